This is an optimization exercise on Yosys and OpenROAD, whose aim is small area, a short achievable clock period and few clock cycles per item, not a production implementation. At most, simulation tests tie the RTL to the original design; equivalence was not proved. Order is by start time. A run may have started before the one above it ended, and the first run may already hold edits. Not every run is shown, and edits may drop behaviour that the tests do not exercise. No functional check of the RTL was part of runs 2 to 12 and 15 to 21. Power and IR drop assume default switching activity.

[design.v]
module friet_permutation_round (a, b, c, rc, new_a, new_b, new_c);
input [127:0] a;
input [127:0] b;
input [127:0] c;
input [4:0] rc;
output [127:0] new_a;
output [127:0] new_b;
output [127:0] new_c;
wire [127:0] temp_a;
wire [127:0] temp_b;
wire [127:0] temp_c;
wire [127:0] temp_t;
wire [127:0] temp_first_mix;
wire [127:0] temp_new_a;
wire [127:0] temp_new_b;
wire [127:0] temp_new_c;
assign temp_a = a;
assign temp_b = b;
assign temp_c[0]  = c[0]  ^ (rc[0] & (~rc[4]));
assign temp_c[4]  = c[4]  ^ (rc[1] & (~rc[4]));
assign temp_c[8]  = c[8]  ^ (rc[2] & (~rc[4]));
assign temp_c[12] = c[12] ^ (rc[3] & (~rc[4]));
assign temp_c[16] = c[16] ^ (rc[0] & rc[4]);
assign temp_c[20] = c[20] ^ (rc[1] & rc[4]);
assign temp_c[24] = c[24] ^ (rc[2] & rc[4]);
assign temp_c[28] = c[28] ^ (rc[3] & rc[4]);
assign temp_c[3:1]    = c[3:1];
assign temp_c[7:5]    = c[7:5];
assign temp_c[11:9]   = c[11:9];
assign temp_c[15:13]  = c[15:13];
assign temp_c[19:17]  = c[19:17];
assign temp_c[23:21]  = c[23:21];
assign temp_c[27:25]  = c[27:25];
assign temp_c[127:29] = c[127:29];
assign temp_t = temp_a ^ temp_b ^ temp_c;
assign temp_first_mix[0]     = temp_a[127]   ^ temp_c[0];
assign temp_first_mix[127:1] = temp_a[126:0] ^ temp_c[127:1];
assign temp_new_c[79:0]   = temp_first_mix[127:48] ^ temp_a[79:0];
assign temp_new_c[127:80] = temp_first_mix[47:0]   ^ temp_a[127:80];
assign temp_new_b = temp_new_c ^ temp_first_mix ^ temp_t;
assign temp_new_a[35:0]   = (temp_new_c[96:61]  & temp_new_b[127:92]) ^ temp_t[35:0];
assign temp_new_a[66:36]  = (temp_new_c[127:97] & temp_new_b[30:0])   ^ temp_t[66:36];
assign temp_new_a[127:67] = (temp_new_c[60:0]   & temp_new_b[91:31])  ^ temp_t[127:67];
assign new_a = temp_new_a;
assign new_b = temp_new_b;
assign new_c = temp_new_c;
endmodule
module friet_permutation_rc(rc, new_rc);
input [4:0] rc;
output [4:0] new_rc;
assign new_rc[0] = rc[0] ^ rc[3];
assign new_rc[1] = rc[0];
assign new_rc[2] = rc[1];
assign new_rc[3] = rc[2];
assign new_rc[4] = ~rc[4];
endmodule
module friet_ae_32_bits_state_machine(clk, arstn, din, din_valid, dout_ready, din_ready, is_din_less_than_four, is_ctr_data_size_zero, is_ctr_data_size_four, is_ctr_data_size_four_five_six_seven, is_ctr_data_size_less_than_four, is_ctr_data_size_start_zero, ctr_data_size_enable, ctr_data_size_load, is_ctr_data_duplex_one, is_ctr_data_duplex_zero, ctr_data_duplex_start, ctr_data_duplex_enable, ctr_data_duplex_force_valid, permutation_force_din_valid, permutation_din_type, permutation_din_padded_force_size_zero, permutation_state_reset, permutation_state_mode_duplex, permutation_state_mode_new_round, permutation_state_din_direct_din, is_last_rc, permutation_rc_enable, permutation_rc_start, accumulated_tag_difference_reset, tag_accumulated_tag_out, receiving_data, tag_generation_mode, tag_verification_mode);
input clk;
input arstn;
input[31:0] din;
input din_valid;
input dout_ready;
output din_ready;
input is_din_less_than_four;
input is_ctr_data_size_zero;
input is_ctr_data_size_four;
input is_ctr_data_size_four_five_six_seven;
input is_ctr_data_size_less_than_four;
input is_ctr_data_size_start_zero;
output ctr_data_size_enable;
output ctr_data_size_load;
input is_ctr_data_duplex_zero;
input is_ctr_data_duplex_one;
output ctr_data_duplex_start;
output ctr_data_duplex_enable;
output ctr_data_duplex_force_valid;
output permutation_force_din_valid;
output [1:0] permutation_din_type;
output permutation_din_padded_force_size_zero;
output permutation_state_reset;
output permutation_state_mode_duplex;
output permutation_state_mode_new_round;
output permutation_state_din_direct_din;
input is_last_rc;
output permutation_rc_enable;
output permutation_rc_start;
output accumulated_tag_difference_reset;
output tag_accumulated_tag_out;
output receiving_data;
output tag_generation_mode;
output tag_verification_mode;
reg r_din_ready;
reg r_ctr_data_size_enable;
reg r_ctr_data_size_load;
reg r_ctr_data_duplex_start;
reg r_ctr_data_duplex_enable;
reg r_ctr_data_duplex_force_valid;
reg r_permutation_force_din_valid;
reg [1:0] r_permutation_din_type;
reg r_permutation_din_padded_force_size_zero;
reg r_permutation_state_reset;
reg r_permutation_state_mode_duplex;
reg r_permutation_state_mode_new_round;
reg r_permutation_state_din_direct_din;
reg r_permutation_rc_enable;
reg r_permutation_rc_start;
reg r_accumulated_tag_difference_reset;
reg r_tag_accumulated_tag_out;
reg r_receiving_data;
reg r_tag_generation_mode;
reg r_tag_verification_mode;
localparam s_reset = 7'b0000000, s_wait_command = 7'b0000001,
s_duplex_empty_0 = 7'b0010000, s_duplex_empty_2 = 7'b0010010, s_duplex_empty_3 = 7'b0010011, s_duplex_empty_4 = 7'b0010100, s_duplex_empty_5 = 7'b0010101, s_duplex_empty_6 = 7'b0010110, s_duplex_empty_7 = 7'b0010111, s_duplex_empty_8 = 7'b0011000,
s_duplex_empty_9 = 7'b0011001, s_duplex_empty_10 = 7'b0011010, s_duplex_empty_6b = 7'b0011011, s_duplex_empty_9b = 7'b0011100,
s_duplex_enc_0 = 7'b0100000, s_duplex_enc_2 = 7'b0100010, s_duplex_enc_3 = 7'b0100011, s_duplex_enc_4 = 7'b0100100, s_duplex_enc_5 = 7'b0100101, s_duplex_enc_6 = 7'b0100110, s_duplex_enc_7 = 7'b0100111, s_duplex_enc_8 = 7'b0101000,
s_duplex_enc_9 = 7'b0101001, s_duplex_enc_10 = 7'b0101010, s_duplex_enc_6b = 7'b0101011, s_duplex_enc_9b = 7'b0101100,
s_duplex_dec_0 = 7'b0110000, s_duplex_dec_2 = 7'b0110010, s_duplex_dec_3 = 7'b0110011, s_duplex_dec_4 = 7'b0110100, s_duplex_dec_5 = 7'b0110101, s_duplex_dec_6 = 7'b0110110, s_duplex_dec_7 = 7'b0110111, s_duplex_dec_8 = 7'b0111000,
s_duplex_dec_9 = 7'b0111001, s_duplex_dec_10 = 7'b0111010, s_duplex_dec_6b = 7'b0111011, s_duplex_dec_9b = 7'b0111100,
s_duplex_gtag_0 = 7'b1000000, s_duplex_gtag_2 = 7'b1000010, s_duplex_gtag_3 = 7'b1000011, s_duplex_gtag_4 = 7'b1000100, s_duplex_gtag_5 = 7'b1000101, s_duplex_gtag_6 = 7'b1000110, s_duplex_gtag_7 = 7'b1000111, s_duplex_gtag_8 = 7'b1001000,
s_duplex_vtag_0 = 7'b1010000, s_duplex_vtag_2 = 7'b1010010, s_duplex_vtag_3 = 7'b1010011, s_duplex_vtag_4 = 7'b1010100, s_duplex_vtag_5 = 7'b1010101, s_duplex_vtag_6 = 7'b1010110, s_duplex_vtag_7 = 7'b1010111, s_duplex_vtag_8 = 7'b1011000;
reg[6:0] actual_state, next_state;
always @(posedge clk or negedge arstn) begin
    if (arstn == 1'b0) begin
        actual_state <= s_reset;
    end
    else begin
        actual_state <= next_state;
    end
end
always @(*) begin
    case(actual_state)
        s_reset : begin
            r_din_ready = 1'b0;
            r_ctr_data_size_enable = 1'b0;
            r_ctr_data_size_load = 1'b0;
            r_ctr_data_duplex_start = 1'b0;
            r_ctr_data_duplex_enable = 1'b0;
            r_ctr_data_duplex_force_valid = 1'b0;
            r_permutation_force_din_valid = 1'b0;
            r_permutation_din_type = 2'b00;
            r_permutation_din_padded_force_size_zero = 1'b0;
            r_permutation_state_reset = 1'b1;
            r_permutation_state_mode_duplex = 1'b0;
            r_permutation_state_mode_new_round = 1'b0;
            r_permutation_state_din_direct_din = 1'b0;
            r_permutation_rc_enable = 1'b0;
            r_permutation_rc_start = 1'b0;
            r_accumulated_tag_difference_reset = 1'b0;
            r_tag_accumulated_tag_out = 1'b0;
            r_receiving_data = 1'b0;
            r_tag_generation_mode = 1'b0;
            r_tag_verification_mode = 1'b0;
        end
        s_wait_command: begin
            r_din_ready = 1'b1;
            r_ctr_data_size_enable = 1'b0;
            r_ctr_data_size_load = 1'b0;
            r_ctr_data_duplex_start = 1'b0;
            r_ctr_data_duplex_enable = 1'b0;
            r_ctr_data_duplex_force_valid = 1'b0;
            r_permutation_force_din_valid = 1'b0;
            r_permutation_din_type = 2'b00;
            r_permutation_din_padded_force_size_zero = 1'b0;
            r_permutation_state_reset = 1'b0;
            r_permutation_state_mode_duplex = 1'b0;
            r_permutation_state_mode_new_round = 1'b0;
            r_permutation_state_din_direct_din = 1'b0;
            r_permutation_rc_enable = 1'b0;
            r_permutation_rc_start = 1'b0;
            r_accumulated_tag_difference_reset = 1'b0;
            r_tag_accumulated_tag_out = 1'b0;
            r_receiving_data = 1'b0;
            r_tag_generation_mode = 1'b0;
            r_tag_verification_mode = 1'b0;
        end
        s_duplex_empty_0: begin
            r_din_ready = 1'b1;
            r_ctr_data_size_enable = 1'b1;
            r_ctr_data_size_load = 1'b1;
            r_ctr_data_duplex_start = 1'b1;
            r_ctr_data_duplex_enable = 1'b1;
            r_ctr_data_duplex_force_valid = 1'b0;
            r_permutation_force_din_valid = 1'b0;
            r_permutation_din_type = 2'b00;
            r_permutation_din_padded_force_size_zero = 1'b0;
            r_permutation_state_reset = 1'b0;
            r_permutation_state_mode_duplex = 1'b0;
            r_permutation_state_mode_new_round = 1'b0;
            r_permutation_state_din_direct_din = 1'b0;
            r_permutation_rc_enable = 1'b0;
            r_permutation_rc_start = 1'b0;
            r_accumulated_tag_difference_reset = 1'b0;
            r_tag_accumulated_tag_out = 1'b0;
            r_receiving_data = 1'b0;
            r_tag_generation_mode = 1'b0;
            r_tag_verification_mode = 1'b0;
        end
        s_duplex_empty_2: begin
            r_din_ready = 1'b1;
            r_ctr_data_size_enable = 1'b1;
            r_ctr_data_size_load = 1'b0;
            r_ctr_data_duplex_start = 1'b1;
            r_ctr_data_duplex_enable = 1'b1;
            r_ctr_data_duplex_force_valid = 1'b0;
            r_permutation_force_din_valid = 1'b0;
            r_permutation_din_type = 2'b11;
            r_permutation_din_padded_force_size_zero = 1'b0;
            r_permutation_state_reset = 1'b0;
            r_permutation_state_mode_duplex = 1'b1;
            r_permutation_state_mode_new_round = 1'b0;
            r_permutation_state_din_direct_din = 1'b0;
            r_permutation_rc_enable = 1'b0;
            r_permutation_rc_start = 1'b0;
            r_accumulated_tag_difference_reset = 1'b0;
            r_tag_accumulated_tag_out = 1'b0;
            r_receiving_data = 1'b0;
            r_tag_generation_mode = 1'b0;
            r_tag_verification_mode = 1'b0;
        end
        s_duplex_empty_3: begin
            r_din_ready = 1'b1;
            r_ctr_data_size_enable = 1'b1;
            r_ctr_data_size_load = 1'b0;
            r_ctr_data_duplex_start = 1'b0;
            r_ctr_data_duplex_enable = 1'b1;
            r_ctr_data_duplex_force_valid = 1'b0;
            r_permutation_force_din_valid = 1'b0;
            r_permutation_din_type = 2'b11;
            r_permutation_din_padded_force_size_zero = 1'b0;
            r_permutation_state_reset = 1'b0;
            r_permutation_state_mode_duplex = 1'b1;
            r_permutation_state_mode_new_round = 1'b0;
            r_permutation_state_din_direct_din = 1'b0;
            r_permutation_rc_enable = 1'b0;
            r_permutation_rc_start = 1'b0;
            r_accumulated_tag_difference_reset = 1'b0;
            r_tag_accumulated_tag_out = 1'b0;
            r_receiving_data = 1'b0;
            r_tag_generation_mode = 1'b0;
            r_tag_verification_mode = 1'b0;
        end
        s_duplex_empty_4: begin
            r_din_ready = 1'b0;
            r_ctr_data_size_enable = 1'b0;
            r_ctr_data_size_load = 1'b0;
            r_ctr_data_duplex_start = 1'b0;
            r_ctr_data_duplex_enable = 1'b0;
            r_ctr_data_duplex_force_valid = 1'b0;
            r_permutation_force_din_valid = 1'b1;
            r_permutation_din_type = 2'b01;
            r_permutation_din_padded_force_size_zero = 1'b1;
            r_permutation_state_reset = 1'b0;
            r_permutation_state_mode_duplex = 1'b1;
            r_permutation_state_mode_new_round = 1'b0;
            r_permutation_state_din_direct_din = 1'b0;
            r_permutation_rc_enable = 1'b1;
            r_permutation_rc_start = 1'b1;
            r_accumulated_tag_difference_reset = 1'b0;
            r_tag_accumulated_tag_out = 1'b0;
            r_receiving_data = 1'b0;
            r_tag_generation_mode = 1'b0;
            r_tag_verification_mode = 1'b0;
        end
        s_duplex_empty_5: begin
            r_din_ready = 1'b0;
            r_ctr_data_size_enable = 1'b0;
            r_ctr_data_size_load = 1'b0;
            r_ctr_data_duplex_start = 1'b0;
            r_ctr_data_duplex_enable = 1'b0;
            r_ctr_data_duplex_force_valid = 1'b0;
            r_permutation_force_din_valid = 1'b0;
            r_permutation_din_type = 2'b00;
            r_permutation_din_padded_force_size_zero = 1'b0;
            r_permutation_state_reset = 1'b0;
            r_permutation_state_mode_duplex = 1'b0;
            r_permutation_state_mode_new_round = 1'b1;
            r_permutation_state_din_direct_din = 1'b0;
            r_permutation_rc_enable = 1'b1;
            r_permutation_rc_start = 1'b0;
            r_accumulated_tag_difference_reset = 1'b0;
            r_tag_accumulated_tag_out = 1'b0;
            r_receiving_data = 1'b0;
            r_tag_generation_mode = 1'b0;
            r_tag_verification_mode = 1'b0;
        end
        s_duplex_empty_6: begin
            r_din_ready = 1'b0;
            r_ctr_data_size_enable = 1'b0;
            r_ctr_data_size_load = 1'b0;
            r_ctr_data_duplex_start = 1'b0;
            r_ctr_data_duplex_enable = 1'b0;
            r_ctr_data_duplex_force_valid = 1'b0;
            r_permutation_force_din_valid = 1'b1;
            r_permutation_din_type = 2'b10;
            r_permutation_din_padded_force_size_zero = 1'b0;
            r_permutation_state_reset = 1'b0;
            r_permutation_state_mode_duplex = 1'b1;
            r_permutation_state_mode_new_round = 1'b0;
            r_permutation_state_din_direct_din = 1'b0;
            r_permutation_rc_enable = 1'b1;
            r_permutation_rc_start = 1'b1;
            r_accumulated_tag_difference_reset = 1'b0;
            r_tag_accumulated_tag_out = 1'b0;
            r_receiving_data = 1'b0;
            r_tag_generation_mode = 1'b0;
            r_tag_verification_mode = 1'b0;
        end
        s_duplex_empty_6b: begin
            r_din_ready = 1'b1;
            r_ctr_data_size_enable = 1'b0;
            r_ctr_data_size_load = 1'b0;
            r_ctr_data_duplex_start = 1'b0;
            r_ctr_data_duplex_enable = 1'b0;
            r_ctr_data_duplex_force_valid = 1'b0;
            r_permutation_force_din_valid = 1'b0;
            r_permutation_din_type = 2'b10;
            r_permutation_din_padded_force_size_zero = 1'b0;
            r_permutation_state_reset = 1'b0;
            r_permutation_state_mode_duplex = 1'b1;
            r_permutation_state_mode_new_round = 1'b0;
            r_permutation_state_din_direct_din = 1'b0;
            r_permutation_rc_enable = 1'b1;
            r_permutation_rc_start = 1'b1;
            r_accumulated_tag_difference_reset = 1'b0;
            r_tag_accumulated_tag_out = 1'b0;
            r_receiving_data = 1'b0;
            r_tag_generation_mode = 1'b0;
            r_tag_verification_mode = 1'b0;
        end
        s_duplex_empty_7: begin
            r_din_ready = 1'b0;
            r_ctr_data_size_enable = 1'b0;
            r_ctr_data_size_load = 1'b0;
            r_ctr_data_duplex_start = 1'b0;
            r_ctr_data_duplex_enable = 1'b1;
            r_ctr_data_duplex_force_valid = 1'b1;
            r_permutation_force_din_valid = 1'b1;
            r_permutation_din_type = 2'b00;
            r_permutation_din_padded_force_size_zero = 1'b0;
            r_permutation_state_reset = 1'b0;
            r_permutation_state_mode_duplex = 1'b1;
            r_permutation_state_mode_new_round = 1'b0;
            r_permutation_state_din_direct_din = 1'b0;
            r_permutation_rc_enable = 1'b1;
            r_permutation_rc_start = 1'b1;
            r_accumulated_tag_difference_reset = 1'b0;
            r_tag_accumulated_tag_out = 1'b0;
            r_receiving_data = 1'b0;
            r_tag_generation_mode = 1'b0;
            r_tag_verification_mode = 1'b0;
        end
        s_duplex_empty_8: begin
            r_din_ready = 1'b0;
            r_ctr_data_size_enable = 1'b0;
            r_ctr_data_size_load = 1'b0;
            r_ctr_data_duplex_start = 1'b0;
            r_ctr_data_duplex_enable = 1'b0;
            r_ctr_data_duplex_force_valid = 1'b0;
            r_permutation_force_din_valid = 1'b0;
            r_permutation_din_type = 2'b00;
            r_permutation_din_padded_force_size_zero = 1'b0;
            r_permutation_state_reset = 1'b0;
            r_permutation_state_mode_duplex = 1'b0;
            r_permutation_state_mode_new_round = 1'b1;
            r_permutation_state_din_direct_din = 1'b0;
            r_permutation_rc_enable = 1'b1;
            r_permutation_rc_start = 1'b0;
            r_accumulated_tag_difference_reset = 1'b0;
            r_tag_accumulated_tag_out = 1'b0;
            r_receiving_data = 1'b0;
            r_tag_generation_mode = 1'b0;
            r_tag_verification_mode = 1'b0;
        end
        s_duplex_empty_9: begin
            r_din_ready = 1'b0;
            r_ctr_data_size_enable = 1'b0;
            r_ctr_data_size_load = 1'b0;
            r_ctr_data_duplex_start = 1'b1;
            r_ctr_data_duplex_enable = 1'b1;
            r_ctr_data_duplex_force_valid = 1'b0;
            r_permutation_force_din_valid = 1'b1;
            r_permutation_din_type = 2'b10;
            r_permutation_din_padded_force_size_zero = 1'b1;
            r_permutation_state_reset = 1'b0;
            r_permutation_state_mode_duplex = 1'b1;
            r_permutation_state_mode_new_round = 1'b0;
            r_permutation_state_din_direct_din = 1'b0;
            r_permutation_rc_enable = 1'b1;
            r_permutation_rc_start = 1'b1;
            r_accumulated_tag_difference_reset = 1'b0;
            r_tag_accumulated_tag_out = 1'b0;
            r_receiving_data = 1'b0;
            r_tag_generation_mode = 1'b0;
            r_tag_verification_mode = 1'b0;
        end
        s_duplex_empty_9b: begin
            r_din_ready = 1'b1;
            r_ctr_data_size_enable = 1'b0;
            r_ctr_data_size_load = 1'b0;
            r_ctr_data_duplex_start = 1'b1;
            r_ctr_data_duplex_enable = 1'b1;
            r_ctr_data_duplex_force_valid = 1'b0;
            r_permutation_force_din_valid = 1'b0;
            r_permutation_din_type = 2'b10;
            r_permutation_din_padded_force_size_zero = 1'b0;
            r_permutation_state_reset = 1'b0;
            r_permutation_state_mode_duplex = 1'b1;
            r_permutation_state_mode_new_round = 1'b0;
            r_permutation_state_din_direct_din = 1'b0;
            r_permutation_rc_enable = 1'b1;
            r_permutation_rc_start = 1'b1;
            r_accumulated_tag_difference_reset = 1'b0;
            r_tag_accumulated_tag_out = 1'b0;
            r_receiving_data = 1'b0;
            r_tag_generation_mode = 1'b0;
            r_tag_verification_mode = 1'b0;
        end
        s_duplex_empty_10: begin
            r_din_ready = 1'b0;
            r_ctr_data_size_enable = 1'b0;
            r_ctr_data_size_load = 1'b0;
            r_ctr_data_duplex_start = 1'b0;
            r_ctr_data_duplex_enable = 1'b0;
            r_ctr_data_duplex_force_valid = 1'b0;
            r_permutation_force_din_valid = 1'b1;
            r_permutation_din_type = 2'b00;
            r_permutation_din_padded_force_size_zero = 1'b0;
            r_permutation_state_reset = 1'b0;
            r_permutation_state_mode_duplex = 1'b1;
            r_permutation_state_mode_new_round = 1'b0;
            r_permutation_state_din_direct_din = 1'b0;
            r_permutation_rc_enable = 1'b1;
            r_permutation_rc_start = 1'b1;
            r_accumulated_tag_difference_reset = 1'b0;
            r_tag_accumulated_tag_out = 1'b0;
            r_receiving_data = 1'b0;
            r_tag_generation_mode = 1'b0;
            r_tag_verification_mode = 1'b0;
        end
        s_duplex_enc_0: begin
            r_din_ready = 1'b1;
            r_ctr_data_size_enable = 1'b1;
            r_ctr_data_size_load = 1'b1;
            r_ctr_data_duplex_start = 1'b1;
            r_ctr_data_duplex_enable = 1'b1;
            r_ctr_data_duplex_force_valid = 1'b0;
            r_permutation_force_din_valid = 1'b0;
            r_permutation_din_type = 2'b00;
            r_permutation_din_padded_force_size_zero = 1'b0;
            r_permutation_state_reset = 1'b0;
            r_permutation_state_mode_duplex = 1'b0;
            r_permutation_state_mode_new_round = 1'b0;
            r_permutation_state_din_direct_din = 1'b0;
            r_permutation_rc_enable = 1'b0;
            r_permutation_rc_start = 1'b0;
            r_accumulated_tag_difference_reset = 1'b0;
            r_tag_accumulated_tag_out = 1'b0;
            r_receiving_data = 1'b0;
            r_tag_generation_mode = 1'b0;
            r_tag_verification_mode = 1'b0;
        end
        s_duplex_enc_2: begin
            r_din_ready = 1'b1;
            r_ctr_data_size_enable = 1'b1;
            r_ctr_data_size_load = 1'b0;
            r_ctr_data_duplex_start = 1'b1;
            r_ctr_data_duplex_enable = 1'b1;
            r_ctr_data_duplex_force_valid = 1'b0;
            r_permutation_force_din_valid = 1'b0;
            r_permutation_din_type = 2'b11;
            r_permutation_din_padded_force_size_zero = 1'b0;
            r_permutation_state_reset = 1'b0;
            r_permutation_state_mode_duplex = 1'b1;
            r_permutation_state_mode_new_round = 1'b0;
            r_permutation_state_din_direct_din = 1'b0;
            r_permutation_rc_enable = 1'b0;
            r_permutation_rc_start = 1'b0;
            r_accumulated_tag_difference_reset = 1'b0;
            r_tag_accumulated_tag_out = 1'b0;
            r_receiving_data = 1'b1;
            r_tag_generation_mode = 1'b0;
            r_tag_verification_mode = 1'b0;
        end
        s_duplex_enc_3: begin
            r_din_ready = 1'b1;
            r_ctr_data_size_enable = 1'b1;
            r_ctr_data_size_load = 1'b0;
            r_ctr_data_duplex_start = 1'b0;
            r_ctr_data_duplex_enable = 1'b1;
            r_ctr_data_duplex_force_valid = 1'b0;
            r_permutation_force_din_valid = 1'b0;
            r_permutation_din_type = 2'b11;
            r_permutation_din_padded_force_size_zero = 1'b0;
            r_permutation_state_reset = 1'b0;
            r_permutation_state_mode_duplex = 1'b1;
            r_permutation_state_mode_new_round = 1'b0;
            r_permutation_state_din_direct_din = 1'b0;
            r_permutation_rc_enable = 1'b0;
            r_permutation_rc_start = 1'b0;
            r_accumulated_tag_difference_reset = 1'b0;
            r_tag_accumulated_tag_out = 1'b0;
            r_receiving_data = 1'b1;
            r_tag_generation_mode = 1'b0;
            r_tag_verification_mode = 1'b0;
        end
        s_duplex_enc_4: begin
            r_din_ready = 1'b0;
            r_ctr_data_size_enable = 1'b0;
            r_ctr_data_size_load = 1'b0;
            r_ctr_data_duplex_start = 1'b0;
            r_ctr_data_duplex_enable = 1'b0;
            r_ctr_data_duplex_force_valid = 1'b0;
            r_permutation_force_din_valid = 1'b1;
            r_permutation_din_type = 2'b10;
            r_permutation_din_padded_force_size_zero = 1'b1;
            r_permutation_state_reset = 1'b0;
            r_permutation_state_mode_duplex = 1'b1;
            r_permutation_state_mode_new_round = 1'b0;
            r_permutation_state_din_direct_din = 1'b0;
            r_permutation_rc_enable = 1'b1;
            r_permutation_rc_start = 1'b1;
            r_accumulated_tag_difference_reset = 1'b0;
            r_tag_accumulated_tag_out = 1'b0;
            r_receiving_data = 1'b0;
            r_tag_generation_mode = 1'b0;
            r_tag_verification_mode = 1'b0;
        end
        s_duplex_enc_5: begin
            r_din_ready = 1'b0;
            r_ctr_data_size_enable = 1'b0;
            r_ctr_data_size_load = 1'b0;
            r_ctr_data_duplex_start = 1'b0;
            r_ctr_data_duplex_enable = 1'b0;
            r_ctr_data_duplex_force_valid = 1'b0;
            r_permutation_force_din_valid = 1'b0;
            r_permutation_din_type = 2'b00;
            r_permutation_din_padded_force_size_zero = 1'b0;
            r_permutation_state_reset = 1'b0;
            r_permutation_state_mode_duplex = 1'b0;
            r_permutation_state_mode_new_round = 1'b1;
            r_permutation_state_din_direct_din = 1'b0;
            r_permutation_rc_enable = 1'b1;
            r_permutation_rc_start = 1'b0;
            r_accumulated_tag_difference_reset = 1'b0;
            r_tag_accumulated_tag_out = 1'b0;
            r_receiving_data = 1'b0;
            r_tag_generation_mode = 1'b0;
            r_tag_verification_mode = 1'b0;
        end
        s_duplex_enc_6: begin
            r_din_ready = 1'b0;
            r_ctr_data_size_enable = 1'b0;
            r_ctr_data_size_load = 1'b0;
            r_ctr_data_duplex_start = 1'b0;
            r_ctr_data_duplex_enable = 1'b0;
            r_ctr_data_duplex_force_valid = 1'b0;
            r_permutation_force_din_valid = 1'b1;
            r_permutation_din_type = 2'b01;
            r_permutation_din_padded_force_size_zero = 1'b0;
            r_permutation_state_reset = 1'b0;
            r_permutation_state_mode_duplex = 1'b1;
            r_permutation_state_mode_new_round = 1'b0;
            r_permutation_state_din_direct_din = 1'b0;
            r_permutation_rc_enable = 1'b1;
            r_permutation_rc_start = 1'b1;
            r_accumulated_tag_difference_reset = 1'b0;
            r_tag_accumulated_tag_out = 1'b0;
            r_receiving_data = 1'b0;
            r_tag_generation_mode = 1'b0;
            r_tag_verification_mode = 1'b0;
        end
        s_duplex_enc_6b: begin
            r_din_ready = 1'b1;
            r_ctr_data_size_enable = 1'b0;
            r_ctr_data_size_load = 1'b0;
            r_ctr_data_duplex_start = 1'b0;
            r_ctr_data_duplex_enable = 1'b0;
            r_ctr_data_duplex_force_valid = 1'b0;
            r_permutation_force_din_valid = 1'b0;
            r_permutation_din_type = 2'b01;
            r_permutation_din_padded_force_size_zero = 1'b0;
            r_permutation_state_reset = 1'b0;
            r_permutation_state_mode_duplex = 1'b1;
            r_permutation_state_mode_new_round = 1'b0;
            r_permutation_state_din_direct_din = 1'b0;
            r_permutation_rc_enable = 1'b1;
            r_permutation_rc_start = 1'b1;
            r_accumulated_tag_difference_reset = 1'b0;
            r_tag_accumulated_tag_out = 1'b0;
            r_receiving_data = 1'b1;
            r_tag_generation_mode = 1'b0;
            r_tag_verification_mode = 1'b0;
        end
        s_duplex_enc_7: begin
            r_din_ready = 1'b0;
            r_ctr_data_size_enable = 1'b0;
            r_ctr_data_size_load = 1'b0;
            r_ctr_data_duplex_start = 1'b0;
            r_ctr_data_duplex_enable = 1'b1;
            r_ctr_data_duplex_force_valid = 1'b1;
            r_permutation_force_din_valid = 1'b1;
            r_permutation_din_type = 2'b00;
            r_permutation_din_padded_force_size_zero = 1'b0;
            r_permutation_state_reset = 1'b0;
            r_permutation_state_mode_duplex = 1'b1;
            r_permutation_state_mode_new_round = 1'b0;
            r_permutation_state_din_direct_din = 1'b0;
            r_permutation_rc_enable = 1'b1;
            r_permutation_rc_start = 1'b1;
            r_accumulated_tag_difference_reset = 1'b0;
            r_tag_accumulated_tag_out = 1'b0;
            r_receiving_data = 1'b0;
            r_tag_generation_mode = 1'b0;
            r_tag_verification_mode = 1'b0;
        end
        s_duplex_enc_8: begin
            r_din_ready = 1'b0;
            r_ctr_data_size_enable = 1'b0;
            r_ctr_data_size_load = 1'b0;
            r_ctr_data_duplex_start = 1'b0;
            r_ctr_data_duplex_enable = 1'b0;
            r_ctr_data_duplex_force_valid = 1'b0;
            r_permutation_force_din_valid = 1'b0;
            r_permutation_din_type = 2'b00;
            r_permutation_din_padded_force_size_zero = 1'b0;
            r_permutation_state_reset = 1'b0;
            r_permutation_state_mode_duplex = 1'b0;
            r_permutation_state_mode_new_round = 1'b1;
            r_permutation_state_din_direct_din = 1'b0;
            r_permutation_rc_enable = 1'b1;
            r_permutation_rc_start = 1'b0;
            r_accumulated_tag_difference_reset = 1'b0;
            r_tag_accumulated_tag_out = 1'b0;
            r_receiving_data = 1'b0;
            r_tag_generation_mode = 1'b0;
            r_tag_verification_mode = 1'b0;
        end
        s_duplex_enc_9: begin
            r_din_ready = 1'b0;
            r_ctr_data_size_enable = 1'b0;
            r_ctr_data_size_load = 1'b0;
            r_ctr_data_duplex_start = 1'b1;
            r_ctr_data_duplex_enable = 1'b1;
            r_ctr_data_duplex_force_valid = 1'b0;
            r_permutation_force_din_valid = 1'b1;
            r_permutation_din_type = 2'b01;
            r_permutation_din_padded_force_size_zero = 1'b1;
            r_permutation_state_reset = 1'b0;
            r_permutation_state_mode_duplex = 1'b1;
            r_permutation_state_mode_new_round = 1'b0;
            r_permutation_state_din_direct_din = 1'b0;
            r_permutation_rc_enable = 1'b1;
            r_permutation_rc_start = 1'b1;
            r_accumulated_tag_difference_reset = 1'b0;
            r_tag_accumulated_tag_out = 1'b0;
            r_receiving_data = 1'b0;
            r_tag_generation_mode = 1'b0;
            r_tag_verification_mode = 1'b0;
        end
        s_duplex_enc_9b: begin
            r_din_ready = 1'b1;
            r_ctr_data_size_enable = 1'b0;
            r_ctr_data_size_load = 1'b0;
            r_ctr_data_duplex_start = 1'b1;
            r_ctr_data_duplex_enable = 1'b1;
            r_ctr_data_duplex_force_valid = 1'b0;
            r_permutation_force_din_valid = 1'b0;
            r_permutation_din_type = 2'b01;
            r_permutation_din_padded_force_size_zero = 1'b0;
            r_permutation_state_reset = 1'b0;
            r_permutation_state_mode_duplex = 1'b1;
            r_permutation_state_mode_new_round = 1'b0;
            r_permutation_state_din_direct_din = 1'b0;
            r_permutation_rc_enable = 1'b1;
            r_permutation_rc_start = 1'b1;
            r_accumulated_tag_difference_reset = 1'b0;
            r_tag_accumulated_tag_out = 1'b0;
            r_receiving_data = 1'b1;
            r_tag_generation_mode = 1'b0;
            r_tag_verification_mode = 1'b0;
        end
        s_duplex_enc_10: begin
            r_din_ready = 1'b0;
            r_ctr_data_size_enable = 1'b0;
            r_ctr_data_size_load = 1'b0;
            r_ctr_data_duplex_start = 1'b0;
            r_ctr_data_duplex_enable = 1'b0;
            r_ctr_data_duplex_force_valid = 1'b0;
            r_permutation_force_din_valid = 1'b1;
            r_permutation_din_type = 2'b00;
            r_permutation_din_padded_force_size_zero = 1'b0;
            r_permutation_state_reset = 1'b0;
            r_permutation_state_mode_duplex = 1'b1;
            r_permutation_state_mode_new_round = 1'b0;
            r_permutation_state_din_direct_din = 1'b0;
            r_permutation_rc_enable = 1'b1;
            r_permutation_rc_start = 1'b1;
            r_accumulated_tag_difference_reset = 1'b0;
            r_tag_accumulated_tag_out = 1'b0;
            r_receiving_data = 1'b0;
            r_tag_generation_mode = 1'b0;
            r_tag_verification_mode = 1'b0;
        end
        s_duplex_dec_0: begin
            r_din_ready = 1'b1;
            r_ctr_data_size_enable = 1'b1;
            r_ctr_data_size_load = 1'b1;
            r_ctr_data_duplex_start = 1'b1;
            r_ctr_data_duplex_enable = 1'b1;
            r_ctr_data_duplex_force_valid = 1'b0;
            r_permutation_force_din_valid = 1'b0;
            r_permutation_din_type = 2'b00;
            r_permutation_din_padded_force_size_zero = 1'b0;
            r_permutation_state_reset = 1'b0;
            r_permutation_state_mode_duplex = 1'b0;
            r_permutation_state_mode_new_round = 1'b0;
            r_permutation_state_din_direct_din = 1'b0;
            r_permutation_rc_enable = 1'b0;
            r_permutation_rc_start = 1'b0;
            r_accumulated_tag_difference_reset = 1'b0;
            r_tag_accumulated_tag_out = 1'b0;
            r_receiving_data = 1'b0;
            r_tag_generation_mode = 1'b0;
            r_tag_verification_mode = 1'b0;
        end
        s_duplex_dec_2: begin
            r_din_ready = 1'b1;
            r_ctr_data_size_enable = 1'b1;
            r_ctr_data_size_load = 1'b0;
            r_ctr_data_duplex_start = 1'b1;
            r_ctr_data_duplex_enable = 1'b1;
            r_ctr_data_duplex_force_valid = 1'b0;
            r_permutation_force_din_valid = 1'b0;
            r_permutation_din_type = 2'b11;
            r_permutation_din_padded_force_size_zero = 1'b0;
            r_permutation_state_reset = 1'b0;
            r_permutation_state_mode_duplex = 1'b1;
            r_permutation_state_mode_new_round = 1'b0;
            r_permutation_state_din_direct_din = 1'b1;
            r_permutation_rc_enable = 1'b0;
            r_permutation_rc_start = 1'b0;
            r_accumulated_tag_difference_reset = 1'b0;
            r_tag_accumulated_tag_out = 1'b0;
            r_receiving_data = 1'b1;
            r_tag_generation_mode = 1'b0;
            r_tag_verification_mode = 1'b0;
        end
        s_duplex_dec_3: begin
            r_din_ready = 1'b1;
            r_ctr_data_size_enable = 1'b1;
            r_ctr_data_size_load = 1'b0;
            r_ctr_data_duplex_start = 1'b0;
            r_ctr_data_duplex_enable = 1'b1;
            r_ctr_data_duplex_force_valid = 1'b0;
            r_permutation_force_din_valid = 1'b0;
            r_permutation_din_type = 2'b11;
            r_permutation_din_padded_force_size_zero = 1'b0;
            r_permutation_state_reset = 1'b0;
            r_permutation_state_mode_duplex = 1'b1;
            r_permutation_state_mode_new_round = 1'b0;
            r_permutation_state_din_direct_din = 1'b1;
            r_permutation_rc_enable = 1'b0;
            r_permutation_rc_start = 1'b0;
            r_accumulated_tag_difference_reset = 1'b0;
            r_tag_accumulated_tag_out = 1'b0;
            r_receiving_data = 1'b1;
            r_tag_generation_mode = 1'b0;
            r_tag_verification_mode = 1'b0;
        end
        s_duplex_dec_4: begin
            r_din_ready = 1'b0;
            r_ctr_data_size_enable = 1'b0;
            r_ctr_data_size_load = 1'b0;
            r_ctr_data_duplex_start = 1'b0;
            r_ctr_data_duplex_enable = 1'b0;
            r_ctr_data_duplex_force_valid = 1'b0;
            r_permutation_force_din_valid = 1'b1;
            r_permutation_din_type = 2'b10;
            r_permutation_din_padded_force_size_zero = 1'b1;
            r_permutation_state_reset = 1'b0;
            r_permutation_state_mode_duplex = 1'b1;
            r_permutation_state_mode_new_round = 1'b0;
            r_permutation_state_din_direct_din = 1'b0;
            r_permutation_rc_enable = 1'b1;
            r_permutation_rc_start = 1'b1;
            r_accumulated_tag_difference_reset = 1'b0;
            r_tag_accumulated_tag_out = 1'b0;
            r_receiving_data = 1'b0;
            r_tag_generation_mode = 1'b0;
            r_tag_verification_mode = 1'b0;
        end
        s_duplex_dec_5: begin
            r_din_ready = 1'b0;
            r_ctr_data_size_enable = 1'b0;
            r_ctr_data_size_load = 1'b0;
            r_ctr_data_duplex_start = 1'b0;
            r_ctr_data_duplex_enable = 1'b0;
            r_ctr_data_duplex_force_valid = 1'b0;
            r_permutation_force_din_valid = 1'b0;
            r_permutation_din_type = 2'b00;
            r_permutation_din_padded_force_size_zero = 1'b0;
            r_permutation_state_reset = 1'b0;
            r_permutation_state_mode_duplex = 1'b0;
            r_permutation_state_mode_new_round = 1'b1;
            r_permutation_state_din_direct_din = 1'b0;
            r_permutation_rc_enable = 1'b1;
            r_permutation_rc_start = 1'b0;
            r_accumulated_tag_difference_reset = 1'b0;
            r_tag_accumulated_tag_out = 1'b0;
            r_receiving_data = 1'b0;
            r_tag_generation_mode = 1'b0;
            r_tag_verification_mode = 1'b0;
        end
        s_duplex_dec_6: begin
            r_din_ready = 1'b0;
            r_ctr_data_size_enable = 1'b0;
            r_ctr_data_size_load = 1'b0;
            r_ctr_data_duplex_start = 1'b0;
            r_ctr_data_duplex_enable = 1'b0;
            r_ctr_data_duplex_force_valid = 1'b0;
            r_permutation_force_din_valid = 1'b1;
            r_permutation_din_type = 2'b01;
            r_permutation_din_padded_force_size_zero = 1'b0;
            r_permutation_state_reset = 1'b0;
            r_permutation_state_mode_duplex = 1'b1;
            r_permutation_state_mode_new_round = 1'b0;
            r_permutation_state_din_direct_din = 1'b0;
            r_permutation_rc_enable = 1'b1;
            r_permutation_rc_start = 1'b1;
            r_accumulated_tag_difference_reset = 1'b0;
            r_tag_accumulated_tag_out = 1'b0;
            r_receiving_data = 1'b0;
            r_tag_generation_mode = 1'b0;
            r_tag_verification_mode = 1'b0;
        end
        s_duplex_dec_6b: begin
            r_din_ready = 1'b1;
            r_ctr_data_size_enable = 1'b0;
            r_ctr_data_size_load = 1'b0;
            r_ctr_data_duplex_start = 1'b0;
            r_ctr_data_duplex_enable = 1'b0;
            r_ctr_data_duplex_force_valid = 1'b0;
            r_permutation_force_din_valid = 1'b0;
            r_permutation_din_type = 2'b01;
            r_permutation_din_padded_force_size_zero = 1'b0;
            r_permutation_state_reset = 1'b0;
            r_permutation_state_mode_duplex = 1'b1;
            r_permutation_state_mode_new_round = 1'b0;
            r_permutation_state_din_direct_din = 1'b1;
            r_permutation_rc_enable = 1'b1;
            r_permutation_rc_start = 1'b1;
            r_accumulated_tag_difference_reset = 1'b0;
            r_tag_accumulated_tag_out = 1'b0;
            r_receiving_data = 1'b1;
            r_tag_generation_mode = 1'b0;
            r_tag_verification_mode = 1'b0;
        end
        s_duplex_dec_7: begin
            r_din_ready = 1'b0;
            r_ctr_data_size_enable = 1'b0;
            r_ctr_data_size_load = 1'b0;
            r_ctr_data_duplex_start = 1'b0;
            r_ctr_data_duplex_enable = 1'b1;
            r_ctr_data_duplex_force_valid = 1'b1;
            r_permutation_force_din_valid = 1'b1;
            r_permutation_din_type = 2'b00;
            r_permutation_din_padded_force_size_zero = 1'b0;
            r_permutation_state_reset = 1'b0;
            r_permutation_state_mode_duplex = 1'b1;
            r_permutation_state_mode_new_round = 1'b0;
            r_permutation_state_din_direct_din = 1'b0;
            r_permutation_rc_enable = 1'b1;
            r_permutation_rc_start = 1'b1;
            r_accumulated_tag_difference_reset = 1'b0;
            r_tag_accumulated_tag_out = 1'b0;
            r_receiving_data = 1'b0;
            r_tag_generation_mode = 1'b0;
            r_tag_verification_mode = 1'b0;
        end
        s_duplex_dec_8: begin
            r_din_ready = 1'b0;
            r_ctr_data_size_enable = 1'b0;
            r_ctr_data_size_load = 1'b0;
            r_ctr_data_duplex_start = 1'b0;
            r_ctr_data_duplex_enable = 1'b0;
            r_ctr_data_duplex_force_valid = 1'b0;
            r_permutation_force_din_valid = 1'b0;
            r_permutation_din_type = 2'b00;
            r_permutation_din_padded_force_size_zero = 1'b0;
            r_permutation_state_reset = 1'b0;
            r_permutation_state_mode_duplex = 1'b0;
            r_permutation_state_mode_new_round = 1'b1;
            r_permutation_state_din_direct_din = 1'b0;
            r_permutation_rc_enable = 1'b1;
            r_permutation_rc_start = 1'b0;
            r_accumulated_tag_difference_reset = 1'b0;
            r_tag_accumulated_tag_out = 1'b0;
            r_receiving_data = 1'b0;
            r_tag_generation_mode = 1'b0;
            r_tag_verification_mode = 1'b0;
        end
        s_duplex_dec_9: begin
            r_din_ready = 1'b0;
            r_ctr_data_size_enable = 1'b0;
            r_ctr_data_size_load = 1'b0;
            r_ctr_data_duplex_start = 1'b1;
            r_ctr_data_duplex_enable = 1'b1;
            r_ctr_data_duplex_force_valid = 1'b0;
            r_permutation_force_din_valid = 1'b1;
            r_permutation_din_type = 2'b01;
            r_permutation_din_padded_force_size_zero = 1'b1;
            r_permutation_state_reset = 1'b0;
            r_permutation_state_mode_duplex = 1'b1;
            r_permutation_state_mode_new_round = 1'b0;
            r_permutation_state_din_direct_din = 1'b0;
            r_permutation_rc_enable = 1'b1;
            r_permutation_rc_start = 1'b1;
            r_accumulated_tag_difference_reset = 1'b0;
            r_tag_accumulated_tag_out = 1'b0;
            r_receiving_data = 1'b0;
            r_tag_generation_mode = 1'b0;
            r_tag_verification_mode = 1'b0;
        end
        s_duplex_dec_9b: begin
            r_din_ready = 1'b1;
            r_ctr_data_size_enable = 1'b0;
            r_ctr_data_size_load = 1'b0;
            r_ctr_data_duplex_start = 1'b1;
            r_ctr_data_duplex_enable = 1'b1;
            r_ctr_data_duplex_force_valid = 1'b0;
            r_permutation_force_din_valid = 1'b0;
            r_permutation_din_type = 2'b01;
            r_permutation_din_padded_force_size_zero = 1'b0;
            r_permutation_state_reset = 1'b0;
            r_permutation_state_mode_duplex = 1'b1;
            r_permutation_state_mode_new_round = 1'b0;
            r_permutation_state_din_direct_din = 1'b1;
            r_permutation_rc_enable = 1'b1;
            r_permutation_rc_start = 1'b1;
            r_accumulated_tag_difference_reset = 1'b0;
            r_tag_accumulated_tag_out = 1'b0;
            r_receiving_data = 1'b1;
            r_tag_generation_mode = 1'b0;
            r_tag_verification_mode = 1'b0;
        end
        s_duplex_dec_10: begin
            r_din_ready = 1'b0;
            r_ctr_data_size_enable = 1'b0;
            r_ctr_data_size_load = 1'b0;
            r_ctr_data_duplex_start = 1'b0;
            r_ctr_data_duplex_enable = 1'b0;
            r_ctr_data_duplex_force_valid = 1'b0;
            r_permutation_force_din_valid = 1'b1;
            r_permutation_din_type = 2'b00;
            r_permutation_din_padded_force_size_zero = 1'b0;
            r_permutation_state_reset = 1'b0;
            r_permutation_state_mode_duplex = 1'b1;
            r_permutation_state_mode_new_round = 1'b0;
            r_permutation_state_din_direct_din = 1'b0;
            r_permutation_rc_enable = 1'b1;
            r_permutation_rc_start = 1'b1;
            r_accumulated_tag_difference_reset = 1'b0;
            r_tag_accumulated_tag_out = 1'b0;
            r_receiving_data = 1'b0;
            r_tag_generation_mode = 1'b0;
            r_tag_verification_mode = 1'b0;
        end
        s_duplex_gtag_0: begin
            r_din_ready = 1'b1;
            r_ctr_data_size_enable = 1'b1;
            r_ctr_data_size_load = 1'b1;
            r_ctr_data_duplex_start = 1'b1;
            r_ctr_data_duplex_enable = 1'b1;
            r_ctr_data_duplex_force_valid = 1'b0;
            r_permutation_force_din_valid = 1'b0;
            r_permutation_din_type = 2'b00;
            r_permutation_din_padded_force_size_zero = 1'b0;
            r_permutation_state_reset = 1'b0;
            r_permutation_state_mode_duplex = 1'b0;
            r_permutation_state_mode_new_round = 1'b0;
            r_permutation_state_din_direct_din = 1'b0;
            r_permutation_rc_enable = 1'b0;
            r_permutation_rc_start = 1'b0;
            r_accumulated_tag_difference_reset = 1'b0;
            r_tag_accumulated_tag_out = 1'b0;
            r_receiving_data = 1'b0;
            r_tag_generation_mode = 1'b0;
            r_tag_verification_mode = 1'b0;
        end
        s_duplex_gtag_2: begin
            r_din_ready = 1'b0;
            r_ctr_data_size_enable = 1'b1;
            r_ctr_data_size_load = 1'b0;
            r_ctr_data_duplex_start = 1'b1;
            r_ctr_data_duplex_enable = 1'b1;
            r_ctr_data_duplex_force_valid = 1'b0;
            r_permutation_force_din_valid = 1'b0;
            r_permutation_din_type = 2'b00;
            r_permutation_din_padded_force_size_zero = 1'b0;
            r_permutation_state_reset = 1'b0;
            r_permutation_state_mode_duplex = 1'b1;
            r_permutation_state_mode_new_round = 1'b0;
            r_permutation_state_din_direct_din = 1'b0;
            r_permutation_rc_enable = 1'b0;
            r_permutation_rc_start = 1'b0;
            r_accumulated_tag_difference_reset = 1'b0;
            r_tag_accumulated_tag_out = 1'b0;
            r_receiving_data = 1'b1;
            r_tag_generation_mode = 1'b1;
            r_tag_verification_mode = 1'b0;
        end
        s_duplex_gtag_3: begin
            r_din_ready = 1'b0;
            r_ctr_data_size_enable = 1'b1;
            r_ctr_data_size_load = 1'b0;
            r_ctr_data_duplex_start = 1'b0;
            r_ctr_data_duplex_enable = 1'b1;
            r_ctr_data_duplex_force_valid = 1'b0;
            r_permutation_force_din_valid = 1'b0;
            r_permutation_din_type = 2'b00;
            r_permutation_din_padded_force_size_zero = 1'b0;
            r_permutation_state_reset = 1'b0;
            r_permutation_state_mode_duplex = 1'b1;
            r_permutation_state_mode_new_round = 1'b0;
            r_permutation_state_din_direct_din = 1'b0;
            r_permutation_rc_enable = 1'b0;
            r_permutation_rc_start = 1'b0;
            r_accumulated_tag_difference_reset = 1'b0;
            r_tag_accumulated_tag_out = 1'b0;
            r_receiving_data = 1'b1;
            r_tag_generation_mode = 1'b1;
            r_tag_verification_mode = 1'b0;
        end
        s_duplex_gtag_4: begin
            r_din_ready = 1'b0;
            r_ctr_data_size_enable = 1'b0;
            r_ctr_data_size_load = 1'b0;
            r_ctr_data_duplex_start = 1'b0;
            r_ctr_data_duplex_enable = 1'b1;
            r_ctr_data_duplex_force_valid = 1'b1;
            r_permutation_force_din_valid = 1'b1;
            r_permutation_din_type = 2'b00;
            r_permutation_din_padded_force_size_zero = 1'b0;
            r_permutation_state_reset = 1'b0;
            r_permutation_state_mode_duplex = 1'b1;
            r_permutation_state_mode_new_round = 1'b0;
            r_permutation_state_din_direct_din = 1'b0;
            r_permutation_rc_enable = 1'b0;
            r_permutation_rc_start = 1'b0;
            r_accumulated_tag_difference_reset = 1'b0;
            r_tag_accumulated_tag_out = 1'b0;
            r_receiving_data = 1'b0;
            r_tag_generation_mode = 1'b0;
            r_tag_verification_mode = 1'b0;
        end
        s_duplex_gtag_5: begin
            r_din_ready = 1'b0;
            r_ctr_data_size_enable = 1'b0;
            r_ctr_data_size_load = 1'b0;
            r_ctr_data_duplex_start = 1'b1;
            r_ctr_data_duplex_enable = 1'b1;
            r_ctr_data_duplex_force_valid = 1'b0;
            r_permutation_force_din_valid = 1'b1;
            r_permutation_din_type = 2'b01;
            r_permutation_din_padded_force_size_zero = 1'b1;
            r_permutation_state_reset = 1'b0;
            r_permutation_state_mode_duplex = 1'b1;
            r_permutation_state_mode_new_round = 1'b0;
            r_permutation_state_din_direct_din = 1'b0;
            r_permutation_rc_enable = 1'b1;
            r_permutation_rc_start = 1'b1;
            r_accumulated_tag_difference_reset = 1'b0;
            r_tag_accumulated_tag_out = 1'b0;
            r_receiving_data = 1'b0;
            r_tag_generation_mode = 1'b0;
            r_tag_verification_mode = 1'b0;
        end
        s_duplex_gtag_6: begin
            r_din_ready = 1'b0;
            r_ctr_data_size_enable = 1'b0;
            r_ctr_data_size_load = 1'b0;
            r_ctr_data_duplex_start = 1'b0;
            r_ctr_data_duplex_enable = 1'b1;
            r_ctr_data_duplex_force_valid = 1'b1;
            r_permutation_force_din_valid = 1'b1;
            r_permutation_din_type = 2'b00;
            r_permutation_din_padded_force_size_zero = 1'b0;
            r_permutation_state_reset = 1'b0;
            r_permutation_state_mode_duplex = 1'b1;
            r_permutation_state_mode_new_round = 1'b0;
            r_permutation_state_din_direct_din = 1'b0;
            r_permutation_rc_enable = 1'b0;
            r_permutation_rc_start = 1'b0;
            r_accumulated_tag_difference_reset = 1'b0;
            r_tag_accumulated_tag_out = 1'b0;
            r_receiving_data = 1'b0;
            r_tag_generation_mode = 1'b0;
            r_tag_verification_mode = 1'b0;
        end
        s_duplex_gtag_7: begin
            r_din_ready = 1'b0;
            r_ctr_data_size_enable = 1'b0;
            r_ctr_data_size_load = 1'b0;
            r_ctr_data_duplex_start = 1'b0;
            r_ctr_data_duplex_enable = 1'b0;
            r_ctr_data_duplex_force_valid = 1'b0;
            r_permutation_force_din_valid = 1'b0;
            r_permutation_din_type = 2'b00;
            r_permutation_din_padded_force_size_zero = 1'b0;
            r_permutation_state_reset = 1'b0;
            r_permutation_state_mode_duplex = 1'b0;
            r_permutation_state_mode_new_round = 1'b1;
            r_permutation_state_din_direct_din = 1'b0;
            r_permutation_rc_enable = 1'b1;
            r_permutation_rc_start = 1'b0;
            r_accumulated_tag_difference_reset = 1'b0;
            r_tag_accumulated_tag_out = 1'b0;
            r_receiving_data = 1'b0;
            r_tag_generation_mode = 1'b0;
            r_tag_verification_mode = 1'b0;
        end
        s_duplex_gtag_8: begin
            r_din_ready = 1'b0;
            r_ctr_data_size_enable = 1'b0;
            r_ctr_data_size_load = 1'b0;
            r_ctr_data_duplex_start = 1'b1;
            r_ctr_data_duplex_enable = 1'b1;
            r_ctr_data_duplex_force_valid = 1'b0;
            r_permutation_force_din_valid = 1'b0;
            r_permutation_din_type = 2'b00;
            r_permutation_din_padded_force_size_zero = 1'b0;
            r_permutation_state_reset = 1'b0;
            r_permutation_state_mode_duplex = 1'b1;
            r_permutation_state_mode_new_round = 1'b0;
            r_permutation_state_din_direct_din = 1'b0;
            r_permutation_rc_enable = 1'b0;
            r_permutation_rc_start = 1'b0;
            r_accumulated_tag_difference_reset = 1'b0;
            r_tag_accumulated_tag_out = 1'b0;
            r_receiving_data = 1'b1;
            r_tag_generation_mode = 1'b1;
            r_tag_verification_mode = 1'b0;
        end
        s_duplex_vtag_0: begin
            r_din_ready = 1'b1;
            r_ctr_data_size_enable = 1'b1;
            r_ctr_data_size_load = 1'b1;
            r_ctr_data_duplex_start = 1'b1;
            r_ctr_data_duplex_enable = 1'b1;
            r_ctr_data_duplex_force_valid = 1'b0;
            r_permutation_force_din_valid = 1'b0;
            r_permutation_din_type = 2'b00;
            r_permutation_din_padded_force_size_zero = 1'b0;
            r_permutation_state_reset = 1'b0;
            r_permutation_state_mode_duplex = 1'b0;
            r_permutation_state_mode_new_round = 1'b0;
            r_permutation_state_din_direct_din = 1'b0;
            r_permutation_rc_enable = 1'b0;
            r_permutation_rc_start = 1'b0;
            r_accumulated_tag_difference_reset = 1'b1;
            r_tag_accumulated_tag_out = 1'b0;
            r_receiving_data = 1'b0;
            r_tag_generation_mode = 1'b0;
            r_tag_verification_mode = 1'b0;
        end
        s_duplex_vtag_2: begin
            r_din_ready = 1'b1;
            r_ctr_data_size_enable = 1'b1;
            r_ctr_data_size_load = 1'b0;
            r_ctr_data_duplex_start = 1'b1;
            r_ctr_data_duplex_enable = 1'b1;
            r_ctr_data_duplex_force_valid = 1'b0;
            r_permutation_force_din_valid = 1'b0;
            r_permutation_din_type = 2'b00;
            r_permutation_din_padded_force_size_zero = 1'b0;
            r_permutation_state_reset = 1'b0;
            r_permutation_state_mode_duplex = 1'b1;
            r_permutation_state_mode_new_round = 1'b0;
            r_permutation_state_din_direct_din = 1'b0;
            r_permutation_rc_enable = 1'b0;
            r_permutation_rc_start = 1'b0;
            r_accumulated_tag_difference_reset = 1'b0;
            r_tag_accumulated_tag_out = 1'b0;
            r_receiving_data = 1'b1;
            r_tag_generation_mode = 1'b0;
            r_tag_verification_mode = 1'b1;
        end
        s_duplex_vtag_3: begin
            r_din_ready = 1'b1;
            r_ctr_data_size_enable = 1'b1;
            r_ctr_data_size_load = 1'b0;
            r_ctr_data_duplex_start = 1'b0;
            r_ctr_data_duplex_enable = 1'b1;
            r_ctr_data_duplex_force_valid = 1'b0;
            r_permutation_force_din_valid = 1'b0;
            r_permutation_din_type = 2'b00;
            r_permutation_din_padded_force_size_zero = 1'b0;
            r_permutation_state_reset = 1'b0;
            r_permutation_state_mode_duplex = 1'b1;
            r_permutation_state_mode_new_round = 1'b0;
            r_permutation_state_din_direct_din = 1'b0;
            r_permutation_rc_enable = 1'b0;
            r_permutation_rc_start = 1'b0;
            r_accumulated_tag_difference_reset = 1'b0;
            r_tag_accumulated_tag_out = 1'b0;
            r_receiving_data = 1'b1;
            r_tag_generation_mode = 1'b0;
            r_tag_verification_mode = 1'b1;
        end
        s_duplex_vtag_4: begin
            r_din_ready = 1'b0;
            r_ctr_data_size_enable = 1'b0;
            r_ctr_data_size_load = 1'b0;
            r_ctr_data_duplex_start = 1'b0;
            r_ctr_data_duplex_enable = 1'b1;
            r_ctr_data_duplex_force_valid = 1'b1;
            r_permutation_force_din_valid = 1'b1;
            r_permutation_din_type = 2'b00;
            r_permutation_din_padded_force_size_zero = 1'b0;
            r_permutation_state_reset = 1'b0;
            r_permutation_state_mode_duplex = 1'b1;
            r_permutation_state_mode_new_round = 1'b0;
            r_permutation_state_din_direct_din = 1'b0;
            r_permutation_rc_enable = 1'b0;
            r_permutation_rc_start = 1'b0;
            r_accumulated_tag_difference_reset = 1'b0;
            r_tag_accumulated_tag_out = 1'b0;
            r_receiving_data = 1'b0;
            r_tag_generation_mode = 1'b0;
            r_tag_verification_mode = 1'b0;
        end
        s_duplex_vtag_5: begin
            r_din_ready = 1'b0;
            r_ctr_data_size_enable = 1'b0;
            r_ctr_data_size_load = 1'b0;
            r_ctr_data_duplex_start = 1'b1;
            r_ctr_data_duplex_enable = 1'b1;
            r_ctr_data_duplex_force_valid = 1'b0;
            r_permutation_force_din_valid = 1'b1;
            r_permutation_din_type = 2'b01;
            r_permutation_din_padded_force_size_zero = 1'b1;
            r_permutation_state_reset = 1'b0;
            r_permutation_state_mode_duplex = 1'b1;
            r_permutation_state_mode_new_round = 1'b0;
            r_permutation_state_din_direct_din = 1'b0;
            r_permutation_rc_enable = 1'b1;
            r_permutation_rc_start = 1'b1;
            r_accumulated_tag_difference_reset = 1'b0;
            r_tag_accumulated_tag_out = 1'b0;
            r_receiving_data = 1'b0;
            r_tag_generation_mode = 1'b0;
            r_tag_verification_mode = 1'b0;
        end
        s_duplex_vtag_6: begin
            r_din_ready = 1'b0;
            r_ctr_data_size_enable = 1'b0;
            r_ctr_data_size_load = 1'b0;
            r_ctr_data_duplex_start = 1'b0;
            r_ctr_data_duplex_enable = 1'b1;
            r_ctr_data_duplex_force_valid = 1'b1;
            r_permutation_force_din_valid = 1'b1;
            r_permutation_din_type = 2'b00;
            r_permutation_din_padded_force_size_zero = 1'b0;
            r_permutation_state_reset = 1'b0;
            r_permutation_state_mode_duplex = 1'b1;
            r_permutation_state_mode_new_round = 1'b0;
            r_permutation_state_din_direct_din = 1'b0;
            r_permutation_rc_enable = 1'b0;
            r_permutation_rc_start = 1'b0;
            r_accumulated_tag_difference_reset = 1'b0;
            r_tag_accumulated_tag_out = 1'b0;
            r_receiving_data = 1'b0;
            r_tag_generation_mode = 1'b0;
            r_tag_verification_mode = 1'b0;
        end
        s_duplex_vtag_7: begin
            r_din_ready = 1'b0;
            r_ctr_data_size_enable = 1'b0;
            r_ctr_data_size_load = 1'b0;
            r_ctr_data_duplex_start = 1'b0;
            r_ctr_data_duplex_enable = 1'b0;
            r_ctr_data_duplex_force_valid = 1'b0;
            r_permutation_force_din_valid = 1'b0;
            r_permutation_din_type = 2'b00;
            r_permutation_din_padded_force_size_zero = 1'b0;
            r_permutation_state_reset = 1'b0;
            r_permutation_state_mode_duplex = 1'b0;
            r_permutation_state_mode_new_round = 1'b1;
            r_permutation_state_din_direct_din = 1'b0;
            r_permutation_rc_enable = 1'b1;
            r_permutation_rc_start = 1'b0;
            r_accumulated_tag_difference_reset = 1'b0;
            r_tag_accumulated_tag_out = 1'b0;
            r_receiving_data = 1'b0;
            r_tag_generation_mode = 1'b0;
            r_tag_verification_mode = 1'b0;
        end
        s_duplex_vtag_8: begin
            r_din_ready = 1'b0;
            r_ctr_data_size_enable = 1'b0;
            r_ctr_data_size_load = 1'b0;
            r_ctr_data_duplex_start = 1'b0;
            r_ctr_data_duplex_enable = 1'b0;
            r_ctr_data_duplex_force_valid = 1'b0;
            r_permutation_force_din_valid = 1'b0;
            r_permutation_din_type = 2'b00;
            r_permutation_din_padded_force_size_zero = 1'b0;
            r_permutation_state_reset = 1'b0;
            r_permutation_state_mode_duplex = 1'b0;
            r_permutation_state_mode_new_round = 1'b0;
            r_permutation_state_din_direct_din = 1'b0;
            r_permutation_rc_enable = 1'b0;
            r_permutation_rc_start = 1'b0;
            r_accumulated_tag_difference_reset = 1'b0;
            r_tag_accumulated_tag_out = 1'b1;
            r_receiving_data = 1'b0;
            r_tag_generation_mode = 1'b1;
            r_tag_verification_mode = 1'b1;
        end
        default : begin
            r_din_ready = 1'b0;
            r_ctr_data_size_enable = 1'b0;
            r_ctr_data_size_load = 1'b0;
            r_ctr_data_duplex_start = 1'b0;
            r_ctr_data_duplex_enable = 1'b0;
            r_ctr_data_duplex_force_valid = 1'b0;
            r_permutation_force_din_valid = 1'b0;
            r_permutation_din_type = 2'b00;
            r_permutation_din_padded_force_size_zero = 1'b0;
            r_permutation_state_reset = 1'b0;
            r_permutation_state_mode_duplex = 1'b0;
            r_permutation_state_mode_new_round = 1'b0;
            r_permutation_state_din_direct_din = 1'b0;
            r_permutation_rc_enable = 1'b0;
            r_permutation_rc_start = 1'b0;
            r_accumulated_tag_difference_reset = 1'b0;
            r_tag_accumulated_tag_out = 1'b0;
            r_receiving_data = 1'b0;
            r_tag_generation_mode = 1'b0;
            r_tag_verification_mode = 1'b0;
        end
    endcase
end
always @(*) begin
    case(actual_state)
        s_reset : begin
            next_state = s_wait_command;
        end
        s_wait_command: begin
            if(din_valid == 1'b1) begin
                case(din[7:0])
                    8'h00: begin
                        next_state = s_reset;
                    end
                    8'h01: begin
                        next_state = s_duplex_empty_0;
                    end
                    8'h02: begin
                        next_state = s_duplex_enc_0;
                    end
                    8'h03: begin
                        next_state = s_duplex_dec_0;
                    end
                    8'h04: begin
                        next_state = s_duplex_gtag_0;
                    end
                    8'h05: begin
                        next_state = s_duplex_vtag_0;
                    end
                    default: begin
                        next_state = s_wait_command;
                    end
                endcase
            end else begin
                next_state = s_wait_command;
            end
        end
        s_duplex_empty_0: begin
            if(din_valid == 1'b1) begin
                if(is_ctr_data_size_start_zero == 1'b1) begin
                    next_state = s_duplex_empty_9;
                end else if(is_din_less_than_four == 1'b1) begin
                    next_state = s_duplex_empty_9b;
                end else begin
                    next_state = s_duplex_empty_2;
                end
            end else begin
                next_state = s_duplex_empty_0;
            end
        end
        s_duplex_empty_2: begin
            if(din_valid == 1'b1) begin
                if(is_ctr_data_size_four == 1'b1) begin
                    next_state = s_duplex_empty_6;
                end else if(is_ctr_data_size_four_five_six_seven == 1'b1) begin
                    next_state = s_duplex_empty_6b;
                end else begin
                    next_state = s_duplex_empty_3;
                end
            end else begin
                next_state = s_duplex_empty_2;
            end
        end
        s_duplex_empty_3: begin
            if(din_valid == 1'b1) begin
                if(is_ctr_data_size_four == 1'b1) begin
                    next_state = s_duplex_empty_6;
                end else if(is_ctr_data_duplex_one == 1'b1) begin
                    next_state = s_duplex_empty_4;
                end else if(is_ctr_data_size_four_five_six_seven == 1'b1) begin
                    next_state = s_duplex_empty_6b;
                end else begin
                    next_state = s_duplex_empty_3;
                end
            end else begin
                next_state = s_duplex_empty_3;
            end
        end
        s_duplex_empty_4: begin
            next_state = s_duplex_empty_5;
        end
        s_duplex_empty_5: begin
            if(is_last_rc == 1'b1) begin
                if(is_ctr_data_size_less_than_four == 1'b1) begin
                    next_state = s_duplex_empty_9b;
                end else begin
                    next_state = s_duplex_empty_2;
                end
            end else begin
                next_state = s_duplex_empty_5;
            end
        end
        s_duplex_empty_6: begin
            if(is_ctr_data_duplex_zero == 1'b1) begin
                next_state = s_duplex_empty_8;
            end else begin
                next_state = s_duplex_empty_7;
            end
        end
        s_duplex_empty_6b: begin
            if(din_valid == 1'b1) begin
                if(is_ctr_data_duplex_zero == 1'b1) begin
                    next_state = s_duplex_empty_8;
                end else begin
                    next_state = s_duplex_empty_7;
                end
            end else begin
                next_state = s_duplex_empty_6b;
            end
        end
        s_duplex_empty_7: begin
            if(is_ctr_data_duplex_one == 1'b1) begin
                next_state = s_duplex_empty_8;
            end else begin
                next_state = s_duplex_empty_7;
            end
        end
        s_duplex_empty_8: begin
            if(is_last_rc == 1'b1) begin
                next_state = s_wait_command;
            end else begin
                next_state = s_duplex_empty_8;
            end
        end
        s_duplex_empty_9: begin
            next_state = s_duplex_empty_10;
        end
        s_duplex_empty_9b: begin
            if(din_valid == 1'b1) begin
                next_state = s_duplex_empty_10;
            end else begin
                next_state = s_duplex_empty_9b;
            end
        end
        s_duplex_empty_10: begin
            next_state = s_duplex_empty_7;
        end
        s_duplex_enc_0: begin
            if(din_valid == 1'b1) begin
                if(is_ctr_data_size_start_zero == 1'b1) begin
                    next_state = s_duplex_enc_9;
                end else if(is_din_less_than_four == 1'b1) begin
                    next_state = s_duplex_enc_9b;
                end else begin
                    next_state = s_duplex_enc_2;
                end
            end else begin
                next_state = s_duplex_enc_0;
            end
        end
        s_duplex_enc_2: begin
            if(din_valid == 1'b1) begin
                if(is_ctr_data_size_four == 1'b1) begin
                    next_state = s_duplex_enc_6;
                end else if(is_ctr_data_size_four_five_six_seven == 1'b1) begin
                    next_state = s_duplex_enc_6b;
                end else begin
                    next_state = s_duplex_enc_3;
                end
            end else begin
                next_state = s_duplex_enc_2;
            end
        end
        s_duplex_enc_3: begin
            if(din_valid == 1'b1) begin
                if(is_ctr_data_size_four == 1'b1) begin
                    next_state = s_duplex_enc_6;
                end else if(is_ctr_data_duplex_one == 1'b1) begin
                    next_state = s_duplex_enc_4;
                end else if(is_ctr_data_size_four_five_six_seven == 1'b1) begin
                    next_state = s_duplex_enc_6b;
                end else begin
                    next_state = s_duplex_enc_3;
                end
            end else begin
                next_state = s_duplex_enc_3;
            end
        end
        s_duplex_enc_4: begin
            next_state = s_duplex_enc_5;
        end
        s_duplex_enc_5: begin
            if(is_last_rc == 1'b1) begin
                if(is_ctr_data_size_less_than_four == 1'b1) begin
                    next_state = s_duplex_enc_9b;
                end else begin
                    next_state = s_duplex_enc_2;
                end
            end else begin
                next_state = s_duplex_enc_5;
            end
        end
        s_duplex_enc_6: begin
            if(is_ctr_data_duplex_zero == 1'b1) begin
                next_state = s_duplex_enc_8;
            end else begin
                next_state = s_duplex_enc_7;
            end
        end
        s_duplex_enc_6b: begin
            if(din_valid == 1'b1) begin
                if(is_ctr_data_duplex_zero == 1'b1) begin
                    next_state = s_duplex_enc_8;
                end else begin
                    next_state = s_duplex_enc_7;
                end
            end else begin
                next_state = s_duplex_enc_6b;
            end
        end
        s_duplex_enc_7: begin
            if(is_ctr_data_duplex_one == 1'b1) begin
                next_state = s_duplex_enc_8;
            end else begin
                next_state = s_duplex_enc_7;
            end
        end
        s_duplex_enc_8: begin
            if(is_last_rc == 1'b1) begin
                next_state = s_wait_command;
            end else begin
                next_state = s_duplex_enc_8;
            end
        end
        s_duplex_enc_9: begin
            next_state = s_duplex_enc_10;
        end
        s_duplex_enc_9b: begin
            if(din_valid == 1'b1) begin
                next_state = s_duplex_enc_10;
            end else begin
                next_state = s_duplex_enc_9b;
            end
        end
        s_duplex_enc_10: begin
            next_state = s_duplex_enc_7;
        end
        s_duplex_dec_0: begin
            if(din_valid == 1'b1) begin
                if(is_ctr_data_size_start_zero == 1'b1) begin
                    next_state = s_duplex_dec_9;
                end else if(is_din_less_than_four == 1'b1) begin
                    next_state = s_duplex_dec_9b;
                end else begin
                    next_state = s_duplex_dec_2;
                end
            end else begin
                next_state = s_duplex_dec_0;
            end
        end
        s_duplex_dec_2: begin
            if(din_valid == 1'b1) begin
                if(is_ctr_data_size_four == 1'b1) begin
                    next_state = s_duplex_dec_6;
                end else if(is_ctr_data_size_four_five_six_seven == 1'b1) begin
                    next_state = s_duplex_dec_6b;
                end else begin
                    next_state = s_duplex_dec_3;
                end
            end else begin
                next_state = s_duplex_dec_2;
            end
        end
        s_duplex_dec_3: begin
            if(din_valid == 1'b1) begin
                if(is_ctr_data_size_four == 1'b1) begin
                    next_state = s_duplex_dec_6;
                end else if(is_ctr_data_duplex_one == 1'b1) begin
                    next_state = s_duplex_dec_4;
                end else if(is_ctr_data_size_four_five_six_seven == 1'b1) begin
                    next_state = s_duplex_dec_6b;
                end else begin
                    next_state = s_duplex_dec_3;
                end
            end else begin
                next_state = s_duplex_dec_3;
            end
        end
        s_duplex_dec_4: begin
            next_state = s_duplex_dec_5;
        end
        s_duplex_dec_5: begin
            if(is_last_rc == 1'b1) begin
                if(is_ctr_data_size_less_than_four == 1'b1) begin
                    next_state = s_duplex_dec_9b;
                end else begin
                    next_state = s_duplex_dec_2;
                end
            end else begin
                next_state = s_duplex_dec_5;
            end
        end
        s_duplex_dec_6: begin
            if(is_ctr_data_duplex_zero == 1'b1) begin
                next_state = s_duplex_dec_8;
            end else begin
                next_state = s_duplex_dec_7;
            end
        end
        s_duplex_dec_6b: begin
            if(din_valid == 1'b1) begin
                if(is_ctr_data_duplex_zero == 1'b1) begin
                    next_state = s_duplex_dec_8;
                end else begin
                    next_state = s_duplex_dec_7;
                end
            end else begin
                next_state = s_duplex_dec_6b;
            end
        end
        s_duplex_dec_7: begin
            if(is_ctr_data_duplex_one == 1'b1) begin
                next_state = s_duplex_dec_8;
            end else begin
                next_state = s_duplex_dec_7;
            end
        end
        s_duplex_dec_8: begin
            if(is_last_rc == 1'b1) begin
                next_state = s_wait_command;
            end else begin
                next_state = s_duplex_dec_8;
            end
        end
        s_duplex_dec_9: begin
            next_state = s_duplex_dec_10;
        end
        s_duplex_dec_9b: begin
            if(din_valid == 1'b1) begin
                next_state = s_duplex_dec_10;
            end else begin
                next_state = s_duplex_dec_9b;
            end
        end
        s_duplex_dec_10: begin
            next_state = s_duplex_dec_7;
        end
        s_duplex_gtag_0: begin
            if(din_valid == 1'b1) begin
                if(is_ctr_data_size_start_zero == 1'b1) begin
                    next_state = s_wait_command;
                end else begin
                    next_state = s_duplex_gtag_2;
                end
            end else begin
                next_state = s_duplex_gtag_0;
            end
        end
        s_duplex_gtag_2: begin
            if(dout_ready == 1'b1) begin
                if((is_ctr_data_size_four == 1'b1) || (is_ctr_data_size_less_than_four == 1'b1)) begin
                    next_state = s_duplex_gtag_4;
                end else begin
                    next_state = s_duplex_gtag_3;
                end
            end else begin
                next_state = s_duplex_gtag_2;
            end
        end
        s_duplex_gtag_3: begin
            if(dout_ready == 1'b1) begin
                if((is_ctr_data_size_four == 1'b1) || (is_ctr_data_size_less_than_four == 1'b1)) begin
                    next_state = s_duplex_gtag_4;
                end else if(is_ctr_data_duplex_one == 1'b1) begin
                    next_state = s_duplex_gtag_4;
                end else begin
                    next_state = s_duplex_gtag_3;
                end
            end else begin
                next_state = s_duplex_gtag_3;
            end
        end
        s_duplex_gtag_4: begin
            if(is_ctr_data_duplex_zero == 1'b1) begin
                next_state = s_duplex_gtag_5;
            end else begin
                next_state = s_duplex_gtag_4;
            end
        end
        s_duplex_gtag_5: begin
            next_state = s_duplex_gtag_6;
        end
        s_duplex_gtag_6: begin
            if(is_ctr_data_duplex_zero == 1'b1) begin
                next_state = s_duplex_gtag_7;
            end else begin
                next_state = s_duplex_gtag_6;
            end
        end
        s_duplex_gtag_7: begin
            if(is_last_rc == 1'b1) begin
                if(is_ctr_data_size_zero == 1'b1) begin
                    next_state = s_wait_command;
                end else begin
                    next_state = s_duplex_gtag_2;
                end
            end else begin
                next_state = s_duplex_gtag_7;
            end
        end
        s_duplex_gtag_8: begin
            if(dout_ready == 1'b1) begin
                next_state = s_duplex_gtag_4;
            end else begin
                next_state = s_duplex_gtag_8;
            end
        end
        s_duplex_vtag_0: begin
            if(din_valid == 1'b1) begin
                if(is_ctr_data_size_start_zero == 1'b1) begin
                    next_state = s_wait_command;
                end else begin
                    next_state = s_duplex_vtag_2;
                end
            end else begin
                next_state = s_duplex_vtag_0;
            end
        end
        s_duplex_vtag_2: begin
            if(din_valid == 1'b1) begin
                if((is_ctr_data_size_four == 1'b1) || (is_ctr_data_size_less_than_four == 1'b1)) begin
                    next_state = s_duplex_vtag_8;
                end else begin
                    next_state = s_duplex_vtag_3;
                end
            end else begin
                next_state = s_duplex_vtag_2;
            end
        end
        s_duplex_vtag_3: begin
            if(din_valid == 1'b1) begin
                if((is_ctr_data_size_four == 1'b1) || (is_ctr_data_size_less_than_four == 1'b1)) begin
                    next_state = s_duplex_vtag_8;
                end else if(is_ctr_data_duplex_one == 1'b1) begin
                    next_state = s_duplex_vtag_4;
                end else begin
                    next_state = s_duplex_vtag_3;
                end
            end else begin
                next_state = s_duplex_vtag_3;
            end
        end
        s_duplex_vtag_4: begin
            if(is_ctr_data_duplex_zero == 1'b1) begin
                next_state = s_duplex_vtag_5;
            end else begin
                next_state = s_duplex_vtag_4;
            end
        end
        s_duplex_vtag_5: begin
            next_state = s_duplex_vtag_6;
        end
        s_duplex_vtag_6: begin
            if(is_ctr_data_duplex_zero == 1'b1) begin
                next_state = s_duplex_vtag_7;
            end else begin
                next_state = s_duplex_vtag_6;
            end
        end
        s_duplex_vtag_7: begin
            if(is_last_rc == 1'b1) begin
                if(is_ctr_data_size_zero == 1'b1) begin
                    next_state = s_wait_command;
                end else begin
                    next_state = s_duplex_vtag_2;
                end
            end else begin
                next_state = s_duplex_vtag_7;
            end
        end
        s_duplex_vtag_8: begin
            if(dout_ready == 1'b1) begin
                next_state = s_duplex_vtag_4;
            end else begin
                next_state = s_duplex_vtag_8;
            end
        end
        default : begin
            next_state = s_reset;
        end
    endcase
end
assign din_ready = r_din_ready;
assign ctr_data_size_enable = r_ctr_data_size_enable;
assign ctr_data_size_load = r_ctr_data_size_load;
assign ctr_data_duplex_start = r_ctr_data_duplex_start;
assign ctr_data_duplex_enable = r_ctr_data_duplex_enable;
assign ctr_data_duplex_force_valid = r_ctr_data_duplex_force_valid;
assign permutation_force_din_valid = r_permutation_force_din_valid;
assign permutation_din_type = r_permutation_din_type;
assign permutation_din_padded_force_size_zero = r_permutation_din_padded_force_size_zero;
assign permutation_state_reset = r_permutation_state_reset;
assign permutation_state_mode_duplex = r_permutation_state_mode_duplex;
assign permutation_state_mode_new_round = r_permutation_state_mode_new_round;
assign permutation_state_din_direct_din = r_permutation_state_din_direct_din;
assign permutation_rc_enable = r_permutation_rc_enable;
assign permutation_rc_start = r_permutation_rc_start;
assign accumulated_tag_difference_reset = r_accumulated_tag_difference_reset;
assign tag_accumulated_tag_out = r_tag_accumulated_tag_out;
assign receiving_data = r_receiving_data;
assign tag_generation_mode = r_tag_generation_mode;
assign tag_verification_mode = r_tag_verification_mode;
endmodule
module friet_ae_32_bits(clk, arstn, din, din_valid, din_ready, dout, dout_valid, dout_ready);
parameter COMBINATIONAL_ROUNDS = 1;
input clk;
input arstn;
input [31:0] din;
input din_valid;
output din_ready;
output [31:0] dout;
output dout_valid;
input dout_ready;
reg is_din_zero;
reg is_din_less_than_four;
wire is_ctr_data_size_start_zero;
reg [31:0] ctr_data_size;
wire ctr_data_size_enable;
wire ctr_data_size_load;
wire [31:0] new_ctr_data_size;
reg is_ctr_data_size_zero;
reg is_ctr_data_size_four_five_six_seven;
reg is_ctr_data_size_less_than_four;
reg is_ctr_data_size_four;
reg [1:0] ctr_data_duplex;
wire ctr_data_duplex_start;
wire ctr_data_duplex_enable;
wire ctr_data_duplex_force_valid;
wire ctr_data_duplex_ctr_valid;
wire [1:0] new_ctr_data_duplex;
reg is_ctr_data_duplex_zero;
reg is_ctr_data_duplex_one;
reg [31:0] permutation_din;
wire permutation_din_valid;
wire permutation_force_din_valid;
wire [1:0] permutation_din_type;
wire [31:0] permutation_din_xor_state;
wire [31:0] permutation_din_xor_state_masked;
reg [31:0] din_padded;
wire permutation_din_padded_force_size_zero;
reg[31:0] permutation_state_direct_din_padded;
wire [1:0] dout_mask_type;
reg [31:0] dout_mask;
wire permutation_state_reset;
wire permutation_state_mode_duplex;
wire permutation_state_mode_new_round;
reg [383:0] permutation_state;
wire [383:0] permutation_state_one_round;
wire [127:0] friet_permutation_state_a [(COMBINATIONAL_ROUNDS - 1) : 0];
wire [127:0] friet_permutation_state_b [(COMBINATIONAL_ROUNDS - 1) : 0];
wire [127:0] friet_permutation_state_c [(COMBINATIONAL_ROUNDS - 1) : 0];
wire [127:0] friet_permutation_state_new_a [(COMBINATIONAL_ROUNDS - 1) : 0];
wire [127:0] friet_permutation_state_new_b [(COMBINATIONAL_ROUNDS - 1) : 0];
wire [127:0] friet_permutation_state_new_c [(COMBINATIONAL_ROUNDS - 1) : 0];
wire [4:0] friet_permutation_rc [(COMBINATIONAL_ROUNDS - 1) : 0];
wire [4:0] friet_permutation_new_rc [(COMBINATIONAL_ROUNDS - 1) : 0];
localparam [4:0] master_round_constant = 5'b01111;
localparam [4:0] last_round_constant_23 = 5'b11001;
localparam [4:0] last_round_constant_22 = 5'b01100;
localparam [4:0] last_round_constant_21 = 5'b10110;
localparam [4:0] last_round_constant_20 = 5'b01011;
localparam [4:0] last_round_constant_18 = 5'b01010;
localparam [4:0] last_round_constant_16 = 5'b01110;
localparam [4:0] last_round_constant_12 = 5'b00001;
localparam [4:0] last_round_constant_0 = 5'b01111;
wire permutation_rc_enable;
wire permutation_rc_start;
reg [4:0] permutation_rc;
reg is_last_rc;
wire accumulated_tag_difference_reset;
reg [31:0] accumulated_tag_difference;
wire tag_accumulated_tag_out;
wire [31:0] tag_difference;
wire permutation_state_din_direct_din;
wire receiving_data;
wire tag_generation_mode;
wire tag_verification_mode;
reg [31:0] reg_dout;
reg reg_dout_valid;
reg reg_dout_enable;
always @(*) begin
    if(ctr_data_size[31:2] == 30'd0) begin
        is_ctr_data_size_less_than_four = 1'b1;
    end else begin
        is_ctr_data_size_less_than_four = 1'b0;
    end
end
always @(*) begin
    if(ctr_data_size[31:2] == 30'd1) begin
        is_ctr_data_size_four_five_six_seven = 1'b1;
    end else begin
        is_ctr_data_size_four_five_six_seven = 1'b0;
    end
end
always @(*) begin
    if(ctr_data_size == 32'd0) begin
        is_ctr_data_size_zero = 1'b1;
    end else begin
        is_ctr_data_size_zero = 1'b0;
    end
end
always @(*) begin
    if((is_ctr_data_size_four_five_six_seven == 1'b1) && (ctr_data_size[1:0] == 2'b00)) begin
        is_ctr_data_size_four = 1'b1;
    end else begin
        is_ctr_data_size_four = 1'b0;
    end
end
always @(*) begin
    if(din == 32'd0) begin
        is_din_zero =  1'b1;
    end else begin
        is_din_zero =  1'b0;
    end
end
always @(*) begin
    if(din[31:2] == 30'd0) begin
        is_din_less_than_four =  1'b1;
    end else begin
        is_din_less_than_four =  1'b0;
    end
end
assign is_ctr_data_size_start_zero = is_din_zero;
assign new_ctr_data_size = ctr_data_size - 32'd04;
always @(posedge clk) begin
    if(ctr_data_size_enable == 1'b1) begin
        if(ctr_data_size_load == 1'b1) begin
            if((din_valid == 1'b1)) begin
                ctr_data_size <= din;
            end
        end else if((din_valid == 1'b1) || (tag_generation_mode == 1'b1 && dout_ready == 1'b1)) begin
            if(is_ctr_data_size_less_than_four == 1'b1) begin
                ctr_data_size <= 32'h00000000;
            end else begin
                ctr_data_size <= new_ctr_data_size;
            end
        end
    end
end
always @(*) begin
    if(ctr_data_duplex == 2'd1) begin
        is_ctr_data_duplex_one =  1'b1;
    end else begin
        is_ctr_data_duplex_one =  1'b0;
    end
end
always @(*) begin
    if(ctr_data_duplex == 2'd0) begin
        is_ctr_data_duplex_zero =  1'b1;
    end else begin
        is_ctr_data_duplex_zero =  1'b0;
    end
end
assign new_ctr_data_duplex = ctr_data_duplex - 2'b01;
assign ctr_data_duplex_ctr_valid = din_valid | ctr_data_duplex_force_valid | (tag_generation_mode & dout_ready);
always @(posedge clk) begin
    if(ctr_data_duplex_enable == 1'b1) begin
        if((ctr_data_duplex_start == 1'b1)) begin
            ctr_data_duplex <= 2'd3;
        end else if((ctr_data_duplex_ctr_valid == 1'b1)) begin
            ctr_data_duplex <= new_ctr_data_duplex;
        end
    end
end
assign permutation_din_valid = din_valid | permutation_force_din_valid | (tag_generation_mode & dout_ready);
always @(*) begin
    if(permutation_din_padded_force_size_zero == 1'b1) begin
        din_padded = {24'h000000, 6'b000000, 1'b1, permutation_din_type[1]};
    end else begin
        case(ctr_data_size[1:0])
            2'b00 : begin
                din_padded = {24'h000000, 6'b000000, 1'b1, permutation_din_type[1]};
            end
            2'b01 : begin
                din_padded = {16'h0000, 6'b000000, 1'b1, permutation_din_type[1], din[7:0]};
            end
            2'b10 : begin
                din_padded = {8'h00, 6'b000000, 1'b1, permutation_din_type[1], din[15:0]};
            end
            default : begin
                din_padded = {6'b000000, 1'b1, permutation_din_type[1], din[23:0]};
            end
        endcase
    end
end
always @(*) begin
    case(permutation_din_type)
        2'b00 : begin
            permutation_din = 32'h00;
        end
        2'b01, 2'b10: begin
            permutation_din = din_padded;
        end
        default : begin
            permutation_din = din;
        end
    endcase
end
assign permutation_din_xor_state = permutation_din ^ permutation_state[31:0];
assign friet_permutation_state_a[0] = permutation_state[127:0];
assign friet_permutation_state_b[0] = permutation_state[255:128];
assign friet_permutation_state_c[0] = permutation_state[383:256];
assign friet_permutation_rc[0] = permutation_rc;
generate
    genvar gen_j;
    for (gen_j = 0; gen_j < COMBINATIONAL_ROUNDS; gen_j = gen_j + 1) begin: all_combinational_rounds
        friet_permutation_round  permutation_gen_j(
            .a(friet_permutation_state_a[gen_j]),
            .b(friet_permutation_state_b[gen_j]),
            .c(friet_permutation_state_c[gen_j]),
            .rc(friet_permutation_rc[gen_j]),
            .new_a(friet_permutation_state_new_a[gen_j]),
            .new_b(friet_permutation_state_new_b[gen_j]),
            .new_c(friet_permutation_state_new_c[gen_j])
            );
        friet_permutation_rc rc_gen_j(
            .rc(friet_permutation_rc[gen_j]),
            .new_rc(friet_permutation_new_rc[gen_j])
        );
        if(gen_j > 0) begin: all_combinational_rounds_next_iteration
            assign friet_permutation_state_a[gen_j]  = friet_permutation_state_new_a[gen_j-1];
            assign friet_permutation_state_b[gen_j]  = friet_permutation_state_new_b[gen_j-1];
            assign friet_permutation_state_c[gen_j]  = friet_permutation_state_new_c[gen_j-1];
            assign friet_permutation_rc[gen_j] = friet_permutation_new_rc[gen_j-1];
        end
    end
endgenerate
always @(posedge clk) begin
    if(permutation_rc_enable == 1'b1) begin
        if(permutation_rc_start == 1'b1) begin
            permutation_rc <= master_round_constant;
        end else begin
            permutation_rc <= friet_permutation_new_rc[COMBINATIONAL_ROUNDS-1];
        end
    end
end
generate
    if(COMBINATIONAL_ROUNDS == 1) begin: last_round_for_1_round
        always @(*) begin
            if(permutation_rc == last_round_constant_23) begin
                is_last_rc = 1'b1;
            end else begin
                is_last_rc = 1'b0;
            end
        end
    end else if(COMBINATIONAL_ROUNDS == 2) begin: last_round_for_2_rounds
        always @(*) begin
            if(permutation_rc == last_round_constant_22) begin
                is_last_rc = 1'b1;
            end else begin
                is_last_rc = 1'b0;
            end
        end
    end else if(COMBINATIONAL_ROUNDS == 3) begin: last_round_for_3_rounds
        always @(*) begin
            if(permutation_rc == last_round_constant_21) begin
                is_last_rc = 1'b1;
            end else begin
                is_last_rc = 1'b0;
            end
        end
    end else if(COMBINATIONAL_ROUNDS == 4) begin: last_round_for_4_rounds
        always @(*) begin
            if(permutation_rc == last_round_constant_20) begin
                is_last_rc = 1'b1;
            end else begin
                is_last_rc = 1'b0;
            end
        end
    end else if(COMBINATIONAL_ROUNDS == 6) begin: last_round_for_6_rounds
        always @(*) begin
            if(permutation_rc == last_round_constant_18) begin
                is_last_rc = 1'b1;
            end else begin
                is_last_rc = 1'b0;
            end
        end
    end else if(COMBINATIONAL_ROUNDS == 8) begin: last_round_for_8_rounds
        always @(*) begin
            if(permutation_rc == last_round_constant_16) begin
                is_last_rc = 1'b1;
            end else begin
                is_last_rc = 1'b0;
            end
        end
    end else if(COMBINATIONAL_ROUNDS == 12) begin: last_round_for_12_rounds
        always @(*) begin
            if(permutation_rc == last_round_constant_12) begin
                is_last_rc = 1'b1;
            end else begin
                is_last_rc = 1'b0;
            end
        end
    end else if(COMBINATIONAL_ROUNDS == 24) begin: last_round_for_24_rounds
        always @(*) begin
            if(permutation_rc == last_round_constant_0) begin
                is_last_rc = 1'b1;
            end else begin
                is_last_rc = 1'b0;
            end
        end
    end
endgenerate
assign permutation_state_one_round = {friet_permutation_state_new_c[COMBINATIONAL_ROUNDS-1], friet_permutation_state_new_b[COMBINATIONAL_ROUNDS-1], friet_permutation_state_new_a[COMBINATIONAL_ROUNDS-1]};
always @(*) begin
    case(dout_mask_type)
        2'b01 : begin
            permutation_state_direct_din_padded <= {permutation_state[31:10], permutation_state[9] ^  1'b1, permutation_state[8] ^ permutation_din_type[1], din[7:0]};
        end
        2'b10 : begin
            permutation_state_direct_din_padded <= {permutation_state[31:18], permutation_state[17] ^  1'b1, permutation_state[16] ^ permutation_din_type[1], din[15:0]};
        end
        2'b11 : begin
            permutation_state_direct_din_padded <= {permutation_state[31:26], permutation_state[25] ^  1'b1, permutation_state[24] ^ permutation_din_type[1], din[23:0]};
        end
        default : begin
            permutation_state_direct_din_padded <= din;
        end
    endcase
end
always @(posedge clk) begin
    if(permutation_state_reset == 1'b1) begin
        permutation_state <= 384'b0;
    end else begin
        if(permutation_state_mode_duplex == 1'b1) begin
            if(permutation_din_valid == 1'b1) begin
                if(permutation_state_din_direct_din == 1'b1) begin
                    permutation_state[159:0] <= {permutation_state_direct_din_padded, permutation_state[159:32]};
                end else begin
                    permutation_state[159:0] <= {permutation_din_xor_state, permutation_state[159:32]};
                end
            end
        end else if(permutation_state_mode_new_round == 1'b1) begin
            permutation_state <= permutation_state_one_round;
        end
    end
end
always @(*) begin
    if((receiving_data == 1'b1 && din_valid == 1'b1) || (tag_generation_mode == 1'b1 && dout_ready == 1'b1)) begin
        reg_dout_enable = 1'b1;
    end else begin
        reg_dout_enable = 1'b0;
    end
end
assign dout_mask_type = ctr_data_size[1:0] & {2{is_ctr_data_size_less_than_four}};
always @(*) begin
    case(dout_mask_type)
        2'b01 : begin
            dout_mask = {24'h00, 8'hff};
        end
        2'b10 : begin
            dout_mask = {16'h00, 16'hffff};
        end
        2'b11 : begin
            dout_mask = {8'h00, 24'hffffff};
        end
        default : begin
            dout_mask = 32'hffffffff;
        end
    endcase
end
assign tag_difference = din ^ (permutation_state[31:0] & dout_mask);
always @(posedge clk) begin
    if(accumulated_tag_difference_reset == 1'b1) begin
        accumulated_tag_difference <= 32'b00;
    end else if(receiving_data == 1'b1 && din_valid == 1'b1 && tag_verification_mode == 1'b1) begin
        accumulated_tag_difference <= accumulated_tag_difference | tag_difference;
    end
end
assign permutation_din_xor_state_masked = permutation_din_xor_state & dout_mask;
always @(posedge clk or negedge arstn) begin
    if(arstn == 1'b0) begin
        reg_dout <= 32'h00;
    end else if(reg_dout_enable == 1'b1) begin
        if(tag_verification_mode == 1'b1) begin
            if(tag_accumulated_tag_out == 1'b1) begin
                reg_dout <= accumulated_tag_difference;
            end else begin
                reg_dout <= tag_difference;
            end
        end else begin
            reg_dout <= permutation_din_xor_state_masked;
        end
    end
end
always @(posedge clk or negedge arstn) begin
    if(arstn == 1'b0) begin
        reg_dout_valid <= 1'b0;
    end else if(reg_dout_enable == 1'b1) begin
        reg_dout_valid <= 1'b1;
    end else begin
        reg_dout_valid <= 1'b0;
    end
end
assign dout = reg_dout;
assign dout_valid = reg_dout_valid;
friet_ae_32_bits_state_machine state_machine(
    .clk(clk),
    .arstn(arstn),
    .din(din),
    .din_valid(din_valid),
    .dout_ready(dout_ready),
    .din_ready(din_ready),
    .is_din_less_than_four(is_din_less_than_four),
    .is_ctr_data_size_zero(is_ctr_data_size_zero),
    .is_ctr_data_size_four(is_ctr_data_size_four),
    .is_ctr_data_size_four_five_six_seven(is_ctr_data_size_four_five_six_seven),
    .is_ctr_data_size_less_than_four(is_ctr_data_size_less_than_four),
    .is_ctr_data_size_start_zero(is_ctr_data_size_start_zero),
    .ctr_data_size_enable(ctr_data_size_enable),
    .ctr_data_size_load(ctr_data_size_load),
    .is_ctr_data_duplex_zero(is_ctr_data_duplex_zero),
    .is_ctr_data_duplex_one(is_ctr_data_duplex_one),
    .ctr_data_duplex_start(ctr_data_duplex_start),
    .ctr_data_duplex_enable(ctr_data_duplex_enable),
    .ctr_data_duplex_force_valid(ctr_data_duplex_force_valid),
    .permutation_force_din_valid(permutation_force_din_valid),
    .permutation_din_type(permutation_din_type),
    .permutation_din_padded_force_size_zero(permutation_din_padded_force_size_zero),
    .permutation_state_reset(permutation_state_reset),
    .permutation_state_mode_duplex(permutation_state_mode_duplex),
    .permutation_state_mode_new_round(permutation_state_mode_new_round),
    .permutation_state_din_direct_din(permutation_state_din_direct_din),
    .is_last_rc(is_last_rc),
    .permutation_rc_enable(permutation_rc_enable),
    .permutation_rc_start(permutation_rc_start),
    .accumulated_tag_difference_reset(accumulated_tag_difference_reset),
    .tag_accumulated_tag_out(tag_accumulated_tag_out),
    .receiving_data(receiving_data),
    .tag_generation_mode(tag_generation_mode),
    .tag_verification_mode(tag_verification_mode)
);
endmodule
[run.sh]
#!/bin/bash
# synth_recipe.tcl (not shown) runs the flow's synth.tcl, then flattens the netlist and writes it again
# the make line also repeats each setting of config.mk as NAME=value (left out here)
make -C /OpenROAD-flow-scripts/flow DESIGN_CONFIG=/design/flow/config.mk WORK_HOME=/design/flow/orfs CLKGATE_MAP_FILE= SYNTH_SCRIPT=/design/flow/synth_recipe.tcl finish
[config.mk]
export PLATFORM = sky130hd
export DESIGN_NAME = friet_ae_32_bits
export DESIGN_NICKNAME = friet_ae_32_bits
export VERILOG_FILES = /design/flow/design.v
export SDC_FILE = /design/flow/constraint.sdc
export NUM_CORES = 4
export LEC_CHECK = 0
export CAP_MARGIN = 20
export CORE_MARGIN = 2
export CORE_UTILIZATION = 40
export SLEW_MARGIN = 20
[constraint.sdc]
create_clock -name core_clock -period 5.0 [get_ports {clk}]
set_input_delay 1.0000 -clock core_clock [delete_from_list [all_inputs] [get_ports {clk}]]
set_output_delay 1.0000 -clock core_clock [all_outputs]
set_load 0.01 [all_outputs]
==> results of run 1 <==
per-stage QoR:
step / util (%) / std cells / setup slack (ns) / power [mW]
2_1_floorplan: - / 3962 / 1.17 / 4.53
3_3_place_gp: 41.8 / 4811 / 1.00 / 4.84
5_1_grt: 44.1 / 4912 / 0.470 / 9.16
3_5_place_dp: 41.8 / 4811 / 0.998 / 4.83
4_1_cts: 44.1 / 4912 / 0.628 / 8.95
6_report: 44.1 / 4912 / 0.599 / 8.92
sequential cells by signal (all words and copies together) (netlist names):
register / count
permutation_rc: 5
accumulated_tag_difference: 32
reg_dout: 32
state_machine.actual_state: 7
permutation_state: 384
ctr_data_duplex: 2
reg_dout_valid: 1
ctr_data_size: 32
metal layers:
metal,up-vias,routed length [µm]
met1,13000,47300
li1,12800,-
met5,-,0
met2,1055,48700
met4,0,3660
met3,161,7820
path summary, 6_finish.rpt:
kind	to	startpoint	slack, ns	depth (start not counted)
setup / recovery	din_ready	state_machine.actual_state[3]	0.60	6
hold / removal	state_machine.actual_state[3]	arstn	0.45	2
setup reg to reg	reg_dout[16]	state_machine.actual_state[0]	0.95	14
hold reg to reg	accumulated_tag_difference[14]	accumulated_tag_difference[14]	0.47	2
max in group asynchronous	reg_dout[29]	arstn	4.07	2
min in group core_clock	accumulated_tag_difference[14]	accumulated_tag_difference[14]	0.47	2
critical path, delay by kind of cell, from the launching register on:
family	cells	cell delay [ns]
and+or+nand+nor	3	1.16
buffers and inverters	2	0.88
DFF	1	0.55
AOI/OAI and AO/OA	1	0.16
cells in the final DEF (no fill, tap or decap), types with 68 or more instances in the layout:
cell               n
nand3_1          120
o21ai_0          177
xor2_1           412
nand2_1          239
nor2_1           665
xnor2_1          665
clkdlybuf4s50_1   68
dfxtp_1          416
a21oi_1          286
mux2i_1           97
area by class of cell:
type | count | area [µm²]
Clock buffer | 92 | 1740
Fill cell | 8007 | 44800
Sequential cell | 495 | 10500
Multi-Input combinational cell | 3098 | 20400
Tap cell | 1060 | 1330
Clock inverter | 9 | 76.3
Timing Repair Buffer | 137 | 1280
Inverter | 21 | 78.8
report_power, final:
group	internal, mW	total (mW)	leakage, nW	switching [mW]
Sequential	4.00	4.01	4.25	0.0123
Clock	2.37	4.15	0.896	1.79
Combinational	0.149	0.752	8.43	0.603
cell families after synthesis:
group / after synthesis / share of synthesized area (%)
adder cells (fa/ha/maj): 17 / 0.660
multiplexers: 106 / 3.32
AND/OR/NAND/NOR: 1183 / 15.7
XOR/XNOR: 1085 / 29.8
AO/OA/AOI/OAI: 707 / 13.4
flip-flops: 495 / 32.6
buffers and inverters: 369 / 4.46
==> results.py, run 1 <==
metrics = {
    "worst_setup_path": {
        "slowest_stage": "nor4_1",
        "crit_required_ns": 4.00,
        "start_kind": "flop",
        "critPathMaxStageDelay_ns": 0.59,
        "arrival_ns": 3.40,
        "crit_fanout": 21,
        "worstSetupPathType": "flop to output pin",
        "end_kind": "output pin",
        "worstPathCellList": "buf_4 -> or2_2 -> nor4_1 -> nand2_1 -> o221ai_1 -> clkdlybuf4s50_1",
    },
    "place": {
        "postPlaceCellArea_um2": 33500,
        "port_buffers": 69,
        "dpl.hpwl_mm": 79.4,
        "gp_congestion": 0.918,
    },
    "logic_synthesis": {
        "yosysWarnings": 2,
        "syn_nets": 4015,
        "ys.flop_type": "dfxtp_1",
        "synth_common_cells": "nor2_1 (669), xnor2_1 (665), dfxtp_1 (416), xor2_1 (412), clkbuf_1 (294)",
        "synthTopCellsByArea": "dfxtp_1 (26%), xnor2_1 (18%), xor2_1 (11%), nor2_1 (7.8%), a21oi_1 (4.4%)",
        "syn_area_per_cell_um2": 8.13,
        "synthesis.area_um2": 32200,
        "synth_area_leader_cell": "dfxtp_1",
        "synth_top_area_share_pct": 25.8,
        "async_reset_ff_share_pct": 8.08,
        "synth_most_common_cell": "nor2_1",
        "ys_seq_elements": 495,
        "postSynthCellCount": 3962,
        "synth_edf_count": 39,
        "yosysSeqAreaShare_pct": 32.6,
        "yosysUniqueCellTypes": 85,
    },
    "power": {
        "irDropWorstVdd_mv": 0.270,
        "p_leak_nw": 13.6,
        "p_per_area_nw_per_um2": 252,
    },
    "final_layout": {
        "drive_gt1_share_pct": 5.09,
        "area_growth_pct": 9.74,
        "n_antenna_cell": 0,
        "final_nets": 3862,
        "final_cell_area_um2": 35400,
    },
    "sta": {
        "hold_slack_ns": 0.452,
        "slew_violations": 0,
        "worst_pin_slew_ns": 1.05,
        "fmax_mhz": 227,
        "rsz0062_at_grt": "no",
        "finalCriticalPeriod_ns": 4.40,
        "fin_crit_sh_pct": 88.0,
        "fin_worst_skew_ns": 0.0214,
        "maxSlewHeadroom_pct": 30.0,
        "setup_violations": 0,
        "setup-tns-final_ns": 0,
        "hold_viol": 0,
    },
    "clock_network": {
        "clock_path_buffers": 3,
        "clock-root-buffer": "clkbuf_16",
        "cts_hold_buffers": 0,
        "htreeDepth": 2,
        "cts.clk_slew.worst_paths_ns": 0.06,
        "numCtsBuffers": 56,
        "cts_tree": "yes",
        "insertion_delay_ns": 0.64,
        "cts_resized": 0,
        "post_cts_buffers": 0,
        "clock-sinks": 495,
    },
    "drt": {
        "drtPass1Iterations": 7,
        "drc_errors": 0,
        "wl_per_cell_um": 21.9,
        "wirelength_mm": 107,
        "drt_iter0_drc": 2608,
        "detailroute.via_count": 27000,
        "antenna_left": 0,
        "viasPerCell": 5.50,
    },
    "job": {
        "drv_cap": 0,
    },
    "die": {
        "io_pins": 70,
        "start_util_pct": 40.2,
        "die_w_um": 288,
        "die_y_um": 288,
        "die_area_um2": 82900,
        "fp.coreArea_um2": 80200,
        "rows": 104,
    },
    "grt": {
        "global_route.usage.met1_pct": 35.3,
        "grt_pass1_vias": 24600,
        "grt.met3_usage_pct": 2.96,
        "grt_usage_pct": 25.3,
        "top_usage_layer": "met2",
        "grt_pass1_wl_mm": 160,
        "globalRouteOverflowTotal": 0,
        "antenna_found_initial": 0,
        "grt_max_degree": 150,
        "use_met2_pct": 40.5,
    },
    "min_path": {
        "hold_path_class": "primary input to async pin",
    },
    "run_status": {
        "status": "timing/DRC/antenna clean",
    },
}
Testbench counts, summed over its fixed seeds: cycles 222,460, bytes 106,199.
==> inputs of run 2 (changes only) <==
==> design.v (replaced) <==
module friet_permutation_round (a, b, c, rc, new_a, new_b, new_c);
input [127:0] a;
input [127:0] b;
input [127:0] c;
input [4:0] rc;
output [127:0] new_a;
output [127:0] new_b;
output [127:0] new_c;
wire [127:0] cc;
wire [127:0] fm;
wire [127:0] t;
assign cc[0]  = c[0]  ^ (rc[0] & (~rc[4]));
assign cc[4]  = c[4]  ^ (rc[1] & (~rc[4]));
assign cc[8]  = c[8]  ^ (rc[2] & (~rc[4]));
assign cc[12] = c[12] ^ (rc[3] & (~rc[4]));
assign cc[16] = c[16] ^ (rc[0] & rc[4]);
assign cc[20] = c[20] ^ (rc[1] & rc[4]);
assign cc[24] = c[24] ^ (rc[2] & rc[4]);
assign cc[28] = c[28] ^ (rc[3] & rc[4]);
assign cc[3:1]    = c[3:1];
assign cc[7:5]    = c[7:5];
assign cc[11:9]   = c[11:9];
assign cc[15:13]  = c[15:13];
assign cc[19:17]  = c[19:17];
assign cc[23:21]  = c[23:21];
assign cc[27:25]  = c[27:25];
assign cc[127:29] = c[127:29];
assign fm = {a[46:0], a[127:47]} ^ {cc[47:0], cc[127:48]};
assign t = a ^ b ^ cc;
assign new_c = fm ^ a;
assign new_b = fm ^ {a[126:0], a[127]} ^ b;
assign new_a = ({new_c[60:0], new_c[127:61]} & {new_b[91:0], new_b[127:92]}) ^ t;
endmodule
module friet_permutation_rc(rc, new_rc);
input [4:0] rc;
output [4:0] new_rc;
assign new_rc[0] = rc[0] ^ rc[3];
assign new_rc[1] = rc[0];
assign new_rc[2] = rc[1];
assign new_rc[3] = rc[2];
assign new_rc[4] = ~rc[4];
endmodule
module friet_ae_32_bits(clk, arstn, din, din_valid, din_ready, dout, dout_valid, dout_ready);
parameter ROUNDS = 1;
input clk;
input arstn;
input [31:0] din;
input din_valid;
output din_ready;
output [31:0] dout;
output dout_valid;
input dout_ready;
localparam [2:0] PH_CMD = 3'd0, PH_SIZE = 3'd1, PH_DATA = 3'd2, PH_PAD0 = 3'd3, PH_ORW = 3'd4;
localparam [2:0] OP_ABS = 3'd1, OP_ENC = 3'd2, OP_DEC = 3'd3, OP_GTAG = 3'd4, OP_VTAG = 3'd5;
localparam [4:0] RC_START = 5'b01111;
localparam [4:0] RC_LAST = (ROUNDS == 1)  ? 5'b11001 :
                           (ROUNDS == 2)  ? 5'b01100 :
                           (ROUNDS == 3)  ? 5'b10110 :
                           (ROUNDS == 4)  ? 5'b01011 :
                           (ROUNDS == 6)  ? 5'b01010 :
                           (ROUNDS == 8)  ? 5'b01110 :
                           (ROUNDS == 12) ? 5'b00001 : 5'b01111;
reg [2:0] phase;
reg [2:0] op;
reg busy;
reg clr;
reg [31:0] ctr;
reg [1:0] widx;
reg [4:0] rc;
reg [383:0] state;
reg [31:0] acc;
reg [31:0] reg_dout;
reg reg_dout_valid;
wire op_abs  = (op == OP_ABS);
wire op_dec  = (op == OP_DEC);
wire op_gtag = (op == OP_GTAG);
wire op_vtag = (op == OP_VTAG);
wire in_data = (phase == PH_DATA);
assign din_ready = (phase == PH_CMD) | (phase == PH_SIZE) | (in_data & ~busy & ~op_gtag);
wire take = din_valid & din_ready;
wire step = in_data & ~busy & (op_gtag ? dout_ready : din_valid);
wire partial = (ctr[31:2] == 30'd0);
wire ctr_four = (ctr[31:2] == 30'd1) & (ctr[1:0] == 2'b00);
wire last = partial | ctr_four;
wire block_end = last | (widx == 2'd3);
reg [31:0] mask;
always @(*) begin
    case ({partial, ctr[1:0]})
        3'b101 : mask = 32'h000000ff;
        3'b110 : mask = 32'h0000ffff;
        3'b111 : mask = 32'h00ffffff;
        default : mask = 32'hffffffff;
    endcase
end
wire fpad0 = op_abs;
reg [31:0] inpad;
always @(*) begin
    case ({partial, ctr[1:0]})
        3'b101 : inpad = {22'd0, 1'b1, fpad0, 8'd0};
        3'b110 : inpad = {14'd0, 1'b1, fpad0, 16'd0};
        3'b111 : inpad = {6'd0, 1'b1, fpad0, 24'd0};
        default : inpad = 32'd0;
    endcase
end
reg [31:0] wsel;
always @(*) begin
    case (widx)
        2'd0 : wsel = state[31:0];
        2'd1 : wsel = state[63:32];
        2'd2 : wsel = state[95:64];
        default : wsel = state[127:96];
    endcase
end
wire [31:0] din_x_w = din ^ wsel;
wire [31:0] din_x_w_masked = din_x_w & mask;
wire [31:0] inj = (op_dec ? din_x_w_masked : (din & mask)) ^ inpad;
wire inj_en = step & ~op_gtag & ~op_vtag;
wire npad_en = step & ~op_gtag & ~op_vtag & (ctr_four | (~last & (widx == 2'd3)));
wire [1:0] npad = {1'b1, ctr_four ? fpad0 : ~fpad0};
wire spad_en = step & (op_gtag | op_vtag) & block_end;
wire zpad_en = (phase == PH_PAD0) & ~busy;
reg [159:0] rate_x;
integer k;
always @(*) begin
    rate_x = 160'd0;
    for (k = 0; k < 4; k = k + 1) begin
        if (inj_en && widx == k) begin
            rate_x[32*k +: 32] = inj;
        end
    end
    for (k = 0; k < 4; k = k + 1) begin
        if (npad_en && widx == k) begin
            rate_x[32*(k+1) +: 2] = npad;
        end
    end
    if (spad_en) begin
        rate_x[1] = 1'b1;
    end
    if (zpad_en) begin
        rate_x[1:0] = {1'b1, fpad0};
    end
end
wire start_perm = (step & block_end) | zpad_en;
wire [127:0] ra [0:ROUNDS];
wire [127:0] rb [0:ROUNDS];
wire [127:0] rcc [0:ROUNDS];
wire [4:0] rrc [0:ROUNDS];
assign ra[0] = state[127:0];
assign rb[0] = state[255:128];
assign rcc[0] = state[383:256];
assign rrc[0] = rc;
genvar g;
generate
    for (g = 0; g < ROUNDS; g = g + 1) begin : rounds
        friet_permutation_round round_g(
            .a(ra[g]), .b(rb[g]), .c(rcc[g]), .rc(rrc[g]),
            .new_a(ra[g+1]), .new_b(rb[g+1]), .new_c(rcc[g+1]));
        friet_permutation_rc rc_g(.rc(rrc[g]), .new_rc(rrc[g+1]));
    end
endgenerate
always @(posedge clk) begin
    if (clr == 1'b1) begin
        state <= 384'd0;
    end else if (busy == 1'b1) begin
        state <= {rcc[ROUNDS], rb[ROUNDS], ra[ROUNDS]};
    end else begin
        state[159:0] <= state[159:0] ^ rate_x;
    end
end
always @(posedge clk) begin
    if (start_perm == 1'b1) begin
        rc <= RC_START;
    end else if (busy == 1'b1) begin
        rc <= rrc[ROUNDS];
    end
end
always @(posedge clk or negedge arstn) begin
    if (arstn == 1'b0) begin
        busy <= 1'b0;
    end else if (phase == PH_CMD && take == 1'b1 && din[7:0] == 8'h00) begin
        busy <= 1'b0;
    end else if (start_perm == 1'b1) begin
        busy <= 1'b1;
    end else if (busy == 1'b1 && rc == RC_LAST) begin
        busy <= 1'b0;
    end
end
always @(posedge clk or negedge arstn) begin
    if (arstn == 1'b0) begin
        clr <= 1'b1;
    end else begin
        clr <= (phase == PH_CMD) & take & (din[7:0] == 8'h00);
    end
end
always @(posedge clk or negedge arstn) begin
    if (arstn == 1'b0) begin
        phase <= PH_CMD;
    end else begin
        case (phase)
            PH_CMD : begin
                if (take == 1'b1 && din[7:0] >= 8'h01 && din[7:0] <= 8'h05) begin
                    phase <= PH_SIZE;
                end
            end
            PH_SIZE : begin
                if (take == 1'b1) begin
                    if (din != 32'd0) begin
                        phase <= PH_DATA;
                    end else if (op_gtag == 1'b1 || op_vtag == 1'b1) begin
                        phase <= PH_CMD;
                    end else begin
                        phase <= PH_PAD0;
                    end
                end
            end
            PH_DATA : begin
                if (step == 1'b1 && last == 1'b1) begin
                    phase <= op_vtag ? PH_ORW : PH_CMD;
                end
            end
            PH_PAD0 : begin
                if (busy == 1'b0) begin
                    phase <= PH_CMD;
                end
            end
            default : begin
                if (dout_ready == 1'b1) begin
                    phase <= PH_CMD;
                end
            end
        endcase
    end
end
always @(posedge clk) begin
    if (phase == PH_CMD && take == 1'b1) begin
        op <= din[2:0];
    end
end
always @(posedge clk) begin
    if (phase == PH_SIZE && take == 1'b1) begin
        ctr <= din;
    end else if (step == 1'b1) begin
        if (partial == 1'b1) begin
            ctr <= 32'd0;
        end else begin
            ctr <= ctr - 32'd4;
        end
    end
end
always @(posedge clk) begin
    if (phase == PH_SIZE) begin
        widx <= 2'd0;
    end else if (step == 1'b1) begin
        if (block_end == 1'b1) begin
            widx <= 2'd0;
        end else begin
            widx <= widx + 2'd1;
        end
    end
end
wire [31:0] tag_difference = din ^ (wsel & mask);
always @(posedge clk) begin
    if (phase == PH_SIZE) begin
        acc <= 32'd0;
    end else if (step == 1'b1 && op_vtag == 1'b1) begin
        acc <= acc | tag_difference;
    end
end
wire out_en = step & ~op_abs;
wire orw_en = (phase == PH_ORW) & dout_ready;
always @(posedge clk or negedge arstn) begin
    if (arstn == 1'b0) begin
        reg_dout <= 32'd0;
    end else if (orw_en == 1'b1) begin
        reg_dout <= acc;
    end else if (out_en == 1'b1) begin
        if (op_vtag == 1'b1) begin
            reg_dout <= tag_difference;
        end else if (op_gtag == 1'b1) begin
            reg_dout <= wsel & mask;
        end else begin
            reg_dout <= din_x_w_masked;
        end
    end
end
always @(posedge clk or negedge arstn) begin
    if (arstn == 1'b0) begin
        reg_dout_valid <= 1'b0;
    end else begin
        reg_dout_valid <= out_en | orw_en;
    end
end
assign dout = reg_dout;
assign dout_valid = reg_dout_valid;
endmodule
==> results.py, run 2 <==
metrics = {
    "run_status": {
        "status": "timing/DRC/antenna clean",
    },
    "die": {
        "start_util_pct": 40.5,
        "io_pins": 70,
        "rows": 103,
        "die_area_um2": 82400,
        "die_y_um": 287,
        "die_w_um": 287,
        "fp.coreArea_um2": 79100,
    },
    "grt": {
        "grt_pass1_vias": 23100,
        "antenna_found_initial": 0,
        "grt_usage_pct": 25.2,
        "globalRouteOverflowTotal": 0,
        "grt_max_degree": 156,
        "grt_pass1_wl_mm": 155,
    },
    "clock_network": {
        "post_cts_buffers": 0,
        "cts_tree": "yes",
        "clock-sinks": 496,
        "numCtsBuffers": 56,
        "htreeDepth": 2,
        "cts_hold_buffers": 0,
        "cts_resized": 0,
        "clock_path_buffers": 3,
        "clock-root-buffer": "clkbuf_16",
        "insertion_delay_ns": 0.63,
        "cts.clk_slew.worst_paths_ns": 0.06,
    },
    "place": {
        "gp_congestion": 0.899,
        "postPlaceCellArea_um2": 33300,
        "port_buffers": 69,
        "dpl.hpwl_mm": 77.5,
    },
    "logic_synthesis": {
        "synth_edf_count": 35,
        "synthesis.area_um2": 32100,
        "ys.flop_type": "dfxtp_1",
        "postSynthCellCount": 3583,
        "synth_common_cells": "xnor2_1 (648), nor2_1 (480), dfxtp_1 (423), xor2_1 (380), nand2_1 (337)",
        "syn_nets": 3626,
        "async_reset_ff_share_pct": 7.66,
        "yosysUniqueCellTypes": 72,
        "synthTopCellsByArea": "dfxtp_1 (26%), xnor2_1 (18%), xor2_1 (10%), xnor3_1 (7.0%), nor2_1 (5.6%)",
        "synth_top_area_share_pct": 26.4,
        "synth_most_common_cell": "xnor2_1",
        "ys_seq_elements": 496,
        "synth_area_leader_cell": "dfxtp_1",
        "yosysWarnings": 1,
        "yosysSeqAreaShare_pct": 32.7,
        "syn_area_per_cell_um2": 8.95,
    },
    "job": {
        "drv_cap": 0,
    },
    "final_layout": {
        "drive_gt1_share_pct": 5.30,
        "area_growth_pct": 9.61,
        "largest-register": "state",
        "largest_reg_flops": 384,
        "final_cell_area_um2": 35100,
        "final_util_pct": 44.4,
        "mostFrequentLayoutCells": "xnor2_1 (648), nor2_1 (480), dfxtp_1 (423)",
        "final_common_cell": "xnor2_1",
        "final_nets": 3488,
    },
    "sta": {
        "fmax_mhz": 280,
        "setup_violations": 0,
        "fin_crit_sh_pct": 71.5,
        "maxSlewHeadroom_pct": 26.1,
        "slew_violations": 0,
        "fin_worst_skew_ns": 0.0129,
        "setup-tns-final_ns": 0,
        "hold_slack_ns": 0.471,
        "finalCriticalPeriod_ns": 3.58,
        "rsz0062_at_grt": "no",
        "worst_pin_slew_ns": 1.11,
        "hold_viol": 0,
    },
    "drt": {
        "detailroute.via_count": 24500,
        "drt_iter0_drc": 2438,
        "viasPerCell": 5.38,
        "wirelength_mm": 106,
        "wl_per_cell_um": 23.3,
        "antenna_left": 0,
        "drc_errors": 0,
        "drtPass1Iterations": 7,
    },
    "worst_setup_path": {
        "start_kind": "flop",
        "crit_fanout": 11,
        "cpLargestDelayFamily": "simple AND/OR/NAND/NOR gates",
        "crit_required_ns": 5.50,
        "arrival_ns": 4.08,
        "cpMostUsedCell": "nor4_4",
        "end_kind": "flop",
        "worstPathCellList": "nor4_4 -> nand4_2 -> nor4_4 -> a21oi_1 -> a311oi_1 -> nor2_1",
        "path_buf_inv": 0,
        "slowest_stage": "nor4_4",
        "worstSetupPathType": "flop to flop",
        "critPathMaxStageDelay_ns": 0.92,
    },
    "min_path": {
        "hold_path_class": "flop to flop",
    },
}
[run 2: cell types whose count changed after synthesis, sizes merged, moves of 96 or more]
cell	before	now
nor2	669	482
a21oi	286	120
a22oi	9	135
o21ai	181	57
nand3	120	10
nand2	241	337
[run 2: stage by stage]
stage | cells | worst slack (ns)
6_report | 4544 | 1.42
5_1_grt | 4543 | 1.31
4_1_cts | 4543 | 1.43
3_5_place_dp | 4437 | 0.888
3_3_place_gp | 4437 | 0.976
2_1_floorplan | 3583 | 2.27
[run 2: layer usage]
metal  track usage [%]  part of all wire [%]
met1              35.8                    45
met2              38.3                    44
met3              3.87                   7.6
met4              9.57                   3.8
met5                 0                     0
[run 2: final timing paths]
| check | to | depth (start not counted) | startpoint | slack [ns] |
|---|---|---|---|---|
| max | reg_dout[28] | 6 | ctr[12] | 1.42 |
| max reg2reg | reg_dout[28] | 6 | ctr[12] | 1.42 |
| min reg2reg | acc[2] | 2 | acc[2] | 0.47 |
| min in group asynchronous | reg_dout[30] | 1 | arstn | 0.51 |
| min | acc[2] | 2 | acc[2] | 0.47 |
| max in group asynchronous | busy | 1 | arstn | 3.80 |
[run 2: worst register-to-register path: cells and delay by family, from the launching register on]
family	cells	cell delay (ns)
AND/OR/NAND/NOR	4	1.97
AO/OA/AOI/OAI	2	0.98
flip-flops	1	0.51
[run 2: cell type report]
type	instances	area [µm²]
clock inverters	20	133
fillers	7798	44000
inverters	18	67.6
well taps	1050	1310
repair buffers	114	1070
diodes	1	2.50
flip-flops and latches	496	10500
clock buffers	86	1730
multi-input cells	2759	20300
[run 2: logic make-up (layout without fill, tap and decap cells)]
kind of cell               after synthesis  in the layout  synth area share [%]
muxes                                  134            134                  4.23
other                                    0              1                     0
xor gates and xnor gates              1129           1129                  35.2
buffers and inverters                  328            238                  3.94
DFF                                    496            496                  32.7
AOI/OAI and AO/OA                      464            464                  9.71
and+or+nand+nor                       1025           1025                  14.0
adders and majority gates                7              7                 0.273
Power of run 2 is left out: the tool's default activity adds up to more than one toggle a clock period on the data nets, which glitch-free logic cannot reach.
==> inputs of run 3 (changes only) <==
--- a/config.mk
+++ b/config.mk
@@ -5,7 +5,9 @@
 export SDC_FILE = /design/flow/constraint.sdc
 export NUM_CORES = 4
 export LEC_CHECK = 0
+export ABC_CLOCK_PERIOD_IN_PS = 2000
 export CAP_MARGIN = 20
 export CORE_MARGIN = 2
 export CORE_UTILIZATION = 40
+export SETUP_SLACK_MARGIN = 3.0
 export SLEW_MARGIN = 20
==> results.py, run 3 <==
metrics = {
    "run_status": {
        "status": "timing/DRC/antenna clean",
    },
    "final_layout": {
        "area_growth_pct": 24.6,
        "final_common_cell": "xnor2_1",
        "largest-register": "state",
        "final_nets": 3709,
        "largest_reg_flops": 384,
        "n_antenna_cell": 0,
        "mostFrequentLayoutCells": "xnor2_1 (638), nor2_1 (437), dfxtp_1 (417)",
        "final_cells": 4763,
        "drive_gt1_share_pct": 21.2,
    },
    "worst_setup_path": {
        "reg2reg_slack_ns": 2.30,
        "r2r_start": "ctr[5]",
        "crit_required_ns": 4.00,
        "end_kind": "output pin",
        "startpoint": "op[2]",
        "crit_fanout": 2,
        "r2r-end": "state[116]",
        "start_kind": "flop",
        "r2r_cells": 10,
        "arrival_ns": 1.85,
        "slowest_stage": "edfxtp_1",
        "crit_cells": 5,
        "cpLargestDelayFamily": "simple AND/OR/NAND/NOR gates",
        "critPathMaxStageDelay_ns": 0.44,
        "worstSetupPathType": "flop to output pin",
        "worstPathCellList": "nand2b_4 -> nor2_4 -> or3_4 -> a21oi_4 -> buf_6",
        "path_buf_inv": 1,
    },
    "clock_network": {
        "cts.clk_slew.worst_paths_ns": 0.06,
        "cts_hold_buffers": 0,
        "clock_path_buffers": 3,
        "numCtsBuffers": 57,
        "htreeDepth": 2,
        "clock-sinks": 496,
        "cts_tree": "yes",
        "clock-root-buffer": "clkbuf_16",
        "insertion_delay_ns": 0.64,
    },
    "grt": {
        "grt_max_degree": 171,
        "grt_usage_pct": 27.3,
        "grt_pass1_wl_mm": 167,
        "globalRouteOverflowTotal": 0,
        "antenna_found_initial": 0,
        "grt_pass1_vias": 24800,
    },
    "sta": {
        "rsz0062_at_grt": "yes",
        "setup-tns-final_ns": 0,
        "finalCriticalPeriod_ns": 2.85,
        "slew_violations": 0,
        "fin_worst_skew_ns": 0.0258,
        "hold_viol": 0,
        "setup_violations": 0,
        "fin_crit_sh_pct": 57.0,
        "worst_pin_slew_ns": 0.939,
        "fmax_mhz": 351,
        "worst_slack_ns": 2.15,
        "maxSlewHeadroom_pct": 37.3,
    },
    "die": {
        "die_y_um": 287,
        "die_w_um": 287,
        "rows": 103,
        "io_pins": 70,
        "fp.coreArea_um2": 79100,
        "start_util_pct": 40.5,
        "die_area_um2": 82400,
    },
    "logic_synthesis": {
        "yosysWarnings": 1,
        "synth_top_area_share_pct": 26.4,
        "postSynthCellCount": 3583,
        "yosysUniqueCellTypes": 72,
        "synth_most_common_cell": "xnor2_1",
        "syn_nets": 3626,
        "ys.flop_type": "dfxtp_1",
        "syn_area_per_cell_um2": 8.95,
        "yosysSeqAreaShare_pct": 32.7,
        "async_reset_ff_share_pct": 7.66,
        "synth_area_leader_cell": "dfxtp_1",
        "synth_edf_count": 35,
        "ys_seq_elements": 496,
        "synthesis.area_um2": 32100,
        "synth_common_cells": "xnor2_1 (648), nor2_1 (480), dfxtp_1 (423), xor2_1 (380), nand2_1 (337)",
        "synthTopCellsByArea": "dfxtp_1 (26%), xnor2_1 (18%), xor2_1 (10%), xnor3_1 (7.0%), nor2_1 (5.6%)",
    },
    "drt": {
        "wl_per_cell_um": 24.6,
        "wirelength_mm": 117,
        "drc_errors": 0,
        "antenna_left": 0,
        "viasPerCell": 5.58,
        "detailroute.via_count": 26600,
        "drt_iter0_drc": 2966,
        "drtPass1Iterations": 8,
    },
    "min_path": {
        "hold_path_class": "primary input to async pin",
    },
    "job": {
        "drv_cap": 0,
    },
    "place": {
        "port_buffers": 69,
        "gp_congestion": 0.909,
        "dp.cells": 4431,
        "place_ws_ns": 1.27,
        "dpl.hpwl_mm": 77.7,
    },
}
run 3: worst register-to-register path, delay by kind of cell (launching register included):
kind	cells	cell delay (ns)
AO/OA/AOI/OAI	2	0.44
buffers and inverters	3	0.58
flip-flops	1	0.51
multiplexers	1	0.30
AND/OR/NAND/NOR	4	0.77
run 3: worst max-delay path by stage:
stage | endpoint | slack [ns]
after floorplan | phase[0] | 2.49
after global placement | state[4] | 1.25
after detailed placement | state[4] | 1.27
after CTS | din_ready | 2.05
after global routing | din_ready | 2.11
final | din_ready | 2.15
run 3: area by class of cell:
class	instances	area, µm²
Fill cell	7193	39200
Multi-Input combinational cell	2764	22700
Sequential cell	496	10500
Timing Repair Buffer	329	3390
Clock buffer	84	1690
Tap cell	1050	1310
Clock inverter	22	283
Inverter	18	83.8
run 3: cells by family after synthesis:
logic type / synth area share, %
flops: 32.7
simple gates: 14.0
fa+ha+maj: 0.273
xor+xnor: 35.2
compound gates: 9.71
mux: 4.23
buf+inv: 3.94
run 3: per-stage QoR:
step                      hold slack [ns]  cell area (µm²)  utilization, %
after floorplan                     0.437            32800               -
after CTS                           0.424            38700            48.9
final                               0.434            39900            50.5
after detailed placement            0.454            33800            42.7
after global placement              0.449            33800            42.7
after global routing                0.467            39900            50.5
run 3: repair_timing:
item / 4_1_cts / 5_1_grt
cloned: 9 / 2
endpoints found under the setup margin: 516 / 430
buffers inserted: 152 / 63
pin swaps: 173 / 129
gates resized for setup: 537 / 140
run 3: layer usage:
layer  wire length [µm]  share of wire, %  vias to the layer above  GRT usage, %
li1                   -                 -                    12000             -
met1              49700                42                    13100          38.3
met2              50700                43                     1241          41.3
met3              10600               9.1                      283          4.77
met4               6170               5.3                        0          11.2
met5                  0                 0                        -             0
Power of run 3 is left out for the same reason.
==> inputs of run 4 (changes only) <==
==> design.v (replaced) <==
module friet_permutation_round (a, b, c, rc, new_a, new_b, new_c);
input [127:0] a;
input [127:0] b;
input [127:0] c;
input [4:0] rc;
output [127:0] new_a;
output [127:0] new_b;
output [127:0] new_c;
wire [127:0] cc;
wire [127:0] fm;
wire [127:0] t;
assign cc[0]  = c[0]  ^ (rc[0] & (~rc[4]));
assign cc[4]  = c[4]  ^ (rc[1] & (~rc[4]));
assign cc[8]  = c[8]  ^ (rc[2] & (~rc[4]));
assign cc[12] = c[12] ^ (rc[3] & (~rc[4]));
assign cc[16] = c[16] ^ (rc[0] & rc[4]);
assign cc[20] = c[20] ^ (rc[1] & rc[4]);
assign cc[24] = c[24] ^ (rc[2] & rc[4]);
assign cc[28] = c[28] ^ (rc[3] & rc[4]);
assign cc[3:1]    = c[3:1];
assign cc[7:5]    = c[7:5];
assign cc[11:9]   = c[11:9];
assign cc[15:13]  = c[15:13];
assign cc[19:17]  = c[19:17];
assign cc[23:21]  = c[23:21];
assign cc[27:25]  = c[27:25];
assign cc[127:29] = c[127:29];
assign fm = {a[46:0], a[127:47]} ^ {cc[47:0], cc[127:48]};
assign t = a ^ b ^ cc;
assign new_c = fm ^ a;
assign new_b = fm ^ {a[126:0], a[127]} ^ b;
assign new_a = ({new_c[60:0], new_c[127:61]} & {new_b[91:0], new_b[127:92]}) ^ t;
endmodule
module friet_permutation_rc(rc, new_rc);
input [4:0] rc;
output [4:0] new_rc;
assign new_rc[0] = rc[0] ^ rc[3];
assign new_rc[1] = rc[0];
assign new_rc[2] = rc[1];
assign new_rc[3] = rc[2];
assign new_rc[4] = ~rc[4];
endmodule
module friet_ae_32_bits(clk, arstn, din, din_valid, din_ready, dout, dout_valid, dout_ready);
parameter ROUNDS = 1;
input clk;
input arstn;
input [31:0] din;
input din_valid;
output din_ready;
output [31:0] dout;
output dout_valid;
input dout_ready;
localparam [1:0] PH_CMD = 2'd0, PH_SIZE = 2'd1, PH_DATA = 2'd2, PH_ORW = 2'd3;
localparam [2:0] OP_ABS = 3'd1, OP_ENC = 3'd2, OP_DEC = 3'd3, OP_GTAG = 3'd4, OP_VTAG = 3'd5;
localparam [4:0] RC_START = 5'b01111;
localparam [4:0] RC_LAST = (ROUNDS == 1)  ? 5'b11001 :
                           (ROUNDS == 2)  ? 5'b01100 :
                           (ROUNDS == 3)  ? 5'b10110 : 5'b01011;
localparam [4:0] RC_PEN  = (ROUNDS == 1)  ? 5'b01100 :
                           (ROUNDS == 2)  ? 5'b01011 :
                           (ROUNDS == 3)  ? 5'b01010 : 5'b01110;
reg [31:0] din_q;
reg vld_q;
reg din_ready_q;
reg [2:0] room;
wire take = din_valid & din_ready_q;
always @(posedge clk) begin
    din_q <= din;
end
wire inc1;
wire data_grant;
wire [2:0] data_amt;
wire [2:0] room_inc = room + {2'b00, inc1};
always @(posedge clk or negedge arstn) begin
    if (arstn == 1'b0) begin
        vld_q <= 1'b0;
        room <= 3'd1;
        din_ready_q <= 1'b1;
    end else begin
        vld_q <= take;
        if (data_grant == 1'b1) begin
            room <= data_amt;
        end else if (take == 1'b1) begin
            room <= room_inc - 3'd1;
        end else begin
            room <= room_inc;
        end
        din_ready_q <= data_grant | inc1 | (take ? (room[2:1] != 2'b00) : din_ready_q);
    end
end
assign din_ready = din_ready_q;
reg [1:0] phase;
reg [2:0] op;
reg busy;
reg clr;
reg pad0_pend;
reg granted;
reg dec16_pend;
reg gtag_done;
reg op_abs_pad0;    
reg orw_done;
reg zero_done;
reg [31:0] ctr;
reg gt16;           
reg [1:0] widx;
reg [4:0] rc;
reg [383:0] state;
reg [31:0] acc;
reg [31:0] reg_dout;
reg reg_dout_valid;
wire op_abs  = (op == OP_ABS);
wire op_enc  = (op == OP_ENC);
wire op_dec  = (op == OP_DEC);
wire op_gtag = (op == OP_GTAG);
wire op_vtag = (op == OP_VTAG);
wire ph_cmd  = (phase == PH_CMD);
wire ph_size = (phase == PH_SIZE);
wire ph_data = (phase == PH_DATA);
wire ph_orw  = (phase == PH_ORW);
wire [3:0] ctr_low_m1 = ctr[3:0] - 4'd1;
wire [1:0] nm1 = gt16 ? 2'd3 : ctr_low_m1[3:2];
wire final_blk = ~gt16;
wire last_w = (widx == nm1);
wire op_last_w = final_blk & last_w;
wire partial = op_last_w & (ctr[1:0] != 2'b00);
wire full_end = op_last_w & (ctr[1:0] == 2'b00);
reg [31:0] mask;
always @(*) begin
    case ({partial, ctr[1:0]})
        3'b101 : mask = 32'h000000ff;
        3'b110 : mask = 32'h0000ffff;
        3'b111 : mask = 32'h00ffffff;
        default : mask = 32'hffffffff;
    endcase
end
wire fpad0 = op_abs;
reg [31:0] inpad;
always @(*) begin
    case ({partial, ctr[1:0]})
        3'b101 : inpad = {22'd0, 1'b1, fpad0, 8'd0};
        3'b110 : inpad = {14'd0, 1'b1, fpad0, 16'd0};
        3'b111 : inpad = {6'd0, 1'b1, fpad0, 24'd0};
        default : inpad = 32'd0;
    endcase
end
reg [31:0] wsel;
always @(*) begin
    case (widx)
        2'd0 : wsel = state[31:0];
        2'd1 : wsel = state[63:32];
        2'd2 : wsel = state[95:64];
        default : wsel = state[127:96];
    endcase
end
wire s_idle = ~busy & ~clr & ~pad0_pend;
wire dstep = vld_q & ph_data;
wire dstep_x = dstep & ~op_vtag;
wire emit_ok = ph_data & op_gtag & s_idle;
wire emit = emit_ok & dout_ready;
wire [31:0] din_x_w = din_q ^ wsel;
wire [31:0] din_x_w_masked = din_x_w & mask;
wire [31:0] wsel_masked = wsel & mask;
wire [31:0] tag_difference = din_q ^ wsel_masked;
wire [31:0] inj = (op_dec ? din_x_w_masked : (din_q & mask)) ^ inpad;
wire npad_en = dstep_x & (full_end | (~final_blk & (widx == 2'd3)));
wire [1:0] npad = {1'b1, final_blk ? fpad0 : ~fpad0};
wire spad_en = (emit & last_w) | (dstep & op_vtag & last_w);
wire zpad_en = pad0_pend & ~busy & ~clr;
reg [159:0] rate_x;
integer k;
always @(*) begin
    rate_x = 160'd0;
    for (k = 0; k < 4; k = k + 1) begin
        if (dstep_x && widx == k) begin
            rate_x[32*k +: 32] = inj;
        end
    end
    for (k = 0; k < 4; k = k + 1) begin
        if (npad_en && widx == k) begin
            rate_x[32*(k+1) +: 2] = npad;
        end
    end
    if (spad_en) begin
        rate_x[1] = 1'b1;
    end
    if (zpad_en) begin
        rate_x[1:0] = {1'b1, op_abs_pad0};
    end
end
wire start_perm = (dstep & last_w) | (emit & last_w) | zpad_en;
wire [127:0] ra [0:ROUNDS];
wire [127:0] rb [0:ROUNDS];
wire [127:0] rcc [0:ROUNDS];
wire [4:0] rrc [0:ROUNDS];
assign ra[0] = state[127:0];
assign rb[0] = state[255:128];
assign rcc[0] = state[383:256];
assign rrc[0] = rc;
genvar g;
generate
    for (g = 0; g < ROUNDS; g = g + 1) begin : rounds
        friet_permutation_round round_g(
            .a(ra[g]), .b(rb[g]), .c(rcc[g]), .rc(rrc[g]),
            .new_a(ra[g+1]), .new_b(rb[g+1]), .new_c(rcc[g+1]));
        friet_permutation_rc rc_g(.rc(rrc[g]), .new_rc(rrc[g+1]));
    end
endgenerate
always @(posedge clk) begin
    if (clr == 1'b1) begin
        state <= 384'd0;
    end else if (busy == 1'b1) begin
        state <= {rcc[ROUNDS], rb[ROUNDS], ra[ROUNDS]};
    end else begin
        state[159:0] <= state[159:0] ^ rate_x;
    end
end
always @(posedge clk) begin
    if (busy == 1'b0) begin
        rc <= RC_START;
    end else begin
        rc <= rrc[ROUNDS];
    end
end
wire cmd_step = vld_q & ph_cmd;
wire [7:0] cmd = din_q[7:0];
wire cmd_clear = cmd_step & (cmd == 8'h00);
wire cmd_op = cmd_step & (cmd >= 8'h01) & (cmd <= 8'h05);
wire size_step = vld_q & ph_size;
wire size_zero = (din_q == 32'd0);
wire size_gt16 = (din_q[31:5] != 27'd0) | (din_q[4] & (din_q[3:0] != 4'd0));
wire op_data = op_abs | op_enc | op_dec | op_vtag;
always @(posedge clk or negedge arstn) begin
    if (arstn == 1'b0) begin
        busy <= 1'b0;
    end else if (cmd_clear == 1'b1) begin
        busy <= 1'b0;
    end else if (start_perm == 1'b1) begin
        busy <= 1'b1;
    end else if (busy == 1'b1 && rc == RC_LAST) begin
        busy <= 1'b0;
    end
end
always @(posedge clk or negedge arstn) begin
    if (arstn == 1'b0) begin
        clr <= 1'b1;
    end else begin
        clr <= cmd_clear;
    end
end
always @(posedge clk or negedge arstn) begin
    if (arstn == 1'b0) begin
        pad0_pend <= 1'b0;
    end else if (cmd_clear == 1'b1) begin
        pad0_pend <= 1'b0;
    end else if (size_step == 1'b1 && size_zero == 1'b1 && op_data == 1'b1 && op_vtag == 1'b0) begin
        pad0_pend <= 1'b1;
    end else if (zpad_en == 1'b1) begin
        pad0_pend <= 1'b0;
    end
end
always @(posedge clk) begin
    if (size_step == 1'b1 && size_zero == 1'b1 && op_data == 1'b1 && op_vtag == 1'b0) begin
        op_abs_pad0 <= op_abs;
    end
end
always @(posedge clk or negedge arstn) begin
    if (arstn == 1'b0) begin
        phase <= PH_CMD;
    end else begin
        case (phase)
            PH_CMD : begin
                if (cmd_op == 1'b1) begin
                    phase <= PH_SIZE;
                end
            end
            PH_SIZE : begin
                if (vld_q == 1'b1) begin
                    phase <= size_zero ? PH_CMD : PH_DATA;
                end
            end
            PH_DATA : begin
                if ((dstep | emit) & op_last_w) begin
                    phase <= op_vtag ? PH_ORW : PH_CMD;
                end
            end
            default : begin
                if (dout_ready == 1'b1) begin
                    phase <= PH_CMD;
                end
            end
        endcase
    end
end
always @(posedge clk) begin
    if (cmd_step == 1'b1) begin
        op <= din_q[2:0];
    end
end
always @(posedge clk) begin
    if (size_step == 1'b1) begin
        ctr <= din_q;
        gt16 <= size_gt16;
    end else if (dec16_pend == 1'b1) begin
        ctr[31:4] <= ctr[31:4] - 28'd1;
        gt16 <= (ctr[31:6] != 26'd0) | (ctr[5] & (ctr[4:0] != 5'd0));
    end
end
always @(posedge clk or negedge arstn) begin
    if (arstn == 1'b0) begin
        dec16_pend <= 1'b0;
    end else begin
        dec16_pend <= (dstep | emit) & last_w & ~final_blk;
    end
end
always @(posedge clk) begin
    if (size_step == 1'b1) begin
        widx <= 2'd0;
    end else if (dstep | emit) begin
        widx <= last_w ? 2'd0 : widx + 2'd1;
    end
end
wire s_ready_soon = ~clr & ~pad0_pend & (~busy | rc == RC_PEN | rc == RC_LAST);
assign data_grant = ph_data & op_data & ~granted & s_ready_soon;
always @(posedge clk) begin
    if (size_step == 1'b1) begin
        granted <= 1'b0;
    end else if (dstep == 1'b1 && last_w == 1'b1) begin
        granted <= 1'b0;
    end else if (data_grant == 1'b1) begin
        granted <= 1'b1;
    end
end
always @(posedge clk or negedge arstn) begin
    if (arstn == 1'b0) begin
        gtag_done <= 1'b0;
        orw_done <= 1'b0;
        zero_done <= 1'b0;
    end else begin
        gtag_done <= emit & op_last_w;
        orw_done <= ph_orw & dout_ready;
        zero_done <= size_step & size_zero;
    end
end
wire [2:0] data_n = {1'b0, nm1} + 3'd1;
assign data_amt = data_n + {2'b00, final_blk & ~op_vtag};
assign inc1 = cmd_step | zero_done | gtag_done | orw_done;
always @(posedge clk) begin
    if (size_step == 1'b1) begin
        acc <= 32'd0;
    end else if (dstep == 1'b1 && op_vtag == 1'b1) begin
        acc <= acc | tag_difference;
    end
end
always @(posedge clk) begin
    if (ph_orw == 1'b1) begin
        reg_dout <= acc;
    end else if (op_gtag == 1'b1) begin
        reg_dout <= wsel_masked;
    end else if (op_vtag == 1'b1) begin
        reg_dout <= tag_difference;
    end else begin
        reg_dout <= din_x_w_masked;
    end
end
always @(posedge clk or negedge arstn) begin
    if (arstn == 1'b0) begin
        reg_dout_valid <= 1'b0;
    end else begin
        reg_dout_valid <= (dstep & ~op_abs) | emit | (ph_orw & dout_ready);
    end
end
assign dout = reg_dout;
assign dout_valid = reg_dout_valid;
endmodule
--- a/config.mk
+++ b/config.mk
@@ -5,9 +5,7 @@
 export SDC_FILE = /design/flow/constraint.sdc
 export NUM_CORES = 4
 export LEC_CHECK = 0
-export ABC_CLOCK_PERIOD_IN_PS = 2000
 export CAP_MARGIN = 20
 export CORE_MARGIN = 2
 export CORE_UTILIZATION = 40
-export SETUP_SLACK_MARGIN = 3.0
 export SLEW_MARGIN = 20
==> results.py, run 4 <==
metrics = {
    "final_layout": {
        "multi_input_area_um2": 20500,
        "largest_reg_flops": 384,
        "regArea_um2": 11300,
        "area_growth_pct": 9.75,
        "largest-register": "state",
        "mostFrequentLayoutCells": "xnor2_1 (638), dfxtp_1 (488), nor2_1 (485)",
        "final_common_cell": "xnor2_1",
        "drive_gt1_share_pct": 5.16,
        "final_nets": 3628,
        "filler_cell_count": 8003,
    },
    "sta": {
        "setup_violations": 0,
        "slew_violations": 0,
        "setup-tns-final_ns": 0,
        "finalCriticalPeriod_ns": 3.69,
        "fin_crit_sh_pct": 73.8,
        "fmax_mhz": 271,
        "worst_pin_slew_ns": 1.12,
        "fin_worst_skew_ns": 0.0227,
        "maxSlewHeadroom_pct": 25.1,
        "hold_viol": 0,
        "rsz0062_at_grt": "no",
    },
    "logic_synthesis": {
        "postSynthCellCount": 3716,
        "syn_area_per_cell_um2": 8.91,
        "syn_nets": 3766,
        "synthesis.area_um2": 33100,
        "ys.flop_type": "dfxtp_1",
        "yosysUniqueCellTypes": 81,
        "yosysSeqAreaShare_pct": 34.0,
        "async_reset_ff_share_pct": 2.78,
        "synth_common_cells": "xnor2_1 (638), dfxtp_1 (488), nor2_1 (487), xor2_1 (384), nand2_1 (378)",
        "ys_seq_elements": 540,
        "synthTopCellsByArea": "dfxtp_1 (30%), xnor2_1 (17%), xor2_1 (10%), xnor3_1 (6.9%), nor2_1 (5.5%)",
        "synth_top_area_share_pct": 29.5,
        "synth_edf_count": 37,
        "yosysWarnings": 1,
        "synth_most_common_cell": "xnor2_1",
        "synth_area_leader_cell": "dfxtp_1",
    },
    "clock_network": {
        "clock-sinks": 540,
        "insertion_delay_ns": 0.61,
        "cts_hold_buffers": 0,
        "clock_path_buffers": 3,
        "numCtsBuffers": 67,
        "cts_resized": 0,
        "post_cts_buffers": 0,
        "htreeDepth": 3,
        "cts_tree": "yes",
        "clock-root-buffer": "clkbuf_16",
        "cts.clk_slew.worst_paths_ns": 0.06,
    },
    "place": {
        "gp_congestion": 0.925,
        "dpl.hpwl_mm": 80.8,
        "port_buffers": 69,
    },
    "drt": {
        "wl_per_cell_um": 23.4,
        "viasPerCell": 5.36,
        "drc_errors": 0,
        "wirelength_mm": 110,
        "drt_iter0_drc": 2714,
        "antenna_left": 0,
        "detailroute.via_count": 25200,
        "drtPass1Iterations": 7,
    },
    "worst_setup_path": {
        "cpLargestDelayFamily": "compound AO/OA/AOI/OAI gates",
        "crit_required_ns": 5.49,
        "path_buf_inv": 2,
        "crit_fanout": 19,
        "start_kind": "flop",
        "slowest_stage": "ha_1",
        "worstPathCellList": "inv_1 -> ha_1 -> buf_4 -> a22oi_1 -> a211oi_1 -> xnor2_1 -> nor2_1 -> a2111oi_0 -> a21oi_1 -> mux2_1",
        "worstSetupPathType": "flop to flop",
        "arrival_ns": 4.18,
        "end_kind": "flop",
        "critPathMaxStageDelay_ns": 0.91,
    },
    "die": {
        "die_w_um": 292,
        "io_pins": 70,
        "start_util_pct": 40.4,
        "die_area_um2": 85000,
        "fp.coreArea_um2": 82000,
        "die_y_um": 292,
        "rows": 105,
    },
    "grt": {
        "globalRouteOverflowTotal": 0,
        "antenna_found_initial": 1,
        "grt_max_degree": 176,
        "grt_pass1_vias": 23400,
        "grt_usage_pct": 25.2,
        "grt_pass1_wl_mm": 159,
    },
    "job": {
        "drv_cap": 0,
    },
    "run_status": {
        "status": "timing/DRC/antenna clean",
    },
    "min_path": {
        "hold_path_class": "flop to flop",
    },
}
[run 4: changes by cell type after synthesis, moves of 25 or more]
| cell | change |
|---|---|
| dfrtp_1 | -25 |
| dfxtp_1 | +65 |
| buf_2 | +37 |
| nand2_1 | +41 |
| a31oi_1 | +27 |
| clkbuf_1 | -29 |
| a22oi_1 | -59 |
| o21ai_0 | +37 |
| a21oi_1 | +73 |
[run 4: through the flow]
stage                     area [µm²]  instances  hold slack, ns  util (%)  worst slack (ns)
after floorplan                33100       3716           0.426         -              2.58
after global placement         34200       4579           0.440      41.7              1.53
after detailed placement       34200       4579           0.445      41.7              1.48
after CTS                      36300       4692           0.448      44.3              1.47
after global routing           36300       4692           0.481      44.3              1.20
final                          36300       4695           0.435      44.3              1.31
[run 4: layer usage]
| layer | vias to the layer above | GRT usage [%] | part of all wire, % |
|---|---|---|---|
| met4 | 0 | 11.5 | 5.1 |
| met3 | 205 | 4.37 | 7.6 |
| li1 | 11900 | - | - |
| met5 | - | 0 | 0 |
| met2 | 926 | 38.3 | 43 |
| met1 | 12200 | 34.9 | 44 |
[run 4: cell families after synthesis]
logic type / after synthesis / share of synthesized area, %
XOR/XNOR: 1127 / 34.2
AND/OR/NAND/NOR: 1048 / 13.5
flip-flops: 540 / 34.0
AO/OA/AOI/OAI: 506 / 9.45
multiplexers: 138 / 4.24
buffers and inverters: 343 / 4.14
adder cells (fa/ha/maj): 14 / 0.529
[run 4: area by class of cell]
class	instances	share of cell area, %
Antenna cell	3	0.0207
Clock buffer	99	5.37
Clock inverter	14	0.376
Inverter	29	0.300
Multi-Input combinational cell	2833	56.4
Sequential cell	540	31.0
Tap cell	1070	3.69
Timing Repair Buffer	107	2.82
[run 4: worst paths after layout]
path                              start            to  slack, ns  cells past startpoint
worst max-delay path            widx[0]      state[1]       1.31                     10
worst min-delay path            acc[10]  reg_dout[10]       0.44                      2
worst max register to register  widx[0]      state[1]       1.31                     10
worst min register to register  acc[10]  reg_dout[10]       0.44                      2
max in group asynchronous         arstn          busy       3.68                      1
min in group asynchronous         arstn       room[2]       0.81                      1
[run 4: tightest hold or removal path: cells and delay by family (launching register included)]
kind,cells,cell delay [ns]
AO/OA/AOI/OAI,1,0.05
AND/OR/NAND/NOR,1,0.05
flip-flops,1,0.31
Power of run 4 is not shown: the default activity estimate is doubtful for this run.
==> inputs of run 5 (changes only) <==
--- a/config.mk
+++ b/config.mk
@@ -8,4 +8,5 @@
 export CAP_MARGIN = 20
 export CORE_MARGIN = 2
 export CORE_UTILIZATION = 40
+export SETUP_SLACK_MARGIN = 2.5
 export SLEW_MARGIN = 20
==> results.py, run 5 <==
metrics = {
    "run_status": {
        "status": "timing/DRC/antenna clean",
    },
    "logic_synthesis": {
        "syn_area_per_cell_um2": 8.91,
        "syn_nets": 3766,
        "yosysUniqueCellTypes": 81,
        "synth_common_cells": "xnor2_1 (638), dfxtp_1 (488), nor2_1 (487), xor2_1 (384), nand2_1 (378)",
        "synth_top_family_by_area": "XOR/XNOR gates",
        "yosysWarnings": 1,
        "async_reset_ff_share_pct": 2.78,
        "yosys.area_share.adder_pct": 0.529,
        "synth-simple-area-share_pct": 13.5,
        "ys_seq_elements": 540,
        "synth-compound-area-share_pct": 9.44,
        "synth_edf_count": 37,
        "ys.flop_type": "dfxtp_1",
        "yosys-mux-area-fraction_pct": 4.24,
        "synth_xor_xnor_area_share_pct": 34.2,
        "synthesis.area_um2": 33100,
        "synth_area_leader_cell": "dfxtp_1",
        "postSynthCellCount": 3716,
        "synth_most_common_cell": "xnor2_1",
        "yosysSeqAreaShare_pct": 34.0,
        "synthTopCellsByArea": "dfxtp_1 (30%), xnor2_1 (17%), xor2_1 (10%), xnor3_1 (6.9%), nor2_1 (5.5%)",
        "synth_top_area_share_pct": 29.5,
    },
    "clock_network": {
        "htreeDepth": 3,
        "cts.clk_slew.worst_paths_ns": 0.06,
        "clock-root-buffer": "clkbuf_16",
        "insertion_delay_ns": 0.61,
        "clock_path_buffers": 3,
        "cts_tree": "yes",
        "clock-sinks": 540,
        "numCtsBuffers": 67,
    },
    "grt": {
        "grt_pass1_wl_mm": 164,
        "grt_usage_pct": 26.1,
        "grt_pass1_vias": 24000,
        "globalRouteOverflowTotal": 0,
        "grt_max_degree": 154,
        "antenna_found_initial": 4,
    },
    "die": {
        "start_util_pct": 40.4,
        "die_w_um": 292,
        "rows": 105,
        "io_pins": 70,
        "die_area_um2": 85000,
        "fp.coreArea_um2": 82000,
        "die_y_um": 292,
    },
    "final_layout": {
        "largest-register": "state",
        "final_util_pct": 47.3,
        "area_growth_pct": 17.2,
        "final_nets": 3739,
        "final_common_cell": "xnor2_1",
        "largest_reg_flops": 384,
        "drive_gt1_share_pct": 13.2,
        "mostFrequentLayoutCells": "xnor2_1 (615), dfxtp_1 (484), nor2_1 (477)",
        "filler_cell_count": 7728,
    },
    "sta": {
        "hold_viol": 0,
        "maxSlewHeadroom_pct": 39.0,
        "fmax_mhz": 374,
        "finalCriticalPeriod_ns": 2.68,
        "worst_pin_slew_ns": 0.914,
        "fin_crit_sh_pct": 53.5,
        "rsz0062_at_grt": "yes",
        "fin_worst_skew_ns": 0.0242,
        "setup_violations": 0,
        "setup-tns-final_ns": 0,
        "slew_violations": 0,
    },
    "worst_setup_path": {
        "worstSetupPathType": "flop to flop",
        "arrival_ns": 3.16,
        "r2r_cells": 7,
        "crit_fanout": 6,
        "start_kind": "flop",
        "crit_required_ns": 5.49,
        "end_kind": "flop",
    },
    "min_path": {
        "hold_depth": 2,
        "hold_path_class": "flop to flop",
    },
    "place": {
        "gp_congestion": 0.925,
        "port_buffers": 69,
        "dpl.hpwl_mm": 80.8,
    },
    "job": {
        "drv_cap": 0,
    },
    "drt": {
        "drtPass1Iterations": 9,
        "antenna_left": 0,
        "detailroute.via_count": 26400,
        "drc_errors": 0,
        "drt_iter0_drc": 2812,
        "viasPerCell": 5.50,
        "wirelength_mm": 117,
        "wl_per_cell_um": 24.3,
    },
}
==> run 5: cell counts after synthesis <==
No cell type changed its count.
==> run 5: area by class of cell <==
class	instances	area (µm²)	share of cell area, %
Clock inverter	14	136	0.352
Multi-Input combinational cell	2834	21600	55.8
Timing Repair Buffer	217	2320	5.99
Tap cell	1070	1340	3.45
Antenna cell	3	7.51	0.0194
Inverter	29	120	0.310
Clock buffer	99	1950	5.03
Sequential cell	540	11300	29.1
==> run 5: routing by layer <==
| layer | vias to the layer above | part of all wire (%) | global-route usage (%) |
|---|---|---|---|
| met5 | - | 0.011 | 0 |
| met4 | 2 | 6.0 | 12.6 |
| met3 | 293 | 9.6 | 4.09 |
| met2 | 1258 | 43 | 39.2 |
| met1 | 12800 | 42 | 36.5 |
| li1 | 12100 | - | - |
==> run 5: critical path, stage by stage, from the launching register on <==
cell	delay (ns)
edfxtp_1	0.49
buf_4	0.22
and3b_1	0.64
nand2_1	0.22
xnor2_2	0.21
a221o_1	0.34
o31a_1	0.12
mux2_1	0.31
==> run 5: kinds of logic after synthesis <==
logic type      after synthesis
compound gates              506
xor+xnor                   1127
fa+ha+maj                    14
buf+inv                     343
flops                       540
mux                         138
simple gates               1048
==> run 5: metrics by stage <==
step	hold slack (ns)	cells	instance area [µm²]	setup slack (ns)
after floorplan	0.426	3716	33100	2.58
after global placement	0.440	4579	34200	1.53
after detailed placement	0.445	4579	34200	1.48
after CTS	0.448	4741	37200	2.32
after global routing	0.483	4803	38800	2.33
final	0.439	4806	38800	2.32
==> run 5: final timing paths <==
kind	from	end	slack, ns
worst max-delay path	op[2]	state[0]	2.32
worst min-delay path	acc[10]	reg_dout[10]	0.44
worst max register to register	op[2]	state[0]	2.32
worst min register to register	acc[10]	reg_dout[10]	0.44
max in group asynchronous	arstn	busy	3.65
min in group asynchronous	arstn	room[2]	0.82
==> run 5: timing repair <==
action / CTS / global route
endpoints found under the setup margin: 324 / 187
hold buffers: 0 / 0
pin swaps: 10 / 94
gates resized for setup: 96 / 210
gates cloned: 5 / 4
buffers inserted: 44 / 58
Power of run 5 is not shown: the default activity estimate is doubtful for this run.
==> inputs of run 6 (changes only) <==
==> design.v (replaced) <==
module friet_permutation_round (a, b, c, rc, new_a, new_b, new_c);
input [127:0] a;
input [127:0] b;
input [127:0] c;
input [4:0] rc;
output [127:0] new_a;
output [127:0] new_b;
output [127:0] new_c;
wire [127:0] cc;
wire [127:0] fm;
wire [127:0] t;
assign cc[0]  = c[0]  ^ (rc[0] & (~rc[4]));
assign cc[4]  = c[4]  ^ (rc[1] & (~rc[4]));
assign cc[8]  = c[8]  ^ (rc[2] & (~rc[4]));
assign cc[12] = c[12] ^ (rc[3] & (~rc[4]));
assign cc[16] = c[16] ^ (rc[0] & rc[4]);
assign cc[20] = c[20] ^ (rc[1] & rc[4]);
assign cc[24] = c[24] ^ (rc[2] & rc[4]);
assign cc[28] = c[28] ^ (rc[3] & rc[4]);
assign cc[3:1]    = c[3:1];
assign cc[7:5]    = c[7:5];
assign cc[11:9]   = c[11:9];
assign cc[15:13]  = c[15:13];
assign cc[19:17]  = c[19:17];
assign cc[23:21]  = c[23:21];
assign cc[27:25]  = c[27:25];
assign cc[127:29] = c[127:29];
assign fm = {a[46:0], a[127:47]} ^ {cc[47:0], cc[127:48]};
assign t = a ^ b ^ cc;
assign new_c = fm ^ a;
assign new_b = fm ^ {a[126:0], a[127]} ^ b;
assign new_a = ({new_c[60:0], new_c[127:61]} & {new_b[91:0], new_b[127:92]}) ^ t;
endmodule
module friet_permutation_rc(rc, new_rc);
input [4:0] rc;
output [4:0] new_rc;
assign new_rc[0] = rc[0] ^ rc[3];
assign new_rc[1] = rc[0];
assign new_rc[2] = rc[1];
assign new_rc[3] = rc[2];
assign new_rc[4] = ~rc[4];
endmodule
module friet_ae_32_bits(clk, arstn, din, din_valid, din_ready, dout, dout_valid, dout_ready);
input clk;
input arstn;
input [31:0] din;
input din_valid;
output din_ready;
output [31:0] dout;
output dout_valid;
input dout_ready;
localparam [4:0] RC_START = 5'b01111;
localparam [4:0] RC_PEN   = 5'b01100;
localparam [4:0] RC_LAST  = 5'b11001;
reg [31:0] din_q;
reg vld_q;
reg din_ready_q;
reg [2:0] room;
wire take = din_valid & din_ready_q;
always @(posedge clk) begin
    din_q <= din;
end
wire [1:0] inc;
wire data_grant;
wire [2:0] data_amt;
wire [2:0] room_inc = room + {1'b0, inc};
always @(posedge clk or negedge arstn) begin
    if (arstn == 1'b0) begin
        vld_q <= 1'b0;
        room <= 3'd2;
        din_ready_q <= 1'b1;
    end else begin
        vld_q <= take;
        if (data_grant == 1'b1) begin
            room <= data_amt;
        end else if (take == 1'b1) begin
            room <= room_inc - 3'd1;
        end else begin
            room <= room_inc;
        end
        din_ready_q <= data_grant | (inc != 2'b00) | (take ? (room[2:1] != 2'b00) : din_ready_q);
    end
end
assign din_ready = din_ready_q;
reg p_cmd, p_size, p_data, p_orw;
reg o_abs, o_enc, o_dec, o_gtag, o_vtag;
reg busy;
reg clr;
reg pad0_pend;
reg pad0_abs;       
reg granted;
reg dec16_pend;
reg gblk_done;      
reg gtag_done;
reg orw_done;
reg zero_done;
reg noop_done;
reg [31:0] ctr;
reg gt16;           
reg [1:0] widx;
reg [4:0] rc;
reg [383:0] state;
reg [31:0] acc;
reg [31:0] reg_dout;
reg reg_dout_valid;
wire o_data = o_abs | o_enc | o_dec | o_vtag;
wire o_dup = o_abs | o_enc | o_dec;
wire [3:0] ctr_low_m1 = ctr[3:0] - 4'd1;
wire [1:0] nm1 = gt16 ? 2'd3 : ctr_low_m1[3:2];
wire final_blk = ~gt16;
wire last_w = (widx == nm1);
wire op_last_w = final_blk & last_w;
wire partial = op_last_w & (ctr[1:0] != 2'b00);
wire full_end = op_last_w & (ctr[1:0] == 2'b00);
wire [3:0] bmask;
assign bmask[0] = 1'b1;
assign bmask[1] = ~partial | (ctr[1:0] != 2'b01);
assign bmask[2] = ~partial | (ctr[1:0] == 2'b11);
assign bmask[3] = ~partial;
wire [31:0] mask = {{8{bmask[3]}}, {8{bmask[2]}}, {8{bmask[1]}}, {8{bmask[0]}}};
wire [3:0] pbyte;
assign pbyte[0] = 1'b0;
assign pbyte[1] = partial & (ctr[1:0] == 2'b01);
assign pbyte[2] = partial & (ctr[1:0] == 2'b10);
assign pbyte[3] = partial & (ctr[1:0] == 2'b11);
wire [31:0] inpad = {6'd0, pbyte[3], pbyte[3] & o_abs, 6'd0, pbyte[2], pbyte[2] & o_abs,
                     6'd0, pbyte[1], pbyte[1] & o_abs, 8'd0};
wire s_idle = ~busy & ~clr & ~pad0_pend;
wire dstep = vld_q & p_data;
wire dstep_x = dstep & o_dup;
wire emit_ok = p_data & o_gtag & s_idle & ~gblk_done;
wire emit = emit_ok & dout_ready;
reg [31:0] wsel;
always @(*) begin
    case (widx)
        2'd0 : wsel = state[31:0];
        2'd1 : wsel = state[63:32];
        2'd2 : wsel = state[95:64];
        default : wsel = state[127:96];
    endcase
end
wire [3:0] wsel_1h;
assign wsel_1h[0] = dstep_x & (widx == 2'd0);
assign wsel_1h[1] = dstep_x & (widx == 2'd1);
assign wsel_1h[2] = dstep_x & (widx == 2'd2);
assign wsel_1h[3] = dstep_x & (widx == 2'd3);
wire npad_en = dstep_x & (full_end | (~final_blk & (widx == 2'd3)));
wire npad0 = final_blk ? o_abs : ~o_abs;
wire spad_en = gblk_done | (dstep & o_vtag & last_w);
wire zpad_en = pad0_pend & ~busy & ~clr;
reg [159:0] rate_x;
integer j;
always @(*) begin
    for (j = 0; j < 4; j = j + 1) begin
        rate_x[32*j +: 32] = ({32{wsel_1h[j]}} & mask & (o_dec ? (din_q ^ state[32*j +: 32]) : din_q))
                           ^ ({32{wsel_1h[j]}} & inpad);
    end
    rate_x[159:128] = 32'd0;
    for (j = 0; j < 4; j = j + 1) begin
        rate_x[32*(j+1)]     = rate_x[32*(j+1)]     ^ (npad_en & (widx == j) & npad0);
        rate_x[32*(j+1) + 1] = rate_x[32*(j+1) + 1] ^ (npad_en & (widx == j));
    end
    rate_x[0] = rate_x[0] ^ (zpad_en & pad0_abs);
    rate_x[1] = rate_x[1] ^ zpad_en ^ spad_en;
end
wire start_perm = (dstep & last_w) | gblk_done | zpad_en;
wire [383:0] state_round;
wire [4:0] rc_next;
friet_permutation_round round_0(
    .a(state[127:0]), .b(state[255:128]), .c(state[383:256]), .rc(rc),
    .new_a(state_round[127:0]), .new_b(state_round[255:128]), .new_c(state_round[383:256]));
friet_permutation_rc rc_0(.rc(rc), .new_rc(rc_next));
always @(posedge clk) begin
    if (clr == 1'b1) begin
        state <= 384'd0;
    end else if (busy == 1'b1) begin
        state <= state_round;
    end else begin
        state[159:0] <= state[159:0] ^ rate_x;
    end
end
always @(posedge clk) begin
    if (busy == 1'b0) begin
        rc <= RC_START;
    end else begin
        rc <= rc_next;
    end
end
wire cmd_step = vld_q & p_cmd;
wire [7:0] cmd = din_q[7:0];
wire cmd_clear = cmd_step & (cmd == 8'h00);
wire cmd_op = (cmd >= 8'h01) & (cmd <= 8'h05);
wire size_step = vld_q & p_size;
wire size_zero = (din_q == 32'd0);
wire size_gt16 = (din_q[31:5] != 27'd0) | (din_q[4] & (din_q[3:0] != 4'd0));
always @(posedge clk or negedge arstn) begin
    if (arstn == 1'b0) begin
        busy <= 1'b0;
    end else if (cmd_clear == 1'b1) begin
        busy <= 1'b0;
    end else if (start_perm == 1'b1) begin
        busy <= 1'b1;
    end else if (busy == 1'b1 && rc == RC_LAST) begin
        busy <= 1'b0;
    end
end
always @(posedge clk or negedge arstn) begin
    if (arstn == 1'b0) begin
        clr <= 1'b1;
    end else begin
        clr <= cmd_clear;
    end
end
always @(posedge clk or negedge arstn) begin
    if (arstn == 1'b0) begin
        pad0_pend <= 1'b0;
    end else if (cmd_clear == 1'b1) begin
        pad0_pend <= 1'b0;
    end else if (size_step == 1'b1 && size_zero == 1'b1 && o_dup == 1'b1) begin
        pad0_pend <= 1'b1;
    end else if (zpad_en == 1'b1) begin
        pad0_pend <= 1'b0;
    end
end
always @(posedge clk) begin
    if (size_step == 1'b1 && size_zero == 1'b1 && o_dup == 1'b1) begin
        pad0_abs <= o_abs;
    end
end
wire blk_end = (dstep | emit) & last_w;
wire op_end = (dstep | emit) & op_last_w;
always @(posedge clk or negedge arstn) begin
    if (arstn == 1'b0) begin
        p_cmd <= 1'b1;
        p_size <= 1'b0;
        p_data <= 1'b0;
        p_orw <= 1'b0;
    end else begin
        p_cmd <= (p_cmd & ~(vld_q & cmd_op)) | (size_step & size_zero) | (op_end & ~o_vtag) | (p_orw & dout_ready);
        p_size <= (p_size & ~vld_q) | (cmd_step & cmd_op);
        p_data <= (p_data & ~op_end) | (size_step & ~size_zero);
        p_orw <= (p_orw & ~dout_ready) | (op_end & o_vtag);
    end
end
always @(posedge clk) begin
    if (cmd_step == 1'b1) begin
        o_abs <= (cmd[2:0] == 3'd1);
        o_enc <= (cmd[2:0] == 3'd2);
        o_dec <= (cmd[2:0] == 3'd3);
        o_gtag <= (cmd[2:0] == 3'd4);
        o_vtag <= (cmd[2:0] == 3'd5);
    end
end
always @(posedge clk) begin
    if (size_step == 1'b1) begin
        ctr <= din_q;
        gt16 <= size_gt16;
    end else if (dec16_pend == 1'b1) begin
        ctr[31:4] <= ctr[31:4] - 28'd1;
        gt16 <= (ctr[31:6] != 26'd0) | (ctr[5] & (ctr[4:0] != 5'd0));
    end
end
always @(posedge clk or negedge arstn) begin
    if (arstn == 1'b0) begin
        dec16_pend <= 1'b0;
        gblk_done <= 1'b0;
    end else begin
        dec16_pend <= blk_end & ~final_blk;
        gblk_done <= emit & last_w;
    end
end
always @(posedge clk) begin
    if (size_step == 1'b1) begin
        widx <= 2'd0;
    end else if (dstep | emit) begin
        widx <= last_w ? 2'd0 : widx + 2'd1;
    end
end
wire s_ready_soon = ~clr & ~pad0_pend & (~busy | rc == RC_PEN | rc == RC_LAST);
assign data_grant = p_data & o_data & ~granted & s_ready_soon;
always @(posedge clk) begin
    if (size_step == 1'b1) begin
        granted <= 1'b0;
    end else if (dstep == 1'b1 && last_w == 1'b1) begin
        granted <= 1'b0;
    end else if (data_grant == 1'b1) begin
        granted <= 1'b1;
    end
end
always @(posedge clk or negedge arstn) begin
    if (arstn == 1'b0) begin
        gtag_done <= 1'b0;
        orw_done <= 1'b0;
        zero_done <= 1'b0;
        noop_done <= 1'b0;
    end else begin
        gtag_done <= emit & op_last_w;
        orw_done <= p_orw & dout_ready;
        zero_done <= size_step & size_zero;
        noop_done <= cmd_step & ~cmd_op;
    end
end
assign data_amt = {1'b0, nm1} + 3'd1 + {final_blk & ~o_vtag, 1'b0};
assign inc = {zero_done | gtag_done | orw_done, noop_done};
wire [31:0] w_m = (o_vtag | o_gtag) ? (wsel & mask) : wsel;
wire [31:0] w_x = o_gtag ? w_m : (din_q ^ w_m);
wire [31:0] out_word = (o_enc | o_dec) ? (w_x & mask) : w_x;
always @(posedge clk) begin
    if (size_step == 1'b1) begin
        acc <= 32'd0;
    end else if (dstep == 1'b1 && o_vtag == 1'b1) begin
        acc <= acc | w_x;
    end
end
always @(posedge clk) begin
    if (p_orw == 1'b1) begin
        reg_dout <= acc;
    end else begin
        reg_dout <= out_word;
    end
end
always @(posedge clk or negedge arstn) begin
    if (arstn == 1'b0) begin
        reg_dout_valid <= 1'b0;
    end else begin
        reg_dout_valid <= (dstep & ~o_abs) | emit | (p_orw & dout_ready);
    end
end
assign dout = reg_dout;
assign dout_valid = reg_dout_valid;
endmodule
--- a/config.mk
+++ b/config.mk
@@ -8,5 +8,5 @@
 export CAP_MARGIN = 20
 export CORE_MARGIN = 2
 export CORE_UTILIZATION = 40
-export SETUP_SLACK_MARGIN = 2.5
+export SETUP_SLACK_MARGIN = 3.2
 export SLEW_MARGIN = 20
==> results.py, run 6 <==
metrics = {
    "sta": {
        "worst_pin_slew_ns": 0.801,
        "rsz0062_at_grt": "yes",
        "fin_crit_sh_pct": 51.6,
        "fmax_mhz": 388,
        "setup_violations": 0,
        "slew_violations": 0,
        "setup-tns-final_ns": 0,
        "fin_worst_skew_ns": 0.0215,
        "finalCriticalPeriod_ns": 2.58,
        "hold_viol": 0,
        "maxSlewHeadroom_pct": 46.4,
    },
    "grt": {
        "grt_pass1_vias": 27900,
        "grt_max_degree": 77,
        "antenna_found_initial": 2,
        "grt_pass1_wl_mm": 194,
        "grt_usage_pct": 30.5,
        "globalRouteOverflowTotal": 0,
    },
    "die": {
        "rows": 106,
        "die_y_um": 294,
        "fp.coreArea_um2": 83400,
        "start_util_pct": 40.3,
        "die_area_um2": 86500,
        "die_w_um": 294,
        "io_pins": 70,
    },
    "worst_setup_path": {
        "critPathMaxStageDelay_ns": 0.63,
        "crit_cells": 9,
        "worstPathCellList": "buf_6 -> nor3_4 -> or4_4 -> a21oi_4 -> buf_8 -> a22oi_2 -> buf_4 -> or3_4 -> a31oi_1",
        "cpLargestDelayFamily": "simple AND/OR/NAND/NOR gates",
        "r2r_start": "ctr[0]",
        "crit_fanout": 8,
        "crit_required_ns": 5.59,
        "worstSetupPathType": "flop to flop",
        "path_buf_inv": 3,
        "start_kind": "flop",
        "reg2reg_slack_ns": 2.42,
        "r2r-end": "state[128]",
        "r2r_cells": 9,
        "slowest_stage": "or4_4",
        "arrival_ns": 3.17,
        "end_kind": "flop",
    },
    "drt": {
        "antenna_left": 0,
        "drtPass1Iterations": 14,
        "drt_iter0_drc": 3893,
        "drc_errors": 0,
        "viasPerCell": 5.91,
        "wl_per_cell_um": 27.3,
        "wirelength_mm": 139,
        "detailroute.via_count": 30100,
    },
    "logic_synthesis": {
        "yosysWarnings": 1,
        "syn_area_per_cell_um2": 8.66,
        "ys.flop_type": "dfxtp_1",
        "synthTopCellsByArea": "dfxtp_1 (29%), xnor2_1 (20%), xor2_1 (8.0%), nor2_1 (4.7%), nand2_1 (4.0%)",
        "ys_seq_elements": 546,
        "synth_common_cells": "xnor2_1 (771), dfxtp_1 (488), nor2_1 (417), nand2_1 (360), xor2_1 (309)",
        "syn_nets": 3932,
        "async_reset_ff_share_pct": 3.48,
        "postSynthCellCount": 3887,
        "synth_most_common_cell": "xnor2_1",
        "yosysUniqueCellTypes": 77,
        "yosysSeqAreaShare_pct": 33.9,
        "synthesis.area_um2": 33600,
        "synth_top_area_share_pct": 29.0,
        "synth_area_leader_cell": "dfxtp_1",
        "synth_edf_count": 39,
    },
    "final_layout": {
        "largest-register": "state",
        "final_cells": 5098,
        "area_growth_pct": 27.7,
        "drive_gt1_share_pct": 22.7,
        "mostFrequentLayoutCells": "xnor2_1 (743), dfxtp_1 (406), nor2_1 (395)",
        "filler_cell_count": 7378,
        "final_common_cell": "xnor2_1",
        "largest_reg_flops": 384,
        "regArea_um2": 11600,
        "multi_input_area_um2": 23700,
        "final_nets": 4012,
    },
    "job": {
        "drv_cap": 0,
    },
    "run_status": {
        "status": "timing/DRC/antenna clean",
    },
    "clock_network": {
        "clock-sinks": 546,
        "cts_tree": "yes",
        "numCtsBuffers": 60,
        "clock_path_buffers": 3,
        "cts.clk_slew.worst_paths_ns": 0.07,
        "clock-root-buffer": "clkbuf_16",
        "htreeDepth": 2,
        "insertion_delay_ns": 0.66,
    },
    "place": {
        "port_buffers": 69,
        "dpl.hpwl_mm": 86.5,
        "dp.cells": 4739,
        "gp_congestion": 0.942,
    },
    "min_path": {
        "hold_path_class": "primary input to async pin",
    },
}
run 6: cell types whose count changed after synthesis, sizes merged, moves of 58 or more:
cell and change:
xnor2 +131, o21ai +85, a21oi -81, xnor3 -75
xor2 -75, nor2 -73, clkbuf +58
run 6: worst reg2reg max path, stage by stage (launching register included):
cell and delay [ns]:
edfxtp_1 0.49, buf_6 0.17, nor3_4 0.06, or4_4 0.63, a21oi_4 0.22, buf_8 0.16, a22oi_2 0.11, buf_4 0.18
or3_4 0.31, a31oi_1 0.16
run 6: routing by layer:
metal | up-vias | GRT usage (%) | routed length [µm]
li1 | 13300 | - | -
met1 | 14500 | 38.5 | 52800
met2 | 1867 | 46.9 | 59600
met3 | 528 | 6.81 | 15100
met4 | 0 | 19.4 | 11500
met5 | - | 0 | 0
run 6: worst max path at each step:
stage            endpoint    from
5_1_grt        state[128]  ctr[3]
6_report       state[128]  ctr[0]
4_1_cts         state[88]  ctr[1]
3_5_place_dp   state[213]    busy
3_3_place_gp   state[180]    busy
2_1_floorplan   state[56]  ctr[1]
run 6: cells by family after synthesis:
logic type / after synthesis / share of synthesized area [%]
xor gates and xnor gates: 1111 / 30.2
and+or+nand+nor: 1025 / 13.2
AOI/OAI and AO/OA: 692 / 14.0
DFF: 546 / 33.9
buffers and inverters: 372 / 4.28
muxes: 132 / 3.99
adders and majority gates: 9 / 0.379
run 6: area by class of cell:
type,count,area share (%)
Multi-Input combinational cell,2982,55.2
Sequential cell,546,26.9
Timing Repair Buffer,347,9.53
Clock buffer,84,4.01
Tap cell,1080,3.14
Clock inverter,27,0.902
Inverter,30,0.314
Antenna cell,2,0.0116
run 6: what timing repair did:
action,in CTS,in global routing
hold buffers,0,0
cloned,28,7
pin swaps,154,173
setup endpoints to repair,551,407
hold endpoints to repair,0,0
resized for setup,584,268
buffers inserted,158,53
run 6: per-stage QoR:
| stage | hold slack, ns | setup WS, ns | utilization [%] | area [µm²] |
|---|---|---|---|---|
| floorplan | 0.422 | 2.63 | - | 34700 |
| global placement | 0.445 | 2.15 | 42.4 | 35400 |
| detailed placement | 0.452 | 2.14 | 42.4 | 35400 |
| CTS | 0.471 | 2.53 | 49.4 | 41200 |
| global route | 0.347 | 2.36 | 51.5 | 43000 |
| finish | 0.321 | 2.42 | 51.5 | 43000 |
Power of run 6 is left out: the tool's default activity adds up to more than one toggle a clock period on the data nets, which glitch-free logic cannot reach.
==> inputs of run 7 (changes only) <==
--- a/design.v
+++ b/design.v
@@ -49,9 +49,14 @@
 output [31:0] dout;
 output dout_valid;
 input dout_ready;
+parameter ROUNDS = 2;
 localparam [4:0] RC_START = 5'b01111;
-localparam [4:0] RC_PEN   = 5'b01100;
-localparam [4:0] RC_LAST  = 5'b11001;
+localparam [4:0] RC_LAST = (ROUNDS == 1)  ? 5'b11001 :
+                           (ROUNDS == 2)  ? 5'b01100 :
+                           (ROUNDS == 3)  ? 5'b10110 : 5'b01011;
+localparam [4:0] RC_PEN  = (ROUNDS == 1)  ? 5'b01100 :
+                           (ROUNDS == 2)  ? 5'b01011 :
+                           (ROUNDS == 3)  ? 5'b01010 : 5'b01110;
 reg [31:0] din_q;
 reg vld_q;
 reg din_ready_q;
@@ -107,28 +112,45 @@
 wire o_dup = o_abs | o_enc | o_dec;
 wire [3:0] ctr_low_m1 = ctr[3:0] - 4'd1;
 wire [1:0] nm1 = gt16 ? 2'd3 : ctr_low_m1[3:2];
+reg [3:0] lastpos;
+reg [3:1] pmask;
+reg r_nz;           
+reg [2:0] blk_n;
+reg flags_ok;
+reg size_step_d;
+always @(posedge clk) begin
+    lastpos <= {nm1 == 2'd3, nm1 == 2'd2, nm1 == 2'd1, nm1 == 2'd0};
+    pmask[1] <= (ctr[1:0] != 2'b01);
+    pmask[2] <= (ctr[1:0] == 2'b11);
+    pmask[3] <= 1'b0;
+    r_nz <= ~gt16 & (ctr[1:0] != 2'b00);
+    blk_n <= {1'b0, nm1} + 3'd1;
+    size_step_d <= size_step;
+    flags_ok <= ~size_step & ~size_step_d;
+end
+reg [3:0] widx_1h;
 wire final_blk = ~gt16;
-wire last_w = (widx == nm1);
+wire last_w = |(widx_1h & lastpos);
 wire op_last_w = final_blk & last_w;
-wire partial = op_last_w & (ctr[1:0] != 2'b00);
-wire full_end = op_last_w & (ctr[1:0] == 2'b00);
+wire partial = last_w & r_nz;
+wire full_end = op_last_w & ~r_nz;
 wire [3:0] bmask;
 assign bmask[0] = 1'b1;
-assign bmask[1] = ~partial | (ctr[1:0] != 2'b01);
-assign bmask[2] = ~partial | (ctr[1:0] == 2'b11);
+assign bmask[1] = ~partial | pmask[1];
+assign bmask[2] = ~partial | pmask[2];
 assign bmask[3] = ~partial;
 wire [31:0] mask = {{8{bmask[3]}}, {8{bmask[2]}}, {8{bmask[1]}}, {8{bmask[0]}}};
 wire [3:0] pbyte;
 assign pbyte[0] = 1'b0;
-assign pbyte[1] = partial & (ctr[1:0] == 2'b01);
-assign pbyte[2] = partial & (ctr[1:0] == 2'b10);
-assign pbyte[3] = partial & (ctr[1:0] == 2'b11);
+assign pbyte[1] = partial & ~pmask[1];
+assign pbyte[2] = partial & pmask[1] & ~pmask[2];
+assign pbyte[3] = partial & pmask[2];
 wire [31:0] inpad = {6'd0, pbyte[3], pbyte[3] & o_abs, 6'd0, pbyte[2], pbyte[2] & o_abs,
                      6'd0, pbyte[1], pbyte[1] & o_abs, 8'd0};
 wire s_idle = ~busy & ~clr & ~pad0_pend;
 wire dstep = vld_q & p_data;
 wire dstep_x = dstep & o_dup;
-wire emit_ok = p_data & o_gtag & s_idle & ~gblk_done;
+wire emit_ok = p_data & o_gtag & s_idle & ~gblk_done & flags_ok;
 wire emit = emit_ok & dout_ready;
 reg [31:0] wsel;
 always @(*) begin
@@ -139,12 +161,8 @@
         default : wsel = state[127:96];
     endcase
 end
-wire [3:0] wsel_1h;
-assign wsel_1h[0] = dstep_x & (widx == 2'd0);
-assign wsel_1h[1] = dstep_x & (widx == 2'd1);
-assign wsel_1h[2] = dstep_x & (widx == 2'd2);
-assign wsel_1h[3] = dstep_x & (widx == 2'd3);
-wire npad_en = dstep_x & (full_end | (~final_blk & (widx == 2'd3)));
+wire [3:0] wsel_1h = {4{dstep_x}} & widx_1h;
+wire npad_en = dstep_x & (full_end | (~final_blk & widx_1h[3]));
 wire npad0 = final_blk ? o_abs : ~o_abs;
 wire spad_en = gblk_done | (dstep & o_vtag & last_w);
 wire zpad_en = pad0_pend & ~busy & ~clr;
@@ -157,19 +175,32 @@
     end
     rate_x[159:128] = 32'd0;
     for (j = 0; j < 4; j = j + 1) begin
-        rate_x[32*(j+1)]     = rate_x[32*(j+1)]     ^ (npad_en & (widx == j) & npad0);
-        rate_x[32*(j+1) + 1] = rate_x[32*(j+1) + 1] ^ (npad_en & (widx == j));
+        rate_x[32*(j+1)]     = rate_x[32*(j+1)]     ^ (npad_en & widx_1h[j] & npad0);
+        rate_x[32*(j+1) + 1] = rate_x[32*(j+1) + 1] ^ (npad_en & widx_1h[j]);
     end
     rate_x[0] = rate_x[0] ^ (zpad_en & pad0_abs);
     rate_x[1] = rate_x[1] ^ zpad_en ^ spad_en;
 end
 wire start_perm = (dstep & last_w) | gblk_done | zpad_en;
-wire [383:0] state_round;
-wire [4:0] rc_next;
-friet_permutation_round round_0(
-    .a(state[127:0]), .b(state[255:128]), .c(state[383:256]), .rc(rc),
-    .new_a(state_round[127:0]), .new_b(state_round[255:128]), .new_c(state_round[383:256]));
-friet_permutation_rc rc_0(.rc(rc), .new_rc(rc_next));
+wire [127:0] ra [0:ROUNDS];
+wire [127:0] rb [0:ROUNDS];
+wire [127:0] rcc [0:ROUNDS];
+wire [4:0] rrc [0:ROUNDS];
+assign ra[0] = state[127:0];
+assign rb[0] = state[255:128];
+assign rcc[0] = state[383:256];
+assign rrc[0] = rc;
+genvar g;
+generate
+    for (g = 0; g < ROUNDS; g = g + 1) begin : rounds
+        friet_permutation_round round_g(
+            .a(ra[g]), .b(rb[g]), .c(rcc[g]), .rc(rrc[g]),
+            .new_a(ra[g+1]), .new_b(rb[g+1]), .new_c(rcc[g+1]));
+        friet_permutation_rc rc_g(.rc(rrc[g]), .new_rc(rrc[g+1]));
+    end
+endgenerate
+wire [383:0] state_round = {rcc[ROUNDS], rb[ROUNDS], ra[ROUNDS]};
+wire [4:0] rc_next = rrc[ROUNDS];
 always @(posedge clk) begin
     if (clr == 1'b1) begin
         state <= 384'd0;
@@ -192,7 +223,6 @@
 wire cmd_op = (cmd >= 8'h01) & (cmd <= 8'h05);
 wire size_step = vld_q & p_size;
 wire size_zero = (din_q == 32'd0);
-wire size_gt16 = (din_q[31:5] != 27'd0) | (din_q[4] & (din_q[3:0] != 4'd0));
 always @(posedge clk or negedge arstn) begin
     if (arstn == 1'b0) begin
         busy <= 1'b0;
@@ -251,14 +281,20 @@
         o_vtag <= (cmd[2:0] == 3'd5);
     end
 end
+reg borrow_q;
 always @(posedge clk) begin
     if (size_step == 1'b1) begin
         ctr <= din_q;
-        gt16 <= size_gt16;
-    end else if (dec16_pend == 1'b1) begin
-        ctr[31:4] <= ctr[31:4] - 28'd1;
-        gt16 <= (ctr[31:6] != 26'd0) | (ctr[5] & (ctr[4:0] != 5'd0));
+    end else begin
+        if (dec16_pend == 1'b1) begin
+            ctr[17:4] <= ctr[17:4] - 14'd1;
+        end
+        if (borrow_q == 1'b1) begin
+            ctr[31:18] <= ctr[31:18] - 14'd1;
+        end
     end
+    borrow_q <= dec16_pend & (ctr[17:4] == 14'd0);
+    gt16 <= (ctr[31:5] != 27'd0) | (ctr[4] & (ctr[3:0] != 4'd0));
 end
 always @(posedge clk or negedge arstn) begin
     if (arstn == 1'b0) begin
@@ -272,12 +308,14 @@
 always @(posedge clk) begin
     if (size_step == 1'b1) begin
         widx <= 2'd0;
+        widx_1h <= 4'b0001;
     end else if (dstep | emit) begin
         widx <= last_w ? 2'd0 : widx + 2'd1;
+        widx_1h <= last_w ? 4'b0001 : {widx_1h[2:0], 1'b0};
     end
 end
 wire s_ready_soon = ~clr & ~pad0_pend & (~busy | rc == RC_PEN | rc == RC_LAST);
-assign data_grant = p_data & o_data & ~granted & s_ready_soon;
+assign data_grant = p_data & o_data & ~granted & s_ready_soon & flags_ok;
 always @(posedge clk) begin
     if (size_step == 1'b1) begin
         granted <= 1'b0;
@@ -300,7 +338,7 @@
         noop_done <= cmd_step & ~cmd_op;
     end
 end
-assign data_amt = {1'b0, nm1} + 3'd1 + {final_blk & ~o_vtag, 1'b0};
+assign data_amt = blk_n + {final_blk & ~o_vtag, 1'b0};
 assign inc = {zero_done | gtag_done | orw_done, noop_done};
 wire [31:0] w_m = (o_vtag | o_gtag) ? (wsel & mask) : wsel;
 wire [31:0] w_x = o_gtag ? w_m : (din_q ^ w_m);
--- a/config.mk
+++ b/config.mk
@@ -8,5 +8,5 @@
 export CAP_MARGIN = 20
 export CORE_MARGIN = 2
 export CORE_UTILIZATION = 40
-export SETUP_SLACK_MARGIN = 3.2
+export SETUP_SLACK_MARGIN = 2.0
 export SLEW_MARGIN = 20
==> results.py, run 7 <==
metrics = {
    "sta": {
        "fmax_mhz": 319,
        "fin_crit_sh_pct": 62.8,
        "finalCriticalPeriod_ns": 3.14,
        "setup-tns-final_ns": 0,
        "worst_pin_slew_ns": 1.27,
        "hold_viol": 0,
        "rsz0062_at_grt": "yes",
        "slew_violations": 0,
        "setup_violations": 0,
        "fin_worst_skew_ns": 0.0369,
        "maxSlewHeadroom_pct": 15.1,
    },
    "clock_network": {
        "insertion_delay_ns": 0.69,
        "clock-root-buffer": "clkbuf_16",
        "clock-sinks": 561,
        "cts_hold_buffers": 0,
        "numCtsBuffers": 71,
        "cts.clk_slew.worst_paths_ns": 0.06,
        "cts_tree": "yes",
        "htreeDepth": 3,
        "clock_path_buffers": 3,
    },
    "logic_synthesis": {
        "synth_area_leader_cell": "dfxtp_1",
        "yosysWarnings": 1,
        "synth_top_area_share_pct": 23.2,
        "syn_area_per_cell_um2": 9.25,
        "yosys.area_share.adder_pct": 0.420,
        "yosysUniqueCellTypes": 82,
        "synth-compound-area-share_pct": 12.3,
        "synth_common_cells": "xnor2_1 (961), dfxtp_1 (504), nor2_1 (444), xor2_1 (409), nand2_1 (350)",
        "ys.flop_type": "dfxtp_1",
        "yosys-mux-area-fraction_pct": 2.49,
        "synth_most_common_cell": "xnor2_1",
        "yosysSeqAreaShare_pct": 26.9,
        "synth_xor_xnor_area_share_pct": 42.2,
        "ys_seq_elements": 561,
        "postSynthCellCount": 4697,
        "syn_nets": 4747,
        "synth-simple-area-share_pct": 11.8,
        "synth_top_family_by_area": "XOR/XNOR gates",
        "synth_edf_count": 38,
        "synthTopCellsByArea": "dfxtp_1 (23%), xnor2_1 (19%), xnor3_1 (9.2%), xor2_1 (8.2%), nor2_1 (3.8%)",
        "async_reset_ff_share_pct": 3.39,
        "synthesis.area_um2": 43500,
    },
    "grt": {
        "grt.met3_usage_pct": 13.8,
        "grt_pass1_vias": 34300,
        "top_usage_layer": "met2",
        "grt_pass1_wl_mm": 271,
        "use_met2_pct": 49.0,
        "globalRouteOverflowTotal": 0,
        "global_route.usage.met1_pct": 42.9,
        "antenna_found_initial": 11,
        "grt_usage_pct": 34.7,
        "grt_max_degree": 155,
    },
    "min_path": {
        "hold_path_class": "primary input to async pin",
    },
    "worst_setup_path": {
        "r2r_cells": 9,
        "crit_required_ns": 5.58,
        "crit_fanout": 9,
        "start_kind": "flop",
        "worstSetupPathType": "flop to flop",
        "arrival_ns": 3.72,
        "end_kind": "flop",
    },
    "die": {
        "die_w_um": 334,
        "io_pins": 70,
        "start_util_pct": 40.5,
        "die_area_um2": 111000,
        "rows": 120,
        "die_y_um": 334,
        "fp.coreArea_um2": 107000,
    },
    "final_layout": {
        "area_growth_pct": 15.8,
        "final_common_cell": "xnor2_1",
        "drive_gt1_share_pct": 16.7,
        "mostFrequentLayoutCells": "xnor2_1 (852), dfxtp_1 (392), nor2_1 (353), xor2_1 (353), nand2_1 (340)",
        "largest-register": "state",
        "largest_reg_flops": 384,
        "final_nets": 4666,
    },
    "place": {
        "dpl.hpwl_mm": 151,
        "port_buffers": 69,
        "gp_congestion": 1.08,
    },
    "drt": {
        "drtPass1Iterations": 7,
        "drt_iter0_drc": 6271,
        "drc_errors": 0,
        "wl_per_cell_um": 32.7,
        "wirelength_mm": 199,
        "viasPerCell": 6.10,
        "detailroute.via_count": 37100,
        "antenna_left": 0,
    },
    "run_status": {
        "status": "timing/DRC/antenna clean",
    },
    "job": {
        "drv_cap": 0,
    },
}
run 7: cell count changes in the layout (fill, tap and decap cells not counted), moves of 61 or more:
cell      before  now
xnor3_1       25  166
a21oi_1       86  185
a311oi_1       8   73
xnor2_1      743  852
xnor2_2       27  127
o21ai_0       67  288
xor2_2         1   62
buf_6         89    3
run 7: timing repair:
item | in CTS | in global routing
cloned | 0 | 0
pin swaps | 13 | 24
setup buffers | 17 | 18
setup endpoints to repair | 226 | 125
gates resized for setup | 348 | 218
run 7: routing by layer:
metal	part of all wire [%]	vias to the layer above
li1	-	15600
met4	8.7	10
met5	0.033	-
met1	36	17800
met3	15	734
met2	40	2894
run 7: cell type report:
class	count	area, µm²
fill	9966	57000
multi-input combinational	3761	32400
sequential	561	11900
clock buffer	97	2030
tap	1403	1760
timing repair buffer	187	1720
clock inverter	28	319
inverter	34	134
antenna	8	20.0
run 7: path summary, 6_finish.rpt:
kind	slack (ns)	start	end
worst max-delay path	1.86	o_enc	state[11]
worst min-delay path	0.30	arstn	dec16_pend
worst max register to register	1.86	o_enc	state[11]
worst min register to register	0.38	size_step_d	flags_ok
max in group asynchronous	4.31	arstn	busy
min in group core_clock	0.38	size_step_d	flags_ok
run 7: worst max-delay path, cell delays in order (launching register included):
cell,delay [ns]
edfxtp_1,0.44
o311a_1,0.49
nand2_2,0.42
buf_4,0.31
nor2_2,0.11
nand2_1,0.23
a21oi_1,0.12
a311oi_1,0.45
nor2_1,0.23
a211oi_1,0.24
run 7: metrics by stage:
stage	cell area (µm²)	worst slack (ns)	util [%]	hold WS [ns]	instances
6_report	50300	1.86	46.9	0.298	6079
5_1_grt	50300	1.87	46.8	0.325	6071
4_1_cts	49000	1.96	45.7	0.383	6052
3_5_place_dp	45100	1.28	42.0	0.373	5910
3_3_place_gp	45100	1.28	42.0	0.374	5909
2_1_floorplan	43500	2.44	-	0.368	4697
run 7: cells by family (layout without fill, tap and decap cells):
| family | count (synthesis) | count (layout) |
|---|---|---|
| XOR/XNOR | 1663 | 1663 |
| AND/OR/NAND/NOR | 1136 | 1136 |
| AO/OA/AOI/OAI | 841 | 841 |
| flip-flops | 561 | 561 |
| buffers and inverters | 375 | 346 |
| multiplexers | 107 | 107 |
| adder cells (fa/ha/maj) | 14 | 14 |
| other | 0 | 8 |
Power of run 7 is left out for the same reason.
==> inputs of run 8 (changes only) <==
--- a/design.v
+++ b/design.v
@@ -49,14 +49,9 @@
 output [31:0] dout;
 output dout_valid;
 input dout_ready;
-parameter ROUNDS = 2;
 localparam [4:0] RC_START = 5'b01111;
-localparam [4:0] RC_LAST = (ROUNDS == 1)  ? 5'b11001 :
-                           (ROUNDS == 2)  ? 5'b01100 :
-                           (ROUNDS == 3)  ? 5'b10110 : 5'b01011;
-localparam [4:0] RC_PEN  = (ROUNDS == 1)  ? 5'b01100 :
-                           (ROUNDS == 2)  ? 5'b01011 :
-                           (ROUNDS == 3)  ? 5'b01010 : 5'b01110;
+localparam [4:0] RC_PEN   = 5'b01100;
+localparam [4:0] RC_LAST  = 5'b11001;
 reg [31:0] din_q;
 reg vld_q;
 reg din_ready_q;
@@ -182,25 +177,12 @@
     rate_x[1] = rate_x[1] ^ zpad_en ^ spad_en;
 end
 wire start_perm = (dstep & last_w) | gblk_done | zpad_en;
-wire [127:0] ra [0:ROUNDS];
-wire [127:0] rb [0:ROUNDS];
-wire [127:0] rcc [0:ROUNDS];
-wire [4:0] rrc [0:ROUNDS];
-assign ra[0] = state[127:0];
-assign rb[0] = state[255:128];
-assign rcc[0] = state[383:256];
-assign rrc[0] = rc;
-genvar g;
-generate
-    for (g = 0; g < ROUNDS; g = g + 1) begin : rounds
-        friet_permutation_round round_g(
-            .a(ra[g]), .b(rb[g]), .c(rcc[g]), .rc(rrc[g]),
-            .new_a(ra[g+1]), .new_b(rb[g+1]), .new_c(rcc[g+1]));
-        friet_permutation_rc rc_g(.rc(rrc[g]), .new_rc(rrc[g+1]));
-    end
-endgenerate
-wire [383:0] state_round = {rcc[ROUNDS], rb[ROUNDS], ra[ROUNDS]};
-wire [4:0] rc_next = rrc[ROUNDS];
+wire [383:0] state_round;
+wire [4:0] rc_next;
+friet_permutation_round round_0(
+    .a(state[127:0]), .b(state[255:128]), .c(state[383:256]), .rc(rc),
+    .new_a(state_round[127:0]), .new_b(state_round[255:128]), .new_c(state_round[383:256]));
+friet_permutation_rc rc_0(.rc(rc), .new_rc(rc_next));
 always @(posedge clk) begin
     if (clr == 1'b1) begin
         state <= 384'd0;
--- a/config.mk
+++ b/config.mk
@@ -8,5 +8,5 @@
 export CAP_MARGIN = 20
 export CORE_MARGIN = 2
 export CORE_UTILIZATION = 40
-export SETUP_SLACK_MARGIN = 2.0
+export SETUP_SLACK_MARGIN = 2.5
 export SLEW_MARGIN = 20
==> results.py, run 8 <==
metrics = {
    "run_status": {
        "status": "timing/DRC/antenna clean",
    },
    "final_layout": {
        "area_growth_pct": 10.3,
        "drive_gt1_share_pct": 6.36,
        "final_common_cell": "xnor2_1",
        "final_nets": 3868,
        "filler_cell_count": 8184,
        "largest_reg_flops": 384,
        "mostFrequentLayoutCells": "xnor2_1 (791), dfxtp_1 (503), nor2_1 (409)",
        "n_antenna_cell": 0,
        "largest-register": "state",
    },
    "die": {
        "die_w_um": 294,
        "io_pins": 70,
        "fp.coreArea_um2": 83400,
        "die_area_um2": 86300,
        "start_util_pct": 40.3,
        "rows": 106,
        "die_y_um": 294,
    },
    "logic_synthesis": {
        "synth_xor_xnor_area_share_pct": 29.7,
        "yosysWarnings": 1,
        "yosys.area_share.adder_pct": 0.544,
        "synth_edf_count": 38,
        "synth_common_cells": "xnor2_1 (791), dfxtp_1 (505), nor2_1 (421), nand2_1 (413), clkbuf_1 (303)",
        "yosys-mux-area-fraction_pct": 2.94,
        "yosysUniqueCellTypes": 77,
        "synth_area_leader_cell": "dfxtp_1",
        "ys_seq_elements": 562,
        "synth-simple-area-share_pct": 14.2,
        "synthesis.area_um2": 33600,
        "syn_nets": 4018,
        "postSynthCellCount": 3968,
        "synthTopCellsByArea": "dfxtp_1 (30%), xnor2_1 (21%), xor2_1 (7.5%), nor2_1 (4.7%), nand2_1 (4.6%)",
        "synth_top_family_by_area": "XOR/XNOR gates",
        "syn_area_per_cell_um2": 8.47,
        "ys.flop_type": "dfxtp_1",
        "synth_most_common_cell": "xnor2_1",
        "async_reset_ff_share_pct": 3.38,
        "synth-compound-area-share_pct": 13.5,
        "yosysSeqAreaShare_pct": 34.9,
        "synth_top_area_share_pct": 30.1,
    },
    "drt": {
        "antenna_left": 0,
        "detailroute.via_count": 27300,
        "drt_iter0_drc": 3357,
        "drtPass1Iterations": 9,
        "wl_per_cell_um": 23.7,
        "viasPerCell": 5.51,
        "wirelength_mm": 117,
        "drc_errors": 0,
    },
    "worst_setup_path": {
        "endpoint": "state[79]",
        "startpoint": "widx_1h[1]",
        "r2r_start": "widx_1h[1]",
        "start_kind": "flop",
        "crit_fanout": 10,
        "arrival_ns": 3.00,
        "worstSetupPathType": "flop to flop",
        "r2r_cells": 6,
        "end_kind": "flop",
        "crit_required_ns": 5.50,
        "reg2reg_slack_ns": 2.50,
        "r2r-end": "state[79]",
    },
    "clock_network": {
        "insertion_delay_ns": 0.66,
        "htreeDepth": 2,
        "clock-root-buffer": "clkbuf_16",
        "numCtsBuffers": 60,
        "cts_tree": "yes",
        "cts.clk_slew.worst_paths_ns": 0.07,
        "clock_path_buffers": 3,
        "clock-sinks": 562,
    },
    "grt": {
        "grt_max_degree": 128,
        "globalRouteOverflowTotal": 0,
        "antenna_found_initial": 0,
        "grt_pass1_vias": 25200,
        "grt_usage_pct": 26.4,
        "grt_pass1_wl_mm": 170,
    },
    "sta": {
        "fmax_mhz": 400,
        "fin_crit_sh_pct": 50.0,
        "hold_viol": 0,
        "fin_worst_skew_ns": 0.0295,
        "worst_pin_slew_ns": 1.30,
        "finalCriticalPeriod_ns": 2.50,
        "slew_violations": 0,
        "setup_violations": 0,
        "maxSlewHeadroom_pct": 12.5,
        "setup-tns-final_ns": 0,
        "rsz0062_at_grt": "yes",
    },
    "place": {
        "port_buffers": 69,
        "dpl.hpwl_mm": 84.2,
        "gp_congestion": 0.969,
    },
    "min_path": {
        "hold_path_class": "primary input to async pin",
    },
    "job": {
        "drv_cap": 0,
    },
}
## run 8: changes by cell type in the layout (fill, tap and decap cells not counted), moves of 62 or more
cell     previous run  this run
xnor3_1           166        22
dfxtp_2            82         2
xor2_2             62         0
xnor2_2           127         0
buf_4             103        40
xor2_1            353       289
dfxtp_1           392       503
nand2_1           340       406
## run 8: cell families after synthesis
family	after synthesis
flip-flops	562
buffers and inverters	368
AND/OR/NAND/NOR	1100
adder cells (fa/ha/maj)	14
AO/OA/AOI/OAI	725
XOR/XNOR	1103
multiplexers	96
## run 8: stage by stage
stage                     std cells  hold WS [ns]  instance area [µm²]  setup slack, ns  utilization [%]
final                          4948         0.324                37100             2.50             44.4
after CTS                      4941         0.405                36900             2.46             44.2
after global routing           4948         0.350                37100             2.44             44.4
after global placement         4828         0.374                34700             2.01             41.6
after detailed placement       4828         0.398                34700             1.98             41.6
after floorplan                3968         0.368                33600             2.65                -
## run 8: worst min-delay path by stage
stage,slack (ns),to,cells past startpoint
after floorplan,0.37,flags_ok,1
after global placement,0.37,flags_ok,1
after detailed placement,0.40,flags_ok,1
after CTS,0.41,flags_ok,1
after global routing,0.35,dec16_pend,1
final,0.32,dec16_pend,1
## run 8: routing by layer
layer / wire length (µm) / part of all wire, % / vias to the layer above / GRT usage [%]
met1: 48400 / 41 / 13000 / 34.9
met4: 6500 / 5.5 / 0 / 12.8
met2: 51900 / 44 / 1239 / 41.7
li1: - / - / 12800 / -
met5: 0 / 0 / - / 0
met3: 10600 / 9.0 / 268 / 4.62
## run 8: repair_timing
item | 4_1_cts | 5_1_grt
hold endpoints to repair | 0 | 0
pin swaps | 0 | 2
setup endpoints to repair | 232 | 106
setup buffers | 0 | 7
resized for setup | 71 | 32
cloned | 1 | 0
hold buffers | 0 | 0
## run 8: layout make-up
type	instances	area (µm²)	area share, %
inverters	35	138	0.371
flip-flops and latches	562	11700	31.7
multi-input cells	3039	20700	55.8
clock buffers	94	1870	5.05
clock inverters	18	176	0.476
well taps	1080	1350	3.65
repair buffers	120	1120	3.01
## run 8: worst max-delay path, cell delays in order (launching register included)
cell and delay [ns]:
dfxtp_1 0.42, a22oi_2 0.48, a211o_2 0.46, nand2_1 0.40, o21ai_0 0.30, o311a_1 0.19, o22ai_1 0.07
Power of run 8 is left out for the same reason.
==> inputs of run 9 (changes only) <==
--- a/design.v
+++ b/design.v
@@ -49,9 +49,14 @@
 output [31:0] dout;
 output dout_valid;
 input dout_ready;
+parameter ROUNDS = 2;
 localparam [4:0] RC_START = 5'b01111;
-localparam [4:0] RC_PEN   = 5'b01100;
-localparam [4:0] RC_LAST  = 5'b11001;
+localparam [4:0] RC_LAST = (ROUNDS == 1)  ? 5'b11001 :
+                           (ROUNDS == 2)  ? 5'b01100 :
+                           (ROUNDS == 3)  ? 5'b10110 : 5'b01011;
+localparam [4:0] RC_PEN  = (ROUNDS == 1)  ? 5'b01100 :
+                           (ROUNDS == 2)  ? 5'b01011 :
+                           (ROUNDS == 3)  ? 5'b01010 : 5'b01110;
 reg [31:0] din_q;
 reg vld_q;
 reg din_ready_q;
@@ -113,6 +118,7 @@
 reg [2:0] blk_n;
 reg flags_ok;
 reg size_step_d;
+reg size_step_dd;
 always @(posedge clk) begin
     lastpos <= {nm1 == 2'd3, nm1 == 2'd2, nm1 == 2'd1, nm1 == 2'd0};
     pmask[1] <= (ctr[1:0] != 2'b01);
@@ -121,32 +127,48 @@
     r_nz <= ~gt16 & (ctr[1:0] != 2'b00);
     blk_n <= {1'b0, nm1} + 3'd1;
     size_step_d <= size_step;
-    flags_ok <= ~size_step & ~size_step_d;
+    size_step_dd <= size_step_d;
+    flags_ok <= ~size_step & ~size_step_d & ~size_step_dd;
 end
-reg [3:0] widx_1h;
 wire final_blk = ~gt16;
-wire last_w = |(widx_1h & lastpos);
-wire op_last_w = final_blk & last_w;
-wire partial = last_w & r_nz;
-wire full_end = op_last_w & ~r_nz;
-wire [3:0] bmask;
-assign bmask[0] = 1'b1;
-assign bmask[1] = ~partial | pmask[1];
-assign bmask[2] = ~partial | pmask[2];
-assign bmask[3] = ~partial;
-wire [31:0] mask = {{8{bmask[3]}}, {8{bmask[2]}}, {8{bmask[1]}}, {8{bmask[0]}}};
-wire [3:0] pbyte;
-assign pbyte[0] = 1'b0;
-assign pbyte[1] = partial & ~pmask[1];
-assign pbyte[2] = partial & pmask[1] & ~pmask[2];
-assign pbyte[3] = partial & pmask[2];
-wire [31:0] inpad = {6'd0, pbyte[3], pbyte[3] & o_abs, 6'd0, pbyte[2], pbyte[2] & o_abs,
-                     6'd0, pbyte[1], pbyte[1] & o_abs, 8'd0};
+reg [3:0] widx_1h;
+reg lw_q;
+reg part_q;
+reg [3:1] bm_q;
+reg [15:0] we_q;
+reg [11:0] ip_q;
+reg [3:0] np_q;
+wire adv;
+wire [3:0] widx_1h_n = size_step ? 4'b0001 :
+                       adv ? (lw_q ? 4'b0001 : {widx_1h[2:0], 1'b0}) : widx_1h;
+wire lw_n = |(widx_1h_n & lastpos);
+wire part_n = lw_n & r_nz;
+wire fe_n = final_blk & lw_n & ~r_nz;
+wire [3:1] bm_n = {~part_n, ~part_n | pmask[2], ~part_n | pmask[1]};
+wire [3:1] pb_n = {part_n & pmask[2], part_n & pmask[1] & ~pmask[2], part_n & ~pmask[1]};
+integer jj, kk;
+always @(posedge clk) begin
+    widx_1h <= widx_1h_n;
+    lw_q <= lw_n;
+    part_q <= part_n;
+    bm_q <= bm_n;
+    for (jj = 0; jj < 4; jj = jj + 1) begin
+        we_q[4*jj] <= widx_1h_n[jj] & o_dup;
+        for (kk = 1; kk < 4; kk = kk + 1) begin
+            we_q[4*jj+kk] <= widx_1h_n[jj] & o_dup & bm_n[kk];
+            ip_q[3*jj+kk-1] <= widx_1h_n[jj] & o_dup & pb_n[kk];
+        end
+        np_q[jj] <= widx_1h_n[jj] & o_dup & (fe_n | (gt16 & (jj == 3)));
+    end
+end
+wire last_w = lw_q;
+wire op_last_w = final_blk & lw_q;
+wire [31:0] mask = {{8{bm_q[3]}}, {8{bm_q[2]}}, {8{bm_q[1]}}, 8'hff};
 wire s_idle = ~busy & ~clr & ~pad0_pend;
 wire dstep = vld_q & p_data;
-wire dstep_x = dstep & o_dup;
 wire emit_ok = p_data & o_gtag & s_idle & ~gblk_done & flags_ok;
 wire emit = emit_ok & dout_ready;
+assign adv = dstep | emit;
 reg [31:0] wsel;
 always @(*) begin
     case (widx)
@@ -156,33 +178,50 @@
         default : wsel = state[127:96];
     endcase
 end
-wire [3:0] wsel_1h = {4{dstep_x}} & widx_1h;
-wire npad_en = dstep_x & (full_end | (~final_blk & widx_1h[3]));
 wire npad0 = final_blk ? o_abs : ~o_abs;
 wire spad_en = gblk_done | (dstep & o_vtag & last_w);
 wire zpad_en = pad0_pend & ~busy & ~clr;
 reg [159:0] rate_x;
-integer j;
+integer j, k;
 always @(*) begin
+    rate_x = 160'd0;
     for (j = 0; j < 4; j = j + 1) begin
-        rate_x[32*j +: 32] = ({32{wsel_1h[j]}} & mask & (o_dec ? (din_q ^ state[32*j +: 32]) : din_q))
-                           ^ ({32{wsel_1h[j]}} & inpad);
+        for (k = 0; k < 4; k = k + 1) begin
+            rate_x[32*j+8*k +: 8] = {8{dstep & we_q[4*j+k]}} &
+                (o_dec ? (din_q[8*k +: 8] ^ state[32*j+8*k +: 8]) : din_q[8*k +: 8]);
+        end
+        for (k = 1; k < 4; k = k + 1) begin
+            rate_x[32*j+8*k]     = rate_x[32*j+8*k]     ^ (dstep & ip_q[3*j+k-1] & o_abs);
+            rate_x[32*j+8*k + 1] = rate_x[32*j+8*k + 1] ^ (dstep & ip_q[3*j+k-1]);
+        end
     end
-    rate_x[159:128] = 32'd0;
     for (j = 0; j < 4; j = j + 1) begin
-        rate_x[32*(j+1)]     = rate_x[32*(j+1)]     ^ (npad_en & widx_1h[j] & npad0);
-        rate_x[32*(j+1) + 1] = rate_x[32*(j+1) + 1] ^ (npad_en & widx_1h[j]);
+        rate_x[32*(j+1)]     = rate_x[32*(j+1)]     ^ (dstep & np_q[j] & npad0);
+        rate_x[32*(j+1) + 1] = rate_x[32*(j+1) + 1] ^ (dstep & np_q[j]);
     end
     rate_x[0] = rate_x[0] ^ (zpad_en & pad0_abs);
     rate_x[1] = rate_x[1] ^ zpad_en ^ spad_en;
 end
 wire start_perm = (dstep & last_w) | gblk_done | zpad_en;
-wire [383:0] state_round;
-wire [4:0] rc_next;
-friet_permutation_round round_0(
-    .a(state[127:0]), .b(state[255:128]), .c(state[383:256]), .rc(rc),
-    .new_a(state_round[127:0]), .new_b(state_round[255:128]), .new_c(state_round[383:256]));
-friet_permutation_rc rc_0(.rc(rc), .new_rc(rc_next));
+wire [127:0] ra [0:ROUNDS];
+wire [127:0] rb [0:ROUNDS];
+wire [127:0] rcc [0:ROUNDS];
+wire [4:0] rrc [0:ROUNDS];
+assign ra[0] = state[127:0];
+assign rb[0] = state[255:128];
+assign rcc[0] = state[383:256];
+assign rrc[0] = rc;
+genvar g;
+generate
+    for (g = 0; g < ROUNDS; g = g + 1) begin : rounds
+        friet_permutation_round round_g(
+            .a(ra[g]), .b(rb[g]), .c(rcc[g]), .rc(rrc[g]),
+            .new_a(ra[g+1]), .new_b(rb[g+1]), .new_c(rcc[g+1]));
+        friet_permutation_rc rc_g(.rc(rrc[g]), .new_rc(rrc[g+1]));
+    end
+endgenerate
+wire [383:0] state_round = {rcc[ROUNDS], rb[ROUNDS], ra[ROUNDS]};
+wire [4:0] rc_next = rrc[ROUNDS];
 always @(posedge clk) begin
     if (clr == 1'b1) begin
         state <= 384'd0;
@@ -290,10 +329,8 @@
 always @(posedge clk) begin
     if (size_step == 1'b1) begin
         widx <= 2'd0;
-        widx_1h <= 4'b0001;
-    end else if (dstep | emit) begin
+    end else if (adv == 1'b1) begin
         widx <= last_w ? 2'd0 : widx + 2'd1;
-        widx_1h <= last_w ? 4'b0001 : {widx_1h[2:0], 1'b0};
     end
 end
 wire s_ready_soon = ~clr & ~pad0_pend & (~busy | rc == RC_PEN | rc == RC_LAST);
--- a/config.mk
+++ b/config.mk
@@ -8,5 +8,5 @@
 export CAP_MARGIN = 20
 export CORE_MARGIN = 2
 export CORE_UTILIZATION = 40
-export SETUP_SLACK_MARGIN = 2.5
+export SETUP_SLACK_MARGIN = 2.0
 export SLEW_MARGIN = 20
==> results.py, run 9 <==
metrics = {
    "clock_network": {
        "htreeDepth": 3,
        "cts_tree": "yes",
        "insertion_delay_ns": 0.68,
        "clock-sinks": 598,
        "numCtsBuffers": 76,
        "clock-root-buffer": "clkbuf_16",
        "cts.clk_slew.worst_paths_ns": 0.06,
        "clock_path_buffers": 3,
        "cts_hold_buffers": 0,
    },
    "die": {
        "rows": 123,
        "start_util_pct": 40.2,
        "io_pins": 70,
        "die_w_um": 340,
        "fp.coreArea_um2": 112000,
        "die_area_um2": 116000,
        "die_y_um": 340,
    },
    "final_layout": {
        "area_growth_pct": 19.0,
        "final_common_cell": "xnor2_1",
        "n_antenna_cell": 0,
        "mostFrequentLayoutCells": "xnor2_1 (864), nor2_1 (523), dfxtp_1 (432)",
        "largest_reg_flops": 384,
        "drive_gt1_share_pct": 18.2,
        "final_util_pct": 47.9,
        "largest-register": "state",
        "final_nets": 4931,
    },
    "logic_synthesis": {
        "async_reset_ff_share_pct": 3.18,
        "yosysUniqueCellTypes": 77,
        "synth_top_area_share_pct": 24.0,
        "synth_edf_count": 38,
        "synthesis.area_um2": 45100,
        "ys_seq_elements": 598,
        "ys.flop_type": "dfxtp_1",
        "postSynthCellCount": 4946,
        "synth_common_cells": "xnor2_1 (1034), nor2_1 (621), dfxtp_1 (541), xor2_1 (434), nand2_1 (261)",
        "yosysSeqAreaShare_pct": 27.6,
        "synth_area_leader_cell": "dfxtp_1",
        "synth_most_common_cell": "xnor2_1",
        "syn_nets": 4996,
        "syn_area_per_cell_um2": 9.12,
        "synthTopCellsByArea": "dfxtp_1 (24%), xnor2_1 (20%), xor2_1 (8.4%), xnor3_1 (7.8%), nor2_1 (5.2%)",
        "yosysWarnings": 1,
    },
    "sta": {
        "fin_worst_skew_ns": 0.0330,
        "fin_crit_sh_pct": 62.9,
        "worst_pin_slew_ns": 1.15,
        "slew_violations": 0,
        "maxSlewHeadroom_pct": 23.2,
        "hold_viol": 0,
        "finalCriticalPeriod_ns": 3.14,
        "rsz0062_at_grt": "yes",
        "setup_violations": 0,
        "fmax_mhz": 318,
        "setup-tns-final_ns": 0,
    },
    "run_status": {
        "status": "timing/DRC/antenna clean",
    },
    "drt": {
        "viasPerCell": 5.87,
        "drc_errors": 0,
        "wirelength_mm": 202,
        "drt_iter0_drc": 5645,
        "detailroute.via_count": 37800,
        "drtPass1Iterations": 10,
        "antenna_left": 0,
        "wl_per_cell_um": 31.4,
    },
    "worst_setup_path": {
        "r2r_cells": 8,
        "reg2reg_slack_ns": 1.86,
        "worstSetupPathType": "flop to flop",
        "end_kind": "flop",
        "start_kind": "flop",
        "r2r_start": "state[25]",
        "arrival_ns": 3.67,
        "r2r-end": "state[82]",
        "crit_fanout": 7,
        "crit_required_ns": 5.53,
    },
    "place": {
        "port_buffers": 69,
        "gp_congestion": 1.07,
        "dpl.hpwl_mm": 159,
    },
    "job": {
        "drv_cap": 0,
    },
    "grt": {
        "grt_usage_pct": 33.9,
        "antenna_found_initial": 6,
        "grt_pass1_vias": 34800,
        "grt_max_degree": 162,
        "grt_pass1_wl_mm": 275,
        "globalRouteOverflowTotal": 0,
    },
    "min_path": {
        "hold_path_class": "flop to flop",
        "min-delay-start": "size_step_d",
        "worstHoldEndpoint": "size_step_dd",
        "hold_depth": 0,
    },
}
==> run 9: changes by cell type in the layout (fill, tap and decap cells not counted), moves of 82 or more <==
cell      before  now
nand2_1      406  254
xnor2_2        0  152
nor2_1       409  523
xnor3_1       22  134
a311oi_1      15  123
o21ai_0      241  144
a21oi_1      148  238
buf_4         40  128
mux2i_1       74  162
xor2_2         0   83
nand2b_1      37  119
==> run 9: cells by family (layout without fill, tap and decap cells) <==
logic type	Yosys count	in the layout	share of synthesized area, %
xor gates and xnor gates	1707	1707	40.3
and+or+nand+nor	1277	1277	12.9
AOI/OAI and AO/OA	727	727	10.6
DFF	598	598	27.6
buffers and inverters	447	442	4.24
muxes	176	176	3.94
adders and majority gates	14	14	0.405
==> run 9: how the worst max path moves through the flow <==
stage / startpoint / to / depth (start not counted) / slack, ns
floorplan: dout_ready / we_q[10] / 7 / 2.31
finish: state[25] / state[82] / 8 / 1.86
CTS: state[56] / state[82] / 7 / 1.85
global placement: state[25] / state[82] / 8 / 0.64
global route: state[42] / state[82] / 8 / 1.83
detailed placement: state[25] / state[82] / 8 / 0.74
==> run 9: routing by layer <==
metal	vias up	GRT usage (%)	wire length, µm
li1	16300	-	-
met1	18500	45.9	80600
met2	2415	47.4	81500
met3	545	8.72	23900
met4	2	22.1	16100
met5	-	0	11
==> run 9: repair_timing <==
item                                    in CTS  in global routing
gates resized for setup                    506                252
hold endpoints to repair                     0                  0
buffers inserted                            13                 37
pin swaps                                   19                 47
endpoints found under the setup margin     323                166
==> run 9: worst max-delay path, stage by stage, from the launching register on <==
cell and delay (ns):
dfxtp_4 0.53, xnor2_1 0.12, xnor2_1 0.41, nor2_2 0.17, xnor2_4 0.43, xnor2_1 0.19
xor2_1 0.20, or3_1 0.42, a311oi_4 0.52
==> run 9: area by class of cell <==
class / instances / area (µm²)
Clock buffer: 105 / 2170
Tap cell: 1500 / 1880
Multi-Input combinational cell: 3901 / 34300
Inverter: 91 / 345
Sequential cell: 598 / 12700
Clock inverter: 33 / 358
Fill cell: 10400 / 58500
Timing Repair Buffer: 213 / 1920
==> run 9: through the flow <==
step | setup WS, ns | hold slack, ns | std cells | instance area [µm²]
2_1_floorplan | 2.31 | 0.332 | 4946 | 45100
3_3_place_gp | 0.635 | 0.339 | 6253 | 46900
3_5_place_dp | 0.739 | 0.340 | 6253 | 46900
4_1_cts | 1.85 | 0.358 | 6404 | 51800
5_1_grt | 1.83 | 0.370 | 6441 | 53700
6_report | 1.86 | 0.354 | 6441 | 53700
Power of run 9 is left out for the same reason.
==> inputs of run 10 (changes only) <==
--- a/design.v
+++ b/design.v
@@ -49,7 +49,7 @@
 output [31:0] dout;
 output dout_valid;
 input dout_ready;
-parameter ROUNDS = 2;
+parameter ROUNDS = 1;
 localparam [4:0] RC_START = 5'b01111;
 localparam [4:0] RC_LAST = (ROUNDS == 1)  ? 5'b11001 :
                            (ROUNDS == 2)  ? 5'b01100 :
--- a/config.mk
+++ b/config.mk
@@ -5,8 +5,9 @@
 export SDC_FILE = /design/flow/constraint.sdc
 export NUM_CORES = 4
 export LEC_CHECK = 0
+export ABC_AREA = 1
 export CAP_MARGIN = 20
 export CORE_MARGIN = 2
 export CORE_UTILIZATION = 40
-export SETUP_SLACK_MARGIN = 2.0
+export SETUP_SLACK_MARGIN = 2.5
 export SLEW_MARGIN = 20
==> results.py, run 10 <==
metrics = {
    "logic_synthesis": {
        "synth_most_common_cell": "nand2_1",
        "synth_edf_count": 38,
        "syn_nets": 4419,
        "synth_top_area_share_pct": 32.1,
        "async_reset_ff_share_pct": 3.17,
        "postSynthCellCount": 4369,
        "synthTopCellsByArea": "dfxtp_1 (32%), xnor2_1 (13%), xor2_1 (10%), o21ai_0 (7.7%), nand2_1 (7.0%)",
        "yosysUniqueCellTypes": 53,
        "synth_area_leader_cell": "dfxtp_1",
        "yosysSeqAreaShare_pct": 36.9,
        "ys.flop_type": "dfxtp_1",
        "syn_area_per_cell_um2": 7.73,
        "synthesis.area_um2": 33800,
        "yosysWarnings": 1,
        "synth_common_cells": "nand2_1 (633), dfxtp_1 (542), o21ai_0 (520), xnor2_1 (500), inv_1 (442)",
        "ys_seq_elements": 599,
    },
    "sta": {
        "slew_violations": 0,
        "setup_violations": 0,
        "setup-tns-final_ns": 0,
        "fin_worst_skew_ns": 0.0318,
        "fmax_mhz": 392,
        "rsz0062_at_grt": "yes",
        "hold_viol": 0,
        "worst_pin_slew_ns": 1.10,
        "fin_crit_sh_pct": 51.0,
        "maxSlewHeadroom_pct": 27.0,
        "finalCriticalPeriod_ns": 2.55,
    },
    "place": {
        "dpl.hpwl_mm": 98.2,
        "gp_congestion": 1.01,
        "postPlaceCellArea_um2": 34900,
        "port_buffers": 69,
    },
    "clock_network": {
        "htreeDepth": 3,
        "insertion_delay_ns": 0.64,
        "cts.clk_slew.worst_paths_ns": 0.06,
        "cts_tree": "yes",
        "numCtsBuffers": 67,
        "clock-sinks": 599,
        "clock_path_buffers": 3,
        "clock-root-buffer": "clkbuf_16",
    },
    "worst_setup_path": {
        "start_kind": "flop",
        "crit_required_ns": 5.50,
        "end_kind": "flop",
        "arrival_ns": 3.05,
        "worstSetupPathType": "flop to flop",
        "crit_fanout": 34,
    },
    "drt": {
        "viasPerCell": 5.62,
        "wl_per_cell_um": 24.5,
        "detailroute.via_count": 30300,
        "wirelength_mm": 132,
        "drtPass1Iterations": 8,
        "antenna_left": 0,
        "drc_errors": 0,
        "drt_iter0_drc": 3904,
    },
    "final_layout": {
        "area_growth_pct": 10.4,
        "mostFrequentLayoutCells": "nand2_1 (630), dfxtp_1 (541), o21ai_0 (519)",
        "regArea_um2": 12500,
        "drive_gt1_share_pct": 4.89,
        "final_cell_area_um2": 37300,
        "multi_input_area_um2": 18500,
        "largest-register": "state",
        "filler_cell_count": 8390,
        "final_nets": 4312,
        "final_common_cell": "nand2_1",
        "largest_reg_flops": 384,
    },
    "die": {
        "rows": 106,
        "die_y_um": 295,
        "start_util_pct": 40.4,
        "io_pins": 70,
        "die_w_um": 295,
        "fp.coreArea_um2": 83600,
        "die_area_um2": 86700,
    },
    "grt": {
        "antenna_found_initial": 3,
        "globalRouteOverflowTotal": 0,
        "grt_usage_pct": 30.0,
        "grt_pass1_vias": 27700,
        "grt_max_degree": 126,
        "grt_pass1_wl_mm": 190,
    },
    "run_status": {
        "status": "timing/DRC/antenna clean",
    },
    "job": {
        "drv_cap": 0,
    },
    "min_path": {
        "hold_path_class": "flop to flop",
    },
}
-- run 10: changes by cell type in the layout (fill, tap and decap cells not counted), moves of 162 or more --
cell / before / now
nor2_1: 523 / 200
inv_1: 87 / 440
o21ai_0: 144 / 519
xnor2_1: 864 / 499
nand2_1: 254 / 630
mux2i_1: 162 / 0
-- run 10: cells by family after synthesis --
family,after synthesis,synth area share (%)
AOI/OAI and AO/OA,1028,16.7
xor gates and xnor gates,895,23.2
adders and majority gates,14,0.541
buffers and inverters,731,8.53
DFF,599,36.9
and+or+nand+nor,1102,14.1
-- run 10: cell type report --
| cell class | instances | share of cell area [%] |
|---|---|---|
| well taps | 1080 | 3.63 |
| clock inverters | 25 | 0.712 |
| inverters | 454 | 4.65 |
| multi-input cells | 3040 | 49.7 |
| repair buffers | 100 | 2.61 |
| flip-flops and latches | 599 | 33.5 |
| diodes | 1 | 0.00671 |
| clock buffers | 95 | 5.25 |
-- run 10: per-stage QoR --
stage / worst slack, ns / utilization [%] / hold WS (ns) / std cells
2_1_floorplan: 2.86 / - / 0.331 / 4369
3_3_place_gp: 2.12 / 41.8 / 0.339 / 5271
3_5_place_dp: 2.10 / 41.8 / 0.343 / 5271
4_1_cts: 2.50 / 44.5 / 0.356 / 5392
5_1_grt: 2.46 / 44.6 / 0.368 / 5394
6_report: 2.45 / 44.6 / 0.357 / 5394
-- run 10: timing repair --
action | CTS | global route
setup endpoints to repair | 259 | 76
setup buffers | 1 | 0
cloned | 0 | 1
hold buffers | 0 | 0
pin swaps | 0 | 2
gates resized for setup | 36 | 24
endpoints found under the hold margin | 0 | 0
-- run 10: worst max-delay path, cell delays in order (launching register included) --
cell     delay (ns)
dfrtp_4        0.41
inv_2          0.09
buf_6          0.23
a21oi_1        0.78
o31ai_1        0.19
buf_4          0.23
nand2_1        0.19
inv_1          0.12
nand2_1        0.07
o21ai_0        0.08
-- run 10: path summary, 6_finish.rpt --
| path | startpoint | to | slack (ns) | depth (start not counted) |
|---|---|---|---|---|
| worst max-delay path | busy | room[0] | 2.45 | 9 |
| worst min-delay path | size_step_d | size_step_dd | 0.36 | 0 |
| worst max register to register | busy | room[0] | 2.45 | 9 |
| worst min register to register | size_step_d | size_step_dd | 0.36 | 0 |
| max in group asynchronous | arstn | busy | 3.37 | 1 |
| min in group asynchronous | arstn | dec16_pend | 0.90 | 1 |
-- run 10: metal layers --
| metal | vias up | part of all wire, % | global-route usage, % |
|---|---|---|---|
| met2 | 1667 | 42 | 44.6 |
| met5 | - | 0 | 0 |
| li1 | 13900 | - | - |
| met3 | 356 | 9.9 | 5.16 |
| met4 | 0 | 5.7 | 15.0 |
| met1 | 14500 | 42 | 41.7 |
Power of run 10 is left out for the same reason.
==> inputs of run 11 (changes only) <==
--- a/config.mk
+++ b/config.mk
@@ -9,5 +9,5 @@
 export CAP_MARGIN = 20
 export CORE_MARGIN = 2
 export CORE_UTILIZATION = 40
-export SETUP_SLACK_MARGIN = 2.5
+export SETUP_SLACK_MARGIN = 2.7
 export SLEW_MARGIN = 20
==> results.py, run 11 <==
metrics = {
    "logic_synthesis": {
        "ys_seq_elements": 599,
        "yosysSeqAreaShare_pct": 36.9,
        "syn_nets": 4419,
        "synthTopCellsByArea": "dfxtp_1 (32%), xnor2_1 (13%), xor2_1 (10%), o21ai_0 (7.7%), nand2_1 (7.0%)",
        "ys.flop_type": "dfxtp_1",
        "yosysUniqueCellTypes": 53,
        "async_reset_ff_share_pct": 3.17,
        "synthesis.area_um2": 33800,
        "synth_area_leader_cell": "dfxtp_1",
        "yosysWarnings": 1,
        "synth_common_cells": "nand2_1 (633), dfxtp_1 (542), o21ai_0 (520), xnor2_1 (500), inv_1 (442)",
        "syn_area_per_cell_um2": 7.73,
        "synth_top_area_share_pct": 32.1,
        "synth_edf_count": 38,
        "synth_most_common_cell": "nand2_1",
        "postSynthCellCount": 4369,
    },
    "drt": {
        "drc_errors": 0,
        "detailroute.via_count": 30500,
        "wirelength_mm": 133,
        "drt_iter0_drc": 3862,
        "drtPass1Iterations": 6,
        "antenna_left": 0,
        "viasPerCell": 5.64,
        "wl_per_cell_um": 24.5,
    },
    "worst_setup_path": {
        "start_kind": "flop",
        "crit_fanout": 100,
        "cpLargestDelayFamily": "buffers and inverters",
        "worstPathCellList": "inv_2 -> buf_6 -> nor2_4 -> buf_16 -> nand3b_1 -> o21ai_0",
        "worstSetupPathType": "flop to flop",
        "arrival_ns": 2.91,
        "path_buf_inv": 3,
        "critPathMaxStageDelay_ns": 0.47,
        "crit_required_ns": 5.54,
        "slowest_stage": "buf_16",
        "end_kind": "flop",
    },
    "sta": {
        "setup-tns-final_ns": 0,
        "slew_violations": 0,
        "hold_viol": 0,
        "fin_crit_sh_pct": 47.6,
        "setup_violations": 0,
        "fmax_mhz": 420,
        "worst_pin_slew_ns": 0.991,
        "maxSlewHeadroom_pct": 33.7,
        "finalCriticalPeriod_ns": 2.38,
        "rsz0062_at_grt": "yes",
        "fin_worst_skew_ns": 0.0331,
    },
    "clock_network": {
        "insertion_delay_ns": 0.64,
        "clock-root-buffer": "clkbuf_16",
        "cts_tree": "yes",
        "numCtsBuffers": 67,
        "clock-sinks": 599,
        "clock_path_buffers": 3,
        "cts.clk_slew.worst_paths_ns": 0.06,
        "htreeDepth": 3,
    },
    "die": {
        "io_pins": 70,
        "die_area_um2": 86700,
        "die_y_um": 295,
        "rows": 106,
        "die_w_um": 295,
        "fp.coreArea_um2": 83600,
        "start_util_pct": 40.4,
    },
    "place": {
        "dpl.hpwl_mm": 98.2,
        "gp_congestion": 1.01,
        "port_buffers": 69,
        "dp.cells": 5271,
    },
    "grt": {
        "antenna_found_initial": 2,
        "grt_pass1_wl_mm": 191,
        "grt_usage_pct": 30.0,
        "grt_pass1_vias": 27800,
        "grt_max_degree": 126,
        "globalRouteOverflowTotal": 0,
    },
    "final_layout": {
        "largest_reg_flops": 384,
        "filler_cell_count": 8350,
        "mostFrequentLayoutCells": "nand2_1 (625), dfxtp_1 (540), o21ai_0 (518)",
        "largest-register": "state",
        "drive_gt1_share_pct": 5.99,
        "area_growth_pct": 11.4,
        "final_nets": 4321,
        "final_cells": 5403,
        "final_common_cell": "nand2_1",
    },
    "run_status": {
        "status": "timing/DRC/antenna clean",
    },
    "min_path": {
        "hold_path_class": "flop to flop",
    },
    "job": {
        "drv_cap": 0,
    },
}
[run 11: changes by cell type in the layout (fill, tap and decap cells not counted), moves of 5 or more]
cell             delta
nand2_4             +5
nor2_1              -5
nand2_1             -5
xnor2_1             -6
xnor2_2             +6
clkdlybuf4s50_1     -6
clkdlybuf4s15_2     +5
[run 11: final timing paths]
check / from / end / slack, ns / cells past startpoint
setup / recovery: busy / state[66] / 2.62 / 6
hold reg to reg: size_step_d / size_step_dd / 0.36 / 0
setup reg to reg: busy / state[66] / 2.62 / 6
hold / removal: size_step_d / size_step_dd / 0.36 / 0
max in group asynchronous: arstn / busy / 3.35 / 1
min in group asynchronous: arstn / dec16_pend / 0.91 / 1
[run 11: timing repair]
action / 4_1_cts / 5_1_grt
setup endpoints to repair: 372 / 162
buffers inserted: 4 / 6
resized for setup: 87 / 53
gates cloned: 0 / 1
pin swaps: 3 / 4
hold buffers: 0 / 0
[run 11: area by class of cell]
cell class	instances	area, µm²	area share [%]
Multi-Input combinational cell	3040	18700	49.7
Timing Repair Buffer	109	1090	2.90
Clock inverter	25	265	0.705
Sequential cell	599	12500	33.2
Tap cell	1080	1350	3.59
Inverter	454	1770	4.69
Antenna cell	1	2.50	0.00665
Clock buffer	95	1960	5.20
[run 11: routing by layer]
| metal | part of all wire [%] | global-route usage [%] | wire length (µm) |
|---|---|---|---|
| met2 | 43 | 44.6 | 56500 |
| met1 | 42 | 41.8 | 55900 |
| met4 | 5.5 | 15.0 | 7250 |
| met5 | 0 | 0 | 0 |
| met3 | 9.8 | 4.95 | 13000 |
[run 11: per-stage QoR]
stage	utilization (%)	hold slack [ns]	setup slack, ns	instance area [µm²]
final	45.0	0.357	2.62	37600
after global routing	45.0	0.368	2.62	37600
after CTS	44.6	0.356	2.70	37300
after detailed placement	41.8	0.343	2.10	34900
after global placement	41.8	0.339	2.12	34900
after floorplan	-	0.331	2.86	33800
[run 11: logic make-up (layout without fill, tap and decap cells)]
kind of cell	after synthesis	after routing	share of synthesized area (%)
compound gates	1028	1028	16.7
xor+xnor	895	895	23.2
fa+ha+maj	14	14	0.541
buf+inv	731	683	8.53
flops	599	599	36.9
other cells	0	1	0
simple gates	1102	1103	14.1
Power of run 11 is left out for the same reason.
==> inputs of run 12 (changes only) <==
--- a/config.mk
+++ b/config.mk
@@ -9,5 +9,5 @@
 export CAP_MARGIN = 20
 export CORE_MARGIN = 2
 export CORE_UTILIZATION = 40
-export SETUP_SLACK_MARGIN = 2.7
+export SETUP_SLACK_MARGIN = 2.9
 export SLEW_MARGIN = 20
==> results.py, run 12 <==
metrics = {
    "run_status": {
        "status": "timing/DRC/antenna clean",
    },
    "sta": {
        "rsz0062_at_grt": "yes",
        "setup-tns-final_ns": 0,
        "fmax_mhz": 441,
        "finalCriticalPeriod_ns": 2.27,
        "worst_pin_slew_ns": 0.962,
        "hold_viol": 0,
        "hold_slack_ns": 0.353,
        "setup_violations": 0,
        "maxSlewHeadroom_pct": 35.8,
        "fin_worst_skew_ns": 0.0265,
        "slew_violations": 0,
        "fin_crit_sh_pct": 45.3,
    },
    "worst_setup_path": {
        "worstSetupPathType": "flop to output pin",
        "slowest_stage": "dfstp_2",
        "path_buf_inv": 1,
        "arrival_ns": 1.27,
        "worstPathCellList": "buf_6",
        "cpLargestDelayFamily": "flip-flops",
        "crit_fanout": 2,
        "start_kind": "flop",
        "critPathMaxStageDelay_ns": 0.54,
        "crit_required_ns": 4.00,
        "end_kind": "output pin",
    },
    "clock_network": {
        "clock-sinks": 599,
        "cts.clk_slew.worst_paths_ns": 0.06,
        "clock_path_buffers": 3,
        "insertion_delay_ns": 0.64,
        "clock-root-buffer": "clkbuf_16",
        "cts_hold_buffers": 0,
        "numCtsBuffers": 66,
        "htreeDepth": 3,
        "cts_tree": "yes",
    },
    "place": {
        "port_buffers": 69,
        "dp.cells": 5271,
        "gp_congestion": 0.990,
        "dpl.hpwl_mm": 99.4,
    },
    "logic_synthesis": {
        "yosysSeqAreaShare_pct": 36.9,
        "synth_common_cells": "nand2_1 (633), dfxtp_1 (542), o21ai_0 (520), xnor2_1 (500), inv_1 (442)",
        "synth_area_leader_cell": "dfxtp_1",
        "postSynthCellCount": 4369,
        "synth_edf_count": 38,
        "synth_most_common_cell": "nand2_1",
        "syn_nets": 4419,
        "yosysWarnings": 1,
        "synthTopCellsByArea": "dfxtp_1 (32%), xnor2_1 (13%), xor2_1 (10%), o21ai_0 (7.7%), nand2_1 (7.0%)",
        "ys.flop_type": "dfxtp_1",
        "syn_area_per_cell_um2": 7.73,
        "yosysUniqueCellTypes": 53,
        "synthesis.area_um2": 33800,
        "synth_top_area_share_pct": 32.1,
        "async_reset_ff_share_pct": 3.17,
        "ys_seq_elements": 599,
    },
    "drt": {
        "detailroute.via_count": 31100,
        "wl_met2_mm": 57.6,
        "drc_errors": 0,
        "wl_met3_mm": 15.3,
        "antenna_left": 0,
        "drt_iter0_drc": 4177,
        "wl_per_cell_um": 25.5,
        "top_layer": "met5",
        "drtPass1Iterations": 5,
        "viasPerCell": 5.71,
        "wirelength_mm": 139,
        "wl_met1_mm": 56.6,
    },
    "grt": {
        "grt_max_degree": 76,
        "grt_pass1_wl_mm": 195,
        "grt_pass1_vias": 27800,
        "antenna_found_initial": 4,
        "grt_usage_pct": 31.0,
        "globalRouteOverflowTotal": 0,
    },
    "die": {
        "start_util_pct": 40.4,
        "die_y_um": 295,
        "fp.coreArea_um2": 83600,
        "die_area_um2": 86700,
        "io_pins": 70,
        "rows": 106,
        "die_w_um": 295,
    },
    "final_layout": {
        "filler_cell_count": 8231,
        "drive_gt1_share_pct": 9.87,
        "final_common_cell": "nand2_1",
        "final_nets": 4366,
        "mostFrequentLayoutCells": "nand2_1 (619), o21ai_0 (509), dfxtp_1 (502)",
        "largest_reg_flops": 384,
        "final_cells": 5449,
        "area_growth_pct": 14.2,
        "largest-register": "state",
    },
    "min_path": {
        "hold_path_class": "flop to flop",
    },
    "job": {
        "drv_cap": 0,
    },
}
==> run 12: cell counts after synthesis <==
No cell type changed its count.
==> run 12: final timing paths <==
check                      depth (start not counted)  slack (ns)           end        start
min in group asynchronous                          1        0.39    dec16_pend        arstn
max in group asynchronous                          1        4.13          busy        arstn
hold / removal                                     0        0.35  size_step_dd  size_step_d
hold reg to reg                                    0        0.35  size_step_dd  size_step_d
setup / recovery                                   1        2.73     din_ready  din_ready_q
setup reg to reg                                   7        2.83    state[112]        vld_q
==> run 12: logic make-up (layout without fill, tap and decap cells) <==
| family | Yosys count | after routing | synth area share, % |
|---|---|---|---|
| and+or+nand+nor | 1102 | 1106 | 14.1 |
| buffers and inverters | 731 | 726 | 8.53 |
| xor gates and xnor gates | 895 | 895 | 23.2 |
| adders and majority gates | 14 | 14 | 0.541 |
| other | 0 | 1 | 0 |
| DFF | 599 | 599 | 36.9 |
| AOI/OAI and AO/OA | 1028 | 1028 | 16.7 |
==> run 12: layout make-up <==
cell class                 instances  area, µm²  area share (%)
tap                             1080       1350            3.51
inverter                         454       1830            4.74
antenna                            1       2.50         0.00649
timing repair buffer             150       1510            3.93
clock buffer                      94       1940            5.04
clock inverter                    26        317           0.821
timing repair inverter             2       17.5          0.0455
multi-input combinational       3043      19000            49.4
sequential                       599      12500            32.5
==> run 12: timing repair <==
item / in CTS / in global routing
pin swaps: 12 / 11
resized for setup: 275 / 125
hold endpoints to repair: 0 / 0
setup buffers: 22 / 25
cloned: 7 / 3
endpoints found under the setup margin: 522 / 221
==> run 12: through the flow <==
step	setup slack [ns]	area (µm²)	utilization (%)
6_report	2.73	38500	46.1
5_1_grt	2.70	38500	46.1
4_1_cts	2.69	37800	45.3
3_5_place_dp	2.10	34900	41.8
3_3_place_gp	2.17	34900	41.8
2_1_floorplan	2.91	33800	-
==> run 12: per-layer routing <==
| metal | vias to the layer above | global-route usage, % |
|---|---|---|
| met2 | 1897 | 45.2 |
| met1 | 14800 | 42.4 |
| met5 | - | 0 |
| li1 | 14000 | - |
| met3 | 419 | 6.56 |
| met4 | 8 | 17.1 |
Power of run 12 is left out for the same reason.
==> inputs of run 13 (changes only) <==
--- a/design.v
+++ b/design.v
@@ -62,11 +62,34 @@
 reg din_ready_q;
 reg [2:0] room;
 wire take = din_valid & din_ready_q;
+reg cq_noop;        
+reg cq_clear;       
+reg [4:0] cq_op;    
+reg sq_zero;        
+reg sq_gt16;        
+reg sq_rnz;         
+reg [3:0] sq_lastpos;
+reg [2:1] sq_pmask;
+reg [2:0] sq_blkn;
+wire [3:0] din_low_m1 = din[3:0] - 4'd1;
+wire din_gt16 = (din[31:5] != 27'd0) | (din[4] & (din[3:0] != 4'd0));
+wire [1:0] din_nm1 = din_gt16 ? 2'd3 : din_low_m1[3:2];
 always @(posedge clk) begin
     din_q <= din;
+    cq_noop <= ~((din[7:0] >= 8'h01) & (din[7:0] <= 8'h05));
+    cq_clear <= (din[7:0] == 8'h00);
+    cq_op <= {din[2:0] == 3'd5, din[2:0] == 3'd4, din[2:0] == 3'd3, din[2:0] == 3'd2, din[2:0] == 3'd1};
+    sq_zero <= (din == 32'd0);
+    sq_gt16 <= din_gt16;
+    sq_rnz <= ~din_gt16 & (din[1:0] != 2'b00);
+    sq_lastpos <= {din_nm1 == 2'd3, din_nm1 == 2'd2, din_nm1 == 2'd1, din_nm1 == 2'd0};
+    sq_pmask[1] <= (din[1:0] != 2'b01);
+    sq_pmask[2] <= (din[1:0] == 2'b11);
+    sq_blkn <= {1'b0, din_nm1} + 3'd1;
 end
 wire [1:0] inc;
 wire data_grant;
+wire size_grant;
 wire [2:0] data_amt;
 wire [2:0] room_inc = room + {1'b0, inc};
 always @(posedge clk or negedge arstn) begin
@@ -76,14 +99,14 @@
         din_ready_q <= 1'b1;
     end else begin
         vld_q <= take;
-        if (data_grant == 1'b1) begin
+        if (data_grant == 1'b1 || size_grant == 1'b1) begin
             room <= data_amt;
         end else if (take == 1'b1) begin
             room <= room_inc - 3'd1;
         end else begin
             room <= room_inc;
         end
-        din_ready_q <= data_grant | (inc != 2'b00) | (take ? (room[2:1] != 2'b00) : din_ready_q);
+        din_ready_q <= data_grant | size_grant | (inc != 2'b00) | (take ? (room[2:1] != 2'b00) : din_ready_q);
     end
 end
 assign din_ready = din_ready_q;
@@ -98,8 +121,6 @@
 reg gblk_done;      
 reg gtag_done;
 reg orw_done;
-reg zero_done;
-reg noop_done;
 reg [31:0] ctr;
 reg gt16;           
 reg [1:0] widx;
@@ -116,19 +137,22 @@
 reg [3:1] pmask;
 reg r_nz;           
 reg [2:0] blk_n;
-reg flags_ok;
 reg size_step_d;
-reg size_step_dd;
 always @(posedge clk) begin
-    lastpos <= {nm1 == 2'd3, nm1 == 2'd2, nm1 == 2'd1, nm1 == 2'd0};
-    pmask[1] <= (ctr[1:0] != 2'b01);
-    pmask[2] <= (ctr[1:0] == 2'b11);
+    if (size_step == 1'b1) begin
+        lastpos <= sq_lastpos;
+        pmask[2:1] <= sq_pmask;
+        r_nz <= sq_rnz;
+        blk_n <= sq_blkn;
+    end else begin
+        lastpos <= {nm1 == 2'd3, nm1 == 2'd2, nm1 == 2'd1, nm1 == 2'd0};
+        pmask[1] <= (ctr[1:0] != 2'b01);
+        pmask[2] <= (ctr[1:0] == 2'b11);
+        r_nz <= ~gt16 & (ctr[1:0] != 2'b00);
+        blk_n <= {1'b0, nm1} + 3'd1;
+    end
     pmask[3] <= 1'b0;
-    r_nz <= ~gt16 & (ctr[1:0] != 2'b00);
-    blk_n <= {1'b0, nm1} + 3'd1;
     size_step_d <= size_step;
-    size_step_dd <= size_step_d;
-    flags_ok <= ~size_step & ~size_step_d & ~size_step_dd;
 end
 wire final_blk = ~gt16;
 reg [3:0] widx_1h;
@@ -166,7 +190,7 @@
 wire [31:0] mask = {{8{bm_q[3]}}, {8{bm_q[2]}}, {8{bm_q[1]}}, 8'hff};
 wire s_idle = ~busy & ~clr & ~pad0_pend;
 wire dstep = vld_q & p_data;
-wire emit_ok = p_data & o_gtag & s_idle & ~gblk_done & flags_ok;
+wire emit_ok = p_data & o_gtag & s_idle & ~gblk_done & ~size_step_d;
 wire emit = emit_ok & dout_ready;
 assign adv = dstep | emit;
 reg [31:0] wsel;
@@ -240,10 +264,10 @@
 end
 wire cmd_step = vld_q & p_cmd;
 wire [7:0] cmd = din_q[7:0];
-wire cmd_clear = cmd_step & (cmd == 8'h00);
-wire cmd_op = (cmd >= 8'h01) & (cmd <= 8'h05);
+wire cmd_clear = cmd_step & cq_clear;
+wire cmd_op = ~cq_noop;
 wire size_step = vld_q & p_size;
-wire size_zero = (din_q == 32'd0);
+wire size_zero = sq_zero;
 always @(posedge clk or negedge arstn) begin
     if (arstn == 1'b0) begin
         busy <= 1'b0;
@@ -295,11 +319,11 @@
 end
 always @(posedge clk) begin
     if (cmd_step == 1'b1) begin
-        o_abs <= (cmd[2:0] == 3'd1);
-        o_enc <= (cmd[2:0] == 3'd2);
-        o_dec <= (cmd[2:0] == 3'd3);
-        o_gtag <= (cmd[2:0] == 3'd4);
-        o_vtag <= (cmd[2:0] == 3'd5);
+        o_abs <= cq_op[0];
+        o_enc <= cq_op[1];
+        o_dec <= cq_op[2];
+        o_gtag <= cq_op[3];
+        o_vtag <= cq_op[4];
     end
 end
 reg borrow_q;
@@ -315,7 +339,7 @@
         end
     end
     borrow_q <= dec16_pend & (ctr[17:4] == 14'd0);
-    gt16 <= (ctr[31:5] != 27'd0) | (ctr[4] & (ctr[3:0] != 4'd0));
+    gt16 <= size_step ? sq_gt16 : ((ctr[31:5] != 27'd0) | (ctr[4] & (ctr[3:0] != 4'd0)));
 end
 always @(posedge clk or negedge arstn) begin
     if (arstn == 1'b0) begin
@@ -334,10 +358,11 @@
     end
 end
 wire s_ready_soon = ~clr & ~pad0_pend & (~busy | rc == RC_PEN | rc == RC_LAST);
-assign data_grant = p_data & o_data & ~granted & s_ready_soon & flags_ok;
+assign data_grant = p_data & o_data & ~granted & s_ready_soon;
+assign size_grant = size_step & ~sq_zero & o_data & s_ready_soon;
 always @(posedge clk) begin
     if (size_step == 1'b1) begin
-        granted <= 1'b0;
+        granted <= size_grant;
     end else if (dstep == 1'b1 && last_w == 1'b1) begin
         granted <= 1'b0;
     end else if (data_grant == 1'b1) begin
@@ -348,17 +373,13 @@
     if (arstn == 1'b0) begin
         gtag_done <= 1'b0;
         orw_done <= 1'b0;
-        zero_done <= 1'b0;
-        noop_done <= 1'b0;
     end else begin
         gtag_done <= emit & op_last_w;
         orw_done <= p_orw & dout_ready;
-        zero_done <= size_step & size_zero;
-        noop_done <= cmd_step & ~cmd_op;
     end
 end
-assign data_amt = blk_n + {final_blk & ~o_vtag, 1'b0};
-assign inc = {zero_done | gtag_done | orw_done, noop_done};
+assign data_amt = size_step ? (sq_blkn + {~sq_gt16 & ~o_vtag, 1'b0}) : (blk_n + {final_blk & ~o_vtag, 1'b0});
+assign inc = {(size_step & sq_zero & ~o_dup) | zpad_en | gtag_done | orw_done, cmd_step & cq_noop};
 wire [31:0] w_m = (o_vtag | o_gtag) ? (wsel & mask) : wsel;
 wire [31:0] w_x = o_gtag ? w_m : (din_q ^ w_m);
 wire [31:0] out_word = (o_enc | o_dec) ? (w_x & mask) : w_x;
--- a/config.mk
+++ b/config.mk
@@ -9,5 +9,5 @@
 export CAP_MARGIN = 20
 export CORE_MARGIN = 2
 export CORE_UTILIZATION = 40
-export SETUP_SLACK_MARGIN = 2.9
+export SETUP_SLACK_MARGIN = 3.1
 export SLEW_MARGIN = 20
==> results.py, run 13 <==
metrics = {
    "logic_synthesis": {
        "postSynthCellCount": 4385,
        "async_reset_ff_share_pct": 2.77,
        "ys.flop_type": "dfxtp_1",
        "synth_edf_count": 39,
        "synth_top_area_share_pct": 32.7,
        "synthTopCellsByArea": "dfxtp_1 (33%), xnor2_1 (13%), xor2_1 (10%), o21ai_0 (7.4%), nand2_1 (7.0%)",
        "synth_common_cells": "nand2_1 (637), dfxtp_1 (557), o21ai_0 (505), xnor2_1 (505), inv_1 (411)",
        "synth_most_common_cell": "nand2_1",
        "yosysUniqueCellTypes": 50,
        "yosysWarnings": 1,
        "ys_seq_elements": 613,
        "yosysSeqAreaShare_pct": 37.4,
        "syn_nets": 4441,
        "synthesis.area_um2": 34100,
        "synth_area_leader_cell": "dfxtp_1",
        "syn_area_per_cell_um2": 7.78,
    },
    "final_layout": {
        "area_growth_pct": 31.6,
        "mostFrequentLayoutCells": "nand2_1 (577), dfxtp_1 (500), xnor2_1 (468)",
        "final_cells": 5733,
        "largest_reg_flops": 384,
        "largest-register": "state",
        "final_common_cell": "nand2_1",
        "final_nets": 4587,
        "drive_gt1_share_pct": 22.7,
        "filler_cell_count": 7579,
    },
    "clock_network": {
        "clock-root-buffer": "clkbuf_16",
        "cts_tree": "yes",
        "cts_hold_buffers": 0,
        "clock-sinks": 613,
        "clock_path_buffers": 3,
        "htreeDepth": 3,
        "cts.clk_slew.worst_paths_ns": 0.06,
        "insertion_delay_ns": 0.66,
        "numCtsBuffers": 70,
    },
    "sta": {
        "fin_worst_skew_ns": 0.0220,
        "setup_violations": 0,
        "slew_violations": 0,
        "rsz0062_at_grt": "yes",
        "setup-tns-final_ns": 0,
        "finalCriticalPeriod_ns": 2.29,
        "fmax_mhz": 437,
        "maxSlewHeadroom_pct": 11.0,
        "worst_pin_slew_ns": 1.33,
        "worst_slack_ns": 2.71,
        "hold_viol": 0,
        "fin_crit_sh_pct": 45.7,
    },
    "die": {
        "die_area_um2": 87700,
        "rows": 107,
        "die_y_um": 296,
        "die_w_um": 296,
        "io_pins": 70,
        "fp.coreArea_um2": 84900,
        "start_util_pct": 40.2,
    },
    "worst_setup_path": {
        "critPathMaxStageDelay_ns": 0.54,
        "start_kind": "flop",
        "crit_required_ns": 4.00,
        "startpoint": "din_ready_q",
        "end_kind": "output pin",
        "crit_fanout": 2,
        "r2r_start": "clr",
        "worstSetupPathType": "flop to output pin",
        "slowest_stage": "dfstp_2",
        "cpLargestDelayFamily": "flip-flops",
        "path_buf_inv": 1,
        "arrival_ns": 1.29,
        "worstPathCellList": "buf_6",
    },
    "drt": {
        "drc_errors": 0,
        "viasPerCell": 5.80,
        "wl_per_cell_um": 26.7,
        "drt_iter0_drc": 4574,
        "antenna_left": 0,
        "wirelength_mm": 153,
        "detailroute.via_count": 33300,
        "drtPass1Iterations": 6,
    },
    "grt": {
        "grt_pass1_wl_mm": 202,
        "grt_usage_pct": 31.9,
        "global_route.usage.met1_pct": 41.7,
        "antenna_found_initial": 6,
        "grt.met3_usage_pct": 6.81,
        "grt_max_degree": 73,
        "grt_pass1_vias": 29000,
        "use_met2_pct": 47.0,
        "globalRouteOverflowTotal": 0,
        "top_usage_layer": "met2",
    },
    "min_path": {
        "hold_path_class": "flop to flop",
        "min-delay-start": "cq_op[3]",
    },
    "place": {
        "gp_congestion": 0.994,
        "dp.cells": 5349,
        "dpl.hpwl_mm": 96.0,
        "port_buffers": 69,
        "place_ws_ns": 1.87,
    },
    "job": {
        "drv_cap": 0,
    },
    "run_status": {
        "status": "timing/DRC/antenna clean",
    },
}
## run 13: metal layers
layer | wire [µm] | part of all wire [%]
met3 | 19600 | 13
met1 | 57000 | 37
met5 | 41 | 0.027
met2 | 62200 | 41
met4 | 14300 | 9.4
## run 13: path summary, 6_finish.rpt
path | endpoint | slack, ns | depth (start not counted)
worst max register to register | room[2] | 2.77 | 9
worst min register to register | o_gtag | 0.41 | 0
worst min-delay path | o_gtag | 0.41 | 0
min in group asynchronous | reg_dout_valid | 0.87 | 1
worst max-delay path | din_ready | 2.71 | 1
max in group asynchronous | busy | 3.41 | 1
## run 13: logic make-up after synthesis
logic type / count (synthesis) / share of synthesized area (%)
AOI/OAI and AO/OA: 1031 / 16.6
xor gates and xnor gates: 902 / 23.1
adders and majority gates: 20 / 0.755
buffers and inverters: 699 / 7.92
DFF: 613 / 37.4
muxes: 1 / 0.0293
and+or+nand+nor: 1119 / 14.1
## run 13: what timing repair did
| action | 4_1_cts | 5_1_grt |
|---|---|---|
| resized for setup | 630 | 635 |
| setup endpoints to repair | 587 | 327 |
| pin swaps | 98 | 248 |
| gates cloned | 23 | 23 |
| setup buffers | 122 | 86 |
## run 13: cell type report
cell class                      instances  area, µm²  share of cell area [%]
Antenna cell                            1       2.50                 0.00557
Timing Repair Buffer                  343       4510                    10.0
Clock buffer                           96       2030                    4.52
Multi-Input combinational cell       3078      21900                    48.7
Timing Repair inverter                  5       51.3                   0.114
Tap cell                             1144       1430                    3.19
Inverter                              420       1760                    3.92
Clock inverter                         33        384                   0.855
Sequential cell                       613      12900                    28.6
## run 13: worst register-to-register path: stages (launching register included)
cell and delay (ns):
dfstp_2 0.59, inv_8 0.05, nand2_8 0.08, nor2_4 0.05, a2111oi_4 0.34, fa_2 0.55
ha_4 0.19, a21oi_2 0.10, nand3b_1 0.11, o21ai_1 0.07
## run 13: stage by stage
step | hold WS (ns) | util (%) | area, µm²
floorplan | 0.375 | - | 34300
global placement | 0.388 | 41.9 | 35600
detailed placement | 0.396 | 41.9 | 35600
CTS | 0.415 | 48.6 | 41300
global route | 0.423 | 52.9 | 44900
finish | 0.411 | 52.9 | 44900
Testbench counts for the RTL of run 13, summed over its fixed seeds: cycles 192,210, bytes 106,199.
Power of run 13 is left out for the same reason.
==> inputs of run 14 (changes only) <==
--- a/config.mk
+++ b/config.mk
@@ -9,5 +9,5 @@
 export CAP_MARGIN = 20
 export CORE_MARGIN = 2
 export CORE_UTILIZATION = 40
-export SETUP_SLACK_MARGIN = 3.1
+export SETUP_SLACK_MARGIN = 2.9
 export SLEW_MARGIN = 20
==> results.py, run 14 <==
metrics = {
    "die": {
        "rows": 107,
        "die_w_um": 296,
        "fp.coreArea_um2": 84900,
        "die_area_um2": 87700,
        "die_y_um": 296,
        "start_util_pct": 40.2,
        "io_pins": 70,
    },
    "logic_synthesis": {
        "yosysSeqAreaShare_pct": 37.4,
        "async_reset_ff_share_pct": 2.77,
        "postSynthCellCount": 4385,
        "yosysWarnings": 1,
        "synth_common_cells": "nand2_1 (637), dfxtp_1 (557), o21ai_0 (505), xnor2_1 (505), inv_1 (411)",
        "synth_top_area_share_pct": 32.7,
        "syn_area_per_cell_um2": 7.78,
        "synthTopCellsByArea": "dfxtp_1 (33%), xnor2_1 (13%), xor2_1 (10%), o21ai_0 (7.4%), nand2_1 (7.0%)",
        "yosysUniqueCellTypes": 50,
        "synthesis.area_um2": 34100,
        "syn_nets": 4441,
        "synth_area_leader_cell": "dfxtp_1",
        "synth_edf_count": 39,
        "synth_most_common_cell": "nand2_1",
        "ys.flop_type": "dfxtp_1",
        "ys_seq_elements": 613,
    },
    "sta": {
        "slew_violations": 0,
        "maxSlewHeadroom_pct": 34.3,
        "rsz0062_at_grt": "yes",
        "setup-tns-final_ns": 0,
        "hold_viol": 0,
        "setup_violations": 0,
        "fin_worst_skew_ns": 0.0226,
        "worst_slack_ns": 2.74,
        "finalCriticalPeriod_ns": 2.26,
        "fmax_mhz": 443,
        "worst_pin_slew_ns": 0.982,
        "fin_crit_sh_pct": 45.2,
    },
    "clock_network": {
        "cts_tree": "yes",
        "cts.clk_slew.worst_paths_ns": 0.06,
        "clock_path_buffers": 3,
        "insertion_delay_ns": 0.64,
        "htreeDepth": 3,
        "clock-sinks": 613,
        "clock-root-buffer": "clkbuf_16",
        "numCtsBuffers": 72,
        "cts_hold_buffers": 0,
    },
    "grt": {
        "grt_pass1_wl_mm": 194,
        "grt_pass1_vias": 28300,
        "grt_usage_pct": 30.5,
        "antenna_found_initial": 10,
        "globalRouteOverflowTotal": 0,
        "grt_max_degree": 88,
    },
    "drt": {
        "drtPass1Iterations": 6,
        "viasPerCell": 5.59,
        "drt_iter0_drc": 4023,
        "wl_per_cell_um": 24.9,
        "detailroute.via_count": 31400,
        "drc_errors": 0,
        "wirelength_mm": 140,
        "antenna_left": 0,
    },
    "worst_setup_path": {
        "worstPathCellList": "buf_6",
        "slowest_stage": "dfstp_2",
        "critPathMaxStageDelay_ns": 0.54,
        "worstSetupPathType": "flop to output pin",
        "path_buf_inv": 1,
        "end_kind": "output pin",
        "start_kind": "flop",
        "crit_required_ns": 4.00,
        "crit_fanout": 2,
        "cpLargestDelayFamily": "flip-flops",
        "arrival_ns": 1.26,
    },
    "place": {
        "place_ws_ns": 1.65,
        "gp_congestion": 0.977,
        "postPlaceCellArea_um2": 35500,
        "port_buffers": 69,
        "dpl.hpwl_mm": 95.2,
    },
    "final_layout": {
        "drive_gt1_share_pct": 12.0,
        "final_nets": 4472,
        "final_cell_area_um2": 40500,
        "filler_cell_count": 8282,
        "area_growth_pct": 18.7,
        "largest_reg_flops": 384,
        "n_antenna_cell": 0,
        "regArea_um2": 12800,
        "largest-register": "state",
        "mostFrequentLayoutCells": "nand2_1 (608), dfxtp_1 (544), xnor2_1 (491)",
        "multi_input_area_um2": 19700,
        "final_common_cell": "nand2_1",
    },
    "job": {
        "drv_cap": 0,
    },
    "run_status": {
        "status": "timing/DRC/antenna clean",
    },
    "min_path": {
        "hold_path_class": "flop to flop",
    },
}
==> run 14: layout make-up <==
cell class	instances	share of cell area [%]
Timing Repair inverter	5	0.127
Sequential cell	613	31.6
Clock buffer	109	5.35
Timing Repair Buffer	229	6.04
Inverter	420	4.27
Tap cell	1144	3.53
Multi-Input combinational cell	3075	48.6
Clock inverter	20	0.491
==> run 14: metrics by stage <==
step | hold WS, ns | std cells | util [%]
finish | 0.402 | 5615 | 47.7
global route | 0.413 | 5615 | 47.7
CTS | 0.402 | 5540 | 46.1
detailed placement | 0.390 | 5350 | 41.8
global placement | 0.386 | 5350 | 41.8
floorplan | 0.375 | 4385 | -
==> run 14: kinds of logic (layout without fill, tap and decap cells) <==
logic type      after synthesis  in the layout  share of synthesized area (%)
simple gates               1119           1121                           14.1
buf+inv                     699            783                           7.92
xor+xnor                    902            902                           23.1
mux                           1              1                         0.0293
flops                       613            613                           37.4
fa+ha+maj                    20             20                          0.755
compound gates             1031           1031                           16.6
==> run 14: timing repair <==
action,4_1_cts,5_1_grt
pin swaps,26,41
buffers inserted,51,64
setup endpoints to repair,578,205
gates resized for setup,316,162
cloned,10,10
==> run 14: worst paths after layout <==
check | to | startpoint | cells after the start | slack [ns]
max | din_ready | din_ready_q | 1 | 2.74
min | o_dec | cq_op[2] | 0 | 0.40
max reg2reg | room[2] | clr | 9 | 2.80
min reg2reg | o_dec | cq_op[2] | 0 | 0.40
max in group asynchronous | busy | arstn | 1 | 3.36
min in group asynchronous | room[0] | arstn | 1 | 0.92
==> run 14: metal layers <==
layer  part of all wire [%]  GRT usage (%)
met3                     12           6.84
met1                     40           40.5
met4                    7.8           20.0
met5                  0.027              0
met2                     41           44.2
Power of run 14 is left out for the same reason.
==> inputs of run 15 (changes only) <==
--- a/design.v
+++ b/design.v
@@ -61,6 +61,7 @@
 reg vld_q;
 reg din_ready_q;
 reg [2:0] room;
+reg start_q;        
 wire take = din_valid & din_ready_q;
 reg cq_noop;        
 reg cq_clear;       
@@ -96,8 +97,10 @@
     if (arstn == 1'b0) begin
         vld_q <= 1'b0;
         room <= 3'd2;
-        din_ready_q <= 1'b1;
+        din_ready_q <= 1'b0;
+        start_q <= 1'b1;
     end else begin
+        start_q <= 1'b0;
         vld_q <= take;
         if (data_grant == 1'b1 || size_grant == 1'b1) begin
             room <= data_amt;
@@ -106,7 +109,7 @@
         end else begin
             room <= room_inc;
         end
-        din_ready_q <= data_grant | size_grant | (inc != 2'b00) | (take ? (room[2:1] != 2'b00) : din_ready_q);
+        din_ready_q <= start_q | data_grant | size_grant | (inc != 2'b00) | (take ? (room[2:1] != 2'b00) : din_ready_q);
     end
 end
 assign din_ready = din_ready_q;
--- a/config.mk
+++ b/config.mk
@@ -9,5 +9,5 @@
 export CAP_MARGIN = 20
 export CORE_MARGIN = 2
 export CORE_UTILIZATION = 40
-export SETUP_SLACK_MARGIN = 2.9
+export SETUP_SLACK_MARGIN = 3.1
 export SLEW_MARGIN = 20
==> results.py, run 15 <==
metrics = {
    "worst_setup_path": {
        "worstSetupPathType": "flop to flop",
        "crit_fanout": 7,
        "arrival_ns": 2.88,
        "slowest_stage": "dfrtp_4",
        "crit_required_ns": 5.53,
        "critPathMaxStageDelay_ns": 0.57,
        "reg2reg_slack_ns": 2.65,
        "start_kind": "flop",
        "r2r_cells": 15,
        "end_kind": "flop",
        "worstPathCellList": "inv_12 -> nand2_8 -> buf_4 -> buf_6 -> buf_12 -> nor2_8 -> nand2_8 -> nand3_2 -> nand4_1 -> nand2_2 -> nor2_4 -> nor2_8 -> nand2_4 -> nand2_2 -> inv_1",
    },
    "clock_network": {
        "cts.clk_slew.worst_paths_ns": 0.07,
        "htreeDepth": 3,
        "insertion_delay_ns": 0.64,
        "cts_tree": "yes",
        "clock-sinks": 614,
        "numCtsBuffers": 70,
        "cts_hold_buffers": 0,
        "clock_path_buffers": 3,
        "clock-root-buffer": "clkbuf_16",
    },
    "sta": {
        "fmax_mhz": 426,
        "fin_worst_skew_ns": 0.0263,
        "setup_violations": 0,
        "setup-tns-final_ns": 0,
        "fin_crit_sh_pct": 47.0,
        "finalCriticalPeriod_ns": 2.35,
        "maxSlewHeadroom_pct": 30.7,
        "worst_pin_slew_ns": 1.04,
        "hold_viol": 0,
        "slew_violations": 0,
        "rsz0062_at_grt": "yes",
    },
    "drt": {
        "wl_per_cell_um": 27.6,
        "drtPass1Iterations": 9,
        "antenna_left": 0,
        "drt_iter0_drc": 4879,
        "wirelength_mm": 159,
        "viasPerCell": 5.89,
        "detailroute.via_count": 33800,
        "drc_errors": 0,
    },
    "logic_synthesis": {
        "yosysWarnings": 1,
        "synth_most_common_cell": "nand2_1",
        "syn_nets": 4444,
        "synth_common_cells": "nand2_1 (653), dfxtp_1 (557), o21ai_0 (521), xnor2_1 (493), inv_1 (412)",
        "yosysUniqueCellTypes": 53,
        "synth_edf_count": 39,
        "yosysSeqAreaShare_pct": 37.4,
        "synthesis.area_um2": 34200,
        "synth_area_leader_cell": "dfxtp_1",
        "synth_top_area_share_pct": 32.6,
        "synthTopCellsByArea": "dfxtp_1 (33%), xnor2_1 (13%), xor2_1 (11%), o21ai_0 (7.6%), nand2_1 (7.2%)",
        "postSynthCellCount": 4388,
        "ys.flop_type": "dfxtp_1",
        "async_reset_ff_share_pct": 2.93,
        "syn_area_per_cell_um2": 7.78,
        "ys_seq_elements": 614,
    },
    "min_path": {
        "hold_path_class": "flop to flop",
        "hold_depth": 0,
    },
    "place": {
        "dpl.hpwl_mm": 95.6,
        "dp.cells": 5368,
        "gp_congestion": 1.01,
        "port_buffers": 69,
    },
    "grt": {
        "grt_usage_pct": 31.4,
        "antenna_found_initial": 5,
        "grt_pass1_wl_mm": 200,
        "grt_max_degree": 82,
        "globalRouteOverflowTotal": 0,
        "grt_pass1_vias": 28700,
    },
    "final_layout": {
        "largest_reg_flops": 384,
        "regArea_um2": 12900,
        "multi_input_area_um2": 21600,
        "filler_cell_count": 7568,
        "area_growth_pct": 31.7,
        "final_common_cell": "nand2_1",
        "largest-register": "state",
        "final_cells": 5744,
        "final_nets": 4604,
        "mostFrequentLayoutCells": "nand2_1 (531), dfxtp_1 (485), xnor2_1 (450)",
        "drive_gt1_share_pct": 23.2,
    },
    "die": {
        "die_w_um": 296,
        "io_pins": 70,
        "start_util_pct": 40.2,
        "fp.coreArea_um2": 84900,
        "die_y_um": 296,
        "rows": 107,
        "die_area_um2": 87700,
    },
    "job": {
        "drv_cap": 0,
    },
    "run_status": {
        "status": "timing/DRC/antenna clean",
    },
}
run 15: metal layers:
layer	track usage (%)	routed length, µm
met3	8.63	22700
met5	0	18
met2	44.2	62200
met4	22.3	15300
met1	41.3	58400
run 15: area by class of cell:
cell class	count	share of cell area [%]
multi-input combinational	3089	48.0
sequential	614	28.6
timing repair buffer	333	10.2
clock buffer	93	4.45
inverter	420	3.90
tap	1144	3.18
timing repair inverter	20	0.829
clock inverter	27	0.701
antenna	4	0.0223
run 15: repair_timing:
item,in CTS,in global routing
setup endpoints to repair,568,381
buffers inserted,83,90
cloned,20,59
pin swaps,54,175
gates resized for setup,515,846
run 15: kinds of logic after synthesis:
kind of cell / Yosys count / share of synthesized area (%)
multiplexers: 1 / 0.0293
AO/OA/AOI/OAI: 1033 / 16.8
XOR/XNOR: 903 / 23.2
buffers and inverters: 687 / 7.76
flip-flops: 614 / 37.4
other: 1 / 0.0110
adder cells (fa/ha/maj): 20 / 0.755
AND/OR/NAND/NOR: 1129 / 14.1
run 15: final timing paths:
check | startpoint | to
setup / recovery | busy | we_q[5]
hold / removal | cq_op[2] | o_dec
setup reg to reg | busy | we_q[5]
hold reg to reg | cq_op[2] | o_dec
max in group asynchronous | arstn | busy
min in group asynchronous | arstn | gblk_done
run 15: critical path, delay by kind of cell, from the launching register on:
family	cells	cell delay, ns
DFF	1	0.57
and+or+nand+nor	10	1.15
buffers and inverters	5	0.51
run 15: metrics by stage:
step,hold slack [ns],cell area [µm²],utilization (%),worst slack (ns)
3_5_place_dp,0.390,35700,42.0,1.91
6_report,0.406,45000,53.0,2.65
3_3_place_gp,0.390,35700,42.0,1.95
5_1_grt,0.419,45000,53.0,2.61
2_1_floorplan,0.375,34300,-,2.82
4_1_cts,0.405,40400,47.6,2.73
Power of run 15 is left out for the same reason.
==> inputs of run 16 (changes only) <==
--- a/design.v
+++ b/design.v
@@ -49,7 +49,7 @@
 output [31:0] dout;
 output dout_valid;
 input dout_ready;
-parameter ROUNDS = 1;
+parameter ROUNDS = 2;
 localparam [4:0] RC_START = 5'b01111;
 localparam [4:0] RC_LAST = (ROUNDS == 1)  ? 5'b11001 :
                            (ROUNDS == 2)  ? 5'b01100 :
--- a/config.mk
+++ b/config.mk
@@ -5,9 +5,8 @@
 export SDC_FILE = /design/flow/constraint.sdc
 export NUM_CORES = 4
 export LEC_CHECK = 0
-export ABC_AREA = 1
 export CAP_MARGIN = 20
 export CORE_MARGIN = 2
 export CORE_UTILIZATION = 40
-export SETUP_SLACK_MARGIN = 3.1
+export SETUP_SLACK_MARGIN = 2.4
 export SLEW_MARGIN = 20
==> results.py, run 16 <==
metrics = {
    "sta": {
        "slew_violations": 0,
        "fin_worst_skew_ns": 0.0345,
        "maxSlewHeadroom_pct": 9.35,
        "setup_violations": 0,
        "hold_viol": 0,
        "finalCriticalPeriod_ns": 3.13,
        "setup-tns-final_ns": 0,
        "rsz0062_at_grt": "yes",
        "fmax_mhz": 319,
        "hold_slack_ns": 0.402,
        "worst_pin_slew_ns": 1.36,
        "fin_crit_sh_pct": 62.7,
    },
    "logic_synthesis": {
        "syn_nets": 4987,
        "postSynthCellCount": 4931,
        "synth_top_family_by_area": "XOR/XNOR gates",
        "yosysUniqueCellTypes": 72,
        "async_reset_ff_share_pct": 2.94,
        "yosysSeqAreaShare_pct": 28.2,
        "synthesis.area_um2": 45300,
        "synth_xor_xnor_area_share_pct": 40.0,
        "synth_area_leader_cell": "dfxtp_1",
        "synth_edf_count": 39,
        "yosys.area_share.adder_pct": 0.570,
        "synth-simple-area-share_pct": 12.3,
        "synth_common_cells": "xnor2_1 (1018), nor2_1 (593), dfxtp_1 (556), xor2_1 (408), nand2_1 (288)",
        "yosys-mux-area-fraction_pct": 3.56,
        "ys_seq_elements": 613,
        "synth-compound-area-share_pct": 11.1,
        "yosysWarnings": 1,
        "synth_top_area_share_pct": 24.6,
        "ys.flop_type": "dfxtp_1",
        "synthTopCellsByArea": "dfxtp_1 (25%), xnor2_1 (20%), xor2_1 (7.9%), xnor3_1 (7.1%), nor2_1 (4.9%)",
        "synth_most_common_cell": "xnor2_1",
        "syn_area_per_cell_um2": 9.18,
    },
    "clock_network": {
        "cts.clk_slew.worst_paths_ns": 0.07,
        "clock-sinks": 613,
        "clock-root-buffer": "clkbuf_16",
        "numCtsBuffers": 75,
        "htreeDepth": 3,
        "cts_tree": "yes",
        "insertion_delay_ns": 0.70,
        "clock_path_buffers": 3,
    },
    "final_layout": {
        "final_util_pct": 59.4,
        "mostFrequentLayoutCells": "buf_4 (585), xnor2_1 (497), nor2_1 (466)",
        "final_common_cell": "buf_4",
        "regArea_um2": 13400,
        "final_nets": 5493,
        "largest_reg_flops": 384,
        "final_cells": 7003,
        "filler_cell_count": 8389,
        "area_growth_pct": 47.4,
        "drive_gt1_share_pct": 41.2,
        "multi_input_area_um2": 41400,
        "largest-register": "state",
    },
    "place": {
        "dpl.hpwl_mm": 155,
        "port_buffers": 69,
        "gp_congestion": 1.08,
        "dp.cells": 6216,
    },
    "worst_setup_path": {
        "critPathMaxStageDelay_ns": 0.48,
        "worstPathCellList": "buf_8 -> xnor2_1 -> xnor2_2 -> nor2_4 -> xnor3_2 -> xor2_2 -> or3_1 -> a311oi_1",
        "start_kind": "flop",
        "crit_fanout": 7,
        "slowest_stage": "xnor3_2",
        "worstSetupPathType": "flop to flop",
        "arrival_ns": 3.71,
        "end_kind": "flop",
        "crit_required_ns": 5.58,
        "reg2reg_slack_ns": 1.87,
    },
    "die": {
        "rows": 123,
        "die_area_um2": 116000,
        "start_util_pct": 40.3,
        "die_w_um": 340,
        "io_pins": 70,
        "fp.coreArea_um2": 112000,
        "die_y_um": 340,
    },
    "drt": {
        "drt_iter0_drc": 7337,
        "drtPass1Iterations": 10,
        "drc_errors": 0,
        "antenna_left": 0,
        "detailroute.via_count": 42900,
        "viasPerCell": 6.12,
        "wirelength_mm": 233,
        "wl_per_cell_um": 33.3,
    },
    "grt": {
        "grt_pass1_wl_mm": 292,
        "grt_max_degree": 171,
        "grt_pass1_vias": 37400,
        "globalRouteOverflowTotal": 0,
        "grt_usage_pct": 35.7,
        "antenna_found_initial": 14,
    },
    "min_path": {
        "hold_path_class": "flop to flop",
    },
    "run_status": {
        "status": "timing/DRC/antenna clean",
    },
    "job": {
        "drv_cap": 0,
    },
}
run 16: cell types whose count changed in the layout (fill, tap and decap cells not counted), moves of 203 or more:
cell     delta
xnor2_2   +308
nand2_1   -279
buf_4     +493
xnor2_4   +203
inv_1     -283
nor2_1    +314
run 16: final timing paths:
| kind | to | start | depth (start not counted) |
|---|---|---|---|
| max | state[67] | state[41] | 8 |
| min | o_gtag | cq_op[3] | 0 |
| max reg2reg | state[67] | state[41] | 8 |
| min reg2reg | o_gtag | cq_op[3] | 0 |
| max in group asynchronous | vld_q | arstn | 1 |
| min in group asynchronous | reg_dout_valid | arstn | 1 |
run 16: metal layers:
layer	global-route usage (%)	share of wire, %	vias up
met2	49.8	39	3570
met5	0	0.025	-
met1	45.7	34	20700
met3	10.9	15	1211
li1	-	-	17300
met4	28.1	11	8
run 16: cells by family (layout without fill, tap and decap cells):
kind of cell | after synthesis | count (layout)
xor+xnor | 1684 | 1684
fa+ha+maj | 20 | 20
simple gates | 1238 | 1239
flops | 613 | 613
other cells | 1 | 7
mux | 160 | 160
compound gates | 759 | 759
buf+inv | 456 | 1021
run 16: cell type report:
cell class | count | area share, %
Clock buffer | 112 | 3.29
Inverter | 102 | 0.574
Tap cell | 1500 | 2.81
Multi-Input combinational cell | 3863 | 62.1
Antenna cell | 6 | 0.0225
Timing Repair Buffer | 782 | 10.5
Sequential cell | 613 | 20.0
Clock inverter | 25 | 0.589
run 16: repair_timing:
action,4_1_cts,5_1_grt
hold endpoints to repair,0,0
pin swaps,280,428
gates cloned,0,1
gates resized for setup,1271,761
setup buffers,244,399
setup endpoints to repair,449,209
hold buffers,0,0
run 16: metrics by stage:
| stage | area (µm²) | worst slack (ns) |
|---|---|---|
| global route | 66700 | 1.86 |
| global placement | 46900 | 0.325 |
| CTS | 58300 | 2.11 |
| finish | 66700 | 1.87 |
| floorplan | 45300 | 2.41 |
| detailed placement | 46900 | 0.582 |
run 16: critical path: cells and delay by family, from the launching register on:
family,cells,cell delay [ns]
xor+xnor,4,1.18
flops,1,0.45
buf+inv,1,0.26
simple gates,2,0.81
compound gates,1,0.30
Power of run 16 is left out for the same reason.
==> inputs of run 17 (changes only) <==
--- a/design.v
+++ b/design.v
@@ -49,7 +49,7 @@
 output [31:0] dout;
 output dout_valid;
 input dout_ready;
-parameter ROUNDS = 2;
+parameter ROUNDS = 1;
 localparam [4:0] RC_START = 5'b01111;
 localparam [4:0] RC_LAST = (ROUNDS == 1)  ? 5'b11001 :
                            (ROUNDS == 2)  ? 5'b01100 :
@@ -72,6 +72,7 @@
 reg [3:0] sq_lastpos;
 reg [2:1] sq_pmask;
 reg [2:0] sq_blkn;
+reg [2:0] sq_amt;      
 wire [3:0] din_low_m1 = din[3:0] - 4'd1;
 wire din_gt16 = (din[31:5] != 27'd0) | (din[4] & (din[3:0] != 4'd0));
 wire [1:0] din_nm1 = din_gt16 ? 2'd3 : din_low_m1[3:2];
@@ -87,6 +88,7 @@
     sq_pmask[1] <= (din[1:0] != 2'b01);
     sq_pmask[2] <= (din[1:0] == 2'b11);
     sq_blkn <= {1'b0, din_nm1} + 3'd1;
+    sq_amt <= {1'b0, din_nm1} + 3'd1 + {~din_gt16, 1'b0};
 end
 wire [1:0] inc;
 wire data_grant;
@@ -193,8 +195,15 @@
 wire [31:0] mask = {{8{bm_q[3]}}, {8{bm_q[2]}}, {8{bm_q[1]}}, 8'hff};
 wire s_idle = ~busy & ~clr & ~pad0_pend;
 wire dstep = vld_q & p_data;
-wire emit_ok = p_data & o_gtag & s_idle & ~gblk_done & ~size_step_d;
-wire emit = emit_ok & dout_ready;
+reg emit_ok_q;
+always @(posedge clk or negedge arstn) begin
+    if (arstn == 1'b0) begin
+        emit_ok_q <= 1'b0;
+    end else begin
+        emit_ok_q <= p_data & o_gtag & s_idle & ~size_step;
+    end
+end
+wire emit = emit_ok_q & p_data & ~busy & ~gblk_done & dout_ready;
 assign adv = dstep | emit;
 reg [31:0] wsel;
 always @(*) begin
@@ -381,7 +390,11 @@
         orw_done <= p_orw & dout_ready;
     end
 end
-assign data_amt = size_step ? (sq_blkn + {~sq_gt16 & ~o_vtag, 1'b0}) : (blk_n + {final_blk & ~o_vtag, 1'b0});
+reg [2:0] blk_amt;
+always @(posedge clk) begin
+    blk_amt <= size_step ? (o_vtag ? sq_blkn : sq_amt) : (blk_n + {final_blk & ~o_vtag, 1'b0});
+end
+assign data_amt = size_step ? (o_vtag ? sq_blkn : sq_amt) : blk_amt;
 assign inc = {(size_step & sq_zero & ~o_dup) | zpad_en | gtag_done | orw_done, cmd_step & cq_noop};
 wire [31:0] w_m = (o_vtag | o_gtag) ? (wsel & mask) : wsel;
 wire [31:0] w_x = o_gtag ? w_m : (din_q ^ w_m);
--- a/config.mk
+++ b/config.mk
@@ -5,8 +5,9 @@
 export SDC_FILE = /design/flow/constraint.sdc
 export NUM_CORES = 4
 export LEC_CHECK = 0
+export ABC_AREA = 1
 export CAP_MARGIN = 20
 export CORE_MARGIN = 2
 export CORE_UTILIZATION = 40
-export SETUP_SLACK_MARGIN = 2.4
+export SETUP_SLACK_MARGIN = 2.9
 export SLEW_MARGIN = 20
==> results.py, run 17 <==
metrics = {
    "clock_network": {
        "insertion_delay_ns": 0.63,
        "clock-sinks": 619,
        "clock_path_buffers": 3,
        "cts_hold_buffers": 0,
        "htreeDepth": 3,
        "cts.clk_slew.worst_paths_ns": 0.06,
        "numCtsBuffers": 71,
        "clock-root-buffer": "clkbuf_16",
        "cts_tree": "yes",
    },
    "worst_setup_path": {
        "worstPathCellList": "inv_16 -> nand3_4 -> inv_4 -> a2111oi_4 -> fa_1 -> ha_2 -> mux2i_1 -> nand2_1 -> o21ai_1",
        "crit_required_ns": 5.57,
        "start_kind": "flop",
        "cpLargestDelayFamily": "adder cells",
        "end_kind": "flop",
        "slowest_stage": "dfstp_4",
        "critPathMaxStageDelay_ns": 0.68,
        "path_buf_inv": 2,
        "arrival_ns": 2.83,
        "crit_fanout": 2,
        "worstSetupPathType": "flop to flop",
    },
    "die": {
        "io_pins": 70,
        "die_y_um": 302,
        "start_util_pct": 40.2,
        "fp.coreArea_um2": 88100,
        "rows": 109,
        "die_w_um": 302,
        "die_area_um2": 91000,
    },
    "final_layout": {
        "mostFrequentLayoutCells": "dfxtp_1 (547), o21ai_0 (498), inv_1 (467)",
        "largest-register": "state",
        "drive_gt1_share_pct": 10.7,
        "largest_reg_flops": 384,
        "area_growth_pct": 16.8,
        "final_common_cell": "dfxtp_1",
        "final_nets": 4703,
    },
    "logic_synthesis": {
        "synth_top_area_share_pct": 31.7,
        "syn_nets": 4720,
        "yosysWarnings": 1,
        "ys.flop_type": "dfxtp_1",
        "ys_seq_elements": 619,
        "syn_area_per_cell_um2": 7.60,
        "async_reset_ff_share_pct": 3.07,
        "yosysSeqAreaShare_pct": 36.3,
        "synth_common_cells": "dfxtp_1 (561), o21ai_0 (525), inv_1 (494), nand2_1 (473), xnor2_1 (460)",
        "synth_area_leader_cell": "dfxtp_1",
        "postSynthCellCount": 4664,
        "synthTopCellsByArea": "dfxtp_1 (32%), xnor2_1 (11%), xor2_1 (11%), o21ai_0 (7.4%), inv_1 (5.2%)",
        "synthesis.area_um2": 35500,
        "yosysUniqueCellTypes": 47,
        "synth_edf_count": 39,
        "synth_most_common_cell": "dfxtp_1",
    },
    "grt": {
        "grt_max_degree": 210,
        "grt_pass1_wl_mm": 203,
        "grt_usage_pct": 30.3,
        "globalRouteOverflowTotal": 0,
        "antenna_found_initial": 3,
        "grt_pass1_vias": 30000,
    },
    "sta": {
        "setup-tns-final_ns": 0,
        "worst_pin_slew_ns": 1.19,
        "setup_violations": 0,
        "hold_viol": 0,
        "hold_slack_ns": 0.404,
        "finalCriticalPeriod_ns": 2.26,
        "fin_crit_sh_pct": 45.3,
        "rsz0062_at_grt": "yes",
        "slew_violations": 0,
        "fin_worst_skew_ns": 0.0246,
        "maxSlewHeadroom_pct": 20.0,
        "fmax_mhz": 442,
    },
    "drt": {
        "detailroute.via_count": 33100,
        "drtPass1Iterations": 6,
        "drc_errors": 0,
        "antenna_left": 0,
        "wirelength_mm": 145,
        "wl_per_cell_um": 24.8,
        "viasPerCell": 5.64,
        "drt_iter0_drc": 4293,
    },
    "job": {
        "drv_cap": 0,
    },
    "run_status": {
        "status": "timing/DRC/antenna clean",
    },
    "place": {
        "port_buffers": 69,
        "gp_congestion": 0.960,
        "dpl.hpwl_mm": 97.6,
    },
    "min_path": {
        "hold_path_class": "flop to flop",
    },
}
-- run 17: changes by cell type after synthesis, moves of 70 or more --
cell      change
xnor3_1     -143
nand3_1     +279
o21ai_0     +346
xnor2_1     -558
a211oi_1     -78
nor2_1      -196
a311oi_1    -125
inv_1       +394
nand2b_1    -103
nand2_1     +185
nor2b_1      -79
mux2i_1     -150
xor3_1       -70
-- run 17: cell families (layout without fill, tap and decap cells) --
family	Yosys count	in the layout	share of synthesized area [%]
compound gates	1030	1030	15.8
xor+xnor	913	913	22.6
fa+ha+maj	20	20	0.748
buf+inv	806	843	8.88
flops	619	619	36.3
mux	1	1	0.0282
other cells	1	2	0.0106
simple gates	1274	1275	15.7
-- run 17: cell type report --
type / count / area, µm²
Clock buffer: 106 / 2130
Tap cell: 1165 / 1460
Timing Repair inverter: 2 / 17.5
Timing Repair Buffer: 214 / 2350
Clock inverter: 22 / 260
Multi-Input combinational cell: 3240 / 20300
Inverter: 499 / 1980
Antenna cell: 1 / 2.50
Fill cell: 8706 / 46700
Sequential cell: 619 / 12900
-- run 17: metal layers --
metal	part of all wire [%]	wire (µm)	global-route usage, %	up-vias
li1	-	-	-	15000
met1	39	56400	39.6	15600
met2	42	60800	44.6	1960
met3	11	16000	6.28	487
met4	8.4	12100	21.5	4
met5	0.019	28	0	-
-- run 17: repair_timing --
item / in CTS / in global routing
setup buffers: 47 / 54
pin swaps: 31 / 31
gates resized for setup: 316 / 158
setup endpoints to repair: 525 / 266
gates cloned: 6 / 8
-- run 17: stage by stage --
stage	worst slack, ns	cell area, µm²	std cells	util (%)
floorplan	2.57	35500	4664	-
global placement	1.49	36800	5624	41.7
detailed placement	1.52	36800	5624	41.7
CTS	2.70	40200	5805	45.6
global route	2.63	41400	5867	47.0
finish	2.74	41400	5868	47.0
-- run 17: path summary, 6_finish.rpt --
| path | end | cells past startpoint | startpoint | slack [ns] |
|---|---|---|---|---|
| max | room[1] | 9 | clr | 2.74 |
| min | o_vtag | 0 | cq_op[4] | 0.40 |
| max reg2reg | room[1] | 9 | clr | 2.74 |
| min reg2reg | o_vtag | 0 | cq_op[4] | 0.40 |
| max in group asynchronous | busy | 1 | arstn | 3.43 |
| min in group asynchronous | room[0] | 1 | arstn | 0.89 |
Power of run 17 is left out for the same reason.
==> inputs of run 18 (changes only) <==
--- a/config.mk
+++ b/config.mk
@@ -9,5 +9,5 @@
 export CAP_MARGIN = 20
 export CORE_MARGIN = 2
 export CORE_UTILIZATION = 40
-export SETUP_SLACK_MARGIN = 2.9
+export SETUP_SLACK_MARGIN = 2.7
 export SLEW_MARGIN = 20
==> results.py, run 18 <==
metrics = {
    "worst_setup_path": {
        "reg2reg_slack_ns": 2.68,
        "start_kind": "flop",
        "r2r_cells": 4,
        "endpoint": "ctr[29]",
        "crit_required_ns": 5.32,
        "end_kind": "flop",
        "r2r-end": "ctr[29]",
        "startpoint": "vld_q",
        "r2r_start": "vld_q",
        "arrival_ns": 2.64,
        "crit_fanout": 43,
        "worstSetupPathType": "flop to flop",
    },
    "drt": {
        "drt_iter0_drc": 4110,
        "drtPass1Iterations": 8,
        "wl_per_cell_um": 23.7,
        "wirelength_mm": 137,
        "detailroute.via_count": 32300,
        "antenna_left": 0,
        "viasPerCell": 5.56,
        "drc_errors": 0,
    },
    "grt": {
        "grt_pass1_vias": 29400,
        "grt_pass1_wl_mm": 198,
        "grt_max_degree": 197,
        "grt_usage_pct": 29.4,
        "antenna_found_initial": 2,
        "globalRouteOverflowTotal": 0,
    },
    "sta": {
        "setup_violations": 0,
        "maxSlewHeadroom_pct": 32.0,
        "worst_pin_slew_ns": 1.02,
        "rsz0062_at_grt": "yes",
        "setup-tns-final_ns": 0,
        "hold_viol": 0,
        "finalCriticalPeriod_ns": 2.32,
        "slew_violations": 0,
        "fin_crit_sh_pct": 46.4,
        "fin_worst_skew_ns": 0.0345,
        "fmax_mhz": 431,
    },
    "clock_network": {
        "htreeDepth": 3,
        "numCtsBuffers": 71,
        "cts_tree": "yes",
        "clock_path_buffers": 3,
        "clock-root-buffer": "clkbuf_16",
        "cts.clk_slew.worst_paths_ns": 0.06,
        "cts_hold_buffers": 0,
        "clock-sinks": 619,
        "insertion_delay_ns": 0.63,
    },
    "die": {
        "die_area_um2": 91000,
        "fp.coreArea_um2": 88100,
        "start_util_pct": 40.2,
        "rows": 109,
        "io_pins": 70,
        "die_w_um": 302,
        "die_y_um": 302,
    },
    "logic_synthesis": {
        "synth_most_common_cell": "dfxtp_1",
        "postSynthCellCount": 4664,
        "async_reset_ff_share_pct": 3.07,
        "yosysSeqAreaShare_pct": 36.3,
        "ys.flop_type": "dfxtp_1",
        "synthTopCellsByArea": "dfxtp_1 (32%), xnor2_1 (11%), xor2_1 (11%), o21ai_0 (7.4%), inv_1 (5.2%)",
        "synth_top_area_share_pct": 31.7,
        "synthesis.area_um2": 35500,
        "yosysWarnings": 1,
        "yosysUniqueCellTypes": 47,
        "syn_area_per_cell_um2": 7.60,
        "synth_area_leader_cell": "dfxtp_1",
        "syn_nets": 4720,
        "synth_common_cells": "dfxtp_1 (561), o21ai_0 (525), inv_1 (494), nand2_1 (473), xnor2_1 (460)",
        "synth_edf_count": 39,
        "ys_seq_elements": 619,
    },
    "final_layout": {
        "final_cell_area_um2": 40000,
        "final_common_cell": "dfxtp_1",
        "largest-register": "state",
        "final_util_pct": 45.4,
        "mostFrequentLayoutCells": "dfxtp_1 (555), o21ai_0 (522), inv_1 (482)",
        "multi_input_area_um2": 19900,
        "final_cells": 5798,
        "largest_reg_flops": 384,
        "area_growth_pct": 12.8,
        "final_nets": 4636,
        "drive_gt1_share_pct": 7.04,
        "regArea_um2": 12900,
        "filler_cell_count": 8796,
    },
    "place": {
        "dpl.hpwl_mm": 98.9,
        "gp_congestion": 0.983,
        "postPlaceCellArea_um2": 36700,
        "port_buffers": 69,
        "dp.cells": 5626,
    },
    "job": {
        "drv_cap": 0,
    },
    "min_path": {
        "hold_path_class": "flop to flop",
    },
    "run_status": {
        "status": "timing/DRC/antenna clean",
    },
}
run 18: cell counts after synthesis:
Identical to the previous run, type by type.
run 18: cell type report:
cell class / count / area share, %
flip-flops and latches: 619 / 32.3
diodes: 1 / 0.00626
repair buffers: 148 / 3.63
inverters: 499 / 4.83
clock buffers: 108 / 5.57
multi-input cells: 3239 / 49.7
well taps: 1165 / 3.64
repair inverters: 2 / 0.0438
clock inverters: 17 / 0.350
run 18: per-stage QoR:
step	setup WS [ns]	hold slack, ns
5_1_grt	2.60	0.412
2_1_floorplan	2.57	0.374
4_1_cts	2.61	0.404
3_3_place_gp	1.47	0.389
6_report	2.68	0.405
3_5_place_dp	1.46	0.389
run 18: how the worst min path moves through the flow:
stage	endpoint	start	cells past startpoint	slack (ns)
final	o_dec	cq_op[2]	0	0.40
after global routing	o_enc	cq_op[1]	0	0.41
after CTS	o_dec	cq_op[2]	0	0.40
after detailed placement	o_dec	cq_op[2]	0	0.39
after global placement	o_dec	cq_op[2]	0	0.39
after floorplan	clr	cq_clear	2	0.37
run 18: repair_timing:
action	CTS	global route
pin swaps	20	23
gates cloned	2	0
endpoints found under the setup margin	382	119
buffers inserted	18	26
resized for setup	154	63
run 18: cells by family after synthesis:
kind of cell,Yosys count,synth area share (%)
buffers and inverters,806,8.88
AOI/OAI and AO/OA,1030,15.8
adders and majority gates,20,0.748
other,1,0.0106
muxes,1,0.0282
and+or+nand+nor,1274,15.7
DFF,619,36.3
xor gates and xnor gates,913,22.6
run 18: metal layers:
layer | routed length (µm) | vias up | part of all wire [%] | track usage, %
li1 | - | 14900 | - | -
met1 | 55200 | 15300 | 40 | 39.4
met2 | 58100 | 1714 | 42 | 43.8
met3 | 14100 | 326 | 10 | 5.18
met4 | 9910 | 4 | 7.2 | 18.8
met5 | 21 | - | 0.015 | 0
run 18: critical path: stages, from the launching register on:
cell and delay (ns):
dfrtp_2 0.49, nand2_8 0.11, buf_4 0.12, clkinv_2 0.54
or2_2 0.71
Power of run 18 is left out for the same reason.
==> inputs of run 19 (changes only) <==
--- a/design.v
+++ b/design.v
@@ -94,31 +94,40 @@
 wire data_grant;
 wire size_grant;
 wire [2:0] data_amt;
-wire [2:0] room_inc = room + {1'b0, inc};
+wire [2:0] room_m1 = room - 3'd1;
+wire [2:0] room_p1 = room + 3'd1;
+wire [2:0] room_p2 = room + 3'd2;
 always @(posedge clk or negedge arstn) begin
     if (arstn == 1'b0) begin
         vld_q <= 1'b0;
-        room <= 3'd2;
+        room <= 3'd0;
         din_ready_q <= 1'b0;
         start_q <= 1'b1;
     end else begin
         start_q <= 1'b0;
         vld_q <= take;
-        if (data_grant == 1'b1 || size_grant == 1'b1) begin
+        if (start_q == 1'b1) begin
+            room <= 3'd2;
+        end else if (data_grant == 1'b1 || size_grant == 1'b1) begin
             room <= data_amt;
-        end else if (take == 1'b1) begin
-            room <= room_inc - 3'd1;
         end else begin
-            room <= room_inc;
+            case ({inc, take})
+                3'b001 : room <= room_m1;
+                3'b010, 3'b101 : room <= room_p1;
+                3'b100 : room <= room_p2;
+                default : room <= room;
+            endcase
         end
         din_ready_q <= start_q | data_grant | size_grant | (inc != 2'b00) | (take ? (room[2:1] != 2'b00) : din_ready_q);
     end
 end
 assign din_ready = din_ready_q;
-reg p_cmd, p_size, p_data, p_orw;
+reg p_size, p_data, p_orw;
+wire p_cmd = ~(p_size | p_data | p_orw);
 reg o_abs, o_enc, o_dec, o_gtag, o_vtag;
 reg busy;
-reg clr;
+reg clr_n;
+wire clr = ~clr_n;   
 reg pad0_pend;
 reg pad0_abs;       
 reg granted;
@@ -293,9 +302,9 @@
 end
 always @(posedge clk or negedge arstn) begin
     if (arstn == 1'b0) begin
-        clr <= 1'b1;
+        clr_n <= 1'b0;
     end else begin
-        clr <= cmd_clear;
+        clr_n <= ~cmd_clear;
     end
 end
 always @(posedge clk or negedge arstn) begin
@@ -318,12 +327,10 @@
 wire op_end = (dstep | emit) & op_last_w;
 always @(posedge clk or negedge arstn) begin
     if (arstn == 1'b0) begin
-        p_cmd <= 1'b1;
         p_size <= 1'b0;
         p_data <= 1'b0;
         p_orw <= 1'b0;
     end else begin
-        p_cmd <= (p_cmd & ~(vld_q & cmd_op)) | (size_step & size_zero) | (op_end & ~o_vtag) | (p_orw & dout_ready);
         p_size <= (p_size & ~vld_q) | (cmd_step & cmd_op);
         p_data <= (p_data & ~op_end) | (size_step & ~size_zero);
         p_orw <= (p_orw & ~dout_ready) | (op_end & o_vtag);
--- a/config.mk
+++ b/config.mk
@@ -9,5 +9,5 @@
 export CAP_MARGIN = 20
 export CORE_MARGIN = 2
 export CORE_UTILIZATION = 40
-export SETUP_SLACK_MARGIN = 2.7
+export SETUP_SLACK_MARGIN = 2.9
 export SLEW_MARGIN = 20
==> results.py, run 19 <==
metrics = {
    "worst_setup_path": {
        "end_kind": "flop",
        "endpoint": "sq_amt[1]",
        "critPathMaxStageDelay_ns": 0.52,
        "reg2reg_slack_ns": 2.89,
        "crit_required_ns": 5.57,
        "worstSetupPathType": "primary input to flop",
        "worstPathCellList": "buf_6 -> or2_4 -> nor3_4 -> nand4_1 -> nand3b_1 -> buf_6 -> nor2_4 -> nand3_4 -> fa_2",
        "startpoint": "din[16]",
        "slowest_stage": "fa_2",
        "start_kind": "primary input",
        "r2r_cells": 7,
        "r2r_start": "din_q[24]",
        "arrival_ns": 3.01,
        "r2r-end": "state[120]",
        "crit_fanout": 4,
        "cpMostUsedCell": "buf_6",
    },
    "logic_synthesis": {
        "yosysWarnings": 1,
        "synth_top_area_share_pct": 31.1,
        "synth_common_cells": "inv_1 (652), nand2_1 (568), dfxtp_1 (561), o21ai_0 (544), xor2_1 (516)",
        "synth_area_leader_cell": "dfxtp_1",
        "synthesis.area_um2": 36100,
        "ys.flop_type": "dfxtp_1",
        "yosysUniqueCellTypes": 49,
        "syn_area_per_cell_um2": 7.38,
        "ys_seq_elements": 618,
        "yosysSeqAreaShare_pct": 35.6,
        "syn_nets": 4946,
        "synth_edf_count": 39,
        "async_reset_ff_share_pct": 2.91,
        "postSynthCellCount": 4891,
        "synthTopCellsByArea": "dfxtp_1 (31%), xor2_1 (13%), xnor2_1 (10%), o21ai_0 (7.5%), inv_1 (6.8%)",
        "synth_most_common_cell": "inv_1",
    },
    "sta": {
        "maxSlewHeadroom_pct": 32.8,
        "slew_violations": 0,
        "worst_pin_slew_ns": 1.01,
        "fin_worst_skew_ns": 0.0291,
        "fin_crit_sh_pct": 48.8,
        "fmax_mhz": 410,
        "setup-tns-final_ns": 0,
        "setup_violations": 0,
        "rsz0062_at_grt": "yes",
        "hold_viol": 0,
        "finalCriticalPeriod_ns": 2.44,
    },
    "final_layout": {
        "area_growth_pct": 16.8,
        "multi_input_area_um2": 20500,
        "final_cell_area_um2": 42100,
        "final_common_cell": "inv_1",
        "mostFrequentLayoutCells": "inv_1 (634), nand2_1 (544), dfxtp_1 (542)",
        "filler_cell_count": 8811,
        "drive_gt1_share_pct": 10.4,
        "regArea_um2": 12900,
        "final_nets": 4941,
        "final_util_pct": 47.0,
        "largest_reg_flops": 384,
        "largest-register": "state",
    },
    "die": {
        "fp.coreArea_um2": 89700,
        "io_pins": 70,
        "die_y_um": 304,
        "die_area_um2": 92600,
        "rows": 110,
        "die_w_um": 304,
        "start_util_pct": 40.2,
    },
    "grt": {
        "grt_pass1_wl_mm": 204,
        "grt_max_degree": 97,
        "globalRouteOverflowTotal": 0,
        "antenna_found_initial": 5,
        "grt_pass1_vias": 30100,
        "grt_usage_pct": 29.6,
    },
    "clock_network": {
        "cts_hold_buffers": 0,
        "clock_path_buffers": 3,
        "clock-root-buffer": "clkbuf_16",
        "clock-sinks": 618,
        "insertion_delay_ns": 0.64,
        "htreeDepth": 3,
        "cts.clk_slew.worst_paths_ns": 0.06,
        "cts_tree": "yes",
        "numCtsBuffers": 70,
    },
    "drt": {
        "drc_errors": 0,
        "drtPass1Iterations": 8,
        "detailroute.via_count": 33200,
        "viasPerCell": 5.43,
        "drt_iter0_drc": 4022,
        "antenna_left": 0,
        "wl_per_cell_um": 23.4,
        "wirelength_mm": 143,
    },
    "min_path": {
        "hold_path_class": "flop to flop",
    },
    "place": {
        "dpl.hpwl_mm": 95.9,
        "port_buffers": 69,
        "postPlaceCellArea_um2": 37400,
        "gp_congestion": 0.964,
    },
    "run_status": {
        "status": "timing/DRC/antenna clean",
    },
    "job": {
        "drv_cap": 0,
    },
}
==> run 19: cell types whose count changed after synthesis, moves of 63 or more <==
cell,before,now
nand2_1,473,568
a21oi_1,273,354
nand3_1,290,91
inv_1,494,652
xor2_1,453,516
nor2_1,397,479
==> run 19: metal layers <==
| layer | wire [µm] | GRT usage (%) | part of all wire [%] |
|---|---|---|---|
| met5 | 46 | 0 | 0.032 |
| met3 | 14700 | 6.78 | 10 |
| met4 | 11600 | 21.3 | 8.2 |
| met2 | 60900 | 44.5 | 43 |
| met1 | 55500 | 37.2 | 39 |
==> run 19: area by class of cell <==
cell class	count	share of cell area (%)
well taps	1176	3.49
clock inverters	21	0.546
flip-flops and latches	618	30.6
repair buffers	212	5.46
repair inverters	6	0.125
multi-input cells	3308	48.6
inverters	670	6.23
diodes	2	0.0119
clock buffers	99	4.95
==> run 19: worst min-delay path by stage <==
stage / from / endpoint / cells past startpoint
final: cq_op[0] / o_abs / 0
after global routing: cq_op[1] / o_enc / 0
after CTS: cq_op[0] / o_abs / 0
after detailed placement: cq_op[3] / o_gtag / 0
after global placement: cq_op[3] / o_gtag / 0
after floorplan: cq_op[0] / o_abs / 0
==> run 19: cell families (layout without fill, tap and decap cells) <==
| kind of cell | count (synthesis) | count (layout) | synth area share, % |
|---|---|---|---|
| other | 1 | 3 | 0.0104 |
| adders and majority gates | 19 | 19 | 0.680 |
| muxes | 1 | 1 | 0.0277 |
| buffers and inverters | 968 | 1008 | 10.3 |
| and+or+nand+nor | 1223 | 1226 | 13.8 |
| DFF | 618 | 618 | 35.6 |
| AOI/OAI and AO/OA | 1131 | 1131 | 17.0 |
| xor gates and xnor gates | 930 | 930 | 22.6 |
==> run 19: timing repair <==
item / CTS / global route
cloned: 13 / 3
pin swaps: 43 / 58
resized for setup: 343 / 107
setup buffers: 62 / 49
endpoints found under the setup margin: 497 / 178
==> run 19: metrics by stage <==
step	setup slack, ns	std cells	hold slack [ns]
after CTS	2.44	6058	0.403
after detailed placement	1.20	5863	0.390
after floorplan	2.48	4891	0.386
final	2.56	6112	0.407
after global routing	2.42	6110	0.409
after global placement	1.20	5863	0.390
==> run 19: critical path, delay by kind of cell <==
| family | cells | cell delay [ns] |
|---|---|---|
| AND/OR/NAND/NOR | 6 | 1.25 |
| buffers and inverters | 2 | 0.24 |
| adder cells (fa/ha/maj) | 1 | 0.52 |
Power of run 19 is left out for the same reason.
==> inputs of run 20 (changes only) <==
--- a/design.v
+++ b/design.v
@@ -75,7 +75,9 @@
 reg [2:0] sq_amt;      
 wire [3:0] din_low_m1 = din[3:0] - 4'd1;
 wire din_gt16 = (din[31:5] != 27'd0) | (din[4] & (din[3:0] != 4'd0));
-wire [1:0] din_nm1 = din_gt16 ? 2'd3 : din_low_m1[3:2];
+wire [1:0] nm1_small = din_low_m1[3:2];
+wire [3:0] lp_small = {nm1_small == 2'd3, nm1_small == 2'd2, nm1_small == 2'd1, nm1_small == 2'd0};
+wire [2:0] n_small = {1'b0, nm1_small} + 3'd1;
 always @(posedge clk) begin
     din_q <= din;
     cq_noop <= ~((din[7:0] >= 8'h01) & (din[7:0] <= 8'h05));
@@ -84,11 +86,11 @@
     sq_zero <= (din == 32'd0);
     sq_gt16 <= din_gt16;
     sq_rnz <= ~din_gt16 & (din[1:0] != 2'b00);
-    sq_lastpos <= {din_nm1 == 2'd3, din_nm1 == 2'd2, din_nm1 == 2'd1, din_nm1 == 2'd0};
+    sq_lastpos <= din_gt16 ? 4'b1000 : lp_small;
     sq_pmask[1] <= (din[1:0] != 2'b01);
     sq_pmask[2] <= (din[1:0] == 2'b11);
-    sq_blkn <= {1'b0, din_nm1} + 3'd1;
-    sq_amt <= {1'b0, din_nm1} + 3'd1 + {~din_gt16, 1'b0};
+    sq_blkn <= din_gt16 ? 3'd4 : n_small;
+    sq_amt <= din_gt16 ? 3'd4 : (n_small + 3'd2);
 end
 wire [1:0] inc;
 wire data_grant;
--- a/config.mk
+++ b/config.mk
@@ -9,5 +9,5 @@
 export CAP_MARGIN = 20
 export CORE_MARGIN = 2
 export CORE_UTILIZATION = 40
-export SETUP_SLACK_MARGIN = 2.9
+export SETUP_SLACK_MARGIN = 3.0
 export SLEW_MARGIN = 20
==> results.py, run 20 <==
metrics = {
    "sta": {
        "fin_crit_sh_pct": 42.8,
        "setup_violations": 0,
        "hold_viol": 0,
        "maxSlewHeadroom_pct": 28.7,
        "setup-tns-final_ns": 0,
        "hold_slack_ns": 0.405,
        "fin_worst_skew_ns": 0.0344,
        "fmax_mhz": 467,
        "slew_violations": 0,
        "finalCriticalPeriod_ns": 2.14,
        "worst_pin_slew_ns": 1.07,
        "rsz0062_at_grt": "yes",
    },
    "die": {
        "start_util_pct": 40.2,
        "rows": 108,
        "fp.coreArea_um2": 86300,
        "die_y_um": 299,
        "die_area_um2": 89200,
        "die_w_um": 299,
        "io_pins": 70,
    },
    "worst_setup_path": {
        "crit_required_ns": 4.00,
        "crit_fanout": 2,
        "start_kind": "flop",
        "slowest_stage": "dfrtp_1",
        "path_buf_inv": 1,
        "r2r_cells": 11,
        "end_kind": "output pin",
        "arrival_ns": 1.14,
        "worstSetupPathType": "flop to output pin",
        "critPathMaxStageDelay_ns": 0.39,
        "cpLargestDelayFamily": "flip-flops",
        "r2r_start": "widx[1]",
        "worstPathCellList": "buf_6",
        "reg2reg_slack_ns": 2.88,
        "r2r-end": "acc[6]",
    },
    "logic_synthesis": {
        "synth_common_cells": "nand2_1 (675), dfxtp_1 (561), inv_1 (504), xnor2_1 (483), o21ai_0 (469)",
        "synth_area_leader_cell": "dfxtp_1",
        "ys.flop_type": "dfxtp_1",
        "synth_edf_count": 39,
        "synth_top_family_by_area": "XOR/XNOR gates",
        "yosys-mux-area-fraction_pct": 0,
        "yosysSeqAreaShare_pct": 37.0,
        "synth-simple-area-share_pct": 13.4,
        "synthesis.area_um2": 34700,
        "syn_nets": 4519,
        "synth_top_area_share_pct": 32.3,
        "syn_area_per_cell_um2": 7.78,
        "synth_xor_xnor_area_share_pct": 23.8,
        "yosysWarnings": 1,
        "yosys.area_share.adder_pct": 0.685,
        "yosysUniqueCellTypes": 49,
        "synth-compound-area-share_pct": 16.4,
        "synth_most_common_cell": "nand2_1",
        "synthTopCellsByArea": "dfxtp_1 (32%), xnor2_1 (12%), xor2_1 (12%), nand2_1 (7.3%), o21ai_0 (6.8%)",
        "async_reset_ff_share_pct": 2.91,
        "postSynthCellCount": 4464,
        "ys_seq_elements": 618,
    },
    "drt": {
        "antenna_left": 0,
        "drc_errors": 0,
        "wl_per_cell_um": 24.9,
        "detailroute.via_count": 32100,
        "drtPass1Iterations": 6,
        "drt_iter0_drc": 4459,
        "viasPerCell": 5.56,
        "wirelength_mm": 144,
    },
    "min_path": {
        "min-delay-start": "cq_op[1]",
        "worstHoldEndpoint": "o_enc",
        "hold_path_class": "flop to flop",
        "hold_depth": 0,
    },
    "job": {
        "drv_cap": 0,
    },
    "final_layout": {
        "largest_reg_flops": 384,
        "multi_input_area_um2": 21200,
        "largest-register": "state",
        "final_util_pct": 50.0,
        "final_common_cell": "nand2_1",
        "filler_cell_count": 7969,
        "drive_gt1_share_pct": 17.2,
        "final_nets": 4614,
        "mostFrequentLayoutCells": "nand2_1 (626), dfxtp_1 (517), inv_1 (471)",
        "regArea_um2": 12900,
        "area_growth_pct": 24.4,
    },
    "clock_network": {
        "htreeDepth": 3,
        "cts.clk_slew.worst_paths_ns": 0.06,
        "cts_hold_buffers": 0,
        "insertion_delay_ns": 0.63,
        "clock-sinks": 618,
        "cts_tree": "yes",
        "clock_path_buffers": 3,
        "numCtsBuffers": 70,
        "clock-root-buffer": "clkbuf_16",
    },
    "grt": {
        "grt_pass1_vias": 29100,
        "grt_max_degree": 166,
        "grt_pass1_wl_mm": 198,
        "grt_usage_pct": 30.1,
        "globalRouteOverflowTotal": 0,
        "antenna_found_initial": 4,
    },
    "place": {
        "gp_congestion": 0.976,
        "dpl.hpwl_mm": 95.7,
        "port_buffers": 69,
    },
    "run_status": {
        "status": "timing/DRC/antenna clean",
    },
}
## run 20: cell families after synthesis
family | Yosys count
AND/OR/NAND/NOR | 1109
AO/OA/AOI/OAI | 997
XOR/XNOR | 944
buffers and inverters | 776
flip-flops | 618
adder cells (fa/ha/maj) | 19
other | 1
## run 20: how the worst max path moves through the flow
stage / from / to / slack [ns] / cells past startpoint
2_1_floorplan: din_valid / room[1] / 2.77 / 14
5_1_grt: o_dec / room[1] / 2.83 / 16
4_1_cts: din_ready_q / din_ready / 2.83 / 1
3_5_place_dp: din[8] / sq_lastpos[3] / 1.72 / 8
6_report: din_ready_q / din_ready / 2.86 / 1
3_3_place_gp: din[8] / sq_lastpos[3] / 1.73 / 8
## run 20: layer usage
metal,track usage (%),up-vias,wire [µm]
met2,45.4,2041,60100
met3,6.52,510,16600
met1,38.4,15100,54000
met5,0,-,0
met4,20.4,0,12800
li1,-,14500,-
## run 20: through the flow
| stage | worst slack [ns] | instance area [µm²] | std cells |
|---|---|---|---|
| 2_1_floorplan | 2.77 | 34800 | 4464 |
| 3_5_place_dp | 1.72 | 36200 | 5457 |
| 4_1_cts | 2.83 | 40400 | 5669 |
| 6_report | 2.86 | 43200 | 5773 |
| 5_1_grt | 2.83 | 43200 | 5770 |
| 3_3_place_gp | 1.73 | 36200 | 5457 |
## run 20: area by class of cell
type	count	area share, %
Inverter	510	4.73
Sequential cell	618	29.9
Multi-Input combinational cell	3073	49.0
Tap cell	1155	3.34
Antenna cell	3	0.0174
Clock inverter	31	0.776
Timing Repair Buffer	286	7.54
Clock buffer	97	4.69
## run 20: what timing repair did
| action | CTS | global route |
|---|---|---|
| endpoints found under the hold margin | 0 | 0 |
| cloned | 8 | 8 |
| endpoints found under the setup margin | 571 | 274 |
| pin swaps | 52 | 166 |
| setup buffers | 76 | 93 |
| gates resized for setup | 404 | 443 |
Power of run 20 is left out for the same reason.
==> inputs of run 21 (changes only) <==
--- a/config.mk
+++ b/config.mk
@@ -9,5 +9,5 @@
 export CAP_MARGIN = 20
 export CORE_MARGIN = 2
 export CORE_UTILIZATION = 40
-export SETUP_SLACK_MARGIN = 3.0
+export SETUP_SLACK_MARGIN = 2.9
 export SLEW_MARGIN = 20
==> results.py, run 21 <==
metrics = {
    "run_status": {
        "status": "timing/DRC/antenna clean",
    },
    "clock_network": {
        "clock_path_buffers": 3,
        "clock-sinks": 618,
        "cts.clk_slew.worst_paths_ns": 0.06,
        "cts_hold_buffers": 0,
        "cts_tree": "yes",
        "numCtsBuffers": 70,
        "insertion_delay_ns": 0.66,
        "clock-root-buffer": "clkbuf_16",
        "htreeDepth": 3,
    },
    "drt": {
        "drc_errors": 0,
        "detailroute.via_count": 31700,
        "wirelength_mm": 141,
        "antenna_left": 0,
        "wl_per_cell_um": 24.7,
        "viasPerCell": 5.56,
        "drt_iter0_drc": 4314,
        "drtPass1Iterations": 8,
    },
    "worst_setup_path": {
        "crit_required_ns": 5.59,
        "worstSetupPathType": "flop to flop",
        "end_kind": "flop",
        "arrival_ns": 2.81,
        "start_kind": "flop",
        "crit_fanout": 6,
    },
    "final_layout": {
        "filler_cell_count": 8332,
        "drive_gt1_share_pct": 11.9,
        "area_growth_pct": 18.5,
        "regArea_um2": 12900,
        "mostFrequentLayoutCells": "nand2_1 (648), dfxtp_1 (533), inv_1 (482)",
        "final_nets": 4543,
        "final_common_cell": "nand2_1",
        "multi_input_area_um2": 20000,
        "largest-register": "state",
        "largest_reg_flops": 384,
    },
    "logic_synthesis": {
        "ys.flop_type": "dfxtp_1",
        "synth_most_common_cell": "nand2_1",
        "synth_area_leader_cell": "dfxtp_1",
        "async_reset_ff_share_pct": 2.91,
        "synthesis.area_um2": 34700,
        "yosysWarnings": 1,
        "syn_nets": 4519,
        "synth_common_cells": "nand2_1 (675), dfxtp_1 (561), inv_1 (504), xnor2_1 (483), o21ai_0 (469)",
        "syn_area_per_cell_um2": 7.78,
        "postSynthCellCount": 4464,
        "synthTopCellsByArea": "dfxtp_1 (32%), xnor2_1 (12%), xor2_1 (12%), nand2_1 (7.3%), o21ai_0 (6.8%)",
        "yosysSeqAreaShare_pct": 37.0,
        "synth_edf_count": 39,
        "ys_seq_elements": 618,
        "yosysUniqueCellTypes": 49,
        "synth_top_area_share_pct": 32.3,
    },
    "place": {
        "gp_congestion": 0.988,
        "dpl.hpwl_mm": 97.2,
        "port_buffers": 69,
    },
    "die": {
        "start_util_pct": 40.2,
        "die_w_um": 299,
        "fp.coreArea_um2": 86300,
        "die_area_um2": 89200,
        "rows": 108,
        "die_y_um": 299,
        "io_pins": 70,
    },
    "grt": {
        "grt_pass1_vias": 28800,
        "globalRouteOverflowTotal": 0,
        "grt_usage_pct": 30.1,
        "grt_pass1_wl_mm": 198,
        "antenna_found_initial": 2,
        "grt_max_degree": 144,
    },
    "sta": {
        "maxSlewHeadroom_pct": 31.2,
        "worst_pin_slew_ns": 1.03,
        "setup_violations": 0,
        "rsz0062_at_grt": "yes",
        "hold_slack_ns": 0.393,
        "fin_worst_skew_ns": 0.0364,
        "fmax_mhz": 451,
        "finalCriticalPeriod_ns": 2.22,
        "slew_violations": 0,
        "hold_viol": 0,
        "fin_crit_sh_pct": 44.3,
        "setup-tns-final_ns": 0,
    },
    "min_path": {
        "hold_path_class": "flop to flop",
    },
    "job": {
        "drv_cap": 0,
    },
}
-- run 21: through the flow --
stage	utilization, %	std cells	area [µm²]	worst slack (ns)
6_report	47.7	5701	41200	2.78
5_1_grt	47.7	5698	41200	2.77
4_1_cts	46.2	5642	39900	2.77
3_5_place_dp	41.9	5458	36200	1.71
3_3_place_gp	41.9	5458	36200	1.69
2_1_floorplan	-	4464	34800	2.77
-- run 21: layout make-up --
cell class | count | area share [%]
Multi-Input combinational cell | 3075 | 48.5
Sequential cell | 618 | 31.3
Timing Repair Buffer | 212 | 5.92
Inverter | 510 | 4.89
Clock buffer | 92 | 4.80
Tap cell | 1155 | 3.51
Clock inverter | 34 | 1.00
Antenna cell | 4 | 0.0243
Timing Repair inverter | 1 | 0.0213
-- run 21: kinds of logic (layout without fill, tap and decap cells) --
group	count (synthesis)	in the layout	synth area share, %
AND/OR/NAND/NOR	1109	1114	13.4
other	1	5	0.0108
XOR/XNOR	944	944	23.8
AO/OA/AOI/OAI	997	997	16.4
buffers and inverters	776	849	8.66
flip-flops	618	618	37.0
adder cells (fa/ha/maj)	19	19	0.685
-- run 21: what timing repair did --
action / in CTS / in global routing
cloned: 10 / 5
resized for setup: 318 / 179
pin swaps: 26 / 58
setup endpoints to repair: 546 / 406
setup buffers: 48 / 50
-- run 21: worst paths after layout --
path | start | cells past startpoint | slack [ns] | endpoint
max in group asynchronous | arstn | 1 | 3.45 | busy
worst min register to register | cq_op[3] | 0 | 0.39 | o_gtag
worst min-delay path | cq_op[3] | 0 | 0.39 | o_gtag
worst max register to register | widx[0] | 10 | 2.78 | acc[20]
min in group asynchronous | arstn | 1 | 0.87 | reg_dout_valid
worst max-delay path | widx[0] | 10 | 2.78 | acc[20]
-- run 21: per-layer routing --
metal  global-route usage, %  part of all wire [%]
met5                       0                     0
met4                    21.0                   8.5
met3                    6.34                    11
met2                    45.5                    42
met1                    38.3                    38
-- run 21: worst max-delay path, stage by stage, from the launching register on --
cell and delay, ns:
dfxtp_2 0.36, inv_4 0.09, ha_4 0.14, clkinvlp_4 0.16, buf_12 0.19, buf_4 0.20
o221ai_1 0.26, nand3_2 0.16, xnor2_4 0.39, nand2_1 0.09, a21oi_1 0.12
Power of run 21 is left out for the same reason.
==> inputs of run 22 (changes only) <==
==> design.v: back to that of run 13 <==
--- a/config.mk
+++ b/config.mk
@@ -5,7 +5,6 @@
 export SDC_FILE = /design/flow/constraint.sdc
 export NUM_CORES = 4
 export LEC_CHECK = 0
-export ABC_AREA = 1
 export CAP_MARGIN = 20
 export CORE_MARGIN = 2
 export CORE_UTILIZATION = 40
==> results.py, run 22 <==
metrics = {
    "place": {
        "dpl.hpwl_mm": 93.8,
        "gp_congestion": 0.937,
        "port_buffers": 69,
    },
    "die": {
        "die_w_um": 307,
        "fp.coreArea_um2": 91400,
        "die_y_um": 307,
        "die_area_um2": 94300,
        "rows": 111,
        "io_pins": 70,
        "start_util_pct": 40.2,
    },
    "worst_setup_path": {
        "r2r_start": "clr",
        "start_kind": "flop",
        "cpLargestDelayFamily": "adder cells",
        "end_kind": "flop",
        "crit_fanout": 3,
        "arrival_ns": 2.95,
        "worstSetupPathType": "flop to flop",
        "critPathMaxStageDelay_ns": 0.68,
        "startpoint": "clr",
        "endpoint": "room[1]",
        "worstPathCellList": "nor2_4 -> a2111oi_4 -> fa_1 -> ha_4 -> mux2_2 -> mux2i_1",
        "r2r_cells": 6,
        "reg2reg_slack_ns": 2.61,
        "crit_cells": 6,
        "path_buf_inv": 0,
        "r2r-end": "room[1]",
        "crit_required_ns": 5.56,
        "slowest_stage": "dfstp_4",
    },
    "grt": {
        "globalRouteOverflowTotal": 0,
        "grt_max_degree": 146,
        "grt_usage_pct": 28.0,
        "grt_pass1_vias": 27800,
        "antenna_found_initial": 1,
        "grt_pass1_wl_mm": 194,
    },
    "sta": {
        "setup_violations": 0,
        "fin_crit_sh_pct": 47.9,
        "fmax_mhz": 418,
        "hold_viol": 0,
        "worst_pin_slew_ns": 1.26,
        "fin_worst_skew_ns": 0.0230,
        "hold_slack_ns": 0.407,
        "maxSlewHeadroom_pct": 16.2,
        "setup-tns-final_ns": 0,
        "rsz0062_at_grt": "yes",
        "slew_violations": 0,
        "finalCriticalPeriod_ns": 2.39,
    },
    "final_layout": {
        "largest-register": "state",
        "largest_reg_flops": 384,
        "final_nets": 4107,
        "final_common_cell": "xnor2_1",
        "filler_cell_count": 8530,
        "area_growth_pct": 18.6,
        "mostFrequentLayoutCells": "xnor2_1 (657), dfxtp_1 (543), nand2_1 (410)",
        "n_antenna_cell": 0,
        "drive_gt1_share_pct": 14.1,
    },
    "clock_network": {
        "clock-sinks": 613,
        "cts_tree": "yes",
        "htreeDepth": 3,
        "clock-root-buffer": "clkbuf_16",
        "insertion_delay_ns": 0.63,
        "numCtsBuffers": 70,
        "clock_path_buffers": 3,
        "cts.clk_slew.worst_paths_ns": 0.06,
    },
    "logic_synthesis": {
        "synthTopCellsByArea": "dfxtp_1 (30%), xnor2_1 (16%), xor2_1 (7.0%), xnor3_1 (7.0%), nand2_1 (4.4%)",
        "ys_seq_elements": 613,
        "synth_area_leader_cell": "dfxtp_1",
        "yosysSeqAreaShare_pct": 34.7,
        "ys.flop_type": "dfxtp_1",
        "synth_most_common_cell": "xnor2_1",
        "postSynthCellCount": 4087,
        "synth_common_cells": "xnor2_1 (680), dfxtp_1 (557), nand2_1 (427), nor2_1 (366)",
        "synth_top_area_share_pct": 30.3,
        "syn_nets": 4143,
        "synth_edf_count": 39,
        "syn_area_per_cell_um2": 8.99,
        "yosysUniqueCellTypes": 71,
        "yosysWarnings": 1,
        "synthesis.area_um2": 36800,
        "async_reset_ff_share_pct": 2.77,
    },
    "drt": {
        "detailroute.via_count": 30600,
        "wirelength_mm": 140,
        "antenna_left": 0,
        "wl_per_cell_um": 26.4,
        "drc_errors": 0,
        "viasPerCell": 5.78,
        "drtPass1Iterations": 7,
        "drt_iter0_drc": 3752,
    },
    "min_path": {
        "hold_depth": 0,
        "hold_path_class": "flop to flop",
    },
    "job": {
        "drv_cap": 0,
    },
    "run_status": {
        "status": "timing/DRC/antenna clean",
    },
}
[run 22: cell type report]
type                       instances  area [µm²]  share of cell area [%]
timing repair buffer             230        2580                    5.93
inverter                          39         176                   0.405
tap                             1186        1480                    3.41
timing repair inverter             1        16.3                  0.0373
multi-input combinational       3096       24100                    55.4
sequential                       613       12800                    29.3
clock buffer                     105        2070                    4.74
clock inverter                    22         330                   0.758
[run 22: metrics by stage]
| step | utilization [%] | instances | cell area (µm²) | setup slack [ns] |
|---|---|---|---|---|
| after floorplan | - | 4087 | 36900 | 2.57 |
| after global placement | 41.6 | 5035 | 38000 | 1.31 |
| after detailed placement | 41.6 | 5035 | 38000 | 1.28 |
| after CTS | 45.8 | 5218 | 41900 | 2.62 |
| after global routing | 47.7 | 5292 | 43600 | 2.57 |
| final | 47.7 | 5292 | 43600 | 2.61 |
[run 22: worst min path at each step]
stage	start	endpoint	slack, ns
2_1_floorplan	cq_op[0]	o_abs	0.39
3_3_place_gp	cq_op[2]	o_dec	0.39
3_5_place_dp	cq_op[2]	o_dec	0.39
4_1_cts	cq_op[2]	o_dec	0.41
5_1_grt	cq_op[2]	o_dec	0.41
6_report	cq_op[1]	o_enc	0.41
[run 22: cells by family (layout without fill, tap and decap cells)]
family / count (synthesis) / in the layout / share of synthesized area [%]
AO/OA/AOI/OAI: 752 / 752 / 13.1
XOR/XNOR: 1092 / 1092 / 30.5
adder cells (fa/ha/maj): 20 / 20 / 0.701
buffers and inverters: 383 / 397 / 3.99
flip-flops: 613 / 613 / 34.7
multiplexers: 144 / 144 / 3.97
AND/OR/NAND/NOR: 1083 / 1088 / 13.1
[run 22: repair_timing]
action                     4_1_cts  5_1_grt
cloned                          11       11
setup endpoints to repair      525      189
pin swaps                       50       89
buffers inserted                45       63
hold buffers                     0        0
resized for setup              391      214
[run 22: layer usage]
metal / global-route usage [%] / vias up / part of all wire, %
li1: - / 13700 / -
met1: 36.7 / 14800 / 39
met2: 42.5 / 1658 / 43
met3: 5.04 / 392 / 10
met4: 18.0 / 0 / 7.5
met5: 0 / - / 0
Testbench counts for the RTL of run 22, summed over its fixed seeds: cycles 192,210, bytes 106,199.
Power of run 22 is left out for the same reason.
==> inputs of run 23 (changes only) <==
--- a/config.mk
+++ b/config.mk
@@ -5,8 +5,10 @@
 export SDC_FILE = /design/flow/constraint.sdc
 export NUM_CORES = 4
 export LEC_CHECK = 0
+export ABC_AREA = 1
 export CAP_MARGIN = 20
 export CORE_MARGIN = 2
-export CORE_UTILIZATION = 40
+export CORE_UTILIZATION = 55
+export PLACE_DENSITY = 0.7
 export SETUP_SLACK_MARGIN = 2.9
 export SLEW_MARGIN = 20
==> results.py, run 23 <==
metrics = {
    "run_status": {
        "status": "timing/DRC/antenna clean",
    },
    "clock_network": {
        "insertion_delay_ns": 0.65,
        "clock-root-buffer": "clkbuf_16",
        "cts_tree": "yes",
        "htreeDepth": 3,
        "clock-sinks": 613,
        "clock_path_buffers": 3,
        "numCtsBuffers": 72,
        "cts_hold_buffers": 0,
        "cts.clk_slew.worst_paths_ns": 0.06,
    },
    "final_layout": {
        "mostFrequentLayoutCells": "nand2_1 (625), dfxtp_1 (540), o21ai_0 (496)",
        "filler_cell_count": 5228,
        "regArea_um2": 12800,
        "largest-register": "state",
        "final_common_cell": "nand2_1",
        "multi_input_area_um2": 19500,
        "final_nets": 4427,
        "largest_reg_flops": 384,
        "drive_gt1_share_pct": 10.3,
        "area_growth_pct": 15.1,
    },
    "logic_synthesis": {
        "synth_common_cells": "nand2_1 (637), dfxtp_1 (557), o21ai_0 (505), xnor2_1 (505), inv_1 (411)",
        "yosysSeqAreaShare_pct": 37.4,
        "yosysWarnings": 1,
        "synthTopCellsByArea": "dfxtp_1 (33%), xnor2_1 (13%), xor2_1 (10%), o21ai_0 (7.4%), nand2_1 (7.0%)",
        "synth_area_leader_cell": "dfxtp_1",
        "synthesis.area_um2": 34100,
        "async_reset_ff_share_pct": 2.77,
        "synth_edf_count": 39,
        "synth_top_area_share_pct": 32.7,
        "yosysUniqueCellTypes": 50,
        "syn_area_per_cell_um2": 7.78,
        "postSynthCellCount": 4385,
        "ys.flop_type": "dfxtp_1",
        "syn_nets": 4441,
        "synth_most_common_cell": "nand2_1",
        "ys_seq_elements": 613,
    },
    "die": {
        "die_area_um2": 64100,
        "die_w_um": 253,
        "start_util_pct": 55.5,
        "fp.coreArea_um2": 61500,
        "die_y_um": 253,
        "rows": 91,
        "io_pins": 70,
    },
    "drt": {
        "wirelength_mm": 129,
        "detailroute.via_count": 31400,
        "drc_errors": 0,
        "antenna_left": 0,
        "drtPass1Iterations": 8,
        "drt_iter0_drc": 4372,
        "viasPerCell": 6.01,
        "wl_per_cell_um": 24.7,
    },
    "grt": {
        "antenna_found_initial": 2,
        "grt_max_degree": 119,
        "grt_pass1_wl_mm": 185,
        "grt_usage_pct": 39.3,
        "globalRouteOverflowTotal": 0,
        "grt_pass1_vias": 28500,
    },
    "place": {
        "port_buffers": 69,
        "gp_congestion": 1.03,
        "dpl.hpwl_mm": 91.0,
    },
    "sta": {
        "fmax_mhz": 439,
        "finalCriticalPeriod_ns": 2.28,
        "maxSlewHeadroom_pct": 43.0,
        "fin_worst_skew_ns": 0.0246,
        "slew_violations": 0,
        "setup_violations": 0,
        "hold_viol": 0,
        "setup-tns-final_ns": 0,
        "fin_crit_sh_pct": 45.5,
        "rsz0062_at_grt": "yes",
        "worst_pin_slew_ns": 0.855,
    },
    "worst_setup_path": {
        "cpLargestDelayFamily": "flip-flops",
        "start_kind": "flop",
        "worstPathCellList": "buf_6",
        "reg2reg_slack_ns": 2.77,
        "slowest_stage": "dfstp_2",
        "critPathMaxStageDelay_ns": 0.54,
        "crit_required_ns": 4.00,
        "end_kind": "output pin",
        "worstSetupPathType": "flop to output pin",
        "path_buf_inv": 1,
        "arrival_ns": 1.28,
        "crit_fanout": 2,
    },
    "job": {
        "drv_cap": 0,
    },
    "min_path": {
        "hold_path_class": "flop to flop",
    },
}
-- run 23: cell type report --
type / count / area share, %
tap: 790 / 2.52
sequential: 613 / 32.6
timing repair buffer: 188 / 4.75
timing repair inverter: 1 / 0.0191
multi-input combinational: 3075 / 49.5
clock inverter: 30 / 1.09
clock buffer: 102 / 5.28
antenna: 4 / 0.0255
inverter: 420 / 4.24
-- run 23: per-layer routing --
layer	vias up	track usage [%]	share of wire, %
li1	14200	-	-
met1	14700	50.0	38
met2	1975	56.8	41
met3	517	9.85	12
met4	0	30.6	9.4
met5	-	0	0
-- run 23: repair_timing --
action | in CTS | in global routing
buffers inserted | 49 | 38
resized for setup | 296 | 90
setup endpoints to repair | 556 | 243
pin swaps | 31 | 29
cloned | 4 | 2
-- run 23: logic make-up (layout without fill, tap and decap cells) --
| logic type | after synthesis | count (layout) | share of synthesized area (%) |
|---|---|---|---|
| xor+xnor | 902 | 902 | 23.1 |
| other cells | 0 | 4 | 0 |
| mux | 1 | 1 | 0.0293 |
| simple gates | 1119 | 1121 | 14.1 |
| fa+ha+maj | 20 | 20 | 0.755 |
| buf+inv | 699 | 741 | 7.92 |
| flops | 613 | 613 | 37.4 |
| compound gates | 1031 | 1031 | 16.6 |
-- run 23: final timing paths --
check                            endpoint  cells after the start   startpoint
max                             din_ready                      1  din_ready_q
min                                o_gtag                      0     cq_op[3]
max reg2reg                       room[2]                      9          clr
min reg2reg                        o_gtag                      0     cq_op[3]
max in group asynchronous            busy                      1        arstn
min in group asynchronous  reg_dout_valid                      1        arstn
-- run 23: metrics by stage --
stage | util (%) | area [µm²] | setup slack (ns) | cells | hold slack (ns)
global placement | 56.9 | 35000 | 1.66 | 4994 | 0.390
finish | 63.9 | 39300 | 2.72 | 5223 | 0.404
global route | 63.9 | 39300 | 2.69 | 5219 | 0.408
floorplan | - | 34200 | 2.84 | 4385 | 0.375
CTS | 62.7 | 38600 | 2.71 | 5179 | 0.402
detailed placement | 56.9 | 35000 | 1.66 | 4994 | 0.389
Power of run 23 is left out for the same reason.
==> inputs of run 24 (changes only) <==
--- a/config.mk
+++ b/config.mk
@@ -8,7 +8,7 @@
 export ABC_AREA = 1
 export CAP_MARGIN = 20
 export CORE_MARGIN = 2
-export CORE_UTILIZATION = 55
-export PLACE_DENSITY = 0.7
+export CORE_UTILIZATION = 65
+export PLACE_DENSITY = 0.8
 export SETUP_SLACK_MARGIN = 2.9
 export SLEW_MARGIN = 20
==> results.py, run 24 <==
metrics = {
    "drt": {
        "antenna_left": 0,
        "drtPass1Iterations": 9,
        "drt_iter0_drc": 5425,
        "detailroute.via_count": 32500,
        "drc_errors": 0,
        "viasPerCell": 6.37,
        "wirelength_mm": 133,
        "wl_per_cell_um": 26.1,
    },
    "die": {
        "fp.coreArea_um2": 51600,
        "die_w_um": 233,
        "rows": 83,
        "start_util_pct": 66.1,
        "die_area_um2": 54400,
        "io_pins": 70,
        "die_y_um": 233,
    },
    "worst_setup_path": {
        "worstSetupPathType": "flop to output pin",
        "arrival_ns": 1.29,
        "slowest_stage": "dfstp_2",
        "critPathMaxStageDelay_ns": 0.55,
        "cpLargestDelayFamily": "flip-flops",
        "crit_fanout": 2,
        "start_kind": "flop",
        "crit_required_ns": 4.00,
        "end_kind": "output pin",
        "worstPathCellList": "buf_6",
        "reg2reg_slack_ns": 2.71,
        "path_buf_inv": 1,
    },
    "clock_network": {
        "numCtsBuffers": 69,
        "insertion_delay_ns": 0.64,
        "htreeDepth": 3,
        "cts_tree": "yes",
        "clock-sinks": 613,
        "clock-root-buffer": "clkbuf_16",
        "cts.clk_slew.worst_paths_ns": 0.06,
        "cts_hold_buffers": 0,
        "clock_path_buffers": 3,
    },
    "logic_synthesis": {
        "synth_most_common_cell": "nand2_1",
        "synth_edf_count": 39,
        "syn_area_per_cell_um2": 7.78,
        "synthTopCellsByArea": "dfxtp_1 (33%), xnor2_1 (13%), xor2_1 (10%), o21ai_0 (7.4%), nand2_1 (7.0%)",
        "yosysWarnings": 1,
        "ys.flop_type": "dfxtp_1",
        "synthesis.area_um2": 34100,
        "yosysUniqueCellTypes": 50,
        "synth_common_cells": "nand2_1 (637), dfxtp_1 (557), o21ai_0 (505), xnor2_1 (505), inv_1 (411)",
        "ys_seq_elements": 613,
        "postSynthCellCount": 4385,
        "synth_top_area_share_pct": 32.7,
        "async_reset_ff_share_pct": 2.77,
        "synth_area_leader_cell": "dfxtp_1",
        "syn_nets": 4441,
        "yosysSeqAreaShare_pct": 37.4,
    },
    "job": {
        "drv_cap": 0,
    },
    "grt": {
        "globalRouteOverflowTotal": 0,
        "grt_max_degree": 117,
        "global_route.usage.met1_pct": 57.6,
        "grt_pass1_vias": 29600,
        "use_met2_pct": 68.6,
        "antenna_found_initial": 3,
        "grt_pass1_wl_mm": 188,
        "grt_usage_pct": 47.1,
        "top_usage_layer": "met2",
        "grt.met3_usage_pct": 13.6,
    },
    "min_path": {
        "hold_path_class": "flop to flop",
    },
    "final_layout": {
        "area_growth_pct": 14.6,
        "final_util_pct": 75.8,
        "drive_gt1_share_pct": 10.5,
        "largest_reg_flops": 384,
        "largest-register": "state",
        "final_nets": 4420,
        "mostFrequentLayoutCells": "nand2_1 (622), dfxtp_1 (542), o21ai_0 (494)",
        "final_common_cell": "nand2_1",
        "final_cells": 5099,
    },
    "sta": {
        "setup_violations": 0,
        "finalCriticalPeriod_ns": 2.29,
        "fin_worst_skew_ns": 0.0253,
        "hold_viol": 0,
        "worst_slack_ns": 2.71,
        "slew_violations": 0,
        "worst_pin_slew_ns": 0.878,
        "setup-tns-final_ns": 0,
        "fin_crit_sh_pct": 45.8,
        "fmax_mhz": 436,
        "rsz0062_at_grt": "yes",
        "maxSlewHeadroom_pct": 41.4,
    },
    "place": {
        "port_buffers": 69,
        "gp_congestion": 1.05,
        "dp.cells": 4885,
        "dpl.hpwl_mm": 89.7,
        "place_ws_ns": 1.72,
    },
    "run_status": {
        "status": "timing/DRC/antenna clean",
    },
}
run 24: layout make-up:
cell class | count | area [µm²]
antenna | 3 | 7.51
timing repair inverter | 2 | 16.3
clock inverter | 32 | 434
sequential | 613 | 12800
fill | 3696 | 12500
timing repair buffer | 182 | 1850
tap | 680 | 851
multi-input combinational | 3076 | 19500
inverter | 420 | 1680
clock buffer | 91 | 1930
run 24: worst paths after layout:
path                             startpoint             end  cells after the start
worst max-delay path            din_ready_q       din_ready                      1
worst min-delay path               cq_op[3]          o_gtag                      0
worst max register to register        vld_q      state[104]                     10
worst min register to register     cq_op[3]          o_gtag                      0
max in group asynchronous             arstn            busy                      1
min in group asynchronous             arstn  reg_dout_valid                      1
run 24: kinds of logic (layout without fill, tap and decap cells):
| group | Yosys count | after routing | synth area share [%] |
|---|---|---|---|
| buf+inv | 699 | 727 | 7.92 |
| compound gates | 1031 | 1031 | 16.6 |
| flops | 613 | 613 | 37.4 |
| other cells | 0 | 3 | 0 |
| mux | 1 | 1 | 0.0293 |
| xor+xnor | 902 | 902 | 23.1 |
| fa+ha+maj | 20 | 20 | 0.755 |
| simple gates | 1119 | 1122 | 14.1 |
run 24: metrics by stage:
step	hold slack (ns)	area [µm²]
2_1_floorplan	0.375	34200
3_3_place_gp	0.388	34900
3_5_place_dp	0.398	34900
4_1_cts	0.408	38100
5_1_grt	0.423	39100
6_report	0.410	39100
run 24: per-layer routing:
layer,wire [µm],up-vias
met3,19400,753
met1,45400,15000
met4,14300,4
met2,54100,2602
li1,-,14100
met5,126,-
run 24: repair_timing:
item,CTS,global route
resized for setup,299,113
pin swaps,22,30
setup buffers,32,46
endpoints found under the setup margin,538,260
cloned,6,4
Power of run 24 is left out for the same reason.
==> inputs of run 25 (changes only) <==
--- a/config.mk
+++ b/config.mk
@@ -8,7 +8,7 @@
 export ABC_AREA = 1
 export CAP_MARGIN = 20
 export CORE_MARGIN = 2
-export CORE_UTILIZATION = 65
-export PLACE_DENSITY = 0.8
-export SETUP_SLACK_MARGIN = 2.9
+export CORE_UTILIZATION = 55
+export PLACE_DENSITY = 0.7
+export SETUP_SLACK_MARGIN = 2.8
 export SLEW_MARGIN = 20
==> results.py, run 25 <==
metrics = {
    "worst_setup_path": {
        "worstSetupPathType": "flop to output pin",
        "crit_required_ns": 4.00,
        "end_kind": "output pin",
        "critPathMaxStageDelay_ns": 0.54,
        "path_buf_inv": 1,
        "arrival_ns": 1.26,
        "worstPathCellList": "buf_6",
        "start_kind": "flop",
        "slowest_stage": "dfstp_2",
        "cpLargestDelayFamily": "flip-flops",
        "crit_fanout": 2,
    },
    "place": {
        "port_buffers": 69,
        "dpl.hpwl_mm": 90.2,
        "gp_congestion": 1.02,
    },
    "die": {
        "rows": 91,
        "io_pins": 70,
        "die_area_um2": 64100,
        "die_w_um": 253,
        "fp.coreArea_um2": 61500,
        "die_y_um": 253,
        "start_util_pct": 55.5,
    },
    "logic_synthesis": {
        "syn_area_per_cell_um2": 7.78,
        "synth_common_cells": "nand2_1 (637), dfxtp_1 (557), o21ai_0 (505), xnor2_1 (505), inv_1 (411)",
        "synth_top_area_share_pct": 32.7,
        "yosysSeqAreaShare_pct": 37.4,
        "synthesis.area_um2": 34100,
        "yosysWarnings": 1,
        "synth_area_leader_cell": "dfxtp_1",
        "syn_nets": 4441,
        "synth_edf_count": 39,
        "synthTopCellsByArea": "dfxtp_1 (33%), xnor2_1 (13%), xor2_1 (10%), o21ai_0 (7.4%), nand2_1 (7.0%)",
        "async_reset_ff_share_pct": 2.77,
        "yosysUniqueCellTypes": 50,
        "postSynthCellCount": 4385,
        "synth_most_common_cell": "nand2_1",
        "ys_seq_elements": 613,
        "ys.flop_type": "dfxtp_1",
    },
    "clock_network": {
        "insertion_delay_ns": 0.63,
        "clock-root-buffer": "clkbuf_16",
        "cts_hold_buffers": 0,
        "cts.clk_slew.worst_paths_ns": 0.06,
        "htreeDepth": 3,
        "cts_tree": "yes",
        "clock_path_buffers": 3,
        "numCtsBuffers": 69,
        "clock-sinks": 613,
    },
    "sta": {
        "fmax_mhz": 443,
        "hold_viol": 0,
        "fin_worst_skew_ns": 0.0211,
        "rsz0062_at_grt": "yes",
        "setup_violations": 0,
        "maxSlewHeadroom_pct": 35.2,
        "slew_violations": 0,
        "setup-tns-final_ns": 0,
        "fin_crit_sh_pct": 45.1,
        "worst_pin_slew_ns": 0.965,
        "finalCriticalPeriod_ns": 2.26,
        "hold_slack_ns": 0.403,
    },
    "drt": {
        "wl_met3_mm": 16.3,
        "top_layer": "met4",
        "antenna_left": 0,
        "drt_iter0_drc": 4209,
        "wirelength_mm": 128,
        "viasPerCell": 6.01,
        "drtPass1Iterations": 8,
        "wl_met1_mm": 48.0,
        "wl_met2_mm": 51.9,
        "wl_per_cell_um": 24.8,
        "drc_errors": 0,
        "detailroute.via_count": 31000,
    },
    "final_layout": {
        "largest-register": "state",
        "drive_gt1_share_pct": 7.70,
        "final_common_cell": "nand2_1",
        "largest_reg_flops": 384,
        "area_growth_pct": 12.8,
        "final_nets": 4378,
        "mostFrequentLayoutCells": "nand2_1 (622), dfxtp_1 (548), o21ai_0 (501)",
    },
    "grt": {
        "grt_pass1_vias": 28300,
        "globalRouteOverflowTotal": 0,
        "grt_pass1_wl_mm": 183,
        "antenna_found_initial": 0,
        "grt_usage_pct": 39.1,
        "grt_max_degree": 108,
    },
    "min_path": {
        "hold_path_class": "flop to flop",
    },
    "job": {
        "drv_cap": 0,
    },
    "run_status": {
        "status": "timing/DRC/antenna clean",
    },
}
## run 25: cell counts after synthesis
No cell type changed its count.
## run 25: area by class of cell
| type | count | area (µm²) |
|---|---|---|
| repair buffers | 143 | 1610 |
| well taps | 790 | 988 |
| clock buffers | 103 | 2020 |
| inverters | 420 | 1680 |
| flip-flops and latches | 613 | 12800 |
| diodes | 1 | 2.50 |
| clock inverters | 20 | 255 |
| fillers | 5372 | 23000 |
| multi-input cells | 3075 | 19200 |
## run 25: timing repair
| action | CTS | global route |
|---|---|---|
| setup buffers | 16 | 21 |
| setup endpoints to repair | 541 | 190 |
| gates cloned | 5 | 3 |
| gates resized for setup | 200 | 76 |
| pin swaps | 14 | 27 |
## run 25: final timing paths
kind | from | to | slack [ns] | depth (start not counted)
min in group asynchronous | arstn | reg_dout_valid | 0.84 | 1
worst max-delay path | din_ready_q | din_ready | 2.74 | 1
worst max register to register | clr | state[160] | 2.76 | 6
max in group asynchronous | arstn | busy | 3.61 | 1
worst min register to register | cq_op[4] | o_vtag | 0.40 | 0
worst min-delay path | cq_op[4] | o_vtag | 0.40 | 0
## run 25: routing by layer
metal / vias to the layer above / GRT usage [%]
met2: 2080 / 56.1
met4: 0 / 31.5
li1: 14000 / -
met3: 504 / 10.3
met1: 14400 / 49.4
met5: - / 0
## run 25: per-stage QoR
step / cells / area (µm²) / worst slack [ns] / utilization, %
2_1_floorplan: 4385 / 34100 / 2.80 / -
3_3_place_gp: 4996 / 35000 / 1.71 / 56.9
3_5_place_dp: 4996 / 35000 / 1.73 / 56.9
4_1_cts: 5140 / 38000 / 2.73 / 61.8
5_1_grt: 5164 / 38500 / 2.65 / 62.6
6_report: 5165 / 38500 / 2.74 / 62.6
## run 25: cell families (layout without fill, tap and decap cells)
group / after synthesis / in the layout / synth area share [%]
buffers and inverters: 699 / 686 / 7.92
adders and majority gates: 20 / 20 / 0.755
xor gates and xnor gates: 902 / 902 / 23.1
DFF: 613 / 613 / 37.4
muxes: 1 / 1 / 0.0293
AOI/OAI and AO/OA: 1031 / 1031 / 16.6
other: 0 / 1 / 0
and+or+nand+nor: 1119 / 1121 / 14.1
Power of run 25 is left out for the same reason.
==> inputs of run 26 (changes only) <==
--- a/config.mk
+++ b/config.mk
@@ -10,5 +10,5 @@
 export CORE_MARGIN = 2
 export CORE_UTILIZATION = 55
 export PLACE_DENSITY = 0.7
-export SETUP_SLACK_MARGIN = 2.8
+export SETUP_SLACK_MARGIN = 2.7
 export SLEW_MARGIN = 20
==> results.py, run 26 <==
metrics = {
    "logic_synthesis": {
        "yosysWarnings": 1,
        "synth_edf_count": 39,
        "postSynthCellCount": 4385,
        "synth_top_family_by_area": "XOR/XNOR gates",
        "async_reset_ff_share_pct": 2.77,
        "syn_area_per_cell_um2": 7.78,
        "synth_xor_xnor_area_share_pct": 23.1,
        "synth_most_common_cell": "nand2_1",
        "yosys.area_share.adder_pct": 0.755,
        "synth_top_area_share_pct": 32.7,
        "yosysUniqueCellTypes": 50,
        "synth_area_leader_cell": "dfxtp_1",
        "syn_nets": 4441,
        "synthTopCellsByArea": "dfxtp_1 (33%), xnor2_1 (13%), xor2_1 (10%), o21ai_0 (7.4%), nand2_1 (7.0%)",
        "yosys-mux-area-fraction_pct": 0.0293,
        "synth-compound-area-share_pct": 16.6,
        "ys.flop_type": "dfxtp_1",
        "ys_seq_elements": 613,
        "yosysSeqAreaShare_pct": 37.4,
        "synthesis.area_um2": 34100,
        "synth_common_cells": "nand2_1 (637), dfxtp_1 (557), o21ai_0 (505), xnor2_1 (505), inv_1 (411)",
        "synth-simple-area-share_pct": 14.1,
    },
    "grt": {
        "grt_pass1_wl_mm": 182,
        "grt_max_degree": 172,
        "globalRouteOverflowTotal": 0,
        "grt_usage_pct": 38.6,
        "grt_pass1_vias": 28300,
        "antenna_found_initial": 2,
    },
    "sta": {
        "setup_violations": 0,
        "hold_slack_ns": 0.406,
        "slew_violations": 0,
        "fmax_mhz": 420,
        "fin_worst_skew_ns": 0.0257,
        "maxSlewHeadroom_pct": 29.1,
        "fin_crit_sh_pct": 47.6,
        "finalCriticalPeriod_ns": 2.38,
        "worst_pin_slew_ns": 1.06,
        "setup-tns-final_ns": 0,
        "hold_viol": 0,
        "rsz0062_at_grt": "yes",
        "worst_slack_ns": 2.62,
    },
    "final_layout": {
        "largest_reg_flops": 384,
        "final_common_cell": "nand2_1",
        "multi_input_area_um2": 19100,
        "area_growth_pct": 11.6,
        "final_cells": 5159,
        "regArea_um2": 12800,
        "largest-register": "state",
        "final_nets": 4366,
        "drive_gt1_share_pct": 7.12,
        "mostFrequentLayoutCells": "nand2_1 (628), dfxtp_1 (551), o21ai_0 (501)",
        "filler_cell_count": 5416,
    },
    "die": {
        "die_area_um2": 64100,
        "start_util_pct": 55.5,
        "die_y_um": 253,
        "die_w_um": 253,
        "io_pins": 70,
        "rows": 91,
        "fp.coreArea_um2": 61500,
    },
    "clock_network": {
        "cts.clk_slew.worst_paths_ns": 0.06,
        "cts_hold_buffers": 0,
        "numCtsBuffers": 69,
        "cts_tree": "yes",
        "clock-sinks": 613,
        "clock_path_buffers": 3,
        "insertion_delay_ns": 0.64,
        "clock-root-buffer": "clkbuf_16",
        "htreeDepth": 3,
    },
    "min_path": {
        "min-delay-start": "cq_op[0]",
        "hold_path_class": "flop to flop",
    },
    "worst_setup_path": {
        "worstSetupPathType": "flop to flop",
        "critPathMaxStageDelay_ns": 0.46,
        "start_kind": "flop",
        "startpoint": "vld_q",
        "slowest_stage": "nor2_4",
        "r2r_cells": 7,
        "endpoint": "state[75]",
        "r2r_start": "vld_q",
        "end_kind": "flop",
        "crit_required_ns": 5.51,
        "arrival_ns": 2.89,
        "worstPathCellList": "buf_12 -> nand2_8 -> nor2_4 -> inv_1 -> o21ai_0 -> a21oi_1 -> or2_2",
        "reg2reg_slack_ns": 2.62,
        "r2r-end": "state[75]",
        "crit_fanout": 19,
    },
    "place": {
        "dp.cells": 4994,
        "dpl.hpwl_mm": 89.4,
        "port_buffers": 69,
        "place_ws_ns": 1.72,
        "gp_congestion": 1.04,
    },
    "drt": {
        "wirelength_mm": 126,
        "viasPerCell": 6.02,
        "antenna_left": 0,
        "wl_per_cell_um": 24.5,
        "detailroute.via_count": 31100,
        "drtPass1Iterations": 8,
        "drc_errors": 0,
        "drt_iter0_drc": 3843,
    },
    "job": {
        "drv_cap": 0,
    },
    "run_status": {
        "status": "timing/DRC/antenna clean",
    },
}
-- run 26: worst max-delay path: cells and delay by family (launching register included) --
kind                   cells  cell delay, ns
AOI/OAI and AO/OA          2            0.33
buffers and inverters      2            0.51
DFF                        1            0.44
and+or+nand+nor            3            0.93
-- run 26: what timing repair did --
| action | 4_1_cts | 5_1_grt |
|---|---|---|
| cloned | 2 | 1 |
| resized for setup | 117 | 54 |
| endpoints found under the setup margin | 408 | 162 |
| buffers inserted | 15 | 17 |
| pin swaps | 11 | 12 |
-- run 26: layer usage --
metal | wire (µm) | track usage, %
met1 | 47900 | 49.6
met2 | 51800 | 55.7
met3 | 15100 | 9.69
met4 | 11200 | 29.2
met5 | 18 | 0
-- run 26: layout make-up --
class                      instances  share of cell area (%)
multi-input combinational       3074                    50.1
sequential                       613                    33.5
clock buffer                      93                    5.06
inverter                         420                    4.27
timing repair buffer             131                    3.42
tap                              790                    2.59
clock inverter                    33                   0.959
antenna                            4                  0.0263
timing repair inverter             1                  0.0197
-- run 26: kinds of logic after synthesis --
| logic type | Yosys count |
|---|---|
| AOI/OAI and AO/OA | 1031 |
| adders and majority gates | 20 |
| DFF | 613 |
| muxes | 1 |
| xor gates and xnor gates | 902 |
| buffers and inverters | 699 |
| and+or+nand+nor | 1119 |
-- run 26: per-stage QoR --
| step | cell area (µm²) | util (%) |
|---|---|---|
| after CTS | 37700 | 61.3 |
| after floorplan | 34100 | - |
| after global routing | 38100 | 61.9 |
| final | 38100 | 62.0 |
| after global placement | 35000 | 56.9 |
| after detailed placement | 35000 | 56.9 |
-- run 26: how the worst min path moves through the flow --
stage / slack [ns] / cells past startpoint / end
floorplan: 0.37 / 2 / clr
global placement: 0.39 / 0 / o_abs
detailed placement: 0.39 / 0 / o_abs
CTS: 0.41 / 0 / o_abs
global route: 0.41 / 0 / o_abs
finish: 0.41 / 0 / o_abs
Power of run 26 is left out for the same reason.
==> inputs of run 27 (changes only) <==
--- a/config.mk
+++ b/config.mk
@@ -10,5 +10,5 @@
 export CORE_MARGIN = 2
 export CORE_UTILIZATION = 55
 export PLACE_DENSITY = 0.7
-export SETUP_SLACK_MARGIN = 2.7
+export SETUP_SLACK_MARGIN = 2.85
 export SLEW_MARGIN = 20
==> results.py, run 27 <==
metrics = {
    "worst_setup_path": {
        "crit_required_ns": 4.00,
        "arrival_ns": 1.27,
        "worstPathCellList": "buf_6",
        "start_kind": "flop",
        "cpLargestDelayFamily": "flip-flops",
        "r2r_start": "vld_q",
        "crit_fanout": 2,
        "critPathMaxStageDelay_ns": 0.53,
        "slowest_stage": "dfstp_2",
        "r2r-end": "state[84]",
        "path_buf_inv": 1,
        "reg2reg_slack_ns": 2.83,
        "r2r_cells": 8,
        "worstSetupPathType": "flop to output pin",
        "end_kind": "output pin",
    },
    "clock_network": {
        "clock-root-buffer": "clkbuf_16",
        "numCtsBuffers": 69,
        "insertion_delay_ns": 0.65,
        "clock-sinks": 613,
        "htreeDepth": 3,
        "cts.clk_slew.worst_paths_ns": 0.06,
        "clock_path_buffers": 3,
        "cts_tree": "yes",
    },
    "final_layout": {
        "largest-register": "state",
        "final_nets": 4405,
        "mostFrequentLayoutCells": "nand2_1 (618), dfxtp_1 (545), o21ai_0 (499)",
        "largest_reg_flops": 384,
        "final_common_cell": "nand2_1",
        "drive_gt1_share_pct": 9.74,
        "filler_cell_count": 5222,
        "area_growth_pct": 13.6,
        "n_antenna_cell": 0,
    },
    "die": {
        "start_util_pct": 55.5,
        "die_y_um": 253,
        "io_pins": 70,
        "rows": 91,
        "fp.coreArea_um2": 61500,
        "die_w_um": 253,
        "die_area_um2": 64100,
    },
    "sta": {
        "setup-tns-final_ns": 0,
        "worst_pin_slew_ns": 0.979,
        "slew_violations": 0,
        "finalCriticalPeriod_ns": 2.27,
        "hold_viol": 0,
        "setup_violations": 0,
        "rsz0062_at_grt": "yes",
        "maxSlewHeadroom_pct": 34.3,
        "fin_worst_skew_ns": 0.0307,
        "fin_crit_sh_pct": 45.4,
        "fmax_mhz": 441,
    },
    "logic_synthesis": {
        "ys_seq_elements": 613,
        "syn_area_per_cell_um2": 7.78,
        "async_reset_ff_share_pct": 2.77,
        "syn_nets": 4441,
        "yosysUniqueCellTypes": 50,
        "yosysSeqAreaShare_pct": 37.4,
        "postSynthCellCount": 4385,
        "ys.flop_type": "dfxtp_1",
        "synthesis.area_um2": 34100,
        "synth_area_leader_cell": "dfxtp_1",
        "synth_common_cells": "nand2_1 (637), dfxtp_1 (557), o21ai_0 (505), xnor2_1 (505), inv_1 (411)",
        "synth_top_area_share_pct": 32.7,
        "synthTopCellsByArea": "dfxtp_1 (33%), xnor2_1 (13%), xor2_1 (10%), o21ai_0 (7.4%), nand2_1 (7.0%)",
        "yosysWarnings": 1,
        "synth_edf_count": 39,
        "synth_most_common_cell": "nand2_1",
    },
    "drt": {
        "viasPerCell": 5.95,
        "antenna_left": 0,
        "wl_per_cell_um": 24.4,
        "detailroute.via_count": 30900,
        "drc_errors": 0,
        "wirelength_mm": 127,
        "drt_iter0_drc": 4132,
        "drtPass1Iterations": 6,
    },
    "place": {
        "port_buffers": 69,
        "gp_congestion": 1.02,
        "dpl.hpwl_mm": 89.2,
    },
    "grt": {
        "grt_usage_pct": 38.6,
        "grt_pass1_vias": 27700,
        "grt_pass1_wl_mm": 182,
        "globalRouteOverflowTotal": 0,
        "antenna_found_initial": 1,
        "grt_max_degree": 153,
    },
    "min_path": {
        "min-delay-start": "cq_op[0]",
        "worstHoldEndpoint": "o_abs",
        "hold_depth": 0,
        "hold_path_class": "flop to flop",
    },
    "job": {
        "drv_cap": 0,
    },
    "run_status": {
        "status": "timing/DRC/antenna clean",
    },
}
==> run 27: cell families after synthesis <==
family / after synthesis / synth area share [%]
adder cells (fa/ha/maj): 20 / 0.755
AO/OA/AOI/OAI: 1031 / 16.6
AND/OR/NAND/NOR: 1119 / 14.1
XOR/XNOR: 902 / 23.1
buffers and inverters: 699 / 7.92
flip-flops: 613 / 37.4
multiplexers: 1 / 0.0293
==> run 27: layout make-up <==
type / count / area (µm²) / area share (%)
inverters: 420 / 1660 / 4.27
clock buffers: 97 / 1970 / 5.09
well taps: 790 / 988 / 2.55
repair buffers: 169 / 1570 / 4.04
clock inverters: 29 / 440 / 1.14
flip-flops and latches: 613 / 12800 / 33.0
repair inverters: 1 / 7.51 / 0.0194
multi-input cells: 3075 / 19300 / 49.9
==> run 27: metrics by stage <==
stage / instances / setup WS, ns / hold WS, ns / cell area [µm²] / util, %
after global routing: 5194 / 2.72 / 0.405 / 38800 / 63.0
final: 5194 / 2.73 / 0.403 / 38800 / 63.0
after CTS: 5155 / 2.72 / 0.403 / 38000 / 61.8
after detailed placement: 4992 / 1.76 / 0.389 / 35000 / 56.9
after floorplan: 4385 / 2.84 / 0.375 / 34200 / -
after global placement: 4992 / 1.72 / 0.387 / 35000 / 56.9
==> run 27: per-layer routing <==
metal / wire length [µm] / up-vias / track usage, %
met5: 12 / - / 0
met3: 15700 / 482 / 10.5
met1: 47700 / 14400 / 49.5
li1: - / 14100 / -
met2: 52900 / 1899 / 56.8
met4: 10500 / 2 / 25.8
==> run 27: repair_timing <==
action,CTS,global route
resized for setup,256,117
cloned,2,2
pin swaps,25,39
setup buffers,35,37
endpoints found under the setup margin,495,220
hold buffers,0,0
==> run 27: worst max-delay path by stage <==
stage | start | endpoint | slack, ns | cells past startpoint
2_1_floorplan | din[24] | sq_blkn[1] | 2.84 | 6
3_3_place_gp | din[20] | sq_blkn[1] | 1.72 | 7
3_5_place_dp | din[20] | sq_blkn[1] | 1.76 | 7
4_1_cts | din_ready_q | din_ready | 2.72 | 1
5_1_grt | din_ready_q | din_ready | 2.72 | 1
6_report | din_ready_q | din_ready | 2.73 | 1
Power of run 27 is left out for the same reason.
==> inputs of run 28 (changes only) <==
--- a/config.mk
+++ b/config.mk
@@ -8,7 +8,7 @@
 export ABC_AREA = 1
 export CAP_MARGIN = 20
 export CORE_MARGIN = 2
-export CORE_UTILIZATION = 55
-export PLACE_DENSITY = 0.7
-export SETUP_SLACK_MARGIN = 2.85
+export CORE_UTILIZATION = 50
+export PLACE_DENSITY = 0.65
+export SETUP_SLACK_MARGIN = 2.8
 export SLEW_MARGIN = 20
==> results.py, run 28 <==
metrics = {
    "run_status": {
        "status": "timing/DRC/antenna clean",
    },
    "clock_network": {
        "cts_hold_buffers": 0,
        "clock_path_buffers": 3,
        "cts_tree": "yes",
        "cts.clk_slew.worst_paths_ns": 0.06,
        "clock-root-buffer": "clkbuf_16",
        "numCtsBuffers": 70,
        "clock-sinks": 613,
        "insertion_delay_ns": 0.64,
        "htreeDepth": 3,
    },
    "place": {
        "place_ws_ns": 1.76,
        "dpl.hpwl_mm": 92.4,
        "gp_congestion": 1.01,
        "postPlaceCellArea_um2": 35100,
        "dp.cells": 5078,
        "port_buffers": 69,
    },
    "sta": {
        "rsz0062_at_grt": "yes",
        "maxSlewHeadroom_pct": 39.6,
        "worst_slack_ns": 2.73,
        "setup_violations": 0,
        "fmax_mhz": 440,
        "finalCriticalPeriod_ns": 2.27,
        "worst_pin_slew_ns": 0.903,
        "hold_viol": 0,
        "fin_crit_sh_pct": 45.4,
        "slew_violations": 0,
        "fin_worst_skew_ns": 0.0194,
        "setup-tns-final_ns": 0,
    },
    "logic_synthesis": {
        "syn_area_per_cell_um2": 7.78,
        "yosysSeqAreaShare_pct": 37.4,
        "ys_seq_elements": 613,
        "synth_area_leader_cell": "dfxtp_1",
        "synth_most_common_cell": "nand2_1",
        "syn_nets": 4441,
        "synthesis.area_um2": 34100,
        "synth_edf_count": 39,
        "synth_common_cells": "nand2_1 (637), dfxtp_1 (557), o21ai_0 (505), xnor2_1 (505), inv_1 (411)",
        "synth_top_area_share_pct": 32.7,
        "async_reset_ff_share_pct": 2.77,
        "yosysUniqueCellTypes": 50,
        "ys.flop_type": "dfxtp_1",
        "postSynthCellCount": 4385,
        "yosysWarnings": 1,
        "synthTopCellsByArea": "dfxtp_1 (33%), xnor2_1 (13%), xor2_1 (10%), o21ai_0 (7.4%), nand2_1 (7.0%)",
    },
    "drt": {
        "wl_per_cell_um": 24.6,
        "detailroute.via_count": 30900,
        "viasPerCell": 5.88,
        "antenna_left": 0,
        "wirelength_mm": 129,
        "drtPass1Iterations": 6,
        "drt_iter0_drc": 3852,
        "drc_errors": 0,
    },
    "final_layout": {
        "final_nets": 4380,
        "largest_reg_flops": 384,
        "largest-register": "state",
        "final_common_cell": "nand2_1",
        "drive_gt1_share_pct": 8.32,
        "area_growth_pct": 13.0,
        "final_cells": 5249,
        "n_antenna_cell": 0,
        "mostFrequentLayoutCells": "nand2_1 (625), dfxtp_1 (549), o21ai_0 (500)",
        "final_cell_area_um2": 38600,
    },
    "grt": {
        "grt_max_degree": 132,
        "grt_pass1_wl_mm": 185,
        "grt_usage_pct": 35.7,
        "antenna_found_initial": 4,
        "globalRouteOverflowTotal": 0,
        "grt_pass1_vias": 27800,
    },
    "worst_setup_path": {
        "startpoint": "din_ready_q",
        "crit_fanout": 2,
        "slowest_stage": "dfstp_2",
        "path_buf_inv": 1,
        "critPathMaxStageDelay_ns": 0.54,
        "end_kind": "output pin",
        "reg2reg_slack_ns": 2.79,
        "r2r_start": "p_data",
        "crit_required_ns": 4.00,
        "crit_cells": 1,
        "endpoint": "din_ready",
        "r2r_cells": 7,
        "start_kind": "flop",
        "r2r-end": "state[8]",
        "arrival_ns": 1.27,
        "cpLargestDelayFamily": "flip-flops",
        "worstSetupPathType": "flop to output pin",
        "worstPathCellList": "buf_6",
    },
    "die": {
        "die_area_um2": 70400,
        "die_w_um": 265,
        "die_y_um": 265,
        "fp.coreArea_um2": 67400,
        "rows": 95,
        "start_util_pct": 50.6,
        "io_pins": 70,
    },
    "job": {
        "drv_cap": 0,
    },
    "min_path": {
        "hold_path_class": "flop to flop",
    },
}
[run 28: cell counts after synthesis]
No cell type changed its count.
[run 28: per-stage QoR]
| stage | util [%] | hold slack [ns] |
|---|---|---|
| final | 57.2 | 0.402 |
| after detailed placement | 52.1 | 0.389 |
| after global placement | 52.1 | 0.388 |
| after CTS | 56.5 | 0.403 |
| after global routing | 57.2 | 0.405 |
| after floorplan | - | 0.375 |
[run 28: what timing repair did]
action / CTS / global route
gates resized for setup: 193 / 88
setup endpoints to repair: 528 / 217
cloned: 2 / 2
buffers inserted: 29 / 14
hold endpoints to repair: 0 / 0
pin swaps: 14 / 23
[run 28: kinds of logic (layout without fill, tap and decap cells)]
| group | Yosys count | after routing | share of synthesized area [%] |
|---|---|---|---|
| flip-flops | 613 | 613 | 37.4 |
| AND/OR/NAND/NOR | 1119 | 1120 | 14.1 |
| AO/OA/AOI/OAI | 1031 | 1031 | 16.6 |
| multiplexers | 1 | 1 | 0.0293 |
| buffers and inverters | 699 | 689 | 7.92 |
| XOR/XNOR | 902 | 902 | 23.1 |
| adder cells (fa/ha/maj) | 20 | 20 | 0.755 |
[run 28: how the worst min path moves through the flow]
stage	from	end	slack (ns)	cells after the start
finish	cq_op[1]	o_enc	0.40	0
floorplan	cq_clear	clr	0.37	2
global route	cq_op[3]	o_gtag	0.41	0
CTS	cq_op[1]	o_enc	0.40	0
detailed placement	cq_op[1]	o_enc	0.39	0
global placement	cq_op[3]	o_gtag	0.39	0
[run 28: cell type report]
class	count	area, µm²
Fill cell	6125	28800
Clock buffer	99	1990
Inverter	420	1650
Sequential cell	613	12800
Timing Repair Buffer	145	1470
Clock inverter	25	223
Multi-Input combinational cell	3074	19400
Tap cell	873	1090
[run 28: layer usage]
layer  GRT usage [%]  vias to the layer above  routed length, µm  share of wire, %
li1                -                    14100                  -                 -
met1            47.1                    14500              50300                39
met2            52.4                     1913              54200                42
met3            7.54                      410              14600                11
met4            24.4                        2              10100               7.8
met5               0                        -                 13             0.010
Power of run 28 is left out for the same reason.

[re-timing with driven ports]
Ports are ideal in the flow. The routed layouts listed here were re-timed in OpenROAD. Step 1 (the two cells are an assumption about what drives the block):
set clk [get_ports {clk}]
set_driving_cell -lib_cell sky130_fd_sc_hd__clkbuf_16 $clk
set_driving_cell -lib_cell sky130_fd_sc_hd__buf_2 [delete_from_list [all_inputs] $clk]
Step 2, shift: input delay + t, output delay - t, t = (earliest + latest rising clock arrival at the registers) / 2. This alone moves slack from input paths to output paths. Three values: no drivers, after step 1, after step 2; two values: the first two.
run | shift t [ns] | setup WS [ns] | worst setup path at the end | worst register clock-pin slew, ns | worst slew at a driven data input, ns
run 1 | 0.697 | 0.599 / 0.529 / 0.947 | register to register | 0.07 / 0.07 | 0.05
run 2 | 0.688 | 1.425 / 1.393 / 0.766 | input to register | 0.07 / 0.07 | 0.05
run 3 | 0.689 | 2.149 / 2.089 / 1.794 | input to register | 0.07 / 0.07 | 0.05
run 4 | 0.669 | 1.312 / 1.312 / 1.312 | register to register | 0.06 / 0.06 | 0.06
run 5 | 0.663 | 2.325 / 2.325 / 1.920 | input to register | 0.06 / 0.06 | 0.06
run 6 | 0.712 | 2.420 / 2.420 / 2.420 | register to register | 0.07 / 0.07 | 0.05
run 7 | 0.744 | 1.861 / 1.861 / 1.861 | register to register | 0.07 / 0.07 | 0.05
run 8 | 0.722 | 2.499 / 2.462 / 2.019 | input to register | 0.07 / 0.07 | 0.04
run 9 | 0.738 | 1.856 / 1.856 / 1.568 | input to register | 0.07 / 0.07 | 0.06
run 10 | 0.692 | 2.452 / 2.452 / 2.062 | input to register | 0.07 / 0.07 | 0.07
run 11 | 0.688 | 2.621 / 2.621 / 2.133 | input to register | 0.07 / 0.07 | 0.07
run 12 | 0.688 | 2.734 / 2.671 / 2.423 | input to register | 0.07 / 0.07 | 0.06
run 13 | 0.718 | 2.713 / 2.643 / 2.307 | input to register | 0.07 / 0.07 | 0.05
run 14 | 0.695 | 2.741 / 2.672 / 2.272 | input to register | 0.07 / 0.07 | 0.04
run 15 | 0.699 | 2.652 / 2.652 / 2.266 | input to register | 0.07 / 0.07 | 0.05
run 16 | 0.768 | 1.866 / 1.866 / 1.693 | input to register | 0.07 / 0.07 | 0.06
run 17 | 0.692 | 2.737 / 2.737 / 2.102 | input to register | 0.07 / 0.07 | 0.04
run 18 | 0.683 | 2.679 / 2.637 / 2.098 | input to register | 0.07 / 0.07 | 0.04
run 19 | 0.690 | 2.559 / 2.597 / 1.907 | input to register | 0.07 / 0.07 | 0.04
run 20 | 0.682 | 2.859 / 2.792 / 2.337 | input to register | 0.07 / 0.07 | 0.05
run 21 | 0.718 | 2.783 / 2.727 / 2.256 | input to register | 0.07 / 0.07 | 0.04
run 22 | 0.691 | 2.606 / 2.606 / 2.027 | input to register | 0.07 / 0.07 | 0.05
run 23 | 0.700 | 2.724 / 2.658 / 2.323 | input to register | 0.07 / 0.07 | 0.04
run 24 | 0.697 | 2.709 / 2.644 / 2.304 | input to register | 0.07 / 0.07 | 0.03
run 25 | 0.685 | 2.745 / 2.677 / 2.219 | input to register | 0.07 / 0.07 | 0.03
run 26 | 0.695 | 2.619 / 2.619 / 2.097 | input to register | 0.06 / 0.06 | 0.03
run 27 | 0.701 | 2.731 / 2.660 / 2.272 | input to register | 0.07 / 0.07 | 0.04
run 28 | 0.704 | 2.729 / 2.660 / 2.241 | input to register | 0.07 / 0.07 | 0.03
After both steps setup and hold are still met in every run listed. The setup slack of run 2, which loses most, moves by -0.032 ns with the drivers and by -0.659 ns with both steps.
